Source: an optimization exercise on an open RTL-to-GDS flow (aim: small area and a short achievable clock period). Production flows keep margins and buffers that such runs may drop. Where RTL was checked, it was by simulation tests only, not by an equivalence proof against the original. The runs stand in the order in which they began. Some may have run side by side, so a run need not build on the results above it, and the first need not be the original design. The series may have gaps, and a smaller design here may also do less where the tests do not look. For runs 2 to 4, 13 to 16, 19 to 26, 29 to 31, 39, 49 and 50, only the layout was checked, not whether the RTL still works. No activity file was given, so power comes from the tool's default toggle rates.

### flow/design.v
module multiplier  #(parameter width = 16)
   ( input    signed  [width-1 : 0] multiplicand,
     input    signed  [width-1 : 0] multiplier,   
     output   signed  [2 * width - 1 : 0] product
   ) ;
   assign  product = multiplicand * multiplier ;
endmodule
module  adder  #(parameter width = 32)  
		( input   signed [width-1 : 0] a ,
		  input   signed [width-1 : 0] b , 
		  output  signed [width-1 : 0] sum
		) ;
    assign   sum = a + b ;
endmodule
module accumulator #(parameter width = 32) 
	(input    clk,
     	 input    ena,
         input    reset,
         input	  signed [width - 1 : 0] acc_in,
   	 output   reg signed [width - 1 : 0] acc_out
	) ;
   always @(posedge clk) begin
      if (reset)  acc_out <= 0 ;
      else if (ena) acc_out <= acc_in ;
   end
endmodule
module mac_demo(input    clk, 
           input    reset, 
           input    ena,
   	   input    signed [16-1 : 0] k,
           input    signed [16-1 : 0] x,   
           output   signed [2 * 16 - 1 : 0] acc_out
          ) ;
           wire     signed [2 * 16 - 1 : 0] p ;
           wire     signed [2 * 16 - 1 : 0] acc_in ;
   multiplier  #(.width(16)) mult_0(.multiplicand(k),
                                          .multiplier(x),
                       			  .product(p)
                			  ) ;
   adder     #(.width(2*16)) add_0(.a(p),
                			 .b(acc_out),
                			 .sum(acc_in)
               				) ;
   accumulator  #(.width(2*16))  acc_0(.clk(clk),
                   			     .reset(reset),
                   			     .ena(ena),
                   			     .acc_in(acc_in),
                   			     .acc_out(acc_out)
                   			) ;
endmodule
### flow/run.sh
#!/bin/bash
# synth_recipe.tcl (not shown) runs the flow's synth.tcl, then flattens the netlist and writes it again
# the make line also repeats each setting of config.mk as NAME=value (left out here)
make -C /OpenROAD-flow-scripts/flow DESIGN_CONFIG=/design/flow/config.mk WORK_HOME=/design/flow/orfs CLKGATE_MAP_FILE= SYNTH_SCRIPT=/design/flow/synth_recipe.tcl finish
### flow/config.mk
export PLATFORM = sky130hd
export DESIGN_NAME = mac_demo
export DESIGN_NICKNAME = mac_demo
export VERILOG_FILES = /design/flow/design.v
export SDC_FILE = /design/flow/constraint.sdc
export NUM_CORES = 4
export LEC_CHECK = 0
export CAP_MARGIN = 20
export CORE_MARGIN = 2
export CORE_UTILIZATION = 40
export SLEW_MARGIN = 20
### flow/constraint.sdc
create_clock -name core_clock -period 7.0 [get_ports {clk}]
set_input_delay 1.4000 -clock core_clock [delete_from_list [all_inputs] [get_ports {clk}]]
set_output_delay 1.4000 -clock core_clock [all_outputs]
set_load 0.01 [all_outputs]
==> flow_summary_export.csv, run 1 <==
group,metric,value,unit
floorplanning,die_x,177,microns
critical_path,arrival,7.00,ns
drt,vias,9126,
cells_and_area,syn_to_final_growth,22.9,%
clock_network,cts_max_level,2,
run,drv_cap,0,
synthesis,synth.most_common_cell,"inv_1",
grt,grt_antenna_before_repair,4,
synthesis,ys_seq_area_share,5.32,%
grt,grtUsageTotal,20.4,%
floorplanning,die_y,177,microns
clock_network,cts_made_buffers,5,
synthesis,ys_top_cells_by_count,"inv_1, fa_1, nand2_1",
synthesis,synth_flop_cell,"dfxtp_1",
timing,setup_viol,0,
grt,grt_max_degree,35,
cells_and_area,nNetsFinal,1935,
floorplanning,start_util,40.6,%
timing,worstMarginPinSlew,0.731,ns
clock_network,clock-sinks,32,
clock_network,cts.path.max_buffers,2,
synthesis,synth-edff-count,0,
run_status,outcome,"no timing/DRC/antenna violations",
synthesis,ys_warn_count,1,
timing,max-slew-margin-rel,51.2,%
synthesis,syn_area,12000,sq um
critical_path,worstPathBufferInverterCount,5,
critical_path,cpMaxStageDelayCell,"fa_1",
cells_and_area,regArea,641,sq um
timing,drv_slew,0,
cells_and_area,reg_top3,"acc_0.acc_out (32)",
synthesis,synth.avg_cell_area,9.22,sq um
synthesis,synth_top_area_share,48.6,%
timing,hold_viol,0,
placed_design,dp_hpwl,26000,microns
drt,dr.pass1.iters,4,
placed_design,portBuffers,66,
synthesis,synth_area_leaders,"fa_1, inv_1, ha_1, and2_1, dfxtp_1",
cells_and_area,largest_register_ffs,32,
grt,grt_pass1_wl,50100,microns
critical_path,critPathCaptureType,"register",
critical_path,critPathLaunchType,"input port",
drt,drc,0,
timing,rsz0062_at_grt,"false",
timing,fin_skew,0.00627,ns
drt,ant_nets,0,
critical_path,cp_common_cell,"fa_1",
drt,wl_per_cell,15.7,microns
critical_path,criticalPathCategory,"in2reg",
cells_and_area,top_register,"acc_0.acc_out",
timing,fmax,0.146,GHz
timing,period_needed,6.84,ns
placed_design,gp_congestion,0.838,
synthesis,netlist_instances,1305,
cells_and_area,multiInputGateArea,10200,sq um
grt,grt_overflow,0,
clock_network,cts_hold_buf,0,
cells_and_area,drive_above_1_share,18.1,%
critical_path,cp_max_fo,7,
critical_path,cpPeakStageDelay,0.57,ns
grt,grt_pass1_vias,9988,
drt,via_per_inst,4.80,
clock_network,cts.reportedPaths.clkPinSlew,0.05,ns
synthesis,synth_top_area_cell,"fa_1",
drt,drt_iter0_markers,470,
floorplanning,io_pins,67,
floorplanning,dieArea,31500,sq um
critical_path,path_cells,"buf_2, buf_12, buf_4, and2_4, fa_1, fa_1, fa_1, fa_1, fa_1, inv_2, fa_1, inv_2, ha_4, o21a_4, a2111oi_4, o31ai_4, a311oi_4, o21ai_4, o31ai_4, xor2_1, o21ai_1",
timing,fin_tns_setup,0,ns
drt,wirelength,30000,microns
cells_and_area,fillers,2812,
timing,min_period_over_period,97.8,%
hold_path,hold_class,"reg2reg",
critical_path,cp.required,7.15,ns
clock_network,cts-root-buf,"clkbuf_16",
floorplanning,core-area,29600,sq um
synthesis,ys_seq_elements,32,
synthesis,synth.distinct_cells,59,
synthesis,async_flop_share,0,%
critical_path,path_delay_family,"adder cells",
floorplanning,rows,63,
clock_network,cts_tree,"done",
clock_network,clk_latency,0.28,ns
path summary, 6_finish.rpt:
path | start | endpoint | slack [ns] | cells past startpoint
setup / recovery | k[3] | acc_0.acc_out[28] | 0.16 | 21
hold / removal | acc_0.acc_out[27] | acc_0.acc_out[27] | 0.51 | 2
setup reg to reg | acc_0.acc_out[15] | acc_0.acc_out[28] | 1.81 | 18
hold reg to reg | acc_0.acc_out[27] | acc_0.acc_out[27] | 0.51 | 2
cell usage in the layout, fill, tap and decap left out, drive strengths merged, types with 29 or more instances in the layout:
cell type        n
inv            341
and2           122
nand2          145
nor2            46
clkdlybuf4s50   35
fa             292
a21oi           29
dfxtp           32
buf            185
ha              98
cell type report:
class,instances,area share [%]
multi-input cells,890,69.2
repair buffers,240,13.4
inverters,341,8.65
flip-flops and latches,32,4.33
well taps,390,3.30
clock buffers,6,0.871
clock inverters,2,0.237
diodes,2,0.0338
per-stage QoR:
stage / setup WS, ns / util (%) / instances / hold WS, ns / cell area, sq um
after floorplan: 0.0165 / - / 1305 / 0.493 / 12000
after global placement: -0.665 / 48.0 / 1869 / 0.485 / 14200
after detailed placement: -0.736 / 48.0 / 1869 / 0.501 / 14200
after CTS: -0.0653 / 49.3 / 1898 / 0.514 / 14600
after global routing: 0.00662 / 49.9 / 1903 / 0.543 / 14800
final: 0.156 / 49.9 / 1903 / 0.511 / 14800
worst reg2reg max path: stages, from the launching register on:
cell       delay (ns)
dfxtp_1          0.37
inv_1            0.10
fa_1             0.50
inv_1            0.05
fa_1             0.47
fa_1             0.53
fa_1             0.55
inv_1            0.07
fa_1             0.52
inv_2            0.05
ha_4             0.23
a211o_1          0.29
a2111oi_4        0.41
o31ai_4          0.11
a311oi_4         0.28
o21ai_4          0.12
o31ai_4          0.20
xor2_1           0.16
o21ai_1          0.07
per-layer routing:
| layer | wire length [microns] | track usage [%] | share of wire (%) | vias to the layer above |
|---|---|---|---|---|
| li1 | - | - | - | 4270 |
| met1 | 12400 | 26.5 | 41 | 4647 |
| met2 | 15800 | 36.9 | 53 | 167 |
| met3 | 1140 | 2.16 | 3.8 | 38 |
| met4 | 529 | 3.72 | 1.8 | 4 |
| met5 | 18 | 0 | 0.060 | - |
kinds of logic (layout without fill, tap and decap cells):
group / after synthesis / in the layout / synth area share, %
muxes: 9 / 9 / 0.759
buffers and inverters: 383 / 589 / 11.9
DFF: 32 / 32 / 5.32
adders and majority gates: 390 / 390 / 58.8
and+or+nand+nor: 352 / 352 / 14.5
other: 0 / 2 / 0
AOI/OAI and AO/OA: 107 / 107 / 6.43
xor gates and xnor gates: 32 / 32 / 2.33
what timing repair did:
item                                    in CTS  in global routing
pin swaps                                   34                 55
endpoints found under the setup margin      13                 12
buffers inserted                            21                  7
gates cloned                                 0                  1
gates resized for setup                    106                 74
Power of run 1 is left out: the tool's default activity adds up to more than one toggle a clock period on the data nets, which glitch-free logic cannot reach.
## Run 2: large edit since run 1, in outline
flow/design.v: 50 -> 558 lines; modules unchanged: 3
  mac_demo: edited, 24 -> 532 lines, shown in part
==> module mac_demo, changes in run 2, first 44 of 556 lines <==
@@ -1,24 +1,532 @@
-module mac_demo(input    clk, 
-           input    reset, 
-           input    ena,
-   	   input    signed [16-1 : 0] k,
-           input    signed [16-1 : 0] x,   
-           output   signed [2 * 16 - 1 : 0] acc_out
-          ) ;
-           wire     signed [2 * 16 - 1 : 0] p ;
-           wire     signed [2 * 16 - 1 : 0] acc_in ;
-   multiplier  #(.width(16)) mult_0(.multiplicand(k),
-                                          .multiplier(x),
-                       			  .product(p)
-                			  ) ;
-   adder     #(.width(2*16)) add_0(.a(p),
-                			 .b(acc_out),
-                			 .sum(acc_in)
-               				) ;
-   accumulator  #(.width(2*16))  acc_0(.clk(clk),
-                   			     .reset(reset),
-                   			     .ena(ena),
-                   			     .acc_in(acc_in),
-                   			     .acc_out(acc_out)
-                   			) ;
+module mac_demo(input clk, input reset, input ena,
+                input signed [15:0] k, input signed [15:0] x,
+                output signed [31:0] acc_out);
+  reg [31:0] rs, rc;
+  wire en = ena & ~reset;
+  wire [15:0] kg = k & {16{en}};
+  wire [16:0] ke = {kg[15], kg};
+  wire [17:0] ke2 = {ke, 1'b0};
+  wire [16:0] xe = {x, 1'b0};
+  wire [31:0] fs = rs & {32{~reset}};
+  wire [31:0] fc = rc & {32{~reset}};
+  wire [7:0] ng;
+  wire b0_one = xe[1] ^ xe[0];
+  wire b0_two = (xe[2] & ~xe[1] & ~xe[0]) | (~xe[2] & xe[1] & xe[0]);
+  assign ng[0] = xe[2];
+  wire [16:0] pp0 = (({17{b0_one}} & ke) | ({17{b0_two}} & ke2[16:0])) ^ {17{ng[0]}};
+  wire b1_one = xe[3] ^ xe[2];
+  wire b1_two = (xe[4] & ~xe[3] & ~xe[2]) | (~xe[4] & xe[3] & xe[2]);
+  assign ng[1] = xe[4];
+  wire [16:0] pp1 = (({17{b1_one}} & ke) | ({17{b1_two}} & ke2[16:0])) ^ {17{ng[1]}};
==> run 2 against run 1 <==
Utilization decreased by 6.0 points. Sequential cell count is 23 higher. Worst hold slack gained 0.093 ns. Register-to-register slack better by 1.2 ns. Still clean on timing, DRC and antenna. Critical path depth is 4 lower. Die area increased by 4.3%. Non-clock buffer count decreased by 114. Cell count grew 10%. Area after synthesis grew 4.4%. Critical path type unchanged. Count of clock-buffer cells in the layout stayed put.
==> flow_summary_export.csv, run 2 <==
group,metric,value,unit
synthesis,ys_warn_count,1,
grt,grt_max_degree,97,
critical_path,cpMaxStageDelayCell,"fa_1",
timing,period_needed,6.23,ns
grt,grt_pass1_wl,60600,microns
clock_network,cts-root-buf,"clkbuf_16",
cells_and_area,top_register,"rs",
pwr,pwr_density_cell,389,nW/um^2
cells_and_area,nNetsFinal,1901,
clock_network,cts-resized-gates,0,
synthesis,synth_area_leaders,"fa_1, dfxtp_1, a21oi_1, maj3_1, nand2_1",
synthesis,synth.distinct_cells,65,
grt,grtUsageTotal,23.0,%
synthesis,synth.avg_cell_area,7.16,sq um
critical_path,cp_max_fo,33,
timing,fmax,0.161,GHz
cells_and_area,syn_to_final_growth,7.63,%
synthesis,synth_mux_area_share,0.518,%
hold_path,hold_class,"reg2reg",
cells_and_area,reg_top3,"rs (32), rc (23)",
synthesis,synth_top_area_cell,"fa_1",
synthesis,synth_flop_cell,"dfxtp_1",
cells_and_area,antenna_cells,0,
synthesis,ys_seq_elements,55,
timing,holdWs,0.603,ns
critical_path,criticalPathCategory,"in2reg",
timing,min_period_over_period,88.9,%
critical_path,worstPathBufferInverterCount,5,
synthesis,synthXorXnorAreaFrac,3.00,%
clock_network,clock-sinks,55,
critical_path,arrival,6.40,ns
drt,wl_per_cell,18.1,microns
synthesis,synth_top_area_share,23.3,%
grt,grt_antenna_before_repair,0,
critical_path,cpPeakStageDelay,0.53,ns
clock_network,cts.reportedPaths.clkPinSlew,0.07,ns
critical_path,critPathLaunchType,"input port",
synthesis,synth_top_family_by_area,"adder cells",
synthesis,synth.most_common_cell,"nand2_1",
grt,use_met2,33.6,%
drt,via_per_inst,5.72,
cells_and_area,utilization,44.0,%
clock_network,cts_made_buffers,5,
synthesis,synth-simple-area-share,18.4,%
grt,grt_pass1_vias,10600,
grt,grt_use_met3,1.65,%
drt,dr.pass1.iters,6,
pwr,peakVddDrop,0.227,mV
clock_network,clk_latency,0.30,ns
critical_path,path_cells,"clkdlybuf4s50_1, nor2b_2, buf_4, and2_1, maj3_1, o22ai_1, a21o_1, fa_1, fa_1, inv_1, fa_1, inv_1, fa_1, inv_1, fa_1, fa_1, fa_1",
synthesis,async_flop_share,0,%
timing,fin_skew,0.00497,ns
pwr,power.total,0.00526,W
cells_and_area,mostFrequentLayoutCells,"nand2_1, a21oi_1, nor2_1",
cells_and_area,drive_above_1_share,5.71,%
timing,max-slew-margin-rel,31.6,%
clock_network,cts.path.max_buffers,2,
clock_network,cts_tree,"done",
drt,drt_iter0_markers,1331,
placed_design,dp_hpwl,30000,microns
cells_and_area,final_common_cell,"nand2_1",
timing,worstMarginPinSlew,1.02,ns
critical_path,cp.required,7.17,ns
critical_path,path_delay_family,"adder cells",
floorplanning,start_util,40.8,%
synthesis,netlist_instances,1753,
clock_network,cts_hold_buf,0,
run_status,outcome,"no timing/DRC/antenna violations",
drt,ant_nets,0,
run,drv_cap,0,
clock_network,post_cts_buffers,0,
synthesis,ys_seq_area_share,8.77,%
placed_design,gp_congestion,0.923,
placed_design,portBuffers,66,
critical_path,critPathCaptureType,"register",
floorplanning,rows,64,
synthesis,synth-edff-count,0,
synthesis,ys_top_cells_by_count,"nand2_1, a21oi_1, nor2_1",
grt,busiest_layer,"met1",
timing,hold_viol,0,
synthesis,syn_area,12600,sq um
floorplanning,die_x,181,microns
synthesis,synthAdderAreaFrac,32.5,%
synthesis,synth-compound-area-share,26.0,%
floorplanning,die_y,181,microns
drt,drc,0,
critical_path,cp_common_cell,"fa_1",
timing,drv_slew,0,
timing,fin_tns_setup,0,ns
floorplanning,io_pins,67,
grt,grt_overflow,0,
timing,setup_viol,0,
drt,vias,12000,
clock_network,cts_max_level,2,
grt,met1_usage,36.5,%
drt,wirelength,38000,microns
floorplanning,dieArea,32800,sq um
timing,rsz0062_at_grt,"false",
floorplanning,core-area,30700,sq um
cells_and_area,largest_register_ffs,32,
pwr,leakage,5.59,nW
-- run 2: worst paths after layout --
| kind | startpoint | to | slack, ns | cells after the start |
|---|---|---|---|---|
| hold / removal | rs[31] | rs[31] | 0.60 | 2 |
| setup reg to reg | rs[17] | rs[21] | 2.98 | 9 |
| setup / recovery | ena | rs[17] | 0.77 | 17 |
| hold reg to reg | rs[31] | rs[31] | 0.60 | 2 |
-- run 2: layer usage --
layer | wire [microns] | share of wire, %
met1 | 18900 | 50
met2 | 15800 | 42
met3 | 2590 | 6.8
met4 | 664 | 1.7
met5 | 0 | 0
-- run 2: cell families after synthesis --
group | Yosys count
xor gates and xnor gates | 43
and+or+nand+nor | 513
buffers and inverters | 337
muxes | 6
AOI/OAI and AO/OA | 543
adders and majority gates | 256
DFF | 55
-- run 2: area by class of cell --
class                   count  area (sq um)
flip-flops and latches     55          1100
fillers                  3136         17200
multi-input cells        1361         10100
well taps                 396           495
clock buffers               6           139
repair buffers            126          1090
inverters                 148           556
clock inverters             2          35.0
-- run 2: metrics by stage --
stage,cell area (sq um),setup slack [ns],std cells
after floorplan,12600,1.27,1753
after global placement,13300,0.528,2086
after detailed placement,13300,0.482,2086
after CTS,13500,0.795,2094
after global routing,13500,0.512,2094
final,13500,0.774,2094
-- run 2: worst min-delay path, stage by stage (launching register included) --
cell     delay (ns)
dfxtp_1        0.32
nor2b_1        0.14
xnor2_1        0.11
-- run 2: where the power goes --
group          internal, W  leakage, nW  switching (W)
Sequential        0.000540        0.464       0.000126
Combinational      0.00197         5.04        0.00233
Clock             0.000178       0.0868       0.000113
Total              0.00269         5.59        0.00257
==> run 3, diff against run 2 <==
--- a/flow/config.mk
+++ b/flow/config.mk
@@ -5,6 +5,7 @@
 export SDC_FILE = /design/flow/constraint.sdc
 export NUM_CORES = 4
 export LEC_CHECK = 0
+export ABC_AREA = 1
 export CAP_MARGIN = 20
 export CORE_MARGIN = 2
 export CORE_UTILIZATION = 40
==> run 3 against run 2 <==
Still clean. Global-route usage is 0.90 points higher. Sequential power rose by 1%. Clock power decreased by 11%. Combinational power is 3% lower. Critical path depth rose by 1. Routed wire length down 25%. Worst hold slack worse by 0.075 ns. Critical path type unchanged. Critical endpoint unchanged.
==> flow_summary_export.csv, run 3 <==
group,metric,value,unit
clock_network,cts_hold_buf,0,
clock_network,cts-resized-gates,0,
clock_network,cts-root-buf,"clkbuf_16",
timing,max-slew-margin-rel,51.5,%
grt,grt_pass1_wl,45700,microns
clock_network,clk_latency,0.30,ns
synthesis,synth_top_area_cell,"fa_1",
drt,dr.pass1.iters,5,
timing,setup_ws,0.882,ns
hold_path,hold_class,"reg2reg",
timing,hold_viol,0,
synthesis,synth.most_common_cell,"nand2_1",
clock_network,post_cts_buffers,0,
clock_network,cts.reportedPaths.clkPinSlew,0.06,ns
cells_and_area,fillers,2403,
timing,drv_slew,0,
drt,via_per_inst,5.03,
pwr,peakVddDrop,0.279,mV
cells_and_area,mostFrequentLayoutCells,"nand2_1, inv_1, fa_1",
cells_and_area,nNetsFinal,1525,
synthesis,synth_area_leaders,"fa_1, xor2_1, dfxtp_1, nand2_1, inv_1",
synthesis,syn_area,9520,sq um
synthesis,ys_seq_elements,55,
cells_and_area,final_common_cell,"nand2_1",
cells_and_area,top_register,"rs",
floorplanning,dieArea,25000,sq um
grt,grt_antenna_before_repair,0,
cells_and_area,largest_register_ffs,32,
synthesis,synth_flop_cell,"dfxtp_1",
clock_network,cts_tree,"done",
critical_path,critPathCaptureType,"register",
critical_path,cp.required,7.17,ns
run,drv_cap,0,
timing,fin_skew,0.00729,ns
grt,grt_overflow,0,
synthesis,ys_top_cells_by_count,"nand2_1, inv_1, fa_1",
timing,min_period_over_period,87.4,%
floorplanning,die_x,158,microns
synthesis,synth-edff-count,0,
placed_design,portBuffers,66,
drt,wl_per_cell,17.3,microns
synthesis,synth.distinct_cells,32,
drt,ant_nets,0,
synthesis,async_flop_share,0,%
critical_path,criticalPathCategory,"in2reg",
critical_path,arrival,6.29,ns
cells_and_area,reg_top3,"rs (32), rc (23)",
grt,busiest_layer,"met2",
drt,vias,8254,
clock_network,clock-sinks,55,
cells_and_area,syn_to_final_growth,12.3,%
drt,drt_iter0_markers,629,
grt,grt_pass1_vias,8417,
drt,wirelength,28400,microns
timing,fin_tns_setup,0,ns
cells_and_area,finalInstanceArea,10700,sq um
floorplanning,rows,56,
drt,drc,0,
placed_design,placed_area,10500,sq um
grt,grt_max_degree,35,
placed_design,gp_congestion,0.945,
synthesis,synth.avg_cell_area,7.49,sq um
synthesis,netlist_instances,1271,
clock_network,cts_made_buffers,5,
timing,period_needed,6.12,ns
floorplanning,start_util,40.7,%
run_status,outcome,"no timing/DRC/antenna violations",
clock_network,cts.path.max_buffers,2,
placed_design,place_ws,0.564,ns
critical_path,rrSetupSlack,2.81,ns
synthesis,ys_warn_count,1,
grt,grtUsageTotal,23.9,%
cells_and_area,antenna_cells,0,
timing,setup_viol,0,
critical_path,cp_max_fo,15,
timing,rsz0062_at_grt,"false",
grt,grt_use_met3,3.81,%
grt,use_met2,37.4,%
pwr,leakage,5.52,nW
timing,fmax,0.163,GHz
floorplanning,io_pins,67,
floorplanning,die_y,158,microns
grt,met1_usage,34.3,%
pwr,pwr_density_cell,477,nW/um^2
synthesis,ys_seq_area_share,11.6,%
clock_network,cts_max_level,2,
synthesis,synth_top_area_share,30.7,%
timing,worstMarginPinSlew,0.719,ns
cells_and_area,drive_above_1_share,4.39,%
placed_design,dp_hpwl,23900,microns
critical_path,critPathLaunchType,"input port",
floorplanning,core-area,23400,sq um
[run 3: layout make-up]
type                       count  area [sq um]  share of cell area (%)
timing repair buffer          97           893                    8.36
sequential                    55          1100                    10.3
inverter                     271          1020                    9.52
clock buffer                   7           143                    1.34
clock inverter                 1          8.76                  0.0820
tap                          319           399                    3.74
multi-input combinational    891          7120                    66.7
[run 3: cells by family after synthesis]
| logic type | count (synthesis) | synth area share (%) |
|---|---|---|
| buffers and inverters | 325 | 13.6 |
| AND/OR/NAND/NOR | 412 | 17.3 |
| multiplexers | 1 | 0.105 |
| AO/OA/AOI/OAI | 168 | 10.7 |
| flip-flops | 55 | 11.6 |
| adder cells (fa/ha/maj) | 169 | 33.7 |
| XOR/XNOR | 141 | 13.0 |
[run 3: power by group]
group	internal, W	switching, W
sequential	0.000542	0.000132
clock	0.000144	0.000114
combinational	0.00178	0.00238
[run 3: critical path: stages]
cell and delay, ns:
clkdlybuf4s50_1 0.43, inv_2 0.11, nand2_1 0.14, inv_2 0.28, nand2_1 0.26, buf_4 0.25, o22ai_1 0.15, xor2_1 0.11
fa_1 0.43, fa_1 0.44, inv_1 0.10, fa_1 0.16, inv_1 0.05, fa_1 0.52, inv_1 0.06, fa_1 0.44
fa_1 0.46, fa_1 0.48
[run 3: metal layers]
metal | vias to the layer above | share of wire (%)
met1 | 3951 | 48
met2 | 290 | 43
met5 | - | 0
met3 | 37 | 6.1
li1 | 3976 | -
met4 | 0 | 2.4
[run 3: metrics by stage]
stage	hold slack [ns]	power [W]	instances	utilization [%]
detailed placement	0.515	0.00487	1633	45.0
CTS	0.531	0.00514	1641	45.7
finish	0.528	0.00510	1641	45.7
floorplan	0.491	0.00336	1271	-
global placement	0.506	0.00478	1633	45.0
global route	0.587	0.00580	1641	45.7
[run 3: worst paths after layout]
| check | startpoint | end | depth (start not counted) |
|---|---|---|---|
| setup / recovery | reset | rs[17] | 18 |
| setup reg to reg | rs[17] | rs[21] | 11 |
| hold / removal | rs[31] | rs[31] | 3 |
| hold reg to reg | rs[31] | rs[31] | 3 |
==> run 4, diff against run 3 <==
--- a/flow/config.mk
+++ b/flow/config.mk
@@ -9,4 +9,5 @@
 export CAP_MARGIN = 20
 export CORE_MARGIN = 2
 export CORE_UTILIZATION = 40
+export SETUP_SLACK_MARGIN = 1.0
 export SLEW_MARGIN = 20
==> run 4 against run 3 <==
Count of clock-buffer cells in the layout unchanged. Worst setup slack improved by 0.31 ns. Synthesized cell count unchanged. Via count up 0.55%. Register-to-register slack is essentially flat. Highest routed layer unchanged.
==> flow_summary_export.csv, run 4 <==
group,metric,value,unit
grt,grt_antenna_before_repair,0,
timing,fin_skew,0.00610,ns
timing,rsz0062_at_grt,"true",
pwr,pwr_density_cell,472,nW/um^2
drt,via_per_inst,5.04,
timing,period_needed,5.81,ns
grt,grt_overflow,0,
placed_design,placed_area,10500,sq um
cells_and_area,reg_top3,"rs (32), rc (23)",
timing,setup_viol,0,
placed_design,dp_cells,1633,
cells_and_area,top_register,"rs",
critical_path,arrival,5.98,ns
synthesis,async_flop_share,0,%
pwr,leakage,5.62,nW
run_status,outcome,"no timing/DRC/antenna violations",
cells_and_area,stdcell_count,1645,
timing,fmax,0.172,GHz
clock_network,cts-root-buf,"clkbuf_16",
clock_network,clk_latency,0.30,ns
cells_and_area,antenna_cells,0,
synthesis,ys_warn_count,1,
synthesis,netlist_instances,1271,
cells_and_area,utilization,46.2,%
clock_network,clock-sinks,55,
clock_network,cts_tree,"done",
drt,wl_per_cell,17.3,microns
cells_and_area,nNetsFinal,1529,
floorplanning,dieArea,25000,sq um
timing,worstMarginPinSlew,0.702,ns
synthesis,ys_seq_elements,55,
clock_network,cts_made_buffers,5,
timing,hold_viol,0,
placed_design,dp_hpwl,23900,microns
timing,drv_slew,0,
floorplanning,die_x,158,microns
critical_path,critPathLaunchType,"input port",
synthesis,synth_top_area_cell,"fa_1",
floorplanning,start_util,40.7,%
drt,drt_iter0_markers,650,
cells_and_area,largest_register_ffs,32,
synthesis,ys_top_cells_by_count,"nand2_1, inv_1, fa_1",
clock_network,cts.reportedPaths.clkPinSlew,0.06,ns
timing,fin_tns_setup,0,ns
synthesis,synth_top_area_share,30.7,%
synthesis,synth.distinct_cells,32,
synthesis,synth.most_common_cell,"nand2_1",
floorplanning,die_y,158,microns
cells_and_area,final_common_cell,"nand2_1",
placed_design,portBuffers,66,
critical_path,cp.required,7.17,ns
drt,wirelength,28500,microns
drt,dr.pass1.iters,5,
run,drv_cap,0,
synthesis,syn_area,9520,sq um
grt,grtUsageTotal,23.9,%
cells_and_area,mostFrequentLayoutCells,"nand2_1, inv_1, fa_1",
synthesis,ys_seq_area_share,11.6,%
grt,grt_pass1_vias,8450,
clock_network,cts_max_level,2,
critical_path,criticalPathCategory,"in2reg",
pwr,peakVddDrop,0.279,mV
clock_network,cts.path.max_buffers,2,
synthesis,synth_flop_cell,"dfxtp_1",
drt,vias,8299,
cells_and_area,finalInstanceArea,10800,sq um
floorplanning,rows,56,
critical_path,critPathCaptureType,"register",
pwr,power.total,0.00510,W
synthesis,synth-edff-count,0,
cells_and_area,drive_above_1_share,5.73,%
hold_path,hold_depth,3,
drt,drc,0,
timing,max-slew-margin-rel,52.7,%
synthesis,synth_area_leaders,"fa_1, xor2_1, dfxtp_1, nand2_1, inv_1",
grt,grt_max_degree,35,
drt,ant_nets,0,
timing,min_period_over_period,83.0,%
critical_path,cp_max_fo,16,
synthesis,synth.avg_cell_area,7.49,sq um
critical_path,r2r_cells,11,
cells_and_area,syn_to_final_growth,13.7,%
grt,grt_pass1_wl,45800,microns
floorplanning,core-area,23400,sq um
floorplanning,io_pins,67,
placed_design,gp_congestion,0.945,
hold_path,hold_class,"reg2reg",
## run 4: cell count changes in the layout (fill, tap and decap cells not counted), sizes merged
cell / before / now
buf: 31 / 34
clkdlybuf4s50: 66 / 63
clkinvlp: 0 / 1
dlymetal6s2s: 0 / 3
## run 4: where the power goes
part           internal (W)  switching (W)  total [W]
clock              0.000144       0.000114   0.000257
combinational       0.00179        0.00239    0.00417
sequential         0.000542       0.000132   0.000674
## run 4: path summary, 6_finish.rpt
check | start | to | slack, ns
setup reg to reg | rs[17] | rs[21] | 2.81
hold reg to reg | rs[31] | rs[31] | 0.53
setup / recovery | reset | rs[17] | 1.19
hold / removal | rs[31] | rs[31] | 0.53
## run 4: repair_timing
| action | in CTS | in global routing |
|---|---|---|
| setup buffers | 2 | 1 |
| endpoints found under the hold margin | 0 | 0 |
| cloned | 1 | 0 |
| pin swaps | 0 | 1 |
| hold buffers | 0 | 0 |
| gates resized for setup | 9 | 27 |
| setup endpoints to repair | 2 | 4 |
## run 4: cells by family after synthesis
| family | share of synthesized area, % |
|---|---|
| simple gates | 17.3 |
| buf+inv | 13.6 |
| fa+ha+maj | 33.7 |
| compound gates | 10.7 |
| xor+xnor | 13.0 |
| flops | 11.6 |
| mux | 0.105 |
## run 4: final cells by class
type	count	area, sq um
Clock inverter	1	8.76
Fill cell	2399	12600
Timing Repair Buffer	100	931
Multi-Input combinational cell	891	7200
Clock buffer	7	143
Timing Repair inverter	1	7.51
Inverter	271	1020
Sequential cell	55	1100
Tap cell	319	399
## run 4: metal layers
metal	global-route usage, %	part of all wire (%)	vias to the layer above
met1	34.4	48	3950
met5	0	0	-
li1	-	-	3989
met2	37.6	43	314
met3	3.78	6.4	46
met4	6.44	2.5	0
## run 4: critical path: stages
cell and delay (ns):
clkdlybuf4s50_1 0.49, inv_2 0.08, nand2_4 0.13, clkinvlp_4 0.11, buf_4 0.17, nand2_4 0.19, o22ai_1 0.14, xor2_1 0.17
fa_1 0.51, inv_1 0.06, fa_1 0.53, inv_1 0.05, fa_1 0.49, inv_1 0.06, fa_1 0.44, fa_1 0.46
fa_1 0.48
## run 4: stage by stage
stage | setup WS, ns | hold WS, ns
after global routing | 0.980 | 0.587
after detailed placement | 0.564 | 0.515
after global placement | 0.607 | 0.506
after floorplan | 1.42 | 0.491
final | 1.19 | 0.529
after CTS | 1.01 | 0.531
## Run 5: large edit since run 4, in outline
flow/design.v: 558 -> 508 lines; modules unchanged: 3
  mac_demo: edited, 532 -> 478 lines, not shown
  fa: new, 4 lines
==> module fa as of run 5 <==
module fa(input a, input b, input c, output s, output co);
  assign s = a ^ b ^ c;
  assign co = (a & b) | (a & c) | (b & c);
endmodule
--- a/flow/config.mk
+++ b/flow/config.mk
@@ -11,3 +11,5 @@
 export CORE_UTILIZATION = 40
 export SETUP_SLACK_MARGIN = 1.0
 export SLEW_MARGIN = 20
+export SYNTH_HIERARCHICAL = 1
+export SYNTH_MINIMUM_KEEP_SIZE = 0
==> run 5 against run 4 <==
Still clean on timing, DRC and antenna. Critical path depth shrank 5. Worst hold slack gained 0.13 ns. First-iteration DRC count shrank 23%. Synthesized cell count shrank 31%. Power shrank 26%. Utilization grew 0.30 points. Sequential share of layout area grew 3.3 points. Register-to-register slack lost 1.0 ns. Count of clock-buffer cells in the layout grew 3. Routed wire length shrank 28%.
==> flow_summary_export.csv, run 5 <==
group,metric,value,unit
timing,setup_viol,0,
synthesis,synth-simple-area-share,8.67,%
grt,grt_antenna_before_repair,0,
timing,period_needed,5.39,ns
synthesis,synth_top_area_share,32.6,%
timing,fin_skew,0.0110,ns
timing,worstMarginPinSlew,0.941,ns
critical_path,cp_common_cell,"fa_1",
clock_network,cts_max_level,3,
drt,drt_iter0_markers,498,
floorplanning,rows,52,
cells_and_area,mostFrequentLayoutCells,"fa_1, xor2_1, o22ai_1",
clock_network,cts_made_buffers,9,
drt,via_per_inst,5.29,
hold_path,hold_class,"reg2reg",
synthesis,synth.distinct_cells,33,
synthesis,synth.avg_cell_area,9.51,sq um
grt,grt_overflow,0,
clock_network,cts.path.max_buffers,2,
clock_network,cts-root-buf,"clkbuf_16",
placed_design,portBuffers,66,
synthesis,synthAdderAreaFrac,40.4,%
cells_and_area,drive_above_1_share,7.77,%
floorplanning,die_x,148,microns
floorplanning,start_util,41.0,%
drt,vias,6333,
pwr,power.total,0.00376,W
synthesis,synthXorXnorAreaFrac,12.8,%
placed_design,dp_hpwl,15900,microns
placed_design,dp_cells,1181,
drt,drc,0,
critical_path,arrival,5.60,ns
critical_path,worstPathBufferInverterCount,4,
grt,grt_pass1_wl,33500,microns
pwr,sw_frac_of_total,43.4,%
clock_network,post_cts_buffers,0,
cells_and_area,finalInstanceArea,9470,sq um
grt,grt_max_degree,32,
synthesis,synth_mux_area_share,0,%
placed_design,placed_area,9180,sq um
drt,ant_nets,0,
timing,hold_viol,0,
floorplanning,die_y,148,microns
placed_design,gp_congestion,0.846,
clock_network,clk_latency,0.34,ns
pwr,leakage,4.68,nW
synthesis,ys_top_cells_by_count,"fa_1, xor2_1, o22ai_1",
timing,fin_tns_setup,0,ns
critical_path,cp.required,7.21,ns
timing,fmax,0.186,GHz
floorplanning,dieArea,22000,sq um
clock_network,cts_hold_buf,0,
critical_path,cp_max_fo,17,
floorplanning,io_pins,67,
critical_path,critPathLaunch,"reset",
pwr,seq_power_share,16.6,%
cells_and_area,antenna_cells,0,
cells_and_area,syn_to_final_growth,13.5,%
cells_and_area,final_common_cell,"fa_1",
pwr,pwr_density_cell,397,nW/um^2
critical_path,path_cells,"clkdlybuf4s50_1, inv_2, nand2_4, inv_4, nand2_1, inv_1, o21ai_0, fa_1, fa_1, fa_1, fa_1, fa_1",
synthesis,synth_flop_cell,"dfxtp_1",
synthesis,synth-edff-count,0,
pwr,peakVddDrop,0.321,mV
synthesis,syn_area,8340,sq um
drt,dr.pass1.iters,5,
pwr,p_int,0.00213,W
timing,drv_slew,0,
timing,min_period_over_period,77.0,%
synthesis,synth_top_family_by_area,"adder cells",
critical_path,path_delay_family,"adder cells",
pwr,pwr-share-clk,11.8,%
timing,max-slew-margin-rel,36.8,%
synthesis,async_flop_share,0,%
synthesis,synth_area_leaders,"fa_1, dfxtp_1, xor2_1, ha_1, o22ai_1",
critical_path,rr_startpoint,"rs[0]",
pwr,switchingPower,0.00163,W
critical_path,criticalPathCategory,"in2reg",
critical_path,cpPeakStageDelay,0.49,ns
grt,grtUsageTotal,19.4,%
cells_and_area,stdcell_count,1197,
floorplanning,core-area,20400,sq um
cells_and_area,nNetsFinal,1145,
critical_path,critPathLaunchType,"input port",
pwr,comb_power_share,71.7,%
synthesis,ys_seq_area_share,15.4,%
hold_path,min_from,"rs[31]",
synthesis,synth-compound-area-share,15.3,%
clock_network,cts_tree,"done",
cells_and_area,reg_top3,"rc (32), rs (32)",
critical_path,critPathCaptureType,"register",
drt,wirelength,20600,microns
timing,holdWs,0.656,ns
clock_network,clock-sinks,64,
drt,wl_per_cell,17.2,microns
synthesis,ys_warn_count,7,
clock_network,cts.reportedPaths.clkPinSlew,0.05,ns
run_status,outcome,"no timing/DRC/antenna violations",
timing,rsz0062_at_grt,"false",
run,drv_cap,0,
synthesis,synth.most_common_cell,"fa_1",
critical_path,cpMaxStageDelayCell,"clkdlybuf4s50_1",
clock_network,cts-resized-gates,0,
synthesis,ys_seq_elements,64,
grt,grt_pass1_vias,6325,
synthesis,netlist_instances,877,
synthesis,synth_top_area_cell,"fa_1",
run 5: cell count changes in the layout (fill, tap and decap cells not counted), moves of 11 or more:
cell and delta:
nand2_1 -190, buf_4 -23, or2_2 +12, nor2_1 -33, o22ai_2 +11, ha_1 +29
nand3_1 -34, xor2_1 -20, a21oi_1 +50, a31oi_1 +17, inv_1 -168, o22ai_1 -24
o21ai_0 -14
run 5: area by class of cell:
| class | instances | area, sq um |
|---|---|---|
| clock inverter | 6 | 60.1 |
| clock buffer | 10 | 229 |
| sequential | 64 | 1280 |
| timing repair buffer | 75 | 728 |
| fill | 1970 | 10900 |
| tap | 270 | 338 |
| multi-input combinational | 676 | 6470 |
| inverter | 96 | 363 |
run 5: power by group through the flow:
stage,Combinational [W],Clock [W],Sequential (W)
after floorplan,0.00179,0,0.000613
after global placement,0.00266,0,0.000628
after detailed placement,0.00273,0,0.000630
after CTS,0.00276,0.000455,0.000623
after global routing,0.00314,0.000473,0.000639
final,0.00269,0.000443,0.000622
run 5: metrics by stage:
stage          util (%)  worst slack [ns]
2_1_floorplan         -              2.24
3_3_place_gp       45.1              1.38
3_5_place_dp       45.1              1.26
4_1_cts            46.5              1.60
5_1_grt            46.5              1.36
6_report           46.5              1.61
run 5: final timing paths:
check | to | slack [ns] | cells after the start
setup / recovery | rc[18] | 1.61 | 12
hold / removal | rs[31] | 0.66 | 3
setup reg to reg | rc[18] | 1.81 | 19
hold reg to reg | rs[31] | 0.66 | 3
run 5: metal layers:
metal / vias to the layer above / part of all wire (%) / routed length, microns / track usage [%]
li1: 2989 / - / - / -
met1: 3072 / 48 / 9840 / 28.9
met2: 251 / 44 / 9080 / 29.3
met3: 21 / 7.3 / 1500 / 3.71
met4: 0 / 1.0 / 213 / 4.24
met5: - / 0 / 0 / 0
run 5: per-module statistics from Yosys (local to each module, per instance):
module | cell area [sq um] | flops+latches | cells
fa | 20.0 | 0 | 1
mac_demo | 5940 | 64 | 757
run 5: worst reg2reg max path, cell delays in order (launching register included):
cell and delay (ns):
dfxtp_1 0.31, ha_1 0.14, inv_1 0.05, fa_1 0.39
inv_1 0.08, nand3_1 0.06, nand2_1 0.13, nand2_1 0.07
nand2_1 0.18, inv_1 0.13, o21bai_1 0.21, a31oi_1 0.15
fa_1 0.40, or2_2 0.29, a21oi_1 0.26, fa_1 0.47
fa_1 0.45, fa_1 0.41, fa_1 0.43, fa_1 0.45
==> run 6, diff against run 5 <==
--- a/flow/config.mk
+++ b/flow/config.mk
@@ -9,7 +9,7 @@
 export CAP_MARGIN = 20
 export CORE_MARGIN = 2
 export CORE_UTILIZATION = 40
-export SETUP_SLACK_MARGIN = 1.0
+export SETUP_SLACK_MARGIN = 2.5
 export SLEW_MARGIN = 20
 export SYNTH_HIERARCHICAL = 1
 export SYNTH_MINIMUM_KEEP_SIZE = 0
==> run 6 against run 5 <==
Combinational power increased by 9.7%. Die area unchanged. Cell count increased by 12%. Cell area increased by 23%. Non-clock buffer count increased by 131. First-iteration DRC count increased by 38%. Utilization increased by 11 points. Clock power increased by 16%. Global-route usage increased by 4.5 points. Critical endpoint is now rc[16].
==> flow_summary_export.csv, run 6 <==
group,metric,value,unit
run_status,outcome,"no timing/DRC/antenna violations",
drt,drt_iter0_markers,689,
cells_and_area,syn_to_final_growth,39.2,%
synthesis,async_flop_share,0,%
clock_network,clk_latency,0.35,ns
clock_network,cts.path.max_buffers,2,
timing,max-slew-margin-rel,63.1,%
floorplanning,io_pins,67,
critical_path,worstPathBufferInverterCount,3,
timing,worstMarginPinSlew,0.552,ns
pwr,switchingPower,0.00179,W
synthesis,synth-edff-count,0,
synthesis,ys_top_cells_by_count,"fa_1, xor2_1, o22ai_1",
synthesis,ys_seq_area_share,15.4,%
floorplanning,core-area,20400,sq um
clock_network,cts_hold_buf,0,
drt,drc,0,
critical_path,critPathLaunchType,"input port",
pwr,peakVddDrop,0.281,mV
floorplanning,start_util,41.0,%
synthesis,synth_top_area_cell,"fa_1",
synthesis,syn_area,8340,sq um
cells_and_area,final_common_cell,"buf_4",
clock_network,cts.reportedPaths.clkPinSlew,0.06,ns
synthesis,ys_warn_count,7,
clock_network,cts-root-buf,"clkbuf_16",
synthesis,synth_top_area_share,32.6,%
timing,hold_viol,0,
drt,ant_nets,0,
run,drv_cap,0,
critical_path,cpPeakStageDelay,0.54,ns
drt,via_per_inst,5.51,
cells_and_area,drive_above_1_share,36.0,%
critical_path,cp_common_cell,"fa_1",
clock_network,clock-sinks,64,
floorplanning,die_x,148,microns
placed_design,dp_hpwl,16200,microns
critical_path,arrival,4.87,ns
synthesis,synth.most_common_cell,"fa_1",
timing,holdWs,0.643,ns
critical_path,critPathCaptureType,"register",
placed_design,portBuffers,66,
timing,rsz0062_at_grt,"true",
drt,dr.pass1.iters,5,
timing,drv_slew,0,
clock_network,cts_tree,"done",
timing,min_period_over_period,66.3,%
floorplanning,die_y,148,microns
clock_network,cts_made_buffers,9,
pwr,leakage,5.50,nW
pwr,seq_power_share,15.3,%
grt,grt_max_degree,32,
pwr,pwr_density_cell,352,nW/um^2
critical_path,cp.required,7.23,ns
drt,wl_per_cell,19.6,microns
cells_and_area,reg_top3,"rc (32), rs (32)",
placed_design,gp_congestion,0.840,
timing,setup_viol,0,
pwr,comb_power_share,72.1,%
grt,grt_overflow,0,
critical_path,path_delay_family,"adder cells",
synthesis,synth_area_leaders,"fa_1, dfxtp_1, xor2_1, ha_1, o22ai_1",
critical_path,cp_max_fo,16,
hold_path,hold_class,"reg2reg",
critical_path,cpMaxStageDelayCell,"fa_1",
cells_and_area,utilization,57.0,%
synthesis,netlist_instances,877,
synthesis,synth.avg_cell_area,9.51,sq um
grt,grt_antenna_before_repair,1,
critical_path,criticalPathCategory,"in2reg",
synthesis,ys_seq_elements,64,
clock_network,cts_max_level,3,
cells_and_area,mostFrequentLayoutCells,"buf_4, xor2_1, fa_1",
pwr,sw_frac_of_total,43.8,%
pwr,pwr-share-clk,12.6,%
floorplanning,rows,52,
drt,vias,7366,
synthesis,synth.distinct_cells,33,
floorplanning,dieArea,22000,sq um
grt,grt_pass1_wl,40200,microns
grt,grt_pass1_vias,7633,
timing,fmax,0.216,GHz
critical_path,path_cells,"clkdlybuf4s15_1, inv_2, a21oi_1, o21ai_1, buf_6, o22ai_2, xor2_2, fa_1, fa_1, fa_2, fa_1, fa_1",
pwr,p_int,0.00230,W
cells_and_area,nNetsFinal,1284,
synthesis,synth_flop_cell,"dfxtp_1",
timing,fin_tns_setup,0,ns
timing,period_needed,4.64,ns
grt,grtUsageTotal,23.9,%
drt,wirelength,26200,microns
timing,fin_skew,0.00811,ns
## run 6: cell counts after synthesis
Identical to the previous run, type by type.
## run 6: cell families after synthesis
| family | count (synthesis) | synth area share, % |
|---|---|---|
| AO/OA/AOI/OAI | 205 | 15.3 |
| adder cells (fa/ha/maj) | 188 | 40.4 |
| AND/OR/NAND/NOR | 153 | 8.67 |
| buffers and inverters | 144 | 7.41 |
| XOR/XNOR | 122 | 12.8 |
| flip-flops | 64 | 15.4 |
| other | 1 | 0.0449 |
## run 6: layout make-up
cell class                 count  area, sq um
multi-input combinational    679         7370
antenna                        1         2.50
clock inverter                 7          110
timing repair inverter         5         32.5
tap                          270          338
sequential                    64         1280
clock buffer                   9          225
fill                        1682         8750
timing repair buffer         206         1780
inverter                      96          472
## run 6: stage by stage
stage / setup slack (ns) / total power [W] / instance area, sq um / cells
after floorplan: 2.45 / 0.00244 / 8680 / 884
after global placement: 1.48 / 0.00336 / 9380 / 1177
after detailed placement: 1.46 / 0.00340 / 9380 / 1177
after CTS: 2.34 / 0.00403 / 11100 / 1311
after global routing: 2.30 / 0.00461 / 11600 / 1337
final: 2.36 / 0.00409 / 11600 / 1337
## run 6: what timing repair did
item / 4_1_cts / 5_1_grt
pin swaps: 54 / 36
setup endpoints to repair: 62 / 39
setup buffers: 112 / 23
gates resized for setup: 174 / 86
gates cloned: 6 / 2
## run 6: final timing paths
kind	startpoint	end	slack, ns	depth (start not counted)
min	rs[31]	rs[31]	0.64	3
max	x[11]	rc[16]	2.36	12
min reg2reg	rs[31]	rs[31]	0.64	3
max reg2reg	rs[0]	rc[16]	2.48	18
## run 6: power groups by stage
stage	logic [W]	clock network [W]	registers, W
final	0.00295	0.000516	0.000625
after global routing	0.00343	0.000542	0.000640
after CTS	0.00288	0.000528	0.000625
after detailed placement	0.00277	0	0.000631
after global placement	0.00273	0	0.000630
after floorplan	0.00183	0	0.000613
## run 6: per-layer routing
metal  share of wire [%]  global-route usage (%)
met1                  39                    30.1
met2                  47                    39.0
met3                 7.6                    4.33
met4                 5.8                    13.0
met5                   0                       0
## run 6: worst min-delay path, stage by stage (launching register included)
cell,delay [ns]
dfxtp_1,0.32
xnor2_1,0.09
xnor2_2,0.15
nand2_1,0.05
## run 6: per-module statistics from Yosys (local to each module, per instance)
module    flops+latches  cell area [sq um]  times used
mac_demo             64               5940           1
fa                    0               20.0         120
==> run 7, diff against run 6 <==
--- a/flow/config.mk
+++ b/flow/config.mk
@@ -9,7 +9,7 @@
 export CAP_MARGIN = 20
 export CORE_MARGIN = 2
 export CORE_UTILIZATION = 40
-export SETUP_SLACK_MARGIN = 2.5
+export SETUP_SLACK_MARGIN = 3.5
 export SLEW_MARGIN = 20
 export SYNTH_HIERARCHICAL = 1
 export SYNTH_MINIMUM_KEEP_SIZE = 0
==> run 7 against run 6 <==
Still clean. First-iteration DRC count is 9.3% higher. Worst hold slack gained 0.0048 ns. Non-clock buffer count grew 37. Clock power decreased by 18%. Critical endpoint is now rc[20]. Largest power group unchanged.
==> flow_summary_export.csv, run 7 <==
group,metric,value,unit
clock_network,cts-root-buf,"clkbuf_16",
cells_and_area,regArea,1280,sq um
hold_path,min_from,"rc[31]",
critical_path,critPathLaunchType,"input port",
placed_design,portBuffers,66,
clock_network,cts.reportedPaths.clkPinSlew,0.05,ns
critical_path,cp_max_fo,7,
drt,via_per_inst,5.65,
critical_path,arrival,4.84,ns
clock_network,cts_hold_buf,0,
synthesis,synth_flop_cell,"dfxtp_1",
synthesis,synth.distinct_cells,33,
floorplanning,die_y,148,microns
clock_network,clock-sinks,64,
placed_design,placed_area,9730,sq um
placed_design,dp_hpwl,16600,microns
run_status,outcome,"no timing/DRC/antenna violations",
timing,fmax,0.217,GHz
floorplanning,start_util,41.0,%
synthesis,synth_area_leaders,"fa_1, dfxtp_1, xor2_1, ha_1, o22ai_1",
pwr,pwr_density_cell,360,nW/um^2
run,drv_cap,0,
hold_path,hold_class,"reg2reg",
placed_design,gp_congestion,0.834,
pwr,peakVddDrop,0.280,mV
timing,min_period_over_period,65.9,%
pwr,leakage,5.73,nW
drt,drt_iter0_markers,753,
timing,fin_skew,0.00725,ns
clock_network,cts_tree,"done",
cells_and_area,finalInstanceArea,12800,sq um
drt,dr.pass1.iters,6,
cells_and_area,final_common_cell,"buf_4",
cells_and_area,mostFrequentLayoutCells,"buf_4, xor2_1, fa_2",
drt,wirelength,28900,microns
drt,vias,7730,
timing,rsz0062_at_grt,"true",
timing,holdWs,0.648,ns
timing,worstMarginPinSlew,0.629,ns
cells_and_area,nNetsFinal,1316,
cells_and_area,multiInputGateArea,8150,sq um
timing,drv_slew,0,
clock_network,cts.path.max_buffers,2,
timing,max-slew-margin-rel,58.0,%
synthesis,synth_top_area_cell,"fa_1",
cells_and_area,antenna_cells,0,
clock_network,cts_made_buffers,9,
drt,ant_nets,0,
critical_path,rr_startpoint,"rs[0]",
grt,grt_pass1_wl,43000,microns
floorplanning,rows,52,
cells_and_area,fillers,1550,
clock_network,clk_latency,0.36,ns
drt,drc,0,
cells_and_area,syn_to_final_growth,53.5,%
critical_path,critPathLaunch,"k[11]",
synthesis,ys_seq_elements,64,
synthesis,async_flop_share,0,%
synthesis,ys_top_cells_by_count,"fa_1, xor2_1, o22ai_1",
grt,grt_pass1_vias,8007,
floorplanning,core-area,20400,sq um
grt,grtUsageTotal,25.5,%
timing,setup_viol,0,
synthesis,ys_seq_area_share,15.4,%
critical_path,cp.required,7.23,ns
synthesis,ys_warn_count,7,
critical_path,critPathCaptureType,"register",
timing,period_needed,4.61,ns
synthesis,netlist_instances,877,
grt,grt_overflow,0,
synthesis,synth.most_common_cell,"fa_1",
synthesis,synth-edff-count,0,
clock_network,cts_max_level,3,
timing,hold_viol,0,
cells_and_area,drive_above_1_share,53.6,%
cells_and_area,reg_top3,"rc (32), rs (32)",
critical_path,criticalPathCategory,"in2reg",
synthesis,syn_area,8340,sq um
timing,fin_tns_setup,0,ns
grt,grt_max_degree,32,
synthesis,synth_top_area_share,32.6,%
grt,grt_antenna_before_repair,0,
floorplanning,dieArea,22000,sq um
floorplanning,die_x,148,microns
synthesis,synth.avg_cell_area,9.51,sq um
drt,wl_per_cell,21.1,microns
floorplanning,io_pins,67,
run 7: cell count changes in the layout (fill, tap and decap cells not counted), sizes merged, moves of 2 or more:
cell	before	now
dlygate4sd2	27	12
clkbuf	19	12
bufinv	4	1
clkdlybuf4s15	5	15
clkinvlp	22	20
clkdlybuf4s50	18	3
dlymetal6s2s	4	0
o21ai	12	10
buf	142	210
run 7: worst paths after layout:
kind,depth (start not counted),slack (ns),end
max,9,2.39,rc[20]
min,3,0.65,rs[31]
max reg2reg,19,2.57,rc[14]
min reg2reg,3,0.65,rs[31]
run 7: worst max-delay path: stages:
cell	delay (ns)
clkdlybuf4s15_2	0.26
clkinvlp_4	0.25
buf_4	0.24
o22ai_1	0.26
xor2_1	0.45
fa_2	0.56
fa_1	0.41
fa_1	0.58
fa_2	0.43
run 7: report_power, final:
group          switching (W)  internal [W]
clock network       0.000177      0.000246
logic                0.00181       0.00175
registers          0.0000710      0.000562
run 7: cell families after synthesis:
family	after synthesis	synth area share, %
buffers and inverters	144	7.41
XOR/XNOR	122	12.8
AND/OR/NAND/NOR	153	8.67
other	1	0.0449
flip-flops	64	15.4
AO/OA/AOI/OAI	205	15.3
adder cells (fa/ha/maj)	188	40.4
run 7: repair_timing:
item	4_1_cts	5_1_grt
gates cloned	4	0
resized for setup	404	117
setup endpoints to repair	85	81
pin swaps	93	58
setup buffers	153	17
run 7: area by class of cell:
class,count,share of cell area [%]
clock buffers,10,1.87
clock inverters,6,0.273
flip-flops and latches,64,10.0
well taps,270,2.64
multi-input cells,677,63.6
repair buffers,243,17.8
inverters,96,3.66
repair inverters,2,0.147
run 7: layer usage:
layer	routed length (microns)	up-vias	global-route usage [%]
met3	2460	153	4.51
met1	11500	3749	33.4
li1	-	3320	-
met4	1680	0	12.9
met2	13200	508	40.6
met5	0	-	0
run 7: Yosys stat by module, one instance, submodules excluded:
| module | copies in the design | cells |
|---|---|---|
| mac_demo | 1 | 757 |
| fa | 120 | 1 |
run 7: through the flow:
step	std cells	util, %	total power, W	setup WS [ns]
4_1_cts	1351	59.7	0.00424	2.47
3_3_place_gp	1178	47.8	0.00351	1.47
3_5_place_dp	1178	47.8	0.00358	1.44
5_1_grt	1368	62.9	0.00514	2.31
6_report	1368	62.9	0.00462	2.39
2_1_floorplan	884	-	0.00262	2.45
==> run 8, diff against run 7 <==
--- a/flow/config.mk
+++ b/flow/config.mk
@@ -9,7 +9,7 @@
 export CAP_MARGIN = 20
 export CORE_MARGIN = 2
 export CORE_UTILIZATION = 40
-export SETUP_SLACK_MARGIN = 3.5
+export SETUP_SLACK_MARGIN = 1.5
 export SLEW_MARGIN = 20
 export SYNTH_HIERARCHICAL = 1
 export SYNTH_MINIMUM_KEEP_SIZE = 0
==> run 8 against run 7 <==
Still clean. Die area is the same. Cell area shrank 26%. Global-route usage shrank 6.1 points. Routed wire length shrank 29%. Clock skew grew 0.0038 ns. Critical endpoint is now rc[13]. Largest power group unchanged.
==> flow_summary_export.csv, run 8 <==
group,metric,value,unit
critical_path,path_cells,"clkdlybuf4s50_1, inv_2, nand2_4, a21oi_1, o21ai_1, buf_4, o22ai_1, xor2_1, fa_1, fa_1, fa_1, fa_1, ha_1",
clock_network,cts.reportedPaths.clkPinSlew,0.05,ns
critical_path,cpPeakStageDelay,0.55,ns
pwr,pg_comb,0.00269,W
cells_and_area,drive_above_1_share,7.98,%
pwr,peakVddDrop,0.320,mV
synthesis,synth_mux_area_share,0,%
drt,via_per_inst,5.29,
pwr,sw_frac_of_total,43.4,%
synthesis,synth_top_family_by_area,"adder cells",
timing,fin_tns_setup,0,ns
placed_design,dp_hpwl,15900,microns
critical_path,path_depth,13,
floorplanning,core-area,20400,sq um
synthesis,ys_warn_count,7,
synthesis,netlist_instances,877,
synthesis,synth-edff-count,0,
cells_and_area,mostFrequentLayoutCells,"fa_1, xor2_1, o22ai_1",
synthesis,synth_flop_cell,"dfxtp_1",
drt,wl_per_cell,17.2,microns
critical_path,arrival,5.56,ns
critical_path,cp_max_fo,16,
floorplanning,io_pins,67,
timing,fmax,0.187,GHz
pwr,p_int,0.00213,W
grt,grt_max_degree,32,
critical_path,worstPathBufferInverterCount,3,
pwr,pwr_density_cell,397,nW/um^2
floorplanning,dieArea,22000,sq um
synthesis,syn_area,8340,sq um
critical_path,cp.required,7.22,ns
pwr,seq_power_share,16.6,%
cells_and_area,stdcell_count,1197,
pwr,power_sequential,0.000622,W
grt,grt_pass1_wl,33500,microns
critical_path,critPathLaunchType,"input port",
placed_design,dp_cells,1181,
synthesis,ys_seq_area_share,15.4,%
timing,max-slew-margin-rel,35.6,%
synthesis,synth-compound-area-share,15.3,%
hold_path,hold_depth,3,
cells_and_area,final_common_cell,"fa_1",
placed_design,gp_congestion,0.846,
cells_and_area,regArea,1280,sq um
run,drv_cap,0,
cells_and_area,reg_top3,"rc (32), rs (32)",
timing,worstMarginPinSlew,0.959,ns
timing,min_period_over_period,76.2,%
floorplanning,rows,52,
pwr,pwr-share-clk,11.8,%
synthesis,synth_area_leaders,"fa_1, dfxtp_1, xor2_1, ha_1, o22ai_1",
clock_network,cts-root-buf,"clkbuf_16",
drt,vias,6327,
synthesis,synthAdderAreaFrac,40.4,%
synthesis,async_flop_share,0,%
grt,grt_pass1_vias,6325,
floorplanning,die_x,148,microns
synthesis,synth_top_area_cell,"fa_1",
critical_path,path_delay_family,"adder cells",
grt,grt_overflow,0,
pwr,comb_power_share,71.7,%
critical_path,criticalPathCategory,"in2reg",
clock_network,clock-sinks,64,
timing,period_needed,5.33,ns
pwr,switchingPower,0.00163,W
drt,dr.pass1.iters,5,
cells_and_area,nNetsFinal,1145,
placed_design,portBuffers,66,
timing,drv_slew,0,
clock_network,cts_tree,"done",
synthesis,ys_top_cells_by_count,"fa_1, xor2_1, o22ai_1",
clock_network,post_cts_buffers,0,
synthesis,ys_seq_elements,64,
synthesis,synth.most_common_cell,"fa_1",
pwr,powerClk,0.000443,W
floorplanning,die_y,148,microns
grt,grt_antenna_before_repair,0,
clock_network,clk_latency,0.34,ns
cells_and_area,finalInstanceArea,9480,sq um
hold_path,hold_class,"reg2reg",
critical_path,r2r_cells,19,
critical_path,cp_common_cell,"fa_1",
clock_network,cts_max_level,3,
pwr,leakage,4.68,nW
timing,setup_viol,0,
cells_and_area,syn_to_final_growth,13.6,%
synthesis,synth_top_area_share,32.6,%
drt,drt_iter0_markers,491,
drt,ant_nets,0,
synthesis,synth-simple-area-share,8.67,%
timing,rsz0062_at_grt,"false",
placed_design,placed_area,9180,sq um
run_status,outcome,"no timing/DRC/antenna violations",
synthesis,synth.avg_cell_area,9.51,sq um
cells_and_area,fillers,1972,
critical_path,critPathCaptureType,"register",
critical_path,cpMaxStageDelayCell,"fa_1",
synthesis,synthXorXnorAreaFrac,12.8,%
clock_network,cts_made_buffers,9,
pwr,power_leader,"combinational logic",
timing,fin_skew,0.0111,ns
drt,wirelength,20500,microns
cells_and_area,antenna_cells,0,
synthesis,synth.distinct_cells,33,
grt,grtUsageTotal,19.4,%
timing,hold_viol,0,
clock_network,cts.path.max_buffers,2,
drt,drc,0,
cells_and_area,multiInputGateArea,6480,sq um
floorplanning,start_util,41.0,%
[run 8: cell counts after synthesis]
No cell type changed its count.
[run 8: repair_timing]
item / 4_1_cts / 5_1_grt
endpoints found under the setup margin: 0 / 5
resized for setup: 0 / 2
hold buffers: 0 / 0
[run 8: worst paths after layout]
path	start	end	slack, ns
worst min register to register	rs[31]	rs[31]	0.66
worst max-delay path	reset	rc[13]	1.67
worst min-delay path	rs[31]	rs[31]	0.66
worst max register to register	rs[0]	rc[18]	1.82
[run 8: per-stage QoR]
| stage | util, % | total power (W) | hold slack (ns) | worst slack, ns |
|---|---|---|---|---|
| 2_1_floorplan | - | 0.00240 | 0.634 | 2.24 |
| 3_3_place_gp | 45.1 | 0.00329 | 0.613 | 1.38 |
| 3_5_place_dp | 45.1 | 0.00336 | 0.634 | 1.26 |
| 4_1_cts | 46.5 | 0.00384 | 0.654 | 1.60 |
| 5_1_grt | 46.5 | 0.00425 | 0.664 | 1.51 |
| 6_report | 46.5 | 0.00376 | 0.656 | 1.67 |
[run 8: area by class of cell]
| class | instances | area share (%) |
|---|---|---|
| Multi-Input combinational cell | 676 | 68.4 |
| Timing Repair Buffer | 75 | 7.68 |
| Clock buffer | 10 | 2.42 |
| Sequential cell | 64 | 13.5 |
| Inverter | 96 | 3.83 |
| Tap cell | 270 | 3.56 |
| Clock inverter | 6 | 0.634 |
[run 8: modules after synthesis, one instance, submodules excluded]
module	times used	flops+latches	cells inside
fa	120	0	1
mac_demo	1	64	757
[run 8: routing by layer]
layer / wire, microns / part of all wire [%] / vias to the layer above / GRT usage (%)
met1: 9900 / 48 / 3072 / 28.9
met2: 8970 / 44 / 243 / 29.3
met5: 0 / 0 / - / 0
met3: 1420 / 6.9 / 20 / 3.71
li1: - / - / 2992 / -
met4: 240 / 1.2 / 0 / 4.24
[run 8: worst register-to-register path: stages (launching register included)]
cell      delay [ns]
dfxtp_1         0.31
ha_1            0.14
inv_1           0.05
fa_1            0.39
inv_1           0.08
nand3_1         0.06
nand2_1         0.13
nand2_1         0.07
nand2_1         0.18
inv_1           0.12
o21bai_1        0.21
a31oi_1         0.15
fa_1            0.40
or2_2           0.29
a21oi_1         0.26
fa_1            0.47
fa_1            0.45
fa_1            0.41
fa_1            0.43
fa_1            0.45
[run 8: kinds of logic (layout without fill, tap and decap cells)]
logic type,Yosys count,count (layout)
xor gates and xnor gates,122,122
buffers and inverters,144,187
other,1,8
adders and majority gates,188,188
DFF,64,64
AOI/OAI and AO/OA,205,205
and+or+nand+nor,153,153
## Run 9: large edit since run 8, in outline
flow/design.v: 508 -> 496 lines; modules unchanged: 4
  mac_demo: edited, 478 -> 462 lines, not shown
  ha: new, 4 lines
==> module ha as of run 9 <==
module ha(input a, input b, output s, output co);
  assign s = a ^ b;
  assign co = a & b;
endmodule
--- a/flow/config.mk
+++ b/flow/config.mk
@@ -9,7 +9,7 @@
 export CAP_MARGIN = 20
 export CORE_MARGIN = 2
 export CORE_UTILIZATION = 40
-export SETUP_SLACK_MARGIN = 1.5
+export SETUP_SLACK_MARGIN = 2.0
 export SLEW_MARGIN = 20
 export SYNTH_HIERARCHICAL = 1
 export SYNTH_MINIMUM_KEEP_SIZE = 0
==> run 9 against run 8 <==
Still clean. Count of clock-buffer cells in the layout decreased by 4. Non-clock buffer count is 84 higher. Maximum frequency increased by 8.4%. Clock skew decreased by 0.0017 ns. Highest routed layer unchanged.
==> flow_summary_export.csv, run 9 <==
group,metric,value,unit
run_status,outcome,"no timing/DRC/antenna violations",
synthesis,synth_top_area_share,31.7,%
placed_design,dp_hpwl,15600,microns
cells_and_area,top_register,"rs",
critical_path,rrSetupSlack,2.68,ns
clock_network,cts_tree,"done",
synthesis,ys_top_cells_by_count,"fa_1, xor2_1, inv_1",
timing,period_needed,4.92,ns
clock_network,cts.reportedPaths.clkPinSlew,0.07,ns
grt,grt_antenna_before_repair,0,
synthesis,ys_seq_area_share,13.7,%
hold_path,min_from,"rs[31]",
synthesis,ys_warn_count,7,
critical_path,cpPeakStageDelay,0.51,ns
grt,grt_pass1_vias,6248,
critical_path,r2r_cells,14,
drt,dr.pass1.iters,5,
cells_and_area,reg_top3,"rs (32), rc (24)",
grt,grt_pass1_wl,33300,microns
critical_path,cp_max_fo,15,
hold_path,hold_depth,3,
timing,rsz0062_at_grt,"true",
clock_network,clk_latency,0.31,ns
critical_path,arrival,5.10,ns
timing,hold_viol,0,
synthesis,ys_seq_elements,56,
pwr,peakVddDrop,0.321,mV
synthesis,synth_flop_cell,"dfxtp_1",
critical_path,critPathLaunch,"ena",
cells_and_area,drive_above_1_share,20.2,%
critical_path,path_depth,13,
synthesis,synth.avg_cell_area,9.66,sq um
pwr,power.total,0.00368,W
synthesis,syn_area,8210,sq um
pwr,leakage,4.93,nW
drt,drc,0,
timing,min_period_over_period,70.3,%
floorplanning,core-area,20200,sq um
cells_and_area,nNetsFinal,1181,
placed_design,gp_congestion,0.887,
synthesis,synth.distinct_cells,36,
clock_network,cts.path.max_buffers,2,
cells_and_area,antenna_cells,0,
run,drv_cap,0,
grt,grt_overflow,0,
critical_path,cp.required,7.18,ns
synthesis,synth_top_area_cell,"fa_1",
cells_and_area,syn_to_final_growth,23.6,%
floorplanning,die_x,147,microns
critical_path,criticalPathCategory,"in2reg",
floorplanning,dieArea,21700,sq um
hold_path,hold_class,"reg2reg",
floorplanning,rows,52,
placed_design,portBuffers,66,
synthesis,synth_area_leaders,"fa_1, dfxtp_1, xor2_1, ha_1, o22ai_1",
critical_path,worstPathBufferInverterCount,3,
timing,worstMarginPinSlew,0.668,ns
synthesis,synth-edff-count,0,
critical_path,regToRegEndpoint,"rc[20]",
cells_and_area,regArea,1120,sq um
critical_path,critPathCaptureType,"register",
clock_network,cts_made_buffers,5,
cells_and_area,final_common_cell,"fa_1",
floorplanning,start_util,40.7,%
drt,vias,6572,
critical_path,path_delay_family,"adder cells",
drt,wl_per_cell,17.6,microns
critical_path,rr_startpoint,"rs[4]",
critical_path,path_cells,"dlygate4sd2_1, nand2_8, clkbuf_4, nor2_4, inv_4, a21oi_1, a21oi_1, a31oi_2, fa_1, fa_1, fa_1, fa_1, fa_1",
clock_network,cts_max_level,2,
pwr,pwr_density_cell,363,nW/um^2
timing,fin_skew,0.00933,ns
timing,setup_viol,0,
clock_network,cts-root-buf,"clkbuf_16",
timing,fmax,0.203,GHz
critical_path,cp_common_cell,"fa_1",
cells_and_area,mostFrequentLayoutCells,"fa_1, xor2_1, inv_1",
drt,ant_nets,0,
clock_network,clock-sinks,56,
timing,max-slew-margin-rel,55.4,%
timing,drv_slew,0,
drt,via_per_inst,5.32,
critical_path,critPathCapture,"rc[16]",
synthesis,async_flop_share,0,%
cells_and_area,multiInputGateArea,6580,sq um
drt,wirelength,21800,microns
drt,drt_iter0_markers,411,
floorplanning,io_pins,67,
synthesis,netlist_instances,850,
synthesis,synth.most_common_cell,"fa_1",
critical_path,critPathLaunchType,"input port",
grt,grtUsageTotal,19.6,%
critical_path,cpMaxStageDelayCell,"fa_1",
timing,fin_tns_setup,0,ns
floorplanning,die_y,147,microns
grt,grt_max_degree,28,
cells_and_area,fillers,1860,
cells_and_area,largest_register_ffs,32,
run 9: stage by stage:
| stage | hold slack, ns | utilization, % | instances | setup slack [ns] | cell area, sq um |
|---|---|---|---|---|---|
| floorplan | 0.588 | - | 850 | 2.22 | 8210 |
| global placement | 0.604 | 43.9 | 1136 | 1.33 | 8860 |
| detailed placement | 0.610 | 43.9 | 1136 | 1.31 | 8860 |
| CTS | 0.628 | 46.7 | 1174 | 2.00 | 9410 |
| global route | 0.675 | 50.3 | 1236 | 1.91 | 10100 |
| finish | 0.614 | 50.3 | 1236 | 2.08 | 10100 |
run 9: worst register-to-register path, cell delays in order, from the launching register on:
cell	delay (ns)
dfxtp_1	0.30
ha_1	0.19
ha_1	0.20
nand3_1	0.08
nand2_1	0.12
nand3_1	0.13
nand3_2	0.17
a31oi_1	0.22
fa_1	0.48
nor2_1	0.20
fa_1	0.44
fa_1	0.39
fa_1	0.45
fa_1	0.38
fa_1	0.44
run 9: logic make-up (layout without fill, tap and decap cells):
kind of cell	Yosys count	after routing	synth area share, %
fa+ha+maj	180	180	39.3
mux	1	1	0.122
xor+xnor	129	129	13.8
buf+inv	160	273	9.51
compound gates	180	180	14.7
simple gates	144	147	8.92
flops	56	56	13.7
run 9: layer usage:
metal	vias up	wire length, microns	GRT usage (%)
li1	3019	-	-
met4	0	619	5.29
met3	49	1470	2.86
met1	3219	9090	26.7
met5	-	0	0
met2	285	10600	32.9
run 9: worst min-delay path by stage:
stage | end | slack, ns
after detailed placement | rs[31] | 0.61
after floorplan | rs[31] | 0.59
final | rs[31] | 0.61
after CTS | rs[31] | 0.63
after global routing | rs[31] | 0.68
after global placement | rs[31] | 0.60
run 9: per-module statistics from Yosys (local to each module, per instance):
module	cells inside	copies in the design	cell area [sq um]	flops+latches
fa	1	119	20.0	0
ha	1	16	12.5	0
mac_demo	715	1	5630	56
run 9: final cells by class:
class                   instances  share of cell area, %
inverters                     107                   4.45
well taps                     270                   3.33
flip-flops and latches         56                   11.1
clock buffers                   6                   1.27
repair buffers                159                   15.0
clock inverters                 1                 0.0493
multi-input cells             637                   64.8
run 9: where the power goes:
part	internal, W	switching [W]	leakage, nW	total (W)
registers	0.000520	0.0000600	0.469	0.000580
logic	0.00137	0.00147	4.40	0.00285
clock network	0.000131	0.000121	0.0667	0.000251
run 9: repair_timing:
item / 4_1_cts / 5_1_grt
hold buffers: 0 / 0
pin swaps: 11 / 20
resized for setup: 20 / 42
cloned: 1 / 2
setup endpoints to repair: 23 / 13
buffers inserted: 30 / 60
==> run 10, diff against run 9 <==
--- a/flow/config.mk
+++ b/flow/config.mk
@@ -9,7 +9,7 @@
 export CAP_MARGIN = 20
 export CORE_MARGIN = 2
 export CORE_UTILIZATION = 40
-export SETUP_SLACK_MARGIN = 2.0
+export SETUP_SLACK_MARGIN = 1.5
 export SLEW_MARGIN = 20
 export SYNTH_HIERARCHICAL = 1
 export SYNTH_MINIMUM_KEEP_SIZE = 0
==> run 10 against run 9 <==
Still clean. Clock skew hardly changed. Global-route usage decreased by 0.65 points. First-iteration DRC count shrank 9.7%. Via count shrank 8.4%. Combinational power decreased by 2%. Critical endpoint is now rc[18]. Largest cell class unchanged.
==> flow_summary_export.csv, run 10 <==
group,metric,value,unit
run_status,outcome,"no timing/DRC/antenna violations",
clock_network,clock-sinks,56,
clock_network,cts.reportedPaths.clkPinSlew,0.07,ns
placed_design,dp_hpwl,15600,microns
run,drv_cap,0,
clock_network,cts.path.max_buffers,2,
drt,drt_iter0_markers,371,
floorplanning,die_x,147,microns
floorplanning,die_y,147,microns
pwr,pwr-share-clk,7.0,%
drt,wirelength,19900,microns
clock_network,cts_hold_buf,0,
cells_and_area,drive_above_1_share,7.79,%
synthesis,ys_seq_elements,56,
pwr,switchingPower,0.00163,W
synthesis,ys_seq_area_share,13.7,%
critical_path,rr_startpoint,"rs[4]",
critical_path,arrival,5.54,ns
synthesis,synth_top_area_share,31.7,%
drt,via_per_inst,5.27,
synthesis,netlist_instances,850,
timing,setup_ws,1.64,ns
critical_path,critPathLaunchType,"input port",
hold_path,hold_class,"reg2reg",
synthesis,syn_area,8210,sq um
critical_path,criticalPathCategory,"in2reg",
timing,setup_viol,0,
grt,grt_pass1_vias,6022,
cells_and_area,final_common_cell,"fa_1",
pwr,sw_frac_of_total,45.1,%
timing,min_period_over_period,76.6,%
timing,worstMarginPinSlew,0.674,ns
synthesis,ys_top_cells_by_count,"fa_1, xor2_1, inv_1",
timing,drv_slew,0,
synthesis,synth-edff-count,0,
synthesis,synth_flop_cell,"dfxtp_1",
pwr,peakVddDrop,0.321,mV
timing,max-slew-margin-rel,55.0,%
grt,grt_max_degree,28,
drt,vias,6020,
drt,dr.pass1.iters,5,
cells_and_area,largest_register_ffs,32,
timing,hold_viol,0,
timing,fin_tns_setup,0,ns
placed_design,portBuffers,66,
timing,holdWs,0.616,ns
cells_and_area,syn_to_final_growth,10.1,%
floorplanning,rows,52,
pwr,p_int,0.00198,W
grt,grtUsageTotal,19.0,%
clock_network,clk_latency,0.31,ns
floorplanning,core-area,20200,sq um
placed_design,gp_congestion,0.887,
timing,fmax,0.186,GHz
synthesis,synth_top_area_cell,"fa_1",
synthesis,synth.distinct_cells,36,
drt,drc,0,
pwr,comb_power_share,77.0,%
critical_path,rrSetupSlack,2.58,ns
synthesis,async_flop_share,0,%
drt,ant_nets,0,
synthesis,synth.most_common_cell,"fa_1",
hold_path,min_from,"rs[31]",
pwr,leakage,4.40,nW
clock_network,cts_max_level,2,
clock_network,cts_made_buffers,5,
critical_path,critPathCaptureType,"register",
cells_and_area,reg_top3,"rs (32), rc (24)",
timing,period_needed,5.36,ns
grt,grt_overflow,0,
pwr,pwr_density_cell,400,nW/um^2
cells_and_area,nNetsFinal,1088,
grt,grt_pass1_wl,32200,microns
floorplanning,start_util,40.7,%
cells_and_area,antenna_cells,0,
timing,rsz0062_at_grt,"false",
clock_network,cts-root-buf,"clkbuf_16",
drt,wl_per_cell,17.4,microns
critical_path,critPathLaunch,"reset",
floorplanning,dieArea,21700,sq um
critical_path,cp.required,7.18,ns
placed_design,place_ws,1.31,ns
grt,grt_antenna_before_repair,0,
synthesis,synth_area_leaders,"fa_1, dfxtp_1, xor2_1, ha_1, o22ai_1",
clock_network,cts_tree,"done",
critical_path,cp_max_fo,17,
floorplanning,io_pins,67,
synthesis,synth.avg_cell_area,9.66,sq um
pwr,seq_power_share,16.1,%
cells_and_area,top_register,"rs",
cells_and_area,fillers,1976,
synthesis,ys_warn_count,7,
cells_and_area,mostFrequentLayoutCells,"fa_1, xor2_1, inv_1",
timing,fin_skew,0.00956,ns
## run 10: area by class of cell
class,count,area (sq um),share of cell area [%]
clock buffer,6,129,1.43
tap,270,338,3.74
clock inverter,1,5.00,0.0554
inverter,107,412,4.56
multi-input combinational,634,6350,70.3
sequential,56,1120,12.4
timing repair buffer,69,683,7.56
## run 10: power by group through the flow
| stage | Combinational (W) | Clock, W | Sequential [W] |
|---|---|---|---|
| final | 0.00278 | 0.000251 | 0.000580 |
| after global routing | 0.00326 | 0.000272 | 0.000595 |
| after CTS | 0.00287 | 0.000262 | 0.000581 |
| after detailed placement | 0.00285 | 0 | 0.000586 |
| after global placement | 0.00279 | 0 | 0.000586 |
| after floorplan | 0.00186 | 0 | 0.000572 |
## run 10: cells by family (layout without fill, tap and decap cells)
group	count (synthesis)	after routing	share of synthesized area (%)
adder cells (fa/ha/maj)	180	180	39.3
multiplexers	1	1	0.122
buffers and inverters	160	183	9.51
XOR/XNOR	129	129	13.8
AO/OA/AOI/OAI	180	180	14.7
AND/OR/NAND/NOR	144	144	8.92
flip-flops	56	56	13.7
## run 10: metrics by stage
stage | std cells | power [W] | util, % | instance area (sq um)
2_1_floorplan | 850 | 0.00243 | - | 8210
3_3_place_gp | 1136 | 0.00338 | 43.9 | 8860
3_5_place_dp | 1136 | 0.00344 | 43.9 | 8860
4_1_cts | 1143 | 0.00372 | 44.6 | 9000
5_1_grt | 1143 | 0.00412 | 44.8 | 9040
6_report | 1143 | 0.00361 | 44.8 | 9040
## run 10: metal layers
layer  vias up  wire (microns)  share of wire [%]  global-route usage [%]
met2       188            9600                 48                    31.8
met4         0             394                2.0                    5.00
met5         -               0                  0                       0
met1      2978            8890                 45                    26.0
met3        24            1010                5.1                    2.61
li1       2830               -                  -                       -
## run 10: path summary, 6_finish.rpt
kind / depth (start not counted) / to
max reg2reg: 14 / rc[20]
min reg2reg: 3 / rs[31]
max: 12 / rc[18]
min: 3 / rs[31]
## run 10: what timing repair did
action / 4_1_cts / 5_1_grt
gates resized for setup: 0 / 8
endpoints found under the setup margin: 0 / 5
setup buffers: 0 / 0
## run 10: worst max-delay path, stage by stage
cell	delay (ns)
clkdlybuf4s50_1	0.53
clkinv_4	0.18
nand2_8	0.25
a21oi_1	0.07
nand2_1	0.44
o22ai_1	0.17
xor2_1	0.19
fa_1	0.43
fa_1	0.55
fa_1	0.43
fa_1	0.41
fa_1	0.47
## run 10: modules after synthesis (local to each module, per instance)
module | flip-flops and latches | cell area [sq um]
fa | 0 | 20.0
mac_demo | 56 | 5630
ha | 0 | 12.5
==> run 11, diff against run 10 <==
--- a/flow/config.mk
+++ b/flow/config.mk
@@ -8,8 +8,8 @@
 export ABC_AREA = 1
 export CAP_MARGIN = 20
 export CORE_MARGIN = 2
-export CORE_UTILIZATION = 40
-export SETUP_SLACK_MARGIN = 1.5
+export CORE_UTILIZATION = 60
+export SETUP_SLACK_MARGIN = 2.0
 export SLEW_MARGIN = 20
 export SYNTH_HIERARCHICAL = 1
 export SYNTH_MINIMUM_KEEP_SIZE = 0
==> run 11 against run 10 <==
Still clean on timing, DRC and antenna. First-iteration DRC count up 44%. Critical path depth unchanged. Combinational power up 5%. Die area down 33%. Cell count about the same. Via count up 12%. Power up 5.5%. Synthesized cell count unchanged.
==> flow_summary_export.csv, run 11 <==
group,metric,value,unit
run_status,outcome,"no timing/DRC/antenna violations",
grt,grt_max_degree,26,
critical_path,cp_common_cell,"fa_1",
critical_path,path_cells,"clkdlybuf4s50_1, or2_2, nand2_1, nand2_4, buf_4, o22ai_1, xor2_1, fa_1, fa_1, fa_1, fa_1, fa_1",
cells_and_area,drive_above_1_share,20.9,%
clock_network,cts.reportedPaths.clkPinSlew,0.07,ns
synthesis,synth.most_common_cell,"fa_1",
synthesis,synth-edff-count,0,
cells_and_area,largest_register_ffs,32,
grt,use_met2,51.8,%
placed_design,placed_area,8740,sq um
timing,rsz0062_at_grt,"true",
floorplanning,dieArea,14600,sq um
drt,wirelength,22700,microns
drt,vias,6722,
timing,fin_tns_setup,0,ns
clock_network,cts-root-buf,"clkbuf_16",
grt,busiest_layer,"met2",
synthesis,ys_seq_elements,56,
cells_and_area,syn_to_final_growth,22.5,%
timing,max-slew-margin-rel,52.2,%
critical_path,criticalPathCategory,"in2reg",
critical_path,arrival,5.15,ns
synthesis,syn_area,8210,sq um
grt,grt_pass1_wl,35700,microns
timing,setup_viol,0,
cells_and_area,antenna_cells,0,
drt,wl_per_cell,19.9,microns
synthesis,synth_top_area_cell,"fa_1",
timing,fin_skew,0.00349,ns
synthesis,ys_seq_area_share,13.7,%
drt,ant_nets,0,
synthesis,synth_area_leaders,"fa_1, dfxtp_1, xor2_1, ha_1, o22ai_1",
clock_network,cts_tree,"done",
floorplanning,io_pins,67,
cells_and_area,nNetsFinal,1180,
clock_network,cts_hold_buf,0,
timing,worstMarginPinSlew,0.716,ns
clock_network,cts_max_level,2,
timing,drv_slew,0,
pwr,pg_comb,0.00291,W
grt,grt_use_met3,6.06,%
pwr,power_sequential,0.000586,W
pwr,switchingPower,0.00170,W
synthesis,ys_warn_count,7,
drt,via_per_inst,5.89,
grt,grt_pass1_vias,6843,
timing,fmax,0.202,GHz
critical_path,critPathCaptureType,"register",
floorplanning,die_x,121,microns
cells_and_area,mostFrequentLayoutCells,"fa_1, xor2_1, inv_1",
pwr,powerClk,0.000314,W
cells_and_area,reg_top3,"rs (32), rc (24)",
drt,dr.pass1.iters,8,
pwr,power_leader,"combinational logic",
run,drv_cap,0,
synthesis,synth_flop_cell,"dfxtp_1",
grt,met1_usage,44.9,%
floorplanning,start_util,61.7,%
pwr,comb_power_share,76.4,%
critical_path,critPathLaunchType,"input port",
synthesis,ys_top_cells_by_count,"fa_1, xor2_1, inv_1",
pwr,pwr-share-clk,8.2,%
hold_path,hold_class,"reg2reg",
floorplanning,core-area,13300,sq um
pwr,pwr_density_cell,379,nW/um^2
placed_design,dp_hpwl,16100,microns
critical_path,cp.required,7.19,ns
grt,grt_overflow,0,
placed_design,gp_congestion,0.928,
pwr,peakVddDrop,0.375,mV
synthesis,netlist_instances,850,
clock_network,cts_made_buffers,5,
clock_network,cts.path.max_buffers,2,
grt,grtUsageTotal,32.1,%
floorplanning,die_y,121,microns
pwr,leakage,4.94,nW
synthesis,synth.avg_cell_area,9.66,sq um
placed_design,portBuffers,66,
synthesis,synth.distinct_cells,36,
timing,hold_viol,0,
timing,min_period_over_period,70.8,%
drt,drc,0,
critical_path,cp_max_fo,10,
timing,period_needed,4.96,ns
clock_network,clock-sinks,56,
grt,grt_antenna_before_repair,0,
critical_path,cpPeakStageDelay,0.47,ns
pwr,sw_frac_of_total,44.8,%
cells_and_area,finalInstanceArea,10100,sq um
pwr,p_int,0.00210,W
critical_path,cpMaxStageDelayCell,"clkdlybuf4s50_1",
synthesis,async_flop_share,0,%
cells_and_area,final_common_cell,"fa_1",
cells_and_area,top_register,"rs",
pwr,seq_power_share,15.4,%
clock_network,clk_latency,0.31,ns
synthesis,synth_top_area_share,31.7,%
floorplanning,rows,42,
drt,drt_iter0_markers,536,
run 11: cell count changes in the layout (fill, tap and decap cells not counted), moves of 8 or more:
cell and delta:
buf_12 +10, o22ai_1 -10, o22ai_2 +8, buf_4 +79
clkinvlp_4 +9, inv_1 -9
run 11: per-module statistics from Yosys, one instance, submodules excluded:
module / times used / cell area [sq um] / cells / flops+latches
mac_demo: 1 / 5630 / 715 / 56
fa: 119 / 20.0 / 1 / 0
ha: 16 / 12.5 / 1 / 0
run 11: worst paths after layout:
path,from,end,slack [ns],cells after the start
setup reg to reg,rs[4],rc[22],2.51,15
hold / removal,rs[31],rs[31],0.58,3
hold reg to reg,rs[31],rs[31],0.58,3
setup / recovery,x[5],rc[20],2.04,12
run 11: critical path, delay by kind of cell:
family	cells	cell delay, ns
adder cells (fa/ha/maj)	5	2.20
buffers and inverters	2	0.64
AND/OR/NAND/NOR	3	0.59
AO/OA/AOI/OAI	1	0.18
XOR/XNOR	1	0.13
run 11: area by class of cell:
class | instances | area (sq um)
Fill cell | 987 | 3240
Tap cell | 176 | 220
Inverter | 107 | 450
Timing Repair Buffer | 160 | 1510
Clock buffer | 7 | 153
Sequential cell | 56 | 1120
Clock inverter | 1 | 30.0
Multi-Input combinational cell | 635 | 6570
run 11: cells by family (layout without fill, tap and decap cells):
family / count (synthesis) / count (layout) / synth area share (%)
buffers and inverters: 160 / 275 / 9.51
AO/OA/AOI/OAI: 180 / 180 / 14.7
multiplexers: 1 / 1 / 0.122
XOR/XNOR: 129 / 129 / 13.8
flip-flops: 56 / 56 / 13.7
adder cells (fa/ha/maj): 180 / 180 / 39.3
AND/OR/NAND/NOR: 144 / 145 / 8.92
run 11: through the flow:
| step | power [W] | setup slack (ns) | hold slack, ns | instances | util (%) |
|---|---|---|---|---|---|
| floorplan | 0.00243 | 2.22 | 0.588 | 850 | - |
| global placement | 0.00331 | 1.25 | 0.574 | 1042 | 65.8 |
| detailed placement | 0.00343 | 1.15 | 0.566 | 1042 | 65.8 |
| CTS | 0.00382 | 2.01 | 0.590 | 1107 | 72.2 |
| global route | 0.00427 | 1.95 | 0.635 | 1142 | 75.6 |
| finish | 0.00381 | 2.04 | 0.583 | 1142 | 75.6 |
run 11: per-layer routing:
metal  vias up  routed length [microns]
met5         -                        0
li1       3009                        -
met3        46                     2000
met4         0                      413
met1      3298                     9580
met2       369                    10700
run 11: timing repair:
action	4_1_cts	5_1_grt
gates cloned	1	0
setup buffers	56	35
resized for setup	28	40
endpoints found under the setup margin	24	14
pin swaps	16	14
==> run 12, diff against run 11 <==
==> flow/flow/run.sh (new file) <==
#!/bin/bash
# The standard layout (standard.sh, unchanged synthesis), except that
# the port buffers are plain buffers and the clock-delay buffer cells are not
# used anywhere. The make output goes to standard.log; ORFS keeps each step's
# log under orfs/logs/.
set -uo pipefail
export BUFFER_PORTS_ARGS="-buffer_cell sky130_fd_sc_hd__buf_2"
export DONT_USE_CELLS="sky130_fd_sc_hd__clkdlybuf4s15_1 sky130_fd_sc_hd__clkdlybuf4s15_2 sky130_fd_sc_hd__clkdlybuf4s18_1 sky130_fd_sc_hd__clkdlybuf4s18_2 sky130_fd_sc_hd__clkdlybuf4s25_1 sky130_fd_sc_hd__clkdlybuf4s25_2 sky130_fd_sc_hd__clkdlybuf4s50_1 sky130_fd_sc_hd__clkdlybuf4s50_2"
bash standard.sh > standard.log 2>&1
==> flow/standard.sh (new file) <==
#!/bin/bash
# synth_recipe.tcl (not shown) runs the flow's synth.tcl, then flattens the netlist and writes it again
# the make line also repeats each setting of config.mk as NAME=value (left out here)
make -C /OpenROAD-flow-scripts/flow DESIGN_CONFIG=/design/flow/config.mk WORK_HOME=/design/flow/orfs CLKGATE_MAP_FILE= SYNTH_SCRIPT=/design/flow/synth_recipe.tcl "${@:-finish}"
--- a/flow/config.mk
+++ b/flow/config.mk
@@ -8,7 +8,7 @@
 export ABC_AREA = 1
 export CAP_MARGIN = 20
 export CORE_MARGIN = 2
-export CORE_UTILIZATION = 60
+export CORE_UTILIZATION = 40
 export SETUP_SLACK_MARGIN = 2.0
 export SLEW_MARGIN = 20
 export SYNTH_HIERARCHICAL = 1
removed: flow/run.sh
==> run 12 against run 11 <==
Largest power group unchanged. Critical path depth unchanged. Still clean on timing, DRC and antenna. Utilization decreased by 32 points. Critical endpoint is now rc[16]. Clock power decreased by about 20%. Non-clock buffer count decreased by 92. Via count decreased by 12%. Worst setup slack improved by 0.11 ns. Sequential power decreased by 1%. Die area increased by 48%.
==> flow_summary_export.csv, run 12 <==
group,metric,value,unit
timing,fmax,0.206,GHz
clock_network,cts_max_level,2,
critical_path,cp.required,7.18,ns
cells_and_area,multiInputGateArea,6360,sq um
clock_network,clock-sinks,56,
synthesis,syn_area,8210,sq um
clock_network,clk_latency,0.31,ns
floorplanning,die_y,147,microns
grt,grtUsageTotal,19.4,%
timing,hold_viol,0,
synthesis,synth-edff-count,0,
run_status,outcome,"no timing/DRC/antenna violations",
cells_and_area,nNetsFinal,1087,
pwr,power.total,0.00334,W
timing,period_needed,4.85,ns
grt,grt_pass1_wl,33200,microns
synthesis,ys_seq_area_share,13.7,%
timing,setup_ws,2.15,ns
critical_path,criticalPathCategory,"in2reg",
critical_path,critPathLaunchType,"input port",
critical_path,cp_max_fo,17,
placed_design,portBuffers,66,
cells_and_area,utilization,43.2,%
drt,wirelength,19600,microns
placed_design,place_ws,1.72,ns
synthesis,synth.avg_cell_area,9.66,sq um
drt,wl_per_cell,17.2,microns
synthesis,synth_flop_cell,"dfxtp_1",
pwr,leakage,4.41,nW
drt,vias,5942,
timing,rsz0062_at_grt,"true",
clock_network,cts.reportedPaths.clkPinSlew,0.07,ns
critical_path,arrival,5.04,ns
floorplanning,die_x,147,microns
floorplanning,start_util,40.7,%
cells_and_area,reg_top3,"rs (32), rc (24)",
cells_and_area,top_register,"rs",
cells_and_area,largest_register_ffs,32,
cells_and_area,regArea,1120,sq um
cells_and_area,syn_to_final_growth,6.10,%
synthesis,synth.distinct_cells,36,
critical_path,path_cells,"buf_2, clkinv_4, nand2_8, inv_6, nand3_4, o22ai_1, xor2_1, fa_1, fa_1, fa_1, fa_1, fa_1",
drt,dr.pass1.iters,5,
critical_path,worstPathBufferInverterCount,3,
floorplanning,core-area,20200,sq um
clock_network,cts.path.max_buffers,2,
clock_network,post_cts_buffers,0,
clock_network,cts-root-buf,"clkbuf_16",
synthesis,synth.most_common_cell,"fa_1",
cells_and_area,antenna_cells,0,
grt,grt_overflow,0,
grt,grt_antenna_before_repair,0,
timing,max-slew-margin-rel,52.7,%
cells_and_area,fillers,2019,
synthesis,ys_warn_count,7,
critical_path,cpPeakStageDelay,0.52,ns
synthesis,async_flop_share,0,%
drt,via_per_inst,5.20,
timing,drv_slew,0,
critical_path,path_delay_family,"adder cells",
floorplanning,dieArea,21700,sq um
timing,holdWs,0.605,ns
hold_path,hold_class,"reg2reg",
timing,setup_viol,0,
drt,drc,0,
placed_design,gp_congestion,0.928,
clock_network,cts_made_buffers,5,
critical_path,cp_common_cell,"fa_1",
synthesis,netlist_instances,850,
synthesis,synth_top_area_share,31.7,%
clock_network,cts_tree,"done",
synthesis,ys_seq_elements,56,
cells_and_area,final_common_cell,"fa_1",
grt,grt_pass1_vias,6270,
timing,fin_tns_setup,0,ns
pwr,pwr_density_cell,384,nW/um^2
synthesis,synth_top_area_cell,"fa_1",
synthesis,ys_top_cells_by_count,"fa_1, xor2_1, inv_1",
drt,drt_iter0_markers,462,
placed_design,dp_hpwl,15500,microns
cells_and_area,drive_above_1_share,15.4,%
pwr,peakVddDrop,0.248,mV
timing,worstMarginPinSlew,0.707,ns
grt,grt_max_degree,30,
run,drv_cap,0,
timing,fin_skew,0.00913,ns
clock_network,cts_hold_buf,0,
critical_path,cpMaxStageDelayCell,"fa_1",
floorplanning,io_pins,67,
floorplanning,rows,52,
cells_and_area,mostFrequentLayoutCells,"fa_1, xor2_1, inv_1",
critical_path,critPathCaptureType,"register",
drt,ant_nets,0,
timing,min_period_over_period,69.3,%
synthesis,synth_area_leaders,"fa_1, dfxtp_1, xor2_1, ha_1, o22ai_1",
## run 12: cell counts after synthesis
No cell type changed its count.
## run 12: worst min-delay path, cell delays in order, from the launching register on
cell and delay (ns):
dfxtp_1 0.32, xor2_1 0.09, nand2_1 0.08, xor2_1 0.06
## run 12: stage by stage
step | std cells | instance area, sq um
2_1_floorplan | 850 | 8210
3_3_place_gp | 1135 | 8520
3_5_place_dp | 1135 | 8520
4_1_cts | 1142 | 8660
5_1_grt | 1142 | 8710
6_report | 1142 | 8710
## run 12: final timing paths
path / startpoint / endpoint / slack [ns] / depth (start not counted)
worst max-delay path: reset / rc[16] / 2.15 / 12
worst min-delay path: rs[31] / rs[31] / 0.60 / 3
worst max register to register: rs[4] / rc[20] / 2.50 / 14
worst min register to register: rs[31] / rs[31] / 0.60 / 3
## run 12: logic make-up (layout without fill, tap and decap cells)
logic type / after synthesis / count (layout) / synth area share [%]
adder cells (fa/ha/maj): 180 / 180 / 39.3
AO/OA/AOI/OAI: 180 / 180 / 14.7
buffers and inverters: 160 / 182 / 9.51
AND/OR/NAND/NOR: 144 / 144 / 8.92
XOR/XNOR: 129 / 129 / 13.8
flip-flops: 56 / 56 / 13.7
multiplexers: 1 / 1 / 0.122
## run 12: what timing repair did
action / 4_1_cts / 5_1_grt
gates resized for setup: 0 / 10
hold endpoints to repair: 0 / 0
setup endpoints to repair: 0 / 7
## run 12: power breakdown
group	total [W]	internal [W]	switching, W
clock	0.000251	0.000131	0.000120
combinational	0.00251	0.00109	0.00142
sequential	0.000580	0.000520	0.0000597
total	0.00334	0.00174	0.00160
## run 12: metal layers
layer / vias to the layer above / global-route usage [%] / wire (microns)
met5: - / 0 / 0
met4: 0 / 5.72 / 463
met3: 23 / 2.20 / 873
met2: 161 / 33.0 / 9440
met1: 2938 / 26.3 / 8820
li1: 2820 / - / -
## run 12: per-module statistics from Yosys (local to each module, per instance)
| module | copies in the design | cell area (sq um) | flip-flops and latches |
|---|---|---|---|
| fa | 119 | 20.0 | 0 |
| ha | 16 | 12.5 | 0 |
| mac_demo | 1 | 5630 | 56 |
## run 12: cell type report
type | count | share of cell area [%]
multi-input combinational | 634 | 73.0
sequential | 56 | 12.9
inverter | 107 | 4.73
timing repair buffer | 68 | 3.97
tap | 270 | 3.88
clock buffer | 6 | 1.48
clock inverter | 1 | 0.0575
==> run 13, diff against run 12 <==
--- a/flow/design.v
+++ b/flow/design.v
@@ -150,37 +150,29 @@
   wire [16:0] ke = {k[15], k};
   wire [17:0] ke2 = {ke, 1'b0};
   wire [7:0] ng;
-  wire b0_one = (xe[1] ^ xe[0]) & en;
-  wire b0_two = ((xe[2] & ~xe[1] & ~xe[0]) | (~xe[2] & xe[1] & xe[0])) & en;
-  assign ng[0] = xe[2] & en;
+  wire b0_one, b0_two;
+  booth_enc u_enc0 (.ena(ena), .reset(reset), .xs(xe[2:0]), .one(b0_one), .two(b0_two), .ng(ng[0]));
   wire [16:0] pp0 = (({17{b0_one}} & ke) | ({17{b0_two}} & ke2[16:0])) ^ {17{ng[0]}};
-  wire b1_one = (xe[3] ^ xe[2]) & en;
-  wire b1_two = ((xe[4] & ~xe[3] & ~xe[2]) | (~xe[4] & xe[3] & xe[2])) & en;
-  assign ng[1] = xe[4] & en;
+  wire b1_one, b1_two;
+  booth_enc u_enc1 (.ena(ena), .reset(reset), .xs(xe[4:2]), .one(b1_one), .two(b1_two), .ng(ng[1]));
   wire [16:0] pp1 = (({17{b1_one}} & ke) | ({17{b1_two}} & ke2[16:0])) ^ {17{ng[1]}};
-  wire b2_one = (xe[5] ^ xe[4]) & en;
-  wire b2_two = ((xe[6] & ~xe[5] & ~xe[4]) | (~xe[6] & xe[5] & xe[4])) & en;
-  assign ng[2] = xe[6] & en;
+  wire b2_one, b2_two;
+  booth_enc u_enc2 (.ena(ena), .reset(reset), .xs(xe[6:4]), .one(b2_one), .two(b2_two), .ng(ng[2]));
   wire [16:0] pp2 = (({17{b2_one}} & ke) | ({17{b2_two}} & ke2[16:0])) ^ {17{ng[2]}};
-  wire b3_one = (xe[7] ^ xe[6]) & en;
-  wire b3_two = ((xe[8] & ~xe[7] & ~xe[6]) | (~xe[8] & xe[7] & xe[6])) & en;
-  assign ng[3] = xe[8] & en;
+  wire b3_one, b3_two;
+  booth_enc u_enc3 (.ena(ena), .reset(reset), .xs(xe[8:6]), .one(b3_one), .two(b3_two), .ng(ng[3]));
   wire [16:0] pp3 = (({17{b3_one}} & ke) | ({17{b3_two}} & ke2[16:0])) ^ {17{ng[3]}};
-  wire b4_one = (xe[9] ^ xe[8]) & en;
-  wire b4_two = ((xe[10] & ~xe[9] & ~xe[8]) | (~xe[10] & xe[9] & xe[8])) & en;
-  assign ng[4] = xe[10] & en;
+  wire b4_one, b4_two;
+  booth_enc u_enc4 (.ena(ena), .reset(reset), .xs(xe[10:8]), .one(b4_one), .two(b4_two), .ng(ng[4]));
   wire [16:0] pp4 = (({17{b4_one}} & ke) | ({17{b4_two}} & ke2[16:0])) ^ {17{ng[4]}};
-  wire b5_one = (xe[11] ^ xe[10]) & en;
-  wire b5_two = ((xe[12] & ~xe[11] & ~xe[10]) | (~xe[12] & xe[11] & xe[10])) & en;
-  assign ng[5] = xe[12] & en;
+  wire b5_one, b5_two;
+  booth_enc u_enc5 (.ena(ena), .reset(reset), .xs(xe[12:10]), .one(b5_one), .two(b5_two), .ng(ng[5]));
   wire [16:0] pp5 = (({17{b5_one}} & ke) | ({17{b5_two}} & ke2[16:0])) ^ {17{ng[5]}};
-  wire b6_one = (xe[13] ^ xe[12]) & en;
-  wire b6_two = ((xe[14] & ~xe[13] & ~xe[12]) | (~xe[14] & xe[13] & xe[12])) & en;
-  assign ng[6] = xe[14] & en;
+  wire b6_one, b6_two;
+  booth_enc u_enc6 (.ena(ena), .reset(reset), .xs(xe[14:12]), .one(b6_one), .two(b6_two), .ng(ng[6]));
   wire [16:0] pp6 = (({17{b6_one}} & ke) | ({17{b6_two}} & ke2[16:0])) ^ {17{ng[6]}};
-  wire b7_one = (xe[15] ^ xe[14]) & en;
-  wire b7_two = ((xe[16] & ~xe[15] & ~xe[14]) | (~xe[16] & xe[15] & xe[14])) & en;
-  assign ng[7] = xe[16] & en;
+  wire b7_one, b7_two;
+  booth_enc u_enc7 (.ena(ena), .reset(reset), .xs(xe[16:14]), .one(b7_one), .two(b7_two), .ng(ng[7]));
   wire [16:0] pp7 = (({17{b7_one}} & ke) | ({17{b7_two}} & ke2[16:0])) ^ {17{ng[7]}};
   wire fs0, fc0;
   fa u_fa0 (.a(ng[0]), .b(fb[0]), .c(pp0[0]), .s(fs0), .co(fc0));
@@ -486,6 +478,12 @@
     rc <= nc;
   end
 endmodule
+module booth_enc(input ena, input reset, input [2:0] xs, output one, output two, output ng);
+  wire en = ena & ~reset;
+  assign one = (xs[1] ^ xs[0]) & en;
+  assign two = ((xs[2] & ~xs[1] & ~xs[0]) | (~xs[2] & xs[1] & xs[0])) & en;
+  assign ng = xs[2] & en;
+endmodule
 module fa(input a, input b, input c, output s, output co);
   assign s = a ^ b ^ c;
   assign co = (a & b) | (a & c) | (b & c);
==> run 13 against run 12 <==
Still clean. First-iteration DRC count down 14%. Clock power up 31%. Sequential cell count unchanged. Die area down 0.19%. Synthesized cell count up 7.1%. Worst setup slack better by 0.028 ns. Clock skew up 0.012 ns. Area after synthesis down 0.20%. Cell area up 2.1%. Highest routed layer unchanged.
==> flow_summary_export.csv, run 13 <==
group,metric,value,unit
critical_path,cp_common_cell,"fa_1",
grt,grt_overflow,0,
critical_path,path_delay_family,"adder cells",
floorplanning,die_y,147,microns
clock_network,post_cts_buffers,0,
clock_network,cts-root-buf,"clkbuf_16",
drt,drt_iter0_markers,396,
critical_path,worstPathBufferInverterCount,3,
critical_path,critPathCaptureType,"register",
synthesis,synth_top_area_share,31.8,%
critical_path,criticalPathCategory,"in2reg",
timing,fin_tns_setup,0,ns
cells_and_area,antenna_cells,0,
drt,ant_nets,0,
cells_and_area,drive_above_1_share,16.1,%
synthesis,synth.avg_cell_area,9.00,sq um
clock_network,cts_hold_buf,0,
critical_path,critPathLaunch,"ena",
run_status,outcome,"no timing/DRC/antenna violations",
synthesis,synth_area_leaders,"fa_1, xor2_1, dfxtp_1, o22ai_1, ha_1",
synthesis,ys_warn_count,7,
timing,setup_ws,2.17,ns
placed_design,portBuffers,66,
synthesis,synth_top_area_cell,"fa_1",
clock_network,cts.path.max_buffers,2,
critical_path,cpMaxStageDelayCell,"fa_1",
clock_network,cts.reportedPaths.clkPinSlew,0.09,ns
placed_design,gp_congestion,0.850,
critical_path,cp_max_fo,16,
pwr,peakVddDrop,0.393,mV
critical_path,cp.required,7.18,ns
floorplanning,io_pins,67,
pwr,leakage,4.67,nW
synthesis,synth_flop_cell,"dfxtp_1",
synthesis,ys_top_cells_by_count,"inv_1, xor2_1, fa_1",
cells_and_area,nNetsFinal,1154,
floorplanning,start_util,40.6,%
synthesis,synth.most_common_cell,"inv_1",
cells_and_area,reg_top3,"rs (32), rc (24)",
timing,fmax,0.207,GHz
placed_design,dp_hpwl,16300,microns
run,drv_cap,0,
floorplanning,die_x,147,microns
synthesis,ys_seq_elements,56,
synthesis,ys_seq_area_share,13.7,%
timing,hold_viol,0,
timing,period_needed,4.83,ns
floorplanning,core-area,20200,sq um
drt,dr.pass1.iters,5,
timing,fin_skew,0.0208,ns
cells_and_area,fillers,2045,
drt,drc,0,
drt,via_per_inst,5.12,
synthesis,netlist_instances,910,
grt,grt_antenna_before_repair,0,
cells_and_area,syn_to_final_growth,8.58,%
cells_and_area,top_register,"rs",
critical_path,rrSetupSlack,2.67,ns
grt,grt_pass1_vias,6488,
floorplanning,rows,52,
floorplanning,dieArea,21600,sq um
hold_path,hold_path_end,"rs[31]",
pwr,pwr_density_cell,401,nW/um^2
synthesis,syn_area,8190,sq um
placed_design,place_ws,1.55,ns
timing,rsz0062_at_grt,"true",
drt,wl_per_cell,16.9,microns
timing,min_period_over_period,68.9,%
grt,grtUsageTotal,20.0,%
hold_path,hold_depth,3,
critical_path,path_cells,"buf_2, inv_1, nor2_4, nand2_1, nor2_1, inv_1, o22ai_1, xor2_1, fa_1, fa_1, fa_1, fa_1, fa_1",
cells_and_area,final_common_cell,"xor2_1",
cells_and_area,largest_register_ffs,32,
clock_network,cts_tree,"done",
critical_path,arrival,5.01,ns
grt,grt_pass1_wl,34100,microns
hold_path,hold_class,"reg2reg",
drt,wirelength,20500,microns
clock_network,cts_made_buffers,5,
timing,worstMarginPinSlew,0.731,ns
synthesis,async_flop_share,0,%
critical_path,rr_startpoint,"rs[4]",
grt,grt_max_degree,26,
drt,vias,6196,
timing,drv_slew,0,
synthesis,synth-edff-count,0,
critical_path,r2r_cells,14,
timing,max-slew-margin-rel,51.2,%
synthesis,synth.distinct_cells,30,
clock_network,clock-sinks,56,
clock_network,clk_latency,0.32,ns
cells_and_area,mostFrequentLayoutCells,"xor2_1, fa_1, inv_1",
critical_path,critPathLaunchType,"input port",
clock_network,cts_max_level,2,
hold_path,min_from,"rs[31]",
critical_path,cpPeakStageDelay,0.52,ns
timing,setup_viol,0,
critical_path,regToRegEndpoint,"rc[16]",
==> run 13: worst max path at each step <==
stage	endpoint	slack, ns	cells after the start
after floorplan	rc[16]	2.31	11
after global placement	rc[18]	1.58	12
after detailed placement	rc[16]	1.55	12
after CTS	rc[18]	2.09	12
after global routing	rc[16]	1.97	12
final	rc[16]	2.17	13
==> run 13: worst min-delay path, delay by kind of cell, from the launching register on <==
| family | cells | cell delay, ns |
|---|---|---|
| XOR/XNOR | 2 | 0.14 |
| flip-flops | 1 | 0.33 |
| AND/OR/NAND/NOR | 1 | 0.07 |
==> run 13: final cells by class <==
cell class                      count  area, sq um  share of cell area [%]
Multi-Input combinational cell    650         6280                    70.6
Tap cell                          270          338                    3.80
Inverter                          151          567                    6.37
Timing Repair Buffer               75          400                    4.50
Clock inverter                      2         60.1                   0.675
Sequential cell                    56         1120                    12.6
Clock buffer                        5          125                    1.41
==> run 13: repair_timing <==
action | CTS | global route
endpoints found under the hold margin | 0 | 0
resized for setup | 1 | 17
gates cloned | 0 | 0
endpoints found under the setup margin | 8 | 9
==> run 13: kinds of logic (layout without fill, tap and decap cells) <==
group                      after synthesis  after routing  share of synthesized area [%]
other                                    1              3                         0.0458
xor gates and xnor gates               145            145                           15.5
and+or+nand+nor                        160            160                           9.27
AOI/OAI and AO/OA                      162            162                           12.0
DFF                                     56             56                           13.7
adders and majority gates              180            180                           39.4
buffers and inverters                  206            233                           10.1
==> run 13: layer usage <==
metal / routed length (microns) / global-route usage (%)
met2: 10300 / 35.0
met3: 1170 / 3.17
met1: 8610 / 25.8
met4: 399 / 5.43
met5: 0 / 0
==> run 13: Yosys stat by module (local to each module, per instance) <==
module	cells	cell area, sq um	flip-flops and latches	times used
mac_demo	655	5060	56	1
booth_enc	15	68.8	0	8
fa	1	20.0	0	119
ha	1	12.5	0	16
==> run 13: stage by stage <==
stage	power (W)	utilization [%]	std cells	hold slack, ns	area (sq um)
5_1_grt	0.00406	44.1	1209	0.625	8890
3_3_place_gp	0.00323	43.1	1202	0.551	8690
4_1_cts	0.00367	44.0	1209	0.582	8880
2_1_floorplan	0.00248	-	912	0.588	8200
6_report	0.00357	44.1	1209	0.575	8890
3_5_place_dp	0.00331	43.1	1202	0.562	8690
==> run 13: report_power, final <==
| part | internal, W | switching (W) |
|---|---|---|
| Sequential | 0.000522 | 0.0000585 |
| Combinational | 0.00114 | 0.00151 |
| Clock | 0.000203 | 0.000126 |
==> run 14, diff against run 13 <==
--- a/flow/config.mk
+++ b/flow/config.mk
@@ -9,7 +9,7 @@
 export CAP_MARGIN = 20
 export CORE_MARGIN = 2
 export CORE_UTILIZATION = 40
-export SETUP_SLACK_MARGIN = 2.0
+export SETUP_SLACK_MARGIN = 2.5
 export SLEW_MARGIN = 20
 export SYNTH_HIERARCHICAL = 1
 export SYNTH_MINIMUM_KEEP_SIZE = 0
==> run 14 against run 13 <==
Area after synthesis is the same. Still clean. Clock skew decreased by 0.0040 ns. Critical path depth did not move.
==> flow_summary_export.csv, run 14 <==
group,metric,value,unit
run_status,outcome,"no timing/DRC/antenna violations",
timing,fin_skew,0.0168,ns
pwr,power.total,0.00359,W
synthesis,ys_seq_elements,56,
grt,grt_pass1_wl,34800,microns
drt,vias,6516,
cells_and_area,fillers,1928,
timing,period_needed,4.53,ns
drt,drc,0,
cells_and_area,largest_register_ffs,32,
synthesis,synth.avg_cell_area,9.00,sq um
placed_design,gp_congestion,0.857,
drt,drt_iter0_markers,478,
placed_design,portBuffers,66,
cells_and_area,reg_top3,"rs (32), rc (24)",
floorplanning,io_pins,67,
timing,fmax,0.221,GHz
synthesis,synth-edff-count,0,
clock_network,post_cts_buffers,11,
critical_path,critPathCaptureType,"register",
floorplanning,rows,52,
timing,drv_slew,0,
placed_design,place_ws,1.59,ns
placed_design,dp_hpwl,16000,microns
critical_path,arrival,4.71,ns
synthesis,async_flop_share,0,%
floorplanning,die_x,147,microns
synthesis,synth_top_area_cell,"fa_1",
drt,via_per_inst,5.22,
clock_network,cts_made_buffers,5,
timing,holdWs,0.562,ns
grt,grt_pass1_vias,6595,
clock_network,cts-root-buf,"clkbuf_16",
timing,hold_viol,0,
critical_path,critPathLaunchType,"input port",
drt,wl_per_cell,17.1,microns
timing,setup_ws,2.47,ns
critical_path,cp_max_fo,6,
floorplanning,core-area,20200,sq um
drt,dr.pass1.iters,7,
clock_network,cts.reportedPaths.clkPinSlew,0.09,ns
drt,ant_nets,0,
cells_and_area,utilization,48.1,%
synthesis,synth_area_leaders,"fa_1, xor2_1, dfxtp_1, o22ai_1, ha_1",
cells_and_area,top_register,"rs",
cells_and_area,final_common_cell,"xor2_1",
synthesis,synth.distinct_cells,30,
clock_network,cts_hold_buf,0,
grt,grtUsageTotal,20.2,%
synthesis,ys_warn_count,7,
clock_network,cts_tree,"done",
cells_and_area,nNetsFinal,1192,
synthesis,ys_seq_area_share,13.7,%
pwr,leakage,4.89,nW
floorplanning,dieArea,21600,sq um
synthesis,synth.most_common_cell,"inv_1",
grt,grt_overflow,0,
clock_network,clock-sinks,56,
cells_and_area,antenna_cells,0,
synthesis,synth_flop_cell,"dfxtp_1",
timing,setup_viol,0,
grt,grt_max_degree,18,
cells_and_area,mostFrequentLayoutCells,"xor2_1, inv_1, fa_1",
cells_and_area,syn_to_final_growth,18.5,%
cells_and_area,drive_above_1_share,25.8,%
synthesis,ys_top_cells_by_count,"inv_1, xor2_1, fa_1",
pwr,pwr_density_cell,370,nW/um^2
clock_network,cts_max_level,2,
timing,worstMarginPinSlew,0.703,ns
synthesis,synth_top_area_share,31.8,%
critical_path,cp.required,7.18,ns
timing,fin_tns_setup,0,ns
clock_network,cts-resized-gates,39,
drt,wirelength,21300,microns
hold_path,hold_class,"reg2reg",
timing,rsz0062_at_grt,"true",
critical_path,criticalPathCategory,"in2reg",
clock_network,clk_latency,0.32,ns
synthesis,syn_area,8190,sq um
floorplanning,start_util,40.6,%
clock_network,cts.path.max_buffers,2,
synthesis,netlist_instances,910,
grt,grt_antenna_before_repair,0,
pwr,peakVddDrop,0.357,mV
floorplanning,die_y,147,microns
timing,min_period_over_period,64.7,%
run,drv_cap,0,
timing,max-slew-margin-rel,53.1,%
## run 14: final cells by class
cell class,instances,area [sq um],area share [%]
Clock buffer,7,143,1.47
Clock inverter,1,7.51,0.0773
Inverter,151,627,6.46
Multi-Input combinational cell,650,6620,68.2
Sequential cell,56,1120,11.5
Tap cell,270,338,3.48
Timing Repair Buffer,111,838,8.63
Timing Repair inverter,2,15.0,0.155
## run 14: where the power goes
group | leakage, nW | internal, W | total [W] | switching, W
combinational | 4.35 | 0.00120 | 0.00274 | 0.00154
clock | 0.0701 | 0.000143 | 0.000272 | 0.000128
sequential | 0.469 | 0.000522 | 0.000580 | 0.0000583
## run 14: modules after synthesis, one instance, submodules excluded
module	times used	cell area [sq um]	cells
mac_demo	1	5060	655
booth_enc	8	68.8	15
ha	16	12.5	1
fa	119	20.0	1
## run 14: critical path, stage by stage
cell	delay (ns)
buf_12	0.11
clkinv_4	0.04
nand2_4	0.05
a21oi_4	0.22
clkinvlp_4	0.22
buf_6	0.18
o22ai_4	0.16
xor2_2	0.10
fa_2	0.41
fa_1	0.53
fa_2	0.45
fa_2	0.37
fa_1	0.45
## run 14: path summary, 6_finish.rpt
| path | slack [ns] | depth (start not counted) | end | startpoint |
|---|---|---|---|---|
| worst max-delay path | 2.47 | 13 | rc[16] | x[7] |
| worst min-delay path | 0.56 | 3 | rs[31] | rs[31] |
| worst max register to register | 2.75 | 14 | rc[20] | rs[4] |
| worst min register to register | 0.56 | 3 | rs[31] | rs[31] |
## run 14: kinds of logic (layout without fill, tap and decap cells)
| family | Yosys count | count (layout) | synth area share, % |
|---|---|---|---|
| XOR/XNOR | 145 | 145 | 15.5 |
| flip-flops | 56 | 56 | 13.7 |
| buffers and inverters | 206 | 272 | 10.1 |
| AO/OA/AOI/OAI | 162 | 162 | 12.0 |
| AND/OR/NAND/NOR | 160 | 160 | 9.27 |
| other | 1 | 3 | 0.0458 |
| adder cells (fa/ha/maj) | 180 | 180 | 39.4 |
## run 14: metrics by stage
stage / instances / area (sq um)
after floorplan: 912 / 8270
after global placement: 1202 / 8730
after detailed placement: 1202 / 8730
after CTS: 1223 / 9150
after global routing: 1248 / 9710
final: 1248 / 9710
## run 14: metal layers
layer | vias to the layer above | part of all wire [%] | wire [microns] | track usage (%)
met4 | 0 | 3.2 | 673 | 7.74
met1 | 3184 | 41 | 8840 | 26.8
met3 | 36 | 5.8 | 1240 | 2.30
li1 | 3019 | - | - | -
met2 | 277 | 50 | 10600 | 34.0
met5 | - | 0 | 0 | 0
--- run 15: outline of the changes from run 14 ---
flow/design.v: 494 -> 494 lines; modules unchanged: 5
  mac_demo: edited, 454 -> 460 lines, shown in part
  removed: booth_enc
==> module mac_demo, changes in run 15, first 33 of 531 lines <==
@@ -124,329 +124,335 @@
   wire [16:0] ke = {k[15], k};
   wire [17:0] ke2 = {ke, 1'b0};
   wire [7:0] ng;
-  wire b0_one, b0_two;
-  booth_enc u_enc0 (.ena(ena), .reset(reset), .xs(xe[2:0]), .one(b0_one), .two(b0_two), .ng(ng[0]));
+  wire b0_one = (xe[1] ^ xe[0]) & en;
+  wire b0_two = ((xe[2] & ~xe[1] & ~xe[0]) | (~xe[2] & xe[1] & xe[0])) & en;
+  assign ng[0] = xe[2];
   wire [16:0] pp0 = (({17{b0_one}} & ke) | ({17{b0_two}} & ke2[16:0])) ^ {17{ng[0]}};
-  wire b1_one, b1_two;
-  booth_enc u_enc1 (.ena(ena), .reset(reset), .xs(xe[4:2]), .one(b1_one), .two(b1_two), .ng(ng[1]));
+  wire b1_one = (xe[3] ^ xe[2]) & en;
+  wire b1_two = ((xe[4] & ~xe[3] & ~xe[2]) | (~xe[4] & xe[3] & xe[2])) & en;
+  assign ng[1] = xe[4];
   wire [16:0] pp1 = (({17{b1_one}} & ke) | ({17{b1_two}} & ke2[16:0])) ^ {17{ng[1]}};
-  wire b2_one, b2_two;
-  booth_enc u_enc2 (.ena(ena), .reset(reset), .xs(xe[6:4]), .one(b2_one), .two(b2_two), .ng(ng[2]));
+  wire b2_one = (xe[5] ^ xe[4]) & en;
+  wire b2_two = ((xe[6] & ~xe[5] & ~xe[4]) | (~xe[6] & xe[5] & xe[4])) & en;
+  assign ng[2] = xe[6];
   wire [16:0] pp2 = (({17{b2_one}} & ke) | ({17{b2_two}} & ke2[16:0])) ^ {17{ng[2]}};
-  wire b3_one, b3_two;
-  booth_enc u_enc3 (.ena(ena), .reset(reset), .xs(xe[8:6]), .one(b3_one), .two(b3_two), .ng(ng[3]));
+  wire b3_one = (xe[7] ^ xe[6]) & en;
+  wire b3_two = ((xe[8] & ~xe[7] & ~xe[6]) | (~xe[8] & xe[7] & xe[6])) & en;
+  assign ng[3] = xe[8];
   wire [16:0] pp3 = (({17{b3_one}} & ke) | ({17{b3_two}} & ke2[16:0])) ^ {17{ng[3]}};
-  wire b4_one, b4_two;
-  booth_enc u_enc4 (.ena(ena), .reset(reset), .xs(xe[10:8]), .one(b4_one), .two(b4_two), .ng(ng[4]));
+  wire b4_one = (xe[9] ^ xe[8]) & en;
+  wire b4_two = ((xe[10] & ~xe[9] & ~xe[8]) | (~xe[10] & xe[9] & xe[8])) & en;
+  assign ng[4] = xe[10];
--- a/flow/config.mk
+++ b/flow/config.mk
@@ -9,7 +9,7 @@
 export CAP_MARGIN = 20
 export CORE_MARGIN = 2
 export CORE_UTILIZATION = 40
-export SETUP_SLACK_MARGIN = 2.5
+export SETUP_SLACK_MARGIN = 2.0
 export SLEW_MARGIN = 20
 export SYNTH_HIERARCHICAL = 1
 export SYNTH_MINIMUM_KEEP_SIZE = 0
==> run 15 against run 14 <==
Global-route usage down 0.48 points. Die area fell by 0.39%. Clock skew fell by 0.0080 ns. Sequential cell count is 8 higher. Cell count shrank 6.5%. Via count decreased by 7.0%. Synthesized cell count is 6.3% lower. First-iteration DRC count increased by 6.9%. Highest routed layer unchanged.
==> flow_summary_export.csv, run 15 <==
group,metric,value,unit
run_status,outcome,"no timing/DRC/antenna violations",
run,drv_cap,0,
clock_network,cts_hold_buf,0,
drt,drt_iter0_markers,511,
grt,grt_overflow,0,
hold_path,hold_class,"reg2reg",
critical_path,cp.required,7.22,ns
drt,vias,6060,
placed_design,place_ws,1.59,ns
critical_path,arrival,4.98,ns
critical_path,worstPathBufferInverterCount,2,
synthesis,netlist_instances,853,
synthesis,synth_area_leaders,"fa_1, dfxtp_1, xor2_1, o22ai_1, ha_1",
critical_path,path_cells,"buf_2, inv_1, o21ai_2, o22ai_1, xor2_1, fa_1, fa_1, fa_1, fa_1",
clock_network,cts_tree,"done",
timing,setup_ws,2.24,ns
drt,via_per_inst,5.19,
timing,fin_tns_setup,0,ns
floorplanning,rows,52,
clock_network,cts.reportedPaths.clkPinSlew,0.05,ns
timing,drv_slew,0,
grt,grt_antenna_before_repair,0,
clock_network,cts_max_level,3,
floorplanning,dieArea,21600,sq um
drt,dr.pass1.iters,5,
timing,min_period_over_period,68.0,%
critical_path,critPathLaunchType,"input port",
timing,setup_viol,0,
cells_and_area,nNetsFinal,1108,
floorplanning,start_util,40.6,%
cells_and_area,mostFrequentLayoutCells,"xor2_1, fa_1, o22ai_1",
synthesis,ys_seq_elements,64,
cells_and_area,fillers,1928,
drt,wirelength,20200,microns
cells_and_area,reg_top3,"rc (32), rs (32)",
clock_network,clk_latency,0.35,ns
clock_network,clock-sinks,64,
critical_path,cp_common_cell,"fa_1",
critical_path,cpPeakStageDelay,0.61,ns
floorplanning,die_y,147,microns
critical_path,critPathCaptureType,"register",
timing,rsz0062_at_grt,"false",
cells_and_area,syn_to_final_growth,11.5,%
cells_and_area,antenna_cells,0,
synthesis,synth.most_common_cell,"xor2_1",
synthesis,synth.distinct_cells,32,
grt,grt_pass1_wl,33100,microns
clock_network,cts.path.max_buffers,2,
grt,grt_pass1_vias,6120,
timing,hold_viol,0,
drt,wl_per_cell,17.3,microns
placed_design,dp_hpwl,15700,microns
grt,grt_max_degree,26,
timing,fin_skew,0.00880,ns
placed_design,portBuffers,66,
synthesis,synth.avg_cell_area,9.57,sq um
cells_and_area,drive_above_1_share,14.7,%
critical_path,path_delay_family,"adder cells",
clock_network,cts_made_buffers,9,
critical_path,cpMaxStageDelayCell,"o21ai_2",
timing,period_needed,4.76,ns
timing,fmax,0.210,GHz
placed_design,gp_congestion,0.845,
critical_path,cp_max_fo,19,
synthesis,ys_seq_area_share,15.7,%
drt,ant_nets,0,
critical_path,criticalPathCategory,"in2reg",
timing,worstMarginPinSlew,0.868,ns
cells_and_area,final_common_cell,"xor2_1",
synthesis,ys_top_cells_by_count,"xor2_1, fa_1, o22ai_1",
synthesis,synth-edff-count,0,
synthesis,synth_top_area_cell,"fa_1",
floorplanning,die_x,147,microns
synthesis,synth_top_area_share,32.6,%
synthesis,ys_warn_count,7,
floorplanning,core-area,20100,sq um
synthesis,synth_flop_cell,"dfxtp_1",
synthesis,syn_area,8160,sq um
drt,drc,0,
floorplanning,io_pins,67,
clock_network,cts-root-buf,"clkbuf_16",
synthesis,async_flop_share,0,%
grt,grtUsageTotal,19.7,%
timing,max-slew-margin-rel,42.1,%
==> run 15: Yosys stat by module (local to each module, per instance) <==
| module | flip-flops and latches | cells inside | cell area [sq um] |
|---|---|---|---|
| mac_demo | 64 | 720 | 5620 |
| fa | 0 | 1 | 20.0 |
| ha | 0 | 1 | 12.5 |
==> run 15: cell families (layout without fill, tap and decap cells) <==
| group | count (synthesis) | count (layout) | synth area share (%) |
|---|---|---|---|
| simple gates | 139 | 139 | 7.61 |
| xor+xnor | 142 | 142 | 15.2 |
| compound gates | 173 | 173 | 13.4 |
| flops | 64 | 64 | 15.7 |
| fa+ha+maj | 181 | 181 | 40.0 |
| buf+inv | 154 | 198 | 8.02 |
==> run 15: worst register-to-register path, delay by kind of cell (launching register included) <==
family,cells,cell delay [ns]
AOI/OAI and AO/OA,3,0.55
adders and majority gates,7,2.77
buffers and inverters,3,0.24
DFF,1,0.31
and+or+nand+nor,5,0.72
==> run 15: final cells by class <==
type | instances | area (sq um) | share of cell area [%]
clock inverters | 7 | 168 | 1.84
well taps | 270 | 338 | 3.71
multi-input cells | 635 | 6250 | 68.7
repair buffers | 80 | 435 | 4.79
clock buffers | 9 | 225 | 2.48
flip-flops and latches | 64 | 1280 | 14.1
inverters | 102 | 398 | 4.38
==> run 15: per-stage QoR <==
step                      hold slack [ns]  utilization, %  area [sq um]  std cells
after floorplan                     0.635               -          8160        853
after global placement              0.585            42.9          8630       1145
after detailed placement            0.590            42.9          8630       1145
after CTS                           0.609            44.9          9030       1161
after global routing                0.663            45.2          9090       1167
final                               0.599            45.2          9090       1167
==> run 15: per-layer routing <==
| metal | global-route usage, % | vias to the layer above | wire length (microns) |
|---|---|---|---|
| met3 | 2.95 | 38 | 934 |
| met2 | 33.1 | 183 | 9970 |
| li1 | - | 2875 | - |
| met1 | 26.3 | 2964 | 8730 |
| met4 | 6.46 | 0 | 534 |
| met5 | 0 | - | 0 |
==> run 15: worst paths after layout <==
check | startpoint | end | slack [ns] | depth (start not counted)
max | x[7] | rc[17] | 2.24 | 9
min | rs[31] | rs[31] | 0.60 | 3
max reg2reg | rc[0] | rc[16] | 2.31 | 18
min reg2reg | rs[31] | rs[31] | 0.60 | 3
==> run 15: what timing repair did <==
item / in CTS / in global routing
gates resized for setup: 1 / 5
setup endpoints to repair: 6 / 13
pin swaps: 0 / 0
setup buffers: 0 / 6
Power of run 15 is not shown: the default activity estimate is doubtful for this run.
==> run 16, diff against run 15 <==
--- a/flow/config.mk
+++ b/flow/config.mk
@@ -9,7 +9,7 @@
 export CAP_MARGIN = 20
 export CORE_MARGIN = 2
 export CORE_UTILIZATION = 40
-export SETUP_SLACK_MARGIN = 2.0
+export SETUP_SLACK_MARGIN = 1.5
 export SLEW_MARGIN = 20
 export SYNTH_HIERARCHICAL = 1
 export SYNTH_MINIMUM_KEEP_SIZE = 0
==> run 16 against run 15 <==
Still clean on timing, DRC and antenna. Highest routed layer unchanged. Register-to-register slack worse by 0.12 ns. Non-clock buffer count decreased by 6. Count of clock-buffer cells in the layout unchanged. Area after synthesis did not move. Global-route usage unchanged. Worst setup slack got worse by 0.21 ns. Routed wire length grew 0.13%. First-iteration DRC count grew 5.1%. Sequential cell count stayed put. Cell area shrank 0.69%. Cell count down 0.51%. Critical path depth up 5.
==> flow_summary_export.csv, run 16 <==
group,metric,value,unit
clock_network,cts_made_buffers,9,
grt,grt_pass1_vias,6120,
timing,hold_viol,0,
synthesis,synth.distinct_cells,32,
clock_network,cts_max_level,3,
critical_path,critPathLaunchType,"input port",
critical_path,path_delay_family,"adder cells",
drt,drc,0,
cells_and_area,antenna_cells,0,
clock_network,clk_latency,0.35,ns
critical_path,rrSetupSlack,2.19,ns
synthesis,netlist_instances,853,
synthesis,synth_area_leaders,"fa_1, dfxtp_1, xor2_1, o22ai_1, ha_1",
critical_path,path_cells,"buf_2, inv_8, nand2_8, inv_8, nand2_2, or2_1, o21ai_2, or2_2, o21ai_1, inv_1, fa_1, fa_1, fa_1, fa_1",
synthesis,async_flop_share,0,%
placed_design,gp_congestion,0.845,
placed_design,portBuffers,66,
drt,top_layer,"met4",
critical_path,cpPeakStageDelay,0.56,ns
synthesis,synth_top_area_cell,"fa_1",
timing,worstMarginPinSlew,0.827,ns
drt,drt_iter0_markers,537,
clock_network,cts_tree,"done",
timing,fin_tns_setup,0,ns
critical_path,critPathCaptureType,"register",
floorplanning,core-area,20100,sq um
floorplanning,die_x,147,microns
cells_and_area,nNetsFinal,1102,
synthesis,syn_area,8160,sq um
timing,max-slew-margin-rel,44.9,%
floorplanning,start_util,40.6,%
synthesis,ys_warn_count,7,
timing,period_needed,4.96,ns
clock_network,post_cts_buffers,0,
drt,met1_length,8640,microns
run_status,outcome,"no timing/DRC/antenna violations",
synthesis,synth.most_common_cell,"xor2_1",
cells_and_area,mostFrequentLayoutCells,"xor2_1, fa_1, o22ai_1",
timing,fin_skew,0.00824,ns
cells_and_area,final_common_cell,"xor2_1",
drt,route.met2.wl,10000,microns
floorplanning,dieArea,21600,sq um
cells_and_area,reg_top3,"rc (32), rs (32)",
drt,wl_per_cell,17.4,microns
floorplanning,rows,52,
critical_path,rr_startpoint,"rc[0]",
grt,grtUsageTotal,19.7,%
grt,grt_overflow,0,
critical_path,cpMaxStageDelayCell,"or2_1",
timing,min_period_over_period,70.9,%
timing,setup_viol,0,
timing,fmax,0.201,GHz
cells_and_area,drive_above_1_share,13.6,%
run,drv_cap,0,
clock_network,cts_hold_buf,0,
drt,ant_nets,0,
clock_network,cts-root-buf,"clkbuf_16",
drt,wirelength,20200,microns
grt,grt_max_degree,26,
critical_path,cp_common_cell,"fa_1",
synthesis,synth_flop_cell,"dfxtp_1",
timing,rsz0062_at_grt,"false",
hold_path,min_from,"rs[31]",
synthesis,synth-edff-count,0,
synthesis,synth_top_area_share,32.6,%
drt,dr_wl_met3,1080,microns
cells_and_area,utilization,44.9,%
critical_path,regToRegEndpoint,"rc[16]",
critical_path,cp_max_fo,15,
hold_path,hold_class,"reg2reg",
synthesis,ys_seq_area_share,15.7,%
critical_path,arrival,5.19,ns
synthesis,ys_seq_elements,64,
placed_design,dp_hpwl,15700,microns
synthesis,ys_top_cells_by_count,"xor2_1, fa_1, o22ai_1",
timing,drv_slew,0,
critical_path,r2r_cells,18,
clock_network,cts.reportedPaths.clkPinSlew,0.05,ns
hold_path,hold_depth,3,
clock_network,cts.path.max_buffers,2,
critical_path,cp.required,7.22,ns
synthesis,synth.avg_cell_area,9.57,sq um
clock_network,clock-sinks,64,
cells_and_area,syn_to_final_growth,10.7,%
drt,dr.pass1.iters,5,
drt,via_per_inst,5.25,
timing,holdWs,0.599,ns
grt,grt_pass1_wl,33100,microns
floorplanning,die_y,147,microns
critical_path,worstPathBufferInverterCount,4,
hold_path,hold_path_end,"rs[31]",
clock_network,cts-resized-gates,0,
critical_path,criticalPathCategory,"in2reg",
grt,grt_antenna_before_repair,0,
floorplanning,io_pins,67,
drt,vias,6095,
-- run 16: layout make-up --
cell class	instances	area (sq um)
Clock buffer	9	225
Clock inverter	7	168
Fill cell	1935	11100
Inverter	102	398
Multi-Input combinational cell	635	6230
Sequential cell	64	1280
Tap cell	270	338
Timing Repair Buffer	74	390
-- run 16: layer usage --
layer  vias to the layer above  GRT usage, %
met5                         -             0
met4                         0          6.46
met3                        34          2.95
met2                       215          33.1
met1                      2986          26.3
li1                       2860             -
-- run 16: Yosys stat by module (local to each module, per instance) --
module	copies in the design	area, sq um
mac_demo	1	5620
fa	117	20.0
ha	16	12.5
-- run 16: tightest hold or removal path, delay by kind of cell, from the launching register on --
family,cells,cell delay [ns]
DFF,1,0.32
xor gates and xnor gates,2,0.20
and+or+nand+nor,1,0.05
-- run 16: cells by family (layout without fill, tap and decap cells) --
family                   after synthesis  in the layout  share of synthesized area (%)
XOR/XNOR                             142            142                           15.2
buffers and inverters                154            192                           8.02
flip-flops                            64             64                           15.7
AO/OA/AOI/OAI                        173            173                           13.4
AND/OR/NAND/NOR                      139            139                           7.61
adder cells (fa/ha/maj)              181            181                           40.0
-- run 16: per-stage QoR --
stage               worst slack, ns  cell area, sq um  instances
finish                         2.04              9030       1161
detailed placement             1.59              8630       1145
floorplan                      2.52              8160        853
global route                   1.83              9030       1161
global placement               1.59              8630       1145
CTS                            1.95              9030       1161
-- run 16: how the worst max path moves through the flow --
| stage | startpoint | endpoint | slack, ns | cells after the start |
|---|---|---|---|---|
| final | reset | rc[17] | 2.04 | 14 |
| after global routing | reset | rc[17] | 1.83 | 14 |
| after CTS | x[7] | rc[19] | 1.95 | 9 |
| after detailed placement | x[7] | rc[19] | 1.59 | 9 |
| after global placement | x[7] | rc[16] | 1.59 | 9 |
| after floorplan | reset | rc[17] | 2.52 | 15 |
Power of run 16 is not shown: the default activity estimate is doubtful for this run.
==> run 17: too many edits to list; what changed since run 16 <==
flow/design.v: 494 -> 498 lines; modules unchanged: 5
  mac_demo: edited, 460 -> 464 lines, not shown
--- a/flow/config.mk
+++ b/flow/config.mk
@@ -9,7 +9,7 @@
 export CAP_MARGIN = 20
 export CORE_MARGIN = 2
 export CORE_UTILIZATION = 40
-export SETUP_SLACK_MARGIN = 1.5
+export SETUP_SLACK_MARGIN = 3.0
 export SLEW_MARGIN = 20
 export SYNTH_HIERARCHICAL = 1
 export SYNTH_MINIMUM_KEEP_SIZE = 0
==> run 17 against run 16 <==
Critical path depth decreased by 2. Critical endpoint is now rc[19]. Global-route usage increased by 2.9 points. Still clean. Count of clock-buffer cells in the layout increased by 3. Cell area increased by 29%. Routed wire length increased by 29%. Largest cell class unchanged.
==> flow_summary_export.csv, run 17 <==
group,metric,value,unit
synthesis,ys_warn_count,7,
timing,rsz0062_at_grt,"true",
drt,wirelength,26100,microns
clock_network,cts_max_level,3,
floorplanning,die_y,146,microns
synthesis,synthXorXnorAreaFrac,15.5,%
synthesis,netlist_instances,841,
critical_path,critPathLaunchType,"input port",
cells_and_area,largest_register_ffs,32,
synthesis,synth_mux_area_share,0,%
drt,top_layer,"met4",
clock_network,cts-root-buf,"clkbuf_16",
drt,vias,6964,
timing,fin_skew,0.00345,ns
grt,met1_usage,28.0,%
placed_design,placed_area,8560,sq um
clock_network,clock-sinks,60,
critical_path,cp_max_fo,8,
run,drv_cap,0,
hold_path,hold_class,"reg2reg",
cells_and_area,nNetsFinal,1202,
synthesis,syn_area,8040,sq um
grt,grt_pass1_wl,37400,microns
timing,period_needed,4.29,ns
synthesis,synth.distinct_cells,31,
grt,grtUsageTotal,22.7,%
drt,met1_length,10100,microns
clock_network,cts_made_buffers,9,
cells_and_area,finalInstanceArea,11700,sq um
synthesis,synth-compound-area-share,13.0,%
drt,dr.pass1.iters,8,
drt,route.met2.wl,12800,microns
pwr,pwr_density_cell,482,nW/um^2
synthesis,synth_area_leaders,"fa_1, dfxtp_1, xor2_1, o22ai_1, ha_1",
synthesis,synth-edff-count,0,
grt,grt_max_degree,26,
drt,drt_iter0_markers,666,
drt,dr_wl_met3,1860,microns
timing,hold_viol,0,
run_status,outcome,"no timing/DRC/antenna violations",
pwr,sw_frac_of_total,45.2,%
placed_design,portBuffers,66,
synthesis,synth_top_area_cell,"fa_1",
timing,drv_slew,0,
placed_design,dp_hpwl,15400,microns
pwr,comb_power_share,78.8,%
pwr,peakVddDrop,0.469,mV
critical_path,regToRegEndpoint,"rc[23]",
cells_and_area,drive_above_1_share,48.2,%
grt,use_met2,38.2,%
drt,drc,0,
drt,via_per_inst,5.53,
synthesis,synth-simple-area-share,8.13,%
critical_path,rrSetupSlack,2.93,ns
drt,ant_nets,0,
grt,grt_antenna_before_repair,0,
pwr,switchingPower,0.00255,W
synthesis,synth.avg_cell_area,9.55,sq um
synthesis,ys_top_cells_by_count,"fa_1, xor2_1, o22ai_1",
pwr,p_int,0.00309,W
drt,wl_per_cell,20.7,microns
synthesis,async_flop_share,0,%
floorplanning,io_pins,67,
cells_and_area,syn_to_final_growth,45.5,%
floorplanning,dieArea,21200,sq um
clock_network,cts_hold_buf,0,
critical_path,critPathCaptureType,"register",
timing,setup_viol,0,
floorplanning,die_x,146,microns
critical_path,criticalPathCategory,"in2reg",
floorplanning,rows,51,
timing,max-slew-margin-rel,50.6,%
cells_and_area,fillers,1519,
clock_network,clk_latency,0.35,ns
critical_path,r2r_cells,18,
grt,busiest_layer,"met2",
clock_network,cts.path.max_buffers,2,
synthesis,synth_flop_cell,"dfxtp_1",
critical_path,rr_startpoint,"rs[7]",
synthesis,synthAdderAreaFrac,40.2,%
hold_path,min_from,"rs[31]",
synthesis,ys_seq_elements,60,
timing,worstMarginPinSlew,0.740,ns
pwr,leakage,5.07,nW
timing,min_period_over_period,61.2,%
synthesis,synth_top_area_share,33.4,%
cells_and_area,final_common_cell,"xor2_1",
placed_design,gp_congestion,0.895,
floorplanning,core-area,19600,sq um
pwr,pwr-share-clk,8.6,%
timing,fin_tns_setup,0,ns
cells_and_area,reg_top3,"rs (32), rc (28)",
cells_and_area,top_register,"rs",
cells_and_area,mostFrequentLayoutCells,"xor2_1, buf_4, fa_1",
critical_path,arrival,4.51,ns
floorplanning,start_util,41.0,%
timing,holdWs,0.628,ns
clock_network,cts_tree,"done",
grt,grt_overflow,0,
hold_path,hold_path_end,"rs[31]",
timing,fmax,0.233,GHz
clock_network,cts.reportedPaths.clkPinSlew,0.05,ns
critical_path,cp.required,7.22,ns
grt,grt_pass1_vias,6941,
synthesis,synth_top_family_by_area,"adder cells",
grt,grt_use_met3,4.11,%
synthesis,ys_seq_area_share,14.9,%
hold_path,hold_depth,3,
pwr,seq_power_share,12.6,%
-- run 17: cells by family after synthesis --
logic type,Yosys count
compound gates,164
simple gates,147
xor+xnor,142
buf+inv,150
flops,60
fa+ha+maj,178
-- run 17: area by class of cell --
class	count	area (sq um)	share of cell area [%]
Inverter	94	438	3.75
Sequential cell	60	1210	10.3
Clock inverter	4	72.6	0.621
Tap cell	265	332	2.84
Antenna cell	1	2.50	0.0214
Multi-Input combinational cell	637	7680	65.7
Timing Repair inverter	1	16.3	0.139
Timing Repair Buffer	186	1700	14.5
Clock buffer	12	246	2.11
-- run 17: timing repair --
action | CTS | global route
endpoints found under the setup margin | 64 | 52
endpoints found under the hold margin | 0 | 0
setup buffers | 60 | 55
pin swaps | 51 | 111
resized for setup | 161 | 168
cloned | 8 | 3
-- run 17: how the worst max path moves through the flow --
stage                      from      to  slack (ns)  cells after the start
after global routing      reset  rc[18]        2.63                     13
after CTS                 reset  rc[16]        2.83                     13
after global placement     x[1]  rc[14]        1.76                      9
after floorplan           reset  rc[11]        2.60                     14
after detailed placement   x[1]  rc[14]        1.62                      9
final                     reset  rc[19]        2.71                     12
-- run 17: metrics by stage --
step | utilization (%) | power, W | worst slack (ns) | instances
floorplan | - | 0.00327 | 2.60 | 841
global placement | 43.7 | 0.00423 | 1.76 | 1117
detailed placement | 43.7 | 0.00432 | 1.62 | 1117
CTS | 52.2 | 0.00522 | 2.83 | 1201
global route | 59.7 | 0.00639 | 2.63 | 1259
finish | 59.7 | 0.00564 | 2.71 | 1260
-- run 17: power by group through the flow --
stage,Sequential (W),Clock [W],Combinational [W]
2_1_floorplan,0.000669,0,0.00261
3_3_place_gp,0.000690,0,0.00354
3_5_place_dp,0.000691,0,0.00363
4_1_cts,0.000689,0.000501,0.00403
5_1_grt,0.000728,0.000509,0.00515
6_report,0.000710,0.000487,0.00444
-- run 17: worst max-delay path, cell delays in order --
cell and delay [ns]:
buf_12 0.11, inv_8 0.06, nand2_8 0.09, buf_6 0.15, a21oi_4 0.14, o21ai_4 0.15
o22ai_2 0.20, xor2_1 0.33, fa_2 0.54, fa_2 0.41, fa_1 0.51, fa_1 0.41
-- run 17: modules after synthesis (local to each module, per instance) --
| module | times used | cells | area (sq um) | flip-flops and latches |
|---|---|---|---|---|
| fa | 121 | 1 | 20.0 | 0 |
| ha | 14 | 1 | 12.5 | 0 |
| mac_demo | 1 | 706 | 5440 | 60 |
==> run 18, diff against run 17 <==
--- a/flow/config.mk
+++ b/flow/config.mk
@@ -9,7 +9,7 @@
 export CAP_MARGIN = 20
 export CORE_MARGIN = 2
 export CORE_UTILIZATION = 40
-export SETUP_SLACK_MARGIN = 3.0
+export SETUP_SLACK_MARGIN = 2.5
 export SLEW_MARGIN = 20
 export SYNTH_HIERARCHICAL = 1
 export SYNTH_MINIMUM_KEEP_SIZE = 0
==> run 18 against run 17 <==
First-iteration DRC count shrank 39%. Non-clock buffer count decreased by 108. Worst hold slack got worse by 0.025 ns. Critical path depth increased by 1. Cell area fell by 23%. Utilization fell by 14 points. Die area stayed put. Routed wire length down 23%. Sequential cell count unchanged. Worst setup slack got worse by 0.14 ns. Highest routed layer unchanged. Synthesized cell count did not move.
==> flow_summary_export.csv, run 18 <==
group,metric,value,unit
run_status,outcome,"no timing/DRC/antenna violations",
timing,rsz0062_at_grt,"false",
drt,drc,0,
critical_path,cp.required,7.22,ns
cells_and_area,final_common_cell,"fa_1",
placed_design,dp_hpwl,15400,microns
hold_path,hold_class,"reg2reg",
cells_and_area,syn_to_final_growth,12.1,%
cells_and_area,largest_register_ffs,32,
run,drv_cap,0,
synthesis,netlist_instances,841,
critical_path,regToRegEndpoint,"rc[16]",
floorplanning,start_util,41.0,%
clock_network,clk_latency,0.35,ns
synthesis,ys_top_cells_by_count,"fa_1, xor2_1, o22ai_1",
synthesis,synth-edff-count,0,
drt,ant_nets,0,
cells_and_area,mostFrequentLayoutCells,"fa_1, xor2_1, o22ai_1",
floorplanning,core-area,19600,sq um
cells_and_area,antenna_cells,0,
timing,fmax,0.226,GHz
clock_network,cts.path.max_buffers,2,
clock_network,cts_made_buffers,9,
cells_and_area,top_register,"rs",
floorplanning,io_pins,67,
grt,grt_overflow,0,
critical_path,cp_max_fo,10,
synthesis,ys_warn_count,7,
floorplanning,dieArea,21200,sq um
synthesis,synth.avg_cell_area,9.55,sq um
critical_path,critPathLaunchType,"input port",
clock_network,cts-root-buf,"clkbuf_16",
clock_network,clock-sinks,60,
timing,holdWs,0.603,ns
hold_path,hold_path_end,"rs[31]",
clock_network,cts.reportedPaths.clkPinSlew,0.05,ns
grt,grt_pass1_vias,6321,
placed_design,portBuffers,66,
synthesis,ys_seq_elements,60,
drt,wirelength,20100,microns
grt,grt_antenna_before_repair,0,
synthesis,ys_seq_area_share,14.9,%
synthesis,synth_top_area_cell,"fa_1",
clock_network,cts_max_level,3,
synthesis,synth.distinct_cells,31,
cells_and_area,drive_above_1_share,15.9,%
critical_path,arrival,4.65,ns
critical_path,rrSetupSlack,2.79,ns
timing,fin_tns_setup,0,ns
placed_design,gp_congestion,0.823,
drt,vias,6033,
cells_and_area,reg_top3,"rs (32), rc (28)",
timing,min_period_over_period,63.3,%
grt,grt_pass1_wl,33600,microns
grt,grtUsageTotal,20.2,%
drt,dr.pass1.iters,5,
synthesis,async_flop_share,0,%
timing,period_needed,4.43,ns
drt,via_per_inst,5.27,
synthesis,syn_area,8040,sq um
floorplanning,die_x,146,microns
floorplanning,die_y,146,microns
timing,hold_viol,0,
synthesis,synth_top_area_share,33.4,%
timing,max-slew-margin-rel,56.0,%
cells_and_area,utilization,46.0,%
hold_path,min_from,"rs[31]",
critical_path,criticalPathCategory,"in2reg",
cells_and_area,nNetsFinal,1087,
grt,grt_max_degree,26,
synthesis,synth_flop_cell,"dfxtp_1",
floorplanning,rows,51,
critical_path,rr_startpoint,"rs[7]",
timing,setup_viol,0,
clock_network,cts_tree,"done",
clock_network,cts_hold_buf,0,
drt,drt_iter0_markers,403,
drt,wl_per_cell,17.6,microns
hold_path,hold_depth,3,
timing,worstMarginPinSlew,0.659,ns
critical_path,critPathCaptureType,"register",
timing,fin_skew,0.00660,ns
synthesis,synth_area_leaders,"fa_1, dfxtp_1, xor2_1, o22ai_1, ha_1",
timing,drv_slew,0,
critical_path,r2r_cells,17,
==> run 18: cell types whose count changed in the layout (fill, tap and decap cells not counted), moves of 17 or more <==
| cell | change |
|---|---|
| buf_4 | -80 |
| fa_1 | +54 |
| fa_2 | -54 |
| inv_1 | +23 |
| nand2_1 | +18 |
| nor2_1 | +17 |
| o22ai_1 | +50 |
| o22ai_2 | -40 |
| xor2_1 | +24 |
| xor2_2 | -22 |
==> run 18: modules after synthesis (local to each module, per instance) <==
module / cells / cell area, sq um
mac_demo: 706 / 5440
fa: 1 / 20.0
ha: 1 / 12.5
==> run 18: cells by family after synthesis <==
kind of cell / after synthesis / share of synthesized area, %
fa+ha+maj: 178 / 40.2
compound gates: 164 / 13.0
buf+inv: 150 / 8.16
simple gates: 147 / 8.13
xor+xnor: 142 / 15.5
flops: 60 / 14.9
==> run 18: worst max-delay path by stage <==
stage	from	end	slack (ns)	cells after the start
2_1_floorplan	reset	rc[17]	2.52	15
3_3_place_gp	x[5]	rc[19]	1.71	9
3_5_place_dp	x[5]	rc[16]	1.64	9
4_1_cts	k[14]	rc[17]	2.51	10
5_1_grt	x[13]	rc[20]	2.48	11
6_report	reset	rc[15]	2.57	13
==> run 18: critical path, cell delays in order <==
cell,delay [ns]
buf_2,0.14
inv_8,0.12
nand2_8,0.10
inv_8,0.13
nand2_2,0.08
or2_4,0.28
buf_4,0.14
o22ai_2,0.13
xor2_2,0.26
fa_1,0.49
fa_1,0.45
fa_1,0.50
fa_1,0.40
==> run 18: per-layer routing <==
layer	wire (microns)	GRT usage, %
met1	8680	26.3
met2	9820	34.0
met3	937	3.01
met4	674	7.84
met5	0	0
==> run 18: final cells by class <==
| class | instances | area (sq um) |
|---|---|---|
| tap | 265 | 332 |
| clock buffer | 12 | 256 |
| sequential | 60 | 1200 |
| inverter | 94 | 372 |
| timing repair buffer | 78 | 463 |
| fill | 1886 | 10600 |
| multi-input combinational | 631 | 6340 |
| clock inverter | 4 | 47.5 |
==> run 18: repair_timing <==
action | in CTS | in global routing
resized for setup | 14 | 30
cloned | 0 | 0
setup endpoints to repair | 35 | 33
buffers inserted | 5 | 0
pin swaps | 1 | 0
endpoints found under the hold margin | 0 | 0
==> run 18: stage by stage <==
stage | setup WS [ns] | std cells | instance area [sq um]
floorplan | 2.52 | 841 | 8040
global placement | 1.71 | 1123 | 8460
detailed placement | 1.64 | 1123 | 8460
CTS | 2.51 | 1144 | 8850
global route | 2.48 | 1144 | 9010
finish | 2.57 | 1144 | 9010
Power of run 18 is not shown: the default activity estimate is doubtful for this run.
==> run 19, diff against run 18 <==
--- a/flow/design.v
+++ b/flow/design.v
@@ -150,36 +150,52 @@
   wire [16:0] ke = {k[15], k};
   wire [17:0] ke2 = {ke, 1'b0};
   wire [7:0] ng;
-  wire b0_one = (xe[1] ^ xe[0]) & en;
-  wire b0_two = ((xe[2] & ~xe[1] & ~xe[0]) | (~xe[2] & xe[1] & xe[0])) & en;
+  wire en0;
+  en_gate u_en0 (.ena(ena), .reset(reset), .en(en0));
+  wire b0_one = (xe[1] ^ xe[0]) & en0;
+  wire b0_two = ((xe[2] & ~xe[1] & ~xe[0]) | (~xe[2] & xe[1] & xe[0])) & en0;
   assign ng[0] = xe[2];
   wire [16:0] pp0 = (({17{b0_one}} & ke) | ({17{b0_two}} & ke2[16:0])) ^ {17{ng[0]}};
-  wire b1_one = (xe[3] ^ xe[2]) & en;
-  wire b1_two = ((xe[4] & ~xe[3] & ~xe[2]) | (~xe[4] & xe[3] & xe[2])) & en;
+  wire en1;
+  en_gate u_en1 (.ena(ena), .reset(reset), .en(en1));
+  wire b1_one = (xe[3] ^ xe[2]) & en1;
+  wire b1_two = ((xe[4] & ~xe[3] & ~xe[2]) | (~xe[4] & xe[3] & xe[2])) & en1;
   assign ng[1] = xe[4];
   wire [16:0] pp1 = (({17{b1_one}} & ke) | ({17{b1_two}} & ke2[16:0])) ^ {17{ng[1]}};
-  wire b2_one = (xe[5] ^ xe[4]) & en;
-  wire b2_two = ((xe[6] & ~xe[5] & ~xe[4]) | (~xe[6] & xe[5] & xe[4])) & en;
+  wire en2;
+  en_gate u_en2 (.ena(ena), .reset(reset), .en(en2));
+  wire b2_one = (xe[5] ^ xe[4]) & en2;
+  wire b2_two = ((xe[6] & ~xe[5] & ~xe[4]) | (~xe[6] & xe[5] & xe[4])) & en2;
   assign ng[2] = xe[6];
   wire [16:0] pp2 = (({17{b2_one}} & ke) | ({17{b2_two}} & ke2[16:0])) ^ {17{ng[2]}};
-  wire b3_one = (xe[7] ^ xe[6]) & en;
-  wire b3_two = ((xe[8] & ~xe[7] & ~xe[6]) | (~xe[8] & xe[7] & xe[6])) & en;
+  wire en3;
+  en_gate u_en3 (.ena(ena), .reset(reset), .en(en3));
+  wire b3_one = (xe[7] ^ xe[6]) & en3;
+  wire b3_two = ((xe[8] & ~xe[7] & ~xe[6]) | (~xe[8] & xe[7] & xe[6])) & en3;
   assign ng[3] = xe[8];
   wire [16:0] pp3 = (({17{b3_one}} & ke) | ({17{b3_two}} & ke2[16:0])) ^ {17{ng[3]}};
-  wire b4_one = (xe[9] ^ xe[8]) & en;
-  wire b4_two = ((xe[10] & ~xe[9] & ~xe[8]) | (~xe[10] & xe[9] & xe[8])) & en;
+  wire en4;
+  en_gate u_en4 (.ena(ena), .reset(reset), .en(en4));
+  wire b4_one = (xe[9] ^ xe[8]) & en4;
+  wire b4_two = ((xe[10] & ~xe[9] & ~xe[8]) | (~xe[10] & xe[9] & xe[8])) & en4;
   assign ng[4] = xe[10];
   wire [16:0] pp4 = (({17{b4_one}} & ke) | ({17{b4_two}} & ke2[16:0])) ^ {17{ng[4]}};
-  wire b5_one = (xe[11] ^ xe[10]) & en;
-  wire b5_two = ((xe[12] & ~xe[11] & ~xe[10]) | (~xe[12] & xe[11] & xe[10])) & en;
+  wire en5;
+  en_gate u_en5 (.ena(ena), .reset(reset), .en(en5));
+  wire b5_one = (xe[11] ^ xe[10]) & en5;
+  wire b5_two = ((xe[12] & ~xe[11] & ~xe[10]) | (~xe[12] & xe[11] & xe[10])) & en5;
   assign ng[5] = xe[12];
   wire [16:0] pp5 = (({17{b5_one}} & ke) | ({17{b5_two}} & ke2[16:0])) ^ {17{ng[5]}};
-  wire b6_one = (xe[13] ^ xe[12]) & en;
-  wire b6_two = ((xe[14] & ~xe[13] & ~xe[12]) | (~xe[14] & xe[13] & xe[12])) & en;
+  wire en6;
+  en_gate u_en6 (.ena(ena), .reset(reset), .en(en6));
+  wire b6_one = (xe[13] ^ xe[12]) & en6;
+  wire b6_two = ((xe[14] & ~xe[13] & ~xe[12]) | (~xe[14] & xe[13] & xe[12])) & en6;
   assign ng[6] = xe[14];
   wire [16:0] pp6 = (({17{b6_one}} & ke) | ({17{b6_two}} & ke2[16:0])) ^ {17{ng[6]}};
-  wire b7_one = (xe[15] ^ xe[14]) & en;
-  wire b7_two = ((xe[16] & ~xe[15] & ~xe[14]) | (~xe[16] & xe[15] & xe[14])) & en;
+  wire en7;
+  en_gate u_en7 (.ena(ena), .reset(reset), .en(en7));
+  wire b7_one = (xe[15] ^ xe[14]) & en7;
+  wire b7_two = ((xe[16] & ~xe[15] & ~xe[14]) | (~xe[16] & xe[15] & xe[14])) & en7;
   assign ng[7] = xe[16];
   wire [16:0] pp7 = (({17{b7_one}} & ke) | ({17{b7_two}} & ke2[16:0])) ^ {17{ng[7]}};
   wire [4:0] pk;
@@ -488,6 +504,9 @@
     rc <= nc;
   end
 endmodule
+module en_gate(input ena, input reset, output en);
+  assign en = ena & ~reset;
+endmodule
 module fa(input a, input b, input c, output s, output co);
   assign s = a ^ b ^ c;
   assign co = (a & b) | (a & c) | (b & c);
==> run 19 against run 18 <==
Die area is 8.7% higher. Area after synthesis is 9.0% higher. Global-route usage is 1.1 points lower. Worst hold slack better by 0.0056 ns. Critical endpoint is now rc[16]. Clock skew is 0.0018 ns higher. Sequential cell count stayed put. Worst setup slack better by 0.046 ns. Sequential share of layout area is 1.0 points lower.
==> flow_summary_export.csv, run 19 <==
group,metric,value,unit
synthesis,synth_flop_cell,"dfxtp_1",
grt,grt_overflow,0,
critical_path,path_cells,"clkbuf_4, nor2_2, nand3b_4, o22ai_2, xor2_1, fa_1, fa_1, fa_1, fa_1",
critical_path,critPathCaptureType,"register",
clock_network,cts_hold_buf,0,
placed_design,portBuffers,66,
critical_path,r2r_cells,18,
drt,drc,0,
pwr,sw_frac_of_total,47.6,%
floorplanning,rows,54,
drt,drt_iter0_markers,325,
pwr,pwr-share-clk,9.8,%
grt,grtUsageTotal,19.0,%
clock_network,cts.path.max_buffers,2,
drt,ant_nets,0,
cells_and_area,final_common_cell,"fa_1",
cells_and_area,top_register,"rs",
hold_path,hold_path_end,"rs[31]",
floorplanning,dieArea,23100,sq um
floorplanning,die_y,152,microns
pwr,pwr_density_cell,479,nW/um^2
cells_and_area,reg_top3,"rs (32), rc (28)",
critical_path,regToRegEndpoint,"rc[23]",
critical_path,cp_common_cell,"fa_1",
pwr,leakage,4.55,nW
placed_design,placed_area,9050,sq um
synthesis,async_flop_share,0,%
run_status,outcome,"no timing/DRC/antenna violations",
hold_path,hold_depth,3,
timing,min_period_over_period,62.6,%
placed_design,gp_congestion,0.805,
cells_and_area,drive_above_1_share,25.8,%
timing,setup_viol,0,
critical_path,cpMaxStageDelayCell,"fa_1",
critical_path,worstPathBufferInverterCount,1,
grt,grt_pass1_vias,6479,
timing,max-slew-margin-rel,39.0,%
cells_and_area,antenna_cells,0,
timing,rsz0062_at_grt,"false",
drt,wl_per_cell,17.7,microns
critical_path,rrSetupSlack,2.79,ns
clock_network,clk_latency,0.34,ns
pwr,comb_power_share,75.5,%
synthesis,syn_area,8750,sq um
synthesis,ys_top_cells_by_count,"fa_1, xor2_1, inv_1",
drt,via_per_inst,5.20,
clock_network,cts_tree,"done",
cells_and_area,syn_to_final_growth,11.5,%
drt,dr.pass1.iters,5,
clock_network,post_cts_buffers,18,
critical_path,cp_max_fo,19,
synthesis,synth-edff-count,0,
synthesis,synth_top_area_cell,"fa_1",
timing,fin_tns_setup,0,ns
hold_path,min_from,"rs[31]",
synthesis,ys_seq_elements,60,
timing,fmax,0.228,GHz
cells_and_area,nNetsFinal,1121,
critical_path,criticalPathCategory,"in2reg",
floorplanning,core-area,21600,sq um
timing,drv_slew,0,
synthesis,synth.most_common_cell,"fa_1",
synthesis,synth_area_leaders,"fa_1, dfxtp_1, xor2_1, o22ai_2, ha_1",
clock_network,cts.reportedPaths.clkPinSlew,0.06,ns
placed_design,dp_cells,1150,
run,drv_cap,0,
grt,grt_antenna_before_repair,0,
hold_path,hold_class,"reg2reg",
cells_and_area,mostFrequentLayoutCells,"fa_1, xor2_1, inv_1",
cells_and_area,stdcell_count,1193,
synthesis,ys_seq_area_share,13.7,%
synthesis,synth.avg_cell_area,10.2,sq um
cells_and_area,finalInstanceArea,9760,sq um
grt,grt_max_degree,23,
drt,vias,6200,
synthesis,netlist_instances,858,
pwr,seq_power_share,14.7,%
synthesis,ys_warn_count,7,
critical_path,critPathLaunchType,"input port",
critical_path,cp.required,7.21,ns
clock_network,cts_made_buffers,9,
clock_network,cts-root-buf,"clkbuf_16",
timing,hold_viol,0,
synthesis,synth.distinct_cells,33,
critical_path,arrival,4.60,ns
critical_path,cpPeakStageDelay,0.50,ns
critical_path,rr_startpoint,"rs[5]",
clock_network,cts_max_level,3,
clock_network,cts-resized-gates,3,
grt,grt_pass1_wl,34600,microns
synthesis,synth_top_area_share,30.6,%
drt,wirelength,21100,microns
pwr,switchingPower,0.00223,W
floorplanning,io_pins,67,
critical_path,path_delay_family,"adder cells",
floorplanning,die_x,152,microns
timing,period_needed,4.38,ns
clock_network,clock-sinks,60,
timing,worstMarginPinSlew,0.914,ns
cells_and_area,largest_register_ffs,32,
floorplanning,start_util,40.5,%
timing,fin_skew,0.00840,ns
pwr,peakVddDrop,0.414,mV
pwr,p_int,0.00245,W
placed_design,dp_hpwl,15800,microns
## run 19: cell types whose count changed after synthesis, sizes merged, moves of 2 or more
cell and delta:
inv +9, o211ai +7, o21ai -8, or2 -2
clkbuf -22, nand2 +10, nor2 +8, a21oi -8
buf +21
## run 19: worst min-delay path, cell delays in order (launching register included)
cell	delay [ns]
dfxtp_1	0.32
xnor2_1	0.08
xnor2_1	0.13
nand2_1	0.05
## run 19: cells by family (layout without fill, tap and decap cells)
group,Yosys count,in the layout,synth area share (%)
fa+ha+maj,178,178,36.9
simple gates,165,165,9.35
buf+inv,158,213,8.92
compound gates,156,156,17.0
xor+xnor,141,141,14.1
flops,60,60,13.7
## run 19: power by group through the flow
stage                     clock [W]  combinational (W)  sequential [W]
after CTS                  0.000473            0.00365        0.000684
after floorplan                   0            0.00258        0.000669
after global placement            0            0.00354        0.000688
final                      0.000459            0.00353        0.000685
after global routing       0.000485            0.00420        0.000705
after detailed placement          0            0.00362        0.000689
## run 19: per-layer routing
layer	GRT usage (%)	routed length, microns
met5	0	0
met4	5.96	538
met3	2.97	980
met2	33.2	10600
met1	24.4	8970
## run 19: layout make-up
| class | instances | area (sq um) |
|---|---|---|
| fillers | 2112 | 11900 |
| multi-input cells | 640 | 6840 |
| flip-flops and latches | 60 | 1200 |
| repair buffers | 94 | 677 |
| inverters | 103 | 387 |
| well taps | 280 | 350 |
| clock buffers | 12 | 256 |
| clock inverters | 4 | 47.5 |
## run 19: metrics by stage
stage	total power, W	worst slack [ns]	util, %	hold WS [ns]
2_1_floorplan	0.00324	2.75	-	0.636
3_3_place_gp	0.00423	1.91	41.9	0.593
3_5_place_dp	0.00430	1.86	41.9	0.597
4_1_cts	0.00481	2.49	44.3	0.620
5_1_grt	0.00539	2.50	45.1	0.638
6_report	0.00467	2.62	45.1	0.608
## run 19: how the worst max path moves through the flow
stage | from | end | slack (ns) | cells past startpoint
2_1_floorplan | x[3] | rc[17] | 2.75 | 10
3_3_place_gp | x[7] | rc[17] | 1.91 | 9
3_5_place_dp | x[7] | rc[20] | 1.86 | 9
4_1_cts | x[7] | rc[20] | 2.49 | 9
5_1_grt | rs[5] | rc[23] | 2.50 | 18
6_report | reset | rc[16] | 2.62 | 9
## run 19: per-module statistics from Yosys (local to each module, per instance)
module    copies in the design  cell area (sq um)  cells inside  flops+latches
ha                          14               12.5             1              0
en_gate                      8               10.0             2              0
fa                         121               20.0             1              0
mac_demo                     1               6080           707             60
==> run 20, diff against run 19 <==
--- a/flow/design.v
+++ b/flow/design.v
@@ -149,55 +149,55 @@
   wire [16:0] xe = {x, 1'b0};
   wire [16:0] ke = {k[15], k};
   wire [17:0] ke2 = {ke, 1'b0};
-  wire [7:0] ng;
-  wire en0;
-  en_gate u_en0 (.ena(ena), .reset(reset), .en(en0));
-  wire b0_one = (xe[1] ^ xe[0]) & en0;
-  wire b0_two = ((xe[2] & ~xe[1] & ~xe[0]) | (~xe[2] & xe[1] & xe[0])) & en0;
+  wire [7:0] ng, ngb;
+  wire b0_one = (xe[1] ^ xe[0]) & en;
+  wire b0_two = ((xe[2] & ~xe[1] & ~xe[0]) | (~xe[2] & xe[1] & xe[0])) & en;
   assign ng[0] = xe[2];
-  wire [16:0] pp0 = (({17{b0_one}} & ke) | ({17{b0_two}} & ke2[16:0])) ^ {17{ng[0]}};
-  wire en1;
-  en_gate u_en1 (.ena(ena), .reset(reset), .en(en1));
-  wire b1_one = (xe[3] ^ xe[2]) & en1;
-  wire b1_two = ((xe[4] & ~xe[3] & ~xe[2]) | (~xe[4] & xe[3] & xe[2])) & en1;
+  wire [16:0] t0 = ke ~^ {17{ng[0]}};
+  wire [16:0] pp0 = ~(({17{b0_one}} & t0) | ({17{b0_two}} & {t0[15:0], ~ng[0]}));
+  assign ngb[0] = ng[0] | ~(b0_one | b0_two);
+  wire b1_one = (xe[3] ^ xe[2]) & en;
+  wire b1_two = ((xe[4] & ~xe[3] & ~xe[2]) | (~xe[4] & xe[3] & xe[2])) & en;
   assign ng[1] = xe[4];
-  wire [16:0] pp1 = (({17{b1_one}} & ke) | ({17{b1_two}} & ke2[16:0])) ^ {17{ng[1]}};
-  wire en2;
-  en_gate u_en2 (.ena(ena), .reset(reset), .en(en2));
-  wire b2_one = (xe[5] ^ xe[4]) & en2;
-  wire b2_two = ((xe[6] & ~xe[5] & ~xe[4]) | (~xe[6] & xe[5] & xe[4])) & en2;
+  wire [16:0] t1 = ke ~^ {17{ng[1]}};
+  wire [16:0] pp1 = ~(({17{b1_one}} & t1) | ({17{b1_two}} & {t1[15:0], ~ng[1]}));
+  assign ngb[1] = ng[1] | ~(b1_one | b1_two);
+  wire b2_one = (xe[5] ^ xe[4]) & en;
+  wire b2_two = ((xe[6] & ~xe[5] & ~xe[4]) | (~xe[6] & xe[5] & xe[4])) & en;
   assign ng[2] = xe[6];
-  wire [16:0] pp2 = (({17{b2_one}} & ke) | ({17{b2_two}} & ke2[16:0])) ^ {17{ng[2]}};
-  wire en3;
-  en_gate u_en3 (.ena(ena), .reset(reset), .en(en3));
-  wire b3_one = (xe[7] ^ xe[6]) & en3;
-  wire b3_two = ((xe[8] & ~xe[7] & ~xe[6]) | (~xe[8] & xe[7] & xe[6])) & en3;
+  wire [16:0] t2 = ke ~^ {17{ng[2]}};
+  wire [16:0] pp2 = ~(({17{b2_one}} & t2) | ({17{b2_two}} & {t2[15:0], ~ng[2]}));
+  assign ngb[2] = ng[2] | ~(b2_one | b2_two);
+  wire b3_one = (xe[7] ^ xe[6]) & en;
+  wire b3_two = ((xe[8] & ~xe[7] & ~xe[6]) | (~xe[8] & xe[7] & xe[6])) & en;
   assign ng[3] = xe[8];
-  wire [16:0] pp3 = (({17{b3_one}} & ke) | ({17{b3_two}} & ke2[16:0])) ^ {17{ng[3]}};
-  wire en4;
-  en_gate u_en4 (.ena(ena), .reset(reset), .en(en4));
-  wire b4_one = (xe[9] ^ xe[8]) & en4;
-  wire b4_two = ((xe[10] & ~xe[9] & ~xe[8]) | (~xe[10] & xe[9] & xe[8])) & en4;
+  wire [16:0] t3 = ke ~^ {17{ng[3]}};
+  wire [16:0] pp3 = ~(({17{b3_one}} & t3) | ({17{b3_two}} & {t3[15:0], ~ng[3]}));
+  assign ngb[3] = ng[3] | ~(b3_one | b3_two);
+  wire b4_one = (xe[9] ^ xe[8]) & en;
+  wire b4_two = ((xe[10] & ~xe[9] & ~xe[8]) | (~xe[10] & xe[9] & xe[8])) & en;
   assign ng[4] = xe[10];
-  wire [16:0] pp4 = (({17{b4_one}} & ke) | ({17{b4_two}} & ke2[16:0])) ^ {17{ng[4]}};
-  wire en5;
-  en_gate u_en5 (.ena(ena), .reset(reset), .en(en5));
-  wire b5_one = (xe[11] ^ xe[10]) & en5;
-  wire b5_two = ((xe[12] & ~xe[11] & ~xe[10]) | (~xe[12] & xe[11] & xe[10])) & en5;
+  wire [16:0] t4 = ke ~^ {17{ng[4]}};
+  wire [16:0] pp4 = ~(({17{b4_one}} & t4) | ({17{b4_two}} & {t4[15:0], ~ng[4]}));
+  assign ngb[4] = ng[4] | ~(b4_one | b4_two);
+  wire b5_one = (xe[11] ^ xe[10]) & en;
+  wire b5_two = ((xe[12] & ~xe[11] & ~xe[10]) | (~xe[12] & xe[11] & xe[10])) & en;
   assign ng[5] = xe[12];
-  wire [16:0] pp5 = (({17{b5_one}} & ke) | ({17{b5_two}} & ke2[16:0])) ^ {17{ng[5]}};
-  wire en6;
-  en_gate u_en6 (.ena(ena), .reset(reset), .en(en6));
-  wire b6_one = (xe[13] ^ xe[12]) & en6;
-  wire b6_two = ((xe[14] & ~xe[13] & ~xe[12]) | (~xe[14] & xe[13] & xe[12])) & en6;
+  wire [16:0] t5 = ke ~^ {17{ng[5]}};
+  wire [16:0] pp5 = ~(({17{b5_one}} & t5) | ({17{b5_two}} & {t5[15:0], ~ng[5]}));
+  assign ngb[5] = ng[5] | ~(b5_one | b5_two);
+  wire b6_one = (xe[13] ^ xe[12]) & en;
+  wire b6_two = ((xe[14] & ~xe[13] & ~xe[12]) | (~xe[14] & xe[13] & xe[12])) & en;
   assign ng[6] = xe[14];
-  wire [16:0] pp6 = (({17{b6_one}} & ke) | ({17{b6_two}} & ke2[16:0])) ^ {17{ng[6]}};
-  wire en7;
-  en_gate u_en7 (.ena(ena), .reset(reset), .en(en7));
-  wire b7_one = (xe[15] ^ xe[14]) & en7;
-  wire b7_two = ((xe[16] & ~xe[15] & ~xe[14]) | (~xe[16] & xe[15] & xe[14])) & en7;
+  wire [16:0] t6 = ke ~^ {17{ng[6]}};
+  wire [16:0] pp6 = ~(({17{b6_one}} & t6) | ({17{b6_two}} & {t6[15:0], ~ng[6]}));
+  assign ngb[6] = ng[6] | ~(b6_one | b6_two);
+  wire b7_one = (xe[15] ^ xe[14]) & en;
+  wire b7_two = ((xe[16] & ~xe[15] & ~xe[14]) | (~xe[16] & xe[15] & xe[14])) & en;
   assign ng[7] = xe[16];
-  wire [16:0] pp7 = (({17{b7_one}} & ke) | ({17{b7_two}} & ke2[16:0])) ^ {17{ng[7]}};
+  wire [16:0] t7 = ke ~^ {17{ng[7]}};
+  wire [16:0] pp7 = ~(({17{b7_one}} & t7) | ({17{b7_two}} & {t7[15:0], ~ng[7]}));
+  assign ngb[7] = ng[7] | ~(b7_one | b7_two);
   wire [4:0] pk;
   assign pk[0] = k[0];
   assign pk[1] = k[1] ^ (ng[7] & |k[0:0]);
@@ -205,23 +205,23 @@
   assign pk[3] = k[3] ^ (ng[7] & |k[2:0]);
   assign pk[4] = k[4] ^ (ng[7] & |k[3:0]);
   wire [4:0] pe7 = ({5{b7_one}} & pk) | ({5{b7_two}} & {pk[3:0], 1'b0});
-  wire c7 = ng[7] & ~(b7_one & |k[4:0]) & ~(b7_two & |k[3:0]);
+  wire c7 = ngb[7] & ~(b7_one & |k[4:0]) & ~(b7_two & |k[3:0]);
   wire fs0, fc0;
-  fa u_fa0 (.a(ng[0]), .b(fb[0]), .c(pp0[0]), .s(fs0), .co(fc0));
+  fa u_fa0 (.a(fb[0]), .b(pp0[0]), .c(ngb[0]), .s(fs0), .co(fc0));
   wire fs1, fc1;
   fa u_fa1 (.a(fb[1]), .b(pp0[1]), .c(fc0), .s(fs1), .co(fc1));
   wire fs2, fc2;
-  fa u_fa2 (.a(ng[1]), .b(fb[2]), .c(pp0[2]), .s(fs2), .co(fc2));
+  fa u_fa2 (.a(fb[2]), .b(pp0[2]), .c(pp1[0]), .s(fs2), .co(fc2));
   wire fs3, fc3;
-  fa u_fa3 (.a(pp1[0]), .b(fs2), .c(fc1), .s(fs3), .co(fc3));
+  fa u_fa3 (.a(ngb[1]), .b(fs2), .c(fc1), .s(fs3), .co(fc3));
   wire fs4, fc4;
   fa u_fa4 (.a(fb[3]), .b(pp0[3]), .c(pp1[1]), .s(fs4), .co(fc4));
   wire hs0, hc0;
   ha u_ha0 (.a(fc2), .b(fs4), .s(hs0), .co(hc0));
   wire fs5, fc5;
-  fa u_fa5 (.a(ng[2]), .b(fb[4]), .c(pp0[4]), .s(fs5), .co(fc5));
+  fa u_fa5 (.a(fb[4]), .b(pp0[4]), .c(pp1[2]), .s(fs5), .co(fc5));
   wire fs6, fc6;
-  fa u_fa6 (.a(pp1[2]), .b(pp2[0]), .c(fc4), .s(fs6), .co(fc6));
+  fa u_fa6 (.a(pp2[0]), .b(ngb[2]), .c(fc4), .s(fs6), .co(fc6));
   wire fs7, fc7;
   fa u_fa7 (.a(fs5), .b(hc0), .c(fs6), .s(fs7), .co(fc7));
   wire fs8, fc8;
@@ -231,9 +231,9 @@
   wire hs1, hc1;
   ha u_ha1 (.a(fc6), .b(fs9), .s(hs1), .co(hc1));
   wire fs10, fc10;
-  fa u_fa10 (.a(ng[3]), .b(fb[6]), .c(pp0[6]), .s(fs10), .co(fc10));
+  fa u_fa10 (.a(fb[6]), .b(pp0[6]), .c(pp1[4]), .s(fs10), .co(fc10));
   wire fs11, fc11;
-  fa u_fa11 (.a(pp1[4]), .b(pp2[2]), .c(pp3[0]), .s(fs11), .co(fc11));
+  fa u_fa11 (.a(pp2[2]), .b(pp3[0]), .c(ngb[3]), .s(fs11), .co(fc11));
   wire fs12, fc12;
   fa u_fa12 (.a(fc8), .b(fs10), .c(fs11), .s(fs12), .co(fc12));
   wire hs2, hc2;
@@ -247,29 +247,29 @@
   wire hs3, hc3;
   ha u_ha3 (.a(fc12), .b(hc2), .s(hs3), .co(hc3));
   wire fs16, fc16;
-  fa u_fa16 (.a(ng[4]), .b(fb[8]), .c(pp0[8]), .s(fs16), .co(fc16));
+  fa u_fa16 (.a(fb[8]), .b(pp0[8]), .c(pp1[6]), .s(fs16), .co(fc16));
   wire fs17, fc17;
-  fa u_fa17 (.a(pp1[6]), .b(pp2[4]), .c(pp3[2]), .s(fs17), .co(fc17));
+  fa u_fa17 (.a(pp2[4]), .b(pp3[2]), .c(pp4[0]), .s(fs17), .co(fc17));
   wire hs4, hc4;
-  ha u_ha4 (.a(pp4[0]), .b(fc13), .s(hs4), .co(hc4));
+  ha u_ha4 (.a(ngb[4]), .b(fc13), .s(hs4), .co(hc4));
   wire fs18, fc18;
   fa u_fa18 (.a(fb[9]), .b(pp0[9]), .c(pp1[7]), .s(fs18), .co(fc18));
   wire hs5, hc5;
   ha u_ha5 (.a(pp2[5]), .b(pp3[3]), .s(hs5), .co(hc5));
   wire fs19, fc19;
-  fa u_fa19 (.a(ng[5]), .b(fb[10]), .c(pp0[10]), .s(fs19), .co(fc19));
+  fa u_fa19 (.a(fb[10]), .b(pp0[10]), .c(pp1[8]), .s(fs19), .co(fc19));
   wire fs20, fc20;
-  fa u_fa20 (.a(pp1[8]), .b(pp2[6]), .c(pp3[4]), .s(fs20), .co(fc20));
+  fa u_fa20 (.a(pp2[6]), .b(pp3[4]), .c(pp4[2]), .s(fs20), .co(fc20));
   wire fs21, fc21;
   fa u_fa21 (.a(fb[11]), .b(pp0[11]), .c(pp1[9]), .s(fs21), .co(fc21));
   wire hs6, hc6;
   ha u_ha6 (.a(pp2[7]), .b(pp3[5]), .s(hs6), .co(hc6));
   wire fs22, fc22;
-  fa u_fa22 (.a(ng[6]), .b(fb[12]), .c(pp0[12]), .s(fs22), .co(fc22));
+  fa u_fa22 (.a(fb[12]), .b(pp0[12]), .c(pp1[10]), .s(fs22), .co(fc22));
   wire fs23, fc23;
-  fa u_fa23 (.a(pp1[10]), .b(pp2[8]), .c(pp3[6]), .s(fs23), .co(fc23));
+  fa u_fa23 (.a(pp2[8]), .b(pp3[6]), .c(pp4[4]), .s(fs23), .co(fc23));
   wire hs7, hc7;
-  ha u_ha7 (.a(pp4[4]), .b(pp5[2]), .s(hs7), .co(hc7));
+  ha u_ha7 (.a(pp5[2]), .b(pp6[0]), .s(hs7), .co(hc7));
   wire fs24, fc24;
   fa u_fa24 (.a(fb[13]), .b(pp0[13]), .c(pp1[11]), .s(fs24), .co(fc24));
   wire fs25, fc25;
@@ -334,7 +334,7 @@
   wire hs11, hc11;
   ha u_ha11 (.a(fc17), .b(fs18), .s(hs11), .co(hc11));
   wire fs50, fc50;
-  fa u_fa50 (.a(pp4[2]), .b(pp5[0]), .c(hc5), .s(fs50), .co(fc50));
+  fa u_fa50 (.a(pp5[0]), .b(ngb[5]), .c(hc5), .s(fs50), .co(fc50));
   wire fs51, fc51;
   fa u_fa51 (.a(fc18), .b(fs19), .c(fs20), .s(fs51), .co(fc51));
   wire fs52, fc52;
@@ -342,7 +342,7 @@
   wire fs53, fc53;
   fa u_fa53 (.a(fc19), .b(fc20), .c(fs21), .s(fs53), .co(fc53));
   wire fs54, fc54;
-  fa u_fa54 (.a(pp6[0]), .b(hc6), .c(hs7), .s(fs54), .co(fc54));
+  fa u_fa54 (.a(ngb[6]), .b(hc6), .c(hs7), .s(fs54), .co(fc54));
   wire fs55, fc55;
   fa u_fa55 (.a(fc21), .b(fs22), .c(fs23), .s(fs55), .co(fc55));
   wire fs56, fc56;
@@ -497,16 +497,13 @@
   wire hs17, hc17;
   assign hs17 = ~fb[31];
   assign hc17 = fb[31];
-  wire [31:0] ns = {hs17, fs123, fs122, fs121, fs120, fc118, fs118, fs117, fc115, fc114, fc113, fc112, fc111, fc110, fc109, fc108, fc107, fc106, fc105, fc104, fc103, fs103, hc16, hs14, fs15, hc1, fc7, fs7, hs0, fs3, fs1, fs0};
-  wire [31:0] nc = {fc123, fc122, fc121, fc120, fc119, fs119, fc117, fc116, fs116, fs115, fs114, fs113, fs112, fs111, fs110, fs109, fs108, fs107, fs106, fs105, fs104, fc102, fs102, hs16, hs3, hs2, hs1, 1'b0, fc3, 1'b0, 1'b0, 1'b0};
+  wire [31:0] ns = {hs17, fs123, fs122, fs121, fs120, fc118, fs118, fs117, fc115, fc114, fc113, fc112, fc111, fc110, fc109, fc108, fc107, fc106, fc105, fc104, fc103, fc102, hc16, hs14, fs15, hc1, fc7, fs7, hs0, fs3, fs1, fs0};
+  wire [31:0] nc = {fc123, fc122, fc121, fc120, fc119, fs119, fc117, fc116, fs116, fs115, fs114, fs113, fs112, fs111, fs110, fs109, fs108, fs107, fs106, fs105, fs104, fs103, fs102, hs16, hs3, hs2, hs1, 1'b0, fc3, 1'b0, 1'b0, 1'b0};
   always @(posedge clk) begin
     rs <= ns;
     rc <= nc;
   end
 endmodule
-module en_gate(input ena, input reset, output en);
-  assign en = ena & ~reset;
-endmodule
 module fa(input a, input b, input c, output s, output co);
   assign s = a ^ b ^ c;
   assign co = (a & b) | (a & c) | (b & c);
==> run 20 against run 19 <==
Still clean on timing, DRC and antenna. Utilization fell by 0.56 points. Via count fell by 3.4%. Global-route usage rose by 0.88 points. Combinational power fell by 11%. Cell area fell by 7.0%.
==> flow_summary_export.csv, run 20 <==
group,metric,value,unit
clock_network,cts_max_level,3,
critical_path,arrival,4.55,ns
drt,top_layer,"met4",
timing,fin_tns_setup,0,ns
cells_and_area,largest_register_ffs,32,
drt,route.met2.wl,9960,microns
timing,hold_viol,0,
synthesis,synth_top_area_cell,"fa_1",
drt,vias,5987,
placed_design,dp_hpwl,16500,microns
pwr,pwr_density_cell,464,nW/um^2
timing,rsz0062_at_grt,"true",
critical_path,critPathLaunchType,"input port",
run,drv_cap,0,
drt,via_per_inst,5.15,
clock_network,post_cts_buffers,0,
cells_and_area,top_register,"rs",
pwr,leakage,3.72,nW
cells_and_area,final_common_cell,"fa_1",
timing,holdWs,0.683,ns
clock_network,cts_tree,"done",
synthesis,async_flop_share,0,%
grt,grt_max_degree,26,
drt,ant_nets,0,
timing,setup_viol,0,
synthesis,netlist_instances,864,
clock_network,clock-sinks,60,
grt,grt_pass1_wl,33800,microns
synthesis,synth-edff-count,0,
run_status,outcome,"no timing/DRC/antenna violations",
clock_network,cts_made_buffers,9,
timing,period_needed,4.33,ns
cells_and_area,regArea,1200,sq um
hold_path,hold_class,"reg2reg",
timing,min_period_over_period,61.9,%
timing,max-slew-margin-rel,70.2,%
synthesis,synth_flop_cell,"dfxtp_1",
synthesis,synth_area_leaders,"fa_1, dfxtp_1, xor2_1, o22a_1, ha_1",
placed_design,gp_congestion,0.877,
floorplanning,core-area,20400,sq um
placed_design,place_ws,2.06,ns
critical_path,criticalPathCategory,"in2reg",
critical_path,critPathCaptureType,"register",
drt,met1_length,9070,microns
grt,grt_antenna_before_repair,0,
critical_path,cp_max_fo,17,
synthesis,ys_warn_count,7,
grt,grtUsageTotal,19.9,%
drt,wirelength,20300,microns
clock_network,cts_hold_buf,0,
pwr,power.total,0.00421,W
synthesis,synth.avg_cell_area,9.68,sq um
drt,dr_wl_met3,771,microns
cells_and_area,drive_above_1_share,14.8,%
drt,drc,0,
synthesis,ys_seq_elements,60,
cells_and_area,syn_to_final_growth,8.54,%
pwr,peakVddDrop,0.331,mV
floorplanning,die_y,149,microns
synthesis,syn_area,8360,sq um
clock_network,cts.reportedPaths.clkPinSlew,0.05,ns
grt,grt_overflow,0,
drt,dr.pass1.iters,4,
clock_network,cts-root-buf,"clkbuf_16",
drt,wl_per_cell,17.5,microns
floorplanning,io_pins,67,
clock_network,cts.path.max_buffers,2,
placed_design,portBuffers,66,
cells_and_area,multiInputGateArea,6500,sq um
hold_path,min_from,"rs[31]",
synthesis,synth.most_common_cell,"fa_1",
floorplanning,rows,52,
cells_and_area,utilization,44.6,%
synthesis,ys_seq_area_share,14.4,%
synthesis,synth_top_area_share,32.1,%
cells_and_area,reg_top3,"rs (32), rc (28)",
timing,worstMarginPinSlew,0.446,ns
timing,fin_skew,0.0101,ns
grt,grt_pass1_vias,6468,
cells_and_area,nNetsFinal,1100,
timing,drv_slew,0,
floorplanning,dieArea,22100,sq um
synthesis,ys_top_cells_by_count,"fa_1, xor2_1, o22a_1",
cells_and_area,fillers,1999,
timing,fmax,0.231,GHz
timing,setup_ws,2.67,ns
critical_path,rr_startpoint,"rc[7]",
clock_network,clk_latency,0.35,ns
cells_and_area,mostFrequentLayoutCells,"fa_1, xor2_1, o22a_1",
synthesis,synth.distinct_cells,38,
floorplanning,die_x,149,microns
critical_path,critPathLaunch,"reset",
critical_path,cp.required,7.22,ns
floorplanning,start_util,41.1,%
drt,drt_iter0_markers,357,
cells_and_area,antenna_cells,0,
run 20: layer usage:
metal,vias to the layer above,GRT usage (%)
li1,2865,-
met5,-,0
met2,128,34.3
met1,2965,25.7
met3,29,3.25
met4,0,6.38
run 20: what timing repair did:
item / 4_1_cts / 5_1_grt
cloned: 0 / 0
resized for setup: 2 / 18
endpoints found under the setup margin: 5 / 29
endpoints found under the hold margin: 0 / 0
pin swaps: 0 / 2
run 20: area by class of cell:
type | count | share of cell area [%]
clock buffer | 12 | 2.94
clock inverter | 4 | 0.248
sequential | 60 | 13.2
multi-input combinational | 646 | 71.6
timing repair buffer | 68 | 4.04
inverter | 102 | 4.27
tap | 270 | 3.72
run 20: worst paths after layout:
| path | to | slack (ns) | cells past startpoint |
|---|---|---|---|
| max | rc[19] | 2.67 | 12 |
| min | rs[31] | 0.68 | 3 |
| max reg2reg | rc[16] | 2.79 | 17 |
| min reg2reg | rs[31] | 0.68 | 3 |
run 20: metrics by stage:
step                      cell area, sq um  cells
after floorplan                       8360    864
after global placement                8710   1146
after detailed placement              8710   1146
after CTS                             9010   1162
after global routing                  9080   1162
final                                 9080   1162
run 20: modules after synthesis, one instance, submodules excluded:
module / cells / copies in the design / area, sq um / flip-flops and latches
fa: 1 / 121 / 20.0 / 0
ha: 1 / 14 / 12.5 / 0
mac_demo: 729 / 1 / 5770 / 60
run 20: power breakdown:
| part | switching, W | internal, W |
|---|---|---|
| clock network | 0.000165 | 0.000266 |
| logic | 0.00178 | 0.00136 |
| registers | 0.0000726 | 0.000567 |
run 20: critical path, stage by stage:
cell      delay (ns)
buf_2           0.15
clkinv_4        0.12
nand2_8         0.14
nor3_4          0.24
buf_4           0.23
nor2_1          0.05
or2_1           0.31
inv_1           0.11
fa_1            0.44
fa_1            0.45
fa_1            0.51
fa_1            0.40
run 20: cell families after synthesis:
group	count (synthesis)	share of synthesized area [%]
xor+xnor	132	13.8
buf+inv	158	8.69
compound gates	160	15.2
flops	60	14.4
simple gates	176	9.27
fa+ha+maj	178	38.7
==> run 21, diff against run 20 <==
--- a/flow/config.mk
+++ b/flow/config.mk
@@ -9,7 +9,7 @@
 export CAP_MARGIN = 20
 export CORE_MARGIN = 2
 export CORE_UTILIZATION = 40
-export SETUP_SLACK_MARGIN = 2.5
+export SETUP_SLACK_MARGIN = 2.2
 export SLEW_MARGIN = 20
 export SYNTH_HIERARCHICAL = 1
 export SYNTH_MINIMUM_KEEP_SIZE = 0
==> run 21 against run 20 <==
Still clean on timing, DRC and antenna. Clock power about the same. Via count about the same. Synthesized cell count unchanged. Sequential cell count unchanged. Global-route usage about the same. Cell count unchanged. Critical endpoint unchanged. Highest routed layer unchanged.
==> flow_summary_export.csv, run 21 <==
group,metric,value,unit
grt,met1_usage,25.7,%
timing,setup_viol,0,
grt,grt_antenna_before_repair,0,
clock_network,cts-root-buf,"clkbuf_16",
cells_and_area,drive_above_1_share,14.0,%
critical_path,r2r_cells,17,
clock_network,clk_latency,0.35,ns
synthesis,ys_top_cells_by_count,"fa_1, xor2_1, o22a_1",
timing,drv_slew,0,
pwr,pwr_density_cell,462,nW/um^2
synthesis,synth.avg_cell_area,9.68,sq um
synthesis,synth_area_leaders,"fa_1, dfxtp_1, xor2_1, o22a_1, ha_1",
drt,dr.pass1.iters,5,
critical_path,cp_common_cell,"fa_1",
critical_path,regToRegEndpoint,"rc[16]",
synthesis,synth_top_area_cell,"fa_1",
grt,busiest_layer,"met2",
critical_path,criticalPathCategory,"in2reg",
timing,hold_viol,0,
run_status,outcome,"no timing/DRC/antenna violations",
drt,met1_length,9070,microns
clock_network,cts_tree,"done",
cells_and_area,syn_to_final_growth,7.60,%
hold_path,hold_class,"reg2reg",
synthesis,synth_flop_cell,"dfxtp_1",
placed_design,portBuffers,66,
critical_path,cpPeakStageDelay,0.54,ns
timing,period_needed,4.49,ns
cells_and_area,utilization,44.2,%
drt,route.met2.wl,9910,microns
drt,top_layer,"met4",
pwr,leakage,3.70,nW
drt,drc,0,
grt,grt_max_degree,26,
cells_and_area,antenna_cells,0,
critical_path,critPathCaptureType,"register",
floorplanning,io_pins,67,
clock_network,cts_made_buffers,9,
critical_path,critPathCapture,"rc[19]",
synthesis,synth.most_common_cell,"fa_1",
critical_path,critPathLaunchType,"input port",
placed_design,gp_congestion,0.877,
floorplanning,rows,52,
drt,wl_per_cell,17.4,microns
timing,max-slew-margin-rel,58.6,%
cells_and_area,nNetsFinal,1100,
synthesis,netlist_instances,864,
placed_design,dp_hpwl,16500,microns
critical_path,cpMaxStageDelayCell,"nor2_2",
synthesis,ys_seq_area_share,14.4,%
critical_path,rrSetupSlack,2.66,ns
drt,vias,5986,
drt,wirelength,20200,microns
clock_network,cts_max_level,3,
critical_path,rr_startpoint,"rc[7]",
floorplanning,dieArea,22100,sq um
critical_path,cp.required,7.22,ns
cells_and_area,final_common_cell,"fa_1",
critical_path,critPathLaunch,"reset",
grt,grt_use_met3,3.25,%
cells_and_area,fillers,1991,
critical_path,path_cells,"buf_2, clkinv_4, nand2_4, nor2_2, nor2_1, or2_1, inv_1, fa_1, fa_1, fa_1, fa_1",
timing,min_period_over_period,64.2,%
grt,use_met2,34.3,%
synthesis,ys_warn_count,7,
synthesis,synth-edff-count,0,
floorplanning,die_y,149,microns
drt,ant_nets,0,
clock_network,cts.reportedPaths.clkPinSlew,0.05,ns
grt,grtUsageTotal,19.9,%
floorplanning,start_util,41.1,%
drt,via_per_inst,5.15,
cells_and_area,mostFrequentLayoutCells,"fa_1, xor2_1, o22a_1",
floorplanning,core-area,20400,sq um
drt,drt_iter0_markers,370,
floorplanning,die_x,149,microns
critical_path,arrival,4.71,ns
cells_and_area,largest_register_ffs,32,
grt,grt_pass1_vias,6471,
synthesis,synth_top_area_share,32.1,%
synthesis,async_flop_share,0,%
timing,worstMarginPinSlew,0.621,ns
timing,fin_skew,0.0102,ns
synthesis,syn_area,8360,sq um
drt,dr_wl_met3,761,microns
clock_network,clock-sinks,60,
grt,grt_overflow,0,
synthesis,ys_seq_elements,60,
clock_network,cts.path.max_buffers,2,
critical_path,cp_max_fo,17,
grt,grt_pass1_wl,33800,microns
cells_and_area,reg_top3,"rs (32), rc (28)",
timing,rsz0062_at_grt,"false",
cells_and_area,top_register,"rs",
timing,fin_tns_setup,0,ns
run,drv_cap,0,
timing,fmax,0.223,GHz
pwr,peakVddDrop,0.331,mV
synthesis,synth.distinct_cells,38,
-- run 21: cell counts after synthesis --
Identical to the previous run, type by type.
-- run 21: what timing repair did --
item / 4_1_cts / 5_1_grt
hold buffers: 0 / 0
gates resized for setup: 0 / 1
setup buffers: 0 / 0
setup endpoints to repair: 0 / 1
-- run 21: area by class of cell --
class / count / area (sq um) / area share [%]
multi-input combinational: 646 / 6440 / 71.5
sequential: 60 / 1200 / 13.3
inverter: 102 / 388 / 4.31
timing repair buffer: 68 / 348 / 3.86
tap: 270 / 338 / 3.75
clock buffer: 12 / 267 / 2.96
clock inverter: 4 / 22.5 / 0.250
-- run 21: stage by stage --
step | hold WS (ns) | power, W | instance area, sq um | setup WS [ns] | instances
2_1_floorplan | 0.635 | 0.00288 | 8360 | 2.64 | 864
3_3_place_gp | 0.641 | 0.00377 | 8710 | 2.14 | 1146
3_5_place_dp | 0.637 | 0.00384 | 8710 | 2.06 | 1146
4_1_cts | 0.656 | 0.00430 | 9000 | 2.41 | 1162
5_1_grt | 0.731 | 0.00477 | 9000 | 2.29 | 1162
6_report | 0.648 | 0.00416 | 9000 | 2.51 | 1162
-- run 21: critical path, delay by kind of cell --
kind | cells | cell delay (ns)
adder cells (fa/ha/maj) | 4 | 1.79
AND/OR/NAND/NOR | 4 | 1.14
buffers and inverters | 3 | 0.37
-- run 21: worst min path at each step --
stage                 from     end  slack [ns]  depth (start not counted)
floorplan           rs[31]  rs[31]        0.63                          3
detailed placement  rs[31]  rs[31]        0.64                          3
global placement    rs[31]  rs[31]        0.64                          3
CTS                 rs[31]  rs[31]        0.66                          3
finish              rs[31]  rs[31]        0.65                          3
global route        rs[31]  rs[31]        0.73                          3
-- run 21: cell families (layout without fill, tap and decap cells) --
kind of cell / Yosys count / after routing / share of synthesized area (%)
adders and majority gates: 178 / 178 / 38.7
and+or+nand+nor: 176 / 176 / 9.27
AOI/OAI and AO/OA: 160 / 160 / 15.2
buffers and inverters: 158 / 186 / 8.69
xor gates and xnor gates: 132 / 132 / 13.8
DFF: 60 / 60 / 14.4
-- run 21: report_power, final --
group	switching (W)	internal (W)	total [W]
combinational	0.00176	0.00133	0.00309
sequential	0.0000725	0.000567	0.000640
clock	0.000164	0.000266	0.000430
-- run 21: per-module statistics from Yosys (local to each module, per instance) --
module | flip-flops and latches | cells | cell area (sq um)
ha | 0 | 1 | 12.5
fa | 0 | 1 | 20.0
mac_demo | 60 | 729 | 5770
==> run 22, diff against run 21 <==
--- a/flow/config.mk
+++ b/flow/config.mk
@@ -9,7 +9,8 @@
 export CAP_MARGIN = 20
 export CORE_MARGIN = 2
 export CORE_UTILIZATION = 40
-export SETUP_SLACK_MARGIN = 2.2
+export CTS_BUF_LIST = sky130_fd_sc_hd__clkbuf_4 sky130_fd_sc_hd__clkbuf_8
+export SETUP_SLACK_MARGIN = 2.5
 export SLEW_MARGIN = 20
 export SYNTH_HIERARCHICAL = 1
 export SYNTH_MINIMUM_KEEP_SIZE = 0
==> run 22 against run 21 <==
Critical endpoint is now rc[15]. Sequential power hardly changed. Die area stayed put. Non-clock buffer count stayed put. Largest cell class unchanged. Maximum frequency is 3.1% higher. Sequential share of layout area hardly changed. Critical path type unchanged. Utilization is 0.12 points lower. Area after synthesis stayed put. Worst hold slack better by 0.037 ns. Combinational power is 2% higher. Global-route usage is 0.093 points lower. Still clean.
==> flow_summary_export.csv, run 22 <==
group,metric,value,unit
run_status,outcome,"no timing/DRC/antenna violations",
critical_path,r2r_cells,17,
timing,rsz0062_at_grt,"true",
cells_and_area,reg_top3,"rs (32), rc (28)",
pwr,sw_frac_of_total,49.1,%
clock_network,cts.reportedPaths.clkPinSlew,0.07,ns
pwr,p_int,0.00208,W
critical_path,critPathLaunch,"x[11]",
timing,drv_slew,0,
synthesis,netlist_instances,864,
pwr,peakVddDrop,0.348,mV
grt,grt_overflow,0,
floorplanning,die_x,149,microns
hold_path,hold_class,"reg2reg",
clock_network,cts_hold_buf,0,
synthesis,synth_flop_cell,"dfxtp_1",
timing,max-slew-margin-rel,62.7,%
critical_path,cp_max_fo,20,
drt,via_per_inst,5.18,
grt,grt_max_degree,26,
floorplanning,die_y,149,microns
synthesis,ys_warn_count,7,
synthesis,synth_top_area_cell,"fa_1",
cells_and_area,drive_above_1_share,14.9,%
clock_network,clk_latency,0.38,ns
cells_and_area,largest_register_ffs,32,
clock_network,cts.path.max_buffers,2,
critical_path,cpMaxStageDelayCell,"fa_1",
timing,worstMarginPinSlew,0.560,ns
critical_path,worstPathBufferInverterCount,2,
placed_design,gp_congestion,0.877,
critical_path,regToRegEndpoint,"rc[16]",
critical_path,path_cells,"buf_2, nand2_1, a211oi_2, inv_2, o22a_1, fa_1, fa_1, fa_1, fa_1",
critical_path,critPathCapture,"rc[15]",
critical_path,critPathLaunchType,"input port",
pwr,switchingPower,0.00201,W
synthesis,syn_area,8360,sq um
synthesis,synth.avg_cell_area,9.68,sq um
synthesis,ys_top_cells_by_count,"fa_1, xor2_1, o22a_1",
drt,ant_nets,0,
critical_path,cpPeakStageDelay,0.54,ns
timing,fmax,0.229,GHz
cells_and_area,antenna_cells,0,
synthesis,ys_seq_area_share,14.4,%
pwr,pwr_density_cell,455,nW/um^2
drt,dr.pass1.iters,7,
grt,grtUsageTotal,19.8,%
synthesis,synth.distinct_cells,38,
critical_path,path_delay_family,"adder cells",
drt,wirelength,20300,microns
synthesis,async_flop_share,0,%
critical_path,criticalPathCategory,"in2reg",
drt,drc,0,
synthesis,synth.most_common_cell,"fa_1",
drt,drt_iter0_markers,396,
placed_design,dp_hpwl,16500,microns
floorplanning,dieArea,22100,sq um
floorplanning,core-area,20400,sq um
cells_and_area,top_register,"rs",
pwr,comb_power_share,76.9,%
timing,min_period_over_period,62.3,%
synthesis,synth_top_area_share,32.1,%
cells_and_area,fillers,2013,
cells_and_area,mostFrequentLayoutCells,"fa_1, xor2_1, o22a_1",
critical_path,arrival,4.61,ns
pwr,leakage,3.68,nW
synthesis,ys_seq_elements,60,
cells_and_area,nNetsFinal,1100,
timing,fin_tns_setup,0,ns
placed_design,portBuffers,66,
drt,wl_per_cell,17.5,microns
clock_network,cts_made_buffers,9,
timing,fin_skew,0.0162,ns
clock_network,cts_tree,"done",
grt,grt_pass1_wl,33600,microns
synthesis,synth_area_leaders,"fa_1, dfxtp_1, xor2_1, o22a_1, ha_1",
critical_path,rrSetupSlack,2.74,ns
clock_network,cts-root-buf,"clkbuf_8",
pwr,pwr-share-clk,7.5,%
floorplanning,rows,52,
timing,setup_viol,0,
critical_path,path_depth,9,
clock_network,clock-sinks,60,
synthesis,synth-edff-count,0,
cells_and_area,final_common_cell,"fa_1",
floorplanning,io_pins,67,
critical_path,cp.required,7.25,ns
critical_path,critPathCaptureType,"register",
critical_path,rr_startpoint,"rc[7]",
critical_path,cp_common_cell,"fa_1",
drt,vias,6018,
timing,period_needed,4.36,ns
cells_and_area,utilization,44.1,%
grt,grt_pass1_vias,6471,
cells_and_area,syn_to_final_growth,7.30,%
clock_network,cts_max_level,3,
floorplanning,start_util,41.1,%
timing,hold_viol,0,
run,drv_cap,0,
pwr,seq_power_share,15.6,%
grt,grt_antenna_before_repair,0,
## run 22: cell types whose count changed in the layout (fill, tap and decap cells not counted), sizes merged
cell	delta
clkbuf	+4
buf	-4
## run 22: worst min-delay path by stage
| stage | startpoint | end | slack, ns | depth (start not counted) |
|---|---|---|---|---|
| after detailed placement | rs[31] | rs[31] | 0.64 | 3 |
| after CTS | rs[31] | rs[31] | 0.67 | 3 |
| after global routing | rs[31] | rs[31] | 0.75 | 3 |
| after floorplan | rs[31] | rs[31] | 0.63 | 3 |
| final | rs[31] | rs[31] | 0.69 | 3 |
| after global placement | rs[31] | rs[31] | 0.64 | 3 |
## run 22: power by group through the flow
stage	Combinational (W)	Sequential (W)	Clock [W]
after floorplan	0.00225	0.000627	0
after CTS	0.00323	0.000641	0.000320
after global routing	0.00371	0.000659	0.000329
final	0.00314	0.000640	0.000306
after global placement	0.00312	0.000646	0
after detailed placement	0.00319	0.000647	0
## run 22: kinds of logic after synthesis
kind of cell,Yosys count,synth area share [%]
adders and majority gates,178,38.7
and+or+nand+nor,176,9.27
AOI/OAI and AO/OA,160,15.2
xor gates and xnor gates,132,13.8
buffers and inverters,158,8.69
DFF,60,14.4
## run 22: timing repair
action / 4_1_cts / 5_1_grt
pin swaps: 0 / 2
resized for setup: 3 / 15
setup endpoints to repair: 5 / 28
setup buffers: 0 / 0
## run 22: cell type report
type                    count  area, sq um  share of cell area [%]
clock buffers              12          165                    1.84
clock inverters             4         22.5                   0.251
inverters                 102          388                    4.32
multi-input cells         646         6500                    72.4
flip-flops and latches     60         1200                    13.4
well taps                 270          338                    3.76
repair buffers             68          364                    4.06
## run 22: through the flow
step / total power, W / hold WS (ns) / instances / setup WS (ns) / instance area, sq um
after floorplan: 0.00288 / 0.635 / 864 / 2.64 / 8360
after global placement: 0.00377 / 0.641 / 1146 / 2.14 / 8710
after detailed placement: 0.00384 / 0.637 / 1146 / 2.06 / 8710
after CTS: 0.00419 / 0.668 / 1162 / 2.48 / 8910
after global routing: 0.00469 / 0.747 / 1162 / 2.43 / 8970
final: 0.00409 / 0.685 / 1162 / 2.64 / 8970
## run 22: routing by layer
layer | part of all wire [%] | vias up | GRT usage, %
li1 | - | 2864 | -
met1 | 44 | 2959 | 25.5
met2 | 48 | 156 | 33.9
met3 | 4.3 | 39 | 3.28
met4 | 2.9 | 0 | 7.05
met5 | 0 | - | 0
==> run 23, diff against run 22 <==
--- a/flow/config.mk
+++ b/flow/config.mk
@@ -9,8 +9,7 @@
 export CAP_MARGIN = 20
 export CORE_MARGIN = 2
 export CORE_UTILIZATION = 40
-export CTS_BUF_LIST = sky130_fd_sc_hd__clkbuf_4 sky130_fd_sc_hd__clkbuf_8
-export SETUP_SLACK_MARGIN = 2.5
+export SETUP_SLACK_MARGIN = 2.7
 export SLEW_MARGIN = 20
 export SYNTH_HIERARCHICAL = 1
 export SYNTH_MINIMUM_KEEP_SIZE = 0
==> run 23 against run 22 <==
Still clean. Sequential share of layout area is 0.44 points lower. Cell area is 3.4% higher. Critical endpoint is now rc[19]. Synthesized cell count stayed put. Critical path type unchanged.
==> flow_summary_export.csv, run 23 <==
group,metric,value,unit
synthesis,netlist_instances,864,
cells_and_area,mostFrequentLayoutCells,"fa_1, xor2_1, o22a_1",
cells_and_area,regArea,1200,sq um
critical_path,r2r_cells,17,
cells_and_area,finalInstanceArea,9280,sq um
pwr,pwr-share-clk,9.5,%
hold_path,hold_depth,3,
placed_design,placed_area,8770,sq um
synthesis,async_flop_share,0,%
cells_and_area,top_register,"rs",
run,drv_cap,0,
timing,fin_tns_setup,0,ns
clock_network,cts-root-buf,"clkbuf_16",
synthesis,synth.avg_cell_area,9.68,sq um
synthesis,synth.distinct_cells,38,
drt,ant_nets,0,
cells_and_area,utilization,45.6,%
synthesis,ys_seq_area_share,14.4,%
clock_network,cts.path.max_buffers,2,
critical_path,cp.required,7.22,ns
synthesis,ys_top_cells_by_count,"fa_1, xor2_1, o22a_1",
synthesis,syn_area,8360,sq um
cells_and_area,reg_top3,"rs (32), rc (28)",
timing,fmax,0.238,GHz
synthesis,synth-edff-count,0,
timing,worstMarginPinSlew,0.487,ns
critical_path,rrSetupSlack,2.89,ns
timing,holdWs,0.696,ns
hold_path,min_from,"rs[0]",
critical_path,rr_startpoint,"rs[7]",
timing,min_period_over_period,60.0,%
drt,wl_per_cell,17.9,microns
critical_path,criticalPathCategory,"in2reg",
floorplanning,rows,52,
timing,fin_skew,0.0116,ns
placed_design,place_ws,2.09,ns
pwr,switchingPower,0.00206,W
timing,setup_ws,2.80,ns
drt,drt_iter0_markers,332,
drt,vias,6074,
placed_design,gp_congestion,0.884,
synthesis,synth_area_leaders,"fa_1, dfxtp_1, xor2_1, o22a_1, ha_1",
pwr,peakVddDrop,0.349,mV
placed_design,dp_hpwl,16600,microns
clock_network,cts.reportedPaths.clkPinSlew,0.06,ns
timing,setup_viol,0,
synthesis,ys_warn_count,7,
grt,grtUsageTotal,20.3,%
cells_and_area,largest_register_ffs,32,
floorplanning,die_x,149,microns
grt,grt_max_degree,26,
hold_path,hold_class,"reg2reg",
timing,drv_slew,0,
clock_network,clk_latency,0.35,ns
synthesis,synth_top_area_share,32.1,%
cells_and_area,final_common_cell,"fa_1",
cells_and_area,drive_above_1_share,18.6,%
timing,period_needed,4.20,ns
grt,grt_overflow,0,
pwr,p_int,0.00227,W
critical_path,cp_max_fo,18,
pwr,pwr_density_cell,466,nW/um^2
pwr,comb_power_share,75.5,%
synthesis,ys_seq_elements,60,
clock_network,cts_max_level,3,
drt,drc,0,
run_status,outcome,"no timing/DRC/antenna violations",
synthesis,synth_flop_cell,"dfxtp_1",
drt,via_per_inst,5.19,
critical_path,critPathLaunchType,"input port",
pwr,sw_frac_of_total,47.6,%
synthesis,synth.most_common_cell,"fa_1",
synthesis,synth_top_area_cell,"fa_1",
placed_design,portBuffers,66,
clock_network,cts_made_buffers,9,
placed_design,dp_cells,1146,
critical_path,regToRegEndpoint,"rc[16]",
drt,dr.pass1.iters,5,
cells_and_area,fillers,1982,
floorplanning,die_y,149,microns
critical_path,critPathCaptureType,"register",
drt,wirelength,20900,microns
cells_and_area,multiInputGateArea,6640,sq um
floorplanning,core-area,20400,sq um
clock_network,clock-sinks,60,
cells_and_area,stdcell_count,1170,
grt,grt_pass1_vias,6436,
cells_and_area,nNetsFinal,1108,
pwr,leakage,3.77,nW
floorplanning,io_pins,67,
floorplanning,dieArea,22100,sq um
timing,hold_viol,0,
timing,rsz0062_at_grt,"true",
cells_and_area,syn_to_final_growth,11.0,%
grt,grt_pass1_wl,34100,microns
critical_path,arrival,4.42,ns
hold_path,hold_path_end,"rs[0]",
grt,grt_antenna_before_repair,0,
clock_network,cts_tree,"done",
cells_and_area,antenna_cells,0,
timing,max-slew-margin-rel,67.2,%
floorplanning,start_util,41.1,%
pwr,power.total,0.00433,W
clock_network,cts_hold_buf,0,
pwr,seq_power_share,15.1,%
-- run 23: changes by cell type in the layout (fill, tap and decap cells not counted), sizes merged --
cell / previous run / this run
buf: 63 / 74
nand2: 84 / 85
clkbuf: 17 / 15
clkinvlp: 1 / 0
clkinv: 4 / 2
inv: 101 / 102
-- run 23: final cells by class --
cell class	count	share of cell area, %
clock buffers	14	2.74
clock inverters	2	0.108
inverters	102	4.29
multi-input cells	647	71.5
flip-flops and latches	60	12.9
well taps	270	3.64
repair buffers	75	4.80
-- run 23: logic make-up (layout without fill, tap and decap cells) --
logic type      Yosys count  in the layout  share of synthesized area [%]
fa+ha+maj               178            178                           38.7
xor+xnor                132            132                           13.8
compound gates          160            160                           15.2
flops                    60             60                           14.4
buf+inv                 158            193                           8.69
simple gates            176            177                           9.27
-- run 23: power by group through the flow --
stage	logic [W]	registers, W	clock network [W]
after global placement	0.00313	0.000646	0
after detailed placement	0.00320	0.000646	0
after floorplan	0.00226	0.000627	0
final	0.00327	0.000652	0.000409
after global routing	0.00384	0.000669	0.000433
after CTS	0.00327	0.000641	0.000423
-- run 23: worst max-delay path by stage --
stage               startpoint  endpoint  slack (ns)  cells after the start
finish                    x[1]    rc[19]        2.80                     11
detailed placement        x[1]    rc[19]        2.09                     11
CTS                      reset    rc[19]        2.69                     12
floorplan                reset    rc[14]        2.69                     11
global route              x[7]    rc[23]        2.67                     10
global placement          x[1]    rc[19]        2.18                     11
-- run 23: layer usage --
| layer | up-vias | global-route usage (%) | wire length [microns] |
|---|---|---|---|
| met4 | 0 | 5.52 | 369 |
| met3 | 22 | 3.10 | 770 |
| met2 | 123 | 34.5 | 10400 |
| met5 | - | 0 | 0 |
| li1 | 2880 | - | - |
| met1 | 3049 | 27.0 | 9340 |
-- run 23: critical path, stage by stage --
cell	delay, ns
buf_6	0.18
inv_1	0.15
nor3_4	0.30
buf_6	0.17
nor2_1	0.04
or2_4	0.27
inv_1	0.07
fa_1	0.45
fa_1	0.45
fa_1	0.51
fa_1	0.40
-- run 23: modules after synthesis (local to each module, per instance) --
module / flip-flops and latches / cell area, sq um
mac_demo: 60 / 5770
ha: 0 / 12.5
fa: 0 / 20.0
-- run 23: timing repair --
| action | CTS | global route |
|---|---|---|
| pin swaps | 1 | 14 |
| resized for setup | 15 | 29 |
| buffers inserted | 0 | 6 |
| cloned | 0 | 2 |
| setup endpoints to repair | 28 | 30 |
==> run 24, diff against run 23 <==
--- a/flow/flow/run.sh
+++ b/flow/flow/run.sh
@@ -4,6 +4,6 @@
 # used anywhere. The make output goes to standard.log; ORFS keeps each step's
 # log under orfs/logs/.
 set -uo pipefail
-export BUFFER_PORTS_ARGS="-buffer_cell sky130_fd_sc_hd__buf_2"
+export BUFFER_PORTS_ARGS="-buffer_cell sky130_fd_sc_hd__buf_1"
 export DONT_USE_CELLS="sky130_fd_sc_hd__clkdlybuf4s15_1 sky130_fd_sc_hd__clkdlybuf4s15_2 sky130_fd_sc_hd__clkdlybuf4s18_1 sky130_fd_sc_hd__clkdlybuf4s18_2 sky130_fd_sc_hd__clkdlybuf4s25_1 sky130_fd_sc_hd__clkdlybuf4s25_2 sky130_fd_sc_hd__clkdlybuf4s50_1 sky130_fd_sc_hd__clkdlybuf4s50_2"
 bash standard.sh > standard.log 2>&1
--- a/flow/config.mk
+++ b/flow/config.mk
@@ -9,6 +9,7 @@
 export CAP_MARGIN = 20
 export CORE_MARGIN = 2
 export CORE_UTILIZATION = 40
+export CTS_BUF_LIST = sky130_fd_sc_hd__clkbuf_4 sky130_fd_sc_hd__clkbuf_8
 export SETUP_SLACK_MARGIN = 2.7
 export SLEW_MARGIN = 20
 export SYNTH_HIERARCHICAL = 1
==> run 24 against run 23 <==
Largest cell class unchanged. Largest power group unchanged. Routed wire length increased by 0.61%. Synthesized cell count unchanged. Worst hold slack got worse by 0.053 ns. Critical path type unchanged. Cell count grew 0.85%. Register-to-register slack about the same.
==> flow_summary_export.csv, run 24 <==
group,metric,value,unit
timing,fin_skew,0.0122,ns
timing,worstMarginPinSlew,0.858,ns
critical_path,critPathLaunchType,"input port",
timing,period_needed,4.22,ns
clock_network,cts_made_buffers,9,
floorplanning,start_util,41.1,%
critical_path,cp.required,7.25,ns
run,drv_cap,0,
drt,wirelength,21000,microns
placed_design,portBuffers,66,
cells_and_area,reg_top3,"rs (32), rc (28)",
synthesis,synth.distinct_cells,38,
cells_and_area,final_common_cell,"fa_1",
drt,vias,6106,
synthesis,synth.avg_cell_area,9.68,sq um
synthesis,syn_area,8360,sq um
run_status,outcome,"no timing/DRC/antenna violations",
clock_network,cts.path.max_buffers,2,
drt,wl_per_cell,17.8,microns
pwr,leakage,3.68,nW
drt,via_per_inst,5.17,
floorplanning,io_pins,67,
timing,rsz0062_at_grt,"false",
grt,grt_max_degree,26,
clock_network,cts-root-buf,"clkbuf_8",
critical_path,criticalPathCategory,"in2reg",
synthesis,async_flop_share,0,%
critical_path,arrival,4.47,ns
grt,grt_pass1_wl,34700,microns
grt,grt_overflow,0,
floorplanning,die_x,149,microns
hold_path,hold_class,"reg2reg",
cells_and_area,top_register,"rs",
grt,grt_pass1_vias,6652,
synthesis,ys_warn_count,7,
cells_and_area,antenna_cells,0,
cells_and_area,mostFrequentLayoutCells,"fa_1, xor2_1, o22a_1",
grt,grtUsageTotal,20.5,%
synthesis,synth.most_common_cell,"fa_1",
pwr,pwr_density_cell,452,nW/um^2
clock_network,cts_max_level,3,
critical_path,r2r_cells,17,
floorplanning,rows,52,
drt,drt_iter0_markers,315,
critical_path,critPathCaptureType,"register",
timing,fin_tns_setup,0,ns
synthesis,synth_top_area_share,32.1,%
synthesis,ys_top_cells_by_count,"fa_1, xor2_1, o22a_1",
drt,drc,0,
synthesis,netlist_instances,864,
pwr,power.total,0.00422,W
drt,ant_nets,0,
critical_path,cp_max_fo,9,
synthesis,ys_seq_area_share,14.4,%
synthesis,ys_seq_elements,60,
cells_and_area,largest_register_ffs,32,
timing,min_period_over_period,60.2,%
synthesis,synth-edff-count,0,
synthesis,synth_top_area_cell,"fa_1",
synthesis,synth_flop_cell,"dfxtp_1",
pwr,peakVddDrop,0.394,mV
timing,drv_slew,0,
drt,dr.pass1.iters,4,
synthesis,synth_area_leaders,"fa_1, dfxtp_1, xor2_1, o22a_1, ha_1",
timing,holdWs,0.643,ns
timing,max-slew-margin-rel,42.8,%
clock_network,cts.reportedPaths.clkPinSlew,0.07,ns
cells_and_area,syn_to_final_growth,11.7,%
floorplanning,core-area,20400,sq um
clock_network,cts_hold_buf,0,
timing,setup_viol,0,
clock_network,cts_tree,"done",
cells_and_area,drive_above_1_share,14.0,%
grt,grt_antenna_before_repair,0,
timing,fmax,0.237,GHz
placed_design,dp_hpwl,16700,microns
clock_network,clock-sinks,60,
placed_design,gp_congestion,0.808,
floorplanning,dieArea,22100,sq um
clock_network,clk_latency,0.38,ns
hold_path,hold_depth,3,
cells_and_area,nNetsFinal,1119,
timing,hold_viol,0,
floorplanning,die_y,149,microns
==> run 24: cell count changes in the layout (fill, tap and decap cells not counted), sizes merged <==
cell | previous run | this run
inv | 102 | 101
clkbuf | 15 | 18
clkinv | 2 | 1
clkinvlp | 0 | 1
bufinv | 0 | 3
buf | 74 | 79
==> run 24: stage by stage <==
step                setup slack, ns  area, sq um  utilization [%]  std cells
detailed placement             2.04         8740             42.9       1153
global route                   2.68         9340             45.9       1180
CTS                            2.67         9030             44.3       1168
floorplan                      2.69         8430                -        864
finish                         2.78         9340             45.9       1180
global placement               2.04         8740             42.9       1153
==> run 24: critical path: stages <==
cell	delay, ns
buf_1	0.62
xor2_1	0.21
o22a_1	0.27
fa_1	0.48
fa_1	0.52
fa_1	0.55
fa_1	0.41
==> run 24: path summary, 6_finish.rpt <==
path	from	endpoint	slack, ns
worst min register to register	rs[31]	rs[31]	0.64
worst max-delay path	k[5]	rc[16]	2.78
worst max register to register	rs[5]	rc[16]	2.88
worst min-delay path	rs[31]	rs[31]	0.64
==> run 24: cell families (layout without fill, tap and decap cells) <==
family	count (synthesis)	count (layout)	share of synthesized area [%]
buffers and inverters	158	203	8.69
xor gates and xnor gates	132	132	13.8
AOI/OAI and AO/OA	160	160	15.2
DFF	60	60	14.4
adders and majority gates	178	178	38.7
and+or+nand+nor	176	177	9.27
==> run 24: per-layer routing <==
layer / GRT usage, % / routed length, microns
met2: 35.3 / 10500
met1: 26.4 / 9150
met3: 4.36 / 972
met5: 0 / 0
met4: 5.14 / 384
==> run 24: modules after synthesis (local to each module, per instance) <==
module,area (sq um),cells
mac_demo,5770,729
fa,20.0,1
ha,12.5,1
==> run 24: area by class of cell <==
type                       instances  area, sq um
inverter                         102          417
clock inverter                     4         72.6
tap                              270          338
timing repair buffer              86          509
clock buffer                      11          151
multi-input combinational        647         6650
sequential                        60         1200
fill                            1990        11000
==> run 24: report_power, final <==
part,switching [W],internal (W),total [W]
combinational,0.00184,0.00136,0.00320
clock,0.000150,0.000217,0.000367
sequential,0.0000859,0.000567,0.000653
==> run 24: timing repair <==
item | CTS | global route
pin swaps | 1 | 13
gates resized for setup | 17 | 53
gates cloned | 0 | 3
buffers inserted | 0 | 9
setup endpoints to repair | 27 | 33
==> run 25, diff against run 24 <==
--- a/flow/flow/run.sh
+++ b/flow/flow/run.sh
@@ -4,6 +4,6 @@
 # used anywhere. The make output goes to standard.log; ORFS keeps each step's
 # log under orfs/logs/.
 set -uo pipefail
-export BUFFER_PORTS_ARGS="-buffer_cell sky130_fd_sc_hd__buf_1"
+export BUFFER_PORTS_ARGS="-buffer_cell sky130_fd_sc_hd__buf_2"
 export DONT_USE_CELLS="sky130_fd_sc_hd__clkdlybuf4s15_1 sky130_fd_sc_hd__clkdlybuf4s15_2 sky130_fd_sc_hd__clkdlybuf4s18_1 sky130_fd_sc_hd__clkdlybuf4s18_2 sky130_fd_sc_hd__clkdlybuf4s25_1 sky130_fd_sc_hd__clkdlybuf4s25_2 sky130_fd_sc_hd__clkdlybuf4s50_1 sky130_fd_sc_hd__clkdlybuf4s50_2"
 bash standard.sh > standard.log 2>&1
==> run 25 against run 24 <==
Still clean. Global-route usage shrank 0.35 points. Combinational power grew 1%. Routed wire length shrank 1.0%. Sequential power grew 0.8%. Synthesized cell count is the same. First-iteration DRC count grew 15%. Clock power shrank 19%. Area after synthesis is the same. Die area is the same. Non-clock buffer count shrank 15. Via count shrank 0.26%. Power shrank 0.46%. Critical endpoint is now rc[19]. Highest routed layer unchanged.
==> flow_summary_export.csv, run 25 <==
group,metric,value,unit
pwr,leakage,3.72,nW
critical_path,criticalPathCategory,"in2reg",
cells_and_area,seq_cells,60,
synthesis,ys_top_cells_by_count,"fa_1, xor2_1, o22a_1",
cells_and_area,largest_class,"multi-input combinational cells",
pwr,peakVddDrop,0.337,mV
timing,setup_viol,0,
clock_network,clock-sinks,60,
cells_and_area,reg_top3,"rs (32), rc (28)",
floorplanning,dieArea,22100,sq um
cells_and_area,seq_share,13.1,%
drt,wirelength,20800,microns
cells_and_area,fillers,1988,
synthesis,ys_seq_area_share,14.4,%
run,drv_cap,0,
pwr,switchingPower,0.00205,W
drt,wl_per_cell,17.8,microns
hold_path,hold_class,"reg2reg",
pwr,pwr-share-clk,7.1,%
synthesis,ys_warn_count,7,
timing,period_needed,4.21,ns
timing,rsz0062_at_grt,"true",
cells_and_area,antenna_cells,0,
placed_design,portBuffers,66,
cells_and_area,syn_to_final_growth,9.99,%
timing,drv_slew,0,
pwr,power.total,0.00420,W
cells_and_area,drive_above_1_share,19.3,%
timing,fmax,0.237,GHz
critical_path,critPathLaunchType,"input port",
drt,drt_iter0_markers,361,
critical_path,cpPeakStageDelay,0.51,ns
clock_network,cts_made_buffers,9,
synthesis,synth_top_area_cell,"fa_1",
cells_and_area,largest_register_ffs,32,
critical_path,cp.required,7.24,ns
synthesis,async_flop_share,0,%
pwr,seq_power_share,15.7,%
cells_and_area,top_register,"rs",
synthesis,synth_area_leaders,"fa_1, dfxtp_1, xor2_1, o22a_1, ha_1",
placed_design,dp_hpwl,16600,microns
clock_network,cts.reportedPaths.clkPinSlew,0.08,ns
run_status,outcome,"no timing/DRC/antenna violations",
grt,grt_max_degree,26,
cells_and_area,clk_share,1.93,%
drt,drc,0,
timing,fin_skew,0.0166,ns
floorplanning,start_util,41.1,%
timing,min_period_over_period,60.2,%
critical_path,arrival,4.45,ns
cells_and_area,n_clock_buffer,14,
cells_and_area,buffers,71,
clock_network,cts_max_level,3,
grt,grt_overflow,0,
critical_path,path_cells,"buf_2, inv_8, nand2_8, nor3_4, buf_6, nor2_1, or2_4, inv_1, fa_1, fa_1, fa_1, fa_1",
synthesis,netlist_instances,864,
cells_and_area,buf_share,4.47,%
grt,grt_pass1_wl,33900,microns
placed_design,gp_congestion,0.884,
cells_and_area,mostFrequentLayoutCells,"fa_1, xor2_1, o22a_1",
drt,dr.pass1.iters,5,
critical_path,worstPathBufferInverterCount,4,
synthesis,synth.most_common_cell,"fa_1",
timing,hold_viol,0,
critical_path,critPathCaptureType,"register",
pwr,comb_power_share,77.3,%
cells_and_area,multiInputGateArea,6680,sq um
synthesis,synth-edff-count,0,
synthesis,syn_area,8360,sq um
clock_network,cts_hold_buf,0,
floorplanning,rows,52,
drt,via_per_inst,5.22,
critical_path,path_delay_family,"adder cells",
pwr,sw_frac_of_total,48.7,%
floorplanning,die_x,149,microns
cells_and_area,nMultiInputCombCells,647,
cells_and_area,inverters,102,
clock_network,cts.path.max_buffers,2,
pwr,pwr_density_cell,456,nW/um^2
cells_and_area,nNetsFinal,1104,
floorplanning,io_pins,67,
pwr,p_int,0.00215,W
grt,grtUsageTotal,20.2,%
floorplanning,taps,270,
timing,worstMarginPinSlew,0.449,ns
clock_network,cts-root-buf,"clkbuf_8",
critical_path,cp_max_fo,9,
timing,max-slew-margin-rel,69.7,%
clock_network,clk_latency,0.37,ns
timing,fin_tns_setup,0,ns
drt,vias,6090,
clock_network,cts_tree,"done",
floorplanning,core-area,20400,sq um
drt,ant_nets,0,
synthesis,synth.avg_cell_area,9.68,sq um
grt,grt_pass1_vias,6411,
synthesis,synth.distinct_cells,38,
synthesis,ys_seq_elements,60,
critical_path,cp_common_cell,"fa_1",
cells_and_area,finalInstanceArea,9200,sq um
synthesis,synth_flop_cell,"dfxtp_1",
synthesis,synth_top_area_share,32.1,%
placed_design,placed_area,8770,sq um
cells_and_area,final_common_cell,"fa_1",
floorplanning,die_y,149,microns
grt,grt_antenna_before_repair,0,
cells_and_area,regArea,1200,sq um
critical_path,cpMaxStageDelayCell,"fa_1",
cells_and_area,multi_input_area_share,72.6,%
## run 25: modules after synthesis (local to each module, per instance)
| module | flops+latches | copies in the design | cells inside |
|---|---|---|---|
| fa | 0 | 121 | 1 |
| ha | 0 | 14 | 1 |
| mac_demo | 60 | 1 | 729 |
## run 25: cells by family after synthesis
kind of cell,after synthesis,share of synthesized area (%)
and+or+nand+nor,176,9.27
xor gates and xnor gates,132,13.8
DFF,60,14.4
AOI/OAI and AO/OA,160,15.2
buffers and inverters,158,8.69
adders and majority gates,178,38.7
## run 25: worst register-to-register path: cells and delay by family, from the launching register on
family,cells,cell delay [ns]
adders and majority gates,6,2.40
AOI/OAI and AO/OA,1,0.21
DFF,1,0.33
buffers and inverters,1,0.09
and+or+nand+nor,9,0.94
## run 25: metal layers
layer / vias up / track usage [%] / wire length [microns]
li1: 2876 / - / -
met1: 3033 / 26.9 / 9030
met2: 160 / 34.4 / 10300
met3: 21 / 2.91 / 1090
met4: 0 / 5.57 / 357
met5: - / 0 / 0
## run 25: final timing paths
kind	slack [ns]	end	from	cells past startpoint
worst min-delay path	0.64	rs[31]	rc[31]	3
worst max-delay path	2.79	rc[19]	reset	12
worst max register to register	2.91	rc[16]	rc[5]	17
worst min register to register	0.64	rs[31]	rc[31]	3
## run 25: power groups by stage
stage / clock network, W / registers [W] / logic (W)
4_1_cts: 0.000311 / 0.000640 / 0.00326
6_report: 0.000297 / 0.000658 / 0.00324
3_3_place_gp: 0 / 0.000646 / 0.00313
5_1_grt: 0.000322 / 0.000675 / 0.00381
3_5_place_dp: 0 / 0.000646 / 0.00320
2_1_floorplan: 0 / 0.000627 / 0.00226
## run 25: what timing repair did
| action | 4_1_cts | 5_1_grt |
|---|---|---|
| setup endpoints to repair | 28 | 32 |
| cloned | 0 | 2 |
| setup buffers | 0 | 2 |
| resized for setup | 15 | 35 |
| pin swaps | 1 | 14 |
## run 25: through the flow
step / hold WS (ns) / worst slack [ns] / util (%) / instances
2_1_floorplan: 0.635 / 2.69 / - / 864
3_3_place_gp: 0.639 / 2.18 / 43.1 / 1146
3_5_place_dp: 0.626 / 2.09 / 43.1 / 1146
4_1_cts: 0.669 / 2.68 / 44.2 / 1162
5_1_grt: 0.702 / 2.69 / 45.2 / 1166
6_report: 0.645 / 2.79 / 45.2 / 1166
## Run 26: large edit since run 25, in outline
flow/design.v: 514 -> 550 lines; modules unchanged: 5
  mac_demo: edited, 480 -> 516 lines, shown in part
==> module mac_demo, changes in run 26, first 31 of 519 lines <==
@@ -2,7 +2,39 @@
                 input signed [15:0] k, input signed [15:0] x,
                 output signed [31:0] acc_out);
   reg [31:0] rs, rc;
-  wire [31:0] ag = rs & rc, ap = rs ^ rc;
+  wire [31:0] ag, ap;
+  ha u_cp0 (.a(rs[0]), .b(rc[0]), .s(ap[0]), .co(ag[0]));
+  ha u_cp1 (.a(rs[1]), .b(rc[1]), .s(ap[1]), .co(ag[1]));
+  ha u_cp2 (.a(rs[2]), .b(rc[2]), .s(ap[2]), .co(ag[2]));
+  ha u_cp3 (.a(rs[3]), .b(rc[3]), .s(ap[3]), .co(ag[3]));
+  ha u_cp4 (.a(rs[4]), .b(rc[4]), .s(ap[4]), .co(ag[4]));
+  ha u_cp5 (.a(rs[5]), .b(rc[5]), .s(ap[5]), .co(ag[5]));
+  ha u_cp6 (.a(rs[6]), .b(rc[6]), .s(ap[6]), .co(ag[6]));
+  ha u_cp7 (.a(rs[7]), .b(rc[7]), .s(ap[7]), .co(ag[7]));
+  ha u_cp8 (.a(rs[8]), .b(rc[8]), .s(ap[8]), .co(ag[8]));
+  ha u_cp9 (.a(rs[9]), .b(rc[9]), .s(ap[9]), .co(ag[9]));
+  ha u_cp10 (.a(rs[10]), .b(rc[10]), .s(ap[10]), .co(ag[10]));
+  ha u_cp11 (.a(rs[11]), .b(rc[11]), .s(ap[11]), .co(ag[11]));
+  ha u_cp12 (.a(rs[12]), .b(rc[12]), .s(ap[12]), .co(ag[12]));
+  ha u_cp13 (.a(rs[13]), .b(rc[13]), .s(ap[13]), .co(ag[13]));
+  ha u_cp14 (.a(rs[14]), .b(rc[14]), .s(ap[14]), .co(ag[14]));
+  ha u_cp15 (.a(rs[15]), .b(rc[15]), .s(ap[15]), .co(ag[15]));
+  ha u_cp16 (.a(rs[16]), .b(rc[16]), .s(ap[16]), .co(ag[16]));
+  ha u_cp17 (.a(rs[17]), .b(rc[17]), .s(ap[17]), .co(ag[17]));
+  ha u_cp18 (.a(rs[18]), .b(rc[18]), .s(ap[18]), .co(ag[18]));
+  ha u_cp19 (.a(rs[19]), .b(rc[19]), .s(ap[19]), .co(ag[19]));
+  ha u_cp20 (.a(rs[20]), .b(rc[20]), .s(ap[20]), .co(ag[20]));
+  ha u_cp21 (.a(rs[21]), .b(rc[21]), .s(ap[21]), .co(ag[21]));
+  ha u_cp22 (.a(rs[22]), .b(rc[22]), .s(ap[22]), .co(ag[22]));
+  ha u_cp23 (.a(rs[23]), .b(rc[23]), .s(ap[23]), .co(ag[23]));
+  ha u_cp24 (.a(rs[24]), .b(rc[24]), .s(ap[24]), .co(ag[24]));
==> run 26 against run 25 <==
Power up 8.2%. Critical endpoint is now rc[16]. Sequential share of layout area about the same. Area after synthesis grew 0.27%. Critical path type unchanged. Highest routed layer unchanged. First-iteration DRC count shrank 7.8%.
==> flow_summary_export.csv, run 26 <==
group,metric,value,unit
floorplanning,rows,52,
timing,fin_skew,0.0164,ns
grt,grtUsageTotal,20.1,%
timing,max-slew-margin-rel,66.5,%
drt,drc,0,
cells_and_area,antenna_cells,0,
placed_design,gp_congestion,0.873,
cells_and_area,stdcell_count,1171,
cells_and_area,finalInstanceArea,9310,sq um
timing,period_needed,4.19,ns
synthesis,ys_top_cells_by_count,"fa_1, xor2_1, o22a_1",
clock_network,cts-root-buf,"clkbuf_8",
drt,vias,6254,
synthesis,synth_top_area_share,28.6,%
synthesis,async_flop_share,0,%
critical_path,worstPathBufferInverterCount,3,
floorplanning,start_util,41.1,%
pwr,seq_power_share,14.2,%
synthesis,synth.avg_cell_area,9.74,sq um
drt,wirelength,21500,microns
synthesis,synth.distinct_cells,39,
cells_and_area,fillers,2011,
pwr,leakage,3.75,nW
pwr,sw_frac_of_total,49.0,%
pwr,p_int,0.00232,W
critical_path,cp.required,7.25,ns
pwr,peakVddDrop,0.274,mV
clock_network,cts_max_level,3,
synthesis,ys_warn_count,7,
critical_path,critPathLaunchType,"input port",
grt,grt_antenna_before_repair,0,
drt,drt_iter0_markers,333,
floorplanning,dieArea,22100,sq um
synthesis,ys_seq_elements,61,
timing,worstMarginPinSlew,0.499,ns
critical_path,cpMaxStageDelayCell,"fa_1",
drt,dr.pass1.iters,6,
critical_path,path_cells,"buf_6, inv_6, nand2_4, nor3_4, inv_4, o22a_1, fa_1, fa_1, fa_1, fa_1",
drt,via_per_inst,5.34,
run,drv_cap,0,
run_status,outcome,"no timing/DRC/antenna violations",
grt,grt_pass1_vias,6509,
cells_and_area,largest_register_ffs,32,
critical_path,criticalPathCategory,"in2reg",
drt,wl_per_cell,18.3,microns
timing,fmax,0.239,GHz
cells_and_area,utilization,45.6,%
clock_network,cts_tree,"done",
grt,grt_pass1_wl,34300,microns
synthesis,synth-edff-count,0,
placed_design,dp_hpwl,16900,microns
cells_and_area,mostFrequentLayoutCells,"fa_1, xor2_1, o22a_1",
floorplanning,core-area,20400,sq um
clock_network,clk_latency,0.38,ns
floorplanning,die_x,149,microns
grt,grt_max_degree,30,
timing,setup_viol,0,
placed_design,portBuffers,66,
critical_path,cp_common_cell,"fa_1",
synthesis,synth_flop_cell,"dfxtp_1",
clock_network,cts.path.max_buffers,2,
cells_and_area,reg_top3,"rs (32), rc (29)",
timing,holdWs,0.662,ns
critical_path,arrival,4.44,ns
floorplanning,io_pins,67,
critical_path,cp_max_fo,29,
clock_network,cts_made_buffers,9,
timing,rsz0062_at_grt,"false",
cells_and_area,final_common_cell,"fa_1",
synthesis,netlist_instances,861,
pwr,switchingPower,0.00223,W
clock_network,clock-sinks,61,
critical_path,cpPeakStageDelay,0.57,ns
hold_path,hold_class,"reg2reg",
pwr,power.total,0.00455,W
placed_design,placed_area,8740,sq um
drt,ant_nets,0,
pwr,comb_power_share,77.7,%
cells_and_area,drive_above_1_share,17.6,%
cells_and_area,top_register,"rs",
synthesis,synth.most_common_cell,"fa_1",
critical_path,critPathCaptureType,"register",
synthesis,synth_area_leaders,"fa_1, dfxtp_1, xor2_1, o22a_1, ha_1",
cells_and_area,syn_to_final_growth,11.0,%
synthesis,ys_seq_area_share,14.6,%
synthesis,synth_top_area_cell,"fa_1",
cells_and_area,nNetsFinal,1118,
timing,hold_viol,0,
placed_design,place_ws,1.76,ns
timing,setup_ws,2.81,ns
timing,drv_slew,0,
timing,min_period_over_period,59.9,%
synthesis,syn_area,8390,sq um
timing,fin_tns_setup,0,ns
clock_network,cts.reportedPaths.clkPinSlew,0.07,ns
pwr,pwr-share-clk,8.1,%
placed_design,dp_cells,1146,
floorplanning,die_y,149,microns
critical_path,path_delay_family,"adder cells",
pwr,pwr_density_cell,488,nW/um^2
grt,grt_overflow,0,
run 26: changes by cell type after synthesis, moves of 4 or more:
cell      change
nand2_2       +5
o21ai_0       +5
inv_1        -14
nor2_1        +7
fa_1         -14
ha_1         +23
buf_4         -4
or2_2         -7
nand2_1      -20
clkbuf_1      -4
a31o_2        +4
run 26: worst paths after layout:
check                               to  slack [ns]  cells after the start    from
worst max-delay path            rc[16]        2.81                     10   reset
worst min-delay path            rs[31]        0.66                      3  rc[31]
worst max register to register  rc[16]        2.84                     16   rs[6]
worst min register to register  rs[31]        0.66                      3  rc[31]
run 26: layout make-up:
class | count | area, sq um | area share, %
sequential | 61 | 1220 | 13.1
tap | 270 | 338 | 3.63
clock buffer | 10 | 138 | 1.48
multi-input combinational | 662 | 6730 | 72.2
inverter | 88 | 353 | 3.79
clock inverter | 6 | 86.3 | 0.927
timing repair buffer | 74 | 449 | 4.82
run 26: layer usage:
| layer | global-route usage, % | share of wire (%) | vias to the layer above |
|---|---|---|---|
| li1 | - | - | 2935 |
| met1 | 28.4 | 47 | 3072 |
| met2 | 31.3 | 45 | 210 |
| met3 | 3.64 | 6.1 | 37 |
| met4 | 6.38 | 2.2 | 0 |
| met5 | 0 | 0 | - |
run 26: power groups by stage:
stage	clock (W)	sequential (W)	combinational, W
floorplan	0	0.000622	0.00243
global placement	0	0.000638	0.00340
detailed placement	0	0.000639	0.00346
CTS	0.000380	0.000634	0.00353
global route	0.000393	0.000660	0.00412
finish	0.000367	0.000645	0.00353
run 26: cells by family (layout without fill, tap and decap cells):
family,count (synthesis),in the layout,synth area share [%]
adders and majority gates,187,187,38.6
xor gates and xnor gates,136,136,14.2
buffers and inverters,141,178,7.82
and+or+nand+nor,168,169,9.18
AOI/OAI and AO/OA,167,167,15.6
other,1,3,0.0447
DFF,61,61,14.6
run 26: per-module statistics from Yosys, one instance, submodules excluded:
| module | area [sq um] | copies in the design | cells | flops+latches |
|---|---|---|---|---|
| ha | 12.5 | 48 | 1 | 0 |
| mac_demo | 5380 | 1 | 693 | 61 |
| fa | 20.0 | 120 | 1 | 0 |
run 26: what timing repair did:
action / in CTS / in global routing
endpoints found under the setup margin: 37 / 28
hold buffers: 0 / 0
gates resized for setup: 24 / 38
buffers inserted: 6 / 2
endpoints found under the hold margin: 0 / 0
pin swaps: 3 / 12
gates cloned: 0 / 1
run 26: tightest hold or removal path, stage by stage (launching register included):
cell and delay [ns]:
dfxtp_1 0.31, ha_1 0.16, xnor2_2 0.10, nand2_1 0.06
==> run 27: too many edits to list; what changed since run 26 <==
flow/design.v: 550 -> 547 lines; modules unchanged: 5
  mac_demo: edited, 516 -> 513 lines, shown in part
==> module mac_demo, changes in run 27, first 40 of 465 lines <==
@@ -205,15 +205,14 @@
   wire [16:0] t7 = ke ~^ {17{ng[7]}};
   wire [16:0] pp7 = ~(({17{b7_one}} & t7) | ({17{b7_two}} & {t7[15:0], ~ng[7]}));
   assign ngb[7] = ng[7] | ~(b7_one | b7_two);
-  wire [5:0] pk;
+  wire [4:0] pk;
   assign pk[0] = kg[0];
   assign pk[1] = kg[1] ^ (ng[7] & |kg[0:0]);
   assign pk[2] = kg[2] ^ (ng[7] & |kg[1:0]);
   assign pk[3] = kg[3] ^ (ng[7] & |kg[2:0]);
   assign pk[4] = kg[4] ^ (ng[7] & |kg[3:0]);
-  assign pk[5] = kg[5] ^ (ng[7] & |kg[4:0]);
-  wire [5:0] pe7 = ({6{b7_one}} & pk) | ({6{b7_two}} & {pk[4:0], 1'b0});
-  wire c7 = ngb[7] & ~(b7_one & |kg[5:0]) & ~(b7_two & |kg[4:0]);
+  wire [4:0] pe7 = ({5{b7_one}} & pk) | ({5{b7_two}} & {pk[3:0], 1'b0});
+  wire c7 = ngb[7] & ~(b7_one & |kg[4:0]) & ~(b7_two & |kg[3:0]);
   wire fs0, fc0;
   fa u_fa0 (.a(fb[0]), .b(pp0[0]), .c(ngb[0]), .s(fs0), .co(fc0));
   wire fs1, fc1;
@@ -230,285 +229,283 @@
   fa u_fa5 (.a(fb[4]), .b(pp0[4]), .c(pp1[2]), .s(fs5), .co(fc5));
   wire fs6, fc6;
   fa u_fa6 (.a(pp2[0]), .b(ngb[2]), .c(fc4), .s(fs6), .co(fc6));
-  wire hs1, hc1;
-  ha u_ha1 (.a(fs5), .b(hc0), .s(hs1), .co(hc1));
   wire fs7, fc7;
-  fa u_fa7 (.a(fb[5]), .b(pp0[5]), .c(pp1[3]), .s(fs7), .co(fc7));
+  fa u_fa7 (.a(fs5), .b(hc0), .c(fs6), .s(fs7), .co(fc7));
   wire fs8, fc8;
-  fa u_fa8 (.a(pp2[1]), .b(fc5), .c(fs7), .s(fs8), .co(fc8));
-  wire hs2, hc2;
-  ha u_ha2 (.a(fc6), .b(hc1), .s(hs2), .co(hc2));
+  fa u_fa8 (.a(fb[5]), .b(pp0[5]), .c(pp1[3]), .s(fs8), .co(fc8));
   wire fs9, fc9;
-  fa u_fa9 (.a(fb[6]), .b(pp0[6]), .c(pp1[4]), .s(fs9), .co(fc9));
+  fa u_fa9 (.a(pp2[1]), .b(fc5), .c(fs8), .s(fs9), .co(fc9));
+  wire hs1, hc1;
+  ha u_ha1 (.a(fc6), .b(fs9), .s(hs1), .co(hc1));
   wire fs10, fc10;
-  fa u_fa10 (.a(pp2[2]), .b(pp3[0]), .c(ngb[3]), .s(fs10), .co(fc10));
==> run 27 against run 26 <==
Still clean on timing, DRC and antenna. Critical path depth grew 2. Cell area down 1.2%. Combinational power down 2%. Worst setup slack gained 0.010 ns. Non-clock buffer count grew 1. Area after synthesis fell by 0.46%. First-iteration DRC count decreased by 11%. Power down 2.7%. Clock skew decreased by 0.0017 ns. Die area decreased by 0.45%. Count of clock-buffer cells in the layout rose by 2. Via count is 2.3% lower. Critical path type unchanged. Largest power group unchanged.
==> flow_summary_export.csv, run 27 <==
group,metric,value,unit
placed_design,gp_congestion,0.849,
synthesis,synth_flop_cell,"dfxtp_1",
run_status,outcome,"no timing/DRC/antenna violations",
floorplanning,die_y,148,microns
grt,grt_pass1_wl,34200,microns
synthesis,netlist_instances,861,
clock_network,cts_hold_buf,0,
critical_path,cp_common_cell,"fa_1",
critical_path,path_delay_family,"adder cells",
cells_and_area,top_register,"rs",
timing,fin_tns_setup,0,ns
drt,wl_per_cell,17.8,microns
grt,grt_pass1_vias,6551,
floorplanning,core-area,20400,sq um
critical_path,critPathLaunchType,"input port",
clock_network,cts.path.max_buffers,2,
timing,fin_skew,0.0146,ns
cells_and_area,stdcell_count,1173,
critical_path,cpPeakStageDelay,0.51,ns
synthesis,synth_top_area_cell,"fa_1",
timing,drv_slew,0,
drt,wirelength,20900,microns
cells_and_area,mostFrequentLayoutCells,"fa_1, xor2_1, o22a_1",
timing,fmax,0.239,GHz
synthesis,ys_seq_area_share,14.4,%
timing,rsz0062_at_grt,"false",
cells_and_area,reg_top3,"rs (32), rc (28)",
placed_design,portBuffers,66,
critical_path,cp_max_fo,29,
grt,grtUsageTotal,20.0,%
hold_path,hold_class,"reg2reg",
drt,vias,6110,
cells_and_area,drive_above_1_share,17.2,%
timing,hold_viol,0,
cells_and_area,final_common_cell,"fa_1",
cells_and_area,regArea,1200,sq um
floorplanning,dieArea,22000,sq um
drt,dr.pass1.iters,5,
cells_and_area,fillers,2005,
drt,drt_iter0_markers,295,
grt,grt_max_degree,30,
cells_and_area,antenna_cells,0,
synthesis,ys_warn_count,7,
clock_network,cts.reportedPaths.clkPinSlew,0.06,ns
pwr,pwr_density_cell,481,nW/um^2
critical_path,cpMaxStageDelayCell,"fa_1",
critical_path,worstPathBufferInverterCount,3,
synthesis,ys_seq_elements,60,
synthesis,async_flop_share,0,%
synthesis,syn_area,8350,sq um
timing,holdWs,0.688,ns
timing,period_needed,4.18,ns
synthesis,synth_area_leaders,"fa_1, dfxtp_1, xor2_1, o22a_1, ha_1",
floorplanning,io_pins,67,
placed_design,placed_area,8720,sq um
placed_design,dp_cells,1148,
critical_path,path_cells,"buf_6, inv_6, nand2_8, nor3_4, inv_4, a21oi_1, nand2_1, o21ai_1, fa_1, fa_1, fa_1, fa_1",
critical_path,cp.required,7.23,ns
synthesis,ys_top_cells_by_count,"fa_1, xor2_1, o22a_1",
synthesis,synth.most_common_cell,"fa_1",
cells_and_area,finalInstanceArea,9200,sq um
clock_network,clk_latency,0.37,ns
synthesis,synth.avg_cell_area,9.70,sq um
grt,grt_overflow,0,
drt,ant_nets,0,
cells_and_area,multiInputGateArea,6670,sq um
clock_network,cts_tree,"done",
synthesis,synth.distinct_cells,40,
synthesis,synth_top_area_share,29.0,%
timing,min_period_over_period,59.7,%
floorplanning,start_util,41.0,%
clock_network,cts_made_buffers,9,
critical_path,rrSetupSlack,2.93,ns
drt,drc,0,
cells_and_area,nNetsFinal,1119,
run,drv_cap,0,
clock_network,clock-sinks,60,
clock_network,cts-root-buf,"clkbuf_8",
clock_network,cts_max_level,3,
timing,setup_viol,0,
grt,grt_antenna_before_repair,0,
pwr,peakVddDrop,0.280,mV
synthesis,synth-edff-count,0,
floorplanning,die_x,148,microns
critical_path,arrival,4.42,ns
pwr,leakage,3.70,nW
critical_path,critPathCaptureType,"register",
critical_path,criticalPathCategory,"in2reg",
cells_and_area,syn_to_final_growth,10.2,%
drt,via_per_inst,5.21,
floorplanning,rows,52,
cells_and_area,largest_register_ffs,32,
placed_design,dp_hpwl,16800,microns
-- run 27: cell count changes after synthesis, moves of 4 or more --
cell / before / now
clkbuf_1: 8 / 13
inv_1: 76 / 71
nand2_1: 60 / 65
nor2_1: 69 / 73
-- run 27: area by class of cell --
class / count / share of cell area [%]
clock inverters: 4 / 0.517
multi-input cells: 665 / 72.5
clock buffers: 12 / 1.73
well taps: 270 / 3.67
repair buffers: 75 / 4.85
inverters: 87 / 3.71
flip-flops and latches: 60 / 13.1
-- run 27: final timing paths --
| check | start | to | cells after the start |
|---|---|---|---|
| min reg2reg | rc[31] | rs[31] | 3 |
| max | reset | rc[19] | 12 |
| max reg2reg | rs[5] | rc[16] | 16 |
| min | rc[31] | rs[31] | 3 |
-- run 27: what timing repair did --
action,4_1_cts,5_1_grt
setup buffers,3,5
gates resized for setup,14,35
setup endpoints to repair,38,27
pin swaps,2,9
cloned,0,1
-- run 27: metal layers --
layer	global-route usage [%]	share of wire (%)
met3	3.80	4.8
met2	33.8	48
met4	5.33	1.6
met1	26.5	46
met5	0	0
-- run 27: cells by family after synthesis --
logic type,share of synthesized area [%]
adders and majority gates,38.8
and+or+nand+nor,9.61
AOI/OAI and AO/OA,15.2
buffers and inverters,7.70
xor gates and xnor gates,14.3
DFF,14.4
other,0.0449
-- run 27: power by group --
| group | internal, W | switching [W] | leakage, nW | total [W] |
|---|---|---|---|---|
| Clock | 0.000187 | 0.000147 | 0.106 | 0.000334 |
| Sequential | 0.000575 | 0.0000618 | 0.505 | 0.000637 |
| Combinational | 0.00149 | 0.00197 | 3.09 | 0.00345 |
| Total | 0.00225 | 0.00218 | 3.70 | 0.00442 |
-- run 27: Yosys stat by module, one instance, submodules excluded --
module,cells inside,flops+latches,area [sq um],times used
mac_demo,694,60,5350,1
ha,1,0,12.5,46
fa,1,0,20.0,121
-- run 27: metrics by stage --
step	worst slack, ns	power [W]	utilization, %
3_3_place_gp	1.84	0.00404	42.8
3_5_place_dp	1.78	0.00409	42.8
4_1_cts	2.70	0.00447	44.2
2_1_floorplan	2.73	0.00306	-
5_1_grt	2.69	0.00505	45.2
6_report	2.82	0.00442	45.2
-- run 27: worst min-delay path: stages (launching register included) --
cell and delay (ns):
dfxtp_1 0.31, ha_1 0.16, xnor2_2 0.10, nand2_1 0.08
==> run 28, diff against run 27 <==
--- a/flow/config.mk
+++ b/flow/config.mk
@@ -10,6 +10,7 @@
 export CORE_MARGIN = 2
 export CORE_UTILIZATION = 40
 export CTS_BUF_LIST = sky130_fd_sc_hd__clkbuf_4 sky130_fd_sc_hd__clkbuf_8
+export PLACE_DENSITY = 0.8
 export SETUP_SLACK_MARGIN = 2.7
 export SLEW_MARGIN = 20
 export SYNTH_HIERARCHICAL = 1
==> run 28 against run 27 <==
Highest routed layer unchanged. Maximum frequency down 0.82%. Die area unchanged. Largest cell class unchanged. Cell area up 0.33%. Routed wire length down 1.0%. Area after synthesis unchanged.
==> flow_summary_export.csv, run 28 <==
group,metric,value,unit
critical_path,cp_common_cell,"fa_1",
cells_and_area,final_common_cell,"fa_1",
clock_network,clk_latency,0.37,ns
cells_and_area,antenna_cells,0,
critical_path,path_cells,"buf_8, inv_4, nand2_4, nor3_4, inv_2, o22ai_1, fa_1, fa_1, fa_1, fa_1",
drt,drt_iter0_markers,504,
synthesis,ys_seq_area_share,14.4,%
run_status,outcome,"no timing/DRC/antenna violations",
floorplanning,die_y,148,microns
grt,grt_antenna_before_repair,1,
critical_path,rr_startpoint,"rc[15]",
timing,hold_viol,0,
cells_and_area,utilization,45.3,%
placed_design,portBuffers,66,
floorplanning,dieArea,22000,sq um
timing,period_needed,4.22,ns
cells_and_area,syn_to_final_growth,10.6,%
synthesis,synth.avg_cell_area,9.70,sq um
critical_path,criticalPathCategory,"in2reg",
synthesis,synth_top_area_share,29.0,%
cells_and_area,reg_top3,"rs (32), rc (28)",
synthesis,ys_top_cells_by_count,"fa_1, xor2_1, o22a_1",
timing,fmax,0.237,GHz
clock_network,cts-root-buf,"clkbuf_8",
synthesis,ys_warn_count,7,
floorplanning,core-area,20400,sq um
cells_and_area,mostFrequentLayoutCells,"fa_1, xor2_1, o22a_1",
floorplanning,rows,52,
grt,grt_overflow,0,
placed_design,gp_congestion,0.903,
synthesis,synth_area_leaders,"fa_1, dfxtp_1, xor2_1, o22a_1, ha_1",
hold_path,hold_class,"reg2reg",
critical_path,worstPathBufferInverterCount,3,
clock_network,cts.reportedPaths.clkPinSlew,0.06,ns
critical_path,cp.required,7.24,ns
cells_and_area,top_register,"rs",
drt,wirelength,20700,microns
cells_and_area,regArea,1200,sq um
timing,setup_viol,0,
synthesis,ys_seq_elements,60,
synthesis,syn_area,8350,sq um
critical_path,critPathCaptureType,"register",
drt,ant_nets,0,
synthesis,synth_top_area_cell,"fa_1",
critical_path,cp_max_fo,29,
drt,via_per_inst,5.44,
synthesis,synth.most_common_cell,"fa_1",
timing,drv_slew,0,
synthesis,synth.distinct_cells,40,
clock_network,cts_tree,"done",
critical_path,path_delay_family,"adder cells",
synthesis,async_flop_share,0,%
clock_network,clock-sinks,60,
critical_path,cpMaxStageDelayCell,"fa_1",
cells_and_area,nNetsFinal,1120,
run,drv_cap,0,
grt,grtUsageTotal,19.6,%
timing,min_period_over_period,60.2,%
clock_network,cts_max_level,3,
synthesis,netlist_instances,861,
critical_path,critPathLaunch,"reset",
synthesis,synth-edff-count,0,
grt,grt_pass1_wl,33800,microns
drt,drc,0,
grt,grt_pass1_vias,6743,
floorplanning,io_pins,67,
hold_path,min_from,"rc[31]",
cells_and_area,fillers,1879,
cells_and_area,multiInputGateArea,6700,sq um
drt,wl_per_cell,17.6,microns
critical_path,arrival,4.45,ns
floorplanning,start_util,41.0,%
grt,grt_max_degree,30,
drt,vias,6388,
synthesis,synth_flop_cell,"dfxtp_1",
critical_path,critPathLaunchType,"input port",
floorplanning,die_x,148,microns
timing,fin_skew,0.0143,ns
clock_network,cts.path.max_buffers,2,
clock_network,cts_hold_buf,0,
critical_path,cpPeakStageDelay,0.52,ns
timing,fin_tns_setup,0,ns
cells_and_area,drive_above_1_share,17.7,%
timing,rsz0062_at_grt,"true",
clock_network,cts_made_buffers,9,
placed_design,dp_hpwl,16600,microns
drt,dr.pass1.iters,5,
cells_and_area,largest_register_ffs,32,
[run 28: logic make-up after synthesis]
logic type,synth area share (%)
other,0.0449
buffers and inverters,7.70
XOR/XNOR,14.3
flip-flops,14.4
AND/OR/NAND/NOR,9.61
AO/OA/AOI/OAI,15.2
adder cells (fa/ha/maj),38.8
[run 28: layer usage]
layer  vias up  wire (microns)  GRT usage [%]
li1       2921               -              -
met1      3168            8550           24.8
met2       256           10000           33.2
met3        43            1560           4.11
met4         0             522           7.00
met5         -               0              0
[run 28: area by class of cell]
cell class | instances | area share, %
well taps | 270 | 3.66
clock inverters | 4 | 0.515
repair buffers | 76 | 4.84
inverters | 87 | 3.67
flip-flops and latches | 60 | 13.0
clock buffers | 12 | 1.72
multi-input cells | 665 | 72.6
[run 28: worst register-to-register path, stage by stage (launching register included)]
cell	delay (ns)
dfxtp_1	0.31
ha_1	0.33
nand2_1	0.10
nor2_2	0.17
inv_1	0.07
nor2_1	0.12
nand2_2	0.08
nand2_4	0.11
buf_4	0.11
a31o_2	0.13
ha_1	0.14
nor2_1	0.05
xnor2_1	0.38
nand2_1	0.12
ha_1	0.31
inv_1	0.06
fa_1	0.43
fa_1	0.50
fa_1	0.40
[run 28: Yosys stat by module (local to each module, per instance)]
module	area, sq um	times used
mac_demo	5350	1
fa	20.0	121
ha	12.5	46
[run 28: worst paths after layout]
path	to	cells past startpoint	slack [ns]
hold / removal	rs[31]	3	0.68
setup reg to reg	rc[20]	18	2.97
setup / recovery	rc[18]	10	2.78
hold reg to reg	rs[31]	3	0.68
[run 28: what timing repair did]
item / CTS / global route
gates resized for setup: 17 / 32
pin swaps: 1 / 7
buffers inserted: 0 / 9
cloned: 0 / 1
setup endpoints to repair: 36 / 21
[run 28: stage by stage]
stage	area (sq um)	hold WS, ns	setup slack (ns)	cells
after floorplan	8360	0.629	2.73	864
after global placement	8720	0.676	1.90	1148
after detailed placement	8720	0.667	1.82	1148
after CTS	8980	0.680	2.72	1164
after global routing	9230	0.721	2.70	1174
final	9230	0.678	2.78	1174
Power of run 28 is not shown: the default activity estimate is doubtful for this run.
==> run 29: too many edits to list; what changed since run 28 <==
flow/design.v: 547 -> 550 lines; modules unchanged: 5
  mac_demo: edited, 513 -> 516 lines, not shown
--- a/flow/config.mk
+++ b/flow/config.mk
@@ -10,7 +10,6 @@
 export CORE_MARGIN = 2
 export CORE_UTILIZATION = 40
 export CTS_BUF_LIST = sky130_fd_sc_hd__clkbuf_4 sky130_fd_sc_hd__clkbuf_8
-export PLACE_DENSITY = 0.8
 export SETUP_SLACK_MARGIN = 2.7
 export SLEW_MARGIN = 20
 export SYNTH_HIERARCHICAL = 1
==> run 29 against run 28 <==
Die area is 2.0% lower. Cell area is 2.8% lower. Via count is 3.4% lower. Non-clock buffer count is 9 lower.
==> flow_summary_export.csv, run 29 <==
group,metric,value,unit
placed_design,placed_area,8550,sq um
critical_path,cpMaxStageDelayCell,"fa_1",
timing,min_period_over_period,60.9,%
clock_network,cts.reportedPaths.clkPinSlew,0.08,ns
floorplanning,rows,52,
pwr,pwr_density_cell,361,nW/um^2
synthesis,async_flop_share,0,%
floorplanning,io_pins,67,
placed_design,dp_cells,1145,
run_status,outcome,"no timing/DRC/antenna violations",
placed_design,place_ws,1.52,ns
clock_network,cts_max_level,3,
grt,grt_pass1_wl,33900,microns
cells_and_area,top_register,"rs",
timing,setup_ws,2.74,ns
placed_design,dp_hpwl,16600,microns
clock_network,cts_hold_buf,0,
timing,rsz0062_at_grt,"true",
synthesis,ys_seq_elements,60,
critical_path,critPathCaptureType,"register",
synthesis,synth.most_common_cell,"xnor2_1",
placed_design,gp_congestion,0.886,
pwr,power.total,0.00324,W
critical_path,path_cells,"buf_8, inv_2, nand2_8, clkinv_8, nand3_4, o22ai_1, fa_1, fa_1, fa_1, fa_1",
synthesis,synth_flop_cell,"dfxtp_1",
synthesis,synth.distinct_cells,40,
timing,period_needed,4.26,ns
grt,grt_max_degree,30,
grt,grt_antenna_before_repair,0,
synthesis,syn_area,8170,sq um
timing,hold_viol,0,
synthesis,synth_area_leaders,"fa_1, dfxtp_1, xnor2_1, ha_1, o22ai_1",
grt,grt_overflow,0,
synthesis,ys_warn_count,7,
floorplanning,core-area,20200,sq um
timing,fin_skew,0.0163,ns
clock_network,cts_tree,"done",
cells_and_area,stdcell_count,1162,
cells_and_area,largest_register_ffs,32,
timing,fin_tns_setup,0,ns
floorplanning,start_util,40.5,%
hold_path,hold_class,"reg2reg",
drt,vias,6173,
drt,drt_iter0_markers,440,
critical_path,critPathLaunchType,"input port",
critical_path,cpPeakStageDelay,0.52,ns
critical_path,path_delay_family,"adder cells",
timing,fmax,0.235,GHz
cells_and_area,mostFrequentLayoutCells,"xnor2_1, fa_1, o22ai_1",
synthesis,synth-edff-count,0,
synthesis,ys_seq_area_share,14.7,%
cells_and_area,finalInstanceArea,8970,sq um
critical_path,arrival,4.51,ns
pwr,peakVddDrop,0.251,mV
clock_network,clk_latency,0.38,ns
clock_network,cts-root-buf,"clkbuf_8",
grt,grtUsageTotal,20.3,%
cells_and_area,final_common_cell,"xnor2_1",
drt,dr.pass1.iters,5,
critical_path,criticalPathCategory,"in2reg",
drt,drc,0,
drt,via_per_inst,5.31,
critical_path,worstPathBufferInverterCount,3,
synthesis,ys_top_cells_by_count,"xnor2_1, fa_1, o22ai_1",
timing,drv_slew,0,
floorplanning,die_x,147,microns
timing,setup_viol,0,
drt,ant_nets,0,
clock_network,cts_made_buffers,9,
synthesis,netlist_instances,860,
floorplanning,die_y,147,microns
cells_and_area,syn_to_final_growth,9.78,%
cells_and_area,nNetsFinal,1116,
placed_design,portBuffers,66,
clock_network,clock-sinks,60,
synthesis,synth.avg_cell_area,9.50,sq um
clock_network,cts.path.max_buffers,2,
critical_path,cp.required,7.25,ns
synthesis,synth_top_area_cell,"fa_1",
drt,wl_per_cell,18.0,microns
cells_and_area,drive_above_1_share,16.3,%
critical_path,cp_common_cell,"fa_1",
floorplanning,dieArea,21600,sq um
critical_path,cp_max_fo,29,
run,drv_cap,0,
drt,wirelength,20900,microns
cells_and_area,antenna_cells,0,
cells_and_area,reg_top3,"rs (32), rc (28)",
grt,grt_pass1_vias,6301,
pwr,leakage,4.12,nW
synthesis,synth_top_area_share,29.6,%
==> run 29: cell types whose count changed in the layout (fill, tap and decap cells not counted), sizes merged, moves of 21 or more <==
| cell | before | now |
|---|---|---|
| nor2 | 80 | 59 |
| o22a | 97 | 0 |
| xor2 | 111 | 9 |
| o22ai | 9 | 116 |
| xnor2 | 25 | 129 |
==> run 29: per-stage QoR <==
step,utilization (%),hold WS (ns)
after floorplan,-,0.629
after global placement,42.4,0.748
after detailed placement,42.4,0.712
after CTS,43.8,0.740
after global routing,44.5,0.747
final,44.5,0.730
==> run 29: power by group <==
| part | switching [W] | internal (W) |
|---|---|---|
| registers | 0.0000536 | 0.000523 |
| clock network | 0.000166 | 0.000129 |
| logic | 0.00137 | 0.00100 |
==> run 29: area by class of cell <==
| cell class | instances | area [sq um] |
|---|---|---|
| Fill cell | 1986 | 11200 |
| Multi-Input combinational cell | 672 | 6590 |
| Sequential cell | 60 | 1200 |
| Timing Repair Buffer | 67 | 368 |
| Tap cell | 270 | 338 |
| Inverter | 77 | 302 |
| Clock buffer | 9 | 124 |
| Clock inverter | 7 | 53.8 |
==> run 29: final timing paths <==
kind | start | endpoint | slack [ns] | cells after the start
worst min-delay path | rc[31] | rs[31] | 0.73 | 3
worst min register to register | rc[31] | rs[31] | 0.73 | 3
worst max register to register | rs[6] | rc[16] | 2.87 | 16
worst max-delay path | reset | rc[15] | 2.74 | 10
==> run 29: modules after synthesis (local to each module, per instance) <==
| module | flip-flops and latches | copies in the design |
|---|---|---|
| mac_demo | 60 | 1 |
| fa | 0 | 121 |
| ha | 0 | 47 |
==> run 29: logic make-up (layout without fill, tap and decap cells) <==
| family | Yosys count | after routing | synth area share [%] |
|---|---|---|---|
| other cells | 1 | 4 | 0.0459 |
| compound gates | 161 | 161 | 12.1 |
| xor+xnor | 138 | 138 | 14.8 |
| buf+inv | 131 | 160 | 7.30 |
| fa+ha+maj | 194 | 194 | 40.8 |
| flops | 60 | 60 | 14.7 |
| simple gates | 175 | 175 | 10.2 |
==> run 29: what timing repair did <==
item,4_1_cts,5_1_grt
setup buffers,0,1
gates resized for setup,27,25
endpoints found under the setup margin,42,28
==> run 29: worst min-delay path: stages, from the launching register on <==
cell and delay, ns:
dfxtp_1 0.32, ha_1 0.16, xnor2_2 0.11, nand2_1 0.11
==> run 29: metal layers <==
layer	wire, microns	global-route usage, %	up-vias
li1	-	-	2936
met1	9790	29.2	3008
met2	9530	32.2	206
met3	1360	3.63	23
met4	267	4.52	0
met5	0	0	-
==> run 30, diff against run 29 <==
--- a/flow/config.mk
+++ b/flow/config.mk
@@ -10,7 +10,7 @@
 export CORE_MARGIN = 2
 export CORE_UTILIZATION = 40
 export CTS_BUF_LIST = sky130_fd_sc_hd__clkbuf_4 sky130_fd_sc_hd__clkbuf_8
-export SETUP_SLACK_MARGIN = 2.7
+export SETUP_SLACK_MARGIN = 2.9
 export SLEW_MARGIN = 20
 export SYNTH_HIERARCHICAL = 1
 export SYNTH_MINIMUM_KEEP_SIZE = 0
==> run 30 against run 29 <==
Highest routed layer unchanged. Maximum frequency grew 4.7%. Global-route usage grew 0.51 points. Die area is the same. Non-clock buffer count grew 39. Synthesized cell count is the same. Sequential share of layout area shrank 1.2 points. Critical path depth grew 1. Power grew 12%. Via count grew 5.6%. Register-to-register slack gained 0.15 ns. Cell area grew 10%.
==> flow_summary_export.csv, run 30 <==
group,metric,value,unit
run_status,outcome,"no timing/DRC/antenna violations",
pwr,leakage,4.46,nW
grt,grt_max_degree,29,
drt,drc,0,
hold_path,min_from,"rs[31]",
drt,via_per_inst,5.42,
clock_network,cts_max_level,3,
floorplanning,core-area,20200,sq um
synthesis,synth_flop_cell,"dfxtp_1",
synthesis,ys_seq_area_share,14.7,%
synthesis,synthAdderAreaFrac,40.8,%
drt,dr.pass1.iters,5,
drt,drt_iter0_markers,393,
drt,wirelength,22300,microns
synthesis,ys_seq_elements,60,
placed_design,dp_hpwl,16600,microns
critical_path,worstPathBufferInverterCount,3,
synthesis,synth_top_family_by_area,"adder cells",
clock_network,cts_made_buffers,9,
drt,wl_per_cell,18.5,microns
timing,fin_skew,0.0103,ns
floorplanning,die_x,147,microns
cells_and_area,reg_top3,"rs (32), rc (28)",
grt,grtUsageTotal,20.8,%
pwr,peakVddDrop,0.500,mV
timing,period_needed,4.07,ns
clock_network,clock-sinks,60,
timing,fin_tns_setup,0,ns
synthesis,synth_top_area_share,29.6,%
timing,hold_viol,0,
floorplanning,rows,52,
critical_path,path_delay_family,"adder cells",
hold_path,hold_class,"reg2reg",
cells_and_area,syn_to_final_growth,20.7,%
synthesis,ys_top_cells_by_count,"xnor2_1, fa_1, o22ai_1",
cells_and_area,antenna_cells,0,
timing,rsz0062_at_grt,"true",
run,drv_cap,0,
timing,min_period_over_period,58.1,%
clock_network,cts-root-buf,"clkbuf_8",
cells_and_area,mostFrequentLayoutCells,"xnor2_1, fa_1, o22ai_1",
clock_network,cts.path.max_buffers,2,
synthesis,synth-edff-count,0,
pwr,switchingPower,0.00170,W
critical_path,cpMaxStageDelayCell,"fa_1",
clock_network,cts_tree,"done",
synthesis,synth_mux_area_share,0,%
timing,max-slew-margin-rel,63.0,%
cells_and_area,final_common_cell,"xnor2_1",
cells_and_area,utilization,48.9,%
pwr,pwr_density_cell,367,nW/um^2
critical_path,path_depth,11,
synthesis,syn_area,8170,sq um
pwr,p_int,0.00192,W
synthesis,synth.distinct_cells,40,
cells_and_area,top_register,"rs",
pwr,seq_power_share,16.3,%
floorplanning,io_pins,67,
critical_path,cp_max_fo,16,
pwr,pwr-share-clk,8.9,%
critical_path,critPathCaptureType,"register",
synthesis,synth-compound-area-share,12.1,%
drt,ant_nets,0,
pwr,power.total,0.00362,W
grt,grt_overflow,0,
timing,setup_viol,0,
synthesis,synth.avg_cell_area,9.50,sq um
critical_path,rr_startpoint,"rc[6]",
critical_path,cp_common_cell,"fa_1",
clock_network,cts.reportedPaths.clkPinSlew,0.07,ns
synthesis,synthXorXnorAreaFrac,14.8,%
drt,vias,6521,
synthesis,synth.most_common_cell,"xnor2_1",
synthesis,synth-simple-area-share,10.2,%
cells_and_area,stdcell_count,1204,
timing,fmax,0.246,GHz
placed_design,portBuffers,66,
pwr,comb_power_share,74.8,%
clock_network,clk_latency,0.37,ns
synthesis,netlist_instances,860,
floorplanning,start_util,40.5,%
pwr,sw_frac_of_total,46.8,%
synthesis,synth_area_leaders,"fa_1, dfxtp_1, xnor2_1, ha_1, o22ai_1",
critical_path,critPathLaunch,"x[15]",
critical_path,path_cells,"buf_6, inv_2, nor2_1, nor2_1, nor3_4, inv_4, o22ai_2, fa_1, fa_1, fa_1, fa_1",
floorplanning,dieArea,21600,sq um
cells_and_area,drive_above_1_share,27.4,%
grt,grt_pass1_wl,35000,microns
synthesis,ys_warn_count,7,
critical_path,cp.required,7.25,ns
grt,grt_pass1_vias,6657,
hold_path,hold_depth,3,
floorplanning,die_y,147,microns
grt,grt_antenna_before_repair,0,
placed_design,gp_congestion,0.865,
synthesis,synth_top_area_cell,"fa_1",
placed_design,dp_cells,1146,
synthesis,async_flop_share,0,%
critical_path,criticalPathCategory,"in2reg",
critical_path,cpPeakStageDelay,0.51,ns
cells_and_area,nNetsFinal,1158,
timing,drv_slew,0,
critical_path,critPathLaunchType,"input port",
cells_and_area,largest_register_ffs,32,
timing,worstMarginPinSlew,0.551,ns
critical_path,arrival,4.32,ns
critical_path,r2r_cells,16,
[run 30: modules after synthesis (local to each module, per instance)]
module / times used / cells inside / flip-flops and latches
fa: 121 / 1 / 0
ha: 47 / 1 / 0
mac_demo: 1 / 692 / 60
[run 30: metal layers]
layer | track usage [%] | vias to the layer above | part of all wire, %
met2 | 33.9 | 246 | 48
met1 | 28.0 | 3222 | 43
met3 | 4.32 | 37 | 7.0
met4 | 6.63 | 0 | 2.5
li1 | - | 3016 | -
met5 | 0 | - | 0
[run 30: worst paths after layout]
kind	end	slack, ns
setup reg to reg	rc[16]	3.02
hold / removal	rs[31]	0.65
hold reg to reg	rs[31]	0.65
setup / recovery	rc[18]	2.93
[run 30: area by class of cell]
type                       count  area [sq um]
clock inverter                 6          63.8
timing repair inverter         1          8.76
timing repair buffer         106           711
tap                          270           338
sequential                    60          1200
fill                        1914         10300
clock buffer                  10           138
multi-input combinational    674          7090
inverter                      77           319
[run 30: cells by family after synthesis]
family | Yosys count
compound gates | 161
simple gates | 175
other cells | 1
fa+ha+maj | 194
buf+inv | 131
flops | 60
xor+xnor | 138
[run 30: repair_timing]
action | 4_1_cts | 5_1_grt
hold buffers | 0 | 0
setup buffers | 14 | 25
endpoints found under the setup margin | 38 | 38
gates cloned | 1 | 2
gates resized for setup | 50 | 83
pin swaps | 7 | 25
[run 30: power groups by stage]
stage          registers (W)  logic, W  clock network (W)
6_report            0.000589   0.00271           0.000323
5_1_grt             0.000603   0.00311           0.000349
4_1_cts             0.000577   0.00255           0.000336
3_5_place_dp        0.000578   0.00238                  0
3_3_place_gp        0.000576   0.00234                  0
2_1_floorplan       0.000563   0.00173                  0
[run 30: worst register-to-register path, cell delays in order, from the launching register on]
cell	delay (ns)
dfxtp_1	0.37
ha_4	0.22
nand2_2	0.07
inv_2	0.04
a21oi_4	0.18
a21oi_1	0.10
or2_1	0.24
a31o_2	0.21
ha_1	0.18
nor2_2	0.12
xnor2_2	0.14
inv_2	0.06
nor2_4	0.12
fa_1	0.46
fa_2	0.38
fa_1	0.54
fa_1	0.42
[run 30: stage by stage]
step | hold WS (ns) | setup slack, ns | cell area [sq um]
global placement | 0.616 | 1.92 | 8680
finish | 0.651 | 2.93 | 9870
floorplan | 0.629 | 2.88 | 8360
global route | 0.670 | 2.83 | 9870
detailed placement | 0.634 | 1.91 | 8680
CTS | 0.654 | 2.89 | 9220
==> run 31, diff against run 30 <==
--- a/flow/config.mk
+++ b/flow/config.mk
@@ -10,7 +10,7 @@
 export CORE_MARGIN = 2
 export CORE_UTILIZATION = 40
 export CTS_BUF_LIST = sky130_fd_sc_hd__clkbuf_4 sky130_fd_sc_hd__clkbuf_8
-export SETUP_SLACK_MARGIN = 2.9
+export SETUP_SLACK_MARGIN = 3.1
 export SLEW_MARGIN = 20
 export SYNTH_HIERARCHICAL = 1
 export SYNTH_MINIMUM_KEEP_SIZE = 0
==> run 31 against run 30 <==
Area after synthesis unchanged. Utilization increased by 10 points. Count of clock-buffer cells in the layout decreased by 1. Clock skew increased by 0.0010 ns. Global-route usage increased by 3.8 points. Sequential cell count unchanged. Worst hold slack improved by 0.11 ns. Critical path depth increased by 2. Worst setup slack improved by 0.060 ns.
==> flow_summary_export.csv, run 31 <==
group,metric,value,unit
synthesis,ys_warn_count,7,
synthesis,synth.avg_cell_area,9.50,sq um
pwr,leakage,4.98,nW
placed_design,place_ws,1.95,ns
floorplanning,die_x,147,microns
clock_network,cts_max_level,3,
floorplanning,start_util,40.5,%
synthesis,synth.most_common_cell,"xnor2_1",
hold_path,hold_class,"reg2reg",
clock_network,clk_latency,0.38,ns
timing,max-slew-margin-rel,66.1,%
grt,grtUsageTotal,24.7,%
floorplanning,rows,52,
critical_path,critPathLaunchType,"input port",
critical_path,cp_max_fo,8,
cells_and_area,top_register,"rs",
critical_path,cp.required,7.25,ns
clock_network,cts_made_buffers,9,
clock_network,clock-sinks,60,
cells_and_area,antenna_cells,0,
timing,fin_skew,0.0113,ns
synthesis,ys_seq_area_share,14.7,%
floorplanning,dieArea,21600,sq um
floorplanning,io_pins,67,
run,drv_cap,0,
synthesis,synth_area_leaders,"fa_1, dfxtp_1, xnor2_1, ha_1, o22ai_1",
cells_and_area,nNetsFinal,1211,
drt,via_per_inst,5.50,
cells_and_area,mostFrequentLayoutCells,"xnor2_1, fa_1, buf_4",
critical_path,criticalPathCategory,"in2reg",
clock_network,cts.reportedPaths.clkPinSlew,0.07,ns
run_status,outcome,"no timing/DRC/antenna violations",
floorplanning,die_y,147,microns
timing,worstMarginPinSlew,0.504,ns
timing,fmax,0.249,GHz
placed_design,portBuffers,66,
synthesis,synth.distinct_cells,40,
synthesis,ys_top_cells_by_count,"xnor2_1, fa_1, o22ai_1",
drt,vias,6912,
timing,setup_viol,0,
timing,period_needed,4.01,ns
clock_network,cts_hold_buf,0,
critical_path,critPathCaptureType,"register",
synthesis,synth_top_area_cell,"fa_1",
critical_path,arrival,4.26,ns
grt,grt_antenna_before_repair,0,
drt,wl_per_cell,20.6,microns
drt,drc,0,
grt,grt_overflow,0,
timing,drv_slew,0,
drt,wirelength,26000,microns
pwr,peakVddDrop,0.387,mV
grt,grt_max_degree,22,
drt,ant_nets,0,
synthesis,synth-edff-count,0,
synthesis,netlist_instances,860,
timing,rsz0062_at_grt,"true",
critical_path,cpPeakStageDelay,0.55,ns
grt,grt_pass1_wl,40500,microns
critical_path,cp_common_cell,"fa_2",
critical_path,path_cells,"buf_8, buf_12, inv_16, nand2_8, buf_12, clkinv_16, buf_4, nand2_8, o22ai_4, fa_1, fa_2, fa_2, fa_2",
timing,min_period_over_period,57.3,%
critical_path,cpMaxStageDelayCell,"fa_2",
drt,dr.pass1.iters,5,
clock_network,cts-root-buf,"clkbuf_8",
synthesis,ys_seq_elements,60,
cells_and_area,finalInstanceArea,12000,sq um
placed_design,placed_area,9570,sq um
clock_network,cts_tree,"done",
synthesis,synth_flop_cell,"dfxtp_1",
synthesis,syn_area,8170,sq um
grt,grt_pass1_vias,7238,
cells_and_area,final_common_cell,"xnor2_1",
drt,drt_iter0_markers,440,
pwr,power.total,0.00416,W
cells_and_area,largest_register_ffs,32,
timing,setup_ws,2.99,ns
cells_and_area,drive_above_1_share,50.4,%
synthesis,async_flop_share,0,%
timing,fin_tns_setup,0,ns
placed_design,dp_hpwl,17700,microns
cells_and_area,syn_to_final_growth,46.5,%
timing,hold_viol,0,
synthesis,synth_top_area_share,29.6,%
cells_and_area,reg_top3,"rs (32), rc (28)",
pwr,pwr_density_cell,348,nW/um^2
floorplanning,core-area,20200,sq um
clock_network,cts.path.max_buffers,2,
placed_design,gp_congestion,0.846,
[run 31: path summary, 6_finish.rpt]
path                               end  cells after the start    from  slack [ns]
worst max-delay path            rc[11]                     13   reset        2.99
worst min-delay path            rs[31]                      4  rc[31]        0.76
worst max register to register  rc[16]                     16   rc[7]        3.03
worst min register to register  rs[31]                      4  rc[31]        0.76
[run 31: where the power goes]
| group | switching, W | internal [W] |
|---|---|---|
| registers | 0.0000640 | 0.000527 |
| clock network | 0.000160 | 0.000199 |
| logic | 0.00168 | 0.00154 |
[run 31: worst max-delay path: cells and delay by family]
family                   cells  cell delay, ns
AO/OA/AOI/OAI                1            0.19
adder cells (fa/ha/maj)      4            1.81
buffers and inverters        6            0.66
AND/OR/NAND/NOR              2            0.18
[run 31: kinds of logic after synthesis]
logic type | after synthesis | share of synthesized area [%]
AOI/OAI and AO/OA | 161 | 12.1
other | 1 | 0.0459
buffers and inverters | 131 | 7.30
xor gates and xnor gates | 138 | 14.8
adders and majority gates | 194 | 40.8
DFF | 60 | 14.7
and+or+nand+nor | 175 | 10.2
[run 31: metrics by stage]
step,hold slack (ns),cells,utilization [%]
CTS,0.628,1238,55.7
global placement,0.618,1146,47.4
floorplan,0.629,863,-
finish,0.765,1257,59.4
detailed placement,0.610,1146,47.4
global route,0.816,1257,59.4
[run 31: layer usage]
layer,global-route usage [%],up-vias,part of all wire (%)
li1,-,3146,-
met1,31.0,3450,40
met2,41.4,250,50
met3,5.19,66,6.3
met4,10.2,0,4.0
met5,0,-,0
[run 31: area by class of cell]
type | instances | area (sq um)
multi-input cells | 679 | 8480
fillers | 1678 | 8190
repair buffers | 153 | 1310
flip-flops and latches | 60 | 1210
inverters | 77 | 369
well taps | 270 | 338
clock buffers | 9 | 124
clock inverters | 7 | 91.3
repair inverters | 2 | 46.3
[run 31: what timing repair did]
| item | in CTS | in global routing |
|---|---|---|
| buffers inserted | 66 | 19 |
| cloned | 10 | 0 |
| pin swaps | 72 | 80 |
| endpoints found under the setup margin | 49 | 48 |
| gates resized for setup | 148 | 128 |
[run 31: per-module statistics from Yosys (local to each module, per instance)]
| module | cells | copies in the design | cell area [sq um] |
|---|---|---|---|
| fa | 1 | 121 | 20.0 |
| mac_demo | 692 | 1 | 5160 |
| ha | 1 | 47 | 12.5 |
==> run 32, diff against run 31 <==
--- a/flow/design.v
+++ b/flow/design.v
@@ -28,6 +28,8 @@
                 input signed [15:0] k, input signed [15:0] x,
                 output signed [31:0] acc_out);
   reg [31:0] rs, rc;
+  reg rz;
+  wire [31:0] acc;
   wire [31:0] ag, ap;
   ha u_cp0 (.a(rs[0]), .b(rc[0]), .s(ap[0]), .co(ag[0]));
   ha u_cp1 (.a(rs[1]), .b(rc[1]), .s(ap[1]), .co(ag[1]));
@@ -175,9 +177,10 @@
   wire pp_56 = ap[28] & pp_35;
   wire pg57 = ag[30] | (ap[30] & pg42);
   wire pp_57 = ap[30] & pp_42;
-  assign acc_out = ap ^ {pg57, pg42, pg56, pg35, pg55, pg41, pg54, pg32, pg53, pg40, pg52, pg34, pg51, pg39, pg50, pg29, pg49, pg38, pg48, pg33, pg47, pg37, pg46, pg25, pg45, pg36, pg44, pg17, pg43, pg1, ag[0], 1'b0};
-  wire en = ena & ~reset;
-  wire [31:0] fb = acc_out & {32{~reset}};
+  assign acc = ap ^ {pg57, pg42, pg56, pg35, pg55, pg41, pg54, pg32, pg53, pg40, pg52, pg34, pg51, pg39, pg50, pg29, pg49, pg38, pg48, pg33, pg47, pg37, pg46, pg25, pg45, pg36, pg44, pg17, pg43, pg1, ag[0], 1'b0};
+  assign acc_out = acc & {32{~rz}};
+  wire en = ena;
+  wire [31:0] fb = acc_out;
   wire [16:0] xe = {x, 1'b0};
   wire [15:0] kg = k;
   wire [16:0] ke = {k[15], k};
@@ -536,6 +539,7 @@
   wire [31:0] ns = {hs18, fs123, fs122, fs121, fs120, fc118, fs118, fs117, fc115, fc114, fc113, fc112, fc111, fc110, fc109, fc108, fc107, fc106, fc105, fc104, fc103, fs103, hc17, hs15, fs15, hc1, fc7, fs7, hs0, fs3, fs1, fs0};
   wire [31:0] nc = {fc123, fc122, fc121, fc120, fc119, fs119, fc117, fc116, fs116, fs115, fs114, fs113, fs112, fs111, fs110, fs109, fs108, fs107, fs106, fs105, fs104, fc102, fs102, hs17, hs3, hs2, hs1, 1'b0, fc3, 1'b0, 1'b0, 1'b0};
   always @(posedge clk) begin
+    rz <= reset;
     rs <= ns;
     rc <= nc;
   end
--- a/flow/config.mk
+++ b/flow/config.mk
@@ -10,7 +10,7 @@
 export CORE_MARGIN = 2
 export CORE_UTILIZATION = 40
 export CTS_BUF_LIST = sky130_fd_sc_hd__clkbuf_4 sky130_fd_sc_hd__clkbuf_8
-export SETUP_SLACK_MARGIN = 3.1
+export SETUP_SLACK_MARGIN = 2.8
 export SLEW_MARGIN = 20
 export SYNTH_HIERARCHICAL = 1
 export SYNTH_MINIMUM_KEEP_SIZE = 0
==> run 32 against run 31 <==
Still clean on timing, DRC and antenna. Maximum frequency shrank 3.0%. Non-clock buffer count fell by 69. Synthesized cell count grew 0.70%. Clock skew increased by 0.0021 ns. Sequential cell count grew 1. Worst hold slack got worse by 0.071 ns. Via count fell by 7.5%. Sequential power rose by 7.6%. Global-route usage down 4.2 points. Area after synthesis decreased by 0.47%. Largest power group unchanged.
==> flow_summary_export.csv, run 32 <==
group,metric,value,unit
run_status,outcome,"no timing/DRC/antenna violations",
cells_and_area,largest_register_ffs,32,
floorplanning,core-area,20100,sq um
synthesis,synth.distinct_cells,36,
synthesis,synth_area_leaders,"fa_1, dfxtp_1, xnor2_1, ha_1, o22ai_1",
drt,wl_per_cell,18.0,microns
floorplanning,dieArea,21500,sq um
critical_path,criticalPathCategory,"in2reg",
pwr,switchingPower,0.00184,W
cells_and_area,final_common_cell,"fa_1",
drt,drc,0,
pwr,pwr-share-clk,8.6,%
placed_design,gp_congestion,0.860,
synthesis,synth.most_common_cell,"fa_1",
clock_network,cts-root-buf,"clkbuf_8",
synthesis,netlist_instances,866,
synthesis,async_flop_share,0,%
critical_path,cp_max_fo,19,
cells_and_area,syn_to_final_growth,13.1,%
cells_and_area,regArea,1230,sq um
synthesis,ys_seq_area_share,15.0,%
clock_network,clk_latency,0.37,ns
pwr,seq_power_share,16.6,%
synthesis,synth-edff-count,0,
grt,grt_antenna_before_repair,0,
cells_and_area,nNetsFinal,1139,
grt,use_met2,32.2,%
cells_and_area,fillers,1936,
critical_path,critPathLaunchType,"input port",
timing,drv_slew,0,
drt,drt_iter0_markers,483,
clock_network,cts.reportedPaths.clkPinSlew,0.07,ns
grt,met1_usage,29.2,%
cells_and_area,mostFrequentLayoutCells,"fa_1, xnor2_1, o22ai_1",
hold_path,hold_depth,4,
timing,rsz0062_at_grt,"true",
cells_and_area,antenna_cells,0,
synthesis,ys_seq_elements,61,
floorplanning,io_pins,67,
cells_and_area,drive_above_1_share,19.6,%
pwr,peakVddDrop,0.188,mV
timing,fin_skew,0.0134,ns
timing,fin_tns_setup,0,ns
grt,grt_overflow,0,
timing,setup_viol,0,
run,drv_cap,0,
synthesis,ys_warn_count,7,
grt,grt_max_degree,33,
clock_network,cts.path.max_buffers,2,
pwr,pwr_density_cell,417,nW/um^2
pwr,p_int,0.00200,W
critical_path,critPathLaunch,"x[1]",
timing,hold_viol,0,
grt,grtUsageTotal,20.5,%
critical_path,rr_startpoint,"rs[7]",
critical_path,arrival,4.38,ns
grt,grt_use_met3,4.72,%
clock_network,cts_tree,"done",
critical_path,rrSetupSlack,2.87,ns
clock_network,clock-sinks,61,
drt,dr.pass1.iters,5,
floorplanning,start_util,40.5,%
floorplanning,rows,52,
hold_path,hold_class,"reg2reg",
drt,wirelength,21400,microns
grt,grt_pass1_vias,6321,
cells_and_area,finalInstanceArea,9200,sq um
synthesis,synth_top_area_cell,"fa_1",
critical_path,r2r_cells,14,
drt,vias,6394,
synthesis,synth.avg_cell_area,9.39,sq um
pwr,power.total,0.00383,W
clock_network,cts_made_buffers,9,
critical_path,regToRegEndpoint,"rc[17]",
cells_and_area,multiInputGateArea,6630,sq um
synthesis,syn_area,8140,sq um
critical_path,cp.required,7.24,ns
cells_and_area,top_register,"rs",
grt,grt_pass1_wl,34200,microns
pwr,comb_power_share,74.8,%
timing,max-slew-margin-rel,63.9,%
cells_and_area,utilization,45.8,%
floorplanning,die_y,147,microns
synthesis,synth_flop_cell,"dfxtp_1",
floorplanning,die_x,147,microns
hold_path,hold_path_end,"rs[31]",
timing,period_needed,4.13,ns
timing,worstMarginPinSlew,0.538,ns
placed_design,dp_cells,1149,
synthesis,synth_top_area_share,29.8,%
placed_design,placed_area,8520,sq um
placed_design,dp_hpwl,16400,microns
hold_path,min_from,"rc[31]",
grt,busiest_layer,"met2",
cells_and_area,stdcell_count,1185,
placed_design,portBuffers,66,
timing,fmax,0.242,GHz
pwr,sw_frac_of_total,47.9,%
critical_path,critPathCaptureType,"register",
cells_and_area,reg_top3,"rs (32), rc (28), rz (1)",
timing,min_period_over_period,59.0,%
synthesis,ys_top_cells_by_count,"fa_1, xnor2_1, o22ai_1",
clock_network,cts_max_level,3,
drt,ant_nets,0,
pwr,leakage,4.13,nW
drt,via_per_inst,5.40,
## run 32: worst max-delay path by stage
stage / endpoint / slack, ns
2_1_floorplan: rc[17] / 2.79
3_3_place_gp: rc[21] / 2.05
3_5_place_dp: rc[21] / 2.01
4_1_cts: acc_out[15] / 2.80
5_1_grt: acc_out[31] / 2.72
6_report: rc[18] / 2.87
## run 32: kinds of logic after synthesis
family	Yosys count	synth area share (%)
other	1	0.0461
AO/OA/AOI/OAI	179	13.5
flip-flops	61	15.0
AND/OR/NAND/NOR	168	9.34
buffers and inverters	136	7.40
adder cells (fa/ha/maj)	194	41.0
XOR/XNOR	127	13.7
## run 32: repair_timing
item,4_1_cts,5_1_grt
setup buffers,3,14
gates cloned,0,3
pin swaps,7,22
gates resized for setup,36,52
hold buffers,0,0
setup endpoints to repair,40,35
## run 32: final cells by class
type	instances	area share [%]
Clock buffer	10	1.50
Clock inverter	6	0.680
Inverter	79	3.22
Multi-Input combinational cell	675	72.1
Sequential cell	61	13.3
Tap cell	270	3.67
Timing Repair Buffer	84	5.49
## run 32: power groups by stage
stage	registers [W]	logic (W)	clock network, W
CTS	0.000624	0.00283	0.000343
detailed placement	0.000628	0.00274	0
global route	0.000655	0.00336	0.000358
finish	0.000636	0.00287	0.000331
floorplan	0.000612	0.00206	0
global placement	0.000627	0.00266	0
## run 32: critical path, cell delays in order
cell	delay [ns]
buf_4	0.29
nand2_1	0.16
o21ai_1	0.12
nand2_2	0.26
o21ai_1	0.29
fa_1	0.48
fa_1	0.46
fa_1	0.51
fa_1	0.40
## run 32: through the flow
stage / hold slack (ns) / setup WS (ns)
final: 0.694 / 2.87
after global routing: 0.760 / 2.72
after CTS: 0.695 / 2.80
after detailed placement: 0.666 / 2.01
after global placement: 0.662 / 2.05
after floorplan: 0.489 / 2.79
## run 32: layer usage
| metal | up-vias | share of wire (%) |
|---|---|---|
| li1 | 3000 | - |
| met1 | 3143 | 45 |
| met2 | 229 | 46 |
| met3 | 22 | 7.5 |
| met4 | 0 | 1.2 |
| met5 | - | 0 |
## run 32: Yosys stat by module, one instance, submodules excluded
module / cells / flops+latches / cell area (sq um) / times used
fa: 1 / 0 / 20.0 / 121
ha: 1 / 0 / 12.5 / 47
mac_demo: 698 / 61 / 5120 / 1
==> run 33, diff against run 32 <==
--- a/flow/flow/run.sh
+++ b/flow/flow/run.sh
@@ -6,4 +6,5 @@
 set -uo pipefail
 export BUFFER_PORTS_ARGS="-buffer_cell sky130_fd_sc_hd__buf_2"
 export DONT_USE_CELLS="sky130_fd_sc_hd__clkdlybuf4s15_1 sky130_fd_sc_hd__clkdlybuf4s15_2 sky130_fd_sc_hd__clkdlybuf4s18_1 sky130_fd_sc_hd__clkdlybuf4s18_2 sky130_fd_sc_hd__clkdlybuf4s25_1 sky130_fd_sc_hd__clkdlybuf4s25_2 sky130_fd_sc_hd__clkdlybuf4s50_1 sky130_fd_sc_hd__clkdlybuf4s50_2"
+export SETUP_MOVE_SEQUENCE="unbuffer,sizeup,swap"
 bash standard.sh > standard.log 2>&1
--- a/flow/config.mk
+++ b/flow/config.mk
@@ -10,7 +10,7 @@
 export CORE_MARGIN = 2
 export CORE_UTILIZATION = 40
 export CTS_BUF_LIST = sky130_fd_sc_hd__clkbuf_4 sky130_fd_sc_hd__clkbuf_8
-export SETUP_SLACK_MARGIN = 2.8
+export SETUP_SLACK_MARGIN = 2.9
 export SLEW_MARGIN = 20
 export SYNTH_HIERARCHICAL = 1
 export SYNTH_MINIMUM_KEEP_SIZE = 0
==> run 33 against run 32 <==
Cell count decreased by 1.6%. Non-clock buffer count decreased by 16. Combinational power increased by 1%. Sequential power increased by 1%. Die area unchanged. Still clean. Clock power increased by 16%. Count of clock-buffer cells in the layout increased by 3. Critical path type unchanged. Clock skew decreased by 0.0085 ns. Global-route usage increased by 0.40 points. Maximum frequency increased by 1.6%. Cell area increased by 3.0%. Critical path depth decreased by 1.
==> flow_summary_export.csv, run 33 <==
group,metric,value,unit
placed_design,placed_area,8660,sq um
floorplanning,core-area,20100,sq um
synthesis,synth.avg_cell_area,9.39,sq um
timing,min_period_over_period,58.1,%
critical_path,critPathCaptureType,"register",
pwr,comb_power_share,73.9,%
placed_design,gp_congestion,0.906,
run_status,outcome,"no timing/DRC/antenna violations",
clock_network,cts-root-buf,"clkbuf_8",
critical_path,critPathLaunchType,"input port",
clock_network,cts_made_buffers,9,
pwr,pwr-share-clk,9.7,%
drt,ant_nets,0,
run,drv_cap,0,
cells_and_area,nNetsFinal,1120,
critical_path,cpMaxStageDelayCell,"fa_1",
grt,grtUsageTotal,20.9,%
critical_path,arrival,4.31,ns
timing,period_needed,4.07,ns
critical_path,path_delay_family,"adder cells",
grt,grt_antenna_before_repair,0,
synthesis,synth_top_area_share,29.8,%
floorplanning,die_y,147,microns
timing,hold_viol,0,
synthesis,synth_top_area_cell,"fa_1",
floorplanning,io_pins,67,
grt,grt_pass1_vias,6684,
pwr,pwr_density_cell,416,nW/um^2
drt,wl_per_cell,18.1,microns
critical_path,path_cells,"buf_6, ha_1, nand2_2, o22ai_1, fa_1, fa_1, fa_1, fa_1",
synthesis,synthXorXnorAreaFrac,13.7,%
timing,drv_slew,0,
synthesis,synth_area_leaders,"fa_1, dfxtp_1, xnor2_1, ha_1, o22ai_1",
synthesis,synth_mux_area_share,0,%
critical_path,rrSetupSlack,3.06,ns
floorplanning,start_util,40.5,%
synthesis,synth-edff-count,0,
critical_path,cp_max_fo,21,
synthesis,syn_area,8140,sq um
timing,fin_tns_setup,0,ns
pwr,leakage,4.18,nW
clock_network,cts_max_level,3,
synthesis,synth-compound-area-share,13.5,%
cells_and_area,drive_above_1_share,24.2,%
pwr,peakVddDrop,0.272,mV
clock_network,cts.path.max_buffers,2,
synthesis,ys_seq_elements,61,
critical_path,worstPathBufferInverterCount,1,
drt,drc,0,
timing,setup_ws,2.93,ns
critical_path,cp_common_cell,"fa_1",
clock_network,post_cts_buffers,0,
cells_and_area,antenna_cells,0,
cells_and_area,largest_register_ffs,32,
pwr,seq_power_share,16.3,%
grt,grt_pass1_wl,34900,microns
drt,vias,6255,
clock_network,cts.reportedPaths.clkPinSlew,0.07,ns
clock_network,cts_tree,"done",
cells_and_area,final_common_cell,"fa_1",
cells_and_area,top_register,"rs",
floorplanning,die_x,147,microns
cells_and_area,mostFrequentLayoutCells,"fa_1, xnor2_1, o22ai_1",
synthesis,synth_top_family_by_area,"adder cells",
floorplanning,rows,52,
hold_path,hold_class,"reg2reg",
timing,rsz0062_at_grt,"true",
synthesis,synth_flop_cell,"dfxtp_1",
grt,grt_max_degree,22,
critical_path,cpPeakStageDelay,0.53,ns
cells_and_area,syn_to_final_growth,16.5,%
timing,setup_viol,0,
cells_and_area,reg_top3,"rs (32), rc (28), rz (1)",
placed_design,portBuffers,66,
drt,wirelength,21100,microns
synthesis,synth-simple-area-share,9.34,%
critical_path,criticalPathCategory,"in2reg",
clock_network,clock-sinks,61,
critical_path,cp.required,7.25,ns
synthesis,ys_seq_area_share,15.0,%
timing,fmax,0.246,GHz
pwr,power.total,0.00394,W
synthesis,ys_top_cells_by_count,"fa_1, xnor2_1, o22ai_1",
pwr,p_int,0.00208,W
synthesis,netlist_instances,866,
pwr,sw_frac_of_total,47.1,%
drt,dr.pass1.iters,5,
cells_and_area,fillers,1937,
synthesis,synth.most_common_cell,"fa_1",
placed_design,place_ws,1.91,ns
synthesis,synth.distinct_cells,36,
drt,drt_iter0_markers,336,
pwr,switchingPower,0.00186,W
floorplanning,dieArea,21500,sq um
grt,grt_overflow,0,
synthesis,ys_warn_count,7,
synthesis,synthAdderAreaFrac,41.0,%
drt,via_per_inst,5.36,
cells_and_area,finalInstanceArea,9480,sq um
timing,fin_skew,0.00482,ns
clock_network,clk_latency,0.37,ns
placed_design,dp_hpwl,16700,microns
synthesis,async_flop_share,0,%
run 33: cell count changes in the layout (fill, tap and decap cells not counted), moves of 4 or more:
cell / delta
ha_1: -6
nand2_2: -4
nor2_1: -4
buf_4: -20
o22ai_1: -28
o22ai_2: +28
nand2_1: -5
buf_6: +4
nand2_4: +6
ha_4: +4
run 33: worst min-delay path, delay by kind of cell, from the launching register on:
family,cells,cell delay [ns]
and+or+nand+nor,1,0.05
DFF,1,0.32
AOI/OAI and AO/OA,1,0.14
buffers and inverters,1,0.04
adders and majority gates,1,0.15
run 33: what timing repair did:
| item | 4_1_cts | 5_1_grt |
|---|---|---|
| setup endpoints to repair | 45 | 43 |
| pin swaps | 17 | 37 |
| hold buffers | 0 | 0 |
| gates resized for setup | 57 | 76 |
run 33: metal layers:
layer	GRT usage, %	part of all wire (%)
met2	36.0	50
met5	0	0
met1	26.5	43
met4	7.28	2.5
met3	3.53	4.8
run 33: per-module statistics from Yosys, one instance, submodules excluded:
| module | copies in the design | cells inside | flops+latches | cell area (sq um) |
|---|---|---|---|---|
| ha | 47 | 1 | 0 | 12.5 |
| mac_demo | 1 | 698 | 61 | 5120 |
| fa | 121 | 1 | 0 | 20.0 |
run 33: path summary, 6_finish.rpt:
check | from | endpoint | cells past startpoint
worst min register to register | rc[31] | rs[31] | 4
worst max register to register | rs[7] | rc[16] | 14
worst max-delay path | x[9] | rc[18] | 8
worst min-delay path | rc[31] | rs[31] | 4
run 33: kinds of logic (layout without fill, tap and decap cells):
group	Yosys count	in the layout
XOR/XNOR	127	127
AO/OA/AOI/OAI	179	179
AND/OR/NAND/NOR	168	168
adder cells (fa/ha/maj)	194	194
flip-flops	61	61
other	1	4
buffers and inverters	136	163
run 33: power groups by stage:
stage	Sequential, W	Clock, W	Combinational (W)
global placement	0.000626	0	0.00268
detailed placement	0.000627	0	0.00274
finish	0.000643	0.000383	0.00291
global route	0.000659	0.000406	0.00342
floorplan	0.000612	0	0.00208
CTS	0.000634	0.000395	0.00285
run 33: area by class of cell:
class	count	area [sq um]	area share (%)
Timing Repair Buffer	68	410	4.33
Clock inverter	3	65.1	0.686
Multi-Input combinational cell	672	6960	73.4
Clock buffer	13	179	1.89
Inverter	79	299	3.15
Tap cell	270	338	3.56
Sequential cell	61	1230	13.0
run 33: metrics by stage:
stage	hold slack [ns]	utilization [%]	cells
2_1_floorplan	0.489	-	869
3_3_place_gp	0.658	43.1	1150
3_5_place_dp	0.665	43.1	1150
4_1_cts	0.695	45.5	1166
5_1_grt	0.799	47.2	1166
6_report	0.718	47.2	1166
==> run 34, diff against run 33 <==
--- a/flow/flow/run.sh
+++ b/flow/flow/run.sh
@@ -6,5 +6,5 @@
 set -uo pipefail
 export BUFFER_PORTS_ARGS="-buffer_cell sky130_fd_sc_hd__buf_2"
 export DONT_USE_CELLS="sky130_fd_sc_hd__clkdlybuf4s15_1 sky130_fd_sc_hd__clkdlybuf4s15_2 sky130_fd_sc_hd__clkdlybuf4s18_1 sky130_fd_sc_hd__clkdlybuf4s18_2 sky130_fd_sc_hd__clkdlybuf4s25_1 sky130_fd_sc_hd__clkdlybuf4s25_2 sky130_fd_sc_hd__clkdlybuf4s50_1 sky130_fd_sc_hd__clkdlybuf4s50_2"
-export SETUP_MOVE_SEQUENCE="unbuffer,sizeup,swap"
+export SETUP_MOVE_SEQUENCE="unbuffer,sizeup,swap,clone"
 bash standard.sh > standard.log 2>&1
==> run 34 against run 33 <==
Register-to-register slack got worse by 0.08 ns. Count of clock-buffer cells in the layout stayed put. Utilization hardly changed. Critical path type unchanged. Critical endpoint is now rc[12]. Cell area about the same. Via count is 1.4% higher. Worst hold slack is essentially flat. Worst setup slack got worse by 0.0038 ns.
==> flow_summary_export.csv, run 34 <==
group,metric,value,unit
grt,busiest_layer,"met2",
drt,route.met2.wl,10600,microns
synthesis,synth.distinct_cells,36,
synthesis,ys_warn_count,7,
critical_path,arrival,4.32,ns
clock_network,cts_tree,"done",
floorplanning,die_x,147,microns
drt,drc,0,
pwr,pwr_density_cell,416,nW/um^2
cells_and_area,largest_register_ffs,32,
critical_path,cp.required,7.25,ns
timing,drv_slew,0,
critical_path,cp_max_fo,21,
floorplanning,start_util,40.5,%
synthesis,synth.avg_cell_area,9.39,sq um
grt,grt_pass1_wl,35500,microns
cells_and_area,final_common_cell,"fa_1",
floorplanning,dieArea,21500,sq um
drt,wirelength,21800,microns
floorplanning,io_pins,67,
synthesis,synth.most_common_cell,"fa_1",
critical_path,rr_startpoint,"rs[7]",
clock_network,clock-sinks,61,
clock_network,cts-root-buf,"clkbuf_8",
synthesis,synth_top_area_cell,"fa_1",
clock_network,clk_latency,0.37,ns
drt,drt_iter0_markers,361,
drt,via_per_inst,5.41,
synthesis,synth_area_leaders,"fa_1, dfxtp_1, xnor2_1, ha_1, o22ai_1",
timing,fin_tns_setup,0,ns
critical_path,critPathLaunchType,"input port",
synthesis,synth-edff-count,0,
synthesis,ys_seq_elements,61,
cells_and_area,mostFrequentLayoutCells,"fa_1, xnor2_1, o22ai_1",
timing,fin_skew,0.00603,ns
grt,grt_pass1_vias,6792,
placed_design,portBuffers,66,
clock_network,cts_hold_buf,0,
floorplanning,die_y,147,microns
pwr,pwr-share-clk,9.7,%
pwr,leakage,4.18,nW
grt,grt_use_met3,3.72,%
cells_and_area,top_register,"rs",
grt,grt_overflow,0,
synthesis,synth_top_area_share,29.8,%
cells_and_area,nNetsFinal,1126,
critical_path,criticalPathCategory,"in2reg",
pwr,sw_frac_of_total,47.2,%
timing,worstMarginPinSlew,0.523,ns
grt,grtUsageTotal,21.3,%
pwr,peakVddDrop,0.272,mV
timing,period_needed,4.07,ns
synthesis,syn_area,8140,sq um
drt,top_layer,"met4",
synthesis,ys_seq_area_share,15.0,%
synthesis,async_flop_share,0,%
critical_path,critPathLaunch,"x[11]",
placed_design,place_ws,1.91,ns
pwr,switchingPower,0.00186,W
pwr,p_int,0.00208,W
timing,setup_ws,2.93,ns
run,drv_cap,0,
cells_and_area,antenna_cells,0,
clock_network,cts_max_level,3,
drt,ant_nets,0,
drt,dr_wl_met3,1200,microns
grt,use_met2,35.9,%
floorplanning,rows,52,
clock_network,post_cts_buffers,0,
placed_design,gp_congestion,0.906,
timing,hold_viol,0,
timing,min_period_over_period,58.1,%
grt,grt_antenna_before_repair,0,
drt,vias,6341,
clock_network,cts.reportedPaths.clkPinSlew,0.07,ns
timing,fmax,0.246,GHz
floorplanning,core-area,20100,sq um
hold_path,hold_class,"reg2reg",
pwr,seq_power_share,16.3,%
run_status,outcome,"no timing/DRC/antenna violations",
drt,dr.pass1.iters,5,
pwr,comb_power_share,73.9,%
timing,setup_viol,0,
synthesis,netlist_instances,866,
grt,met1_usage,26.8,%
cells_and_area,syn_to_final_growth,16.5,%
hold_path,min_from,"rc[31]",
grt,grt_max_degree,22,
timing,max-slew-margin-rel,64.8,%
timing,rsz0062_at_grt,"true",
clock_network,cts_made_buffers,9,
cells_and_area,fillers,1932,
critical_path,critPathCaptureType,"register",
cells_and_area,reg_top3,"rs (32), rc (28), rz (1)",
cells_and_area,drive_above_1_share,24.2,%
drt,met1_length,9190,microns
drt,wl_per_cell,18.6,microns
placed_design,dp_hpwl,16700,microns
synthesis,ys_top_cells_by_count,"fa_1, xnor2_1, o22ai_1",
clock_network,cts.path.max_buffers,2,
synthesis,synth_flop_cell,"dfxtp_1",
[run 34: cell counts after synthesis]
Identical to the previous run, type by type.
[run 34: power by group through the flow]
stage / combinational, W / sequential, W / clock, W
2_1_floorplan: 0.00208 / 0.000612 / 0
3_3_place_gp: 0.00268 / 0.000626 / 0
3_5_place_dp: 0.00274 / 0.000627 / 0
4_1_cts: 0.00286 / 0.000634 / 0.000395
5_1_grt: 0.00342 / 0.000659 / 0.000406
6_report: 0.00291 / 0.000643 / 0.000384
[run 34: cell type report]
type | instances | area, sq um | share of cell area (%)
Clock inverter | 3 | 65.1 | 0.686
Timing Repair Buffer | 68 | 405 | 4.28
Clock buffer | 13 | 179 | 1.89
Sequential cell | 61 | 1230 | 13.0
Tap cell | 270 | 338 | 3.56
Multi-Input combinational cell | 678 | 6960 | 73.5
Inverter | 79 | 299 | 3.16
[run 34: per-stage QoR]
stage | cell area (sq um) | util [%] | hold slack [ns] | power (W) | std cells
after detailed placement | 8660 | 43.1 | 0.665 | 0.00337 | 1150
after global routing | 9480 | 47.1 | 0.799 | 0.00449 | 1172
after global placement | 8660 | 43.1 | 0.658 | 0.00331 | 1150
final | 9480 | 47.1 | 0.718 | 0.00394 | 1172
after CTS | 9140 | 45.5 | 0.695 | 0.00388 | 1170
after floorplan | 8330 | - | 0.489 | 0.00269 | 869
[run 34: modules after synthesis, one instance, submodules excluded]
module / flip-flops and latches / cell area (sq um)
ha: 0 / 12.5
mac_demo: 61 / 5120
fa: 0 / 20.0
[run 34: worst max-delay path, cell delays in order]
cell	delay [ns]
buf_6	0.16
o21ai_0	0.38
nand2_1	0.33
o22ai_1	0.32
ha_1	0.31
fa_1	0.47
fa_1	0.54
fa_1	0.40
[run 34: path summary, 6_finish.rpt]
kind / to / slack [ns] / depth (start not counted)
max: rc[12] / 2.93 / 8
min: rs[31] / 0.72 / 4
max reg2reg: rc[16] / 2.98 / 14
min reg2reg: rs[31] / 0.72 / 4
[run 34: repair_timing]
action	in CTS	in global routing
setup endpoints to repair	45	43
pin swaps	18	29
gates resized for setup	60	78
cloned	4	2
[run 34: kinds of logic (layout without fill, tap and decap cells)]
family	after synthesis	count (layout)	synth area share, %
xor+xnor	127	127	13.7
fa+ha+maj	194	194	41.0
other cells	1	4	0.0461
buf+inv	136	163	7.40
simple gates	168	174	9.34
compound gates	179	179	13.5
flops	61	61	15.0
==> run 35, diff against run 34 <==
--- a/flow/flow/run.sh
+++ b/flow/flow/run.sh
@@ -6,5 +6,4 @@
 set -uo pipefail
 export BUFFER_PORTS_ARGS="-buffer_cell sky130_fd_sc_hd__buf_2"
 export DONT_USE_CELLS="sky130_fd_sc_hd__clkdlybuf4s15_1 sky130_fd_sc_hd__clkdlybuf4s15_2 sky130_fd_sc_hd__clkdlybuf4s18_1 sky130_fd_sc_hd__clkdlybuf4s18_2 sky130_fd_sc_hd__clkdlybuf4s25_1 sky130_fd_sc_hd__clkdlybuf4s25_2 sky130_fd_sc_hd__clkdlybuf4s50_1 sky130_fd_sc_hd__clkdlybuf4s50_2"
-export SETUP_MOVE_SEQUENCE="unbuffer,sizeup,swap,clone"
 bash standard.sh > standard.log 2>&1
--- a/flow/config.mk
+++ b/flow/config.mk
@@ -10,7 +10,7 @@
 export CORE_MARGIN = 2
 export CORE_UTILIZATION = 40
 export CTS_BUF_LIST = sky130_fd_sc_hd__clkbuf_4 sky130_fd_sc_hd__clkbuf_8
-export SETUP_SLACK_MARGIN = 2.9
+export SETUP_SLACK_MARGIN = 2.7
 export SLEW_MARGIN = 20
 export SYNTH_HIERARCHICAL = 1
 export SYNTH_MINIMUM_KEEP_SIZE = 0
==> run 35 against run 34 <==
Die area stayed put. Area after synthesis stayed put. Synthesized cell count stayed put. Worst hold slack worse by 0.027 ns. Worst setup slack worse by 0.14 ns. Non-clock buffer count is 3 higher. Critical path depth is 1 higher. Utilization is 2.5 points lower. Via count is 0.58% lower. Clock power is 14% lower. Global-route usage is 0.94 points lower. Power is 4.2% lower.
==> flow_summary_export.csv, run 35 <==
group,metric,value,unit
clock_network,cts_tree,"done",
cells_and_area,nNetsFinal,1124,
floorplanning,rows,52,
hold_path,hold_class,"reg2reg",
grt,grt_pass1_vias,6291,
cells_and_area,final_common_cell,"fa_1",
cells_and_area,antenna_cells,0,
synthesis,synth_area_leaders,"fa_1, dfxtp_1, xnor2_1, ha_1, o22ai_1",
floorplanning,dieArea,21500,sq um
cells_and_area,reg_top3,"rs (32), rc (28), rz (1)",
grt,grtUsageTotal,20.3,%
critical_path,cp.required,7.24,ns
clock_network,cts.reportedPaths.clkPinSlew,0.07,ns
synthesis,ys_top_cells_by_count,"fa_1, xnor2_1, o22ai_1",
timing,setup_viol,0,
cells_and_area,mostFrequentLayoutCells,"fa_1, xnor2_1, o22ai_1",
run_status,outcome,"no timing/DRC/antenna violations",
timing,fin_tns_setup,0,ns
synthesis,synth_top_area_cell,"fa_1",
pwr,pwr_density_cell,421,nW/um^2
synthesis,ys_seq_area_share,15.0,%
floorplanning,die_y,147,microns
synthesis,syn_area,8140,sq um
clock_network,cts-root-buf,"clkbuf_8",
drt,drc,0,
grt,grt_pass1_wl,34000,microns
placed_design,gp_congestion,0.860,
synthesis,netlist_instances,866,
floorplanning,die_x,147,microns
clock_network,cts_max_level,3,
floorplanning,core-area,20100,sq um
clock_network,clk_latency,0.37,ns
drt,wirelength,21000,microns
critical_path,critPathCaptureType,"register",
drt,vias,6304,
cells_and_area,largest_register_ffs,32,
pwr,peakVddDrop,0.208,mV
synthesis,ys_warn_count,7,
grt,grt_overflow,0,
synthesis,async_flop_share,0,%
drt,via_per_inst,5.39,
drt,wl_per_cell,18.0,microns
synthesis,synth_flop_cell,"dfxtp_1",
synthesis,synth.avg_cell_area,9.39,sq um
pwr,leakage,4.03,nW
cells_and_area,drive_above_1_share,16.2,%
clock_network,cts_made_buffers,9,
critical_path,criticalPathCategory,"in2reg",
timing,rsz0062_at_grt,"true",
floorplanning,io_pins,67,
drt,ant_nets,0,
placed_design,place_ws,2.01,ns
timing,period_needed,4.21,ns
critical_path,critPathLaunchType,"input port",
synthesis,synth.distinct_cells,36,
drt,drt_iter0_markers,455,
clock_network,cts.path.max_buffers,2,
placed_design,dp_hpwl,16400,microns
grt,grt_antenna_before_repair,0,
timing,fin_skew,0.0152,ns
drt,dr.pass1.iters,5,
placed_design,portBuffers,66,
clock_network,clock-sinks,61,
timing,min_period_over_period,60.2,%
grt,grt_max_degree,33,
floorplanning,start_util,40.5,%
timing,setup_ws,2.79,ns
cells_and_area,top_register,"rs",
critical_path,arrival,4.45,ns
timing,fmax,0.237,GHz
cells_and_area,syn_to_final_growth,10.2,%
run,drv_cap,0,
timing,hold_viol,0,
synthesis,ys_seq_elements,61,
timing,drv_slew,0,
critical_path,cp_max_fo,18,
synthesis,synth.most_common_cell,"fa_1",
synthesis,synth_top_area_share,29.8,%
synthesis,synth-edff-count,0,
## run 35: cell types whose count changed in the layout (fill, tap and decap cells not counted), moves of 8 or more
cell,change
buf_4,+8
o22ai_1,+32
o22ai_2,-32
nand2_1,+8
o21ai_0,+11
## run 35: final cells by class
cell class	instances	area (sq um)
clock buffer	10	138
clock inverter	6	62.6
fill	1953	11100
inverter	79	297
multi-input combinational	673	6510
sequential	61	1230
tap	270	338
timing repair buffer	71	394
## run 35: worst max-delay path: stages
cell,delay (ns)
clkbuf_4,0.29
nand2_1,0.20
o21ai_2,0.23
nand2_1,0.25
o22ai_1,0.28
fa_1,0.45
fa_1,0.41
fa_1,0.54
fa_1,0.40
## run 35: cells by family (layout without fill, tap and decap cells)
kind of cell    Yosys count  in the layout  share of synthesized area [%]
xor+xnor                127            127                           13.7
simple gates            168            169                           9.34
flops                    61             61                           15.0
other cells               1              4                         0.0461
fa+ha+maj               194            194                           41.0
compound gates          179            179                           13.5
buf+inv                 136            166                           7.40
## run 35: path summary, 6_finish.rpt
path	to	slack [ns]	cells past startpoint	from
setup / recovery	rc[20]	2.79	9	ena
hold / removal	rs[31]	0.69	4	rc[31]
setup reg to reg	rc[17]	2.87	14	rs[7]
hold reg to reg	rs[31]	0.69	4	rc[31]
## run 35: power by group
group | switching (W) | total [W] | internal (W)
logic | 0.00159 | 0.00281 | 0.00122
registers | 0.0000659 | 0.000637 | 0.000571
clock network | 0.000158 | 0.000330 | 0.000173
total | 0.00181 | 0.00378 | 0.00196
## run 35: timing repair
action	4_1_cts	5_1_grt
gates cloned	0	1
setup buffers	0	4
hold buffers	0	0
resized for setup	21	35
pin swaps	0	6
setup endpoints to repair	35	37
## run 35: per-stage QoR
step                      instance area, sq um  std cells  util, %  total power [W]  hold WS [ns]
after floorplan                           8150        869        -          0.00267         0.489
after global placement                    8520       1149     42.4          0.00329         0.662
after detailed placement                  8520       1149     42.4          0.00337         0.666
after CTS                                 8780       1165     43.7          0.00374         0.693
after global routing                      8970       1170     44.6          0.00431         0.760
final                                     8970       1170     44.6          0.00378         0.692
## run 35: per-module statistics from Yosys (local to each module, per instance)
module	cell area, sq um	flops+latches	cells inside
ha	12.5	0	1
fa	20.0	0	1
mac_demo	5120	61	698
## run 35: routing by layer
metal | share of wire, % | GRT usage, %
met1 | 46 | 29.2
met4 | 1.0 | 4.03
met2 | 46 | 31.7
met5 | 0 | 0
met3 | 7.4 | 4.66
==> run 36, diff against run 35 <==
--- a/flow/config.mk
+++ b/flow/config.mk
@@ -10,7 +10,7 @@
 export CORE_MARGIN = 2
 export CORE_UTILIZATION = 40
 export CTS_BUF_LIST = sky130_fd_sc_hd__clkbuf_4 sky130_fd_sc_hd__clkbuf_8
-export SETUP_SLACK_MARGIN = 2.7
+export SETUP_SLACK_MARGIN = 2.5
 export SLEW_MARGIN = 20
 export SYNTH_HIERARCHICAL = 1
 export SYNTH_MINIMUM_KEEP_SIZE = 0
==> run 36 against run 35 <==
Register-to-register slack got worse by 0.18 ns. Synthesized cell count did not move. Sequential cell count stayed put. Combinational power is 3% lower. Largest cell class unchanged. Sequential share of layout area increased by 0.22 points. Via count down 1.3%. Cell area fell by 2.1%. Cell count shrank 0.43%. Critical path depth decreased by 1. First-iteration DRC count down 7.9%. Global-route usage about the same. Worst hold slack worse by 0.014 ns.
==> flow_summary_export.csv, run 36 <==
group,metric,value,unit
cells_and_area,reg_top3,"rs (32), rc (28), rz (1)",
timing,fin_skew,0.0154,ns
synthesis,synth_top_area_cell,"fa_1",
synthesis,syn_area,8140,sq um
hold_path,hold_class,"reg2reg",
cells_and_area,largest_register_ffs,32,
synthesis,netlist_instances,866,
cells_and_area,drive_above_1_share,13.2,%
pwr,comb_power_share,74.1,%
pwr,pwr_density_cell,418,nW/um^2
synthesis,ys_warn_count,7,
placed_design,gp_congestion,0.860,
floorplanning,core-area,20100,sq um
synthesis,synth_flop_cell,"dfxtp_1",
cells_and_area,syn_to_final_growth,7.97,%
clock_network,cts_tree,"done",
timing,drv_slew,0,
critical_path,cpMaxStageDelayCell,"fa_1",
floorplanning,die_x,147,microns
critical_path,criticalPathCategory,"in2reg",
drt,drt_iter0_markers,419,
pwr,p_int,0.00190,W
timing,period_needed,4.34,ns
timing,setup_viol,0,
critical_path,critPathLaunch,"x[11]",
synthesis,synth-edff-count,0,
cells_and_area,fillers,1958,
timing,hold_viol,0,
clock_network,clock-sinks,61,
synthesis,ys_top_cells_by_count,"fa_1, xnor2_1, o22ai_1",
timing,fmax,0.230,GHz
critical_path,critPathCaptureType,"register",
critical_path,path_cells,"clkbuf_4, ha_1, nand2_1, o22ai_1, fa_1, fa_1, fa_1, fa_1",
cells_and_area,final_common_cell,"fa_1",
cells_and_area,finalInstanceArea,8780,sq um
floorplanning,die_y,147,microns
pwr,pwr-share-clk,9.0,%
hold_path,min_from,"rc[31]",
clock_network,cts-root-buf,"clkbuf_8",
critical_path,cp.required,7.25,ns
placed_design,placed_area,8520,sq um
synthesis,ys_seq_area_share,15.0,%
grt,grtUsageTotal,20.3,%
synthesis,async_flop_share,0,%
critical_path,arrival,4.59,ns
synthesis,synth.distinct_cells,36,
pwr,power.total,0.00367,W
clock_network,cts_made_buffers,9,
grt,grt_overflow,0,
clock_network,cts_max_level,3,
synthesis,synth.avg_cell_area,9.39,sq um
pwr,peakVddDrop,0.204,mV
cells_and_area,nNetsFinal,1119,
critical_path,path_depth,8,
run,drv_cap,0,
floorplanning,io_pins,67,
cells_and_area,mostFrequentLayoutCells,"fa_1, xnor2_1, o22ai_1",
critical_path,cpPeakStageDelay,0.52,ns
critical_path,rr_startpoint,"rs[7]",
critical_path,critPathLaunchType,"input port",
critical_path,r2r_cells,14,
grt,grt_max_degree,33,
floorplanning,rows,52,
synthesis,synth.most_common_cell,"fa_1",
timing,max-slew-margin-rel,62.5,%
pwr,leakage,3.99,nW
run_status,outcome,"no timing/DRC/antenna violations",
clock_network,clk_latency,0.37,ns
clock_network,cts.path.max_buffers,2,
pwr,switchingPower,0.00177,W
critical_path,worstPathBufferInverterCount,1,
placed_design,dp_hpwl,16400,microns
drt,via_per_inst,5.34,
critical_path,cp_max_fo,21,
critical_path,path_delay_family,"adder cells",
drt,wl_per_cell,17.7,microns
drt,wirelength,20600,microns
synthesis,ys_seq_elements,61,
synthesis,synth_area_leaders,"fa_1, dfxtp_1, xnor2_1, ha_1, o22ai_1",
cells_and_area,antenna_cells,0,
pwr,sw_frac_of_total,48.2,%
timing,fin_tns_setup,0,ns
floorplanning,dieArea,21500,sq um
placed_design,portBuffers,66,
drt,drc,0,
drt,ant_nets,0,
synthesis,synth_top_area_share,29.8,%
timing,rsz0062_at_grt,"false",
drt,dr.pass1.iters,5,
floorplanning,start_util,40.5,%
timing,worstMarginPinSlew,0.561,ns
grt,grt_antenna_before_repair,0,
hold_path,hold_depth,4,
grt,grt_pass1_vias,6286,
timing,min_period_over_period,62.0,%
grt,grt_pass1_wl,34000,microns
cells_and_area,top_register,"rs",
critical_path,cp_common_cell,"fa_1",
pwr,seq_power_share,16.9,%
drt,vias,6221,
clock_network,cts.reportedPaths.clkPinSlew,0.08,ns
==> run 36: layout make-up <==
class | count | area (sq um) | share of cell area (%)
Clock buffer | 10 | 138 | 1.57
Tap cell | 270 | 338 | 3.85
Inverter | 79 | 297 | 3.38
Multi-Input combinational cell | 672 | 6370 | 72.5
Timing Repair Buffer | 67 | 355 | 4.05
Sequential cell | 61 | 1220 | 13.9
Clock inverter | 6 | 62.6 | 0.712
==> run 36: power groups by stage <==
stage	clock [W]	sequential (W)	combinational [W]
2_1_floorplan	0	0.000612	0.00206
3_3_place_gp	0	0.000627	0.00266
3_5_place_dp	0	0.000628	0.00274
4_1_cts	0.000343	0.000622	0.00277
5_1_grt	0.000357	0.000638	0.00321
6_report	0.000331	0.000621	0.00272
==> run 36: final timing paths <==
check                           slack [ns]     end
worst min-delay path                  0.68  rs[31]
worst max-delay path                  2.66  rc[15]
worst min register to register        0.68  rs[31]
worst max register to register        2.69  rc[16]
==> run 36: Yosys stat by module (local to each module, per instance) <==
| module | area, sq um | times used |
|---|---|---|
| mac_demo | 5120 | 1 |
| fa | 20.0 | 121 |
| ha | 12.5 | 47 |
==> run 36: repair_timing <==
| action | in CTS | in global routing |
|---|---|---|
| hold buffers | 0 | 0 |
| gates cloned | 0 | 0 |
| hold endpoints to repair | 0 | 0 |
| setup endpoints to repair | 13 | 26 |
| gates resized for setup | 6 | 15 |
| setup buffers | 0 | 0 |
==> run 36: per-layer routing <==
| metal | vias up | track usage [%] | part of all wire [%] |
|---|---|---|---|
| met3 | 13 | 4.78 | 7.9 |
| li1 | 2961 | - | - |
| met4 | 0 | 4.03 | 0.93 |
| met5 | - | 0 | 0 |
| met2 | 215 | 31.6 | 45 |
| met1 | 3032 | 29.1 | 46 |
==> run 36: per-stage QoR <==
| stage | cells | hold slack, ns | worst slack, ns | utilization (%) |
|---|---|---|---|---|
| 6_report | 1165 | 0.677 | 2.66 | 43.7 |
| 5_1_grt | 1165 | 0.752 | 2.53 | 43.7 |
| 4_1_cts | 1165 | 0.693 | 2.49 | 43.5 |
| 3_5_place_dp | 1149 | 0.666 | 2.01 | 42.4 |
| 3_3_place_gp | 1149 | 0.662 | 2.05 | 42.4 |
| 2_1_floorplan | 869 | 0.489 | 2.79 | - |
==> run 36: logic make-up after synthesis <==
logic type               after synthesis  share of synthesized area, %
AO/OA/AOI/OAI                        179                          13.5
other                                  1                        0.0461
flip-flops                            61                          15.0
AND/OR/NAND/NOR                      168                          9.34
adder cells (fa/ha/maj)              194                          41.0
buffers and inverters                136                          7.40
XOR/XNOR                             127                          13.7
==> run 37, diff against run 36 <==
--- a/flow/config.mk
+++ b/flow/config.mk
@@ -10,7 +10,7 @@
 export CORE_MARGIN = 2
 export CORE_UTILIZATION = 40
 export CTS_BUF_LIST = sky130_fd_sc_hd__clkbuf_4 sky130_fd_sc_hd__clkbuf_8
-export SETUP_SLACK_MARGIN = 2.5
+export SETUP_SLACK_MARGIN = 2.4
 export SLEW_MARGIN = 20
 export SYNTH_HIERARCHICAL = 1
 export SYNTH_MINIMUM_KEEP_SIZE = 0
==> run 37 against run 36 <==
Still clean. Sequential share of layout area barely moved. Non-clock buffer count unchanged. Sequential power hardly changed. Area after synthesis unchanged. First-iteration DRC count rose by 5.5%. Utilization shrank 0.12 points. Clock power is essentially flat. Critical path type unchanged. Highest routed layer unchanged.
==> flow_summary_export.csv, run 37 <==
group,metric,value,unit
cells_and_area,largest_register_ffs,32,
floorplanning,start_util,40.5,%
synthesis,synth.avg_cell_area,9.39,sq um
timing,drv_slew,0,
synthesis,syn_area,8140,sq um
grt,grt_pass1_vias,6273,
placed_design,placed_area,8520,sq um
synthesis,ys_seq_area_share,15.0,%
grt,grt_antenna_before_repair,0,
synthesis,synth_mux_area_share,0,%
pwr,pwr_density_cell,418,nW/um^2
synthesis,ys_warn_count,7,
hold_path,hold_class,"reg2reg",
grt,grt_max_degree,33,
cells_and_area,nNetsFinal,1119,
drt,vias,6225,
clock_network,clock-sinks,61,
drt,wl_per_cell,17.5,microns
critical_path,path_delay_family,"adder cells",
cells_and_area,mostFrequentLayoutCells,"fa_1, xnor2_1, o22ai_1",
floorplanning,core-area,20100,sq um
timing,rsz0062_at_grt,"false",
cells_and_area,finalInstanceArea,8760,sq um
placed_design,gp_congestion,0.860,
critical_path,criticalPathCategory,"in2reg",
run,drv_cap,0,
grt,grtUsageTotal,20.3,%
cells_and_area,antenna_cells,0,
clock_network,cts_hold_buf,0,
clock_network,post_cts_buffers,0,
clock_network,cts-root-buf,"clkbuf_8",
timing,worstMarginPinSlew,0.654,ns
synthesis,synthAdderAreaFrac,41.0,%
synthesis,async_flop_share,0,%
critical_path,path_cells,"buf_2, nand2_1, o21ai_1, nand2_1, o21ai_0, fa_1, fa_1, fa_1, fa_1",
critical_path,cp_max_fo,18,
clock_network,cts-resized-gates,0,
synthesis,synth.most_common_cell,"fa_1",
synthesis,synth.distinct_cells,36,
floorplanning,dieArea,21500,sq um
cells_and_area,reg_top3,"rs (32), rc (28), rz (1)",
placed_design,portBuffers,66,
critical_path,cp.required,7.24,ns
drt,wirelength,20400,microns
synthesis,synthXorXnorAreaFrac,13.7,%
synthesis,synth_top_area_share,29.8,%
synthesis,ys_seq_elements,61,
drt,drc,0,
pwr,leakage,3.98,nW
placed_design,dp_hpwl,16400,microns
floorplanning,rows,52,
critical_path,cpPeakStageDelay,0.51,ns
floorplanning,die_y,147,microns
drt,via_per_inst,5.34,
critical_path,critPathLaunchType,"input port",
critical_path,cpMaxStageDelayCell,"fa_1",
synthesis,synth_area_leaders,"fa_1, dfxtp_1, xnor2_1, ha_1, o22ai_1",
clock_network,clk_latency,0.37,ns
floorplanning,die_x,147,microns
timing,fmax,0.223,GHz
critical_path,cp_common_cell,"fa_1",
clock_network,cts.path.max_buffers,2,
timing,max-slew-margin-rel,56.3,%
synthesis,synth_flop_cell,"dfxtp_1",
drt,dr.pass1.iters,5,
clock_network,cts.reportedPaths.clkPinSlew,0.07,ns
clock_network,cts_made_buffers,9,
synthesis,synth-simple-area-share,9.34,%
drt,drt_iter0_markers,442,
critical_path,arrival,4.71,ns
grt,grt_pass1_wl,33900,microns
synthesis,synth-compound-area-share,13.5,%
cells_and_area,syn_to_final_growth,7.67,%
synthesis,netlist_instances,866,
timing,setup_viol,0,
critical_path,worstPathBufferInverterCount,1,
synthesis,synth-edff-count,0,
synthesis,ys_top_cells_by_count,"fa_1, xnor2_1, o22ai_1",
floorplanning,io_pins,67,
synthesis,synth_top_area_cell,"fa_1",
pwr,peakVddDrop,0.203,mV
timing,hold_viol,0,
critical_path,critPathCaptureType,"register",
cells_and_area,drive_above_1_share,12.6,%
cells_and_area,top_register,"rs",
cells_and_area,utilization,43.6,%
synthesis,synth_top_family_by_area,"adder cells",
clock_network,cts_max_level,3,
timing,period_needed,4.47,ns
run_status,outcome,"no timing/DRC/antenna violations",
drt,ant_nets,0,
timing,min_period_over_period,63.9,%
timing,fin_skew,0.0148,ns
cells_and_area,final_common_cell,"fa_1",
clock_network,cts_tree,"done",
grt,grt_overflow,0,
timing,fin_tns_setup,0,ns
## run 37: cell types whose count changed in the layout (fill, tap and decap cells not counted), sizes merged
cell,before,now
buf,64,61
clkbuf,13,16
## run 37: through the flow
step                      total power, W  std cells  setup WS [ns]  hold slack [ns]
after floorplan                  0.00267        869           2.79            0.489
after global placement           0.00329       1149           2.05            0.662
after detailed placement         0.00337       1149           2.01            0.666
after CTS                        0.00373       1165           2.41            0.693
after global routing             0.00419       1165           2.42            0.752
final                            0.00366       1165           2.53            0.677
## run 37: kinds of logic (layout without fill, tap and decap cells)
group / Yosys count / after routing
AOI/OAI and AO/OA: 179 / 179
xor gates and xnor gates: 127 / 127
adders and majority gates: 194 / 194
buffers and inverters: 136 / 162
DFF: 61 / 61
other: 1 / 4
and+or+nand+nor: 168 / 168
## run 37: final cells by class
cell class | instances | area, sq um
fill | 1956 | 11300
multi-input combinational | 672 | 6350
sequential | 61 | 1220
timing repair buffer | 67 | 353
tap | 270 | 338
inverter | 79 | 297
clock buffer | 10 | 138
clock inverter | 6 | 62.6
## run 37: tightest hold or removal path: stages (launching register included)
cell and delay (ns):
dfxtp_1 0.31, ha_1 0.13, o21a_1 0.11, nor3_1 0.05
inv_1 0.04
## run 37: Yosys stat by module (local to each module, per instance)
| module | cells inside | area [sq um] |
|---|---|---|
| mac_demo | 698 | 5120 |
| ha | 1 | 12.5 |
| fa | 1 | 20.0 |
## run 37: final timing paths
| kind | endpoint | depth (start not counted) | startpoint | slack (ns) |
|---|---|---|---|---|
| hold reg to reg | rs[31] | 4 | rc[31] | 0.68 |
| hold / removal | rs[31] | 4 | rc[31] | 0.68 |
| setup / recovery | rc[18] | 9 | ena | 2.53 |
| setup reg to reg | rc[16] | 14 | rs[7] | 2.69 |
## run 37: per-layer routing
metal | up-vias | wire length [microns] | share of wire [%] | global-route usage [%]
li1 | 2964 | - | - | -
met1 | 3036 | 9530 | 47 | 29.1
met2 | 212 | 9170 | 45 | 31.6
met3 | 13 | 1550 | 7.6 | 4.78
met4 | 0 | 192 | 0.94 | 4.03
met5 | - | 0 | 0 | 0
## run 37: power by group
| part | switching, W | internal (W) |
|---|---|---|
| Combinational | 0.00155 | 0.00116 |
| Clock | 0.000158 | 0.000173 |
| Sequential | 0.0000524 | 0.000568 |
==> run 38, diff against run 37 <==
--- a/flow/config.mk
+++ b/flow/config.mk
@@ -10,7 +10,7 @@
 export CORE_MARGIN = 2
 export CORE_UTILIZATION = 40
 export CTS_BUF_LIST = sky130_fd_sc_hd__clkbuf_4 sky130_fd_sc_hd__clkbuf_8
-export SETUP_SLACK_MARGIN = 2.4
+export SETUP_SLACK_MARGIN = 2.75
 export SLEW_MARGIN = 20
 export SYNTH_HIERARCHICAL = 1
 export SYNTH_MINIMUM_KEEP_SIZE = 0
==> run 38 against run 37 <==
Cell count grew 0.69%. Via count grew 1.5%. Global-route usage is essentially flat. Critical endpoint is now rc[20]. Still clean. Die area is the same.
==> flow_summary_export.csv, run 38 <==
group,metric,value,unit
pwr,power_sequential,0.000637,W
timing,rsz0062_at_grt,"true",
synthesis,synth_area_leaders,"fa_1, dfxtp_1, xnor2_1, ha_1, o22ai_1",
cells_and_area,antenna_cells,0,
clock_network,cts_tree,"done",
synthesis,synth.avg_cell_area,9.39,sq um
synthesis,syn_area,8140,sq um
floorplanning,dieArea,21500,sq um
pwr,power.total,0.00380,W
pwr,peakVddDrop,0.187,mV
grt,grt_antenna_before_repair,0,
drt,via_per_inst,5.39,
cells_and_area,final_common_cell,"fa_1",
floorplanning,die_y,147,microns
placed_design,dp_cells,1149,
timing,setup_viol,0,
placed_design,gp_congestion,0.860,
cells_and_area,fillers,1952,
floorplanning,io_pins,67,
run,drv_cap,0,
drt,wl_per_cell,18.0,microns
cells_and_area,syn_to_final_growth,11.4,%
critical_path,cp_max_fo,21,
clock_network,cts.reportedPaths.clkPinSlew,0.07,ns
grt,grt_pass1_wl,34000,microns
clock_network,clk_latency,0.37,ns
cells_and_area,largest_register_ffs,32,
pwr,switchingPower,0.00183,W
synthesis,ys_seq_area_share,15.0,%
clock_network,cts_hold_buf,0,
floorplanning,start_util,40.5,%
pwr,seq_power_share,16.8,%
grt,grt_overflow,0,
pwr,pwr-share-clk,8.7,%
critical_path,arrival,4.38,ns
floorplanning,die_x,147,microns
clock_network,cts_made_buffers,9,
synthesis,ys_top_cells_by_count,"fa_1, xnor2_1, o22ai_1",
pwr,comb_power_share,74.5,%
pwr,power_leader,"combinational logic",
grt,grt_max_degree,33,
synthesis,synth_flop_cell,"dfxtp_1",
grt,grt_pass1_vias,6286,
cells_and_area,nNetsFinal,1127,
critical_path,criticalPathCategory,"in2reg",
floorplanning,core-area,20100,sq um
timing,fin_skew,0.0151,ns
pwr,p_int,0.00197,W
synthesis,synth_top_area_cell,"fa_1",
pwr,pwr_density_cell,419,nW/um^2
pwr,leakage,4.07,nW
hold_path,hold_class,"reg2reg",
cells_and_area,mostFrequentLayoutCells,"fa_1, xnor2_1, o22ai_1",
pwr,pg_comb,0.00283,W
timing,fmax,0.241,GHz
synthesis,synth-edff-count,0,
placed_design,dp_hpwl,16400,microns
synthesis,ys_warn_count,7,
cells_and_area,stdcell_count,1173,
cells_and_area,top_register,"rs",
cells_and_area,drive_above_1_share,17.8,%
cells_and_area,reg_top3,"rs (32), rc (28), rz (1)",
synthesis,synth.distinct_cells,36,
drt,vias,6319,
cells_and_area,utilization,45.1,%
timing,drv_slew,0,
grt,grtUsageTotal,20.3,%
synthesis,synth_top_area_share,29.8,%
critical_path,rr_startpoint,"rs[7]",
pwr,sw_frac_of_total,48.1,%
timing,worstMarginPinSlew,0.539,ns
clock_network,clock-sinks,61,
pwr,powerClk,0.000331,W
critical_path,critPathLaunchType,"input port",
drt,drc,0,
critical_path,critPathCaptureType,"register",
floorplanning,rows,52,
critical_path,cp.required,7.24,ns
hold_path,min_from,"rc[31]",
drt,ant_nets,0,
run_status,outcome,"no timing/DRC/antenna violations",
timing,fin_tns_setup,0,ns
timing,min_period_over_period,59.2,%
clock_network,cts.path.max_buffers,2,
synthesis,async_flop_share,0,%
placed_design,portBuffers,66,
clock_network,cts_max_level,3,
critical_path,critPathLaunch,"x[11]",
drt,dr.pass1.iters,5,
clock_network,cts-root-buf,"clkbuf_8",
timing,max-slew-margin-rel,63.8,%
timing,hold_viol,0,
synthesis,ys_seq_elements,61,
synthesis,synth.most_common_cell,"fa_1",
drt,drt_iter0_markers,476,
timing,period_needed,4.14,ns
drt,wirelength,21100,microns
synthesis,netlist_instances,866,
==> run 38: worst paths after layout <==
kind / end / slack [ns] / cells after the start
max: rc[20] / 2.86 / 9
min: rs[31] / 0.69 / 4
max reg2reg: rc[14] / 2.91 / 13
min reg2reg: rs[31] / 0.69 / 4
==> run 38: cell type report <==
| cell class | instances | area (sq um) | area share [%] |
|---|---|---|---|
| inverter | 79 | 297 | 3.27 |
| tap | 270 | 338 | 3.73 |
| multi-input combinational | 673 | 6580 | 72.6 |
| timing repair buffer | 74 | 424 | 4.68 |
| clock inverter | 6 | 62.6 | 0.690 |
| clock buffer | 10 | 138 | 1.52 |
| sequential | 61 | 1230 | 13.5 |
==> run 38: kinds of logic (layout without fill, tap and decap cells) <==
| family | Yosys count | count (layout) | share of synthesized area (%) |
|---|---|---|---|
| adders and majority gates | 194 | 194 | 41.0 |
| AOI/OAI and AO/OA | 179 | 179 | 13.5 |
| and+or+nand+nor | 168 | 169 | 9.34 |
| buffers and inverters | 136 | 169 | 7.40 |
| xor gates and xnor gates | 127 | 127 | 13.7 |
| DFF | 61 | 61 | 15.0 |
| other | 1 | 4 | 0.0461 |
==> run 38: worst max-delay path, cell delays in order <==
cell and delay, ns:
buf_4 0.29, nand2_1 0.17, o21ai_0 0.21, nand2_2 0.24, o22ai_1 0.26, fa_1 0.47
fa_1 0.41, fa_1 0.54, fa_1 0.40
==> run 38: routing by layer <==
metal / global-route usage [%] / up-vias / routed length [microns]
li1: - / 2979 / -
met1: 29.2 / 3100 / 9500
met2: 31.7 / 227 / 9740
met3: 4.63 / 13 / 1660
met4: 4.03 / 0 / 189
met5: 0 / - / 0
==> run 38: what timing repair did <==
| action | in CTS | in global routing |
|---|---|---|
| setup endpoints to repair | 38 | 34 |
| setup buffers | 0 | 7 |
| resized for setup | 27 | 46 |
| gates cloned | 0 | 1 |
| pin swaps | 0 | 11 |
==> run 38: stage by stage <==
stage / cell area, sq um / hold WS (ns) / setup WS, ns
5_1_grt: 9070 / 0.760 / 2.73
4_1_cts: 8800 / 0.695 / 2.66
3_3_place_gp: 8520 / 0.662 / 2.05
3_5_place_dp: 8520 / 0.666 / 2.01
6_report: 9070 / 0.694 / 2.86
2_1_floorplan: 8150 / 0.489 / 2.79
==> run 38: Yosys stat by module, one instance, submodules excluded <==
| module | area [sq um] | cells inside | copies in the design |
|---|---|---|---|
| fa | 20.0 | 1 | 121 |
| mac_demo | 5120 | 698 | 1 |
| ha | 12.5 | 1 | 47 |
==> run 39, diff against run 38 <==
--- a/flow/design.v
+++ b/flow/design.v
@@ -182,55 +182,55 @@
   wire en = ena;
   wire [31:0] fb = acc_out;
   wire [16:0] xe = {x, 1'b0};
-  wire [15:0] kg = k;
-  wire [16:0] ke = {k[15], k};
+  wire [15:0] kg = k & {16{en}};
+  wire [16:0] ke = {kg[15], kg};
   wire [17:0] ke2 = {ke, 1'b0};
   wire [7:0] ng, ngb;
-  wire b0_one = (xe[1] ^ xe[0]) & en;
-  wire b0_two = ((xe[2] & ~xe[1] & ~xe[0]) | (~xe[2] & xe[1] & xe[0])) & en;
-  assign ng[0] = xe[2];
+  wire b0_one = xe[1] ^ xe[0];
+  wire b0_two = (xe[2] & ~xe[1] & ~xe[0]) | (~xe[2] & xe[1] & xe[0]);
+  assign ng[0] = xe[2] & en;
   wire [16:0] t0 = ke ^ {17{ng[0]}};
   wire [16:0] pp0 = ({17{b0_one}} & t0) | ({17{b0_two}} & {t0[15:0], ng[0]});
   assign ngb[0] = xe[2] & ~(xe[1] & xe[0]) & en;
-  wire b1_one = (xe[3] ^ xe[2]) & en;
-  wire b1_two = ((xe[4] & ~xe[3] & ~xe[2]) | (~xe[4] & xe[3] & xe[2])) & en;
-  assign ng[1] = xe[4];
+  wire b1_one = xe[3] ^ xe[2];
+  wire b1_two = (xe[4] & ~xe[3] & ~xe[2]) | (~xe[4] & xe[3] & xe[2]);
+  assign ng[1] = xe[4] & en;
   wire [16:0] t1 = ke ^ {17{ng[1]}};
   wire [16:0] pp1 = ({17{b1_one}} & t1) | ({17{b1_two}} & {t1[15:0], ng[1]});
   assign ngb[1] = xe[4] & ~(xe[3] & xe[2]) & en;
-  wire b2_one = (xe[5] ^ xe[4]) & en;
-  wire b2_two = ((xe[6] & ~xe[5] & ~xe[4]) | (~xe[6] & xe[5] & xe[4])) & en;
-  assign ng[2] = xe[6];
+  wire b2_one = xe[5] ^ xe[4];
+  wire b2_two = (xe[6] & ~xe[5] & ~xe[4]) | (~xe[6] & xe[5] & xe[4]);
+  assign ng[2] = xe[6] & en;
   wire [16:0] t2 = ke ^ {17{ng[2]}};
   wire [16:0] pp2 = ({17{b2_one}} & t2) | ({17{b2_two}} & {t2[15:0], ng[2]});
   assign ngb[2] = xe[6] & ~(xe[5] & xe[4]) & en;
-  wire b3_one = (xe[7] ^ xe[6]) & en;
-  wire b3_two = ((xe[8] & ~xe[7] & ~xe[6]) | (~xe[8] & xe[7] & xe[6])) & en;
-  assign ng[3] = xe[8];
+  wire b3_one = xe[7] ^ xe[6];
+  wire b3_two = (xe[8] & ~xe[7] & ~xe[6]) | (~xe[8] & xe[7] & xe[6]);
+  assign ng[3] = xe[8] & en;
   wire [16:0] t3 = ke ^ {17{ng[3]}};
   wire [16:0] pp3 = ({17{b3_one}} & t3) | ({17{b3_two}} & {t3[15:0], ng[3]});
   assign ngb[3] = xe[8] & ~(xe[7] & xe[6]) & en;
-  wire b4_one = (xe[9] ^ xe[8]) & en;
-  wire b4_two = ((xe[10] & ~xe[9] & ~xe[8]) | (~xe[10] & xe[9] & xe[8])) & en;
-  assign ng[4] = xe[10];
+  wire b4_one = xe[9] ^ xe[8];
+  wire b4_two = (xe[10] & ~xe[9] & ~xe[8]) | (~xe[10] & xe[9] & xe[8]);
+  assign ng[4] = xe[10] & en;
   wire [16:0] t4 = ke ^ {17{ng[4]}};
   wire [16:0] pp4 = ({17{b4_one}} & t4) | ({17{b4_two}} & {t4[15:0], ng[4]});
   assign ngb[4] = xe[10] & ~(xe[9] & xe[8]) & en;
-  wire b5_one = (xe[11] ^ xe[10]) & en;
-  wire b5_two = ((xe[12] & ~xe[11] & ~xe[10]) | (~xe[12] & xe[11] & xe[10])) & en;
-  assign ng[5] = xe[12];
+  wire b5_one = xe[11] ^ xe[10];
+  wire b5_two = (xe[12] & ~xe[11] & ~xe[10]) | (~xe[12] & xe[11] & xe[10]);
+  assign ng[5] = xe[12] & en;
   wire [16:0] t5 = ke ^ {17{ng[5]}};
   wire [16:0] pp5 = ({17{b5_one}} & t5) | ({17{b5_two}} & {t5[15:0], ng[5]});
   assign ngb[5] = xe[12] & ~(xe[11] & xe[10]) & en;
-  wire b6_one = (xe[13] ^ xe[12]) & en;
-  wire b6_two = ((xe[14] & ~xe[13] & ~xe[12]) | (~xe[14] & xe[13] & xe[12])) & en;
-  assign ng[6] = xe[14];
+  wire b6_one = xe[13] ^ xe[12];
+  wire b6_two = (xe[14] & ~xe[13] & ~xe[12]) | (~xe[14] & xe[13] & xe[12]);
+  assign ng[6] = xe[14] & en;
   wire [16:0] t6 = ke ^ {17{ng[6]}};
   wire [16:0] pp6 = ({17{b6_one}} & t6) | ({17{b6_two}} & {t6[15:0], ng[6]});
   assign ngb[6] = xe[14] & ~(xe[13] & xe[12]) & en;
-  wire b7_one = (xe[15] ^ xe[14]) & en;
-  wire b7_two = ((xe[16] & ~xe[15] & ~xe[14]) | (~xe[16] & xe[15] & xe[14])) & en;
-  assign ng[7] = xe[16];
+  wire b7_one = xe[15] ^ xe[14];
+  wire b7_two = (xe[16] & ~xe[15] & ~xe[14]) | (~xe[16] & xe[15] & xe[14]);
+  assign ng[7] = xe[16] & en;
   wire [16:0] t7 = ke ^ {17{ng[7]}};
   wire [16:0] pp7 = ({17{b7_one}} & t7) | ({17{b7_two}} & {t7[15:0], ng[7]});
   assign ngb[7] = xe[16] & ~(xe[15] & xe[14]) & en;
--- a/flow/config.mk
+++ b/flow/config.mk
@@ -10,7 +10,7 @@
 export CORE_MARGIN = 2
 export CORE_UTILIZATION = 40
 export CTS_BUF_LIST = sky130_fd_sc_hd__clkbuf_4 sky130_fd_sc_hd__clkbuf_8
-export SETUP_SLACK_MARGIN = 2.75
+export SETUP_SLACK_MARGIN = 2.6
 export SLEW_MARGIN = 20
 export SYNTH_HIERARCHICAL = 1
 export SYNTH_MINIMUM_KEEP_SIZE = 0
==> run 39 against run 38 <==
First-iteration DRC count grew 70%. Cell count grew 11%. Area after synthesis grew 1.4%. Maximum frequency shrank 2.9%. Non-clock buffer count shrank 6. Sequential cell count is the same. Worst setup slack lost 0.12 ns. Synthesized cell count grew 16%. Worst hold slack lost 0.0033 ns. Via count grew 17%. Combinational power shrank 14%. Critical path type unchanged. Largest power group unchanged.
==> flow_summary_export.csv, run 39 <==
group,metric,value,unit
run_status,outcome,"no timing/DRC/antenna violations",
critical_path,criticalPathCategory,"in2reg",
timing,setup_viol,0,
clock_network,cts_tree,"done",
drt,route.met2.wl,11500,microns
pwr,pwr-share-clk,10.3,%
cells_and_area,mostFrequentLayoutCells,"nor2_1, a21oi_1, fa_1",
drt,wl_per_cell,19.6,microns
synthesis,synth-simple-area-share,15.3,%
grt,grtUsageTotal,24.4,%
critical_path,critPathLaunchType,"input port",
synthesis,synth.distinct_cells,35,
timing,drv_slew,0,
grt,use_met2,38.3,%
pwr,leakage,4.16,nW
timing,period_needed,4.26,ns
critical_path,arrival,4.51,ns
clock_network,cts.path.max_buffers,2,
synthesis,async_flop_share,0,%
synthesis,synth-compound-area-share,20.7,%
drt,top_layer,"met4",
placed_design,portBuffers,66,
drt,drc,0,
synthesis,netlist_instances,1001,
synthesis,synth.avg_cell_area,8.24,sq um
cells_and_area,drive_above_1_share,14.2,%
critical_path,cp_common_cell,"fa_1",
cells_and_area,syn_to_final_growth,8.04,%
floorplanning,start_util,40.7,%
clock_network,cts_made_buffers,9,
grt,grt_max_degree,25,
floorplanning,rows,52,
timing,min_period_over_period,60.9,%
grt,grt_use_met3,5.12,%
pwr,switchingPower,0.00162,W
drt,wirelength,25400,microns
timing,rsz0062_at_grt,"true",
pwr,power.total,0.00339,W
synthesis,ys_top_cells_by_count,"nor2_1, a21oi_1, fa_1",
drt,dr_wl_met3,2310,microns
critical_path,cpMaxStageDelayCell,"fa_1",
cells_and_area,largest_register_ffs,32,
pwr,p_int,0.00177,W
synthesis,synth_mux_area_share,0,%
floorplanning,io_pins,67,
floorplanning,core-area,20200,sq um
timing,hold_viol,0,
synthesis,synth.most_common_cell,"nor2_1",
synthesis,ys_seq_area_share,14.8,%
placed_design,dp_hpwl,20100,microns
synthesis,synth-edff-count,0,
run,drv_cap,0,
timing,max-slew-margin-rel,44.3,%
clock_network,cts-root-buf,"clkbuf_8",
floorplanning,die_x,148,microns
synthesis,synth_top_family_by_area,"adder cells",
synthesis,synth_area_leaders,"fa_1, dfxtp_1, ha_1, o22ai_1, a21oi_1",
critical_path,cp.required,7.25,ns
clock_network,clock-sinks,61,
synthesis,synth_top_area_cell,"fa_1",
pwr,comb_power_share,71.9,%
drt,met1_length,11000,microns
cells_and_area,nNetsFinal,1255,
grt,grt_pass1_wl,40900,microns
clock_network,cts.reportedPaths.clkPinSlew,0.07,ns
placed_design,gp_congestion,0.972,
timing,fin_skew,0.0171,ns
grt,met1_usage,33.6,%
grt,grt_antenna_before_repair,0,
synthesis,ys_warn_count,7,
synthesis,synthAdderAreaFrac,40.5,%
critical_path,cpPeakStageDelay,0.55,ns
pwr,peakVddDrop,0.228,mV
drt,dr.pass1.iters,7,
synthesis,ys_seq_elements,61,
clock_network,clk_latency,0.38,ns
critical_path,rrSetupSlack,2.88,ns
cells_and_area,top_register,"rs",
critical_path,critPathCaptureType,"register",
pwr,seq_power_share,17.8,%
hold_path,hold_class,"reg2reg",
synthesis,synth_flop_cell,"dfxtp_1",
synthesis,synthXorXnorAreaFrac,0.531,%
clock_network,cts_max_level,3,
synthesis,synth_top_area_share,29.4,%
synthesis,syn_area,8250,sq um
grt,busiest_layer,"met2",
drt,vias,7371,
pwr,sw_frac_of_total,47.7,%
timing,worstMarginPinSlew,0.834,ns
grt,grt_overflow,0,
grt,grt_pass1_vias,7349,
critical_path,cp_max_fo,16,
timing,fin_tns_setup,0,ns
drt,ant_nets,0,
cells_and_area,reg_top3,"rs (32), rc (28), rz (1)",
drt,via_per_inst,5.67,
floorplanning,die_y,148,microns
drt,drt_iter0_markers,808,
cells_and_area,antenna_cells,0,
floorplanning,dieArea,21800,sq um
timing,fmax,0.235,GHz
cells_and_area,final_common_cell,"nor2_1",
critical_path,path_cells,"buf_2, clkinvlp_4, nand2_1, nand2_1, o21ai_0, fa_1, fa_1, fa_1, fa_1",
pwr,pwr_density_cell,380,nW/um^2
==> run 39: cell types whose count changed after synthesis, moves of 7 or more <==
cell / before / now
o21ai_0: 33 / 24
clkbuf_1: 6 / 30
inv_2: 2 / 17
xor2_1: 13 / 5
nor2_1: 38 / 150
xnor2_1: 114 / 0
a21oi_1: 11 / 124
buf_2: 33 / 9
nand2_2: 6 / 13
==> run 39: power groups by stage <==
stage	Combinational, W	Sequential [W]	Clock (W)
finish	0.00243	0.000603	0.000349
global route	0.00287	0.000621	0.000373
CTS	0.00245	0.000604	0.000357
detailed placement	0.00243	0.000611	0
global placement	0.00237	0.000609	0
floorplan	0.00183	0.000596	0
==> run 39: cells by family after synthesis <==
group / count (synthesis)
AOI/OAI and AO/OA: 295
xor gates and xnor gates: 5
adders and majority gates: 194
buffers and inverters: 151
DFF: 61
other: 1
and+or+nand+nor: 294
==> run 39: per-stage QoR <==
step / hold slack, ns / utilization (%) / instance area (sq um) / instances / setup slack [ns]
3_3_place_gp: 0.652 / 42.6 / 8610 / 1284 / 2.21
2_1_floorplan: 0.489 / - / 8260 / 1004 / 2.75
6_report: 0.690 / 44.0 / 8910 / 1301 / 2.74
3_5_place_dp: 0.667 / 42.6 / 8610 / 1284 / 2.13
4_1_cts: 0.688 / 43.7 / 8840 / 1300 / 2.61
5_1_grt: 0.729 / 44.0 / 8910 / 1301 / 2.57
==> run 39: worst paths after layout <==
check,cells after the start,startpoint,to
worst max-delay path,9,x[1],rc[19]
worst min-delay path,4,rc[31],rs[31]
worst max register to register,14,rs[7],rc[16]
worst min register to register,4,rc[31],rs[31]
==> run 39: area by class of cell <==
cell class                 count  area (sq um)
multi-input combinational    792          6430
tap                          270           338
inverter                      94           360
timing repair buffer          68           348
clock buffer                  13           173
clock inverter                 3          42.5
sequential                    61          1220
fill                        2069         11300
==> run 39: timing repair <==
| item | 4_1_cts | 5_1_grt |
|---|---|---|
| pin swaps | 0 | 1 |
| hold endpoints to repair | 0 | 0 |
| cloned | 0 | 0 |
| endpoints found under the setup margin | 3 | 23 |
| setup buffers | 0 | 1 |
| gates resized for setup | 2 | 15 |
| hold buffers | 0 | 0 |
==> run 39: critical path: cells and delay by family <==
family                     cells  cell delay [ns]
AOI/OAI and AO/OA              1             0.46
and+or+nand+nor                2             0.25
buffers and inverters          2             0.48
adders and majority gates      4             1.92
==> run 39: per-module statistics from Yosys, one instance, submodules excluded <==
module,flip-flops and latches,times used,cells,cell area (sq um)
mac_demo,61,1,833,5240
fa,0,121,1,20.0
ha,0,47,1,12.5
==> run 40, diff against run 39 <==
==> flow/design.v: back to that of run 32 <==
==> run 40 against run 39 <==
Count of clock-buffer cells in the layout is 3 lower. Combinational power grew 13%. Global-route usage is 4.1 points lower. Still clean. Largest cell class unchanged.
==> flow_summary_export.csv, run 40 <==
group,metric,value,unit
cells_and_area,drive_above_1_share,14.1,%
grt,grt_max_degree,33,
timing,worstMarginPinSlew,0.544,ns
synthesis,ys_seq_area_share,15.0,%
clock_network,cts_max_level,3,
cells_and_area,top_register,"rs",
pwr,leakage,4.00,nW
placed_design,portBuffers,66,
hold_path,hold_class,"reg2reg",
clock_network,cts_made_buffers,9,
synthesis,synth_top_area_share,29.8,%
timing,fmax,0.237,GHz
placed_design,placed_area,8520,sq um
timing,fin_tns_setup,0,ns
clock_network,cts-root-buf,"clkbuf_8",
floorplanning,core-area,20100,sq um
drt,via_per_inst,5.37,
clock_network,cts.path.max_buffers,2,
clock_network,cts_tree,"done",
drt,wirelength,20600,microns
timing,drv_slew,0,
synthesis,netlist_instances,866,
synthesis,synth_top_area_cell,"fa_1",
run_status,outcome,"no timing/DRC/antenna violations",
synthesis,ys_seq_elements,61,
timing,holdWs,0.687,ns
floorplanning,die_x,147,microns
synthesis,ys_top_cells_by_count,"fa_1, xnor2_1, o22ai_1",
run,drv_cap,0,
timing,period_needed,4.23,ns
cells_and_area,mostFrequentLayoutCells,"fa_1, xnor2_1, o22ai_1",
clock_network,clock-sinks,61,
cells_and_area,nNetsFinal,1120,
synthesis,synth.distinct_cells,36,
cells_and_area,largest_register_ffs,32,
cells_and_area,antenna_cells,0,
pwr,pwr_density_cell,419,nW/um^2
synthesis,async_flop_share,0,%
cells_and_area,stdcell_count,1166,
grt,grt_pass1_wl,34000,microns
cells_and_area,reg_top3,"rs (32), rc (28), rz (1)",
grt,grtUsageTotal,20.3,%
grt,grt_overflow,0,
drt,ant_nets,0,
critical_path,critPathCaptureType,"register",
placed_design,dp_hpwl,16400,microns
floorplanning,start_util,40.5,%
cells_and_area,final_common_cell,"fa_1",
synthesis,ys_warn_count,7,
critical_path,rrSetupSlack,2.77,ns
drt,drt_iter0_markers,411,
synthesis,synth.most_common_cell,"fa_1",
critical_path,critPathLaunchType,"register",
timing,setup_viol,0,
drt,drc,0,
timing,max-slew-margin-rel,63.5,%
critical_path,arrival,4.47,ns
cells_and_area,finalInstanceArea,8830,sq um
grt,grt_antenna_before_repair,0,
grt,grt_pass1_vias,6287,
floorplanning,rows,52,
critical_path,criticalPathCategory,"reg2reg",
clock_network,clk_latency,0.37,ns
floorplanning,dieArea,21500,sq um
timing,min_period_over_period,60.4,%
drt,wl_per_cell,17.7,microns
placed_design,gp_congestion,0.860,
placed_design,dp_cells,1149,
timing,fin_skew,0.0143,ns
floorplanning,die_y,147,microns
synthesis,synth-edff-count,0,
critical_path,cp.required,7.25,ns
cells_and_area,syn_to_final_growth,8.49,%
timing,hold_viol,0,
clock_network,cts.reportedPaths.clkPinSlew,0.08,ns
drt,vias,6264,
floorplanning,io_pins,67,
synthesis,synth_area_leaders,"fa_1, dfxtp_1, xnor2_1, ha_1, o22ai_1",
timing,rsz0062_at_grt,"false",
drt,dr.pass1.iters,5,
synthesis,syn_area,8140,sq um
synthesis,synth_flop_cell,"dfxtp_1",
critical_path,cp_max_fo,4,
pwr,peakVddDrop,0.207,mV
synthesis,synth.avg_cell_area,9.39,sq um
run 40: changes by cell type after synthesis, sizes merged, moves of 4 or more:
cell / before / now
xnor2: 0 / 114
a21oi: 126 / 13
nor2: 153 / 42
buf: 27 / 50
clkbuf: 30 / 7
inv: 92 / 78
xor2: 5 / 13
or2: 7 / 1
nand3: 14 / 10
run 40: cell type report:
type,count,area [sq um]
timing repair buffer,68,365
tap,270,338
clock inverter,6,62.6
fill,1961,11300
clock buffer,10,138
multi-input combinational,672,6400
sequential,61,1220
inverter,79,297
run 40: final timing paths:
check | start | to | cells past startpoint
setup reg to reg | rs[7] | rc[15] | 14
hold / removal | rc[31] | rs[31] | 4
setup / recovery | rs[7] | rc[15] | 14
hold reg to reg | rc[31] | rs[31] | 4
run 40: where the power goes:
part / switching, W / internal [W]
sequential: 0.0000523 / 0.000568
combinational: 0.00157 / 0.00117
clock: 0.000157 / 0.000173
total: 0.00178 / 0.00192
run 40: through the flow:
| stage | util [%] | worst slack, ns | power [W] |
|---|---|---|---|
| 6_report | 43.9 | 2.77 | 0.00369 |
| 5_1_grt | 43.9 | 2.60 | 0.00423 |
| 4_1_cts | 43.6 | 2.59 | 0.00374 |
| 3_5_place_dp | 42.4 | 2.01 | 0.00337 |
| 3_3_place_gp | 42.4 | 2.05 | 0.00329 |
| 2_1_floorplan | - | 2.79 | 0.00267 |
run 40: cells by family after synthesis:
family          share of synthesized area (%)
flops                                    15.0
simple gates                             9.34
xor+xnor                                 13.7
compound gates                           13.5
fa+ha+maj                                41.0
buf+inv                                  7.40
other cells                            0.0461
run 40: layer usage:
metal	global-route usage [%]	vias to the layer above	part of all wire, %
met5	0	-	0
met1	29.1	3077	46
li1	-	2966	-
met3	4.78	17	7.1
met4	4.03	0	1.1
met2	31.6	204	45
run 40: worst max-delay path, stage by stage, from the launching register on:
cell and delay, ns:
dfxtp_1 0.31, ha_1 0.33, nand2_1 0.11, inv_1 0.07, a21oi_4 0.21, a21oi_1 0.11, or2_1 0.25, a31o_1 0.20
ha_1 0.27, inv_1 0.03, nor2_1 0.30, fa_1 0.49, fa_1 0.46, fa_1 0.51, fa_1 0.43
run 40: timing repair:
action	CTS	global route
pin swaps	0	1
resized for setup	16	17
hold buffers	0	0
buffers inserted	0	1
cloned	0	0
setup endpoints to repair	27	30
run 40: per-module statistics from Yosys (local to each module, per instance):
module | flops+latches | copies in the design | cell area [sq um] | cells inside
fa | 0 | 121 | 20.0 | 1
ha | 0 | 47 | 12.5 | 1
mac_demo | 61 | 1 | 5120 | 698
==> run 41, diff against run 40 <==
--- a/flow/config.mk
+++ b/flow/config.mk
@@ -10,6 +10,7 @@
 export CORE_MARGIN = 2
 export CORE_UTILIZATION = 40
 export CTS_BUF_LIST = sky130_fd_sc_hd__clkbuf_4 sky130_fd_sc_hd__clkbuf_8
+export GPL_ROUTABILITY_DRIVEN = 0
 export SETUP_SLACK_MARGIN = 2.6
 export SLEW_MARGIN = 20
 export SYNTH_HIERARCHICAL = 1
==> run 41 against run 40 <==
Worst hold slack did not move. Clock skew did not move. Largest power group unchanged. Still clean. Cell area did not move. Die area did not move. Global-route usage did not move. Sequential power barely moved. First-iteration DRC count did not move. Critical path depth did not move. Area after synthesis did not move. Synthesized cell count did not move. Combinational power barely moved.
==> flow_summary_export.csv, run 41 <==
group,metric,value,unit
synthesis,ys_seq_area_share,15.0,%
timing,setup_ws,2.77,ns
timing,hold_viol,0,
pwr,pwr_density_cell,419,nW/um^2
timing,drv_slew,0,
run_status,outcome,"no timing/DRC/antenna violations",
cells_and_area,antenna_cells,0,
clock_network,cts.reportedPaths.clkPinSlew,0.08,ns
clock_network,clock-sinks,61,
timing,fmax,0.237,GHz
placed_design,portBuffers,66,
synthesis,synth.avg_cell_area,9.39,sq um
clock_network,cts.path.max_buffers,2,
critical_path,path_cells,"ha_1, nand2_1, inv_1, a21oi_4, a21oi_1, or2_1, a31o_1, ha_1, inv_1, nor2_1, fa_1, fa_1, fa_1, fa_1",
timing,setup_viol,0,
run,drv_cap,0,
drt,dr.pass1.iters,5,
timing,fin_skew,0.0143,ns
synthesis,synth_top_area_share,29.8,%
floorplanning,die_y,147,microns
hold_path,hold_class,"reg2reg",
synthesis,syn_area,8140,sq um
clock_network,cts_max_level,3,
critical_path,cp.required,7.25,ns
cells_and_area,top_register,"rs",
cells_and_area,fillers,1961,
cells_and_area,largest_register_ffs,32,
drt,vias,6264,
clock_network,clk_latency,0.37,ns
drt,ant_nets,0,
clock_network,cts_hold_buf,0,
grt,grt_pass1_vias,6287,
synthesis,synth_top_area_cell,"fa_1",
floorplanning,dieArea,21500,sq um
drt,wirelength,20600,microns
critical_path,criticalPathCategory,"reg2reg",
critical_path,cpPeakStageDelay,0.51,ns
cells_and_area,reg_top3,"rs (32), rc (28), rz (1)",
clock_network,cts_made_buffers,9,
grt,grt_max_degree,33,
grt,grt_overflow,0,
drt,drt_iter0_markers,411,
synthesis,synth.most_common_cell,"fa_1",
synthesis,synth-edff-count,0,
timing,min_period_over_period,60.4,%
pwr,power.total,0.00369,W
synthesis,async_flop_share,0,%
drt,drc,0,
floorplanning,rows,52,
grt,grtUsageTotal,20.3,%
grt,grt_antenna_before_repair,0,
cells_and_area,nNetsFinal,1120,
critical_path,arrival,4.47,ns
placed_design,dp_hpwl,16400,microns
floorplanning,start_util,40.5,%
drt,wl_per_cell,17.7,microns
floorplanning,io_pins,67,
pwr,peakVddDrop,0.207,mV
synthesis,ys_seq_elements,61,
clock_network,cts_tree,"done",
clock_network,cts-root-buf,"clkbuf_8",
synthesis,synth.distinct_cells,36,
placed_design,place_ws,2.01,ns
critical_path,cp_max_fo,4,
synthesis,ys_top_cells_by_count,"fa_1, xnor2_1, o22ai_1",
timing,worstMarginPinSlew,0.544,ns
cells_and_area,utilization,43.9,%
cells_and_area,mostFrequentLayoutCells,"fa_1, xnor2_1, o22ai_1",
drt,via_per_inst,5.37,
synthesis,ys_warn_count,7,
synthesis,synth_area_leaders,"fa_1, dfxtp_1, xnor2_1, ha_1, o22ai_1",
timing,rsz0062_at_grt,"false",
floorplanning,die_x,147,microns
cells_and_area,final_common_cell,"fa_1",
floorplanning,core-area,20100,sq um
timing,holdWs,0.687,ns
timing,period_needed,4.23,ns
cells_and_area,syn_to_final_growth,8.49,%
pwr,leakage,4.00,nW
critical_path,critPathLaunchType,"register",
critical_path,critPathCaptureType,"register",
timing,fin_tns_setup,0,ns
critical_path,cp_common_cell,"fa_1",
synthesis,synth_flop_cell,"dfxtp_1",
cells_and_area,drive_above_1_share,14.1,%
timing,max-slew-margin-rel,63.5,%
synthesis,netlist_instances,866,
grt,grt_pass1_wl,34000,microns
critical_path,cpMaxStageDelayCell,"fa_1",
run 41: cell counts in the layout (fill, tap and decap cells not counted):
Identical to the previous run, type by type.
run 41: metrics by stage:
step / cells / cell area [sq um]
floorplan: 869 / 8150
global placement: 1149 / 8520
detailed placement: 1149 / 8520
CTS: 1165 / 8760
global route: 1166 / 8830
finish: 1166 / 8830
run 41: final timing paths:
path	start	end	slack [ns]	depth (start not counted)
max reg2reg	rs[7]	rc[15]	2.77	14
min	rc[31]	rs[31]	0.69	4
max	rs[7]	rc[15]	2.77	14
min reg2reg	rc[31]	rs[31]	0.69	4
run 41: metal layers:
metal / vias to the layer above / track usage, % / wire (microns)
met2: 204 / 31.6 / 9360
met3: 17 / 4.78 / 1470
met4: 0 / 4.03 / 221
li1: 2966 / - / -
met5: - / 0 / 0
met1: 3077 / 29.1 / 9580
run 41: logic make-up (layout without fill, tap and decap cells):
kind of cell               after synthesis  after routing  share of synthesized area (%)
and+or+nand+nor                        168            168                           9.34
other                                    1              4                         0.0461
adders and majority gates              194            194                           41.0
xor gates and xnor gates               127            127                           13.7
DFF                                     61             61                           15.0
AOI/OAI and AO/OA                      179            179                           13.5
buffers and inverters                  136            163                           7.40
run 41: critical path: cells and delay by family, from the launching register on:
family	cells	cell delay, ns
AOI/OAI and AO/OA	3	0.52
adders and majority gates	6	2.49
buffers and inverters	2	0.10
DFF	1	0.31
and+or+nand+nor	3	0.66
run 41: final cells by class:
type                    instances  area (sq um)  area share, %
well taps                     270           338           3.83
multi-input cells             672          6400           72.6
repair buffers                 68           365           4.14
clock inverters                 6          62.6          0.709
inverters                      79           297           3.36
clock buffers                  10           138           1.56
flip-flops and latches         61          1220           13.8
run 41: report_power, final:
| part | switching (W) | total, W | internal [W] |
|---|---|---|---|
| combinational | 0.00157 | 0.00274 | 0.00117 |
| sequential | 0.0000523 | 0.000620 | 0.000568 |
| clock | 0.000157 | 0.000330 | 0.000173 |
| total | 0.00178 | 0.00369 | 0.00192 |
run 41: Yosys stat by module, one instance, submodules excluded:
module / copies in the design / flip-flops and latches / cells inside / cell area (sq um)
fa: 121 / 0 / 1 / 20.0
ha: 47 / 0 / 1 / 12.5
mac_demo: 1 / 61 / 698 / 5120
run 41: what timing repair did:
action / 4_1_cts / 5_1_grt
setup buffers: 0 / 1
pin swaps: 0 / 1
gates resized for setup: 16 / 17
setup endpoints to repair: 27 / 30
endpoints found under the hold margin: 0 / 0
==> run 42, diff against run 41 <==
--- a/flow/config.mk
+++ b/flow/config.mk
@@ -9,8 +9,8 @@
 export CAP_MARGIN = 20
 export CORE_MARGIN = 2
 export CORE_UTILIZATION = 40
-export CTS_BUF_LIST = sky130_fd_sc_hd__clkbuf_4 sky130_fd_sc_hd__clkbuf_8
-export GPL_ROUTABILITY_DRIVEN = 0
+export CTS_BUF_LIST = sky130_fd_sc_hd__clkbuf_8
+export CTS_CLUSTER_SIZE = 15
 export SETUP_SLACK_MARGIN = 2.6
 export SLEW_MARGIN = 20
 export SYNTH_HIERARCHICAL = 1
==> run 42 against run 41 <==
Combinational power is essentially flat. Clock skew stayed put. Sequential power is essentially flat. Sequential cell count unchanged. Maximum frequency unchanged. Still clean on timing, DRC and antenna. Global-route usage unchanged. Highest routed layer unchanged. Sequential share of layout area did not move.
==> flow_summary_export.csv, run 42 <==
group,metric,value,unit
synthesis,synth-simple-area-share,9.34,%
cells_and_area,drive_above_1_share,14.1,%
timing,max-slew-margin-rel,63.5,%
floorplanning,io_pins,67,
drt,vias,6264,
pwr,seq_power_share,16.8,%
synthesis,netlist_instances,866,
cells_and_area,final_common_cell,"fa_1",
floorplanning,die_x,147,microns
drt,dr_wl_met3,1470,microns
timing,fin_tns_setup,0,ns
floorplanning,die_y,147,microns
clock_network,cts.reportedPaths.clkPinSlew,0.08,ns
cells_and_area,top_register,"rs",
cells_and_area,finalInstanceArea,8830,sq um
clock_network,cts_tree,"done",
cells_and_area,mostFrequentLayoutCells,"fa_1, xnor2_1, o22ai_1",
timing,holdWs,0.687,ns
pwr,switchingPower,0.00178,W
drt,ant_nets,0,
cells_and_area,reg_top3,"rs (32), rc (28), rz (1)",
timing,fmax,0.237,GHz
critical_path,cp_max_fo,4,
pwr,sw_frac_of_total,48.2,%
drt,top_layer,"met4",
grt,grtUsageTotal,20.3,%
synthesis,synth_flop_cell,"dfxtp_1",
timing,rsz0062_at_grt,"false",
clock_network,clock-sinks,61,
hold_path,hold_class,"reg2reg",
drt,dr.pass1.iters,5,
pwr,pwr_density_cell,419,nW/um^2
grt,grt_pass1_wl,34000,microns
clock_network,clk_latency,0.37,ns
synthesis,synth_mux_area_share,0,%
critical_path,criticalPathCategory,"reg2reg",
clock_network,cts_max_level,3,
placed_design,dp_hpwl,16400,microns
grt,grt_antenna_before_repair,0,
synthesis,synth_top_family_by_area,"adder cells",
drt,via_per_inst,5.37,
timing,drv_slew,0,
clock_network,cts_hold_buf,0,
cells_and_area,fillers,1961,
timing,setup_ws,2.77,ns
synthesis,ys_seq_area_share,15.0,%
placed_design,gp_congestion,0.860,
timing,hold_viol,0,
grt,grt_max_degree,33,
pwr,power.total,0.00369,W
synthesis,syn_area,8140,sq um
cells_and_area,syn_to_final_growth,8.49,%
synthesis,synth-compound-area-share,13.5,%
critical_path,critPathCaptureType,"register",
grt,grt_pass1_vias,6287,
drt,drc,0,
synthesis,synthXorXnorAreaFrac,13.7,%
placed_design,placed_area,8520,sq um
pwr,comb_power_share,74.3,%
timing,min_period_over_period,60.4,%
timing,worstMarginPinSlew,0.544,ns
synthesis,synth.distinct_cells,36,
pwr,pwr-share-clk,8.9,%
critical_path,arrival,4.47,ns
synthesis,synthAdderAreaFrac,41.0,%
synthesis,synth_area_leaders,"fa_1, dfxtp_1, xnor2_1, ha_1, o22ai_1",
floorplanning,core-area,20100,sq um
pwr,peakVddDrop,0.207,mV
drt,wirelength,20600,microns
timing,period_needed,4.23,ns
synthesis,synth_top_area_share,29.8,%
drt,drt_iter0_markers,411,
critical_path,rrSetupSlack,2.77,ns
cells_and_area,antenna_cells,0,
drt,route.met2.wl,9360,microns
drt,wl_per_cell,17.7,microns
synthesis,synth.avg_cell_area,9.39,sq um
critical_path,critPathLaunchType,"register",
synthesis,synth-edff-count,0,
drt,met1_length,9580,microns
synthesis,synth_top_area_cell,"fa_1",
floorplanning,dieArea,21500,sq um
clock_network,cts_made_buffers,9,
synthesis,async_flop_share,0,%
placed_design,portBuffers,66,
pwr,p_int,0.00192,W
grt,grt_overflow,0,
synthesis,ys_seq_elements,61,
floorplanning,start_util,40.5,%
cells_and_area,largest_register_ffs,32,
critical_path,cp.required,7.25,ns
clock_network,cts.path.max_buffers,2,
timing,fin_skew,0.0143,ns
synthesis,synth.most_common_cell,"fa_1",
run_status,outcome,"no timing/DRC/antenna violations",
floorplanning,rows,52,
synthesis,ys_warn_count,7,
placed_design,place_ws,2.01,ns
clock_network,cts-root-buf,"clkbuf_8",
cells_and_area,nNetsFinal,1120,
synthesis,ys_top_cells_by_count,"fa_1, xnor2_1, o22ai_1",
pwr,leakage,4.00,nW
run,drv_cap,0,
timing,setup_viol,0,
run 42: cell counts in the layout (fill, tap and decap cells not counted):
No cell type changed its count.
run 42: logic make-up (layout without fill, tap and decap cells):
group,after synthesis,in the layout
DFF,61,61
buffers and inverters,136,163
other,1,4
AOI/OAI and AO/OA,179,179
xor gates and xnor gates,127,127
adders and majority gates,194,194
and+or+nand+nor,168,168
run 42: cell type report:
cell class / instances / area [sq um] / area share, %
Inverter: 79 / 297 / 3.36
Sequential cell: 61 / 1220 / 13.8
Clock inverter: 6 / 62.6 / 0.709
Clock buffer: 10 / 138 / 1.56
Tap cell: 270 / 338 / 3.83
Timing Repair Buffer: 68 / 365 / 4.14
Multi-Input combinational cell: 672 / 6400 / 72.6
run 42: critical path: stages, from the launching register on:
cell	delay, ns
dfxtp_1	0.31
ha_1	0.33
nand2_1	0.11
inv_1	0.07
a21oi_4	0.21
a21oi_1	0.11
or2_1	0.25
a31o_1	0.20
ha_1	0.27
inv_1	0.03
nor2_1	0.30
fa_1	0.49
fa_1	0.46
fa_1	0.51
fa_1	0.43
run 42: metal layers:
metal  GRT usage [%]  up-vias
met5               0        -
li1                -     2966
met2            31.6      204
met3            4.78       17
met1            29.1     3077
met4            4.03        0
run 42: worst paths after layout:
kind / to / from / depth (start not counted)
setup / recovery: rc[15] / rs[7] / 14
hold / removal: rs[31] / rc[31] / 4
setup reg to reg: rc[15] / rs[7] / 14
hold reg to reg: rs[31] / rc[31] / 4
run 42: through the flow:
stage / std cells / util [%]
global placement: 1149 / 42.4
floorplan: 869 / -
finish: 1166 / 43.9
global route: 1166 / 43.9
CTS: 1165 / 43.6
detailed placement: 1149 / 42.4
run 42: Yosys stat by module (local to each module, per instance):
module	cells inside	times used	flops+latches
mac_demo	698	1	61
fa	1	121	0
ha	1	47	0
run 42: power by group through the flow:
stage	clock network, W	registers [W]	logic (W)
floorplan	0	0.000612	0.00206
global placement	0	0.000627	0.00266
detailed placement	0	0.000628	0.00274
CTS	0.000343	0.000622	0.00277
global route	0.000357	0.000638	0.00323
finish	0.000330	0.000620	0.00274
run 42: repair_timing:
item / 4_1_cts / 5_1_grt
endpoints found under the hold margin: 0 / 0
resized for setup: 16 / 17
pin swaps: 0 / 1
buffers inserted: 0 / 1
cloned: 0 / 0
endpoints found under the setup margin: 27 / 30
==> run 43, diff against run 42 <==
==> flow/flow/run.sh (replaced) <==
#!/bin/bash
# The standard layout (standard.sh and its synthesis script), with:
# - plain buffers (buf_2) as the port buffers, and the clock-delay buffer
#   cells not used anywhere;
# - ABC's area mapping script replaced by a copy that maps with "map -a"
#   after "dch -f" (ORFS's scripts are copied here; only that file differs).
# The make output goes to standard.log; ORFS keeps each step's log under
# orfs/logs/.
set -uo pipefail
rm -rf myscripts
cp -r "$FLOW_HOME/scripts" myscripts
printf 'strash\ndch -f\nmap -a\ntopo\nstime -c\nbuffer -c\nupsize -c\ndnsize -c\n' > myscripts/abc_area.script
export SCRIPTS_DIR="$PWD/myscripts"
export BUFFER_PORTS_ARGS="-buffer_cell sky130_fd_sc_hd__buf_2"
export DONT_USE_CELLS="sky130_fd_sc_hd__clkdlybuf4s15_1 sky130_fd_sc_hd__clkdlybuf4s15_2 sky130_fd_sc_hd__clkdlybuf4s18_1 sky130_fd_sc_hd__clkdlybuf4s18_2 sky130_fd_sc_hd__clkdlybuf4s25_1 sky130_fd_sc_hd__clkdlybuf4s25_2 sky130_fd_sc_hd__clkdlybuf4s50_1 sky130_fd_sc_hd__clkdlybuf4s50_2"
bash standard.sh > standard.log 2>&1
--- a/flow/config.mk
+++ b/flow/config.mk
@@ -9,9 +9,8 @@
 export CAP_MARGIN = 20
 export CORE_MARGIN = 2
 export CORE_UTILIZATION = 40
-export CTS_BUF_LIST = sky130_fd_sc_hd__clkbuf_8
-export CTS_CLUSTER_SIZE = 15
-export SETUP_SLACK_MARGIN = 2.6
+export CTS_BUF_LIST = sky130_fd_sc_hd__clkbuf_4 sky130_fd_sc_hd__clkbuf_8
+export SETUP_SLACK_MARGIN = 2.45
 export SLEW_MARGIN = 20
 export SYNTH_HIERARCHICAL = 1
 export SYNTH_MINIMUM_KEEP_SIZE = 0
==> run 43 against run 42 <==
Still clean on timing, DRC and antenna. Die area fell by 2.5%. Worst setup slack lost 0.41 ns. First-iteration DRC count fell by 8.8%. Register-to-register slack lost 0.31 ns. Cell count grew 1.1%. Synthesized cell count is 3.5% lower. Global-route usage rose by 0.93 points. Maximum frequency down 8.8%. Critical endpoint is now acc_out[31]. Largest cell class unchanged. Largest power group unchanged.
==> flow_summary_export.csv, run 43 <==
group,metric,value,unit
run_status,outcome,"no timing/DRC/antenna violations",
synthesis,synth.distinct_cells,34,
grt,grt_overflow,0,
synthesis,synth_top_area_cell,"fa_1",
synthesis,synth.avg_cell_area,9.48,sq um
synthesis,ys_seq_elements,61,
timing,period_needed,4.63,ns
critical_path,cp.required,5.60,ns
cells_and_area,antenna_cells,0,
grt,grt_pass1_wl,33300,microns
grt,grt_antenna_before_repair,0,
clock_network,cts_made_buffers,9,
floorplanning,rows,51,
floorplanning,dieArea,21000,sq um
clock_network,cts.reportedPaths.clkPinSlew,0.08,ns
critical_path,critPathLaunchType,"register",
timing,rsz0062_at_grt,"true",
hold_path,hold_class,"reg2reg",
clock_network,clk_latency,0.38,ns
drt,wl_per_cell,18.2,microns
cells_and_area,nNetsFinal,1138,
synthesis,ys_top_cells_by_count,"xnor2_1, fa_1, o22ai_1",
timing,worstMarginPinSlew,0.621,ns
hold_path,min_from,"rs[0]",
timing,setup_viol,0,
drt,wirelength,21500,microns
critical_path,cpMaxStageDelayCell,"dfxtp_2",
drt,top_layer,"met4",
critical_path,worstPathBufferInverterCount,3,
timing,fin_tns_setup,0,ns
drt,drc,0,
synthesis,syn_area,7920,sq um
floorplanning,die_y,145,microns
drt,met1_length,9200,microns
cells_and_area,multiInputGateArea,6510,sq um
floorplanning,core-area,19500,sq um
timing,fin_skew,0.0124,ns
critical_path,path_delay_family,"compound AO/OA/AOI/OAI gates",
run,drv_cap,0,
drt,ant_nets,0,
grt,grt_pass1_vias,6390,
drt,route.met2.wl,10500,microns
placed_design,portBuffers,66,
floorplanning,io_pins,67,
clock_network,cts_hold_buf,0,
clock_network,clock-sinks,61,
drt,dr_wl_met3,1230,microns
synthesis,netlist_instances,836,
timing,hold_viol,0,
cells_and_area,finalInstanceArea,9410,sq um
critical_path,rr_startpoint,"rs[11]",
critical_path,arrival,3.23,ns
cells_and_area,reg_top3,"rs (32), rc (28), rz (1)",
drt,vias,6293,
pwr,leakage,4.12,nW
timing,min_period_over_period,66.2,%
pwr,peakVddDrop,0.320,mV
synthesis,ys_warn_count,7,
synthesis,synth-edff-count,0,
synthesis,ys_seq_area_share,15.4,%
drt,via_per_inst,5.34,
timing,max-slew-margin-rel,58.1,%
cells_and_area,regArea,1230,sq um
cells_and_area,drive_above_1_share,22.2,%
placed_design,placed_area,8370,sq um
synthesis,synth_area_leaders,"fa_1, dfxtp_1, xnor2_1, ha_1, o22ai_1",
synthesis,async_flop_share,0,%
synthesis,synth_flop_cell,"dfxtp_1",
cells_and_area,top_register,"rs",
clock_network,cts-root-buf,"clkbuf_8",
floorplanning,start_util,40.7,%
grt,grt_max_degree,32,
drt,dr.pass1.iters,5,
critical_path,critPathCaptureType,"output pin",
timing,drv_slew,0,
timing,fmax,0.216,GHz
clock_network,cts_tree,"done",
placed_design,dp_hpwl,16300,microns
floorplanning,die_x,145,microns
critical_path,criticalPathCategory,"reg2out",
critical_path,cpPeakStageDelay,0.33,ns
clock_network,cts_max_level,3,
cells_and_area,syn_to_final_growth,18.8,%
clock_network,cts.path.max_buffers,2,
placed_design,gp_congestion,0.900,
grt,grtUsageTotal,21.3,%
cells_and_area,mostFrequentLayoutCells,"xnor2_1, fa_1, o22ai_1",
drt,drt_iter0_markers,375,
synthesis,synth.most_common_cell,"xnor2_1",
critical_path,critPathLaunch,"rc[9]",
pwr,pwr_density_cell,454,nW/um^2
cells_and_area,largest_register_ffs,32,
cells_and_area,final_common_cell,"xnor2_1",
critical_path,cp_max_fo,2,
cells_and_area,fillers,1827,
critical_path,path_cells,"ha_4, a21oi_4, nor2_2, a211oi_2, o221ai_1, nor2_2, inv_2, a221oi_4, inv_2, nand2_1, and3_4, o21ai_4, ha_4, o21a_1, nor3_2, buf_2",
cells_and_area,utilization,48.4,%
synthesis,synth_top_area_share,30.6,%
## run 43: timing repair
action	in CTS	in global routing
setup buffers	33	15
gates resized for setup	42	64
pin swaps	17	19
endpoints found under the setup margin	35	47
## run 43: where the power goes
part / total (W) / internal, W / leakage, nW / switching (W)
clock: 0.000400 / 0.000238 / 0.116 / 0.000162
combinational: 0.00324 / 0.00153 / 3.49 / 0.00171
sequential: 0.000632 / 0.000570 / 0.513 / 0.0000612
## run 43: per-stage QoR
stage               std cells  power (W)  setup slack, ns  hold slack (ns)
global placement         1115    0.00320             1.90            0.654
floorplan                 839    0.00259             2.51            0.464
detailed placement       1115    0.00326             1.85            0.674
CTS                      1164    0.00405             2.17            0.898
finish                   1179    0.00427             2.37            0.893
global route             1179    0.00483             2.15            0.937
## run 43: layer usage
| metal | track usage, % | vias up |
|---|---|---|
| met5 | 0 | - |
| met4 | 7.20 | 0 |
| met3 | 4.67 | 43 |
| met2 | 36.4 | 183 |
| met1 | 26.7 | 3080 |
| li1 | - | 2987 |
## run 43: cell families after synthesis
logic type,count (synthesis),synth area share [%]
compound gates,189,14.8
xor+xnor,127,14.0
fa+ha+maj,194,42.1
buf+inv,134,6.65
flops,61,15.4
other cells,1,0.0473
simple gates,130,6.95
## run 43: worst paths after layout
path	slack, ns	cells past startpoint	end
max	2.37	16	acc_out[31]
min	0.89	4	rs[0]
max reg2reg	2.46	20	rc[18]
min reg2reg	0.89	4	rs[0]
## run 43: area by class of cell
cell class / instances / area share (%)
Clock buffer: 9 / 1.32
Clock inverter: 7 / 1.30
Inverter: 78 / 3.24
Multi-Input combinational cell: 644 / 69.1
Sequential cell: 61 / 13.0
Tap cell: 265 / 3.52
Timing Repair Buffer: 115 / 8.43
## run 43: worst register-to-register path, cell delays in order (launching register included)
cell and delay, ns:
dfxtp_2 0.33, ha_4 0.28, inv_4 0.04, nor2_2 0.13, inv_2 0.05, buf_4 0.12, buf_4 0.12, buf_4 0.12
nor2_1 0.09, inv_1 0.07, nor3_2 0.18, nor2_2 0.09, inv_2 0.10, buf_4 0.13, ha_1 0.15, nor3_1 0.05
nor3_1 0.48, fa_1 0.52, fa_1 0.45, fa_1 0.51, fa_1 0.40
## run 43: Yosys stat by module, one instance, submodules excluded
| module | flops+latches | area (sq um) | cells |
|---|---|---|---|
| fa | 0 | 20.0 | 1 |
| ha | 0 | 12.5 | 1 |
| mac_demo | 61 | 4910 | 668 |
==> run 44, diff against run 43 <==
--- a/flow/config.mk
+++ b/flow/config.mk
@@ -10,7 +10,7 @@
 export CORE_MARGIN = 2
 export CORE_UTILIZATION = 40
 export CTS_BUF_LIST = sky130_fd_sc_hd__clkbuf_4 sky130_fd_sc_hd__clkbuf_8
-export SETUP_SLACK_MARGIN = 2.45
+export SETUP_SLACK_MARGIN = 2.6
 export SLEW_MARGIN = 20
 export SYNTH_HIERARCHICAL = 1
 export SYNTH_MINIMUM_KEEP_SIZE = 0
==> run 44 against run 43 <==
Register-to-register slack gained 0.09 ns. Power fell by 5.1%. Cell area fell by 1.5%. Clock skew shrank 0.0012 ns. Non-clock buffer count shrank 20. Count of clock-buffer cells in the layout is 3 higher. Area after synthesis is the same.
==> flow_summary_export.csv, run 44 <==
group,metric,value,unit
clock_network,clk_latency,0.37,ns
timing,setup_viol,0,
synthesis,synth_top_area_share,30.6,%
critical_path,criticalPathCategory,"reg2out",
synthesis,ys_seq_elements,61,
critical_path,cp.required,5.60,ns
grt,grt_overflow,0,
synthesis,netlist_instances,836,
pwr,peakVddDrop,0.286,mV
floorplanning,die_y,145,microns
grt,grtUsageTotal,21.1,%
grt,grt_use_met3,3.88,%
grt,met1_usage,27.5,%
placed_design,gp_congestion,0.913,
placed_design,dp_hpwl,16100,microns
synthesis,ys_top_cells_by_count,"xnor2_1, fa_1, o22ai_1",
critical_path,cp_max_fo,2,
cells_and_area,stdcell_count,1159,
run,drv_cap,0,
timing,hold_viol,0,
timing,holdWs,0.698,ns
cells_and_area,nNetsFinal,1118,
timing,max-slew-margin-rel,58.5,%
critical_path,worstPathBufferInverterCount,6,
critical_path,critPathLaunchType,"register",
drt,wirelength,20600,microns
clock_network,cts_hold_buf,0,
drt,via_per_inst,5.36,
drt,vias,6210,
timing,rsz0062_at_grt,"true",
synthesis,ys_seq_area_share,15.4,%
cells_and_area,drive_above_1_share,21.9,%
cells_and_area,syn_to_final_growth,17.0,%
synthesis,synth.distinct_cells,34,
pwr,pwr_density_cell,437,nW/um^2
floorplanning,io_pins,67,
cells_and_area,fillers,1876,
cells_and_area,top_register,"rs",
clock_network,clock-sinks,61,
pwr,comb_power_share,75.1,%
grt,use_met2,35.5,%
synthesis,async_flop_share,0,%
clock_network,cts_max_level,3,
timing,min_period_over_period,65.5,%
drt,top_layer,"met4",
synthesis,synth.most_common_cell,"xnor2_1",
grt,grt_max_degree,32,
critical_path,critPathCaptureType,"output pin",
drt,dr_wl_met3,1290,microns
pwr,sw_frac_of_total,45.9,%
critical_path,arrival,3.18,ns
synthesis,synth_top_area_cell,"fa_1",
floorplanning,dieArea,21000,sq um
timing,fin_tns_setup,0,ns
floorplanning,start_util,40.7,%
drt,drt_iter0_markers,367,
critical_path,cpPeakStageDelay,0.33,ns
synthesis,synth_area_leaders,"fa_1, dfxtp_1, xnor2_1, ha_1, o22ai_1",
pwr,switchingPower,0.00186,W
pwr,p_int,0.00219,W
clock_network,cts_tree,"done",
timing,fmax,0.218,GHz
cells_and_area,reg_top3,"rs (32), rc (28), rz (1)",
hold_path,hold_class,"reg2reg",
critical_path,path_cells,"ha_4, a21oi_4, nor2_2, a211oi_2, o221ai_2, nor2_4, inv_2, a221oi_4, inv_2, buf_4, buf_6, buf_6, ha_4, o21a_1, nor3_2, buf_2",
cells_and_area,mostFrequentLayoutCells,"xnor2_1, fa_1, o22ai_1",
pwr,power.total,0.00405,W
pwr,seq_power_share,15.8,%
drt,drc,0,
floorplanning,die_x,145,microns
pwr,leakage,4.05,nW
timing,drv_slew,0,
placed_design,place_ws,1.85,ns
placed_design,placed_area,8400,sq um
clock_network,cts_made_buffers,9,
grt,busiest_layer,"met2",
synthesis,synth.avg_cell_area,9.48,sq um
drt,dr.pass1.iters,4,
drt,met1_length,8960,microns
drt,route.met2.wl,10000,microns
timing,period_needed,4.58,ns
synthesis,ys_warn_count,7,
synthesis,syn_area,7920,sq um
pwr,pwr-share-clk,9.1,%
clock_network,cts.reportedPaths.clkPinSlew,0.07,ns
clock_network,cts.path.max_buffers,2,
cells_and_area,antenna_cells,0,
synthesis,synth_flop_cell,"dfxtp_1",
floorplanning,core-area,19500,sq um
synthesis,synth-edff-count,0,
timing,setup_ws,2.42,ns
floorplanning,rows,51,
placed_design,portBuffers,66,
timing,fin_skew,0.0111,ns
timing,worstMarginPinSlew,0.621,ns
cells_and_area,finalInstanceArea,9270,sq um
drt,ant_nets,0,
placed_design,dp_cells,1115,
cells_and_area,largest_register_ffs,32,
grt,grt_pass1_vias,6289,
critical_path,path_delay_family,"compound AO/OA/AOI/OAI gates",
drt,wl_per_cell,17.8,microns
grt,grt_antenna_before_repair,0,
critical_path,cpMaxStageDelayCell,"dfxtp_2",
cells_and_area,utilization,47.6,%
cells_and_area,final_common_cell,"xnor2_1",
clock_network,cts-root-buf,"clkbuf_8",
grt,grt_pass1_wl,33100,microns
run_status,outcome,"no timing/DRC/antenna violations",
-- run 44: cell types whose count changed in the layout (fill, tap and decap cells not counted), moves of 4 or more --
cell	change
buf_6	-13
o22ai_1	-8
o22ai_2	+8
buf_4	-6
dfxtp_1	-4
dfxtp_2	+4
-- run 44: cell families (layout without fill, tap and decap cells) --
logic type / after synthesis / after routing / synth area share (%)
other: 1 / 4 / 0.0473
AOI/OAI and AO/OA: 189 / 189 / 14.8
DFF: 61 / 61 / 15.4
and+or+nand+nor: 130 / 130 / 6.95
adders and majority gates: 194 / 194 / 42.1
buffers and inverters: 134 / 189 / 6.65
xor gates and xnor gates: 127 / 127 / 14.0
-- run 44: final timing paths --
path	to	start	slack [ns]	cells after the start
worst min register to register	rs[31]	rc[31]	0.70	4
worst max-delay path	acc_out[25]	rc[9]	2.42	16
worst max register to register	rc[18]	rc[9]	2.55	16
worst min-delay path	rs[31]	rc[31]	0.70	4
-- run 44: per-module statistics from Yosys (local to each module, per instance) --
module / times used / cells
fa: 121 / 1
ha: 47 / 1
mac_demo: 1 / 668
-- run 44: final cells by class --
| cell class | instances | area, sq um | share of cell area, % |
|---|---|---|---|
| clock buffers | 12 | 159 | 1.71 |
| clock inverters | 4 | 70.1 | 0.756 |
| inverters | 78 | 307 | 3.31 |
| multi-input cells | 644 | 6580 | 70.9 |
| flip-flops and latches | 61 | 1230 | 13.3 |
| well taps | 265 | 332 | 3.58 |
| repair buffers | 95 | 597 | 6.44 |
-- run 44: worst register-to-register path, stage by stage, from the launching register on --
cell      delay, ns
dfxtp_2        0.33
ha_4           0.25
a21oi_4        0.16
nor2_2         0.05
a211oi_2       0.22
o221ai_2       0.15
nor2_4         0.16
inv_2          0.08
buf_4          0.13
buf_6          0.12
ha_1           0.18
o21a_1         0.18
nor3_1         0.43
fa_1           0.53
fa_1           0.45
fa_1           0.51
fa_1           0.40
-- run 44: what timing repair did --
action	4_1_cts	5_1_grt
resized for setup	45	61
setup endpoints to repair	50	46
pin swaps	18	26
buffers inserted	13	15
gates cloned	0	0
-- run 44: power by group through the flow --
stage | combinational (W) | sequential [W] | clock, W
global route | 0.00356 | 0.000655 | 0.000392
floorplan | 0.00198 | 0.000611 | 0
global placement | 0.00257 | 0.000626 | 0
CTS | 0.00283 | 0.000629 | 0.000380
finish | 0.00304 | 0.000639 | 0.000369
detailed placement | 0.00263 | 0.000628 | 0
==> run 45, diff against run 44 <==
==> flow/flow/run.sh (replaced) <==
#!/bin/bash
# The standard layout (standard.sh and its synthesis script), with:
# - plain buffers (buf_2) as the port buffers, and the clock-delay buffer
#   cells not used anywhere;
# - ABC's area mapping script replaced by a copy that maps as ORFS does
#   without ABC's own buffering and upsizing, which the layout's repair does
#   instead (ORFS's scripts are copied here; only that file differs).
# The make output goes to standard.log; ORFS keeps each step's log under
# orfs/logs/.
set -uo pipefail
rm -rf myscripts
cp -r "$FLOW_HOME/scripts" myscripts
printf 'strash\ndch\nmap -B 0.9\ntopo\ndnsize -c\n' > myscripts/abc_area.script
export SCRIPTS_DIR="$PWD/myscripts"
export BUFFER_PORTS_ARGS="-buffer_cell sky130_fd_sc_hd__buf_2"
export DONT_USE_CELLS="sky130_fd_sc_hd__clkdlybuf4s15_1 sky130_fd_sc_hd__clkdlybuf4s15_2 sky130_fd_sc_hd__clkdlybuf4s18_1 sky130_fd_sc_hd__clkdlybuf4s18_2 sky130_fd_sc_hd__clkdlybuf4s25_1 sky130_fd_sc_hd__clkdlybuf4s25_2 sky130_fd_sc_hd__clkdlybuf4s50_1 sky130_fd_sc_hd__clkdlybuf4s50_2"
bash standard.sh > standard.log 2>&1
==> run 45 against run 44 <==
Still clean. Routed wire length fell by 1.3%. Critical path depth fell by 7. Synthesized cell count fell by 2.8%. Power fell by 6.6%. Via count fell by 0.50%. Clock skew rose by 0.0024 ns. Sequential power fell by 2%. Cell area fell by 4.5%. Sequential cell count did not move. Non-clock buffer count fell by 27. Global-route usage rose by 0.083 points.
==> flow_summary_export.csv, run 45 <==
group,metric,value,unit
placed_design,dp_cells,1139,
synthesis,synth-edff-count,0,
grt,grtUsageTotal,21.1,%
drt,ant_nets,0,
timing,drv_slew,0,
pwr,peakVddDrop,0.197,mV
timing,max-slew-margin-rel,48.7,%
drt,top_layer,"met4",
drt,dr_wl_met3,1190,microns
drt,dr.pass1.iters,5,
pwr,seq_power_share,16.6,%
clock_network,clock-sinks,61,
clock_network,cts_made_buffers,9,
floorplanning,die_x,143,microns
run,drv_cap,0,
drt,via_per_inst,5.34,
drt,met1_length,9330,microns
critical_path,cp_max_fo,21,
critical_path,worstPathBufferInverterCount,1,
grt,use_met2,33.4,%
synthesis,synth.avg_cell_area,9.56,sq um
grt,busiest_layer,"met2",
pwr,pwr_density_cell,427,nW/um^2
clock_network,cts.reportedPaths.clkPinSlew,0.08,ns
clock_network,clk_latency,0.38,ns
timing,fin_tns_setup,0,ns
pwr,p_int,0.00201,W
synthesis,synth_area_leaders,"fa_1, dfxtp_1, xnor2_1, ha_1, o22ai_1",
critical_path,path_cells,"buf_4, nand2_1, o21ai_2, nand2_1, o22ai_1, fa_1, fa_1, fa_1, fa_1",
drt,wirelength,20300,microns
drt,drc,0,
critical_path,arrival,4.55,ns
cells_and_area,antenna_cells,0,
cells_and_area,drive_above_1_share,13.9,%
cells_and_area,syn_to_final_growth,13.9,%
floorplanning,core-area,18900,sq um
grt,grt_max_degree,22,
floorplanning,start_util,41.1,%
synthesis,synth_flop_cell,"dfxtp_1",
synthesis,synth_top_area_cell,"fa_1",
critical_path,path_delay_family,"adder cells",
timing,rsz0062_at_grt,"true",
drt,wl_per_cell,17.6,microns
floorplanning,dieArea,20600,sq um
grt,grt_pass1_vias,6248,
critical_path,critPathLaunchType,"input port",
pwr,sw_frac_of_total,47.0,%
pwr,switchingPower,0.00178,W
synthesis,ys_top_cells_by_count,"fa_1, xnor2_1, o22ai_1",
placed_design,gp_congestion,0.863,
floorplanning,io_pins,67,
synthesis,async_flop_share,0,%
critical_path,criticalPathCategory,"in2reg",
cells_and_area,reg_top3,"rs (32), rc (28), rz (1)",
synthesis,ys_seq_elements,61,
critical_path,critPathCaptureType,"register",
cells_and_area,nNetsFinal,1121,
grt,grt_use_met3,3.43,%
grt,grt_antenna_before_repair,0,
timing,fin_skew,0.0135,ns
placed_design,portBuffers,66,
hold_path,hold_class,"reg2reg",
synthesis,ys_warn_count,7,
synthesis,synth.distinct_cells,21,
clock_network,cts_max_level,3,
synthesis,synth_top_area_share,31.2,%
synthesis,ys_seq_area_share,15.7,%
drt,drt_iter0_markers,361,
synthesis,synth.most_common_cell,"fa_1",
cells_and_area,mostFrequentLayoutCells,"fa_1, xnor2_1, o22ai_1",
pwr,pwr-share-clk,10.6,%
cells_and_area,final_common_cell,"fa_1",
run_status,outcome,"no timing/DRC/antenna violations",
cells_and_area,largest_register_ffs,32,
grt,met1_usage,29.4,%
timing,min_period_over_period,61.2,%
synthesis,netlist_instances,813,
critical_path,cp_common_cell,"fa_1",
grt,grt_pass1_wl,33300,microns
timing,setup_viol,0,
floorplanning,rows,50,
timing,fmax,0.233,GHz
critical_path,cpPeakStageDelay,0.50,ns
pwr,comb_power_share,72.8,%
critical_path,cp.required,7.26,ns
clock_network,cts-root-buf,"clkbuf_8",
clock_network,cts_tree,"done",
timing,worstMarginPinSlew,0.768,ns
timing,period_needed,4.29,ns
drt,route.met2.wl,9340,microns
clock_network,cts.path.max_buffers,2,
cells_and_area,top_register,"rs",
critical_path,cpMaxStageDelayCell,"fa_1",
grt,grt_overflow,0,
synthesis,syn_area,7770,sq um
floorplanning,die_y,143,microns
placed_design,dp_hpwl,16300,microns
pwr,leakage,3.73,nW
drt,vias,6179,
cells_and_area,stdcell_count,1157,
timing,hold_viol,0,
-- run 45: timing repair --
| item | 4_1_cts | 5_1_grt |
|---|---|---|
| setup endpoints to repair | 48 | 35 |
| hold buffers | 0 | 0 |
| buffers inserted | 0 | 1 |
| gates resized for setup | 27 | 31 |
| gates cloned | 0 | 1 |
| pin swaps | 1 | 5 |
-- run 45: worst paths after layout --
kind         startpoint     end  slack (ns)  cells after the start
min reg2reg      rc[31]  rs[31]        0.68                      4
max                x[7]  rc[21]        2.71                      9
min              rc[31]  rs[31]        0.68                      4
max reg2reg       rs[6]  rc[16]        2.73                     14
-- run 45: worst register-to-register path, stage by stage, from the launching register on --
cell and delay [ns]:
dfxtp_1 0.31, ha_1 0.31, nand2_2 0.09, inv_2 0.05, a21oi_4 0.19, a21oi_1 0.12
or2_2 0.32, a31o_2 0.22, ha_1 0.19, nor3_1 0.28, nor3_4 0.12, fa_1 0.49
fa_1 0.51, fa_1 0.54, fa_1 0.42
-- run 45: layout make-up --
type,instances,area (sq um)
fill,1885,10000
multi-input combinational,673,6390
sequential,61,1220
timing repair buffer,68,365
tap,260,325
inverter,79,299
clock buffer,10,138
clock inverter,6,110
-- run 45: power by group through the flow --
stage / registers [W] / logic, W / clock network, W
floorplan: 0.000614 / 0.00199 / 0
global placement: 0.000629 / 0.00263 / 0
detailed placement: 0.000629 / 0.00270 / 0
CTS: 0.000623 / 0.00276 / 0.000414
global route: 0.000644 / 0.00323 / 0.000428
finish: 0.000627 / 0.00275 / 0.000403
-- run 45: metrics by stage --
stage | utilization [%] | setup slack (ns) | total power [W] | cell area [sq um] | hold WS, ns
after floorplan | - | 2.69 | 0.00260 | 7780 | 0.625
after global placement | 44.5 | 1.93 | 0.00326 | 8420 | 0.649
after detailed placement | 44.5 | 1.89 | 0.00333 | 8420 | 0.648
after CTS | 46.3 | 2.62 | 0.00380 | 8740 | 0.680
after global routing | 46.9 | 2.55 | 0.00431 | 8850 | 0.744
final | 46.9 | 2.71 | 0.00378 | 8850 | 0.679
-- run 45: per-module statistics from Yosys, one instance, submodules excluded --
module,area (sq um),cells inside,times used,flip-flops and latches
ha,12.5,1,47,0
mac_demo,4760,645,1,61
fa,20.0,1,121,0
-- run 45: cells by family after synthesis --
kind of cell             after synthesis  share of synthesized area (%)
adder cells (fa/ha/maj)              194                           42.9
AO/OA/AOI/OAI                        179                           14.0
AND/OR/NAND/NOR                      168                           8.84
XOR/XNOR                             127                           14.3
buffers and inverters                 83                           4.20
flip-flops                            61                           15.7
other                                  1                         0.0482
==> run 46, diff against run 45 <==
==> flow/flow/run.sh (replaced) <==
#!/bin/bash
# The standard layout (standard.sh and its synthesis script), with:
# - plain buffers (buf_2) as the port buffers, and the clock-delay buffer
#   cells not used anywhere;
# - ABC's area mapping script replaced by a copy that maps with "amap"
#   after "dch -f", without ABC's buffering and upsizing (ORFS's scripts
#   are copied here; only that file differs).
# The make output goes to standard.log; ORFS keeps each step's log under
# orfs/logs/.
set -uo pipefail
rm -rf myscripts
cp -r "$FLOW_HOME/scripts" myscripts
printf 'strash\ndch -f\namap\ntopo\ndnsize -c\n' > myscripts/abc_area.script
export SCRIPTS_DIR="$PWD/myscripts"
export BUFFER_PORTS_ARGS="-buffer_cell sky130_fd_sc_hd__buf_2"
export DONT_USE_CELLS="sky130_fd_sc_hd__clkdlybuf4s15_1 sky130_fd_sc_hd__clkdlybuf4s15_2 sky130_fd_sc_hd__clkdlybuf4s18_1 sky130_fd_sc_hd__clkdlybuf4s18_2 sky130_fd_sc_hd__clkdlybuf4s25_1 sky130_fd_sc_hd__clkdlybuf4s25_2 sky130_fd_sc_hd__clkdlybuf4s50_1 sky130_fd_sc_hd__clkdlybuf4s50_2"
bash standard.sh > standard.log 2>&1
==> run 46 against run 45 <==
Count of clock-buffer cells in the layout increased by 2. Cell area is 3.9% higher. Clock power fell by 6.7%. Die area is 4.6% lower. Register-to-register slack got worse by 0.15 ns. Clock skew down 0.0070 ns. Non-clock buffer count is 37 higher.
==> flow_summary_export.csv, run 46 <==
group,metric,value,unit
synthesis,synth_top_area_share,32.7,%
clock_network,cts-root-buf,"clkbuf_8",
critical_path,regToRegEndpoint,"rc[18]",
synthesis,synth-edff-count,0,
synthesis,synth.avg_cell_area,9.48,sq um
timing,worstMarginPinSlew,0.709,ns
drt,wl_per_cell,22.5,microns
critical_path,arrival,3.17,ns
cells_and_area,final_common_cell,"o22ai_1",
clock_network,clk_latency,0.38,ns
pwr,p_int,0.00213,W
timing,holdWs,0.888,ns
pwr,peakVddDrop,0.253,mV
pwr,pwr_density_cell,426,nW/um^2
grt,grtUsageTotal,25.9,%
synthesis,ys_top_cells_by_count,"o22ai_1, fa_1, ha_1",
timing,fin_skew,0.00650,ns
placed_design,dp_hpwl,18800,microns
floorplanning,core-area,18100,sq um
synthesis,async_flop_share,0,%
cells_and_area,top_register,"rs",
cells_and_area,syn_to_final_growth,24.2,%
critical_path,cpMaxStageDelayCell,"dfxtp_2",
timing,fmax,0.219,GHz
hold_path,hold_depth,3,
critical_path,critPathCaptureType,"output pin",
synthesis,ys_seq_area_share,16.5,%
floorplanning,rows,49,
critical_path,rrSetupSlack,2.58,ns
grt,grt_overflow,0,
cells_and_area,drive_above_1_share,25.0,%
grt,grt_antenna_before_repair,0,
run,drv_cap,0,
critical_path,cp.required,5.60,ns
hold_path,hold_path_end,"rs[0]",
critical_path,path_cells,"ha_4, a21oi_4, nor2_2, a211oi_2, o2111ai_2, a21oi_4, nor3_2, nor4_1, buf_4, o41ai_2, nand3_1, nand2_1, ha_2, o21a_1, nor3_2, buf_2",
pwr,seq_power_share,16.1,%
synthesis,synth.most_common_cell,"o22ai_1",
drt,ant_nets,0,
run_status,outcome,"no timing/DRC/antenna violations",
placed_design,place_ws,1.57,ns
drt,vias,7277,
timing,max-slew-margin-rel,52.6,%
critical_path,cp_max_fo,4,
timing,setup_viol,0,
clock_network,cts.path.max_buffers,2,
timing,period_needed,4.57,ns
pwr,power.total,0.00392,W
critical_path,critPathLaunch,"rc[9]",
pwr,pwr-share-clk,9.6,%
cells_and_area,mostFrequentLayoutCells,"o22ai_1, fa_1, ha_1",
grt,grt_max_degree,33,
critical_path,r2r_cells,15,
synthesis,netlist_instances,781,
pwr,sw_frac_of_total,45.7,%
pwr,leakage,3.83,nW
drt,dr.pass1.iters,21,
critical_path,critPathLaunchType,"register",
placed_design,portBuffers,66,
cells_and_area,largest_register_ffs,32,
synthesis,ys_warn_count,7,
timing,min_period_over_period,65.3,%
placed_design,gp_congestion,1.01,
floorplanning,die_y,140,microns
cells_and_area,reg_top3,"rs (32), rc (28), rz (1)",
timing,setup_ws,2.43,ns
synthesis,synth.distinct_cells,27,
critical_path,criticalPathCategory,"reg2out",
clock_network,clock-sinks,61,
pwr,switchingPower,0.00179,W
clock_network,cts_max_level,3,
cells_and_area,nNetsFinal,1127,
cells_and_area,antenna_cells,0,
synthesis,ys_seq_elements,61,
critical_path,rr_startpoint,"rc[9]",
synthesis,synth_area_leaders,"fa_1, o22ai_1, dfxtp_1, ha_1, clkinv_1",
floorplanning,io_pins,67,
drt,drt_iter0_markers,817,
synthesis,synth_top_area_cell,"fa_1",
drt,wirelength,25400,microns
drt,via_per_inst,6.43,
timing,rsz0062_at_grt,"true",
timing,drv_slew,0,
floorplanning,start_util,40.9,%
floorplanning,die_x,140,microns
critical_path,cpPeakStageDelay,0.33,ns
floorplanning,dieArea,19600,sq um
grt,grt_pass1_vias,7130,
pwr,comb_power_share,74.3,%
synthesis,synth_flop_cell,"dfxtp_1",
clock_network,cts.reportedPaths.clkPinSlew,0.07,ns
hold_path,hold_class,"reg2reg",
timing,fin_tns_setup,0,ns
clock_network,cts_made_buffers,9,
drt,drc,0,
timing,hold_viol,0,
synthesis,syn_area,7400,sq um
hold_path,min_from,"rs[0]",
grt,grt_pass1_wl,39400,microns
clock_network,cts_tree,"done",
[run 46: changes by cell type after synthesis, moves of 8 or more]
cell / previous run / this run
clkinv_1: 79 / 66
xor2_1: 13 / 0
o21ai_0: 36 / 28
nor2b_1: 0 / 17
xnor2_1: 114 / 0
nand2_1: 84 / 40
o22ai_1: 112 / 237
a21oi_1: 13 / 23
[run 46: cell families after synthesis]
kind of cell    share of synthesized area [%]
flops                                    16.5
compound gates                           25.8
buf+inv                                  3.75
fa+ha+maj                                45.0
simple gates                             8.84
other cells                            0.0506
[run 46: how the worst max path moves through the flow]
stage	end	cells after the start
4_1_cts	acc_out[31]	16
3_3_place_gp	rc[18]	13
2_1_floorplan	rc[18]	12
6_report	acc_out[31]	16
5_1_grt	acc_out[31]	16
3_5_place_dp	rc[17]	13
[run 46: timing repair]
item                                    in CTS  in global routing
pin swaps                                   13                  6
gates resized for setup                     87                 41
buffers inserted                            25                 11
gates cloned                                 1                  1
hold endpoints to repair                     0                  0
endpoints found under the setup margin      61                 51
hold buffers                                 0                  0
[run 46: routing by layer]
| metal | up-vias | routed length [microns] | global-route usage [%] |
|---|---|---|---|
| met5 | - | 0 | 0 |
| met4 | 0 | 1140 | 12.1 |
| met3 | 90 | 2280 | 4.85 |
| met2 | 416 | 11700 | 40.6 |
| met1 | 3534 | 10300 | 35.0 |
| li1 | 3237 | - | - |
[run 46: power groups by stage]
stage,combinational (W),sequential (W),clock (W)
final,0.00291,0.000632,0.000376
after global routing,0.00339,0.000648,0.000398
after CTS,0.00291,0.000634,0.000390
after detailed placement,0.00266,0.000632,0
after global placement,0.00257,0.000629,0
after floorplan,0.00192,0.000618,0
[run 46: final cells by class]
cell class	count	area, sq um
multi-input combinational	653	6370
inverter	66	378
sequential	61	1230
tap	229	287
fill	1717	8890
timing repair buffer	105	701
clock buffer	12	159
clock inverter	4	70.1
timing repair inverter	2	10.0
[run 46: stage by stage]
| step | cell area (sq um) | utilization (%) | cells |
|---|---|---|---|
| global placement | 8130 | 45.0 | 1078 |
| detailed placement | 8130 | 45.0 | 1078 |
| CTS | 8930 | 49.4 | 1120 |
| finish | 9200 | 50.9 | 1132 |
| floorplan | 7520 | - | 784 |
| global route | 9200 | 50.9 | 1132 |
[run 46: critical path, delay by kind of cell, from the launching register on]
| kind | cells | cell delay (ns) |
|---|---|---|
| adders and majority gates | 2 | 0.42 |
| DFF | 1 | 0.33 |
| buffers and inverters | 2 | 0.35 |
| and+or+nand+nor | 6 | 0.62 |
| AOI/OAI and AO/OA | 6 | 1.07 |
==> run 47, diff against run 46 <==
==> flow/flow/run.sh (replaced) <==
#!/bin/bash
# The standard layout (standard.sh, unchanged synthesis), except that
# the port buffers are plain buffers and the clock-delay buffer cells are not
# used anywhere. The make output goes to standard.log; ORFS keeps each step's
# log under orfs/logs/.
set -uo pipefail
export BUFFER_PORTS_ARGS="-buffer_cell sky130_fd_sc_hd__buf_2"
export DONT_USE_CELLS="sky130_fd_sc_hd__clkdlybuf4s15_1 sky130_fd_sc_hd__clkdlybuf4s15_2 sky130_fd_sc_hd__clkdlybuf4s18_1 sky130_fd_sc_hd__clkdlybuf4s18_2 sky130_fd_sc_hd__clkdlybuf4s25_1 sky130_fd_sc_hd__clkdlybuf4s25_2 sky130_fd_sc_hd__clkdlybuf4s50_1 sky130_fd_sc_hd__clkdlybuf4s50_2"
bash standard.sh > standard.log 2>&1
--- a/flow/config.mk
+++ b/flow/config.mk
@@ -10,7 +10,7 @@
 export CORE_MARGIN = 2
 export CORE_UTILIZATION = 40
 export CTS_BUF_LIST = sky130_fd_sc_hd__clkbuf_4 sky130_fd_sc_hd__clkbuf_8
-export SETUP_SLACK_MARGIN = 2.6
+export SETUP_SLACK_MARGIN = 2.55
 export SLEW_MARGIN = 20
 export SYNTH_HIERARCHICAL = 1
 export SYNTH_MINIMUM_KEEP_SIZE = 0
==> run 47 against run 46 <==
Sequential power decreased by 2%. Count of clock-buffer cells in the layout decreased by 2. Sequential share of layout area increased by 0.54 points. First-iteration DRC count decreased by 48%. Cell count increased by 3.0%. Cell area decreased by 4.3%. Synthesized cell count increased by 11%.
==> flow_summary_export.csv, run 47 <==
group,metric,value,unit
run_status,outcome,"no timing/DRC/antenna violations",
floorplanning,core-area,20100,sq um
placed_design,portBuffers,66,
cells_and_area,reg_top3,"rs (32), rc (28), rz (1)",
timing,drv_slew,0,
clock_network,cts_tree,"done",
clock_network,cts_max_level,3,
floorplanning,rows,52,
cells_and_area,finalInstanceArea,8800,sq um
synthesis,synth.most_common_cell,"fa_1",
timing,hold_viol,0,
placed_design,dp_hpwl,16400,microns
synthesis,ys_top_cells_by_count,"fa_1, xnor2_1, o22ai_1",
synthesis,synth_flop_cell,"dfxtp_1",
drt,wl_per_cell,17.7,microns
synthesis,synth_area_leaders,"fa_1, dfxtp_1, xnor2_1, ha_1, o22ai_1",
drt,via_per_inst,5.33,
timing,fin_tns_setup,0,ns
grt,grt_max_degree,33,
pwr,pwr-share-clk,9.0,%
cells_and_area,syn_to_final_growth,8.21,%
drt,vias,6214,
critical_path,criticalPathCategory,"in2reg",
synthesis,netlist_instances,866,
critical_path,arrival,4.59,ns
pwr,seq_power_share,16.8,%
timing,fmax,0.230,GHz
run,drv_cap,0,
timing,period_needed,4.35,ns
synthesis,synth.distinct_cells,36,
cells_and_area,mostFrequentLayoutCells,"fa_1, xnor2_1, o22ai_1",
pwr,power_sequential,0.000620,W
cells_and_area,fillers,1966,
clock_network,clock-sinks,61,
pwr,pwr_density_cell,418,nW/um^2
pwr,pg_comb,0.00273,W
floorplanning,die_y,147,microns
timing,min_period_over_period,62.1,%
cells_and_area,multiInputGateArea,6380,sq um
clock_network,cts-root-buf,"clkbuf_8",
synthesis,ys_seq_elements,61,
pwr,leakage,3.99,nW
cells_and_area,largest_register_ffs,32,
critical_path,cp_max_fo,21,
critical_path,cp.required,7.24,ns
pwr,sw_frac_of_total,48.1,%
cells_and_area,nNetsFinal,1120,
grt,grt_overflow,0,
clock_network,cts.reportedPaths.clkPinSlew,0.07,ns
cells_and_area,drive_above_1_share,13.6,%
placed_design,placed_area,8520,sq um
cells_and_area,regArea,1220,sq um
pwr,peakVddDrop,0.207,mV
pwr,comb_power_share,74.2,%
clock_network,cts_made_buffers,9,
drt,drc,0,
grt,grtUsageTotal,20.3,%
hold_path,hold_class,"reg2reg",
placed_design,gp_congestion,0.860,
pwr,switchingPower,0.00177,W
floorplanning,dieArea,21500,sq um
grt,grt_antenna_before_repair,0,
timing,worstMarginPinSlew,0.562,ns
pwr,p_int,0.00191,W
floorplanning,io_pins,67,
pwr,powerClk,0.000331,W
cells_and_area,final_common_cell,"fa_1",
synthesis,ys_warn_count,7,
cells_and_area,top_register,"rs",
timing,fin_skew,0.0153,ns
cells_and_area,antenna_cells,0,
synthesis,ys_seq_area_share,15.0,%
floorplanning,die_x,147,microns
timing,setup_viol,0,
synthesis,synth.avg_cell_area,9.39,sq um
critical_path,critPathCaptureType,"register",
drt,ant_nets,0,
grt,grt_pass1_wl,34000,microns
synthesis,synth_top_area_cell,"fa_1",
synthesis,syn_area,8140,sq um
timing,rsz0062_at_grt,"true",
drt,dr.pass1.iters,5,
drt,wirelength,20600,microns
synthesis,synth_top_area_share,29.8,%
drt,drt_iter0_markers,428,
clock_network,clk_latency,0.37,ns
synthesis,synth-edff-count,0,
grt,grt_pass1_vias,6286,
synthesis,async_flop_share,0,%
clock_network,cts_hold_buf,0,
critical_path,critPathLaunchType,"input port",
timing,max-slew-margin-rel,62.4,%
floorplanning,start_util,40.5,%
pwr,power_leader,"combinational logic",
clock_network,cts.path.max_buffers,2,
==> run 47: cell count changes in the layout (fill, tap and decap cells not counted), sizes merged, moves of 3 or more <==
cell / before / now
a211oi: 3 / 0
a21oi: 23 / 13
a31o: 0 / 4
buf: 103 / 64
bufinv: 4 / 1
clkinv: 59 / 3
inv: 7 / 78
nand2: 40 / 84
nand3: 6 / 10
nor2b: 17 / 0
o21ai: 28 / 36
o22ai: 237 / 112
xnor2: 0 / 114
xor2: 0 / 13
==> run 47: worst max-delay path, cell delays in order <==
cell	delay, ns
clkbuf_4	0.33
ha_1	0.29
nand2_1	0.42
o22ai_1	0.22
fa_1	0.51
fa_1	0.47
fa_1	0.53
fa_1	0.40
==> run 47: layout make-up <==
type / count / share of cell area [%]
Timing Repair Buffer: 68 / 4.15
Tap cell: 270 / 3.84
Clock buffer: 10 / 1.56
Sequential cell: 61 / 13.9
Inverter: 79 / 3.37
Clock inverter: 6 / 0.711
Multi-Input combinational cell: 672 / 72.5
==> run 47: Yosys stat by module (local to each module, per instance) <==
module    times used  cells
fa               121      1
mac_demo           1    698
ha                47      1
==> run 47: final timing paths <==
path                            cells after the start      to  slack (ns)    from
worst max-delay path                                8  rc[18]        2.65    x[9]
worst min-delay path                                4  rs[31]        0.69  rc[31]
worst max register to register                     14  rc[16]        2.71   rs[7]
worst min register to register                      4  rs[31]        0.69  rc[31]
==> run 47: layer usage <==
metal	routed length (microns)	part of all wire [%]	up-vias	global-route usage [%]
met3	1530	7.4	15	4.78
met5	0	0	-	0
li1	-	-	2958	-
met4	195	0.94	0	4.03
met2	9370	45	214	31.6
met1	9540	46	3027	29.1
==> run 47: kinds of logic after synthesis <==
family | synth area share (%)
buffers and inverters | 7.40
adders and majority gates | 41.0
DFF | 15.0
xor gates and xnor gates | 13.7
AOI/OAI and AO/OA | 13.5
and+or+nand+nor | 9.34
other | 0.0461
==> run 47: repair_timing <==
item	in CTS	in global routing
gates resized for setup	7	19
endpoints found under the hold margin	0	0
pin swaps	0	1
buffers inserted	0	1
setup endpoints to repair	19	30
gates cloned	0	0
==> run 47: per-stage QoR <==
step	setup slack, ns	util, %	std cells	total power (W)	hold slack (ns)
2_1_floorplan	2.79	-	869	0.00267	0.489
3_3_place_gp	2.05	42.4	1149	0.00329	0.662
3_5_place_dp	2.01	42.4	1149	0.00337	0.666
4_1_cts	2.56	43.5	1165	0.00373	0.693
5_1_grt	2.53	43.8	1166	0.00422	0.752
6_report	2.65	43.8	1166	0.00368	0.687
==> run 48, diff against run 47 <==
--- a/flow/config.mk
+++ b/flow/config.mk
@@ -10,7 +10,7 @@
 export CORE_MARGIN = 2
 export CORE_UTILIZATION = 40
 export CTS_BUF_LIST = sky130_fd_sc_hd__clkbuf_4 sky130_fd_sc_hd__clkbuf_8
-export SETUP_SLACK_MARGIN = 2.55
+export SETUP_SLACK_MARGIN = 2.65
 export SLEW_MARGIN = 20
 export SYNTH_HIERARCHICAL = 1
 export SYNTH_MINIMUM_KEEP_SIZE = 0
==> run 48 against run 47 <==
Still clean on timing, DRC and antenna. First-iteration DRC count up 11%. Count of clock-buffer cells in the layout unchanged. Cell area up 0.72%. Sequential share of layout area down 0.10 points. Worst setup slack better by 0.14 ns. Register-to-register slack better by 0.10 ns. Sequential power about the same. Clock power about the same. Combinational power up 1%. Power up 1.1%. Cell count about the same. Largest cell class unchanged. Largest power group unchanged. Highest routed layer unchanged.
==> flow_summary_export.csv, run 48 <==
group,metric,value,unit
cells_and_area,largest_register_ffs,32,
timing,fin_skew,0.0147,ns
pwr,power.total,0.00372,W
cells_and_area,stdcell_count,1167,
cells_and_area,fillers,1968,
timing,period_needed,4.21,ns
clock_network,clk_latency,0.37,ns
grt,grtUsageTotal,20.3,%
grt,grt_max_degree,33,
drt,via_per_inst,5.37,
timing,fmax,0.238,GHz
critical_path,criticalPathCategory,"in2reg",
floorplanning,rows,52,
synthesis,netlist_instances,866,
drt,wl_per_cell,17.7,microns
drt,drt_iter0_markers,475,
drt,ant_nets,0,
placed_design,dp_hpwl,16400,microns
timing,setup_viol,0,
placed_design,dp_cells,1149,
critical_path,cpMaxStageDelayCell,"fa_1",
synthesis,ys_top_cells_by_count,"fa_1, xnor2_1, o22ai_1",
synthesis,synth-edff-count,0,
clock_network,cts_max_level,3,
synthesis,syn_area,8140,sq um
cells_and_area,reg_top3,"rs (32), rc (28), rz (1)",
critical_path,cp.required,7.24,ns
synthesis,synth.avg_cell_area,9.39,sq um
pwr,leakage,4.01,nW
cells_and_area,syn_to_final_growth,9.00,%
timing,drv_slew,0,
hold_path,hold_class,"reg2reg",
drt,wirelength,20700,microns
synthesis,synth.most_common_cell,"fa_1",
grt,grt_antenna_before_repair,0,
synthesis,synth_area_leaders,"fa_1, dfxtp_1, xnor2_1, ha_1, o22ai_1",
run,drv_cap,0,
critical_path,path_cells,"buf_4, ha_1, nand2_2, inv_1, o21ai_1, o22ai_1, ha_1, fa_1, fa_1, fa_1",
grt,grt_pass1_vias,6291,
timing,min_period_over_period,60.1,%
clock_network,cts_hold_buf,0,
clock_network,cts-root-buf,"clkbuf_8",
clock_network,cts.path.max_buffers,2,
cells_and_area,multiInputGateArea,6430,sq um
cells_and_area,top_register,"rs",
clock_network,cts_tree,"done",
timing,worstMarginPinSlew,0.511,ns
synthesis,synth_flop_cell,"dfxtp_1",
timing,fin_tns_setup,0,ns
synthesis,ys_seq_area_share,15.0,%
placed_design,gp_congestion,0.860,
critical_path,cp_max_fo,21,
drt,vias,6268,
cells_and_area,drive_above_1_share,14.8,%
critical_path,cpPeakStageDelay,0.53,ns
timing,max-slew-margin-rel,65.9,%
cells_and_area,antenna_cells,0,
placed_design,portBuffers,66,
grt,grt_pass1_wl,34000,microns
floorplanning,dieArea,21500,sq um
cells_and_area,final_common_cell,"fa_1",
synthesis,async_flop_share,0,%
synthesis,synth.distinct_cells,36,
drt,drc,0,
timing,hold_viol,0,
synthesis,ys_warn_count,7,
pwr,peakVddDrop,0.208,mV
cells_and_area,regArea,1220,sq um
floorplanning,io_pins,67,
critical_path,critPathLaunchType,"input port",
clock_network,cts_made_buffers,9,
run_status,outcome,"no timing/DRC/antenna violations",
drt,dr.pass1.iters,5,
pwr,pwr_density_cell,420,nW/um^2
synthesis,synth_top_area_cell,"fa_1",
critical_path,cp_common_cell,"fa_1",
synthesis,synth_top_area_share,29.8,%
floorplanning,start_util,40.5,%
clock_network,clock-sinks,61,
synthesis,ys_seq_elements,61,
cells_and_area,mostFrequentLayoutCells,"fa_1, xnor2_1, o22ai_1",
grt,grt_overflow,0,
clock_network,cts.reportedPaths.clkPinSlew,0.07,ns
timing,rsz0062_at_grt,"false",
floorplanning,core-area,20100,sq um
cells_and_area,nNetsFinal,1121,
critical_path,arrival,4.45,ns
floorplanning,die_y,147,microns
floorplanning,die_x,147,microns
critical_path,critPathCaptureType,"register",
==> run 48: final timing paths <==
check / from / endpoint / slack, ns / cells after the start
setup / recovery: x[13] / rc[19] / 2.79 / 10
hold / removal: rc[31] / rs[31] / 0.69 / 4
setup reg to reg: rs[7] / rc[16] / 2.81 / 14
hold reg to reg: rc[31] / rs[31] / 0.69 / 4
==> run 48: final cells by class <==
| cell class | count | share of cell area [%] |
|---|---|---|
| flip-flops and latches | 61 | 13.8 |
| inverters | 79 | 3.34 |
| well taps | 270 | 3.81 |
| clock buffers | 10 | 1.55 |
| multi-input cells | 672 | 72.6 |
| clock inverters | 6 | 0.706 |
| repair buffers | 69 | 4.25 |
==> run 48: per-layer routing <==
metal | global-route usage (%) | vias up | wire length [microns]
met5 | 0 | - | 0
met3 | 4.66 | 15 | 1470
met2 | 31.7 | 201 | 9440
li1 | - | 2970 | -
met1 | 29.2 | 3082 | 9590
met4 | 4.03 | 0 | 196
==> run 48: cells by family after synthesis <==
logic type	Yosys count	synth area share [%]
flip-flops	61	15.0
AO/OA/AOI/OAI	179	13.5
XOR/XNOR	127	13.7
buffers and inverters	136	7.40
adder cells (fa/ha/maj)	194	41.0
AND/OR/NAND/NOR	168	9.34
other	1	0.0461
==> run 48: critical path: cells and delay by family <==
kind	cells	cell delay (ns)
adders and majority gates	5	2.07
AOI/OAI and AO/OA	2	0.41
buffers and inverters	2	0.37
and+or+nand+nor	1	0.18
==> run 48: report_power, final <==
part | switching (W) | total [W] | internal, W
Clock | 0.000158 | 0.000330 | 0.000173
Sequential | 0.0000522 | 0.000620 | 0.000568
Combinational | 0.00159 | 0.00277 | 0.00119
==> run 48: modules after synthesis, one instance, submodules excluded <==
module	area, sq um	times used	cells inside
fa	20.0	121	1
ha	12.5	47	1
mac_demo	5120	1	698
==> run 48: what timing repair did <==
| item | CTS | global route |
|---|---|---|
| endpoints found under the hold margin | 0 | 0 |
| pin swaps | 0 | 4 |
| gates resized for setup | 17 | 24 |
| endpoints found under the setup margin | 32 | 28 |
| buffers inserted | 0 | 2 |
==> run 48: metrics by stage <==
stage / instance area (sq um) / worst slack (ns) / util [%] / hold WS, ns
2_1_floorplan: 8150 / 2.79 / - / 0.489
3_3_place_gp: 8520 / 2.05 / 42.4 / 0.662
3_5_place_dp: 8520 / 2.01 / 42.4 / 0.666
4_1_cts: 8770 / 2.59 / 43.6 / 0.693
5_1_grt: 8870 / 2.65 / 44.1 / 0.752
6_report: 8870 / 2.79 / 44.1 / 0.686
==> run 49, diff against run 48 <==
--- a/flow/design.v
+++ b/flow/design.v
@@ -95,89 +95,135 @@
   wire pp_15 = ap[29] & ap[28];
   wire pg16 = ag[31] | (ap[31] & ag[30]);
   wire pp_16 = ap[31] & ap[30];
-  wire pg17 = pg2 | (pp_2 & pg1);
-  wire pp_17 = pp_2 & pp_1;
-  wire pg18 = pg4 | (pp_4 & pg3);
-  wire pp_18 = pp_4 & pp_3;
-  wire pg19 = pg6 | (pp_6 & pg5);
-  wire pp_19 = pp_6 & pp_5;
-  wire pg20 = pg8 | (pp_8 & pg7);
-  wire pp_20 = pp_8 & pp_7;
-  wire pg21 = pg10 | (pp_10 & pg9);
-  wire pp_21 = pp_10 & pp_9;
-  wire pg22 = pg12 | (pp_12 & pg11);
-  wire pp_22 = pp_12 & pp_11;
-  wire pg23 = pg14 | (pp_14 & pg13);
-  wire pp_23 = pp_14 & pp_13;
-  wire pg24 = pg16 | (pp_16 & pg15);
-  wire pp_24 = pp_16 & pp_15;
-  wire pg25 = pg18 | (pp_18 & pg17);
-  wire pp_25 = pp_18 & pp_17;
-  wire pg26 = pg20 | (pp_20 & pg19);
-  wire pp_26 = pp_20 & pp_19;
-  wire pg27 = pg22 | (pp_22 & pg21);
-  wire pp_27 = pp_22 & pp_21;
-  wire pg28 = pg24 | (pp_24 & pg23);
-  wire pp_28 = pp_24 & pp_23;
-  wire pg29 = pg26 | (pp_26 & pg25);
-  wire pp_29 = pp_26 & pp_25;
-  wire pg30 = pg28 | (pp_28 & pg27);
-  wire pp_30 = pp_28 & pp_27;
-  wire pg31 = pg30 | (pp_30 & pg29);
-  wire pp_31 = pp_30 & pp_29;
-  wire pg32 = pg27 | (pp_27 & pg29);
-  wire pp_32 = pp_27 & pp_29;
-  wire pg33 = pg19 | (pp_19 & pg25);
-  wire pp_33 = pp_19 & pp_25;
-  wire pg34 = pg21 | (pp_21 & pg29);
-  wire pp_34 = pp_21 & pp_29;
-  wire pg35 = pg23 | (pp_23 & pg32);
-  wire pp_35 = pp_23 & pp_32;
-  wire pg36 = pg3 | (pp_3 & pg17);
-  wire pp_36 = pp_3 & pp_17;
-  wire pg37 = pg5 | (pp_5 & pg25);
-  wire pp_37 = pp_5 & pp_25;
-  wire pg38 = pg7 | (pp_7 & pg33);
-  wire pp_38 = pp_7 & pp_33;
-  wire pg39 = pg9 | (pp_9 & pg29);
-  wire pp_39 = pp_9 & pp_29;
-  wire pg40 = pg11 | (pp_11 & pg34);
-  wire pp_40 = pp_11 & pp_34;
-  wire pg41 = pg13 | (pp_13 & pg32);
-  wire pp_41 = pp_13 & pp_32;
-  wire pg42 = pg15 | (pp_15 & pg35);
-  wire pp_42 = pp_15 & pp_35;
-  wire pg43 = ag[2] | (ap[2] & pg1);
-  wire pp_43 = ap[2] & pp_1;
-  wire pg44 = ag[4] | (ap[4] & pg17);
-  wire pp_44 = ap[4] & pp_17;
-  wire pg45 = ag[6] | (ap[6] & pg36);
-  wire pp_45 = ap[6] & pp_36;
-  wire pg46 = ag[8] | (ap[8] & pg25);
-  wire pp_46 = ap[8] & pp_25;
-  wire pg47 = ag[10] | (ap[10] & pg37);
-  wire pp_47 = ap[10] & pp_37;
-  wire pg48 = ag[12] | (ap[12] & pg33);
-  wire pp_48 = ap[12] & pp_33;
-  wire pg49 = ag[14] | (ap[14] & pg38);
-  wire pp_49 = ap[14] & pp_38;
-  wire pg50 = ag[16] | (ap[16] & pg29);
-  wire pp_50 = ap[16] & pp_29;
-  wire pg51 = ag[18] | (ap[18] & pg39);
-  wire pp_51 = ap[18] & pp_39;
-  wire pg52 = ag[20] | (ap[20] & pg34);
-  wire pp_52 = ap[20] & pp_34;
-  wire pg53 = ag[22] | (ap[22] & pg40);
-  wire pp_53 = ap[22] & pp_40;
-  wire pg54 = ag[24] | (ap[24] & pg32);
-  wire pp_54 = ap[24] & pp_32;
-  wire pg55 = ag[26] | (ap[26] & pg41);
-  wire pp_55 = ap[26] & pp_41;
-  wire pg56 = ag[28] | (ap[28] & pg35);
-  wire pp_56 = ap[28] & pp_35;
-  wire pg57 = ag[30] | (ap[30] & pg42);
-  wire pp_57 = ap[30] & pp_42;
-  assign acc = ap ^ {pg57, pg42, pg56, pg35, pg55, pg41, pg54, pg32, pg53, pg40, pg52, pg34, pg51, pg39, pg50, pg29, pg49, pg38, pg48, pg33, pg47, pg37, pg46, pg25, pg45, pg36, pg44, pg17, pg43, pg1, ag[0], 1'b0};
+  wire pg17 = ag[2] | (ap[2] & pg1);
+  wire pp_17 = ap[2] & pp_1;
+  wire pg18 = pg2 | (pp_2 & pg1);
+  wire pp_18 = pp_2 & pp_1;
+  wire pg19 = ag[6] | (ap[6] & pg3);
+  wire pp_19 = ap[6] & pp_3;
+  wire pg20 = pg4 | (pp_4 & pg3);
+  wire pp_20 = pp_4 & pp_3;
+  wire pg21 = ag[10] | (ap[10] & pg5);
+  wire pp_21 = ap[10] & pp_5;
+  wire pg22 = pg6 | (pp_6 & pg5);
+  wire pp_22 = pp_6 & pp_5;
+  wire pg23 = ag[14] | (ap[14] & pg7);
+  wire pp_23 = ap[14] & pp_7;
+  wire pg24 = pg8 | (pp_8 & pg7);
+  wire pp_24 = pp_8 & pp_7;
+  wire pg25 = ag[18] | (ap[18] & pg9);
+  wire pp_25 = ap[18] & pp_9;
+  wire pg26 = pg10 | (pp_10 & pg9);
+  wire pp_26 = pp_10 & pp_9;
+  wire pg27 = ag[22] | (ap[22] & pg11);
+  wire pp_27 = ap[22] & pp_11;
+  wire pg28 = pg12 | (pp_12 & pg11);
+  wire pp_28 = pp_12 & pp_11;
+  wire pg29 = ag[26] | (ap[26] & pg13);
+  wire pp_29 = ap[26] & pp_13;
+  wire pg30 = pg14 | (pp_14 & pg13);
+  wire pp_30 = pp_14 & pp_13;
+  wire pg31 = ag[30] | (ap[30] & pg15);
+  wire pp_31 = ap[30] & pp_15;
+  wire pg32 = pg16 | (pp_16 & pg15);
+  wire pp_32 = pp_16 & pp_15;
+  wire pg33 = ag[4] | (ap[4] & pg18);
+  wire pp_33 = ap[4] & pp_18;
+  wire pg34 = pg3 | (pp_3 & pg18);
+  wire pp_34 = pp_3 & pp_18;
+  wire pg35 = pg19 | (pp_19 & pg18);
+  wire pp_35 = pp_19 & pp_18;
+  wire pg36 = pg20 | (pp_20 & pg18);
+  wire pp_36 = pp_20 & pp_18;
+  wire pg37 = ag[12] | (ap[12] & pg22);
+  wire pp_37 = ap[12] & pp_22;
+  wire pg38 = pg7 | (pp_7 & pg22);
+  wire pp_38 = pp_7 & pp_22;
+  wire pg39 = pg23 | (pp_23 & pg22);
+  wire pp_39 = pp_23 & pp_22;
+  wire pg40 = pg24 | (pp_24 & pg22);
+  wire pp_40 = pp_24 & pp_22;
+  wire pg41 = ag[20] | (ap[20] & pg26);
+  wire pp_41 = ap[20] & pp_26;
+  wire pg42 = pg11 | (pp_11 & pg26);
+  wire pp_42 = pp_11 & pp_26;
+  wire pg43 = pg27 | (pp_27 & pg26);
+  wire pp_43 = pp_27 & pp_26;
+  wire pg44 = pg28 | (pp_28 & pg26);
+  wire pp_44 = pp_28 & pp_26;
+  wire pg45 = ag[28] | (ap[28] & pg30);
+  wire pp_45 = ap[28] & pp_30;
+  wire pg46 = pg15 | (pp_15 & pg30);
+  wire pp_46 = pp_15 & pp_30;
+  wire pg47 = pg31 | (pp_31 & pg30);
+  wire pp_47 = pp_31 & pp_30;
+  wire pg48 = pg32 | (pp_32 & pg30);
+  wire pp_48 = pp_32 & pp_30;
+  wire pg49 = ag[8] | (ap[8] & pg36);
+  wire pp_49 = ap[8] & pp_36;
+  wire pg50 = pg5 | (pp_5 & pg36);
+  wire pp_50 = pp_5 & pp_36;
+  wire pg51 = pg21 | (pp_21 & pg36);
+  wire pp_51 = pp_21 & pp_36;
+  wire pg52 = pg22 | (pp_22 & pg36);
+  wire pp_52 = pp_22 & pp_36;
+  wire pg53 = pg37 | (pp_37 & pg36);
+  wire pp_53 = pp_37 & pp_36;
+  wire pg54 = pg38 | (pp_38 & pg36);
+  wire pp_54 = pp_38 & pp_36;
+  wire pg55 = pg39 | (pp_39 & pg36);
+  wire pp_55 = pp_39 & pp_36;
+  wire pg56 = pg40 | (pp_40 & pg36);
+  wire pp_56 = pp_40 & pp_36;
+  wire pg57 = ag[24] | (ap[24] & pg44);
+  wire pp_57 = ap[24] & pp_44;
+  wire pg58 = pg13 | (pp_13 & pg44);
+  wire pp_58 = pp_13 & pp_44;
+  wire pg59 = pg29 | (pp_29 & pg44);
+  wire pp_59 = pp_29 & pp_44;
+  wire pg60 = pg30 | (pp_30 & pg44);
+  wire pp_60 = pp_30 & pp_44;
+  wire pg61 = pg45 | (pp_45 & pg44);
+  wire pp_61 = pp_45 & pp_44;
+  wire pg62 = pg46 | (pp_46 & pg44);
+  wire pp_62 = pp_46 & pp_44;
+  wire pg63 = pg47 | (pp_47 & pg44);
+  wire pp_63 = pp_47 & pp_44;
+  wire pg64 = pg48 | (pp_48 & pg44);
+  wire pp_64 = pp_48 & pp_44;
+  wire pg65 = ag[16] | (ap[16] & pg56);
+  wire pp_65 = ap[16] & pp_56;
+  wire pg66 = pg9 | (pp_9 & pg56);
+  wire pp_66 = pp_9 & pp_56;
+  wire pg67 = pg25 | (pp_25 & pg56);
+  wire pp_67 = pp_25 & pp_56;
+  wire pg68 = pg26 | (pp_26 & pg56);
+  wire pp_68 = pp_26 & pp_56;
+  wire pg69 = pg41 | (pp_41 & pg56);
+  wire pp_69 = pp_41 & pp_56;
+  wire pg70 = pg42 | (pp_42 & pg56);
+  wire pp_70 = pp_42 & pp_56;
+  wire pg71 = pg43 | (pp_43 & pg56);
+  wire pp_71 = pp_43 & pp_56;
+  wire pg72 = pg44 | (pp_44 & pg56);
+  wire pp_72 = pp_44 & pp_56;
+  wire pg73 = pg57 | (pp_57 & pg56);
+  wire pp_73 = pp_57 & pp_56;
+  wire pg74 = pg58 | (pp_58 & pg56);
+  wire pp_74 = pp_58 & pp_56;
+  wire pg75 = pg59 | (pp_59 & pg56);
+  wire pp_75 = pp_59 & pp_56;
+  wire pg76 = pg60 | (pp_60 & pg56);
+  wire pp_76 = pp_60 & pp_56;
+  wire pg77 = pg61 | (pp_61 & pg56);
+  wire pp_77 = pp_61 & pp_56;
+  wire pg78 = pg62 | (pp_62 & pg56);
+  wire pp_78 = pp_62 & pp_56;
+  wire pg79 = pg63 | (pp_63 & pg56);
+  wire pp_79 = pp_63 & pp_56;
+  wire pg80 = pg64 | (pp_64 & pg56);
+  wire pp_80 = pp_64 & pp_56;
+  assign acc = ap ^ {pg79, pg78, pg77, pg76, pg75, pg74, pg73, pg72, pg71, pg70, pg69, pg68, pg67, pg66, pg65, pg56, pg55, pg54, pg53, pg52, pg51, pg50, pg49, pg36, pg35, pg34, pg33, pg18, pg17, pg1, ag[0], 1'b0};
   assign acc_out = acc & {32{~rz}};
   wire en = ena;
   wire [31:0] fb = acc_out;
--- a/flow/config.mk
+++ b/flow/config.mk
@@ -10,7 +10,7 @@
 export CORE_MARGIN = 2
 export CORE_UTILIZATION = 40
 export CTS_BUF_LIST = sky130_fd_sc_hd__clkbuf_4 sky130_fd_sc_hd__clkbuf_8
-export SETUP_SLACK_MARGIN = 2.65
+export SETUP_SLACK_MARGIN = 2.8
 export SLEW_MARGIN = 20
 export SYNTH_HIERARCHICAL = 1
 export SYNTH_MINIMUM_KEEP_SIZE = 0
==> run 49 against run 48 <==
Non-clock buffer count rose by 10. Clock skew rose by 0.0035 ns. Via count rose by 11%. Clock power fell by 5%. Power rose by 3.6%. Still clean. Die area rose by 5.2%. Utilization rose by 1.1 points. Sequential cell count did not move. Sequential power fell by 1%. Worst hold slack got worse by 0.093 ns. Routed wire length rose by 10%.
==> flow_summary_export.csv, run 49 <==
group,metric,value,unit
clock_network,cts_hold_buf,0,
cells_and_area,top_register,"rs",
timing,drv_slew,0,
clock_network,cts_made_buffers,9,
clock_network,clock-sinks,61,
pwr,leakage,4.46,nW
clock_network,clk_latency,0.38,ns
synthesis,ys_seq_area_share,14.2,%
floorplanning,core-area,21000,sq um
pwr,comb_power_share,76.0,%
floorplanning,die_y,150,microns
cells_and_area,nNetsFinal,1243,
critical_path,r2r_cells,14,
synthesis,ys_warn_count,7,
synthesis,netlist_instances,989,
clock_network,cts.reportedPaths.clkPinSlew,0.07,ns
cells_and_area,stdcell_count,1305,
pwr,seq_power_share,15.9,%
synthesis,synth-simple-area-share,13.6,%
synthesis,synth-compound-area-share,13.9,%
run_status,outcome,"no timing/DRC/antenna violations",
synthesis,synth-edff-count,0,
timing,max-slew-margin-rel,37.0,%
critical_path,path_delay_family,"adder cells",
placed_design,portBuffers,66,
timing,holdWs,0.593,ns
grt,grt_pass1_vias,6655,
grt,grt_overflow,0,
floorplanning,dieArea,22600,sq um
pwr,switchingPower,0.00192,W
hold_path,min_from,"rc[31]",
critical_path,path_depth,9,
placed_design,place_ws,2.02,ns
critical_path,arrival,4.42,ns
pwr,peakVddDrop,0.183,mV
cells_and_area,syn_to_final_growth,10.9,%
critical_path,cp_common_cell,"fa_1",
cells_and_area,utilization,45.2,%
synthesis,synthAdderAreaFrac,37.3,%
synthesis,synth.avg_cell_area,8.67,sq um
synthesis,synth.distinct_cells,40,
synthesis,synthXorXnorAreaFrac,12.9,%
cells_and_area,finalInstanceArea,9510,sq um
cells_and_area,reg_top3,"rs (32), rc (28), rz (1)",
drt,dr.pass1.iters,5,
synthesis,ys_seq_elements,61,
placed_design,gp_congestion,0.905,
pwr,sw_frac_of_total,49.9,%
critical_path,regToRegEndpoint,"rc[18]",
critical_path,cpPeakStageDelay,0.52,ns
synthesis,synth_top_area_cell,"fa_1",
clock_network,cts.path.max_buffers,2,
floorplanning,die_x,150,microns
synthesis,ys_top_cells_by_count,"nand2_1, fa_1, xnor2_1",
drt,wl_per_cell,17.5,microns
synthesis,synth.most_common_cell,"nand2_1",
critical_path,cp.required,7.25,ns
timing,hold_viol,0,
critical_path,path_cells,"buf_6, o21ai_0, nand2_2, buf_4, o22ai_1, fa_1, fa_1, fa_1, fa_1",
cells_and_area,final_common_cell,"nand2_1",
drt,vias,6979,
cells_and_area,antenna_cells,0,
timing,fmax,0.240,GHz
hold_path,hold_class,"reg2reg",
pwr,pwr-share-clk,8.1,%
timing,setup_viol,0,
critical_path,rr_startpoint,"rs[9]",
run,drv_cap,0,
grt,grt_antenna_before_repair,0,
critical_path,critPathLaunch,"x[5]",
drt,wirelength,22800,microns
timing,min_period_over_period,59.5,%
timing,rsz0062_at_grt,"false",
critical_path,critPathLaunchType,"input port",
timing,worstMarginPinSlew,0.944,ns
synthesis,synth_flop_cell,"dfxtp_1",
floorplanning,rows,53,
critical_path,rrSetupSlack,3.07,ns
floorplanning,start_util,40.8,%
hold_path,hold_path_end,"rs[31]",
clock_network,cts_max_level,3,
floorplanning,io_pins,67,
synthesis,synth_area_leaders,"fa_1, dfxtp_1, xnor2_1, ha_1, o22ai_1",
pwr,power.total,0.00386,W
critical_path,cp_max_fo,21,
synthesis,syn_area,8570,sq um
placed_design,placed_area,8980,sq um
critical_path,critPathCaptureType,"register",
timing,fin_tns_setup,0,ns
drt,ant_nets,0,
cells_and_area,drive_above_1_share,16.4,%
clock_network,cts-root-buf,"clkbuf_8",
critical_path,criticalPathCategory,"in2reg",
placed_design,dp_cells,1275,
cells_and_area,largest_register_ffs,32,
synthesis,synth_top_area_share,28.3,%
timing,fin_skew,0.0182,ns
grt,grt_pass1_wl,36000,microns
timing,setup_ws,2.83,ns
grt,grtUsageTotal,20.8,%
synthesis,synth_mux_area_share,0,%
critical_path,cpMaxStageDelayCell,"fa_1",
pwr,p_int,0.00193,W
hold_path,hold_depth,3,
placed_design,dp_hpwl,18000,microns
pwr,pwr_density_cell,406,nW/um^2
synthesis,async_flop_share,0,%
drt,via_per_inst,5.35,
clock_network,cts_tree,"done",
grt,grt_max_degree,25,
critical_path,worstPathBufferInverterCount,2,
drt,drt_iter0_markers,422,
timing,period_needed,4.17,ns
drt,drc,0,
synthesis,synth_top_family_by_area,"adder cells",
cells_and_area,mostFrequentLayoutCells,"nand2_1, fa_1, xnor2_1",
-- run 49: changes by cell type in the layout (fill, tap and decap cells not counted), sizes merged, moves of 3 or more --
| cell | previous run | this run |
|---|---|---|
| a31o | 4 | 0 |
| inv | 78 | 97 |
| ha | 73 | 62 |
| clkbuf | 12 | 17 |
| a21oi | 13 | 43 |
| clkinvlp | 3 | 0 |
| buf | 67 | 77 |
| o21ai | 36 | 39 |
| nand2 | 84 | 158 |
| nand3 | 10 | 29 |
| o21a | 12 | 5 |
| nor3 | 29 | 14 |
| nor2 | 42 | 56 |
-- run 49: power by group through the flow --
stage | Sequential, W | Clock (W) | Combinational, W
after floorplan | 0.000608 | 0 | 0.00223
after global placement | 0.000619 | 0 | 0.00279
after detailed placement | 0.000623 | 0 | 0.00288
after CTS | 0.000616 | 0.000322 | 0.00290
after global routing | 0.000631 | 0.000337 | 0.00346
final | 0.000613 | 0.000312 | 0.00293
-- run 49: cell families (layout without fill, tap and decap cells) --
family,Yosys count,in the layout
flip-flops,61,61
buffers and inverters,157,193
adder cells (fa/ha/maj),183,183
AO/OA/AOI/OAI,204,204
other,1,4
XOR/XNOR,126,126
AND/OR/NAND/NOR,257,259
-- run 49: worst max-delay path by stage --
stage                     slack (ns)  endpoint
after floorplan                 2.80    rc[16]
after global placement          2.11    rc[21]
after detailed placement        2.02    rc[21]
after CTS                       2.75    rc[21]
after global routing            2.80    rc[11]
final                           2.83    rc[11]
-- run 49: final cells by class --
class | count | area [sq um]
clock inverters | 1 | 5.00
well taps | 275 | 344
clock buffers | 15 | 181
repair buffers | 79 | 526
inverters | 98 | 368
flip-flops and latches | 61 | 1220
multi-input cells | 776 | 6860
fillers | 2103 | 11500
-- run 49: layer usage --
metal  global-route usage [%]  wire length, microns  vias to the layer above
met3                     3.39                  1570                       22
li1                         -                     -                     3351
met2                     31.5                 10200                      220
met5                        0                     0                        -
met4                     4.72                   307                        0
met1                     31.2                 10700                     3386
-- run 49: worst min-delay path, cell delays in order, from the launching register on --
cell and delay, ns:
dfxtp_1 0.32, ha_1 0.14, nand2_1 0.05, nand3_1 0.06
-- run 49: per-module statistics from Yosys, one instance, submodules excluded --
module    cells  flip-flops and latches  area (sq um)  times used
fa            1                       0          20.0         121
ha            1                       0          12.5          47
mac_demo    821                      61          5560           1
-- run 49: repair_timing --
action                                  in CTS  in global routing
pin swaps                                    0                  7
cloned                                       0                  2
endpoints found under the hold margin        0                  0
buffers inserted                             0                 12
endpoints found under the setup margin      36                 33
resized for setup                           29                 36
==> run 50, diff against run 49 <==
--- a/flow/config.mk
+++ b/flow/config.mk
@@ -10,7 +10,7 @@
 export CORE_MARGIN = 2
 export CORE_UTILIZATION = 40
 export CTS_BUF_LIST = sky130_fd_sc_hd__clkbuf_4 sky130_fd_sc_hd__clkbuf_8
-export SETUP_SLACK_MARGIN = 2.8
+export SETUP_SLACK_MARGIN = 2.6
 export SLEW_MARGIN = 20
 export SYNTH_HIERARCHICAL = 1
 export SYNTH_MINIMUM_KEEP_SIZE = 0
==> run 50 against run 49 <==
Still clean on timing, DRC and antenna. Count of clock-buffer cells in the layout shrank 4. Utilization shrank 1.5 points. Worst setup slack lost 0.11 ns. Area after synthesis is the same. Register-to-register slack lost 0.05 ns. Maximum frequency shrank 2.5%.
==> flow_summary_export.csv, run 50 <==
group,metric,value,unit
grt,grt_pass1_wl,35800,microns
critical_path,cp_max_fo,21,
cells_and_area,final_common_cell,"nand2_1",
grt,grt_max_degree,25,
pwr,p_int,0.00188,W
critical_path,path_cells,"clkbuf_4, ha_1, nand2_1, o22ai_1, fa_1, fa_1, fa_1, fa_1",
floorplanning,die_x,150,microns
synthesis,synth_area_leaders,"fa_1, dfxtp_1, xnor2_1, ha_1, o22ai_1",
synthesis,ys_seq_elements,61,
critical_path,rr_startpoint,"rs[9]",
cells_and_area,nNetsFinal,1229,
cells_and_area,mostFrequentLayoutCells,"nand2_1, fa_1, xnor2_1",
timing,worstMarginPinSlew,0.964,ns
synthesis,synth-edff-count,0,
timing,hold_viol,0,
timing,min_period_over_period,61.0,%
placed_design,gp_congestion,0.913,
timing,max-slew-margin-rel,35.6,%
drt,via_per_inst,5.30,
grt,grt_use_met3,3.24,%
synthesis,synth_top_area_cell,"fa_1",
cells_and_area,fillers,2075,
grt,met1_usage,30.1,%
synthesis,synth.avg_cell_area,8.67,sq um
pwr,pwr-share-clk,8.7,%
synthesis,ys_seq_area_share,14.2,%
synthesis,synth.most_common_cell,"nand2_1",
drt,ant_nets,0,
timing,rsz0062_at_grt,"false",
run_status,outcome,"no timing/DRC/antenna violations",
floorplanning,rows,53,
synthesis,ys_top_cells_by_count,"nand2_1, fa_1, xnor2_1",
critical_path,cpMaxStageDelayCell,"fa_1",
critical_path,critPathLaunch,"x[11]",
critical_path,critPathLaunchType,"input port",
drt,drt_iter0_markers,508,
drt,vias,6841,
clock_network,cts-root-buf,"clkbuf_8",
drt,drc,0,
timing,fin_skew,0.0125,ns
drt,wl_per_cell,16.9,microns
hold_path,hold_class,"reg2reg",
drt,dr_wl_met3,1560,microns
clock_network,cts_tree,"done",
critical_path,critPathCaptureType,"register",
drt,met1_length,10400,microns
placed_design,place_ws,1.93,ns
pwr,peakVddDrop,0.178,mV
floorplanning,io_pins,67,
clock_network,post_cts_buffers,0,
pwr,pwr_density_cell,409,nW/um^2
synthesis,synth_flop_cell,"dfxtp_1",
timing,fmax,0.234,GHz
floorplanning,start_util,40.8,%
cells_and_area,reg_top3,"rs (32), rc (28), rz (1)",
floorplanning,dieArea,22600,sq um
clock_network,cts.reportedPaths.clkPinSlew,0.07,ns
clock_network,clock-sinks,61,
critical_path,rrSetupSlack,3.02,ns
clock_network,cts_hold_buf,0,
critical_path,criticalPathCategory,"in2reg",
grt,use_met2,32.1,%
synthesis,synth.distinct_cells,40,
cells_and_area,drive_above_1_share,12.6,%
critical_path,arrival,4.54,ns
pwr,leakage,4.35,nW
run,drv_cap,0,
timing,fin_tns_setup,0,ns
synthesis,synth_top_area_share,28.3,%
pwr,switchingPower,0.00188,W
grt,grt_overflow,0,
cells_and_area,top_register,"rs",
clock_network,clk_latency,0.39,ns
timing,period_needed,4.27,ns
pwr,comb_power_share,75.0,%
placed_design,dp_hpwl,17800,microns
timing,drv_slew,0,
grt,grt_pass1_vias,6693,
floorplanning,die_y,150,microns
grt,grt_antenna_before_repair,0,
drt,wirelength,21800,microns
cells_and_area,antenna_cells,0,
synthesis,async_flop_share,0,%
timing,setup_viol,0,
drt,dr.pass1.iters,5,
drt,top_layer,"met4",
cells_and_area,utilization,43.8,%
pwr,seq_power_share,16.3,%
clock_network,cts_max_level,3,
clock_network,cts.path.max_buffers,2,
critical_path,cpPeakStageDelay,0.53,ns
drt,route.met2.wl,9580,microns
synthesis,ys_warn_count,7,
cells_and_area,largest_register_ffs,32,
critical_path,worstPathBufferInverterCount,1,
pwr,sw_frac_of_total,50.1,%
hold_path,min_from,"rc[31]",
placed_design,portBuffers,66,
synthesis,netlist_instances,989,
critical_path,cp_common_cell,"fa_1",
clock_network,cts_made_buffers,9,
timing,setup_ws,2.73,ns
critical_path,cp.required,7.26,ns
synthesis,syn_area,8570,sq um
grt,grtUsageTotal,20.6,%
cells_and_area,syn_to_final_growth,7.34,%
floorplanning,core-area,21000,sq um
grt,busiest_layer,"met2",
critical_path,path_delay_family,"adder cells",
## run 50: changes by cell type in the layout (fill, tap and decap cells not counted), sizes merged
| cell | before | now |
|---|---|---|
| nand2 | 158 | 156 |
| buf | 77 | 64 |
| clkbuf | 17 | 14 |
| bufinv | 0 | 1 |
| clkinv | 2 | 5 |
## run 50: worst paths after layout
check,end,depth (start not counted)
setup / recovery,rc[16],8
hold / removal,rs[31],3
setup reg to reg,rc[18],14
hold reg to reg,rs[31],3
## run 50: repair_timing
action                                 CTS  global route
setup endpoints to repair               20            31
gates resized for setup                 10            14
endpoints found under the hold margin    0             0
pin swaps                                0             0
## run 50: through the flow
step | power (W) | area (sq um) | hold slack (ns) | std cells
after detailed placement | 0.00348 | 8950 | 0.561 | 1275
after CTS | 0.00382 | 9170 | 0.590 | 1291
after global routing | 0.00431 | 9200 | 0.612 | 1291
after floorplan | 0.00283 | 8580 | 0.538 | 992
after global placement | 0.00340 | 8950 | 0.572 | 1275
final | 0.00376 | 9200 | 0.583 | 1291
## run 50: logic make-up (layout without fill, tap and decap cells)
kind of cell	Yosys count	after routing	synth area share (%)
compound gates	204	204	13.9
flops	61	61	14.2
xor+xnor	126	126	12.9
other cells	1	4	0.0438
simple gates	257	257	13.6
fa+ha+maj	183	183	37.3
buf+inv	157	181	7.96
## run 50: worst reg2reg max path: stages, from the launching register on
cell and delay [ns]:
dfxtp_1 0.32, ha_1 0.33, nand2_1 0.09, nand2_1 0.08, nand2_1 0.09, nand2_1 0.11
a21oi_2 0.19, nand2_4 0.18, ha_1 0.26, o21a_1 0.18, nor3_2 0.21, fa_1 0.46
fa_1 0.45, fa_1 0.50, fa_1 0.40
## run 50: layout make-up
cell class | count | area [sq um] | area share (%)
clock buffers | 11 | 145 | 1.58
flip-flops and latches | 61 | 1220 | 13.3
clock inverters | 5 | 50.0 | 0.544
well taps | 275 | 344 | 3.74
multi-input cells | 774 | 6710 | 73.0
inverters | 98 | 368 | 4.00
repair buffers | 67 | 358 | 3.89
## run 50: per-module statistics from Yosys, one instance, submodules excluded
module    cell area [sq um]  cells
fa                     20.0      1
ha                     12.5      1
mac_demo               5560    821
## run 50: power by group through the flow
stage	clock, W	combinational [W]	sequential (W)
2_1_floorplan	0	0.00222	0.000608
3_3_place_gp	0	0.00278	0.000620
3_5_place_dp	0	0.00285	0.000622
4_1_cts	0.000340	0.00287	0.000614
5_1_grt	0.000353	0.00333	0.000627
6_report	0.000329	0.00282	0.000612
==> run 51, diff against run 50 <==
==> flow/design.v: back to that of run 32 <==
--- a/flow/config.mk
+++ b/flow/config.mk
@@ -8,7 +8,7 @@
 export ABC_AREA = 1
 export CAP_MARGIN = 20
 export CORE_MARGIN = 2
-export CORE_UTILIZATION = 40
+export CORE_UTILIZATION = 30
 export CTS_BUF_LIST = sky130_fd_sc_hd__clkbuf_4 sky130_fd_sc_hd__clkbuf_8
 export SETUP_SLACK_MARGIN = 2.6
 export SLEW_MARGIN = 20
==> run 51 against run 50 <==
Cell count shrank 4.1%. Routed wire length down 3.0%. Sequential power is 3% higher. Clock power is 23% higher. Highest routed layer is now met5. Cell area decreased by 2.0%. Critical path depth up 1. Sequential cell count stayed put. Global-route usage decreased by 4.9 points. Via count down 10%. Power rose by 1.3%. Utilization decreased by 10 points.
==> flow_summary_export.csv, run 51 <==
group,metric,value,unit
critical_path,cp.required,7.25,ns
placed_design,dp_hpwl,17000,microns
hold_path,hold_class,"reg2reg",
synthesis,synth_mux_area_share,0,%
grt,grt_overflow,0,
placed_design,gp_congestion,0.881,
cells_and_area,stdcell_count,1238,
pwr,comb_power_share,72.9,%
cells_and_area,nNetsFinal,1120,
critical_path,rrSetupSlack,2.78,ns
drt,vias,6149,
synthesis,synth_area_leaders,"fa_1, dfxtp_1, xnor2_1, ha_1, o22ai_1",
cells_and_area,final_common_cell,"fa_1",
synthesis,synth_flop_cell,"dfxtp_1",
clock_network,cts-root-buf,"clkbuf_8",
pwr,pg_comb,0.00278,W
floorplanning,die_y,169,microns
synthesis,synth_top_area_cell,"fa_1",
clock_network,clock-sinks,61,
clock_network,cts_made_buffers,9,
timing,setup_ws,2.70,ns
synthesis,async_flop_share,0,%
floorplanning,start_util,30.4,%
run,drv_cap,0,
hold_path,hold_depth,4,
critical_path,rr_startpoint,"rs[6]",
clock_network,cts_hold_buf,0,
cells_and_area,syn_to_final_growth,10.8,%
drt,dr.pass1.iters,5,
synthesis,ys_seq_area_share,15.0,%
synthesis,synth.avg_cell_area,9.39,sq um
critical_path,critPathCaptureType,"register",
synthesis,netlist_instances,866,
timing,fmax,0.233,GHz
grt,grt_pass1_wl,34500,microns
pwr,p_int,0.00201,W
placed_design,dp_cells,1220,
drt,via_per_inst,4.97,
pwr,power.total,0.00381,W
synthesis,synthAdderAreaFrac,41.0,%
timing,period_needed,4.30,ns
grt,grt_max_degree,33,
critical_path,criticalPathCategory,"in2reg",
cells_and_area,top_register,"rs",
floorplanning,core-area,26800,sq um
grt,grtUsageTotal,15.7,%
cells_and_area,mostFrequentLayoutCells,"fa_1, xnor2_1, o22ai_1",
timing,drv_slew,0,
pwr,pwr_density_cell,423,nW/um^2
floorplanning,io_pins,67,
synthesis,synth.most_common_cell,"fa_1",
cells_and_area,largest_register_ffs,32,
pwr,peakVddDrop,0.118,mV
timing,worstMarginPinSlew,0.551,ns
synthesis,synthXorXnorAreaFrac,13.7,%
drt,drt_iter0_markers,424,
synthesis,synth-compound-area-share,13.5,%
critical_path,r2r_cells,14,
synthesis,synth_top_area_share,29.8,%
timing,min_period_over_period,61.4,%
critical_path,cp_max_fo,21,
clock_network,cts_max_level,3,
cells_and_area,drive_above_1_share,14.6,%
synthesis,ys_top_cells_by_count,"fa_1, xnor2_1, o22ai_1",
floorplanning,die_x,169,microns
critical_path,critPathLaunchType,"input port",
drt,wl_per_cell,17.1,microns
synthesis,synth-simple-area-share,9.34,%
pwr,pwr-share-clk,10.6,%
pwr,switchingPower,0.00181,W
clock_network,cts_tree,"done",
pwr,powerClk,0.000406,W
synthesis,synth.distinct_cells,36,
synthesis,syn_area,8140,sq um
pwr,seq_power_share,16.5,%
drt,wirelength,21100,microns
critical_path,regToRegEndpoint,"rc[15]",
cells_and_area,reg_top3,"rs (32), rc (28), rz (1)",
pwr,power_leader,"combinational logic",
timing,setup_viol,0,
timing,max-slew-margin-rel,63.2,%
placed_design,portBuffers,66,
floorplanning,rows,60,
pwr,leakage,4.03,nW
timing,hold_viol,0,
hold_path,hold_path_end,"rs[31]",
clock_network,cts.reportedPaths.clkPinSlew,0.07,ns
grt,grt_pass1_vias,6290,
timing,rsz0062_at_grt,"true",
synthesis,ys_seq_elements,61,
pwr,sw_frac_of_total,47.3,%
drt,ant_nets,0,
drt,drc,0,
clock_network,clk_latency,0.37,ns
cells_and_area,fillers,2697,
synthesis,ys_warn_count,7,
placed_design,place_ws,1.99,ns
synthesis,synth-edff-count,0,
hold_path,min_from,"rc[31]",
synthesis,synth_top_family_by_area,"adder cells",
timing,fin_skew,0.0160,ns
critical_path,arrival,4.55,ns
grt,grt_antenna_before_repair,5,
floorplanning,dieArea,28500,sq um
run_status,outcome,"no timing/DRC/antenna violations",
timing,fin_tns_setup,0,ns
clock_network,cts.path.max_buffers,2,
timing,holdWs,0.698,ns
pwr,power_sequential,0.000628,W
==> run 51: changes by cell type after synthesis, moves of 6 or more <==
| cell | previous run | this run |
|---|---|---|
| nor2_1 | 53 | 38 |
| ha_1 | 62 | 73 |
| nor3_1 | 10 | 29 |
| nand2_1 | 140 | 73 |
| nand3_1 | 24 | 10 |
| o21a_1 | 5 | 12 |
| buf_4 | 5 | 11 |
| inv_1 | 96 | 76 |
| a21oi_1 | 41 | 11 |
==> run 51: worst max path at each step <==
stage	to	cells after the start	startpoint	slack [ns]
6_report	rc[14]	9	x[5]	2.70
5_1_grt	rc[21]	10	x[5]	2.53
4_1_cts	acc_out[15]	11	rs[7]	2.61
3_5_place_dp	rc[21]	9	x[3]	1.99
3_3_place_gp	rc[21]	9	x[3]	2.06
2_1_floorplan	rc[17]	10	ena	2.79
==> run 51: what timing repair did <==
item,4_1_cts,5_1_grt
cloned,0,0
gates resized for setup,17,20
buffers inserted,0,1
setup endpoints to repair,26,35
pin swaps,0,5
==> run 51: kinds of logic after synthesis <==
family,Yosys count
fa+ha+maj,194
compound gates,179
simple gates,168
buf+inv,136
xor+xnor,127
flops,61
other cells,1
==> run 51: layer usage <==
layer / routed length (microns) / track usage, % / part of all wire [%]
met1: 9320 / 20.9 / 44
met2: 9540 / 24.6 / 45
met3: 1900 / 5.31 / 9.0
met4: 359 / 4.09 / 1.7
met5: 24 / 0 / 0.11
==> run 51: critical path, stage by stage <==
cell	delay, ns
buf_4	0.28
nand2_1	0.16
o21ai_0	0.24
nand2_2	0.23
o22ai_1	0.40
fa_1	0.48
fa_1	0.39
fa_1	0.53
fa_1	0.41
==> run 51: area by class of cell <==
| cell class | instances | area (sq um) | area share [%] |
|---|---|---|---|
| flip-flops and latches | 61 | 1220 | 13.6 |
| multi-input cells | 672 | 6450 | 71.6 |
| inverters | 79 | 297 | 3.29 |
| well taps | 341 | 427 | 4.73 |
| repair buffers | 68 | 365 | 4.05 |
| clock buffers | 10 | 138 | 1.53 |
| diodes | 1 | 2.50 | 0.0278 |
| clock inverters | 6 | 110 | 1.22 |
==> run 51: per-module statistics from Yosys (local to each module, per instance) <==
module | cells | area (sq um)
mac_demo | 698 | 5120
fa | 1 | 20.0
ha | 1 | 12.5
==> run 51: metrics by stage <==
stage / area [sq um] / utilization [%]
after detailed placement: 8610 / 32.1
after CTS: 8910 / 33.2
after global routing: 9010 / 33.6
after floorplan: 8150 / -
final: 9010 / 33.6
after global placement: 8610 / 32.1
==> run 52, diff against run 51 <==
--- a/flow/config.mk
+++ b/flow/config.mk
@@ -8,7 +8,7 @@
 export ABC_AREA = 1
 export CAP_MARGIN = 20
 export CORE_MARGIN = 2
-export CORE_UTILIZATION = 30
+export CORE_UTILIZATION = 55
 export CTS_BUF_LIST = sky130_fd_sc_hd__clkbuf_4 sky130_fd_sc_hd__clkbuf_8
 export SETUP_SLACK_MARGIN = 2.6
 export SLEW_MARGIN = 20
==> run 52 against run 51 <==
Worst hold slack got worse by 0.013 ns. Global-route usage rose by 13 points. Count of clock-buffer cells in the layout did not move. Combinational power barely moved. Power fell by 0.70%. Area after synthesis did not move. Die area fell by 45%. Utilization rose by 27 points. Sequential cell count did not move.
==> flow_summary_export.csv, run 52 <==
group,metric,value,unit
cells_and_area,drive_above_1_share,14.0,%
floorplanning,io_pins,67,
synthesis,synth_area_leaders,"fa_1, dfxtp_1, xnor2_1, ha_1, o22ai_1",
drt,vias,6341,
cells_and_area,nNetsFinal,1119,
timing,setup_viol,0,
synthesis,syn_area,8140,sq um
drt,top_layer,"met4",
floorplanning,die_x,126,microns
synthesis,ys_top_cells_by_count,"fa_1, xnor2_1, o22ai_1",
drt,ant_nets,0,
synthesis,ys_warn_count,7,
placed_design,gp_congestion,0.945,
cells_and_area,top_register,"rs",
cells_and_area,mostFrequentLayoutCells,"fa_1, xnor2_1, o22ai_1",
timing,fin_tns_setup,0,ns
timing,min_period_over_period,61.6,%
cells_and_area,largest_register_ffs,32,
synthesis,synth.avg_cell_area,9.39,sq um
pwr,pwr_density_cell,433,nW/um^2
cells_and_area,final_common_cell,"fa_1",
critical_path,r2r_cells,14,
floorplanning,start_util,56.2,%
placed_design,dp_hpwl,17300,microns
clock_network,cts_tree,"done",
cells_and_area,syn_to_final_growth,7.61,%
clock_network,cts_made_buffers,9,
drt,drt_iter0_markers,306,
hold_path,hold_class,"reg2reg",
critical_path,critPathCaptureType,"register",
critical_path,criticalPathCategory,"in2reg",
drt,met1_length,8670,microns
clock_network,cts-root-buf,"clkbuf_8",
synthesis,synth_flop_cell,"dfxtp_1",
timing,setup_ws,2.69,ns
cells_and_area,fillers,1249,
run_status,outcome,"no timing/DRC/antenna violations",
drt,dr.pass1.iters,5,
grt,grt_pass1_vias,6979,
floorplanning,rows,44,
grt,grt_max_degree,22,
clock_network,cts.path.max_buffers,2,
floorplanning,dieArea,15800,sq um
timing,fmax,0.232,GHz
cells_and_area,antenna_cells,0,
grt,grt_pass1_wl,35500,microns
drt,wirelength,21500,microns
timing,rsz0062_at_grt,"true",
timing,period_needed,4.31,ns
clock_network,clk_latency,0.38,ns
drt,route.met2.wl,10800,microns
critical_path,cp.required,7.25,ns
grt,grtUsageTotal,29.1,%
placed_design,portBuffers,66,
timing,drv_slew,0,
cells_and_area,reg_top3,"rs (32), rc (28), rz (1)",
hold_path,hold_depth,4,
placed_design,place_ws,1.96,ns
synthesis,ys_seq_elements,61,
synthesis,async_flop_share,0,%
timing,fin_skew,0.0153,ns
synthesis,ys_seq_area_share,15.0,%
critical_path,cp_max_fo,19,
timing,max-slew-margin-rel,41.2,%
timing,worstMarginPinSlew,0.881,ns
clock_network,cts.reportedPaths.clkPinSlew,0.08,ns
grt,grt_antenna_before_repair,0,
run,drv_cap,0,
pwr,leakage,4.02,nW
grt,grt_overflow,0,
floorplanning,die_y,126,microns
clock_network,cts_max_level,3,
clock_network,post_cts_buffers,0,
floorplanning,core-area,14500,sq um
clock_network,clock-sinks,61,
critical_path,critPathLaunchType,"input port",
synthesis,synth_top_area_cell,"fa_1",
drt,dr_wl_met3,1050,microns
drt,via_per_inst,5.88,
synthesis,synth.distinct_cells,36,
synthesis,synth_top_area_share,29.8,%
pwr,peakVddDrop,0.287,mV
critical_path,arrival,4.56,ns
timing,hold_viol,0,
synthesis,netlist_instances,866,
drt,drc,0,
synthesis,synth-edff-count,0,
synthesis,synth.most_common_cell,"fa_1",
drt,wl_per_cell,19.9,microns
[run 52: cell count changes in the layout (fill, tap and decap cells not counted), moves of 2 or more]
| cell | change |
|---|---|
| ha_4 | -3 |
| nor3_4 | -2 |
| ha_1 | +3 |
| nor3_1 | +2 |
[run 52: Yosys stat by module, one instance, submodules excluded]
| module | cells | cell area, sq um |
|---|---|---|
| ha | 1 | 12.5 |
| mac_demo | 698 | 5120 |
| fa | 1 | 20.0 |
[run 52: cell type report]
cell class / count / area [sq um] / area share (%)
clock buffers: 10 / 138 / 1.57
clock inverters: 6 / 110 / 1.26
inverters: 79 / 297 / 3.39
multi-input cells: 672 / 6400 / 73.1
flip-flops and latches: 61 / 1220 / 13.9
well taps: 184 / 230 / 2.63
repair buffers: 67 / 362 / 4.13
[run 52: per-layer routing]
layer	vias to the layer above	GRT usage [%]
met5	-	0
met4	0	13.8
met3	61	4.33
met2	212	50.4
met1	3112	35.8
li1	2956	-
[run 52: repair_timing]
action	4_1_cts	5_1_grt
pin swaps	0	0
hold buffers	0	0
gates resized for setup	12	20
endpoints found under the setup margin	25	30
[run 52: power by group]
group	switching (W)	internal [W]
clock	0.000162	0.000245
sequential	0.0000565	0.000568
combinational	0.00158	0.00118
[run 52: logic make-up after synthesis]
family,Yosys count,synth area share (%)
fa+ha+maj,194,41.0
compound gates,179,13.5
simple gates,168,9.34
buf+inv,136,7.40
xor+xnor,127,13.7
flops,61,15.0
other cells,1,0.0461
[run 52: worst max-delay path, cell delays in order]
cell	delay, ns
buf_4	0.21
ha_1	0.33
nand2_1	0.32
o22ai_1	0.43
fa_1	0.50
fa_1	0.44
fa_1	0.51
fa_1	0.41
[run 52: path summary, 6_finish.rpt]
kind,slack (ns),to,startpoint
setup / recovery,2.69,rc[17],x[1]
hold / removal,0.69,rs[31],rc[31]
setup reg to reg,2.86,rc[16],rs[7]
hold reg to reg,0.69,rs[31],rc[31]
[run 52: stage by stage]
stage / hold slack [ns] / area (sq um) / power (W) / util (%) / instances
5_1_grt: 0.740 / 8750 / 0.00428 / 60.5 / 1079
6_report: 0.685 / 8750 / 0.00379 / 60.5 / 1079
3_5_place_dp: 0.662 / 8410 / 0.00340 / 58.1 / 1063
4_1_cts: 0.683 / 8690 / 0.00384 / 60.0 / 1079
3_3_place_gp: 0.638 / 8410 / 0.00328 / 58.1 / 1063
2_1_floorplan: 0.489 / 8150 / 0.00267 / - / 869

[separate check: timing with driven ports]
The results above use ideal ports. As a check the final layouts listed here were re-extracted and re-timed, cells and wires unchanged.
Step 1: set_driving_cell puts a clkbuf_16 on clk and a buf_2 on each other input, an assumption about the parent block.
Step 2 times the ports against the registers' clock, not the clock port: input delays grow and output delays shrink by t, the midpoint of the rising clock arrivals with the driver on.
Slacks: ideal / step 1 / step 2; pairs: ideal / step 1.
| run | shift t [ns] | setup WS [ns] | worst register clock-pin slew, ns | worst data-port slew with drivers (ns) |
|---|---|---|---|---|
| run 1 | 0.311 | 0.156 / 0.162 / -0.149 | 0.06 / 0.06 | 0.11 |
| run 2 | 0.333 | 0.774 / 0.791 / 0.458 | 0.07 / 0.07 | 0.08 |
| run 3 | 0.335 | 0.882 / 0.903 / 0.568 | 0.07 / 0.07 | 0.06 |
| run 4 | 0.335 | 1.189 / 1.208 / 0.874 | 0.07 / 0.07 | 0.06 |
| run 5 | 0.379 | 1.611 / 1.629 / 1.251 | 0.06 / 0.06 | 0.04 |
| run 6 | 0.397 | 2.360 / 2.385 / 1.989 | 0.06 / 0.06 | 0.06 |
| run 7 | 0.403 | 2.386 / 2.398 / 1.996 | 0.06 / 0.06 | 0.06 |
| run 8 | 0.379 | 1.667 / 1.685 / 1.307 | 0.06 / 0.06 | 0.04 |
| run 9 | 0.350 | 2.081 / 2.095 / 1.745 | 0.07 / 0.07 | 0.04 |
| run 10 | 0.348 | 1.636 / 1.656 / 1.308 | 0.07 / 0.07 | 0.04 |
| run 11 | 0.347 | 2.041 / 2.054 / 1.706 | 0.07 / 0.07 | 0.04 |
| run 12 | 0.351 | 2.147 / 2.175 / 1.823 | 0.07 / 0.07 | 0.04 |
| run 13 | 0.354 | 2.175 / 2.196 / 1.842 | 0.09 / 0.09 | 0.04 |
| run 14 | 0.354 | 2.471 / 2.419 / 2.064 | 0.09 / 0.09 | 0.16 |
| run 15 | 0.388 | 2.240 / 2.242 / 1.854 | 0.06 / 0.06 | 0.04 |
| run 16 | 0.389 | 2.035 / 2.054 / 1.665 | 0.06 / 0.06 | 0.04 |
| run 17 | 0.391 | 2.713 / 2.607 / 2.216 | 0.05 / 0.05 | 0.20 |
| run 18 | 0.384 | 2.571 / 2.594 / 2.210 | 0.05 / 0.05 | 0.05 |
| run 19 | 0.384 | 2.617 / 2.639 / 2.255 | 0.06 / 0.06 | 0.04 |
| run 20 | 0.383 | 2.668 / 2.687 / 2.304 | 0.06 / 0.06 | 0.04 |
| run 21 | 0.384 | 2.506 / 2.525 / 2.142 | 0.06 / 0.06 | 0.03 |
| run 22 | 0.405 | 2.641 / 2.647 / 2.252 | 0.08 / 0.08 | 0.04 |
| run 23 | 0.384 | 2.798 / 2.789 / 2.419 | 0.06 / 0.06 | 0.07 |
| run 24 | 0.415 | 2.784 / 2.798 / 2.383 | 0.08 / 0.08 | 0.05 |
| run 25 | 0.402 | 2.787 / 2.806 / 2.404 | 0.08 / 0.08 | 0.05 |
| run 26 | 0.409 | 2.809 / 2.804 / 2.405 | 0.08 / 0.08 | 0.07 |
| run 27 | 0.402 | 2.819 / 2.816 / 2.420 | 0.08 / 0.08 | 0.05 |
| run 28 | 0.406 | 2.785 / 2.786 / 2.380 | 0.08 / 0.08 | 0.05 |
| run 29 | 0.407 | 2.740 / 2.741 / 2.334 | 0.09 / 0.09 | 0.06 |
| run 30 | 0.405 | 2.930 / 2.931 / 2.526 | 0.08 / 0.08 | 0.05 |
| run 31 | 0.415 | 2.989 / 2.953 / 2.574 | 0.08 / 0.08 | 0.07 |
| run 32 | 0.408 | 2.867 / 2.842 / 2.462 | 0.08 / 0.08 | 0.06 |
| run 33 | 0.408 | 2.934 / 2.909 / 2.522 | 0.07 / 0.07 | 0.06 |
| run 34 | 0.408 | 2.930 / 2.895 / 2.512 | 0.07 / 0.07 | 0.06 |
| run 35 | 0.405 | 2.788 / 2.800 / 2.395 | 0.08 / 0.08 | 0.05 |
| run 36 | 0.408 | 2.660 / 2.637 / 2.265 | 0.08 / 0.08 | 0.05 |
| run 37 | 0.406 | 2.525 / 2.538 / 2.132 | 0.08 / 0.08 | 0.04 |
| run 38 | 0.406 | 2.858 / 2.853 / 2.466 | 0.08 / 0.08 | 0.05 |
| run 39 | 0.414 | 2.736 / 2.758 / 2.343 | 0.08 / 0.08 | 0.04 |
| run 40 | 0.406 | 2.774 / 2.762 / 2.391 | 0.08 / 0.08 | 0.04 |
| run 41 | 0.406 | 2.774 / 2.762 / 2.391 | 0.08 / 0.08 | 0.04 |
| run 42 | 0.406 | 2.774 / 2.762 / 2.391 | 0.08 / 0.08 | 0.04 |
| run 43 | 0.413 | 2.366 / 2.327 / 2.156 | 0.08 / 0.08 | 0.04 |
| run 44 | 0.405 | 2.418 / 2.377 / 2.282 | 0.07 / 0.07 | 0.05 |
| run 45 | 0.413 | 2.713 / 2.728 / 2.316 | 0.08 / 0.08 | 0.05 |
| run 46 | 0.415 | 2.431 / 2.391 / 2.135 | 0.07 / 0.07 | 0.08 |
| run 47 | 0.408 | 2.653 / 2.653 / 2.245 | 0.08 / 0.08 | 0.05 |
| run 48 | 0.406 | 2.792 / 2.760 / 2.404 | 0.08 / 0.08 | 0.05 |
| run 49 | 0.407 | 2.834 / 2.827 / 2.420 | 0.08 / 0.08 | 0.07 |
| run 50 | 0.417 | 2.727 / 2.736 / 2.319 | 0.07 / 0.07 | 0.04 |
| run 51 | 0.404 | 2.703 / 2.699 / 2.295 | 0.08 / 0.08 | 0.07 |
| run 52 | 0.409 | 2.689 / 2.708 / 2.299 | 0.08 / 0.08 | 0.05 |
With both steps, setup timing fails in run 1, where it was met with ideal ports. The setup slack of run 17, which loses most, moves by -0.106 ns with the drivers and by -0.497 ns with both steps.
